Source: an optimization exercise on an open RTL-to-GDS flow (aim: small area and a short achievable clock period). Production flows keep margins and buffers that such runs may drop.
RTL that was checked went through simulation tests only; none was proved equivalent to the original.
Runs are listed by start time; runs that overlapped did not see each other's results, and the first one shown may already differ from the original design.
Some runs may be left out. An edit can pass the tests and still lose a function that they never use.
Function not checked in runs 2, 3, 10, 15 to 18, 26, 29, 32 and 33: the RTL went through the layout flow alone.
The clock cells of runs 9 to 36 come from the design's own scripts or RTL, not from TritonCTS.
No driver is modelled on the clock port, so clock power and skew are understated where the tree is cut down; a real chip needs a root buffer or a tree.
Power and IR drop assume default switching activity.

==> flow/design.v <==
module KSA (s, a, b, c);
   parameter BITS = 64;
   parameter LEVELS = 6;
   input [BITS-1:0]  a;
   input [BITS-1:0]  b;
   input             c;       
   output [BITS:0]   s;       
   wire [BITS-1:0]   Plvl[LEVELS:0], Glvl[LEVELS:0];
   assign Plvl[0][BITS-1:0] = a^b;
   assign Glvl[0][BITS-1:0] = {a[BITS-1:1]&b[BITS-1:1], (a[0]&b[0]) | ((a[0]^b[0])&c)};
   genvar 	     lvl;
   generate
      for (lvl = 1; lvl <= LEVELS; lvl = lvl + 1) begin
	 assign Plvl[lvl][2**(lvl-1)-1:0] = Plvl[lvl-1][2**(lvl-1)-1:0];
	 assign Glvl[lvl][2**(lvl-1)-1:0] = Glvl[lvl-1][2**(lvl-1)-1:0];
	 assign Plvl[lvl][BITS-1:2**(lvl-1)] = Plvl[lvl-1][BITS-1:2**(lvl-1)] & Plvl[lvl-1][BITS-1 - 2**(lvl-1):0];
	 assign Glvl[lvl][BITS-1:2**(lvl-1)] = (Plvl[lvl-1][BITS-1:2**(lvl-1)] & Glvl[lvl-1][BITS-1 - 2**(lvl-1):0]) | Glvl[lvl-1][BITS-1:2**(lvl-1)];
      end
   endgenerate
   assign s = {1'b0, Plvl[0]}^{Glvl[LEVELS], c};
endmodule
module KSA_pipe(s, a, b, c, clk);
   parameter BITS = 64;
   parameter LEVELS = 6;
   input [BITS-1:0]	a;
   input [BITS-1:0] 	b;
   input 		c;
   input 		clk;
   output [BITS:0] 	s;
   wire [BITS-1:0] 	aIn;
   wire [BITS-1:0] 	bIn;
   wire 		cIn;
   wire [BITS:0] 	sOut;
   REGS #(.BITS(BITS)) inputBUF_A (aIn, a, clk);
   REGS #(.BITS(BITS)) inputBUF_B (bIn, b, clk);
   REG 			inputBUF_C (cIn, c, clk);
   KSA #(.BITS(BITS), .LEVELS(LEVELS))adder4 (sOut, aIn, bIn, cIn);
   REGS #(.BITS(BITS+1)) outputBUF_S (s, sOut, clk);
endmodule
module REGS (Q, D, clk);
   parameter BITS = 64;
   input [BITS-1:0]	D;
   input 		clk;
   output [BITS-1:0] 	Q;
   genvar 		i;
   generate
      for (i = 0; i < BITS; i = i + 1) begin
	 REG RR (Q[i], D[i], clk);
      end
   endgenerate
endmodule
module REG (Q, D, clk);
   input		D;
   input 		clk;
   output reg 		Q;
   always @ (posedge clk) begin
      Q <= D;
   end
endmodule
==> flow/run.sh <==
#!/bin/bash
# synth_recipe.tcl (not shown) runs the flow's synth.tcl, then flattens the netlist and writes it again
# the make line also repeats each setting of config.mk as NAME=value (left out here)
make -C /OpenROAD-flow-scripts/flow DESIGN_CONFIG=/design/flow/config.mk WORK_HOME=/design/flow/orfs CLKGATE_MAP_FILE= SYNTH_SCRIPT=/design/flow/synth_recipe.tcl finish
==> flow/config.mk <==
export PLATFORM = sky130hd
export DESIGN_NAME = KSA_pipe
export DESIGN_NICKNAME = KSA_pipe
export VERILOG_FILES = /design/flow/design.v
export SDC_FILE = /design/flow/constraint.sdc
export NUM_CORES = 4
export LEC_CHECK = 0
export CAP_MARGIN = 20
export CORE_MARGIN = 2
export CORE_UTILIZATION = 40
export SLEW_MARGIN = 20
==> flow/constraint.sdc <==
create_clock -name core_clock -period 3.4 [get_ports {clk}]
set_input_delay 0.6800 -clock core_clock [delete_from_list [all_inputs] [get_ports {clk}]]
set_output_delay 0.6800 -clock core_clock [all_outputs]
set_load 0.01 [all_outputs]
==> run_results.csv, run 1 <==
group,metric,value,unit
run_status,outcome,"timing/DRC/antenna clean",
clock_tree,cts_root_buf,"sky130_fd_sc_hd__clkbuf_16",
timing,maximum_clock_skew_at_final_layout,0.00938,ns
synth,synth.cell_area,0.00818,sq mm
global_route,grt_max_degree,17,
placed_design,hpwl,14600,um
setup_path,crit_path_max_fanout,5,
setup_path,critical_path.startpoint_type,"flop",
die,io_pins,195,
global_route,first_global_vias,6004,
clock_tree,clkSinkCount,194,
die,floorplan.die.width,147,um
placed_design,io_buffers,194,
timing,timing.final.crit_share,94.5,%
finish,nets,1151,
synth,library_cell_with_the_highest_instance_count_after_synthesis,"sky130_fd_sc_hd__dfxtp_1",
setup_path,timing.critical_path.arrival,3.53,ns
timing,fmaxAchievable,0.311,GHz
clock_tree,path_clk_slew,0.07,ns
timing,timing_worst_slew_pin_value,0.545,ns
global_route,grt_first_pass_wirelength,29700,um
timing,rsz0062_at_grt,"false",
clock_tree,clock_insertion_delay_worst_skew,0.43,ns
synth,yosysUniqueCellTypes,55,
timing,final_setup_violation_count,0,
synth,synth-seq-area-share,47.5,%
setup_path,max_incr_delay_on_cp,0.57,ns
finish,fillers,1883,
clock_tree,cts_max_level,4,
placed_design,routabilityCongestion,0.850,
setup_path,ff2ff_path_depth,13,
synth,synthTopCellsByCount,"sky130_fd_sc_hd__dfxtp_1, sky130_fd_sc_hd__a21oi_1, sky130_fd_sc_hd__buf_4",
placed_design,place_area,0.00990,sq mm
synth,asyncSetResetFlopFracSynth,0,%
placed_design,dp_slack,-0.0721,ns
timing,hold_slack,0.548,ns
synth,postSynthRegisterBits,194,
finish,design_area,0.0105,sq mm
synth,dominantRegCellSynth,"sky130_fd_sc_hd__dfxtp_1",
die,core-area,0.0202,sq mm
timing,timing.final.hold_violations,0,
setup_path,cpLargestDelayFamily,"compound AO/OA/AOI/OAI gates",
die,fp.dieH,147,um
synth,synthesis.yosys.warnings,2,
flow_run,maxCapViolCount,0,
min_path,worstHoldPathType,"reg2reg",
setup_path,critical_path_required,3.72,ns
synth,synth_edf_count,0,
setup_path,slowest_stage,"sky130_fd_sc_hd__or4_4",
min_path,hold_depth,1,
route,detailedRoute.firstIterationViolations,351,
die,fp.dieArea,0.0216,sq mm
global_route,grt_use_total,17.4,%
setup_path,critical_path_depth,13,
synth,postSynthAreaPerCell,9.89,sq um
synth,synth_top_area_cell,"sky130_fd_sc_hd__dfxtp_1",
pwr,irDropWorstVdd,0.292,mV
clock_tree,cts-buffers-inserted,17,
pwr,leakage,4.39,nW
synth,synth_nets,1022,
route,route.detailed.wl_per_inst,15.1,um
synth,synth.top_cell.area_share,47.5,%
route,ant_nets,0,
die,row_count,52,
route,remaining_drc_errors,0,
global_route,initial_antenna_violation_count,2,
setup_path,cp_num_buf_inv,2,
finish,synthToLayoutAreaGrowth,28.6,%
clock_tree,clock_tree_from_tritoncts,"done",
synth,top_post_synthesis_cells_by_area,"sky130_fd_sc_hd__dfxtp_1, sky130_fd_sc_hd__ha_1, sky130_fd_sc_hd__buf_4, sky130_fd_sc_hd__a21oi_1, sky130_fd_sc_hd__xnor2_1",
timing,final-max-slew-violation-count,0,
setup_path,crit_type,"reg2reg",
route,vias,6068,
timing,final_period_minus_worst_setup_slack,3.21,ns
global_route,grt-ovfl-total,0,
timing,worst_slack,0.188,ns
synth,syn_inst,827,
route,first_pass_iters,4,
timing,timing.max_slew.rel_slack,63.3,%
clock_tree,ctsLongestPathBuffers,2,
pwr,cellPowerDensity,565,mW/mm^2
die,start_util,40.5,%
finish,drive_above_1_share,5.48,%
setup_path,path_cells,"inv_1 > fa_1 > inv_1 > fa_1 > a21oi_2 > nor3_1 > or4_4 > o311ai_2 > a31oi_1 > nand3b_1 > o21ba_4 > o41ai_4 > a221o_1",
setup_path,setup.worst_path.end_class,"flop",
route,vias_per_cell,4.90,
route,total_length_of_routed_wires,18700,um
## worst reg2reg max path: stages, from the launching register on
cell and delay, ns:
sky130_fd_sc_hd__dfxtp_1 0.30, sky130_fd_sc_hd__inv_1 0.07, sky130_fd_sc_hd__fa_1 0.19, sky130_fd_sc_hd__inv_1 0.05, sky130_fd_sc_hd__fa_1 0.40, sky130_fd_sc_hd__a21oi_2 0.18, sky130_fd_sc_hd__nor3_1 0.07, sky130_fd_sc_hd__or4_4 0.57
sky130_fd_sc_hd__o311ai_2 0.30, sky130_fd_sc_hd__a31oi_1 0.17, sky130_fd_sc_hd__nand3b_1 0.17, sky130_fd_sc_hd__o21ba_4 0.18, sky130_fd_sc_hd__o41ai_4 0.10, sky130_fd_sc_hd__a221o_1 0.33
## cells by family (layout without fill, tap and decap cells)
kind of cell / Yosys count / count (layout) / synth area share (%)
compound gates: 219 / 219 / 17.0
simple gates: 173 / 173 / 10.4
buf+inv: 114 / 255 / 8.28
xor+xnor: 62 / 62 / 6.64
fa+ha+maj: 65 / 65 / 10.1
flops: 194 / 194 / 47.5
other cells: 0 / 1 / 0
## final timing paths
kind | from | to | slack [ns]
setup / recovery | inputBUF_A.genblk1[0].RR.Q | outputBUF_S.genblk1[64].RR.Q | 0.19
hold / removal | inputBUF_B.genblk1[1].RR.Q | outputBUF_S.genblk1[1].RR.Q | 0.55
setup reg to reg | inputBUF_A.genblk1[0].RR.Q | outputBUF_S.genblk1[64].RR.Q | 0.19
hold reg to reg | inputBUF_B.genblk1[1].RR.Q | outputBUF_S.genblk1[1].RR.Q | 0.55
## routing by layer
| metal | global-route usage (%) | vias up | wire length [um] |
|---|---|---|---|
| met1 | 22.6 | 2776 | 8630 |
| met2 | 27.9 | 166 | 8560 |
| li1 | - | 3103 | - |
| met5 | 0 | - | 0 |
| met4 | 6.73 | 0 | 414 |
| met3 | 4.47 | 23 | 1100 |
## through the flow
step	instances	util (%)	setup TNS [ns]	power (W)
after floorplan	827	-	0	0.00360
after global placement	1205	49.1	0	0.00405
after detailed placement	1205	49.1	-0.161	0.00405
after CTS	1236	52.0	0	0.00601
after global routing	1238	52.1	0	0.00625
final	1239	52.2	0	0.00595
## cell usage in the layout, fill, tap and decap left out, types with 14 or more instances in the layout
| cell type | n |
|---|---|
| sky130_fd_sc_hd__xor2_1 | 26 |
| sky130_fd_sc_hd__nand3_1 | 19 |
| sky130_fd_sc_hd__o21bai_1 | 14 |
| sky130_fd_sc_hd__a21o_1 | 30 |
| sky130_fd_sc_hd__o21ai_0 | 26 |
| sky130_fd_sc_hd__clkbuf_16 | 17 |
| sky130_fd_sc_hd__dfxtp_1 | 194 |
| sky130_fd_sc_hd__o21ai_1 | 18 |
| sky130_fd_sc_hd__nand4_1 | 24 |
| sky130_fd_sc_hd__ha_1 | 63 |
| sky130_fd_sc_hd__clkdlybuf4s50_1 | 194 |
| sky130_fd_sc_hd__nor2_1 | 34 |
| sky130_fd_sc_hd__xnor2_1 | 36 |
| sky130_fd_sc_hd__nand2_1 | 54 |
| sky130_fd_sc_hd__inv_1 | 25 |
| sky130_fd_sc_hd__a21oi_1 | 76 |
## final cells by class
cell class / count / area [sq um] / share of cell area, %
clock inverter: 10 / 98.8 / 0.940
inverter: 25 / 93.8 / 0.892
antenna: 1 / 2.50 / 0.0238
timing repair buffer: 199 / 1980 / 18.8
tap: 270 / 338 / 3.21
sequential: 194 / 3880 / 36.9
clock buffer: 21 / 470 / 4.47
multi-input combinational: 519 / 3650 / 34.7
## registers in the layout, summed over array words and instances (netlist names)
signal and count:
inputBUF_B.genblk1.RR.Q 64, inputBUF_A.genblk1.RR.Q 64, outputBUF_S.genblk1.RR.Q 65, inputBUF_C.Q 1
## power by group
group          internal, W  switching (W)
Sequential         0.00254      0.0000862
Clock              0.00107       0.000866
Combinational     0.000738       0.000649
Total              0.00435        0.00160
## repair_timing
item / 4_1_cts / 5_1_grt
endpoints found under the hold margin: 0 / 0
endpoints found under the setup margin: 5 / 3
gates resized for setup: 3 / 3
hold buffers: 0 / 0
pin swaps: 1 / 2
buffers inserted: 0 / 2
==> run 2: changes to the inputs <==
==> flow/design.v (replaced) <==
module KSA (s, x);
   parameter BITS = 64;
   parameter K    = 16;
   localparam NB  = BITS / K;
   input  [NB*(K+1)-1:0] x;
   output [BITS:0]       s;
   reg [NB:0]   cy;       
   reg [K-1:0]  lo;
   reg          run;
   reg [BITS:0] t;
   integer      j, i;
   always @* begin
      cy[0] = 1'b0;
      for (j = 0; j < NB; j = j + 1)
        cy[j+1] = x[j*(K+1)+K] | (&x[j*(K+1) +: K] & cy[j]);
      for (j = 0; j < NB; j = j + 1) begin
         lo  = x[j*(K+1) +: K];
         run = cy[j];
         for (i = 0; i < K; i = i + 1) begin
            t[j*K+i] = lo[i] ^ run;
            run      = run & lo[i];
         end
      end
      t[BITS] = cy[NB];
   end
   assign s = t;
endmodule
module KSA_pipe(s, a, b, c, clk);
   parameter BITS = 64;
   parameter K    = 16;             
   localparam NB  = BITS / K;       
   input [BITS-1:0] a;
   input [BITS-1:0] b;
   input            c;
   input            clk;
   output [BITS:0]  s;
   reg  [NB*(K+1)-1:0] xr;
   reg  [BITS:0]       sr;
   wire [BITS:0]       sOut;
   integer j;
   always @(posedge clk) begin
      for (j = 0; j < NB; j = j + 1)
        xr[j*(K+1) +: K+1] <= {1'b0, a[j*K +: K]} + {1'b0, b[j*K +: K]} + ((j == 0) ? c : 1'b0);
   end
   KSA #(.BITS(BITS), .K(K)) adder (.s(sOut), .x(xr));
   always @(posedge clk)
     sr <= sOut;
   assign s = sr;
endmodule
--- a/flow/config.mk
+++ b/flow/config.mk
@@ -5,7 +5,9 @@
 export SDC_FILE = /design/flow/constraint.sdc
 export NUM_CORES = 4
 export LEC_CHECK = 0
+export ABC_CLOCK_PERIOD_IN_PS = 1200
 export CAP_MARGIN = 20
 export CORE_MARGIN = 2
 export CORE_UTILIZATION = 40
+export SETUP_SLACK_MARGIN = 2.0
 export SLEW_MARGIN = 20
==> run_results.csv, run 2 <==
group,metric,value,unit
synth,asyncSetResetFlopFracSynth,0,%
finish,drive_above_1_share,57.5,%
global_route,grt_max_degree,17,
setup_path,cp_num_buf_inv,0,
finish,final_cell_count_no_fill,1091,
synth,yosysUniqueCellTypes,46,
finish,mostFrequentLayoutCells,"sky130_fd_sc_hd__buf_6, sky130_fd_sc_hd__dfxtp_1, sky130_fd_sc_hd__ha_4",
timing,fmaxAchievable,0.288,GHz
die,fp.dieArea,0.0166,sq mm
clock_tree,cts_max_level,4,
timing,timing.final.crit_share,102,%
synth,synth_nets,821,
synth,synth_top_area_cell,"sky130_fd_sc_hd__dfxtp_1",
timing,final_setup_violation_count,1,
setup_path,critical_path_required,3.70,ns
finish,layout_top_registers,"xr x68, sr x65",
placed_design,place_area,0.00933,sq mm
min_path,min_delay_worst_endpoint,"sr[11]",
setup_path,timing.critical_path.arrival,3.77,ns
clock_tree,clkSinkCount,133,
global_route,initial_antenna_violation_count,1,
route,route.detailed.wl_per_inst,16.3,um
timing,timing_worst_slew_pin_value,0.365,ns
setup_path,crit_path_max_fanout,2,
die,io_pins,195,
clock_tree,cts_root_buf,"sky130_fd_sc_hd__clkbuf_16",
synth,synth_edf_count,0,
clock_tree,path_clk_slew,0.06,ns
setup_path,r2r_slack,-0.07,ns
finish,synthToLayoutAreaGrowth,84.1,%
clock_tree,post_cts_hold_buffer_count,0,
setup_path,critical_path.startpoint_type,"flop",
route,vias,5515,
global_route,grt_first_pass_wirelength,27200,um
synth,library_cell_with_the_highest_instance_count_after_synthesis,"sky130_fd_sc_hd__dfxtp_1",
timing,maximum_clock_skew_at_final_layout,0.00566,ns
die,fp.dieH,129,um
setup_path,path_cells,"nand4_1 > nor4_2 > a41o_1 > a21o_1 > ha_4 > ha_4 > ha_4 > ha_4 > ha_4 > ha_4 > ha_4 > ha_4 > ha_4 > ha_4 > ha_4 > ha_4 > ha_4 > ha_4 > ha_4 > xor2_1",
setup_path,cpLargestDelayFamily,"adder cells",
timing,final_period_minus_worst_setup_slack,3.47,ns
synth,synthesis.yosys.warnings,2,
setup_path,slowest_stage,"sky130_fd_sc_hd__dfxtp_2",
placed_design,post_placement_cell_count,972,
pwr,irDropWorstVdd,0.360,mV
min_path,hold_depth,0,
synth,dominantRegCellSynth,"sky130_fd_sc_hd__dfxtp_1",
global_route,grt-ovfl-total,0,
pwr,cellPowerDensity,510,mW/mm^2
synth,synth-seq-area-share,42.7,%
setup_path,setup.worst_path.end_class,"flop",
finish,largest-register,"xr",
finish,design_area,0.0115,sq mm
finish,final_util,75.5,%
pwr,report.power.total,0.00585,W
setup_path,crit_type,"reg2reg",
route,remaining_drc_errors,0,
timing,timing.final.hold_violations,0,
synth,postSynthRegisterBits,133,
synth,postSynthAreaPerCell,10.8,sq um
die,start_util,41.0,%
setup_path,worst_path_most_repeated_cell,"sky130_fd_sc_hd__ha_4",
setup_path,max_incr_delay_on_cp,0.32,ns
clock_tree,ctsLongestPathBuffers,2,
synth,synth.cell_area,0.00623,sq mm
clock_tree,clock_insertion_delay_worst_skew,0.41,ns
run_status,outcome,"failed layout checks",
synth,synth.top_cell.area_share,42.7,%
run_status,layout.failed_checks,"negative setup slack",
synth,synthTopCellsByCount,"sky130_fd_sc_hd__dfxtp_1, sky130_fd_sc_hd__ha_1, sky130_fd_sc_hd__a21oi_1, sky130_fd_sc_hd__nor2_1",
setup_path,critical_path.reg2reg.startpoint,"xr[19]",
timing,timing.max_slew.rel_slack,75.4,%
route,total_length_of_routed_wires,17800,um
setup_path,critical_path.reg2reg.endpoint,"sr[63]",
timing,worst_slack,-0.0694,ns
die,core-area,0.0152,sq mm
route,detailedRoute.firstIterationViolations,164,
placed_design,io_buffers,194,
flow_run,maxCapViolCount,0,
timing,final-max-slew-violation-count,0,
global_route,first_global_vias,5781,
die,row_count,45,
setup_path,critical_path_depth,20,
clock_tree,cts-buffers-inserted,17,
placed_design,routabilityCongestion,0.875,
synth,syn_inst,578,
route,first_pass_iters,5,
finish,mostFrequentLayoutCell,"sky130_fd_sc_hd__buf_6",
route,vias_per_cell,5.05,
finish,nets,1132,
global_route,grt_use_total,20.9,%
finish,largest_register_ff_count,68,
synth,top_post_synthesis_cells_by_area,"sky130_fd_sc_hd__dfxtp_1, sky130_fd_sc_hd__ha_1, sky130_fd_sc_hd__xnor2_1, sky130_fd_sc_hd__a21oi_1, sky130_fd_sc_hd__a21o_1",
clock_tree,clock_tree_from_tritoncts,"done",
die,floorplan.die.width,129,um
pwr,leakage,4.84,nW
setup_path,ff2ff_path_depth,20,
timing,rsz0062_at_grt,"true",
placed_design,hpwl,12400,um
route,ant_nets,0,
min_path,min-delay-start,"xr[11]",
min_path,worstHoldPathType,"reg2reg",
finish,fillers,1023,
run 2: cell count changes after synthesis, sizes merged, moves of 10 or more:
cell / previous run / this run
nand4: 24 / 14
nand2: 54 / 22
buf: 67 / 0
nand3: 19 / 5
a21oi: 77 / 39
o21bai: 14 / 3
ha: 63 / 108
dfxtp: 194 / 133
xor2: 26 / 15
clkbuf: 22 / 0
run 2: worst max-delay path by stage:
stage                 from     end  slack (ns)
floorplan           xr[20]  sr[63]        0.07
global route        xr[19]  sr[63]       -0.17
detailed placement  xr[19]  sr[63]       -0.13
finish              xr[19]  sr[63]       -0.07
CTS                 xr[20]  sr[63]       -0.14
global placement    xr[20]  sr[63]       -0.06
run 2: cells by family after synthesis:
logic type               Yosys count  synth area share [%]
adder cells (fa/ha/maj)          113                  23.3
XOR/XNOR                          46                  6.46
AND/OR/NAND/NOR                  114                  9.19
buffers and inverters             23                  1.39
flip-flops                       133                  42.7
AO/OA/AOI/OAI                    149                  16.9
run 2: cell type report:
cell class | instances | area (sq um) | share of cell area [%]
Multi-Input combinational cell | 422 | 5080 | 44.3
Tap cell | 188 | 235 | 2.05
Timing Repair Buffer | 292 | 2680 | 23.4
Antenna cell | 1 | 2.50 | 0.0218
Clock inverter | 13 | 180 | 1.57
Inverter | 23 | 106 | 0.927
Clock buffer | 19 | 453 | 3.95
Sequential cell | 133 | 2730 | 23.8
run 2: repair_timing:
action,in CTS,in global routing
gates resized for setup,677,117
pin swaps,132,78
endpoints found under the setup margin,176,166
buffers inserted,69,17
run 2: per-layer routing:
layer / GRT usage [%] / routed length [um] / up-vias
met1: 23.0 / 7010 / 2587
met4: 9.78 / 529 / 0
met3: 6.40 / 1250 / 37
met2: 36.8 / 8990 / 164
li1: - / - / 2727
met5: 0 / 0 / -
run 2: power by group:
part	switching, W	total, W	internal, W
Combinational	0.000749	0.00178	0.00103
Clock	0.000672	0.00193	0.00126
Sequential	0.000202	0.00214	0.00194
Total	0.00162	0.00585	0.00423
run 2: stage by stage:
step	setup slack (ns)	setup TNS [ns]	hold WS, ns
global route	-0.172	-0.359	0.331
global placement	-0.0615	-0.0615	0.311
floorplan	0.0665	0	0.310
finish	-0.0694	-0.0694	0.325
CTS	-0.144	-0.244	0.325
detailed placement	-0.126	-0.197	0.312
==> run 3: changes to the inputs <==
==> flow/config.mk (replaced) <==
export PLATFORM = sky130hd
export DESIGN_NAME = KSA_pipe
export DESIGN_NICKNAME = KSA_pipe
export VERILOG_FILES = /design/flow/design.v
export SDC_FILE = /design/flow/constraint.sdc
export NUM_CORES = 4
export LEC_CHECK = 0
export CAP_MARGIN = 20
export CORE_MARGIN = 2
export CORE_UTILIZATION = 40
export SLEW_MARGIN = 20
==> run_results.csv, run 3 <==
group,metric,value,unit
die,fp.dieArea,0.0166,sq mm
min_path,hold_depth,0,
die,io_pins,195,
clock_tree,clkSinkCount,133,
clock_tree,cts_root_buf,"sky130_fd_sc_hd__clkbuf_16",
timing,maximum_clock_skew_at_final_layout,0.00387,ns
timing,fin_tns_setup,-0.201,ns
finish,synthToLayoutAreaGrowth,56.6,%
die,row_count,45,
timing,final-max-slew-violation-count,0,
setup_path,path_cells,"nand4_1 > nor4_2 > a41o_1 > a21o_1 > ha_2 > ha_4 > ha_4 > ha_4 > ha_4 > ha_4 > ha_4 > ha_4 > ha_4 > ha_4 > ha_4 > ha_4 > ha_4 > ha_4 > ha_4 > xor2_1",
global_route,initial_antenna_violation_count,0,
min_path,worstHoldPathType,"reg2reg",
synth,synth_top_area_cell,"sky130_fd_sc_hd__dfxtp_1",
run_status,outcome,"failed layout checks",
setup_path,critical_path.reg2reg.startpoint,"xr[20]",
timing,timing.final.hold_violations,0,
finish,mostFrequentLayoutCell,"sky130_fd_sc_hd__clkdlybuf4s50_1",
clock_tree,clock_insertion_delay_worst_skew,0.41,ns
setup_path,cp_num_buf_inv,0,
setup_path,max_incr_delay_on_cp,0.32,ns
pwr,report.power.total,0.00552,W
synth,postSynthRegisterBits,133,
clock_tree,cts-buffers-inserted,17,
setup_path,r2r_slack,-0.13,ns
route,remaining_drc_errors,0,
die,floorplan.die.width,129,um
finish,mostFrequentLayoutCells,"sky130_fd_sc_hd__clkdlybuf4s50_1, sky130_fd_sc_hd__dfxtp_1, sky130_fd_sc_hd__ha_1",
placed_design,io_buffers,194,
setup_path,ff2ff_path_depth,20,
timing,timing_worst_slew_pin_value,0.405,ns
setup_path,crit_path_max_fanout,2,
synth,synth_nets,821,
placed_design,dp_slack,-0.580,ns
synth,synthTopCellsByCount,"sky130_fd_sc_hd__dfxtp_1, sky130_fd_sc_hd__ha_1, sky130_fd_sc_hd__a21oi_1, sky130_fd_sc_hd__nor2_1",
finish,count_of_inserted_antenna_diode_cells,0,
timing,worst_slack,-0.133,ns
synth,top_post_synthesis_cells_by_area,"sky130_fd_sc_hd__dfxtp_1, sky130_fd_sc_hd__ha_1, sky130_fd_sc_hd__xnor2_1, sky130_fd_sc_hd__a21oi_1, sky130_fd_sc_hd__a21o_1",
timing,timing.max_slew.rel_slack,72.7,%
finish,largest_register_ff_count,68,
setup_path,worst_path_most_repeated_cell,"sky130_fd_sc_hd__ha_4",
finish,design_area,0.00976,sq mm
pwr,cellPowerDensity,566,mW/mm^2
global_route,grt_first_pass_wirelength,23200,um
setup_path,setup.worst_path.end_class,"flop",
setup_path,slowest_stage,"sky130_fd_sc_hd__dfxtp_2",
route,route.detailed.wl_per_inst,14.2,um
route,vias,5043,
synth,postSynthAreaPerCell,10.8,sq um
synth,synth_edf_count,0,
route,first_pass_iters,4,
die,start_util,41.0,%
synth,syn_inst,578,
placed_design,hpwl,11700,um
clock_tree,path_clk_slew,0.06,ns
die,core-area,0.0152,sq mm
route,total_length_of_routed_wires,14600,um
finish,largest-register,"xr",
setup_path,timing.critical_path.arrival,3.83,ns
setup_path,crit_type,"reg2reg",
global_route,grt_max_degree,17,
pwr,leakage,4.18,nW
flow_run,maxCapViolCount,0,
synth,synth.top_cell.area_share,42.7,%
synth,synth-seq-area-share,42.7,%
setup_path,cpLargestDelayFamily,"adder cells",
timing,rsz0062_at_grt,"true",
clock_tree,clock_tree_from_tritoncts,"done",
finish,nets,1071,
global_route,grt-ovfl-total,0,
finish,drive_above_1_share,15.5,%
setup_path,critical_path.reg2reg.endpoint,"sr[63]",
timing,timing.final.crit_share,104,%
route,ant_nets,0,
placed_design,place_area,0.00871,sq mm
clock_tree,ctsLongestPathBuffers,2,
setup_path,critical_path_required,3.69,ns
global_route,grt_use_total,17.9,%
timing,final_period_minus_worst_setup_slack,3.53,ns
route,detailedRoute.firstIterationViolations,155,
setup_path,critical_path.startpoint_type,"flop",
synth,library_cell_with_the_highest_instance_count_after_synthesis,"sky130_fd_sc_hd__dfxtp_1",
placed_design,routabilityCongestion,0.846,
synth,synthesis.yosys.warnings,2,
global_route,first_global_vias,5058,
clock_tree,cts_max_level,4,
min_path,min_delay_worst_endpoint,"sr[11]",
die,fp.dieH,129,um
min_path,min-delay-start,"xr[11]",
synth,dominantRegCellSynth,"sky130_fd_sc_hd__dfxtp_1",
timing,fmaxAchievable,0.283,GHz
timing,final_setup_violation_count,3,
route,vias_per_cell,4.90,
pwr,irDropWorstVdd,0.359,mV
finish,layout_top_registers,"xr x68, sr x65",
synth,synth.cell_area,0.00623,sq mm
synth,yosysUniqueCellTypes,46,
run_status,layout.failed_checks,"negative setup slack",
synth,asyncSetResetFlopFracSynth,0,%
-- run 3: cell types whose count changed in the layout (fill, tap and decap cells not counted), sizes merged, moves of 2 or more --
cell and change:
clkinv -2, dlymetal6s2s -2, buf -169, clkbuf +2, clkdlybuf4s15 -2, dlygate4sd2 -34, inv +2, clkdlybuf4s50 +146
clkinvlp -3
-- run 3: final cells by class --
cell class,instances,area (sq um)
Clock buffer,21,480
Clock inverter,11,195
Fill cell,1228,5440
Inverter,23,86.3
Multi-Input combinational cell,422,3870
Sequential cell,133,2670
Tap cell,188,235
Timing Repair Buffer,231,2220
-- run 3: logic make-up after synthesis --
group	share of synthesized area [%]
compound gates	16.9
xor+xnor	6.46
fa+ha+maj	23.3
buf+inv	1.39
flops	42.7
simple gates	9.19
-- run 3: power breakdown --
part / switching [W] / internal, W / total (W)
Clock: 0.000641 / 0.00138 / 0.00202
Sequential: 0.000158 / 0.00191 / 0.00207
Combinational: 0.000591 / 0.000842 / 0.00143
Total: 0.00139 / 0.00413 / 0.00552
-- run 3: worst max-delay path by stage --
stage           start  endpoint  cells after the start
2_1_floorplan  xr[19]    sr[62]                     19
3_3_place_gp   xr[19]    sr[62]                     20
3_5_place_dp   xr[20]    sr[62]                     20
4_1_cts        xr[18]    sr[63]                     20
5_1_grt        xr[20]    sr[63]                     20
6_report       xr[20]    sr[63]                     20
-- run 3: per-layer routing --
layer / GRT usage [%] / vias to the layer above / wire (um)
li1: - / 2606 / -
met1: 20.9 / 2273 / 6440
met2: 31.0 / 143 / 6990
met3: 4.66 / 21 / 798
met4: 7.74 / 0 / 339
met5: 0 / - / 0
-- run 3: what timing repair did --
item,CTS,global route
endpoints found under the setup margin,10,7
hold buffers,0,0
pin swaps,8,5
resized for setup,50,7
setup buffers,1,2
-- run 3: stage by stage --
step                utilization [%]  hold slack [ns]  instances
finish                         64.2            0.322       1029
global placement               57.3            0.310        995
CTS                            64.0            0.325       1027
floorplan                         -            0.310        578
detailed placement             57.3            0.312        995
global route                   64.2            0.329       1029
==> run 4: changes to the inputs <==
==> flow/design.v (replaced) <==
module KSA (s, x);
   input  [79:0] x;
   output [64:0] s;
   wire bp1_1;
   wire bp2_2;
   wire bp3_3;
   wire bp4_4;
   wire bp5_5;
   wire bp6_6;
   wire bp7_7;
   wire bp8_8;
   wire bp9_9;
   wire bp10_10;
   wire bp11_11;
   wire bp12_12;
   wire bp13_13;
   wire bp14_14;
   wire bp15_15;
   wire s2_g16;
   wire s2_g17;
   wire s2_p18;
   wire s2_g19;
   wire s2_p20;
   wire s2_g21;
   wire s2_p22;
   wire s2_g23;
   wire s2_p24;
   wire s2_g25;
   wire s2_p26;
   wire s2_g27;
   wire s2_p28;
   wire s2_g29;
   wire s2_p30;
   wire s2_g31;
   wire s2_g32;
   wire s2_g33;
   wire s2_p34;
   wire s2_g35;
   wire s2_p36;
   wire s2_g37;
   wire s2_p38;
   wire s2_g39;
   wire s2_p40;
   wire s2_g41;
   wire s2_p42;
   wire s2_g43;
   wire s2_p44;
   wire s2_g45;
   wire s2_g46;
   wire s2_g47;
   wire s2_g48;
   wire s2_g49;
   wire s2_p50;
   wire s2_g51;
   wire s2_p52;
   wire s2_g53;
   wire s2_p54;
   wire s2_g55;
   wire s2_p56;
   wire s2_g57;
   wire s2_g58;
   wire s2_g59;
   wire s2_g60;
   wire s2_g61;
   wire s2_g62;
   wire s2_g63;
   wire s2_g64;
   assign bp1_1 = x[5] & x[6] & x[7] & x[8];
   assign bp2_2 = x[10] & x[11] & x[12] & x[13];
   assign bp3_3 = x[15] & x[16] & x[17] & x[18];
   assign bp4_4 = x[20] & x[21] & x[22] & x[23];
   assign bp5_5 = x[25] & x[26] & x[27] & x[28];
   assign bp6_6 = x[30] & x[31] & x[32] & x[33];
   assign bp7_7 = x[35] & x[36] & x[37] & x[38];
   assign bp8_8 = x[40] & x[41] & x[42] & x[43];
   assign bp9_9 = x[45] & x[46] & x[47] & x[48];
   assign bp10_10 = x[50] & x[51] & x[52] & x[53];
   assign bp11_11 = x[55] & x[56] & x[57] & x[58];
   assign bp12_12 = x[60] & x[61] & x[62] & x[63];
   assign bp13_13 = x[65] & x[66] & x[67] & x[68];
   assign bp14_14 = x[70] & x[71] & x[72] & x[73];
   assign bp15_15 = x[75] & x[76] & x[77] & x[78];
   assign s2_g16 = x[9] | (bp1_1 & x[4]);
   assign s2_g17 = x[19] | (bp3_3 & x[14]);
   assign s2_p18 = bp3_3 & bp2_2;
   assign s2_g19 = x[29] | (bp5_5 & x[24]);
   assign s2_p20 = bp5_5 & bp4_4;
   assign s2_g21 = x[39] | (bp7_7 & x[34]);
   assign s2_p22 = bp7_7 & bp6_6;
   assign s2_g23 = x[49] | (bp9_9 & x[44]);
   assign s2_p24 = bp9_9 & bp8_8;
   assign s2_g25 = x[59] | (bp11_11 & x[54]);
   assign s2_p26 = bp11_11 & bp10_10;
   assign s2_g27 = x[69] | (bp13_13 & x[64]);
   assign s2_p28 = bp13_13 & bp12_12;
   assign s2_g29 = x[79] | (bp15_15 & x[74]);
   assign s2_p30 = bp15_15 & bp14_14;
   assign s2_g31 = x[14] | (bp2_2 & s2_g16);
   assign s2_g32 = s2_g17 | (s2_p18 & s2_g16);
   assign s2_g33 = x[34] | (bp6_6 & s2_g19);
   assign s2_p34 = bp6_6 & s2_p20;
   assign s2_g35 = s2_g21 | (s2_p22 & s2_g19);
   assign s2_p36 = s2_p22 & s2_p20;
   assign s2_g37 = x[54] | (bp10_10 & s2_g23);
   assign s2_p38 = bp10_10 & s2_p24;
   assign s2_g39 = s2_g25 | (s2_p26 & s2_g23);
   assign s2_p40 = s2_p26 & s2_p24;
   assign s2_g41 = x[74] | (bp14_14 & s2_g27);
   assign s2_p42 = bp14_14 & s2_p28;
   assign s2_g43 = s2_g29 | (s2_p30 & s2_g27);
   assign s2_p44 = s2_p30 & s2_p28;
   assign s2_g45 = x[24] | (bp4_4 & s2_g32);
   assign s2_g46 = s2_g19 | (s2_p20 & s2_g32);
   assign s2_g47 = s2_g33 | (s2_p34 & s2_g32);
   assign s2_g48 = s2_g35 | (s2_p36 & s2_g32);
   assign s2_g49 = x[64] | (bp12_12 & s2_g39);
   assign s2_p50 = bp12_12 & s2_p40;
   assign s2_g51 = s2_g27 | (s2_p28 & s2_g39);
   assign s2_p52 = s2_p28 & s2_p40;
   assign s2_g53 = s2_g41 | (s2_p42 & s2_g39);
   assign s2_p54 = s2_p42 & s2_p40;
   assign s2_g55 = s2_g43 | (s2_p44 & s2_g39);
   assign s2_p56 = s2_p44 & s2_p40;
   assign s2_g57 = x[44] | (bp8_8 & s2_g48);
   assign s2_g58 = s2_g23 | (s2_p24 & s2_g48);
   assign s2_g59 = s2_g37 | (s2_p38 & s2_g48);
   assign s2_g60 = s2_g39 | (s2_p40 & s2_g48);
   assign s2_g61 = s2_g49 | (s2_p50 & s2_g48);
   assign s2_g62 = s2_g51 | (s2_p52 & s2_g48);
   assign s2_g63 = s2_g53 | (s2_p54 & s2_g48);
   assign s2_g64 = s2_g55 | (s2_p56 & s2_g48);
   assign s[0] = x[0];
   assign s[1] = x[1];
   assign s[2] = x[2];
   assign s[3] = x[3];
   assign s[4] = x[5] ^ x[4];
   assign s[5] = x[6] ^ x[4] & x[5];
   assign s[6] = x[7] ^ x[4] & x[5] & x[6];
   assign s[7] = x[8] ^ x[4] & x[5] & x[6] & x[7];
   assign s[8] = x[10] ^ s2_g16;
   assign s[9] = x[11] ^ s2_g16 & x[10];
   assign s[10] = x[12] ^ s2_g16 & x[10] & x[11];
   assign s[11] = x[13] ^ s2_g16 & x[10] & x[11] & x[12];
   assign s[12] = x[15] ^ s2_g31;
   assign s[13] = x[16] ^ s2_g31 & x[15];
   assign s[14] = x[17] ^ s2_g31 & x[15] & x[16];
   assign s[15] = x[18] ^ s2_g31 & x[15] & x[16] & x[17];
   assign s[16] = x[20] ^ s2_g32;
   assign s[17] = x[21] ^ s2_g32 & x[20];
   assign s[18] = x[22] ^ s2_g32 & x[20] & x[21];
   assign s[19] = x[23] ^ s2_g32 & x[20] & x[21] & x[22];
   assign s[20] = x[25] ^ s2_g45;
   assign s[21] = x[26] ^ s2_g45 & x[25];
   assign s[22] = x[27] ^ s2_g45 & x[25] & x[26];
   assign s[23] = x[28] ^ s2_g45 & x[25] & x[26] & x[27];
   assign s[24] = x[30] ^ s2_g46;
   assign s[25] = x[31] ^ s2_g46 & x[30];
   assign s[26] = x[32] ^ s2_g46 & x[30] & x[31];
   assign s[27] = x[33] ^ s2_g46 & x[30] & x[31] & x[32];
   assign s[28] = x[35] ^ s2_g47;
   assign s[29] = x[36] ^ s2_g47 & x[35];
   assign s[30] = x[37] ^ s2_g47 & x[35] & x[36];
   assign s[31] = x[38] ^ s2_g47 & x[35] & x[36] & x[37];
   assign s[32] = x[40] ^ s2_g48;
   assign s[33] = x[41] ^ s2_g48 & x[40];
   assign s[34] = x[42] ^ s2_g48 & x[40] & x[41];
   assign s[35] = x[43] ^ s2_g48 & x[40] & x[41] & x[42];
   assign s[36] = x[45] ^ s2_g57;
   assign s[37] = x[46] ^ s2_g57 & x[45];
   assign s[38] = x[47] ^ s2_g57 & x[45] & x[46];
   assign s[39] = x[48] ^ s2_g57 & x[45] & x[46] & x[47];
   assign s[40] = x[50] ^ s2_g58;
   assign s[41] = x[51] ^ s2_g58 & x[50];
   assign s[42] = x[52] ^ s2_g58 & x[50] & x[51];
   assign s[43] = x[53] ^ s2_g58 & x[50] & x[51] & x[52];
   assign s[44] = x[55] ^ s2_g59;
   assign s[45] = x[56] ^ s2_g59 & x[55];
   assign s[46] = x[57] ^ s2_g59 & x[55] & x[56];
   assign s[47] = x[58] ^ s2_g59 & x[55] & x[56] & x[57];
   assign s[48] = x[60] ^ s2_g60;
   assign s[49] = x[61] ^ s2_g60 & x[60];
   assign s[50] = x[62] ^ s2_g60 & x[60] & x[61];
   assign s[51] = x[63] ^ s2_g60 & x[60] & x[61] & x[62];
   assign s[52] = x[65] ^ s2_g61;
   assign s[53] = x[66] ^ s2_g61 & x[65];
   assign s[54] = x[67] ^ s2_g61 & x[65] & x[66];
   assign s[55] = x[68] ^ s2_g61 & x[65] & x[66] & x[67];
   assign s[56] = x[70] ^ s2_g62;
   assign s[57] = x[71] ^ s2_g62 & x[70];
   assign s[58] = x[72] ^ s2_g62 & x[70] & x[71];
   assign s[59] = x[73] ^ s2_g62 & x[70] & x[71] & x[72];
   assign s[60] = x[75] ^ s2_g63;
   assign s[61] = x[76] ^ s2_g63 & x[75];
   assign s[62] = x[77] ^ s2_g63 & x[75] & x[76];
   assign s[63] = x[78] ^ s2_g63 & x[75] & x[76] & x[77];
   assign s[64] = s2_g64;
endmodule
module KSA_pipe(s, a, b, c, clk);
   input [63:0] a;
   input [63:0] b;
   input        c;
   input        clk;
   output [64:0] s;
   wire [79:0] x;
   reg  [79:0] xr;
   wire [64:0] sOut;
   reg  [64:0] sr;
   wire s1b0_p1;
   wire s1b0_p2;
   wire s1b0_p3;
   wire s1b0_p4;
   wire s1b0_g5;
   wire s1b0_g6;
   wire s1b0_g7;
   wire s1b0_g8;
   wire s1b0_g9;
   wire s1b0_g10;
   wire s1b0_g11;
   wire s1b0_g12;
   wire s1b1_p13;
   wire s1b1_p14;
   wire s1b1_p15;
   wire s1b1_p16;
   wire s1b1_g17;
   wire s1b1_g18;
   wire s1b1_g19;
   wire s1b1_g20;
   wire s1b1_g21;
   wire s1b1_g22;
   wire s1b1_g23;
   wire s1b2_p24;
   wire s1b2_p25;
   wire s1b2_p26;
   wire s1b2_p27;
   wire s1b2_g28;
   wire s1b2_g29;
   wire s1b2_g30;
   wire s1b2_g31;
   wire s1b2_g32;
   wire s1b2_g33;
   wire s1b2_g34;
   wire s1b3_p35;
   wire s1b3_p36;
   wire s1b3_p37;
   wire s1b3_p38;
   wire s1b3_g39;
   wire s1b3_g40;
   wire s1b3_g41;
   wire s1b3_g42;
   wire s1b3_g43;
   wire s1b3_g44;
   wire s1b3_g45;
   wire s1b4_p46;
   wire s1b4_p47;
   wire s1b4_p48;
   wire s1b4_p49;
   wire s1b4_g50;
   wire s1b4_g51;
   wire s1b4_g52;
   wire s1b4_g53;
   wire s1b4_g54;
   wire s1b4_g55;
   wire s1b4_g56;
   wire s1b5_p57;
   wire s1b5_p58;
   wire s1b5_p59;
   wire s1b5_p60;
   wire s1b5_g61;
   wire s1b5_g62;
   wire s1b5_g63;
   wire s1b5_g64;
   wire s1b5_g65;
   wire s1b5_g66;
   wire s1b5_g67;
   wire s1b6_p68;
   wire s1b6_p69;
   wire s1b6_p70;
   wire s1b6_p71;
   wire s1b6_g72;
   wire s1b6_g73;
   wire s1b6_g74;
   wire s1b6_g75;
   wire s1b6_g76;
   wire s1b6_g77;
   wire s1b6_g78;
   wire s1b7_p79;
   wire s1b7_p80;
   wire s1b7_p81;
   wire s1b7_p82;
   wire s1b7_g83;
   wire s1b7_g84;
   wire s1b7_g85;
   wire s1b7_g86;
   wire s1b7_g87;
   wire s1b7_g88;
   wire s1b7_g89;
   wire s1b8_p90;
   wire s1b8_p91;
   wire s1b8_p92;
   wire s1b8_p93;
   wire s1b8_g94;
   wire s1b8_g95;
   wire s1b8_g96;
   wire s1b8_g97;
   wire s1b8_g98;
   wire s1b8_g99;
   wire s1b8_g100;
   wire s1b9_p101;
   wire s1b9_p102;
   wire s1b9_p103;
   wire s1b9_p104;
   wire s1b9_g105;
   wire s1b9_g106;
   wire s1b9_g107;
   wire s1b9_g108;
   wire s1b9_g109;
   wire s1b9_g110;
   wire s1b9_g111;
   wire s1b10_p112;
   wire s1b10_p113;
   wire s1b10_p114;
   wire s1b10_p115;
   wire s1b10_g116;
   wire s1b10_g117;
   wire s1b10_g118;
   wire s1b10_g119;
   wire s1b10_g120;
   wire s1b10_g121;
   wire s1b10_g122;
   wire s1b11_p123;
   wire s1b11_p124;
   wire s1b11_p125;
   wire s1b11_p126;
   wire s1b11_g127;
   wire s1b11_g128;
   wire s1b11_g129;
   wire s1b11_g130;
   wire s1b11_g131;
   wire s1b11_g132;
   wire s1b11_g133;
   wire s1b12_p134;
   wire s1b12_p135;
   wire s1b12_p136;
   wire s1b12_p137;
   wire s1b12_g138;
   wire s1b12_g139;
   wire s1b12_g140;
   wire s1b12_g141;
   wire s1b12_g142;
   wire s1b12_g143;
   wire s1b12_g144;
   wire s1b13_p145;
   wire s1b13_p146;
   wire s1b13_p147;
   wire s1b13_p148;
   wire s1b13_g149;
   wire s1b13_g150;
   wire s1b13_g151;
   wire s1b13_g152;
   wire s1b13_g153;
   wire s1b13_g154;
   wire s1b13_g155;
   wire s1b14_p156;
   wire s1b14_p157;
   wire s1b14_p158;
   wire s1b14_p159;
   wire s1b14_g160;
   wire s1b14_g161;
   wire s1b14_g162;
   wire s1b14_g163;
   wire s1b14_g164;
   wire s1b14_g165;
   wire s1b14_g166;
   wire s1b15_p167;
   wire s1b15_p168;
   wire s1b15_p169;
   wire s1b15_p170;
   wire s1b15_g171;
   wire s1b15_g172;
   wire s1b15_g173;
   wire s1b15_g174;
   wire s1b15_g175;
   wire s1b15_g176;
   wire s1b15_g177;
   assign s1b0_p1 = a[0] ^ b[0];
   assign s1b0_p2 = a[1] ^ b[1];
   assign s1b0_p3 = a[2] ^ b[2];
   assign s1b0_p4 = a[3] ^ b[3];
   assign s1b0_g5 = a[0] & b[0];
   assign s1b0_g6 = a[1] & b[1];
   assign s1b0_g7 = a[2] & b[2];
   assign s1b0_g8 = a[3] & b[3];
   assign s1b0_g9 = s1b0_g5 | (s1b0_p1 & c);
   assign s1b0_g10 = s1b0_g6 | (s1b0_p2 & s1b0_g9);
   assign s1b0_g11 = s1b0_g7 | (s1b0_p3 & s1b0_g10);
   assign s1b0_g12 = s1b0_g8 | (s1b0_p4 & s1b0_g11);
   assign x[0] = s1b0_p1 ^ c;
   assign x[1] = s1b0_p2 ^ s1b0_g9;
   assign x[2] = s1b0_p3 ^ s1b0_g10;
   assign x[3] = s1b0_p4 ^ s1b0_g11;
   assign x[4] = s1b0_g12;
   assign s1b1_p13 = a[4] ^ b[4];
   assign s1b1_p14 = a[5] ^ b[5];
   assign s1b1_p15 = a[6] ^ b[6];
   assign s1b1_p16 = a[7] ^ b[7];
   assign s1b1_g17 = a[4] & b[4];
   assign s1b1_g18 = a[5] & b[5];
   assign s1b1_g19 = a[6] & b[6];
   assign s1b1_g20 = a[7] & b[7];
   assign s1b1_g21 = s1b1_g18 | (s1b1_p14 & s1b1_g17);
   assign s1b1_g22 = s1b1_g19 | (s1b1_p15 & s1b1_g21);
   assign s1b1_g23 = s1b1_g20 | (s1b1_p16 & s1b1_g22);
   assign x[5] = s1b1_p13;
   assign x[6] = s1b1_p14 ^ s1b1_g17;
   assign x[7] = s1b1_p15 ^ s1b1_g21;
   assign x[8] = s1b1_p16 ^ s1b1_g22;
   assign x[9] = s1b1_g23;
   assign s1b2_p24 = a[8] ^ b[8];
   assign s1b2_p25 = a[9] ^ b[9];
   assign s1b2_p26 = a[10] ^ b[10];
   assign s1b2_p27 = a[11] ^ b[11];
   assign s1b2_g28 = a[8] & b[8];
   assign s1b2_g29 = a[9] & b[9];
   assign s1b2_g30 = a[10] & b[10];
   assign s1b2_g31 = a[11] & b[11];
   assign s1b2_g32 = s1b2_g29 | (s1b2_p25 & s1b2_g28);
   assign s1b2_g33 = s1b2_g30 | (s1b2_p26 & s1b2_g32);
   assign s1b2_g34 = s1b2_g31 | (s1b2_p27 & s1b2_g33);
   assign x[10] = s1b2_p24;
   assign x[11] = s1b2_p25 ^ s1b2_g28;
   assign x[12] = s1b2_p26 ^ s1b2_g32;
   assign x[13] = s1b2_p27 ^ s1b2_g33;
   assign x[14] = s1b2_g34;
   assign s1b3_p35 = a[12] ^ b[12];
   assign s1b3_p36 = a[13] ^ b[13];
   assign s1b3_p37 = a[14] ^ b[14];
   assign s1b3_p38 = a[15] ^ b[15];
   assign s1b3_g39 = a[12] & b[12];
   assign s1b3_g40 = a[13] & b[13];
   assign s1b3_g41 = a[14] & b[14];
   assign s1b3_g42 = a[15] & b[15];
   assign s1b3_g43 = s1b3_g40 | (s1b3_p36 & s1b3_g39);
   assign s1b3_g44 = s1b3_g41 | (s1b3_p37 & s1b3_g43);
   assign s1b3_g45 = s1b3_g42 | (s1b3_p38 & s1b3_g44);
   assign x[15] = s1b3_p35;
   assign x[16] = s1b3_p36 ^ s1b3_g39;
   assign x[17] = s1b3_p37 ^ s1b3_g43;
   assign x[18] = s1b3_p38 ^ s1b3_g44;
   assign x[19] = s1b3_g45;
   assign s1b4_p46 = a[16] ^ b[16];
   assign s1b4_p47 = a[17] ^ b[17];
   assign s1b4_p48 = a[18] ^ b[18];
   assign s1b4_p49 = a[19] ^ b[19];
   assign s1b4_g50 = a[16] & b[16];
   assign s1b4_g51 = a[17] & b[17];
   assign s1b4_g52 = a[18] & b[18];
   assign s1b4_g53 = a[19] & b[19];
   assign s1b4_g54 = s1b4_g51 | (s1b4_p47 & s1b4_g50);
   assign s1b4_g55 = s1b4_g52 | (s1b4_p48 & s1b4_g54);
   assign s1b4_g56 = s1b4_g53 | (s1b4_p49 & s1b4_g55);
   assign x[20] = s1b4_p46;
   assign x[21] = s1b4_p47 ^ s1b4_g50;
   assign x[22] = s1b4_p48 ^ s1b4_g54;
   assign x[23] = s1b4_p49 ^ s1b4_g55;
   assign x[24] = s1b4_g56;
   assign s1b5_p57 = a[20] ^ b[20];
   assign s1b5_p58 = a[21] ^ b[21];
   assign s1b5_p59 = a[22] ^ b[22];
   assign s1b5_p60 = a[23] ^ b[23];
   assign s1b5_g61 = a[20] & b[20];
   assign s1b5_g62 = a[21] & b[21];
   assign s1b5_g63 = a[22] & b[22];
   assign s1b5_g64 = a[23] & b[23];
   assign s1b5_g65 = s1b5_g62 | (s1b5_p58 & s1b5_g61);
   assign s1b5_g66 = s1b5_g63 | (s1b5_p59 & s1b5_g65);
   assign s1b5_g67 = s1b5_g64 | (s1b5_p60 & s1b5_g66);
   assign x[25] = s1b5_p57;
   assign x[26] = s1b5_p58 ^ s1b5_g61;
   assign x[27] = s1b5_p59 ^ s1b5_g65;
   assign x[28] = s1b5_p60 ^ s1b5_g66;
   assign x[29] = s1b5_g67;
   assign s1b6_p68 = a[24] ^ b[24];
   assign s1b6_p69 = a[25] ^ b[25];
   assign s1b6_p70 = a[26] ^ b[26];
   assign s1b6_p71 = a[27] ^ b[27];
   assign s1b6_g72 = a[24] & b[24];
   assign s1b6_g73 = a[25] & b[25];
   assign s1b6_g74 = a[26] & b[26];
   assign s1b6_g75 = a[27] & b[27];
   assign s1b6_g76 = s1b6_g73 | (s1b6_p69 & s1b6_g72);
   assign s1b6_g77 = s1b6_g74 | (s1b6_p70 & s1b6_g76);
   assign s1b6_g78 = s1b6_g75 | (s1b6_p71 & s1b6_g77);
   assign x[30] = s1b6_p68;
   assign x[31] = s1b6_p69 ^ s1b6_g72;
   assign x[32] = s1b6_p70 ^ s1b6_g76;
   assign x[33] = s1b6_p71 ^ s1b6_g77;
   assign x[34] = s1b6_g78;
   assign s1b7_p79 = a[28] ^ b[28];
   assign s1b7_p80 = a[29] ^ b[29];
   assign s1b7_p81 = a[30] ^ b[30];
   assign s1b7_p82 = a[31] ^ b[31];
   assign s1b7_g83 = a[28] & b[28];
   assign s1b7_g84 = a[29] & b[29];
   assign s1b7_g85 = a[30] & b[30];
   assign s1b7_g86 = a[31] & b[31];
   assign s1b7_g87 = s1b7_g84 | (s1b7_p80 & s1b7_g83);
   assign s1b7_g88 = s1b7_g85 | (s1b7_p81 & s1b7_g87);
   assign s1b7_g89 = s1b7_g86 | (s1b7_p82 & s1b7_g88);
   assign x[35] = s1b7_p79;
   assign x[36] = s1b7_p80 ^ s1b7_g83;
   assign x[37] = s1b7_p81 ^ s1b7_g87;
   assign x[38] = s1b7_p82 ^ s1b7_g88;
   assign x[39] = s1b7_g89;
   assign s1b8_p90 = a[32] ^ b[32];
   assign s1b8_p91 = a[33] ^ b[33];
   assign s1b8_p92 = a[34] ^ b[34];
   assign s1b8_p93 = a[35] ^ b[35];
   assign s1b8_g94 = a[32] & b[32];
   assign s1b8_g95 = a[33] & b[33];
   assign s1b8_g96 = a[34] & b[34];
   assign s1b8_g97 = a[35] & b[35];
   assign s1b8_g98 = s1b8_g95 | (s1b8_p91 & s1b8_g94);
   assign s1b8_g99 = s1b8_g96 | (s1b8_p92 & s1b8_g98);
   assign s1b8_g100 = s1b8_g97 | (s1b8_p93 & s1b8_g99);
   assign x[40] = s1b8_p90;
   assign x[41] = s1b8_p91 ^ s1b8_g94;
   assign x[42] = s1b8_p92 ^ s1b8_g98;
   assign x[43] = s1b8_p93 ^ s1b8_g99;
   assign x[44] = s1b8_g100;
   assign s1b9_p101 = a[36] ^ b[36];
   assign s1b9_p102 = a[37] ^ b[37];
   assign s1b9_p103 = a[38] ^ b[38];
   assign s1b9_p104 = a[39] ^ b[39];
   assign s1b9_g105 = a[36] & b[36];
   assign s1b9_g106 = a[37] & b[37];
   assign s1b9_g107 = a[38] & b[38];
   assign s1b9_g108 = a[39] & b[39];
   assign s1b9_g109 = s1b9_g106 | (s1b9_p102 & s1b9_g105);
   assign s1b9_g110 = s1b9_g107 | (s1b9_p103 & s1b9_g109);
   assign s1b9_g111 = s1b9_g108 | (s1b9_p104 & s1b9_g110);
   assign x[45] = s1b9_p101;
   assign x[46] = s1b9_p102 ^ s1b9_g105;
   assign x[47] = s1b9_p103 ^ s1b9_g109;
   assign x[48] = s1b9_p104 ^ s1b9_g110;
   assign x[49] = s1b9_g111;
   assign s1b10_p112 = a[40] ^ b[40];
   assign s1b10_p113 = a[41] ^ b[41];
   assign s1b10_p114 = a[42] ^ b[42];
   assign s1b10_p115 = a[43] ^ b[43];
   assign s1b10_g116 = a[40] & b[40];
   assign s1b10_g117 = a[41] & b[41];
   assign s1b10_g118 = a[42] & b[42];
   assign s1b10_g119 = a[43] & b[43];
   assign s1b10_g120 = s1b10_g117 | (s1b10_p113 & s1b10_g116);
   assign s1b10_g121 = s1b10_g118 | (s1b10_p114 & s1b10_g120);
   assign s1b10_g122 = s1b10_g119 | (s1b10_p115 & s1b10_g121);
   assign x[50] = s1b10_p112;
   assign x[51] = s1b10_p113 ^ s1b10_g116;
   assign x[52] = s1b10_p114 ^ s1b10_g120;
   assign x[53] = s1b10_p115 ^ s1b10_g121;
   assign x[54] = s1b10_g122;
   assign s1b11_p123 = a[44] ^ b[44];
   assign s1b11_p124 = a[45] ^ b[45];
   assign s1b11_p125 = a[46] ^ b[46];
   assign s1b11_p126 = a[47] ^ b[47];
   assign s1b11_g127 = a[44] & b[44];
   assign s1b11_g128 = a[45] & b[45];
   assign s1b11_g129 = a[46] & b[46];
   assign s1b11_g130 = a[47] & b[47];
   assign s1b11_g131 = s1b11_g128 | (s1b11_p124 & s1b11_g127);
   assign s1b11_g132 = s1b11_g129 | (s1b11_p125 & s1b11_g131);
   assign s1b11_g133 = s1b11_g130 | (s1b11_p126 & s1b11_g132);
   assign x[55] = s1b11_p123;
   assign x[56] = s1b11_p124 ^ s1b11_g127;
   assign x[57] = s1b11_p125 ^ s1b11_g131;
   assign x[58] = s1b11_p126 ^ s1b11_g132;
   assign x[59] = s1b11_g133;
   assign s1b12_p134 = a[48] ^ b[48];
   assign s1b12_p135 = a[49] ^ b[49];
   assign s1b12_p136 = a[50] ^ b[50];
   assign s1b12_p137 = a[51] ^ b[51];
   assign s1b12_g138 = a[48] & b[48];
   assign s1b12_g139 = a[49] & b[49];
   assign s1b12_g140 = a[50] & b[50];
   assign s1b12_g141 = a[51] & b[51];
   assign s1b12_g142 = s1b12_g139 | (s1b12_p135 & s1b12_g138);
   assign s1b12_g143 = s1b12_g140 | (s1b12_p136 & s1b12_g142);
   assign s1b12_g144 = s1b12_g141 | (s1b12_p137 & s1b12_g143);
   assign x[60] = s1b12_p134;
   assign x[61] = s1b12_p135 ^ s1b12_g138;
   assign x[62] = s1b12_p136 ^ s1b12_g142;
   assign x[63] = s1b12_p137 ^ s1b12_g143;
   assign x[64] = s1b12_g144;
   assign s1b13_p145 = a[52] ^ b[52];
   assign s1b13_p146 = a[53] ^ b[53];
   assign s1b13_p147 = a[54] ^ b[54];
   assign s1b13_p148 = a[55] ^ b[55];
   assign s1b13_g149 = a[52] & b[52];
   assign s1b13_g150 = a[53] & b[53];
   assign s1b13_g151 = a[54] & b[54];
   assign s1b13_g152 = a[55] & b[55];
   assign s1b13_g153 = s1b13_g150 | (s1b13_p146 & s1b13_g149);
   assign s1b13_g154 = s1b13_g151 | (s1b13_p147 & s1b13_g153);
   assign s1b13_g155 = s1b13_g152 | (s1b13_p148 & s1b13_g154);
   assign x[65] = s1b13_p145;
   assign x[66] = s1b13_p146 ^ s1b13_g149;
   assign x[67] = s1b13_p147 ^ s1b13_g153;
   assign x[68] = s1b13_p148 ^ s1b13_g154;
   assign x[69] = s1b13_g155;
   assign s1b14_p156 = a[56] ^ b[56];
   assign s1b14_p157 = a[57] ^ b[57];
   assign s1b14_p158 = a[58] ^ b[58];
   assign s1b14_p159 = a[59] ^ b[59];
   assign s1b14_g160 = a[56] & b[56];
   assign s1b14_g161 = a[57] & b[57];
   assign s1b14_g162 = a[58] & b[58];
   assign s1b14_g163 = a[59] & b[59];
   assign s1b14_g164 = s1b14_g161 | (s1b14_p157 & s1b14_g160);
   assign s1b14_g165 = s1b14_g162 | (s1b14_p158 & s1b14_g164);
   assign s1b14_g166 = s1b14_g163 | (s1b14_p159 & s1b14_g165);
   assign x[70] = s1b14_p156;
   assign x[71] = s1b14_p157 ^ s1b14_g160;
   assign x[72] = s1b14_p158 ^ s1b14_g164;
   assign x[73] = s1b14_p159 ^ s1b14_g165;
   assign x[74] = s1b14_g166;
   assign s1b15_p167 = a[60] ^ b[60];
   assign s1b15_p168 = a[61] ^ b[61];
   assign s1b15_p169 = a[62] ^ b[62];
   assign s1b15_p170 = a[63] ^ b[63];
   assign s1b15_g171 = a[60] & b[60];
   assign s1b15_g172 = a[61] & b[61];
   assign s1b15_g173 = a[62] & b[62];
   assign s1b15_g174 = a[63] & b[63];
   assign s1b15_g175 = s1b15_g172 | (s1b15_p168 & s1b15_g171);
   assign s1b15_g176 = s1b15_g173 | (s1b15_p169 & s1b15_g175);
   assign s1b15_g177 = s1b15_g174 | (s1b15_p170 & s1b15_g176);
   assign x[75] = s1b15_p167;
   assign x[76] = s1b15_p168 ^ s1b15_g171;
   assign x[77] = s1b15_p169 ^ s1b15_g175;
   assign x[78] = s1b15_p170 ^ s1b15_g176;
   assign x[79] = s1b15_g177;
   always @(posedge clk)
     xr <= x;
   KSA adder (.s(sOut), .x(xr));
   always @(posedge clk)
     sr <= sOut;
   assign s = sr;
endmodule
==> flow/flow/run.sh (new file) <==
#!/bin/bash
# Layout: the standard flow, except that synthesis maps no full or half
# adder cells (ADDER_MAP_FILE empty), so that abc maps the adder logic itself.
set -euo pipefail
bash standard.sh ADDER_MAP_FILE= finish > standard.log 2>&1
==> flow/standard.sh (new file) <==
#!/bin/bash
# synth_recipe.tcl (not shown) runs the flow's synth.tcl, then flattens the netlist and writes it again
# the make line also repeats each setting of config.mk as NAME=value (left out here)
make -C /OpenROAD-flow-scripts/flow DESIGN_CONFIG=/design/flow/config.mk WORK_HOME=/design/flow/orfs CLKGATE_MAP_FILE= SYNTH_SCRIPT=/design/flow/synth_recipe.tcl "${@:-finish}"
--- a/flow/config.mk
+++ b/flow/config.mk
@@ -5,7 +5,9 @@
 export SDC_FILE = /design/flow/constraint.sdc
 export NUM_CORES = 4
 export LEC_CHECK = 0
+export ABC_AREA = 1
 export CAP_MARGIN = 20
 export CORE_MARGIN = 2
 export CORE_UTILIZATION = 40
+export SETUP_SLACK_MARGIN = 1.6
 export SLEW_MARGIN = 20
removed: flow/run.sh
==> run_results.csv, run 4 <==
group,metric,value,unit
finish,design_area,0.00903,sq mm
die,io_pins,195,
setup_path,crit_type,"in2reg",
synth,synth.cell_area,0.00622,sq mm
global_route,grt_use_total,16.3,%
finish,mostFrequentLayoutCell,"sky130_fd_sc_hd__dfxtp_1",
clock_tree,ctsLongestPathBuffers,2,
setup_path,critical_path.startpoint_type,"input port",
global_route,grt-ovfl-total,0,
timing,timing_worst_slew_pin_value,0.433,ns
finish,nets,1020,
setup_path,setup.worst_path.end_class,"flop",
timing,final_period_minus_worst_setup_slack,1.77,ns
clock_tree,cts_max_level,4,
global_route,grt_max_degree,17,
synth,synthesis.yosys.warnings,1,
timing,final-max-slew-violation-count,0,
synth,asyncSetResetFlopFracSynth,0,%
pwr,cellPowerDensity,570,mW/mm^2
synth,synth-seq-area-share,46.6,%
finish,final_util,59.4,%
placed_design,io_buffers,194,
synth,synth_edf_count,0,
setup_path,crit_path_max_fanout,3,
clock_tree,path_clk_slew,0.06,ns
pwr,irDropWorstVdd,0.359,mV
global_route,first_global_vias,4686,
die,fp.dieH,129,um
synth,yosysUniqueCellTypes,30,
route,vias,4859,
placed_design,hpwl,10700,um
route,vias_per_cell,4.45,
timing,hold_slack,0.326,ns
synth,postSynthRegisterBits,145,
timing,timing.final.crit_share,52.0,%
synth,dominantRegCellSynth,"sky130_fd_sc_hd__dfxtp_1",
route,total_length_of_routed_wires,13200,um
finish,count_of_inserted_antenna_diode_cells,0,
synth,library_cell_with_the_highest_instance_count_after_synthesis,"sky130_fd_sc_hd__dfxtp_1",
setup_path,path_cells,"clkdlybuf4s50_1 > nor2_1 > o21ai_1 > maj3_1 > maj3_1",
synth,synth_top_area_cell,"sky130_fd_sc_hd__dfxtp_1",
placed_design,place_area,0.00840,sq mm
clock_tree,cts-buffers-inserted,17,
finish,mostFrequentLayoutCells,"sky130_fd_sc_hd__dfxtp_1, sky130_fd_sc_hd__clkdlybuf4s50_1, sky130_fd_sc_hd__xor2_1",
setup_path,r2r_slack,1.75,ns
placed_design,routabilityCongestion,0.803,
timing,timing.max_slew.rel_slack,71.1,%
pwr,report.power.total,0.00515,W
min_path,worstHoldPathType,"reg2reg",
route,route.detailed.wl_per_inst,12.1,um
pwr,leakage,4.17,nW
synth,synthTopCellsByCount,"sky130_fd_sc_hd__dfxtp_1, sky130_fd_sc_hd__xor2_1, sky130_fd_sc_hd__nand2_1",
route,remaining_drc_errors,0,
synth,postSynthAreaPerCell,9.24,sq um
clock_tree,post_cts_hold_buffer_count,0,
synth,synth_nets,804,
route,first_pass_iters,4,
route,ant_nets,0,
timing,rsz0062_at_grt,"true",
die,core-area,0.0152,sq mm
timing,maximum_clock_skew_at_final_layout,0.00913,ns
global_route,grt_first_pass_wirelength,21000,um
route,detailedRoute.firstIterationViolations,153,
synth,syn_inst,674,
setup_path,timing.critical_path.arrival,2.06,ns
timing,final_setup_violation_count,0,
finish,layout_top_registers,"xr x80, sr x65",
timing,fin_tns_setup,0,ns
synth,synth.top_cell.area_share,46.6,%
synth,top_post_synthesis_cells_by_area,"sky130_fd_sc_hd__dfxtp_1, sky130_fd_sc_hd__xor2_1, sky130_fd_sc_hd__nand2_1, sky130_fd_sc_hd__maj3_1, sky130_fd_sc_hd__nor2_1",
setup_path,max_incr_delay_on_cp,0.45,ns
clock_tree,clock_tree_from_tritoncts,"done",
die,fp.dieArea,0.0166,sq mm
finish,drive_above_1_share,15.2,%
finish,synthToLayoutAreaGrowth,45.1,%
global_route,initial_antenna_violation_count,0,
clock_tree,clock_insertion_delay_worst_skew,0.41,ns
setup_path,worst_path_most_repeated_cell,"sky130_fd_sc_hd__maj3_1",
run_status,outcome,"timing/DRC/antenna clean",
clock_tree,clkSinkCount,145,
timing,timing.final.hold_violations,0,
finish,largest_register_ff_count,80,
die,floorplan.die.width,129,um
finish,largest-register,"xr",
setup_path,slowest_stage,"sky130_fd_sc_hd__clkdlybuf4s50_1",
flow_run,maxCapViolCount,0,
clock_tree,cts_root_buf,"sky130_fd_sc_hd__clkbuf_16",
die,row_count,45,
timing,fmaxAchievable,0.565,GHz
setup_path,critical_path_required,3.69,ns
die,start_util,40.9,%
run 4: cell types whose count changed in the layout (fill, tap and decap cells not counted), sizes merged, moves of 31 or more:
cell           delta
buf              -35
clkdlybuf4s50    -71
dlygate4sd2      +65
ha              -108
inv              +42
maj3             +31
nand2           +115
nor2             +56
xor2             +97
run 4: path summary, 6_finish.rpt:
| kind | from | to | cells past startpoint |
|---|---|---|---|
| worst max-delay path | b[9] | xr[14] | 5 |
| worst min-delay path | xr[2] | sr[2] | 0 |
| worst max register to register | xr[47] | sr[61] | 11 |
| worst min register to register | xr[2] | sr[2] | 0 |
run 4: area by class of cell:
class	count	area, sq um
inverters	62	233
well taps	188	235
clock inverters	13	150
multi-input cells	468	3160
fillers	1365	6170
repair buffers	196	1890
flip-flops and latches	145	2910
clock buffers	19	453
run 4: through the flow:
stage          instances  setup slack (ns)
2_1_floorplan        674              1.64
3_3_place_gp        1056              1.12
3_5_place_dp        1056              1.08
4_1_cts             1089              1.60
5_1_grt             1091              1.55
6_report            1091              1.63
run 4: worst max-delay path, delay by kind of cell:
kind                     cells  cell delay (ns)
AO/OA/AOI/OAI                1             0.10
AND/OR/NAND/NOR              1             0.13
buffers and inverters        1             0.45
adder cells (fa/ha/maj)      2             0.70
run 4: layer usage:
metal	routed length [um]	share of wire [%]	GRT usage (%)	vias up
met5	0	0	0	-
met4	252	1.9	6.14	0
met3	743	5.6	5.95	16
met2	6810	52	28.9	112
met1	5360	41	17.7	2176
li1	-	-	-	2555
run 4: timing repair:
action,4_1_cts,5_1_grt
buffers inserted,1,1
cloned,0,1
endpoints found under the setup margin,74,33
endpoints found under the hold margin,0,0
gates resized for setup,76,42
pin swaps,1,4
run 4: cells by family after synthesis:
logic type | count (synthesis) | share of synthesized area, %
XOR/XNOR | 134 | 19.1
AND/OR/NAND/NOR | 260 | 21.6
AO/OA/AOI/OAI | 42 | 3.94
buffers and inverters | 62 | 3.74
flip-flops | 145 | 46.6
adder cells (fa/ha/maj) | 31 | 4.98
run 4: report_power, final:
group	leakage [nW]	total (W)	switching (W)	internal (W)
clock	0.279	0.00185	0.000720	0.00113
combinational	2.67	0.00110	0.000552	0.000551
sequential	1.22	0.00219	0.000167	0.00203
total	4.17	0.00515	0.00144	0.00371
==> run 5: changes to the inputs <==
--- a/flow/config.mk
+++ b/flow/config.mk
@@ -9,5 +9,5 @@
 export CAP_MARGIN = 20
 export CORE_MARGIN = 2
 export CORE_UTILIZATION = 40
-export SETUP_SLACK_MARGIN = 1.6
+export SETUP_SLACK_MARGIN = 2.0
 export SLEW_MARGIN = 20
==> run_results.csv, run 5 <==
group,metric,value,unit
finish,largest_register_ff_count,80,
pwr,irDropWorstVdd,0.408,mV
timing,final_period_minus_worst_setup_slack,1.57,ns
route,route.detailed.wl_per_inst,12.3,um
timing,final_setup_violation_count,0,
clock_tree,post_cts_hold_buffer_count,0,
global_route,grt_max_degree,17,
route,first_pass_iters,4,
clock_tree,clock_insertion_delay_worst_skew,0.41,ns
setup_path,critical_path.startpoint_type,"flop",
die,io_pins,195,
synth,synth_nets,804,
finish,design_area,0.0101,sq mm
setup_path,max_incr_delay_on_cp,0.39,ns
synth,synth.top_cell.area_share,46.6,%
timing,timing.final.crit_share,46.1,%
timing,fmaxAchievable,0.638,GHz
global_route,initial_antenna_violation_count,2,
finish,synthToLayoutAreaGrowth,62.1,%
finish,largest-register,"xr",
global_route,first_global_vias,5220,
clock_tree,cts_max_level,4,
synth,synthesis.yosys.warnings,1,
synth,postSynthRegisterBits,145,
clock_tree,clkSinkCount,145,
route,remaining_drc_errors,0,
clock_tree,path_clk_slew,0.06,ns
placed_design,routabilityCongestion,0.731,
pwr,leakage,4.63,nW
timing,timing.final.hold_violations,0,
synth,synth_edf_count,0,
finish,final_cell_count_no_fill,1155,
synth,dominantRegCellSynth,"sky130_fd_sc_hd__dfxtp_1",
route,vias_per_cell,4.47,
synth,asyncSetResetFlopFracSynth,0,%
placed_design,hpwl,10500,um
setup_path,setup.worst_path.end_class,"flop",
global_route,grt-ovfl-total,0,
finish,nets,1082,
timing,maximum_clock_skew_at_final_layout,0.00721,ns
run_status,outcome,"timing/DRC/antenna clean",
global_route,grt_use_total,17.6,%
finish,mostFrequentLayoutCell,"sky130_fd_sc_hd__xor2_1",
die,fp.dieArea,0.0166,sq mm
finish,layout_top_registers,"xr x80, sr x65",
flow_run,maxCapViolCount,0,
die,core-area,0.0152,sq mm
synth,postSynthAreaPerCell,9.24,sq um
clock_tree,ctsLongestPathBuffers,2,
timing,fin_tns_setup,0,ns
die,floorplan.die.width,129,um
timing,rsz0062_at_grt,"true",
finish,mostFrequentLayoutCells,"sky130_fd_sc_hd__xor2_1, sky130_fd_sc_hd__dfxtp_2, sky130_fd_sc_hd__nand2_1",
die,fp.dieH,129,um
route,ant_nets,0,
placed_design,post_placement_cell_count,1056,
route,total_length_of_routed_wires,14200,um
clock_tree,cts-buffers-inserted,17,
timing,final-max-slew-violation-count,0,
route,detailedRoute.firstIterationViolations,146,
die,start_util,40.9,%
synth,syn_inst,674,
synth,synthTopCellsByCount,"sky130_fd_sc_hd__dfxtp_1, sky130_fd_sc_hd__xor2_1, sky130_fd_sc_hd__nand2_1",
placed_design,place_area,0.00875,sq mm
synth,library_cell_with_the_highest_instance_count_after_synthesis,"sky130_fd_sc_hd__dfxtp_1",
setup_path,timing.critical_path.arrival,1.87,ns
global_route,grt_first_pass_wirelength,23000,um
setup_path,crit_path_max_fanout,5,
route,vias,5162,
synth,yosysUniqueCellTypes,30,
synth,synth-seq-area-share,46.6,%
setup_path,critical_path_required,3.70,ns
setup_path,crit_type,"reg2reg",
timing,hold_slack,0.326,ns
synth,synth_top_area_cell,"sky130_fd_sc_hd__dfxtp_1",
finish,drive_above_1_share,49.5,%
clock_tree,cts_root_buf,"sky130_fd_sc_hd__clkbuf_16",
synth,synth.cell_area,0.00622,sq mm
setup_path,path_cells,"nand4_4 > buf_4 > nor3_4 > nand3_4 > nand2_4 > nand2_2 > xnor2_2",
pwr,cellPowerDensity,562,mW/mm^2
placed_design,io_buffers,194,
synth,top_post_synthesis_cells_by_area,"sky130_fd_sc_hd__dfxtp_1, sky130_fd_sc_hd__xor2_1, sky130_fd_sc_hd__nand2_1, sky130_fd_sc_hd__maj3_1, sky130_fd_sc_hd__nor2_1",
clock_tree,clock_tree_from_tritoncts,"done",
die,row_count,45,
setup_path,slowest_stage,"sky130_fd_sc_hd__dfxtp_2",
min_path,worstHoldPathType,"reg2reg",
timing,timing_worst_slew_pin_value,0.369,ns
timing,timing.max_slew.rel_slack,75.3,%
run 5: changes by cell type in the layout (fill, tap and decap cells not counted), sizes merged:
cell	previous run	this run
clkbuf	19	33
dlygate4sd2	65	39
bufinv	2	5
clkinvlp	5	2
inv	66	62
buf	2	148
clkdlybuf4s50	123	34
clkinv	2	3
dlymetal6s2s	6	0
diode	0	2
clkdlybuf4s15	0	26
run 5: layout make-up:
| type | count | area, sq um |
|---|---|---|
| clock buffer | 22 | 474 |
| sequential | 145 | 3020 |
| tap | 188 | 235 |
| timing repair buffer | 258 | 2180 |
| inverter | 62 | 233 |
| clock inverter | 10 | 180 |
| multi-input combinational | 468 | 3760 |
| fill | 1257 | 5110 |
| antenna | 2 | 5.00 |
run 5: what timing repair did:
item / CTS / global route
resized for setup: 563 / 116
setup endpoints to repair: 143 / 141
pin swaps: 57 / 62
gates cloned: 1 / 0
buffers inserted: 47 / 17
run 5: path summary, 6_finish.rpt:
check,start,to,slack [ns],depth (start not counted)
setup / recovery,xr[51],sr[62],1.83,7
setup reg to reg,xr[51],sr[62],1.83,7
hold / removal,xr[1],sr[1],0.33,0
hold reg to reg,xr[1],sr[1],0.33,0
run 5: power breakdown:
part           switching (W)  total, W  internal (W)
Clock               0.000672   0.00203       0.00136
Combinational       0.000661   0.00138      0.000715
Sequential          0.000193   0.00226       0.00207
Total                0.00153   0.00567       0.00414
run 5: worst max-delay path, delay by kind of cell (launching register included):
kind	cells	cell delay [ns]
AND/OR/NAND/NOR	5	0.77
flip-flops	1	0.39
buffers and inverters	1	0.17
XOR/XNOR	1	0.12
run 5: cell families after synthesis:
kind of cell	after synthesis	share of synthesized area [%]
AOI/OAI and AO/OA	42	3.94
adders and majority gates	31	4.98
buffers and inverters	62	3.74
and+or+nand+nor	260	21.6
DFF	145	46.6
xor gates and xnor gates	134	19.1
run 5: metal layers:
metal,up-vias,part of all wire (%),global-route usage [%]
met4,0,2.3,8.06
met3,24,7.8,6.20
li1,2685,-,-
met5,-,0,0
met1,2312,38,18.8
met2,141,52,31.3
run 5: metrics by stage:
step / util (%) / setup WS (ns) / power, W
after floorplan: - / 1.81 / 0.00283
after global placement: 57.6 / 1.21 / 0.00350
after detailed placement: 57.6 / 1.19 / 0.00352
after CTS: 64.6 / 1.82 / 0.00562
after global routing: 66.4 / 1.71 / 0.00596
final: 66.4 / 1.83 / 0.00567
==> run 6: changes to the inputs <==
==> flow/flow/run.sh (replaced) <==
#!/bin/bash
# Layout: the standard flow (standard.sh) with these changes: synthesis maps
# no full or half adder cells (ADDER_MAP_FILE empty), so abc maps the adder logic
# itself; and the make variables below for port buffers and clock tree synthesis.
set -euo pipefail
bash standard.sh ADDER_MAP_FILE= BUFFER_PORTS_ARGS=-buffer_cell\ sky130_fd_sc_hd__buf_2 finish > standard.log 2>&1
==> run_results.csv, run 6 <==
group,metric,value,unit
min_path,hold_depth,0,
global_route,grt_first_pass_wirelength,21300,um
synth,top_post_synthesis_cells_by_area,"sky130_fd_sc_hd__dfxtp_1, sky130_fd_sc_hd__xor2_1, sky130_fd_sc_hd__nand2_1, sky130_fd_sc_hd__maj3_1, sky130_fd_sc_hd__nor2_1",
finish,synthToLayoutAreaGrowth,52.5,%
route,detailedRoute.firstIterationViolations,144,
clock_tree,clkSinkCount,145,
die,core-area,0.0152,sq mm
synth,syn_inst,674,
timing,final_period_minus_worst_setup_slack,1.61,ns
setup_path,timing.critical_path.arrival,1.91,ns
timing,timing.final.crit_share,47.4,%
die,row_count,45,
synth,synth_top_area_cell,"sky130_fd_sc_hd__dfxtp_1",
synth,synth-seq-area-share,46.6,%
setup_path,critical_path_required,3.70,ns
finish,drive_above_1_share,58.8,%
finish,count_of_inserted_antenna_diode_cells,0,
synth,postSynthRegisterBits,145,
timing,final-max-slew-violation-count,0,
die,fp.dieH,129,um
synth,synthesis.yosys.warnings,1,
timing,fin_tns_setup,0,ns
route,ant_nets,0,
finish,regArea,0.00303,sq mm
timing,fmaxAchievable,0.620,GHz
finish,largest_register_ff_count,80,
route,vias,5176,
flow_run,maxCapViolCount,0,
finish,final_cell_count_no_fill,1133,
finish,mostFrequentLayoutCell,"sky130_fd_sc_hd__buf_2",
global_route,grt_use_total,16.2,%
setup_path,setup.worst_path.end_class,"flop",
route,total_length_of_routed_wires,13800,um
global_route,grt_max_degree,17,
pwr,irDropWorstVdd,0.354,mV
die,start_util,40.9,%
finish,nets,1062,
synth,synth.cell_area,0.00622,sq mm
synth,synth_edf_count,0,
timing,rsz0062_at_grt,"true",
global_route,grt-ovfl-total,0,
timing,timing_worst_slew_pin_value,0.405,ns
run_status,outcome,"timing/DRC/antenna clean",
finish,layout_top_registers,"xr x80, sr x65",
synth,yosysUniqueCellTypes,30,
timing,final_setup_violation_count,0,
clock_tree,clock_insertion_delay_worst_skew,0.41,ns
timing,timing.max_slew.rel_slack,72.9,%
global_route,first_global_vias,5014,
synth,library_cell_with_the_highest_instance_count_after_synthesis,"sky130_fd_sc_hd__dfxtp_1",
timing,timing.final.hold_violations,0,
placed_design,post_placement_cell_count,1056,
synth,synthTopCellsByCount,"sky130_fd_sc_hd__dfxtp_1, sky130_fd_sc_hd__xor2_1, sky130_fd_sc_hd__nand2_1",
route,vias_per_cell,4.57,
clock_tree,clock_tree_from_tritoncts,"done",
global_route,initial_antenna_violation_count,0,
synth,asyncSetResetFlopFracSynth,0,%
die,io_pins,195,
clock_tree,cts_root_buf,"sky130_fd_sc_hd__clkbuf_16",
setup_path,ff2ff_path_depth,11,
finish,fillers,1268,
pwr,cellPowerDensity,569,mW/mm^2
synth,postSynthAreaPerCell,9.24,sq um
placed_design,routabilityCongestion,0.799,
finish,multiInputGateArea,0.00380,sq mm
placed_design,hpwl,9940,um
route,route.detailed.wl_per_inst,12.2,um
pwr,leakage,4.43,nW
placed_design,io_buffers,194,
die,floorplan.die.width,129,um
clock_tree,ctsLongestPathBuffers,2,
synth,synth.top_cell.area_share,46.6,%
timing,maximum_clock_skew_at_final_layout,0.0101,ns
setup_path,critical_path.startpoint_type,"flop",
clock_tree,post_cts_hold_buffer_count,0,
setup_path,crit_type,"reg2reg",
min_path,worstHoldPathType,"reg2reg",
synth,synth_nets,804,
die,fp.dieArea,0.0166,sq mm
synth,dominantRegCellSynth,"sky130_fd_sc_hd__dfxtp_1",
finish,largest-register,"xr",
route,first_pass_iters,4,
clock_tree,path_clk_slew,0.06,ns
route,remaining_drc_errors,0,
clock_tree,cts-buffers-inserted,17,
clock_tree,cts_max_level,4,
finish,mostFrequentLayoutCells,"sky130_fd_sc_hd__buf_2, sky130_fd_sc_hd__xor2_1, sky130_fd_sc_hd__dfxtp_2",
setup_path,crit_path_max_fanout,5,
-- run 6: repair_timing --
action                                  CTS  global route
pin swaps                                26            42
endpoints found under the setup margin  110           116
setup buffers                            23            21
gates resized for setup                  95           126
cloned                                    1             0
-- run 6: kinds of logic after synthesis --
kind of cell,synth area share [%]
and+or+nand+nor,21.6
buffers and inverters,3.74
xor gates and xnor gates,19.1
adders and majority gates,4.98
DFF,46.6
AOI/OAI and AO/OA,3.94
-- run 6: layout make-up --
cell class / instances / area share [%]
clock buffer: 21 / 4.85
clock inverter: 11 / 1.19
inverter: 62 / 2.45
multi-input combinational: 468 / 40.1
sequential: 145 / 31.9
tap: 188 / 2.48
timing repair buffer: 238 / 17.0
-- run 6: worst paths after layout --
| check | from | end | slack, ns |
|---|---|---|---|
| worst max register to register | xr[10] | sr[58] | 1.79 |
| worst max-delay path | xr[10] | sr[58] | 1.79 |
| worst min-delay path | xr[2] | sr[2] | 0.33 |
| worst min register to register | xr[2] | sr[2] | 0.33 |
-- run 6: power breakdown --
| part | internal (W) | switching [W] |
|---|---|---|
| combinational | 0.000689 | 0.000663 |
| clock | 0.00111 | 0.000661 |
| sequential | 0.00207 | 0.000205 |
-- run 6: per-layer routing --
metal	GRT usage [%]	up-vias	part of all wire, %
met2	29.4	144	53
met4	7.23	0	2.1
li1	-	2630	-
met3	5.61	19	6.3
met5	0	-	0
met1	16.9	2383	39
-- run 6: through the flow --
| stage | instance area [sq um] | total power (W) | util, % | hold WS, ns | setup slack [ns] |
|---|---|---|---|---|---|
| floorplan | 6570 | 0.00283 | - | 0.310 | 1.81 |
| global placement | 7780 | 0.00323 | 51.2 | 0.312 | 1.63 |
| detailed placement | 7780 | 0.00326 | 51.2 | 0.315 | 1.59 |
| CTS | 8870 | 0.00524 | 58.3 | 0.328 | 1.81 |
| global route | 9490 | 0.00567 | 62.5 | 0.339 | 1.69 |
| finish | 9490 | 0.00540 | 62.5 | 0.326 | 1.79 |
-- run 6: critical path: stages, from the launching register on --
cell and delay, ns:
sky130_fd_sc_hd__dfxtp_2 0.34, sky130_fd_sc_hd__nand4_1 0.18, sky130_fd_sc_hd__nor2_4 0.18, sky130_fd_sc_hd__nand2_4 0.08
sky130_fd_sc_hd__nand2_8 0.09, sky130_fd_sc_hd__nand2_8 0.09, sky130_fd_sc_hd__nand2_8 0.15, sky130_fd_sc_hd__nand2_4 0.08
sky130_fd_sc_hd__nand2_4 0.07, sky130_fd_sc_hd__nand2_2 0.06, sky130_fd_sc_hd__o21ai_1 0.12, sky130_fd_sc_hd__nand2_1 0.06
==> run 7: changes to the inputs <==
==> flow/flow/run.sh (replaced) <==
#!/bin/bash
# Layout: the standard flow (standard.sh) with these changes: synthesis maps
# no full or half adder cells (ADDER_MAP_FILE empty), so abc maps the adder logic
# itself; and the make variables below for port buffers and clock tree synthesis.
set -euo pipefail
bash standard.sh ADDER_MAP_FILE= BUFFER_PORTS_ARGS=-buffer_cell\ sky130_fd_sc_hd__buf_1 CTS_ARGS=-sink_clustering_enable\ -repair_clock_nets\ -dont_use_dummy_load\ -buf_list\ sky130_fd_sc_hd__clkbuf_8\ -sink_clustering_size\ 24\ -sink_clustering_max_diameter\ 80 finish > standard.log 2>&1
==> run_results.csv, run 7 <==
group,metric,value,unit
route,ant_nets,0,
finish,synthToLayoutAreaGrowth,41.1,%
placed_design,hpwl,8960,um
route,total_length_of_routed_wires,12100,um
synth,synth_nets,804,
setup_path,timing.critical_path.arrival,1.93,ns
synth,asyncSetResetFlopFracSynth,0,%
synth,postSynthRegisterBits,145,
global_route,first_global_vias,4434,
synth,synthesis.yosys.warnings,1,
finish,largest_register_ff_count,80,
clock_tree,post_cts_hold_buffer_count,0,
route,vias_per_cell,4.43,
clock_tree,cts-buffers-inserted,17,
synth,dominantRegCellSynth,"sky130_fd_sc_hd__dfxtp_1",
timing,timing_worst_slew_pin_value,0.365,ns
setup_path,critical_path.reg2reg.endpoint,"sr[35]",
die,floorplan.die.width,129,um
finish,mostFrequentLayoutCell,"sky130_fd_sc_hd__buf_1",
die,fp.dieH,129,um
synth,yosysUniqueCellTypes,30,
flow_run,maxCapViolCount,0,
synth,synthXorXnorAreaFrac,19.1,%
synth,synthTopCellsByCount,"sky130_fd_sc_hd__dfxtp_1, sky130_fd_sc_hd__xor2_1, sky130_fd_sc_hd__nand2_1",
setup_path,worst_path_most_repeated_cell,"sky130_fd_sc_hd__nand2_8",
global_route,grt_use_total,14.8,%
finish,largest-register,"xr",
setup_path,critical_path_depth,10,
finish,drive_above_1_share,42.8,%
pwr,report.power.total,0.00448,W
global_route,grt-ovfl-total,0,
finish,fillers,1356,
setup_path,path_cells,"nand4_1 > nor2_4 > nand2_4 > nand2_8 > nand2_8 > nand2_8 > nand2_4 > nor2_4 > nand2_2 > xor2_1",
run_status,outcome,"timing/DRC/antenna clean",
setup_path,ff2ff_path_depth,10,
setup_path,critical_path.startpoint_type,"flop",
global_route,grt_max_degree,17,
timing,timing.max_slew.rel_slack,75.6,%
route,first_pass_iters,4,
route,route.detailed.wl_per_inst,10.9,um
setup_path,r2r_slack,1.78,ns
pwr,cellPowerDensity,510,mW/mm^2
pwr,leakage,3.88,nW
synth,synth_compound_area_share,3.94,%
setup_path,timing.critical_path.from,"xr[10]",
global_route,initial_antenna_violation_count,0,
die,start_util,40.9,%
min_path,worstHoldPathType,"reg2reg",
synth,syn_inst,674,
setup_path,crit_type,"reg2reg",
synth,library_cell_with_the_highest_instance_count_after_synthesis,"sky130_fd_sc_hd__dfxtp_1",
synth,synth.top_cell.area_share,46.6,%
clock_tree,path_clk_slew,0.08,ns
clock_tree,cts_root_buf,"sky130_fd_sc_hd__clkbuf_8",
timing,timing.final.hold_violations,0,
placed_design,io_buffers,194,
timing,final_period_minus_worst_setup_slack,1.62,ns
synth,synth_edf_count,0,
timing,final-max-slew-violation-count,0,
finish,nets,1055,
setup_path,max_incr_delay_on_cp,0.34,ns
timing,final_setup_violation_count,0,
route,remaining_drc_errors,0,
clock_tree,clkSinkCount,145,
synth,synth_top_area_cell,"sky130_fd_sc_hd__dfxtp_1",
clock_tree,clock_insertion_delay_worst_skew,0.45,ns
synth,postSynthAreaPerCell,9.24,sq um
timing,fin_tns_setup,0,ns
clock_tree,cts_max_level,4,
die,row_count,45,
synth,synth_simple_gate_area_share,21.6,%
pwr,irDropWorstVdd,0.227,mV
finish,count_of_inserted_antenna_diode_cells,0,
finish,layout_top_registers,"xr x80, sr x65",
synth,synth-seq-area-share,46.6,%
route,vias,4918,
timing,maximum_clock_skew_at_final_layout,0.0213,ns
timing,timing.final.crit_share,47.7,%
setup_path,critical_path_required,3.71,ns
synth,synth-adder-area-share,4.98,%
die,io_pins,195,
synth,post_synth_mux_area_share,0,%
setup_path,crit_path_end,"sr[35]",
setup_path,crit_path_max_fanout,5,
timing,rsz0062_at_grt,"true",
route,detailedRoute.firstIterationViolations,100,
die,core-area,0.0152,sq mm
setup_path,cp_num_buf_inv,0,
timing,fmaxAchievable,0.617,GHz
clock_tree,clock_tree_from_tritoncts,"done",
global_route,grt_first_pass_wirelength,19100,um
synth,synth.cell_area,0.00622,sq mm
finish,mostFrequentLayoutCells,"sky130_fd_sc_hd__buf_1, sky130_fd_sc_hd__xor2_1, sky130_fd_sc_hd__dfxtp_2",
placed_design,routabilityCongestion,0.795,
clock_tree,ctsLongestPathBuffers,2,
synth,dominant_combinational_cell_family_by_area_after_synthesis,"simple AND/OR/NAND/NOR gates",
synth,top_post_synthesis_cells_by_area,"sky130_fd_sc_hd__dfxtp_1, sky130_fd_sc_hd__xor2_1, sky130_fd_sc_hd__nand2_1, sky130_fd_sc_hd__maj3_1, sky130_fd_sc_hd__nor2_1",
die,fp.dieArea,0.0166,sq mm
setup_path,cpLargestDelayFamily,"simple AND/OR/NAND/NOR gates",
setup_path,setup.worst_path.end_class,"flop",
setup_path,critical_path.reg2reg.startpoint,"xr[10]",
setup_path,slowest_stage,"sky130_fd_sc_hd__dfxtp_2",
run 7: cell counts after synthesis:
Identical to the previous run, type by type.
run 7: how the worst min path moves through the flow:
stage,start,to,depth (start not counted)
2_1_floorplan,xr[0],sr[0],0
3_3_place_gp,xr[0],sr[0],0
3_5_place_dp,xr[1],sr[1],0
4_1_cts,xr[0],sr[0],0
5_1_grt,xr[1],sr[1],0
6_report,xr[0],sr[0],0
run 7: what timing repair did:
item | in CTS | in global routing
pin swaps | 22 | 27
hold endpoints to repair | 0 | 0
gates resized for setup | 159 | 93
cloned | 1 | 0
setup endpoints to repair | 112 | 117
buffers inserted | 23 | 14
run 7: report_power, final:
part | internal, W | leakage (nW) | switching (W)
registers | 0.00207 | 1.23 | 0.000195
logic | 0.000639 | 2.53 | 0.000613
clock network | 0.000439 | 0.122 | 0.000529
run 7: kinds of logic after synthesis:
group / count (synthesis)
compound gates: 42
fa+ha+maj: 31
xor+xnor: 134
buf+inv: 62
flops: 145
simple gates: 260
run 7: per-layer routing:
layer | track usage [%] | part of all wire (%) | routed length (um) | vias up
met5 | 0 | 0 | 0 | -
met4 | 7.23 | 2.4 | 286 | 0
met3 | 6.11 | 7.3 | 884 | 20
met2 | 24.1 | 48 | 5750 | 138
met1 | 16.9 | 43 | 5140 | 2156
li1 | - | - | - | 2604
run 7: layout make-up:
type                    instances  area (sq um)  share of cell area (%)
multi-input cells             468          3690                    42.1
flip-flops and latches        145          3020                    34.4
repair buffers                231          1360                    15.5
well taps                     188           235                    2.68
clock buffers                  17           234                    2.66
inverters                      62           233                    2.65
run 7: per-stage QoR:
stage                     cells  util, %  worst slack (ns)  cell area [sq um]  hold WS, ns
after floorplan             674        -              1.81               6570        0.310
after global placement     1056     49.6              1.57               7540        0.312
final                      1111     57.8              1.78               8780        0.327
after CTS                  1097     55.2              1.78               8390        0.327
after detailed placement   1056     49.6              1.54               7540        0.318
after global routing       1111     57.8              1.66               8780        0.331
==> run 8: changes to the inputs <==
--- a/flow/design.v
+++ b/flow/design.v
@@ -1,134 +1,104 @@
 module KSA (s, x);
-   input  [79:0] x;
+   input  [94:0] x;
    output [64:0] s;
-   wire bp1_1;
-   wire bp2_2;
-   wire bp3_3;
-   wire bp4_4;
-   wire bp5_5;
-   wire bp6_6;
-   wire bp7_7;
-   wire bp8_8;
-   wire bp9_9;
-   wire bp10_10;
-   wire bp11_11;
-   wire bp12_12;
-   wire bp13_13;
-   wire bp14_14;
-   wire bp15_15;
+   wire s2_g1;
+   wire s2_g2;
+   wire s2_p3;
+   wire s2_g4;
+   wire s2_p5;
+   wire s2_g6;
+   wire s2_p7;
+   wire s2_g8;
+   wire s2_p9;
+   wire s2_g10;
+   wire s2_p11;
+   wire s2_g12;
+   wire s2_p13;
+   wire s2_g14;
+   wire s2_p15;
    wire s2_g16;
    wire s2_g17;
-   wire s2_p18;
-   wire s2_g19;
-   wire s2_p20;
-   wire s2_g21;
-   wire s2_p22;
-   wire s2_g23;
-   wire s2_p24;
-   wire s2_g25;
-   wire s2_p26;
-   wire s2_g27;
-   wire s2_p28;
-   wire s2_g29;
-   wire s2_p30;
+   wire s2_g18;
+   wire s2_p19;
+   wire s2_g20;
+   wire s2_p21;
+   wire s2_g22;
+   wire s2_p23;
+   wire s2_g24;
+   wire s2_p25;
+   wire s2_g26;
+   wire s2_p27;
+   wire s2_g28;
+   wire s2_p29;
+   wire s2_g30;
    wire s2_g31;
    wire s2_g32;
    wire s2_g33;
-   wire s2_p34;
-   wire s2_g35;
-   wire s2_p36;
-   wire s2_g37;
-   wire s2_p38;
-   wire s2_g39;
-   wire s2_p40;
-   wire s2_g41;
-   wire s2_p42;
+   wire s2_g34;
+   wire s2_p35;
+   wire s2_g36;
+   wire s2_p37;
+   wire s2_g38;
+   wire s2_p39;
+   wire s2_g40;
+   wire s2_p41;
+   wire s2_g42;
    wire s2_g43;
-   wire s2_p44;
+   wire s2_g44;
    wire s2_g45;
    wire s2_g46;
    wire s2_g47;
    wire s2_g48;
    wire s2_g49;
-   wire s2_p50;
-   wire s2_g51;
-   wire s2_p52;
-   wire s2_g53;
-   wire s2_p54;
-   wire s2_g55;
-   wire s2_p56;
-   wire s2_g57;
-   wire s2_g58;
-   wire s2_g59;
-   wire s2_g60;
-   wire s2_g61;
-   wire s2_g62;
-   wire s2_g63;
-   wire s2_g64;
-   assign bp1_1 = x[5] & x[6] & x[7] & x[8];
-   assign bp2_2 = x[10] & x[11] & x[12] & x[13];
-   assign bp3_3 = x[15] & x[16] & x[17] & x[18];
-   assign bp4_4 = x[20] & x[21] & x[22] & x[23];
-   assign bp5_5 = x[25] & x[26] & x[27] & x[28];
-   assign bp6_6 = x[30] & x[31] & x[32] & x[33];
-   assign bp7_7 = x[35] & x[36] & x[37] & x[38];
-   assign bp8_8 = x[40] & x[41] & x[42] & x[43];
-   assign bp9_9 = x[45] & x[46] & x[47] & x[48];
-   assign bp10_10 = x[50] & x[51] & x[52] & x[53];
-   assign bp11_11 = x[55] & x[56] & x[57] & x[58];
-   assign bp12_12 = x[60] & x[61] & x[62] & x[63];
-   assign bp13_13 = x[65] & x[66] & x[67] & x[68];
-   assign bp14_14 = x[70] & x[71] & x[72] & x[73];
-   assign bp15_15 = x[75] & x[76] & x[77] & x[78];
-   assign s2_g16 = x[9] | (bp1_1 & x[4]);
-   assign s2_g17 = x[19] | (bp3_3 & x[14]);
-   assign s2_p18 = bp3_3 & bp2_2;
-   assign s2_g19 = x[29] | (bp5_5 & x[24]);
-   assign s2_p20 = bp5_5 & bp4_4;
-   assign s2_g21 = x[39] | (bp7_7 & x[34]);
-   assign s2_p22 = bp7_7 & bp6_6;
-   assign s2_g23 = x[49] | (bp9_9 & x[44]);
-   assign s2_p24 = bp9_9 & bp8_8;
-   assign s2_g25 = x[59] | (bp11_11 & x[54]);
-   assign s2_p26 = bp11_11 & bp10_10;
-   assign s2_g27 = x[69] | (bp13_13 & x[64]);
-   assign s2_p28 = bp13_13 & bp12_12;
-   assign s2_g29 = x[79] | (bp15_15 & x[74]);
-   assign s2_p30 = bp15_15 & bp14_14;
-   assign s2_g31 = x[14] | (bp2_2 & s2_g16);
-   assign s2_g32 = s2_g17 | (s2_p18 & s2_g16);
-   assign s2_g33 = x[34] | (bp6_6 & s2_g19);
-   assign s2_p34 = bp6_6 & s2_p20;
-   assign s2_g35 = s2_g21 | (s2_p22 & s2_g19);
-   assign s2_p36 = s2_p22 & s2_p20;
-   assign s2_g37 = x[54] | (bp10_10 & s2_g23);
-   assign s2_p38 = bp10_10 & s2_p24;
-   assign s2_g39 = s2_g25 | (s2_p26 & s2_g23);
-   assign s2_p40 = s2_p26 & s2_p24;
-   assign s2_g41 = x[74] | (bp14_14 & s2_g27);
-   assign s2_p42 = bp14_14 & s2_p28;
-   assign s2_g43 = s2_g29 | (s2_p30 & s2_g27);
-   assign s2_p44 = s2_p30 & s2_p28;
-   assign s2_g45 = x[24] | (bp4_4 & s2_g32);
-   assign s2_g46 = s2_g19 | (s2_p20 & s2_g32);
-   assign s2_g47 = s2_g33 | (s2_p34 & s2_g32);
-   assign s2_g48 = s2_g35 | (s2_p36 & s2_g32);
-   assign s2_g49 = x[64] | (bp12_12 & s2_g39);
-   assign s2_p50 = bp12_12 & s2_p40;
-   assign s2_g51 = s2_g27 | (s2_p28 & s2_g39);
-   assign s2_p52 = s2_p28 & s2_p40;
-   assign s2_g53 = s2_g41 | (s2_p42 & s2_g39);
-   assign s2_p54 = s2_p42 & s2_p40;
-   assign s2_g55 = s2_g43 | (s2_p44 & s2_g39);
-   assign s2_p56 = s2_p44 & s2_p40;
-   assign s2_g57 = x[44] | (bp8_8 & s2_g48);
-   assign s2_g58 = s2_g23 | (s2_p24 & s2_g48);
-   assign s2_g59 = s2_g37 | (s2_p38 & s2_g48);
-   assign s2_g60 = s2_g39 | (s2_p40 & s2_g48);
-   assign s2_g61 = s2_g49 | (s2_p50 & s2_g48);
-   assign s2_g62 = s2_g51 | (s2_p52 & s2_g48);
-   assign s2_g63 = s2_g53 | (s2_p54 & s2_g48);
-   assign s2_g64 = s2_g55 | (s2_p56 & s2_g48);
+   assign s2_g1 = x[9] | (x[80] & x[4]);
+   assign s2_g2 = x[19] | (x[82] & x[14]);
+   assign s2_p3 = x[82] & x[81];
+   assign s2_g4 = x[29] | (x[84] & x[24]);
+   assign s2_p5 = x[84] & x[83];
+   assign s2_g6 = x[39] | (x[86] & x[34]);
+   assign s2_p7 = x[86] & x[85];
+   assign s2_g8 = x[49] | (x[88] & x[44]);
+   assign s2_p9 = x[88] & x[87];
+   assign s2_g10 = x[59] | (x[90] & x[54]);
+   assign s2_p11 = x[90] & x[89];
+   assign s2_g12 = x[69] | (x[92] & x[64]);
+   assign s2_p13 = x[92] & x[91];
+   assign s2_g14 = x[79] | (x[94] & x[74]);
+   assign s2_p15 = x[94] & x[93];
+   assign s2_g16 = x[14] | (x[81] & s2_g1);
+   assign s2_g17 = s2_g2 | (s2_p3 & s2_g1);
+   assign s2_g18 = x[34] | (x[85] & s2_g4);
+   assign s2_p19 = x[85] & s2_p5;
+   assign s2_g20 = s2_g6 | (s2_p7 & s2_g4);
+   assign s2_p21 = s2_p7 & s2_p5;
+   assign s2_g22 = x[54] | (x[89] & s2_g8);
+   assign s2_p23 = x[89] & s2_p9;
+   assign s2_g24 = s2_g10 | (s2_p11 & s2_g8);
+   assign s2_p25 = s2_p11 & s2_p9;
+   assign s2_g26 = x[74] | (x[93] & s2_g12);
+   assign s2_p27 = x[93] & s2_p13;
+   assign s2_g28 = s2_g14 | (s2_p15 & s2_g12);
+   assign s2_p29 = s2_p15 & s2_p13;
+   assign s2_g30 = x[24] | (x[83] & s2_g17);
+   assign s2_g31 = s2_g4 | (s2_p5 & s2_g17);
+   assign s2_g32 = s2_g18 | (s2_p19 & s2_g17);
+   assign s2_g33 = s2_g20 | (s2_p21 & s2_g17);
+   assign s2_g34 = x[64] | (x[91] & s2_g24);
+   assign s2_p35 = x[91] & s2_p25;
+   assign s2_g36 = s2_g12 | (s2_p13 & s2_g24);
+   assign s2_p37 = s2_p13 & s2_p25;
+   assign s2_g38 = s2_g26 | (s2_p27 & s2_g24);
+   assign s2_p39 = s2_p27 & s2_p25;
+   assign s2_g40 = s2_g28 | (s2_p29 & s2_g24);
+   assign s2_p41 = s2_p29 & s2_p25;
+   assign s2_g42 = x[44] | (x[87] & s2_g33);
+   assign s2_g43 = s2_g8 | (s2_p9 & s2_g33);
+   assign s2_g44 = s2_g22 | (s2_p23 & s2_g33);
+   assign s2_g45 = s2_g24 | (s2_p25 & s2_g33);
+   assign s2_g46 = s2_g34 | (s2_p35 & s2_g33);
+   assign s2_g47 = s2_g36 | (s2_p37 & s2_g33);
+   assign s2_g48 = s2_g38 | (s2_p39 & s2_g33);
+   assign s2_g49 = s2_g40 | (s2_p41 & s2_g33);
    assign s[0] = x[0];
    assign s[1] = x[1];
    assign s[2] = x[2];
@@ -137,63 +107,63 @@
    assign s[5] = x[6] ^ x[4] & x[5];
    assign s[6] = x[7] ^ x[4] & x[5] & x[6];
    assign s[7] = x[8] ^ x[4] & x[5] & x[6] & x[7];
-   assign s[8] = x[10] ^ s2_g16;
-   assign s[9] = x[11] ^ s2_g16 & x[10];
-   assign s[10] = x[12] ^ s2_g16 & x[10] & x[11];
-   assign s[11] = x[13] ^ s2_g16 & x[10] & x[11] & x[12];
-   assign s[12] = x[15] ^ s2_g31;
-   assign s[13] = x[16] ^ s2_g31 & x[15];
-   assign s[14] = x[17] ^ s2_g31 & x[15] & x[16];
-   assign s[15] = x[18] ^ s2_g31 & x[15] & x[16] & x[17];
-   assign s[16] = x[20] ^ s2_g32;
-   assign s[17] = x[21] ^ s2_g32 & x[20];
-   assign s[18] = x[22] ^ s2_g32 & x[20] & x[21];
-   assign s[19] = x[23] ^ s2_g32 & x[20] & x[21] & x[22];
-   assign s[20] = x[25] ^ s2_g45;
-   assign s[21] = x[26] ^ s2_g45 & x[25];
-   assign s[22] = x[27] ^ s2_g45 & x[25] & x[26];
-   assign s[23] = x[28] ^ s2_g45 & x[25] & x[26] & x[27];
-   assign s[24] = x[30] ^ s2_g46;
-   assign s[25] = x[31] ^ s2_g46 & x[30];
-   assign s[26] = x[32] ^ s2_g46 & x[30] & x[31];
-   assign s[27] = x[33] ^ s2_g46 & x[30] & x[31] & x[32];
-   assign s[28] = x[35] ^ s2_g47;
-   assign s[29] = x[36] ^ s2_g47 & x[35];
-   assign s[30] = x[37] ^ s2_g47 & x[35] & x[36];
-   assign s[31] = x[38] ^ s2_g47 & x[35] & x[36] & x[37];
-   assign s[32] = x[40] ^ s2_g48;
-   assign s[33] = x[41] ^ s2_g48 & x[40];
-   assign s[34] = x[42] ^ s2_g48 & x[40] & x[41];
-   assign s[35] = x[43] ^ s2_g48 & x[40] & x[41] & x[42];
-   assign s[36] = x[45] ^ s2_g57;
-   assign s[37] = x[46] ^ s2_g57 & x[45];
-   assign s[38] = x[47] ^ s2_g57 & x[45] & x[46];
-   assign s[39] = x[48] ^ s2_g57 & x[45] & x[46] & x[47];
-   assign s[40] = x[50] ^ s2_g58;
-   assign s[41] = x[51] ^ s2_g58 & x[50];
-   assign s[42] = x[52] ^ s2_g58 & x[50] & x[51];
-   assign s[43] = x[53] ^ s2_g58 & x[50] & x[51] & x[52];
-   assign s[44] = x[55] ^ s2_g59;
-   assign s[45] = x[56] ^ s2_g59 & x[55];
-   assign s[46] = x[57] ^ s2_g59 & x[55] & x[56];
-   assign s[47] = x[58] ^ s2_g59 & x[55] & x[56] & x[57];
-   assign s[48] = x[60] ^ s2_g60;
-   assign s[49] = x[61] ^ s2_g60 & x[60];
-   assign s[50] = x[62] ^ s2_g60 & x[60] & x[61];
-   assign s[51] = x[63] ^ s2_g60 & x[60] & x[61] & x[62];
-   assign s[52] = x[65] ^ s2_g61;
-   assign s[53] = x[66] ^ s2_g61 & x[65];
-   assign s[54] = x[67] ^ s2_g61 & x[65] & x[66];
-   assign s[55] = x[68] ^ s2_g61 & x[65] & x[66] & x[67];
-   assign s[56] = x[70] ^ s2_g62;
-   assign s[57] = x[71] ^ s2_g62 & x[70];
-   assign s[58] = x[72] ^ s2_g62 & x[70] & x[71];
-   assign s[59] = x[73] ^ s2_g62 & x[70] & x[71] & x[72];
-   assign s[60] = x[75] ^ s2_g63;
-   assign s[61] = x[76] ^ s2_g63 & x[75];
-   assign s[62] = x[77] ^ s2_g63 & x[75] & x[76];
-   assign s[63] = x[78] ^ s2_g63 & x[75] & x[76] & x[77];
-   assign s[64] = s2_g64;
+   assign s[8] = x[10] ^ s2_g1;
+   assign s[9] = x[11] ^ s2_g1 & x[10];
+   assign s[10] = x[12] ^ s2_g1 & x[10] & x[11];
+   assign s[11] = x[13] ^ s2_g1 & x[10] & x[11] & x[12];
+   assign s[12] = x[15] ^ s2_g16;
+   assign s[13] = x[16] ^ s2_g16 & x[15];
+   assign s[14] = x[17] ^ s2_g16 & x[15] & x[16];
+   assign s[15] = x[18] ^ s2_g16 & x[15] & x[16] & x[17];
+   assign s[16] = x[20] ^ s2_g17;
+   assign s[17] = x[21] ^ s2_g17 & x[20];
+   assign s[18] = x[22] ^ s2_g17 & x[20] & x[21];
+   assign s[19] = x[23] ^ s2_g17 & x[20] & x[21] & x[22];
+   assign s[20] = x[25] ^ s2_g30;
+   assign s[21] = x[26] ^ s2_g30 & x[25];
+   assign s[22] = x[27] ^ s2_g30 & x[25] & x[26];
+   assign s[23] = x[28] ^ s2_g30 & x[25] & x[26] & x[27];
+   assign s[24] = x[30] ^ s2_g31;
+   assign s[25] = x[31] ^ s2_g31 & x[30];
+   assign s[26] = x[32] ^ s2_g31 & x[30] & x[31];
+   assign s[27] = x[33] ^ s2_g31 & x[30] & x[31] & x[32];
+   assign s[28] = x[35] ^ s2_g32;
+   assign s[29] = x[36] ^ s2_g32 & x[35];
+   assign s[30] = x[37] ^ s2_g32 & x[35] & x[36];
+   assign s[31] = x[38] ^ s2_g32 & x[35] & x[36] & x[37];
+   assign s[32] = x[40] ^ s2_g33;
+   assign s[33] = x[41] ^ s2_g33 & x[40];
+   assign s[34] = x[42] ^ s2_g33 & x[40] & x[41];
+   assign s[35] = x[43] ^ s2_g33 & x[40] & x[41] & x[42];
+   assign s[36] = x[45] ^ s2_g42;
+   assign s[37] = x[46] ^ s2_g42 & x[45];
+   assign s[38] = x[47] ^ s2_g42 & x[45] & x[46];
+   assign s[39] = x[48] ^ s2_g42 & x[45] & x[46] & x[47];
+   assign s[40] = x[50] ^ s2_g43;
+   assign s[41] = x[51] ^ s2_g43 & x[50];
+   assign s[42] = x[52] ^ s2_g43 & x[50] & x[51];
+   assign s[43] = x[53] ^ s2_g43 & x[50] & x[51] & x[52];
+   assign s[44] = x[55] ^ s2_g44;
+   assign s[45] = x[56] ^ s2_g44 & x[55];
+   assign s[46] = x[57] ^ s2_g44 & x[55] & x[56];
+   assign s[47] = x[58] ^ s2_g44 & x[55] & x[56] & x[57];
+   assign s[48] = x[60] ^ s2_g45;
+   assign s[49] = x[61] ^ s2_g45 & x[60];
+   assign s[50] = x[62] ^ s2_g45 & x[60] & x[61];
+   assign s[51] = x[63] ^ s2_g45 & x[60] & x[61] & x[62];
+   assign s[52] = x[65] ^ s2_g46;
+   assign s[53] = x[66] ^ s2_g46 & x[65];
+   assign s[54] = x[67] ^ s2_g46 & x[65] & x[66];
+   assign s[55] = x[68] ^ s2_g46 & x[65] & x[66] & x[67];
+   assign s[56] = x[70] ^ s2_g47;
+   assign s[57] = x[71] ^ s2_g47 & x[70];
+   assign s[58] = x[72] ^ s2_g47 & x[70] & x[71];
+   assign s[59] = x[73] ^ s2_g47 & x[70] & x[71] & x[72];
+   assign s[60] = x[75] ^ s2_g48;
+   assign s[61] = x[76] ^ s2_g48 & x[75];
+   assign s[62] = x[77] ^ s2_g48 & x[75] & x[76];
+   assign s[63] = x[78] ^ s2_g48 & x[75] & x[76] & x[77];
+   assign s[64] = s2_g49;
 endmodule
 module KSA_pipe(s, a, b, c, clk);
    input [63:0] a;
@@ -201,8 +171,8 @@
    input        c;
    input        clk;
    output [64:0] s;
-   wire [79:0] x;
-   reg  [79:0] xr;
+   wire [94:0] x;
+   reg  [94:0] xr;
    wire [64:0] sOut;
    reg  [64:0] sr;
    wire s1b0_p1;
@@ -415,6 +385,7 @@
    assign x[7] = s1b1_p15 ^ s1b1_g21;
    assign x[8] = s1b1_p16 ^ s1b1_g22;
    assign x[9] = s1b1_g23;
+   assign x[80] = s1b1_p13 & s1b1_p14 & s1b1_p15 & s1b1_p16;
    assign s1b2_p24 = a[8] ^ b[8];
    assign s1b2_p25 = a[9] ^ b[9];
    assign s1b2_p26 = a[10] ^ b[10];
@@ -431,6 +402,7 @@
    assign x[12] = s1b2_p26 ^ s1b2_g32;
    assign x[13] = s1b2_p27 ^ s1b2_g33;
    assign x[14] = s1b2_g34;
+   assign x[81] = s1b2_p24 & s1b2_p25 & s1b2_p26 & s1b2_p27;
    assign s1b3_p35 = a[12] ^ b[12];
    assign s1b3_p36 = a[13] ^ b[13];
    assign s1b3_p37 = a[14] ^ b[14];
@@ -447,6 +419,7 @@
    assign x[17] = s1b3_p37 ^ s1b3_g43;
    assign x[18] = s1b3_p38 ^ s1b3_g44;
    assign x[19] = s1b3_g45;
+   assign x[82] = s1b3_p35 & s1b3_p36 & s1b3_p37 & s1b3_p38;
    assign s1b4_p46 = a[16] ^ b[16];
    assign s1b4_p47 = a[17] ^ b[17];
    assign s1b4_p48 = a[18] ^ b[18];
@@ -463,6 +436,7 @@
    assign x[22] = s1b4_p48 ^ s1b4_g54;
    assign x[23] = s1b4_p49 ^ s1b4_g55;
    assign x[24] = s1b4_g56;
+   assign x[83] = s1b4_p46 & s1b4_p47 & s1b4_p48 & s1b4_p49;
    assign s1b5_p57 = a[20] ^ b[20];
    assign s1b5_p58 = a[21] ^ b[21];
    assign s1b5_p59 = a[22] ^ b[22];
@@ -479,6 +453,7 @@
    assign x[27] = s1b5_p59 ^ s1b5_g65;
    assign x[28] = s1b5_p60 ^ s1b5_g66;
    assign x[29] = s1b5_g67;
+   assign x[84] = s1b5_p57 & s1b5_p58 & s1b5_p59 & s1b5_p60;
    assign s1b6_p68 = a[24] ^ b[24];
    assign s1b6_p69 = a[25] ^ b[25];
    assign s1b6_p70 = a[26] ^ b[26];
@@ -495,6 +470,7 @@
    assign x[32] = s1b6_p70 ^ s1b6_g76;
    assign x[33] = s1b6_p71 ^ s1b6_g77;
    assign x[34] = s1b6_g78;
+   assign x[85] = s1b6_p68 & s1b6_p69 & s1b6_p70 & s1b6_p71;
    assign s1b7_p79 = a[28] ^ b[28];
    assign s1b7_p80 = a[29] ^ b[29];
    assign s1b7_p81 = a[30] ^ b[30];
@@ -511,6 +487,7 @@
    assign x[37] = s1b7_p81 ^ s1b7_g87;
    assign x[38] = s1b7_p82 ^ s1b7_g88;
    assign x[39] = s1b7_g89;
+   assign x[86] = s1b7_p79 & s1b7_p80 & s1b7_p81 & s1b7_p82;
    assign s1b8_p90 = a[32] ^ b[32];
    assign s1b8_p91 = a[33] ^ b[33];
    assign s1b8_p92 = a[34] ^ b[34];
@@ -527,6 +504,7 @@
    assign x[42] = s1b8_p92 ^ s1b8_g98;
    assign x[43] = s1b8_p93 ^ s1b8_g99;
    assign x[44] = s1b8_g100;
+   assign x[87] = s1b8_p90 & s1b8_p91 & s1b8_p92 & s1b8_p93;
    assign s1b9_p101 = a[36] ^ b[36];
    assign s1b9_p102 = a[37] ^ b[37];
    assign s1b9_p103 = a[38] ^ b[38];
@@ -543,6 +521,7 @@
    assign x[47] = s1b9_p103 ^ s1b9_g109;
    assign x[48] = s1b9_p104 ^ s1b9_g110;
    assign x[49] = s1b9_g111;
+   assign x[88] = s1b9_p101 & s1b9_p102 & s1b9_p103 & s1b9_p104;
    assign s1b10_p112 = a[40] ^ b[40];
    assign s1b10_p113 = a[41] ^ b[41];
    assign s1b10_p114 = a[42] ^ b[42];
@@ -559,6 +538,7 @@
    assign x[52] = s1b10_p114 ^ s1b10_g120;
    assign x[53] = s1b10_p115 ^ s1b10_g121;
    assign x[54] = s1b10_g122;
+   assign x[89] = s1b10_p112 & s1b10_p113 & s1b10_p114 & s1b10_p115;
    assign s1b11_p123 = a[44] ^ b[44];
    assign s1b11_p124 = a[45] ^ b[45];
    assign s1b11_p125 = a[46] ^ b[46];
@@ -575,6 +555,7 @@
    assign x[57] = s1b11_p125 ^ s1b11_g131;
    assign x[58] = s1b11_p126 ^ s1b11_g132;
    assign x[59] = s1b11_g133;
+   assign x[90] = s1b11_p123 & s1b11_p124 & s1b11_p125 & s1b11_p126;
    assign s1b12_p134 = a[48] ^ b[48];
    assign s1b12_p135 = a[49] ^ b[49];
    assign s1b12_p136 = a[50] ^ b[50];
@@ -591,6 +572,7 @@
    assign x[62] = s1b12_p136 ^ s1b12_g142;
    assign x[63] = s1b12_p137 ^ s1b12_g143;
    assign x[64] = s1b12_g144;
+   assign x[91] = s1b12_p134 & s1b12_p135 & s1b12_p136 & s1b12_p137;
    assign s1b13_p145 = a[52] ^ b[52];
    assign s1b13_p146 = a[53] ^ b[53];
    assign s1b13_p147 = a[54] ^ b[54];
@@ -607,6 +589,7 @@
    assign x[67] = s1b13_p147 ^ s1b13_g153;
    assign x[68] = s1b13_p148 ^ s1b13_g154;
    assign x[69] = s1b13_g155;
+   assign x[92] = s1b13_p145 & s1b13_p146 & s1b13_p147 & s1b13_p148;
    assign s1b14_p156 = a[56] ^ b[56];
    assign s1b14_p157 = a[57] ^ b[57];
    assign s1b14_p158 = a[58] ^ b[58];
@@ -623,6 +606,7 @@
    assign x[72] = s1b14_p158 ^ s1b14_g164;
    assign x[73] = s1b14_p159 ^ s1b14_g165;
    assign x[74] = s1b14_g166;
+   assign x[93] = s1b14_p156 & s1b14_p157 & s1b14_p158 & s1b14_p159;
    assign s1b15_p167 = a[60] ^ b[60];
    assign s1b15_p168 = a[61] ^ b[61];
    assign s1b15_p169 = a[62] ^ b[62];
@@ -639,6 +623,7 @@
    assign x[77] = s1b15_p169 ^ s1b15_g175;
    assign x[78] = s1b15_p170 ^ s1b15_g176;
    assign x[79] = s1b15_g177;
+   assign x[94] = s1b15_p167 & s1b15_p168 & s1b15_p169 & s1b15_p170;
    always @(posedge clk)
      xr <= x;
    KSA adder (.s(sOut), .x(xr));
==> flow/flow/run.sh (replaced) <==
#!/bin/bash
# Layout: the standard flow (standard.sh) with these changes: synthesis maps
# no full or half adder cells (ADDER_MAP_FILE empty), so abc maps the adder logic
# itself; and the make variables below for port buffers and clock tree synthesis.
set -euo pipefail
bash standard.sh ADDER_MAP_FILE= BUFFER_PORTS_ARGS=-buffer_cell\ sky130_fd_sc_hd__buf_1 CTS_ARGS=-sink_clustering_enable\ -repair_clock_nets\ -dont_use_dummy_load\ -root_buf\ sky130_fd_sc_hd__clkbuf_16\ -buf_list\ sky130_fd_sc_hd__clkbuf_16\ -sink_clustering_size\ 40\ -sink_clustering_max_diameter\ 200 finish > standard.log 2>&1
==> run_results.csv, run 8 <==
group,metric,value,unit
timing,fmaxAchievable,0.652,GHz
setup_path,setup.worst_path.end_class,"output pin",
setup_path,cp_num_buf_inv,1,
die,fp.dieArea,0.0170,sq mm
die,start_util,40.6,%
global_route,grt-ovfl-total,0,
pwr,report.power.total,0.00501,W
synth,yosysUniqueCellTypes,19,
placed_design,hpwl,9680,um
global_route,grt_max_degree,17,
pwr,cellPowerDensity,563,mW/mm^2
global_route,grt_first_pass_wirelength,19900,um
finish,nets,1143,
finish,mostFrequentLayoutCell,"sky130_fd_sc_hd__nand2_1",
finish,final_cell_count_no_fill,1227,
global_route,first_global_vias,4572,
pwr,irDropWorstVdd,0.358,mV
timing,final_setup_violation_count,0,
timing,timing.max_slew.rel_slack,68.1,%
timing,timing.final.hold_violations,0,
global_route,initial_antenna_violation_count,0,
synth,synthTopCellsByCount,"sky130_fd_sc_hd__nand2_1, sky130_fd_sc_hd__dfxtp_1, sky130_fd_sc_hd__xor2_1",
run_status,outcome,"timing/DRC/antenna clean",
placed_design,dp_slack,1.71,ns
clock_tree,post_cts_hold_buffer_count,0,
timing,hold_slack,0.324,ns
route,vias,5188,
global_route,grt_use_total,15.1,%
setup_path,crit_type,"reg2out",
setup_path,critical_path_required,2.72,ns
route,route.detailed.wl_per_inst,10.4,um
synth,postSynthRegisterBits,160,
finish,layout_top_registers,"xr x95, sr x65",
synth,synthesis.yosys.warnings,1,
route,vias_per_cell,4.23,
timing,timing_worst_slew_pin_value,0.478,ns
timing,worst_slack,1.87,ns
clock_tree,cts_root_buf,"sky130_fd_sc_hd__clkbuf_16",
flow_run,maxCapViolCount,0,
synth,dominantRegCellSynth,"sky130_fd_sc_hd__dfxtp_1",
clock_tree,clock_tree_from_tritoncts,"done",
die,io_pins,195,
finish,drive_above_1_share,24.2,%
synth,asyncSetResetFlopFracSynth,0,%
synth,synth.top_cell.area_share,50.2,%
finish,largest_register_ff_count,95,
synth,synth_edf_count,0,
setup_path,crit_path_max_fanout,1,
synth,synth_top_area_cell,"sky130_fd_sc_hd__dfxtp_1",
synth,synth-seq-area-share,50.2,%
setup_path,timing.critical_path.arrival,0.85,ns
placed_design,post_placement_cell_count,1198,
clock_tree,clkSinkCount,160,
setup_path,slowest_stage,"sky130_fd_sc_hd__dfxtp_1",
die,fp.dieH,130,um
timing,final-max-slew-violation-count,0,
finish,fillers,1476,
setup_path,max_incr_delay_on_cp,0.31,ns
setup_path,critical_path.startpoint_type,"flop",
finish,largest-register,"xr",
min_path,worstHoldPathType,"reg2reg",
timing,timing.final.crit_share,45.1,%
synth,synth.cell_area,0.00638,sq mm
route,total_length_of_routed_wires,12700,um
pwr,leakage,4.32,nW
finish,mostFrequentLayoutCells,"sky130_fd_sc_hd__nand2_1, sky130_fd_sc_hd__buf_1, sky130_fd_sc_hd__dfxtp_1",
clock_tree,path_clk_slew,0.06,ns
clock_tree,cts_max_level,4,
die,floorplan.die.width,130,um
route,first_pass_iters,5,
placed_design,routabilityCongestion,0.763,
setup_path,path_cells,"buf_2",
synth,syn_inst,788,
synth,top_post_synthesis_cells_by_area,"sky130_fd_sc_hd__dfxtp_1, sky130_fd_sc_hd__xor2_1, sky130_fd_sc_hd__nand2_1, sky130_fd_sc_hd__inv_1, sky130_fd_sc_hd__nor2_1",
synth,synth_nets,918,
clock_tree,cts-buffers-inserted,17,
route,ant_nets,0,
timing,fin_tns_setup,0,ns
finish,count_of_inserted_antenna_diode_cells,0,
die,core-area,0.0157,sq mm
clock_tree,clock_insertion_delay_worst_skew,0.42,ns
timing,maximum_clock_skew_at_final_layout,0.0227,ns
clock_tree,ctsLongestPathBuffers,2,
placed_design,io_buffers,194,
setup_path,cpLargestDelayFamily,"flip-flops",
route,remaining_drc_errors,0,
die,row_count,46,
synth,library_cell_with_the_highest_instance_count_after_synthesis,"sky130_fd_sc_hd__nand2_1",
finish,synthToLayoutAreaGrowth,39.5,%
timing,rsz0062_at_grt,"true",
route,detailedRoute.firstIterationViolations,103,
timing,final_period_minus_worst_setup_slack,1.53,ns
synth,postSynthAreaPerCell,8.10,sq um
==> run 8: changes by cell type in the layout (fill, tap and decap cells not counted), sizes merged, moves of 2 or more <==
cell	delta
inv	+35
buf	-24
nor4	+15
nand4	-6
nand2	+102
clkbuf	-2
a21oi	+3
xor2	-5
xnor2	-14
dfxtp	+15
nand3	-6
maj3	-31
nor2	+7
==> run 8: cell families after synthesis <==
group                  synth area share [%]
AO/OA/AOI/OAI                          4.02
XOR/XNOR                               15.8
flip-flops                             50.2
AND/OR/NAND/NOR                        24.3
buffers and inverters                  5.70
==> run 8: report_power, final <==
part | internal [W] | switching (W)
Sequential | 0.00223 | 0.000165
Clock | 0.000865 | 0.000624
Combinational | 0.000542 | 0.000584
==> run 8: final timing paths <==
| check | cells after the start | from | slack [ns] | endpoint |
|---|---|---|---|---|
| setup / recovery | 1 | sr[8] | 1.87 | s[8] |
| hold / removal | 0 | xr[1] | 0.32 | sr[1] |
| setup reg to reg | 11 | xr[4] | 1.98 | sr[58] |
| hold reg to reg | 0 | xr[1] | 0.32 | sr[1] |
==> run 8: metrics by stage <==
step,util (%),cell area [sq um]
after global placement,48.2,7570
after detailed placement,48.2,7570
after global routing,56.7,8900
final,56.7,8900
after CTS,53.8,8460
after floorplan,-,6570
==> run 8: per-layer routing <==
metal / up-vias / share of wire, % / track usage, %
met1: 2215 / 44 / 17.8
met2: 116 / 49 / 25.3
li1: 2836 / - / -
met3: 21 / 5.5 / 4.59
met5: - / 0 / 0
met4: 0 / 1.9 / 6.76
==> run 8: final cells by class <==
type | instances | area, sq um | share of cell area (%)
Tap cell | 216 | 270 | 3.04
Inverter | 97 | 364 | 4.09
Multi-Input combinational cell | 532 | 3440 | 38.6
Sequential cell | 160 | 3260 | 36.6
Timing Repair Buffer | 205 | 1150 | 12.9
Clock buffer | 17 | 425 | 4.78
==> run 8: worst register-to-register path: stages, from the launching register on <==
cell,delay (ns)
sky130_fd_sc_hd__dfxtp_2,0.34
sky130_fd_sc_hd__nand2_2,0.07
sky130_fd_sc_hd__nand2_2,0.07
sky130_fd_sc_hd__nand2_2,0.06
sky130_fd_sc_hd__nand2_4,0.12
sky130_fd_sc_hd__nand2_8,0.10
sky130_fd_sc_hd__nand2_8,0.13
sky130_fd_sc_hd__nand2_4,0.09
sky130_fd_sc_hd__nand2_4,0.08
sky130_fd_sc_hd__nand2_4,0.06
sky130_fd_sc_hd__o21ai_2,0.12
sky130_fd_sc_hd__nand2_1,0.06
==> run 8: repair_timing <==
item	4_1_cts	5_1_grt
resized for setup	151	98
pin swaps	9	26
endpoints found under the hold margin	0	0
endpoints found under the setup margin	102	101
setup buffers	5	6
gates cloned	1	0
==> run 9: changes to the inputs <==
==> flow/flow/run.sh (replaced) <==
#!/bin/bash
# Layout: the standard flow (standard.sh) with these changes: synthesis maps
# no full or half adder cells (ADDER_MAP_FILE empty), so abc maps the adder logic
# itself; ports get the buffer cell named below; and after clock tree synthesis
# flow/clocktree.tcl replaces the tree by one level of buffers driven by the clock
# port.  The flow's output goes to standard.log, and ORFS's own logs to orfs/logs.
set -euo pipefail
bash standard.sh ADDER_MAP_FILE= "POST_CTS_TCL=$PWD/flow/clocktree.tcl" BUFFER_PORTS_ARGS=-buffer_cell\ sky130_fd_sc_hd__buf_1 CTS_ARGS=-sink_clustering_enable\ -dont_use_dummy_load\ -root_buf\ sky130_fd_sc_hd__clkbuf_16\ -buf_list\ sky130_fd_sc_hd__clkbuf_16\ -sink_clustering_size\ 40\ -sink_clustering_max_diameter\ 200 CLKTREE_CELL=sky130_fd_sc_hd__clkbuf_8 CLKTREE_NLEAF=3 CLKTREE_LEAF_CELL=sky130_fd_sc_hd__clkbuf_8 finish > standard.log 2>&1
==> flow/flow/clocktree.tcl (new file) <==
set nbuf 4
if {[info exists ::env(CLKTREE_NBUF)]} { set nbuf $::env(CLKTREE_NBUF) }
set bufcell sky130_fd_sc_hd__clkbuf_16
if {[info exists ::env(CLKTREE_CELL)]} { set bufcell $::env(CLKTREE_CELL) }

set db [ord::get_db]
set block [ord::get_db_block]
set port_net [[$block findBTerm clk] getNet]

set sinks {}
foreach inst [$block getInsts] {
  if {[[$inst getMaster] isSequential]} {
    lappend sinks [$inst findITerm CLK]
  }
}
puts "clocktree: [llength $sinks] register clock pins"

# the cells CTS added: drivers of clock nets other than the port's net
set old_insts {}
set old_nets {}
foreach net [$block getNets] {
  if {[$net getSigType] ne "CLOCK" || $net eq $port_net} { continue }
  lappend old_nets $net
  foreach it [$net getITerms] {
    if {[$it isOutputSignal]} { lappend old_insts [$it getInst] }
  }
}
# cells hanging on the port net other than registers (root buffers, loads)
foreach it [$port_net getITerms] {
  set inst [$it getInst]
  if {![[$inst getMaster] isSequential] && [lsearch -exact $old_insts $inst] < 0} {
    lappend old_insts $inst
  }
}
puts "clocktree: removing [llength $old_insts] cells and [llength $old_nets] nets"
foreach s $sinks { $s disconnect }
foreach inst $old_insts { odb::dbInst_destroy $inst }
foreach net $old_nets { odb::dbNet_destroy $net }

# split the registers into nbuf groups of equal size by position
proc loc {it} {
  set b [[$it getInst] getBBox]
  return [list [expr {([$b xMin] + [$b xMax]) / 2}] [expr {([$b yMin] + [$b yMax]) / 2}]]
}
set pts {}
foreach s $sinks { lappend pts [concat [loc $s] [list $s]] }
proc split_groups {pts n axis} {
  if {$n <= 1} { return [list $pts] }
  set sorted [lsort -integer -index $axis $pts]
  set n1 [expr {$n / 2}]
  set cut [expr {[llength $sorted] * $n1 / $n}]
  set a [lrange $sorted 0 [expr {$cut - 1}]]
  set b [lrange $sorted $cut end]
  set nxt [expr {1 - $axis}]
  return [concat [split_groups $a $n1 $nxt] [split_groups $b [expr {$n - $n1}] $nxt]]
}
# first cut along the longer side of the registers' spread
set xs [lsort -integer [lmap p $pts {lindex $p 0}]]
set ys [lsort -integer [lmap p $pts {lindex $p 1}]]
set axis [expr {([lindex $xs end] - [lindex $xs 0]) >= ([lindex $ys end] - [lindex $ys 0]) ? 0 : 1}]
set groups [split_groups $pts $nbuf $axis]

set nleaf 0
if {[info exists ::env(CLKTREE_NLEAF)]} { set nleaf $::env(CLKTREE_NLEAF) }
set leafcell $bufcell
if {[info exists ::env(CLKTREE_LEAF_CELL)]} { set leafcell $::env(CLKTREE_LEAF_CELL) }

proc centre {grp} {
  set sx 0; set sy 0
  foreach p $grp { incr sx [lindex $p 0]; incr sy [lindex $p 1] }
  return [list [expr {$sx / [llength $grp]}] [expr {$sy / [llength $grp]}]]
}
# a buffer of cell type mname at (x, y), input from net in, driving a new net
proc add_buf {name mname in x y} {
  set master [[ord::get_db] findMaster $mname]
  set block [ord::get_db_block]
  set buf [odb::dbInst_create $block $master $name]
  set net [odb::dbNet_create $block "${name}_net"]
  $net setSigType CLOCK
  [$buf findITerm A] connect $in
  [$buf findITerm X] connect $net
  $buf setLocation [expr {$x - [$master getWidth] / 2}] [expr {$y - [$master getHeight] / 2}]
  $buf setPlacementStatus PLACED
  return $net
}

set g 0
foreach grp $groups {
  lassign [centre $grp] cx cy
  if {$nleaf <= 1} {
    set net [add_buf "clktree_buf_$g" $bufcell $port_net $cx $cy]
    foreach p $grp { [lindex $p 2] connect $net }
    puts "clocktree: buffer $g drives [llength $grp] registers at ($cx, $cy)"
  } else {
    # leaves first, so the root sits at the centre of its leaves
    set leaves [split_groups $grp $nleaf [expr {1 - $axis}]]
    set lpts {}
    foreach lg $leaves { lappend lpts [centre $lg] }
    lassign [centre $lpts] rx ry
    set rnet [add_buf "clktree_buf_$g" $bufcell $port_net $rx $ry]
    set l 0
    foreach lg $leaves {
      lassign [centre $lg] lx ly
      set net [add_buf "clktree_buf_${g}_$l" $leafcell $rnet $lx $ly]
      foreach p $lg { [lindex $p 2] connect $net }
      puts "clocktree: buffer ${g}_$l drives [llength $lg] registers at ($lx, $ly)"
      incr l
    }
  }
  incr g
}

detailed_placement
estimate_parasitics -placement
report_clock_skew
if { !$::env(SKIP_CTS_REPAIR_TIMING) } {
  repair_timing_helper
  detailed_placement
}
check_placement -verbose
report_clock_skew
report_wns
--- a/flow/config.mk
+++ b/flow/config.mk
@@ -8,6 +8,7 @@
 export ABC_AREA = 1
 export CAP_MARGIN = 20
 export CORE_MARGIN = 2
-export CORE_UTILIZATION = 40
+export CORE_UTILIZATION = 50
+export PLACE_DENSITY = 0.65
 export SETUP_SLACK_MARGIN = 2.0
 export SLEW_MARGIN = 20
==> run_results.csv, run 9 <==
group,metric,value,unit
synth,synth_nets,918,
run_status,outcome,"timing/DRC/antenna clean",
synth,yosysUniqueCellTypes,19,
finish,final_util,68.1,%
finish,regArea,0.00325,sq mm
pwr,irDropWorstVdd,0.411,mV
finish,multiInputGateArea,0.00332,sq mm
synth,top_post_synthesis_cells_by_area,"sky130_fd_sc_hd__dfxtp_1, sky130_fd_sc_hd__xor2_1, sky130_fd_sc_hd__nand2_1, sky130_fd_sc_hd__inv_1, sky130_fd_sc_hd__nor2_1",
placed_design,hpwl,9350,um
setup_path,timing.critical_path.arrival,0.74,ns
finish,fillers,1125,
synth,library_cell_with_the_highest_instance_count_after_synthesis,"sky130_fd_sc_hd__nand2_1",
route,total_length_of_routed_wires,12300,um
die,core-area,0.0125,sq mm
setup_path,critical_path.startpoint_type,"flop",
finish,design_area,0.00852,sq mm
timing,final_setup_violation_count,0,
route,vias,5263,
timing,final-max-slew-violation-count,0,
synth,postSynthAreaPerCell,8.10,sq um
synth,synth-seq-area-share,50.2,%
min_path,min-delay-start,"xr[2]",
finish,largest_register_ff_count,95,
flow_run,maxCapViolCount,0,
global_route,first_global_vias,4753,
die,row_count,41,
route,remaining_drc_errors,0,
setup_path,cpLargestDelayFamily,"flip-flops",
setup_path,cp_num_buf_inv,1,
finish,mostFrequentLayoutCell,"sky130_fd_sc_hd__nand2_1",
setup_path,setup.worst_path.end_class,"output pin",
timing,fin_tns_setup,0,ns
setup_path,crit_type,"reg2out",
die,fp.dieArea,0.0137,sq mm
synth,postSynthRegisterBits,160,
route,vias_per_cell,4.45,
route,detailedRoute.firstIterationViolations,154,
min_path,worstHoldPathType,"reg2reg",
setup_path,path_cells,"buf_6",
synth,synthTopCellsByCount,"sky130_fd_sc_hd__nand2_1, sky130_fd_sc_hd__dfxtp_1, sky130_fd_sc_hd__xor2_1",
setup_path,critical_path.reg2reg.startpoint,"xr[85]",
global_route,grt_max_degree,15,
clock_tree,path_clk_slew,0.09,ns
finish,layout_top_registers,"xr x95, sr x65",
die,start_util,51.0,%
global_route,grt_use_total,17.8,%
clock_tree,clkSinkCount,160,
global_route,initial_antenna_violation_count,0,
synth,synth_top_area_cell,"sky130_fd_sc_hd__dfxtp_1",
pwr,leakage,4.17,nW
timing,maximum_clock_skew_at_final_layout,0.0178,ns
synth,syn_inst,788,
finish,synthToLayoutAreaGrowth,33.5,%
route,route.detailed.wl_per_inst,10.4,um
placed_design,io_buffers,194,
route,first_pass_iters,4,
setup_path,ff2ff_path_depth,11,
synth,synthesis.yosys.warnings,1,
route,ant_nets,0,
placed_design,routabilityCongestion,0.799,
setup_path,slowest_stage,"sky130_fd_sc_hd__dfxtp_2",
min_path,hold_depth,0,
timing,worst_slack,1.98,ns
timing,final_period_minus_worst_setup_slack,1.42,ns
finish,largest-register,"xr",
synth,dominantRegCellSynth,"sky130_fd_sc_hd__dfxtp_1",
timing,rsz0062_at_grt,"true",
die,io_pins,195,
min_path,min_delay_worst_endpoint,"sr[2]",
timing,timing.final.crit_share,41.7,%
synth,synth.cell_area,0.00638,sq mm
setup_path,max_incr_delay_on_cp,0.33,ns
synth,asyncSetResetFlopFracSynth,0,%
pwr,cellPowerDensity,519,mW/mm^2
setup_path,critical_path_required,2.72,ns
setup_path,crit_path_max_fanout,1,
synth,synth_edf_count,0,
die,fp.dieH,117,um
global_route,grt_first_pass_wirelength,19400,um
setup_path,r2r_slack,2.01,ns
setup_path,critical_path.reg2reg.endpoint,"sr[46]",
clock_tree,clock_insertion_delay_worst_skew,0.29,ns
timing,timing.final.hold_violations,0,
timing,timing_worst_slew_pin_value,0.368,ns
placed_design,dp_slack,1.72,ns
finish,nets,1143,
synth,synth.top_cell.area_share,50.2,%
finish,count_of_inserted_antenna_diode_cells,0,
global_route,grt-ovfl-total,0,
finish,mostFrequentLayoutCells,"sky130_fd_sc_hd__nand2_1, sky130_fd_sc_hd__dfxtp_1, sky130_fd_sc_hd__buf_1",
placed_design,place_area,0.00751,sq mm
timing,fmaxAchievable,0.705,GHz
die,floorplan.die.width,117,um
finish,drive_above_1_share,25.7,%
timing,timing.max_slew.rel_slack,75.2,%
==> run 9: power breakdown <==
group | internal, W | leakage [nW] | switching (W) | total, W
sequential | 0.00222 | 1.35 | 0.000164 | 0.00239
combinational | 0.000521 | 2.71 | 0.000572 | 0.00109
clock | 0.000425 | 0.115 | 0.000520 | 0.000946
total | 0.00317 | 4.17 | 0.00126 | 0.00442
==> run 9: cell type report <==
class	instances	share of cell area, %
Sequential cell	160	38.1
Timing Repair Buffer	206	13.5
Tap cell	172	2.53
Inverter	97	4.27
Multi-Input combinational cell	532	39.0
Buffer	16	2.58
==> run 9: worst max path at each step <==
stage | startpoint | end | depth (start not counted)
2_1_floorplan | a[0] | xr[3] | 8
3_3_place_gp | b[61] | xr[78] | 7
3_5_place_dp | a[0] | xr[4] | 9
5_1_grt | xr[4] | sr[43] | 10
6_report | sr[64] | s[64] | 1
==> run 9: worst reg2reg max path, delay by kind of cell (launching register included) <==
kind / cells / cell delay, ns
AOI/OAI and AO/OA: 1 / 0.17
buffers and inverters: 2 / 0.21
and+or+nand+nor: 8 / 0.56
DFF: 1 / 0.33
==> run 9: per-layer routing <==
metal / up-vias / global-route usage, % / share of wire [%]
met5: - / 0 / 0
met4: 0 / 6.67 / 3.1
li1: 2843 / - / -
met3: 25 / 5.25 / 6.4
met2: 135 / 31.7 / 50
met1: 2260 / 20.2 / 41
==> run 9: cell families (layout without fill, tap and decap cells) <==
logic type / Yosys count / in the layout / share of synthesized area (%)
xor gates and xnor gates: 115 / 115 / 15.8
DFF: 160 / 160 / 50.2
AOI/OAI and AO/OA: 45 / 45 / 4.02
buffers and inverters: 97 / 319 / 5.70
and+or+nand+nor: 371 / 372 / 24.3
==> run 9: through the flow <==
stage / instances / hold slack, ns / total power, W
after global routing: 1183 / 0.339 / 0.00472
after global placement: 1154 / 0.314 / 0.00323
final: 1183 / 0.332 / 0.00442
after detailed placement: 1154 / 0.313 / 0.00324
after floorplan: 788 / 0.310 / 0.00292
==> run 10: too many edits to list; what changed since run 9 <==
flow/design.v: 633 -> 765 lines; modules unchanged: 0
  KSA: edited, 167 -> 235 lines, not shown
  KSA_pipe: edited, 466 -> 530 lines, shown in part
==> module KSA_pipe, changes in run 10, first 94 of 920 lines <==
@@ -19,172 +19,204 @@
    wire s1b0_g9;
    wire s1b0_g10;
    wire s1b0_g11;
-   wire s1b0_g12;
-   wire s1b1_p13;
-   wire s1b1_p14;
+   wire s1b0_p12;
+   wire s1b0_g13;
+   wire s1b0_g14;
    wire s1b1_p15;
    wire s1b1_p16;
-   wire s1b1_g17;
-   wire s1b1_g18;
+   wire s1b1_p17;
+   wire s1b1_p18;
    wire s1b1_g19;
    wire s1b1_g20;
    wire s1b1_g21;
    wire s1b1_g22;
    wire s1b1_g23;
-   wire s1b2_p24;
-   wire s1b2_p25;
-   wire s1b2_p26;
-   wire s1b2_p27;
-   wire s1b2_g28;
-   wire s1b2_g29;
-   wire s1b2_g30;
-   wire s1b2_g31;
+   wire s1b1_g24;
+   wire s1b1_p25;
+   wire s1b1_g26;
+   wire s1b1_g27;
+   wire s1b2_p28;
+   wire s1b2_p29;
+   wire s1b2_p30;
+   wire s1b2_p31;
    wire s1b2_g32;
    wire s1b2_g33;
    wire s1b2_g34;
-   wire s1b3_p35;
-   wire s1b3_p36;
-   wire s1b3_p37;
-   wire s1b3_p38;
-   wire s1b3_g39;
-   wire s1b3_g40;
-   wire s1b3_g41;
-   wire s1b3_g42;
-   wire s1b3_g43;
-   wire s1b3_g44;
+   wire s1b2_g35;
+   wire s1b2_g36;
+   wire s1b2_g37;
+   wire s1b2_p38;
+   wire s1b2_g39;
+   wire s1b2_g40;
+   wire s1b3_p41;
+   wire s1b3_p42;
+   wire s1b3_p43;
+   wire s1b3_p44;
    wire s1b3_g45;
-   wire s1b4_p46;
-   wire s1b4_p47;
-   wire s1b4_p48;
-   wire s1b4_p49;
-   wire s1b4_g50;
-   wire s1b4_g51;
-   wire s1b4_g52;
-   wire s1b4_g53;
-   wire s1b4_g54;
-   wire s1b4_g55;
-   wire s1b4_g56;
-   wire s1b5_p57;
-   wire s1b5_p58;
-   wire s1b5_p59;
-   wire s1b5_p60;
-   wire s1b5_g61;
-   wire s1b5_g62;
-   wire s1b5_g63;
-   wire s1b5_g64;
-   wire s1b5_g65;
-   wire s1b5_g66;
-   wire s1b5_g67;
-   wire s1b6_p68;
-   wire s1b6_p69;
-   wire s1b6_p70;
-   wire s1b6_p71;
-   wire s1b6_g72;
-   wire s1b6_g73;
-   wire s1b6_g74;
-   wire s1b6_g75;
-   wire s1b6_g76;
-   wire s1b6_g77;
-   wire s1b6_g78;
==> flow/flow/run.sh (replaced) <==
#!/bin/bash
# Layout: the standard flow (standard.sh) with these changes: synthesis maps
# no full or half adder cells (ADDER_MAP_FILE empty), so abc maps the adder logic
# itself; ports get the buffer cell named below; and after clock tree synthesis
# flow/clocktree.tcl replaces the tree by one level of buffers driven by the clock
# port.  The flow's output goes to standard.log, and ORFS's own logs to orfs/logs.
set -euo pipefail
bash standard.sh ADDER_MAP_FILE= "POST_CTS_TCL=$PWD/flow/clocktree.tcl" BUFFER_PORTS_ARGS=-buffer_cell\ sky130_fd_sc_hd__buf_1 CTS_ARGS=-sink_clustering_enable\ -dont_use_dummy_load\ -root_buf\ sky130_fd_sc_hd__clkbuf_16\ -buf_list\ sky130_fd_sc_hd__clkbuf_16\ -sink_clustering_size\ 40\ -sink_clustering_max_diameter\ 200 CLKTREE_CELL=sky130_fd_sc_hd__clkbuf_16 CLKTREE_NLEAF=3 CLKTREE_LEAF_CELL=sky130_fd_sc_hd__clkbuf_16 finish > standard.log 2>&1
--- a/flow/config.mk
+++ b/flow/config.mk
@@ -10,5 +10,5 @@
 export CORE_MARGIN = 2
 export CORE_UTILIZATION = 50
 export PLACE_DENSITY = 0.65
-export SETUP_SLACK_MARGIN = 2.0
+export SETUP_SLACK_MARGIN = 2.1
 export SLEW_MARGIN = 20
==> run_results.csv, run 10 <==
group,metric,value,unit
clock_tree,clkSinkCount,160,
setup_path,max_incr_delay_on_cp,0.33,ns
setup_path,critical_path_required,2.72,ns
synth,postSynthAreaPerCell,8.20,sq um
route,first_pass_iters,4,
timing,fin_tns_setup,0,ns
finish,largest-register,"xr",
run_status,outcome,"timing/DRC/antenna clean",
setup_path,cpLargestDelayFamily,"flip-flops",
setup_path,cp_num_buf_inv,1,
route,ant_nets,0,
pwr,netSwitchingPower,0.00139,W
synth,top_post_synthesis_cells_by_area,"sky130_fd_sc_hd__dfxtp_1, sky130_fd_sc_hd__xor2_1, sky130_fd_sc_hd__nand2_1, sky130_fd_sc_hd__inv_1, sky130_fd_sc_hd__nor2_1",
finish,nets,1195,
global_route,first_global_vias,5200,
die,row_count,41,
pwr,share_seq_of_total_power,47.4,%
die,core-area,0.0127,sq mm
global_route,grt-ovfl-total,0,
route,route.detailed.wl_per_inst,11.7,um
finish,synthToLayoutAreaGrowth,49.2,%
route,vias,5642,
route,vias_per_cell,4.57,
global_route,initial_antenna_violation_count,0,
synth,synth_nets,931,
finish,largest_register_ff_count,95,
pwr,p_comb_share,25.2,%
placed_design,hpwl,9960,um
die,start_util,51.6,%
die,fp.dieArea,0.0141,sq mm
global_route,grt_first_pass_wirelength,21900,um
pwr,power_report.internal_total,0.00371,W
route,total_length_of_routed_wires,14500,um
global_route,grt_max_degree,15,
die,floorplan.die.width,119,um
die,io_pins,195,
synth,synth_edf_count,0,
min_path,worstHoldPathType,"reg2reg",
synth,syn_inst,801,
timing,worst_slack,2.01,ns
timing,maximum_clock_skew_at_final_layout,0.00627,ns
placed_design,routabilityCongestion,0.799,
finish,layout_top_registers,"xr x95, sr x65",
die,fp.dieH,119,um
timing,timing_worst_slew_pin_value,0.324,ns
synth,library_cell_with_the_highest_instance_count_after_synthesis,"sky130_fd_sc_hd__nand2_1",
setup_path,setup.worst_path.end_class,"output pin",
timing,final_setup_violation_count,0,
pwr,cellPowerDensity,520,mW/mm^2
clock_tree,clock_insertion_delay_worst_skew,0.27,ns
route,remaining_drc_errors,0,
synth,postSynthRegisterBits,160,
pwr,irDropWorstVdd,0.398,mV
setup_path,slowest_stage,"sky130_fd_sc_hd__dfxtp_2",
timing,timing.final.hold_violations,0,
placed_design,io_buffers,194,
pwr,leakage,4.79,nW
timing,fmaxAchievable,0.718,GHz
timing,rsz0062_at_grt,"true",
setup_path,timing.critical_path.arrival,0.71,ns
setup_path,crit_path_max_fanout,1,
synth,synth.cell_area,0.00657,sq mm
finish,mostFrequentLayoutCells,"sky130_fd_sc_hd__nand2_1, sky130_fd_sc_hd__dfxtp_1, sky130_fd_sc_hd__buf_1",
global_route,grt_use_total,18.8,%
pwr,share_clk_of_total_power,27.5,%
setup_path,critical_path.startpoint_type,"flop",
placed_design,dp_slack,1.62,ns
synth,yosysUniqueCellTypes,31,
flow_run,maxCapViolCount,0,
synth,synthesis.yosys.warnings,1,
synth,dominantRegCellSynth,"sky130_fd_sc_hd__dfxtp_1",
timing,timing.max_slew.rel_slack,78.3,%
synth,synth_top_area_cell,"sky130_fd_sc_hd__dfxtp_1",
synth,synthTopCellsByCount,"sky130_fd_sc_hd__nand2_1, sky130_fd_sc_hd__dfxtp_1, sky130_fd_sc_hd__xor2_1",
synth,asyncSetResetFlopFracSynth,0,%
clock_tree,path_clk_slew,0.06,ns
pwr,power.switching_fraction,27.2,%
timing,final_period_minus_worst_setup_slack,1.39,ns
timing,timing.final.crit_share,41.0,%
finish,mostFrequentLayoutCell,"sky130_fd_sc_hd__nand2_1",
synth,synth.top_cell.area_share,48.8,%
setup_path,path_cells,"buf_6",
setup_path,crit_type,"reg2out",
finish,count_of_inserted_antenna_diode_cells,0,
route,detailedRoute.firstIterationViolations,162,
timing,final-max-slew-violation-count,0,
finish,drive_above_1_share,37.3,%
synth,synth-seq-area-share,48.8,%
-- run 10: cell types whose count changed in the layout (fill, tap and decap cells not counted), moves of 20 or more --
cell	previous run	this run
sky130_fd_sc_hd__inv_1	96	71
sky130_fd_sc_hd__nand2_4	11	31
sky130_fd_sc_hd__inv_2	1	22
sky130_fd_sc_hd__nand3_1	0	20
sky130_fd_sc_hd__nand2_1	190	148
sky130_fd_sc_hd__buf_4	12	54
-- run 10: per-layer routing --
| metal | GRT usage (%) | up-vias | wire (um) |
|---|---|---|---|
| li1 | - | 2952 | - |
| met1 | 22.5 | 2514 | 5830 |
| met2 | 32.8 | 144 | 7400 |
| met3 | 4.54 | 32 | 877 |
| met4 | 6.25 | 0 | 363 |
| met5 | 0 | - | 0 |
-- run 10: per-stage QoR --
stage / util [%] / instances / hold slack [ns] / cell area (sq um) / total power (W)
6_report: 77.0 / 1235 / 0.322 / 9800 / 0.00510
2_1_floorplan: - / 801 / 0.310 / 6750 / 0.00296
3_3_place_gp: 60.5 / 1167 / 0.311 / 7690 / 0.00328
5_1_grt: 77.0 / 1235 / 0.339 / 9800 / 0.00538
3_5_place_dp: 60.5 / 1167 / 0.313 / 7690 / 0.00329
-- run 10: kinds of logic (layout without fill, tap and decap cells) --
family / count (synthesis) / in the layout / share of synthesized area (%)
xor gates and xnor gates: 129 / 129 / 17.3
buffers and inverters: 97 / 359 / 5.54
DFF: 160 / 160 / 48.8
and+or+nand+nor: 364 / 364 / 24.2
AOI/OAI and AO/OA: 51 / 51 / 4.12
-- run 10: worst register-to-register path, delay by kind of cell (launching register included) --
kind	cells	cell delay [ns]
xor+xnor	1	0.16
flops	1	0.39
simple gates	7	0.70
-- run 10: layout make-up --
class                           instances  area, sq um
Tap cell                              172          215
Multi-Input combinational cell        544         3850
Timing Repair Buffer                  246         1680
Fill cell                             918         2920
Buffer                                 16          400
Inverter                               97          377
Sequential cell                       160         3280
-- run 10: power by group through the flow --
stage / Clock (W) / Sequential (W) / Combinational [W]
global route: 0.00152 / 0.00245 / 0.00141
finish: 0.00140 / 0.00241 / 0.00128
detailed placement: 0 / 0.00240 / 0.000893
floorplan: 0 / 0.00247 / 0.000483
global placement: 0 / 0.00240 / 0.000883
-- run 10: final timing paths --
check | startpoint | endpoint | slack, ns | depth (start not counted)
worst min-delay path | xr[1] | sr[1] | 0.32 | 0
worst max-delay path | sr[50] | s[50] | 2.01 | 1
worst max register to register | xr[84] | sr[62] | 2.03 | 8
worst min register to register | xr[1] | sr[1] | 0.32 | 0
==> run 11: changes to the inputs <==
==> flow/design.v: back to that of run 8 <==
==> flow/flow/run.sh (replaced) <==
#!/bin/bash
# Layout: the standard flow (standard.sh) with these changes: synthesis maps
# no full or half adder cells (ADDER_MAP_FILE empty), so abc maps the adder logic
# itself; ports get the buffer cell named below; and after clock tree synthesis
# flow/clocktree.tcl replaces the tree by one level of buffers driven by the clock
# port.  The flow's output goes to standard.log, and ORFS's own logs to orfs/logs.
set -euo pipefail
bash standard.sh ADDER_MAP_FILE= "POST_CTS_TCL=$PWD/flow/clocktree.tcl" BUFFER_PORTS_ARGS=-buffer_cell\ sky130_fd_sc_hd__buf_1 CTS_ARGS=-sink_clustering_enable\ -dont_use_dummy_load\ -root_buf\ sky130_fd_sc_hd__clkbuf_16\ -buf_list\ sky130_fd_sc_hd__clkbuf_16\ -sink_clustering_size\ 40\ -sink_clustering_max_diameter\ 200 CLKTREE_CELL=sky130_fd_sc_hd__clkbuf_8 CLKTREE_NLEAF=3 CLKTREE_LEAF_CELL=sky130_fd_sc_hd__clkbuf_8 finish > standard.log 2>&1
--- a/flow/config.mk
+++ b/flow/config.mk
@@ -10,5 +10,5 @@
 export CORE_MARGIN = 2
 export CORE_UTILIZATION = 50
 export PLACE_DENSITY = 0.65
-export SETUP_SLACK_MARGIN = 2.1
+export SETUP_SLACK_MARGIN = 1.9
 export SLEW_MARGIN = 20
==> run_results.csv, run 11 <==
group,metric,value,unit
run_status,outcome,"timing/DRC/antenna clean",
setup_path,crit_path_max_fanout,2,
finish,largest-register,"xr",
synth,asyncSetResetFlopFracSynth,0,%
global_route,grt_first_pass_wirelength,19700,um
timing,timing.final.crit_share,42.4,%
timing,final_setup_violation_count,0,
global_route,grt_use_total,18.1,%
placed_design,io_buffers,194,
timing,rsz0062_at_grt,"true",
global_route,grt_max_degree,15,
setup_path,crit_type,"in2reg",
timing,timing.max_slew.rel_slack,74.1,%
finish,layout_top_registers,"xr x95, sr x65",
route,ant_nets,0,
route,detailedRoute.firstIterationViolations,193,
setup_path,critical_path_required,3.62,ns
finish,mostFrequentLayoutCell,"sky130_fd_sc_hd__nand2_1",
synth,dominantRegCellSynth,"sky130_fd_sc_hd__dfxtp_1",
synth,synth.cell_area,0.00638,sq mm
die,row_count,41,
timing,hold_slack,0.332,ns
setup_path,timing.critical_path.arrival,1.66,ns
setup_path,critical_path.reg2reg.startpoint,"xr[4]",
timing,fin_tns_setup,0,ns
route,first_pass_iters,7,
finish,final_util,64.4,%
synth,postSynthAreaPerCell,8.10,sq um
setup_path,timing.critical_path.from,"a[45]",
finish,mostFrequentLayoutCells,"sky130_fd_sc_hd__nand2_1, sky130_fd_sc_hd__dfxtp_1, sky130_fd_sc_hd__buf_1",
pwr,irDropWorstVdd,0.342,mV
placed_design,routabilityCongestion,0.811,
pwr,report.power.total,0.00434,W
timing,timing_worst_slew_pin_value,0.385,ns
global_route,first_global_vias,4618,
pwr,cellPowerDensity,538,mW/mm^2
synth,synth.top_cell.area_share,50.2,%
synth,synth_edf_count,0,
timing,timing.final.hold_violations,0,
timing,maximum_clock_skew_at_final_layout,0.0135,ns
synth,synth_top_area_cell,"sky130_fd_sc_hd__dfxtp_1",
die,floorplan.die.width,117,um
route,remaining_drc_errors,0,
synth,synthTopCellsByCount,"sky130_fd_sc_hd__nand2_1, sky130_fd_sc_hd__dfxtp_1, sky130_fd_sc_hd__xor2_1",
timing,final_period_minus_worst_setup_slack,1.44,ns
min_path,min-delay-start,"xr[0]",
global_route,initial_antenna_violation_count,0,
finish,nets,1137,
die,core-area,0.0125,sq mm
finish,count_of_inserted_antenna_diode_cells,0,
synth,syn_inst,788,
synth,synth_nets,918,
timing,final-max-slew-violation-count,0,
min_path,worstHoldPathType,"reg2reg",
synth,yosysUniqueCellTypes,19,
die,fp.dieH,117,um
clock_tree,path_clk_slew,0.09,ns
finish,largest_register_ff_count,95,
global_route,grt-ovfl-total,0,
route,route.detailed.wl_per_inst,10.7,um
clock_tree,clock_insertion_delay_worst_skew,0.28,ns
route,vias,5182,
synth,top_post_synthesis_cells_by_area,"sky130_fd_sc_hd__dfxtp_1, sky130_fd_sc_hd__xor2_1, sky130_fd_sc_hd__nand2_1, sky130_fd_sc_hd__inv_1, sky130_fd_sc_hd__nor2_1",
synth,synthesis.yosys.warnings,1,
synth,library_cell_with_the_highest_instance_count_after_synthesis,"sky130_fd_sc_hd__nand2_1",
die,start_util,51.0,%
flow_run,maxCapViolCount,0,
timing,fmaxAchievable,0.694,GHz
synth,synth-seq-area-share,50.2,%
die,io_pins,195,
placed_design,hpwl,9490,um
finish,drive_above_1_share,18.0,%
pwr,leakage,4.02,nW
finish,synthToLayoutAreaGrowth,26.2,%
die,fp.dieArea,0.0137,sq mm
setup_path,setup.worst_path.end_class,"flop",
synth,postSynthRegisterBits,160,
setup_path,critical_path.startpoint_type,"input port",
route,total_length_of_routed_wires,12600,um
clock_tree,clkSinkCount,160,
route,vias_per_cell,4.40,
==> run 11: cell count changes after synthesis, moves of 4 or more <==
cell | before | now
sky130_fd_sc_hd__o21ai_1 | 15 | 0
sky130_fd_sc_hd__nand4_1 | 4 | 16
sky130_fd_sc_hd__xnor2_1 | 14 | 8
sky130_fd_sc_hd__and2_1 | 4 | 0
sky130_fd_sc_hd__inv_1 | 93 | 97
sky130_fd_sc_hd__a21oi_2 | 0 | 4
sky130_fd_sc_hd__xor2_1 | 114 | 107
sky130_fd_sc_hd__nor4_1 | 0 | 15
sky130_fd_sc_hd__nor2_2 | 4 | 8
sky130_fd_sc_hd__nand2_1 | 204 | 219
sky130_fd_sc_hd__nand3_2 | 10 | 0
sky130_fd_sc_hd__nand3_1 | 22 | 1
sky130_fd_sc_hd__nand2_2 | 13 | 17
sky130_fd_sc_hd__o21ai_0 | 15 | 24
==> run 11: path summary, 6_finish.rpt <==
kind	to	slack, ns	cells past startpoint
setup / recovery	xr[58]	1.96	7
hold reg to reg	sr[0]	0.33	0
setup reg to reg	sr[35]	1.99	10
hold / removal	sr[0]	0.33	0
==> run 11: area by class of cell <==
cell class / instances / area, sq um
tap: 172 / 215
sequential: 160 / 3240
inverter: 97 / 364
multi-input combinational: 532 / 3010
buffer: 16 / 220
timing repair buffer: 200 / 1010
fill: 1146 / 4460
==> run 11: routing by layer <==
metal | GRT usage [%] | wire, um | part of all wire [%]
met2 | 30.3 | 5810 | 46
met4 | 4.39 | 156 | 1.2
met5 | 0 | 0 | 0
met1 | 23.7 | 5820 | 46
met3 | 4.17 | 790 | 6.3
==> run 11: through the flow <==
stage	std cells	area [sq um]	setup WS [ns]
after floorplan	788	6380	1.93
after global placement	1154	7330	1.68
after detailed placement	1154	7330	1.64
after global routing	1177	8060	1.85
final	1177	8060	1.96
==> run 11: worst max-delay path, stage by stage <==
cell and delay [ns]:
sky130_fd_sc_hd__buf_1 0.11, sky130_fd_sc_hd__xor2_1 0.25, sky130_fd_sc_hd__inv_1 0.12, sky130_fd_sc_hd__o21ai_2 0.17, sky130_fd_sc_hd__nand2_1 0.07, sky130_fd_sc_hd__nand2_1 0.10, sky130_fd_sc_hd__xor2_1 0.17
==> run 11: cells by family (layout without fill, tap and decap cells) <==
| group | Yosys count | after routing | share of synthesized area, % |
|---|---|---|---|
| flops | 160 | 160 | 50.2 |
| buf+inv | 97 | 313 | 5.70 |
| xor+xnor | 115 | 115 | 15.8 |
| simple gates | 371 | 372 | 24.3 |
| compound gates | 45 | 45 | 4.02 |
==> run 11: report_power, final <==
part / total, W / switching, W / internal, W
registers: 0.00237 / 0.000158 / 0.00222
logic: 0.00100 / 0.000544 / 0.000455
clock network: 0.000962 / 0.000536 / 0.000426
==> run 12: changes to the inputs <==
--- a/flow/config.mk
+++ b/flow/config.mk
@@ -10,5 +10,5 @@
 export CORE_MARGIN = 2
 export CORE_UTILIZATION = 50
 export PLACE_DENSITY = 0.65
-export SETUP_SLACK_MARGIN = 1.9
+export SETUP_SLACK_MARGIN = 1.6
 export SLEW_MARGIN = 20
==> run_results.csv, run 12 <==
group,metric,value,unit
route,total_length_of_routed_wires,11800,um
die,fp.dieArea,0.0137,sq mm
synth,postSynthRegisterBits,160,
timing,timing.max_slew.rel_slack,75.9,%
timing,final_period_minus_worst_setup_slack,1.57,ns
global_route,grt_max_degree,15,
route,remaining_drc_errors,0,
synth,library_cell_with_the_highest_instance_count_after_synthesis,"sky130_fd_sc_hd__nand2_1",
synth,synth.top_cell.area_share,50.2,%
route,detailedRoute.firstIterationViolations,141,
timing,rsz0062_at_grt,"false",
placed_design,hpwl,9520,um
synth,dominantRegCellSynth,"sky130_fd_sc_hd__dfxtp_1",
setup_path,crit_type,"reg2reg",
finish,final_util,60.3,%
synth,postSynthAreaPerCell,8.10,sq um
placed_design,routabilityCongestion,0.859,
finish,mostFrequentLayoutCells,"sky130_fd_sc_hd__nand2_1, sky130_fd_sc_hd__buf_1, sky130_fd_sc_hd__dfxtp_1",
pwr,cellPowerDensity,546,mW/mm^2
synth,synth_top_area_cell,"sky130_fd_sc_hd__dfxtp_1",
setup_path,critical_path_required,3.58,ns
finish,layout_top_registers,"xr x95, sr x65",
global_route,first_global_vias,4427,
synth,synthesis.yosys.warnings,1,
finish,largest-register,"xr",
synth,synthTopCellsByCount,"sky130_fd_sc_hd__nand2_1, sky130_fd_sc_hd__dfxtp_1, sky130_fd_sc_hd__xor2_1",
synth,syn_inst,788,
global_route,grt_first_pass_wirelength,18800,um
route,first_pass_iters,4,
setup_path,crit_path_max_fanout,10,
timing,maximum_clock_skew_at_final_layout,0.0188,ns
pwr,power.switching_fraction,28.6,%
finish,largest_register_ff_count,95,
setup_path,setup.worst_path.end_class,"flop",
setup_path,critical_path.startpoint_type,"flop",
timing,timing_worst_slew_pin_value,0.361,ns
placed_design,io_buffers,194,
placed_design,dp_slack,1.57,ns
synth,synth-seq-area-share,50.2,%
timing,timing.final.hold_violations,0,
die,fp.dieH,117,um
pwr,netSwitchingPower,0.00118,W
synth,synth_edf_count,0,
run_status,outcome,"timing/DRC/antenna clean",
die,row_count,41,
die,floorplan.die.width,117,um
pwr,irDropWorstVdd,0.256,mV
finish,synthToLayoutAreaGrowth,18.2,%
setup_path,timing.critical_path.arrival,1.75,ns
global_route,grt-ovfl-total,0,
timing,fmaxAchievable,0.637,GHz
route,vias_per_cell,4.39,
timing,final-max-slew-violation-count,0,
timing,fin_tns_setup,0,ns
route,ant_nets,0,
pwr,share_clk_of_total_power,23.0,%
global_route,initial_antenna_violation_count,0,
route,vias,5131,
pwr,report.power.total,0.00412,W
route,route.detailed.wl_per_inst,10.1,um
finish,mostFrequentLayoutCell,"sky130_fd_sc_hd__nand2_1",
setup_path,path_cells,"nand2_1 > nand2_2 > nand2_2 > nand2_4 > nand2_2 > nand2_4 > nand2_2 > nand2_2 > nand2_1 > o21ai_0 > nand2_1",
pwr,leakage,3.68,nW
pwr,share_seq_of_total_power,56.9,%
setup_path,slowest_stage,"sky130_fd_sc_hd__dfxtp_1",
timing,hold_slack,0.324,ns
min_path,worstHoldPathType,"reg2reg",
pwr,p_comb_share,20.1,%
finish,count_of_inserted_antenna_diode_cells,0,
setup_path,cpLargestDelayFamily,"simple AND/OR/NAND/NOR gates",
die,core-area,0.0125,sq mm
die,io_pins,195,
global_route,grt_use_total,17.3,%
synth,top_post_synthesis_cells_by_area,"sky130_fd_sc_hd__dfxtp_1, sky130_fd_sc_hd__xor2_1, sky130_fd_sc_hd__nand2_1, sky130_fd_sc_hd__inv_1, sky130_fd_sc_hd__nor2_1",
synth,yosysUniqueCellTypes,19,
synth,asyncSetResetFlopFracSynth,0,%
synth,synth_nets,918,
timing,worst_slack,1.83,ns
pwr,power_report.internal_total,0.00294,W
synth,synth.cell_area,0.00638,sq mm
setup_path,cp_num_buf_inv,0,
setup_path,worst_path_most_repeated_cell,"sky130_fd_sc_hd__nand2_2",
timing,timing.final.crit_share,46.2,%
finish,nets,1130,
finish,drive_above_1_share,4.81,%
setup_path,max_incr_delay_on_cp,0.36,ns
flow_run,maxCapViolCount,0,
clock_tree,clkSinkCount,160,
clock_tree,clock_insertion_delay_worst_skew,0.29,ns
die,start_util,51.0,%
timing,final_setup_violation_count,0,
clock_tree,path_clk_slew,0.09,ns
[run 12: cell counts after synthesis]
No cell type changed its count.
[run 12: path summary, 6_finish.rpt]
path,startpoint,to,depth (start not counted),slack (ns)
min,xr[2],sr[2],0,0.32
min reg2reg,xr[2],sr[2],0,0.32
max reg2reg,xr[4],sr[58],11,1.83
max,xr[4],sr[58],11,1.83
[run 12: logic make-up after synthesis]
family	synth area share (%)
and+or+nand+nor	24.3
buffers and inverters	5.70
xor gates and xnor gates	15.8
DFF	50.2
AOI/OAI and AO/OA	4.02
[run 12: per-layer routing]
layer  track usage (%)  routed length (um)  vias to the layer above
met5                 0                   0                        -
met4              4.55                 190                        0
met3              4.53                 781                       15
met2              28.8                5260                      148
met1              22.3                5590                     2148
li1                  -                   -                     2820
[run 12: final cells by class]
type                            instances  area [sq um]
Fill cell                            1188          4970
Sequential cell                       160          3200
Multi-Input combinational cell        531          2820
Timing Repair Buffer                  194           728
Inverter                               97           364
Buffer                                 16           220
Tap cell                              172           215
[run 12: power by group through the flow]
| stage | combinational [W] | sequential, W | clock [W] |
|---|---|---|---|
| after floorplan | 0.000448 | 0.00245 | 0 |
| after global placement | 0.000824 | 0.00239 | 0 |
| after detailed placement | 0.000834 | 0.00239 | 0 |
| after global routing | 0.000953 | 0.00238 | 0.00105 |
| final | 0.000828 | 0.00234 | 0.000946 |
[run 12: metrics by stage]
step	instance area, sq um	std cells
2_1_floorplan	6380	788
3_3_place_gp	7330	1154
3_5_place_dp	7330	1154
5_1_grt	7550	1170
6_report	7550	1170
==> run 13: changes to the inputs <==
--- a/flow/config.mk
+++ b/flow/config.mk
@@ -10,5 +10,5 @@
 export CORE_MARGIN = 2
 export CORE_UTILIZATION = 50
 export PLACE_DENSITY = 0.65
-export SETUP_SLACK_MARGIN = 1.6
+export SETUP_SLACK_MARGIN = 1.7
 export SLEW_MARGIN = 20
==> run_results.csv, run 13 <==
group,metric,value,unit
finish,synthToLayoutAreaGrowth,18.4,%
placed_design,io_buffers,194,
timing,timing.final.crit_share,45.8,%
min_path,worstHoldPathType,"reg2reg",
timing,final_setup_violation_count,0,
timing,final_period_minus_worst_setup_slack,1.56,ns
synth,synthesis.yosys.warnings,1,
route,total_length_of_routed_wires,11800,um
placed_design,routabilityCongestion,0.859,
setup_path,crit_path_max_fanout,2,
finish,largest-register,"xr",
die,io_pins,195,
finish,regArea,0.00320,sq mm
route,dr_wl_met3,801,um
finish,multiInputGateArea,0.00283,sq mm
timing,final-max-slew-violation-count,0,
route,route.detailed.wl_per_inst,10.1,um
setup_path,setup.worst_path.end_class,"flop",
setup_path,ff2ff_path_depth,11,
timing,timing.final.hold_violations,0,
route,first_pass_iters,4,
setup_path,critical_path.startpoint_type,"input port",
clock_tree,clock_insertion_delay_worst_skew,0.29,ns
timing,timing.max_slew.rel_slack,73.1,%
route,vias,5127,
synth,synth_top_area_cell,"sky130_fd_sc_hd__dfxtp_1",
synth,dominantRegCellSynth,"sky130_fd_sc_hd__dfxtp_1",
flow_run,maxCapViolCount,0,
die,start_util,51.0,%
route,route.met2.wl,5260,um
finish,nets,1130,
placed_design,post_placement_cell_count,1154,
route,routed.top_layer,"met4",
finish,mostFrequentLayoutCell,"sky130_fd_sc_hd__nand2_1",
die,floorplan.die.width,117,um
timing,timing_worst_slew_pin_value,0.404,ns
clock_tree,path_clk_slew,0.09,ns
global_route,first_global_vias,4427,
finish,largest_register_ff_count,95,
clock_tree,clkSinkCount,160,
route,ant_nets,0,
die,fp.dieArea,0.0137,sq mm
synth,synth_nets,918,
timing,maximum_clock_skew_at_final_layout,0.0187,ns
die,row_count,41,
synth,synth.top_cell.area_share,50.2,%
pwr,leakage,3.68,nW
finish,fillers,1188,
synth,asyncSetResetFlopFracSynth,0,%
finish,drive_above_1_share,4.81,%
placed_design,hpwl,9520,um
finish,mostFrequentLayoutCells,"sky130_fd_sc_hd__nand2_1, sky130_fd_sc_hd__buf_1, sky130_fd_sc_hd__dfxtp_1",
synth,syn_inst,788,
die,core-area,0.0125,sq mm
route,vias_per_cell,4.38,
pwr,cellPowerDensity,545,mW/mm^2
synth,library_cell_with_the_highest_instance_count_after_synthesis,"sky130_fd_sc_hd__nand2_1",
global_route,grt_first_pass_wirelength,18800,um
timing,rsz0062_at_grt,"true",
synth,synth.cell_area,0.00638,sq mm
synth,synth-seq-area-share,50.2,%
finish,count_of_inserted_antenna_diode_cells,0,
synth,synthTopCellsByCount,"sky130_fd_sc_hd__nand2_1, sky130_fd_sc_hd__dfxtp_1, sky130_fd_sc_hd__xor2_1",
synth,postSynthAreaPerCell,8.10,sq um
setup_path,critical_path_required,3.62,ns
timing,hold_slack,0.324,ns
global_route,initial_antenna_violation_count,0,
global_route,grt-ovfl-total,0,
timing,fmaxAchievable,0.642,GHz
setup_path,timing.critical_path.arrival,1.78,ns
route,met1_wirelength,5550,um
route,remaining_drc_errors,0,
run_status,outcome,"timing/DRC/antenna clean",
global_route,grt_use_total,17.3,%
synth,synth_edf_count,0,
finish,final_cell_count_no_fill,1170,
setup_path,crit_type,"in2reg",
finish,layout_top_registers,"xr x95, sr x65",
synth,postSynthRegisterBits,160,
synth,top_post_synthesis_cells_by_area,"sky130_fd_sc_hd__dfxtp_1, sky130_fd_sc_hd__xor2_1, sky130_fd_sc_hd__nand2_1, sky130_fd_sc_hd__inv_1, sky130_fd_sc_hd__nor2_1",
synth,yosysUniqueCellTypes,19,
min_path,hold_depth,0,
pwr,irDropWorstVdd,0.257,mV
die,fp.dieH,117,um
global_route,grt_max_degree,15,
timing,fin_tns_setup,0,ns
route,detailedRoute.firstIterationViolations,147,
==> run 13: cell types whose count changed in the layout (fill, tap and decap cells not counted) <==
cell,previous run,this run
sky130_fd_sc_hd__nand2_4,2,1
sky130_fd_sc_hd__nand2_8,0,1
sky130_fd_sc_hd__o21ai_0,24,23
sky130_fd_sc_hd__o21ai_1,0,1
==> run 13: layer usage <==
layer,global-route usage (%),up-vias
li1,-,2822
met1,22.3,2143
met2,28.8,147
met3,4.53,15
met4,4.55,0
met5,0,-
==> run 13: per-stage QoR <==
step	power, W	worst slack [ns]	cell area [sq um]	util [%]
2_1_floorplan	0.00290	1.87	6380	-
3_3_place_gp	0.00321	1.60	7330	58.5
3_5_place_dp	0.00322	1.57	7330	58.5
5_1_grt	0.00439	1.70	7560	60.4
6_report	0.00412	1.84	7560	60.4
==> run 13: report_power, final <==
group	internal, W	total [W]	switching, W	leakage (nW)
sequential	0.00220	0.00234	0.000142	1.35
combinational	0.000315	0.000830	0.000515	2.22
clock	0.000425	0.000946	0.000520	0.115
==> run 13: critical path: stages <==
cell                      delay [ns]
sky130_fd_sc_hd__buf_1          0.11
sky130_fd_sc_hd__xor2_1         0.29
sky130_fd_sc_hd__inv_1          0.09
sky130_fd_sc_hd__o21ai_0        0.28
sky130_fd_sc_hd__nand2_1        0.09
sky130_fd_sc_hd__nand2_1        0.10
sky130_fd_sc_hd__xor2_1         0.14
==> run 13: path summary, 6_finish.rpt <==
path	start	to	slack, ns
setup / recovery	a[17]	xr[23]	1.84
setup reg to reg	xr[4]	sr[58]	1.88
hold reg to reg	xr[2]	sr[2]	0.32
hold / removal	xr[2]	sr[2]	0.32
==> run 13: kinds of logic after synthesis <==
kind of cell / after synthesis / synth area share, %
buffers and inverters: 97 / 5.70
xor gates and xnor gates: 115 / 15.8
and+or+nand+nor: 371 / 24.3
DFF: 160 / 50.2
AOI/OAI and AO/OA: 45 / 4.02
==> run 13: area by class of cell <==
type | count | area share, %
Sequential cell | 160 | 42.4
Multi-Input combinational cell | 531 | 37.4
Timing Repair Buffer | 194 | 9.64
Inverter | 97 | 4.82
Buffer | 16 | 2.91
Tap cell | 172 | 2.85
==> run 14: changes to the inputs <==
--- a/flow/config.mk
+++ b/flow/config.mk
@@ -10,5 +10,5 @@
 export CORE_MARGIN = 2
 export CORE_UTILIZATION = 50
 export PLACE_DENSITY = 0.65
-export SETUP_SLACK_MARGIN = 1.7
+export SETUP_SLACK_MARGIN = 1.8
 export SLEW_MARGIN = 20
==> run_results.csv, run 14 <==
group,metric,value,unit
finish,synthToLayoutAreaGrowth,19.6,%
finish,nets,1133,
placed_design,hpwl,9520,um
setup_path,timing.critical_path.from,"a[5]",
setup_path,critical_path.reg2reg.startpoint,"xr[88]",
global_route,grt_first_pass_wirelength,18800,um
clock_tree,clock_insertion_delay_worst_skew,0.29,ns
global_route,grt_max_degree,15,
finish,mostFrequentLayoutCells,"sky130_fd_sc_hd__nand2_1, sky130_fd_sc_hd__buf_1, sky130_fd_sc_hd__dfxtp_1",
synth,synthTopCellsByCount,"sky130_fd_sc_hd__nand2_1, sky130_fd_sc_hd__dfxtp_1, sky130_fd_sc_hd__xor2_1",
setup_path,crit_path_max_fanout,2,
timing,maximum_clock_skew_at_final_layout,0.0196,ns
timing,hold_slack,0.325,ns
synth,syn_inst,788,
synth,synth_top_area_cell,"sky130_fd_sc_hd__dfxtp_1",
route,first_pass_iters,4,
route,route.detailed.wl_per_inst,10.3,um
clock_tree,path_clk_slew,0.08,ns
pwr,cellPowerDensity,543,mW/mm^2
route,remaining_drc_errors,0,
die,io_pins,195,
synth,yosysUniqueCellTypes,19,
flow_run,maxCapViolCount,0,
min_path,min-delay-start,"xr[2]",
finish,count_of_inserted_antenna_diode_cells,0,
finish,final_cell_count_no_fill,1173,
finish,largest_register_ff_count,95,
timing,fin_tns_setup,0,ns
global_route,grt_use_total,17.3,%
route,vias,5151,
route,detailedRoute.firstIterationViolations,144,
synth,postSynthAreaPerCell,8.10,sq um
setup_path,path_cells,"buf_1 > xor2_1 > inv_1 > o21ai_0 > nand2_1 > nand2_1 > xor2_1",
pwr,leakage,3.73,nW
die,floorplan.die.width,117,um
die,fp.dieH,117,um
clock_tree,clkSinkCount,160,
timing,final_period_minus_worst_setup_slack,1.48,ns
finish,layout_top_registers,"xr x95, sr x65",
synth,asyncSetResetFlopFracSynth,0,%
run_status,outcome,"timing/DRC/antenna clean",
synth,top_post_synthesis_cells_by_area,"sky130_fd_sc_hd__dfxtp_1, sky130_fd_sc_hd__xor2_1, sky130_fd_sc_hd__nand2_1, sky130_fd_sc_hd__inv_1, sky130_fd_sc_hd__nor2_1",
timing,timing.final.crit_share,43.6,%
setup_path,crit_type,"in2reg",
synth,postSynthRegisterBits,160,
setup_path,cp_num_buf_inv,2,
die,fp.dieArea,0.0137,sq mm
setup_path,timing.critical_path.arrival,1.69,ns
timing,final_setup_violation_count,0,
global_route,grt-ovfl-total,0,
finish,regArea,0.00320,sq mm
timing,rsz0062_at_grt,"true",
setup_path,max_incr_delay_on_cp,0.25,ns
route,ant_nets,0,
die,row_count,41,
finish,largest-register,"xr",
pwr,irDropWorstVdd,0.257,mV
global_route,first_global_vias,4427,
die,core-area,0.0125,sq mm
placed_design,io_buffers,194,
synth,library_cell_with_the_highest_instance_count_after_synthesis,"sky130_fd_sc_hd__nand2_1",
synth,synth-seq-area-share,50.2,%
synth,dominantRegCellSynth,"sky130_fd_sc_hd__dfxtp_1",
synth,synthesis.yosys.warnings,1,
finish,final_util,61.0,%
min_path,worstHoldPathType,"reg2reg",
synth,synth_edf_count,0,
setup_path,critical_path.startpoint_type,"input port",
setup_path,cpLargestDelayFamily,"XOR/XNOR gates",
synth,synth.cell_area,0.00638,sq mm
setup_path,setup.worst_path.end_class,"flop",
global_route,initial_antenna_violation_count,0,
finish,drive_above_1_share,6.89,%
synth,synth_nets,918,
timing,timing_worst_slew_pin_value,0.334,ns
timing,timing.max_slew.rel_slack,77.7,%
timing,fmaxAchievable,0.674,GHz
timing,timing.final.hold_violations,0,
finish,multiInputGateArea,0.00287,sq mm
finish,fillers,1181,
die,start_util,51.0,%
timing,final-max-slew-violation-count,0,
placed_design,routabilityCongestion,0.859,
setup_path,critical_path_required,3.61,ns
synth,synth.top_cell.area_share,50.2,%
setup_path,slowest_stage,"sky130_fd_sc_hd__o21ai_0",
route,vias_per_cell,4.39,
placed_design,post_placement_cell_count,1154,
finish,mostFrequentLayoutCell,"sky130_fd_sc_hd__nand2_1",
route,total_length_of_routed_wires,12000,um
run 14: where the power goes:
part           leakage, nW  internal, W  total [W]  switching, W
logic                 2.27     0.000331   0.000855      0.000524
clock network        0.115     0.000425   0.000947      0.000521
registers             1.35      0.00220    0.00234      0.000142
total                 3.73      0.00296    0.00415       0.00119
run 14: cells by family (layout without fill, tap and decap cells):
| family | Yosys count | count (layout) | share of synthesized area (%) |
|---|---|---|---|
| compound gates | 45 | 45 | 4.02 |
| simple gates | 371 | 372 | 24.3 |
| xor+xnor | 115 | 115 | 15.8 |
| flops | 160 | 160 | 50.2 |
| buf+inv | 97 | 309 | 5.70 |
run 14: final cells by class:
type	instances	share of cell area [%]
multi-input combinational	532	37.6
sequential	160	42.0
buffer	16	2.89
inverter	97	4.77
timing repair buffer	196	9.92
tap	172	2.82
run 14: layer usage:
| layer | track usage (%) | vias up | wire length [um] |
|---|---|---|---|
| met5 | 0 | - | 0 |
| met4 | 4.55 | 0 | 196 |
| met3 | 4.53 | 17 | 774 |
| met2 | 28.8 | 137 | 5360 |
| met1 | 22.3 | 2168 | 5700 |
| li1 | - | 2829 | - |
run 14: per-stage QoR:
step	setup WS [ns]	power [W]	area (sq um)
after detailed placement	1.57	0.00322	7330
after global routing	1.77	0.00442	7630
after floorplan	1.87	0.00290	6380
final	1.92	0.00415	7630
after global placement	1.60	0.00321	7330
run 14: path summary, 6_finish.rpt:
path,slack (ns),depth (start not counted),endpoint
setup / recovery,1.92,7,xr[8]
hold / removal,0.32,0,sr[2]
setup reg to reg,1.95,8,sr[62]
hold reg to reg,0.32,0,sr[2]
run 14: worst register-to-register path: stages, from the launching register on:
cell	delay, ns
sky130_fd_sc_hd__dfxtp_1	0.37
sky130_fd_sc_hd__nand2_1	0.10
sky130_fd_sc_hd__inv_1	0.10
sky130_fd_sc_hd__nand2_1	0.17
sky130_fd_sc_hd__nor3_2	0.20
sky130_fd_sc_hd__nand2_2	0.11
sky130_fd_sc_hd__nand2_2	0.10
sky130_fd_sc_hd__nand3_1	0.08
sky130_fd_sc_hd__xnor2_1	0.13
## Run 15: large edit since run 14, in outline
flow/design.v: 633 -> 697 lines; modules unchanged: 1
  KSA_pipe: edited, 466 -> 530 lines, shown in part
==> module KSA_pipe, changes in run 15, first 94 of 920 lines <==
@@ -19,172 +19,204 @@
    wire s1b0_g9;
    wire s1b0_g10;
    wire s1b0_g11;
-   wire s1b0_g12;
-   wire s1b1_p13;
-   wire s1b1_p14;
+   wire s1b0_p12;
+   wire s1b0_g13;
+   wire s1b0_g14;
    wire s1b1_p15;
    wire s1b1_p16;
-   wire s1b1_g17;
-   wire s1b1_g18;
+   wire s1b1_p17;
+   wire s1b1_p18;
    wire s1b1_g19;
    wire s1b1_g20;
    wire s1b1_g21;
    wire s1b1_g22;
    wire s1b1_g23;
-   wire s1b2_p24;
-   wire s1b2_p25;
-   wire s1b2_p26;
-   wire s1b2_p27;
-   wire s1b2_g28;
-   wire s1b2_g29;
-   wire s1b2_g30;
-   wire s1b2_g31;
+   wire s1b1_g24;
+   wire s1b1_p25;
+   wire s1b1_g26;
+   wire s1b1_g27;
+   wire s1b2_p28;
+   wire s1b2_p29;
+   wire s1b2_p30;
+   wire s1b2_p31;
    wire s1b2_g32;
    wire s1b2_g33;
    wire s1b2_g34;
-   wire s1b3_p35;
-   wire s1b3_p36;
-   wire s1b3_p37;
-   wire s1b3_p38;
-   wire s1b3_g39;
-   wire s1b3_g40;
-   wire s1b3_g41;
-   wire s1b3_g42;
-   wire s1b3_g43;
-   wire s1b3_g44;
+   wire s1b2_g35;
+   wire s1b2_g36;
+   wire s1b2_g37;
+   wire s1b2_p38;
+   wire s1b2_g39;
+   wire s1b2_g40;
+   wire s1b3_p41;
+   wire s1b3_p42;
+   wire s1b3_p43;
+   wire s1b3_p44;
    wire s1b3_g45;
-   wire s1b4_p46;
-   wire s1b4_p47;
-   wire s1b4_p48;
-   wire s1b4_p49;
-   wire s1b4_g50;
-   wire s1b4_g51;
-   wire s1b4_g52;
-   wire s1b4_g53;
-   wire s1b4_g54;
-   wire s1b4_g55;
-   wire s1b4_g56;
-   wire s1b5_p57;
-   wire s1b5_p58;
-   wire s1b5_p59;
-   wire s1b5_p60;
-   wire s1b5_g61;
-   wire s1b5_g62;
-   wire s1b5_g63;
-   wire s1b5_g64;
-   wire s1b5_g65;
-   wire s1b5_g66;
-   wire s1b5_g67;
-   wire s1b6_p68;
-   wire s1b6_p69;
-   wire s1b6_p70;
-   wire s1b6_p71;
-   wire s1b6_g72;
-   wire s1b6_g73;
-   wire s1b6_g74;
-   wire s1b6_g75;
-   wire s1b6_g76;
-   wire s1b6_g77;
-   wire s1b6_g78;
==> run_results.csv, run 15 <==
group,metric,value,unit
synth,synth-seq-area-share,50.3,%
clock_tree,clock_insertion_delay_worst_skew,0.29,ns
finish,largest-register,"xr",
synth,library_cell_with_the_highest_instance_count_after_synthesis,"sky130_fd_sc_hd__nand2_1",
min_path,worstHoldPathType,"reg2reg",
synth,asyncSetResetFlopFracSynth,0,%
route,detailedRoute.firstIterationViolations,204,
pwr,cellPowerDensity,542,mW/mm^2
finish,final_cell_count_no_fill,1173,
finish,largest_register_ff_count,95,
timing,fmaxAchievable,0.655,GHz
timing,timing.final.crit_share,44.9,%
setup_path,timing.critical_path.arrival,1.75,ns
setup_path,critical_path.startpoint_type,"input port",
clock_tree,path_clk_slew,0.08,ns
finish,drive_above_1_share,6.59,%
die,io_pins,195,
placed_design,routabilityCongestion,0.789,
finish,synthToLayoutAreaGrowth,19.5,%
finish,layout_top_registers,"xr x95, sr x65",
synth,dominantRegCellSynth,"sky130_fd_sc_hd__dfxtp_1",
global_route,first_global_vias,4483,
die,core-area,0.0125,sq mm
timing,timing.max_slew.rel_slack,75.9,%
timing,final-max-slew-violation-count,0,
global_route,grt-ovfl-total,0,
finish,design_area,0.00762,sq mm
synth,synth_top_area_cell,"sky130_fd_sc_hd__dfxtp_1",
synth,synth_edf_count,0,
synth,syn_inst,790,
synth,synth_nets,920,
route,ant_nets,0,
setup_path,crit_path_max_fanout,2,
route,vias_per_cell,4.39,
die,fp.dieArea,0.0137,sq mm
route,remaining_drc_errors,0,
timing,rsz0062_at_grt,"true",
finish,count_of_inserted_antenna_diode_cells,0,
timing,fin_tns_setup,0,ns
global_route,initial_antenna_violation_count,0,
finish,fillers,1201,
flow_run,maxCapViolCount,0,
setup_path,path_cells,"buf_1 > xor2_1 > inv_1 > o21ai_1 > nand2_1 > nand2_1 > xor2_1",
synth,postSynthAreaPerCell,8.07,sq um
route,total_length_of_routed_wires,11700,um
placed_design,hpwl,9280,um
die,row_count,41,
placed_design,io_buffers,194,
timing,hold_slack,0.331,ns
die,start_util,50.9,%
setup_path,crit_type,"in2reg",
placed_design,place_area,0.00732,sq mm
synth,synth.cell_area,0.00637,sq mm
timing,final_period_minus_worst_setup_slack,1.53,ns
route,vias,5150,
setup_path,critical_path_required,3.62,ns
synth,postSynthRegisterBits,160,
finish,nets,1133,
global_route,grt_use_total,17.1,%
timing,timing.final.hold_violations,0,
synth,synth.top_cell.area_share,50.3,%
synth,top_post_synthesis_cells_by_area,"sky130_fd_sc_hd__dfxtp_1, sky130_fd_sc_hd__xor2_1, sky130_fd_sc_hd__nand2_1, sky130_fd_sc_hd__nor2_1, sky130_fd_sc_hd__inv_1",
global_route,grt_first_pass_wirelength,18600,um
setup_path,setup.worst_path.end_class,"flop",
timing,final_setup_violation_count,0,
timing,maximum_clock_skew_at_final_layout,0.0138,ns
finish,mostFrequentLayoutCells,"sky130_fd_sc_hd__nand2_1, sky130_fd_sc_hd__buf_1, sky130_fd_sc_hd__dfxtp_1",
global_route,grt_max_degree,15,
setup_path,slowest_stage,"sky130_fd_sc_hd__xor2_1",
route,first_pass_iters,5,
finish,final_util,60.9,%
pwr,leakage,3.69,nW
run_status,outcome,"timing/DRC/antenna clean",
synth,yosysUniqueCellTypes,19,
placed_design,post_placement_cell_count,1156,
synth,synthTopCellsByCount,"sky130_fd_sc_hd__nand2_1, sky130_fd_sc_hd__dfxtp_1, sky130_fd_sc_hd__nor2_1",
die,floorplan.die.width,117,um
die,fp.dieH,117,um
timing,timing_worst_slew_pin_value,0.358,ns
synth,synthesis.yosys.warnings,1,
setup_path,max_incr_delay_on_cp,0.29,ns
clock_tree,clkSinkCount,160,
pwr,irDropWorstVdd,0.372,mV
route,route.detailed.wl_per_inst,9.97,um
-- run 15: changes by cell type after synthesis, moves of 3 or more --
cell	change
sky130_fd_sc_hd__nor4_1	-15
sky130_fd_sc_hd__o21ai_0	+8
sky130_fd_sc_hd__nor2_1	+25
sky130_fd_sc_hd__xor2_1	-8
sky130_fd_sc_hd__nand3_1	+18
sky130_fd_sc_hd__a31oi_1	+3
sky130_fd_sc_hd__xnor2_1	+4
sky130_fd_sc_hd__nand2_1	-33
sky130_fd_sc_hd__o211ai_1	+3
-- run 15: per-stage QoR --
step / setup slack, ns / power (W)
after floorplan: 1.87 / 0.00289
after global routing: 1.77 / 0.00441
after global placement: 1.58 / 0.00320
final: 1.87 / 0.00413
after detailed placement: 1.51 / 0.00321
-- run 15: metal layers --
metal	track usage, %	vias to the layer above	share of wire (%)
met5	0	-	0
met4	7.22	0	2.7
met3	3.76	20	6.0
met2	28.8	125	45
met1	21.2	2172	47
li1	-	2833	-
-- run 15: critical path: cells and delay by family --
family                 cells  cell delay [ns]
XOR/XNOR                   2             0.43
buffers and inverters      2             0.22
AO/OA/AOI/OAI              1             0.22
AND/OR/NAND/NOR            2             0.19
-- run 15: path summary, 6_finish.rpt --
kind | start | endpoint | slack, ns | cells past startpoint
hold reg to reg | xr[2] | sr[2] | 0.33 | 0
setup reg to reg | xr[4] | sr[38] | 1.94 | 11
setup / recovery | a[53] | xr[68] | 1.87 | 7
hold / removal | xr[2] | sr[2] | 0.33 | 0
-- run 15: report_power, final --
group | switching (W) | total, W | internal (W)
sequential | 0.000140 | 0.00234 | 0.00220
clock | 0.000523 | 0.000948 | 0.000425
combinational | 0.000513 | 0.000841 | 0.000328
total | 0.00118 | 0.00413 | 0.00295
-- run 15: logic make-up (layout without fill, tap and decap cells) --
logic type	Yosys count	count (layout)	synth area share, %
flops	160	160	50.3
buf+inv	96	306	5.65
xor+xnor	111	111	15.3
simple gates	365	366	23.7
compound gates	58	58	5.10
-- run 15: cell type report --
cell class | count | area [sq um] | share of cell area, %
repair buffers | 194 | 739 | 9.71
inverters | 96 | 360 | 4.73
flip-flops and latches | 160 | 3200 | 42.1
well taps | 172 | 215 | 2.82
multi-input cells | 535 | 2880 | 37.8
plain buffers | 16 | 220 | 2.89
--- run 16: outline of the changes from run 15 ---
flow/design.v: 697 -> 729 lines; modules unchanged: 0
  KSA: edited, 167 -> 103 lines, not shown
  KSA_pipe: edited, 530 -> 626 lines, shown in part
==> module KSA_pipe, changes in run 16, first 94 of 1121 lines <==
@@ -4,523 +4,619 @@
    input        c;
    input        clk;
    output [64:0] s;
-   wire [94:0] x;
-   reg  [94:0] xr;
+   wire [78:0] x;
+   reg  [78:0] xr;
    wire [64:0] sOut;
    reg  [64:0] sr;
    wire s1b0_p1;
    wire s1b0_p2;
    wire s1b0_p3;
    wire s1b0_p4;
-   wire s1b0_g5;
-   wire s1b0_g6;
-   wire s1b0_g7;
-   wire s1b0_g8;
+   wire s1b0_p5;
+   wire s1b0_p6;
+   wire s1b0_p7;
+   wire s1b0_p8;
    wire s1b0_g9;
    wire s1b0_g10;
    wire s1b0_g11;
-   wire s1b0_p12;
+   wire s1b0_g12;
    wire s1b0_g13;
    wire s1b0_g14;
-   wire s1b1_p15;
-   wire s1b1_p16;
-   wire s1b1_p17;
-   wire s1b1_p18;
-   wire s1b1_g19;
-   wire s1b1_g20;
-   wire s1b1_g21;
-   wire s1b1_g22;
-   wire s1b1_g23;
-   wire s1b1_g24;
-   wire s1b1_p25;
-   wire s1b1_g26;
-   wire s1b1_g27;
-   wire s1b2_p28;
-   wire s1b2_p29;
-   wire s1b2_p30;
-   wire s1b2_p31;
-   wire s1b2_g32;
-   wire s1b2_g33;
-   wire s1b2_g34;
-   wire s1b2_g35;
-   wire s1b2_g36;
-   wire s1b2_g37;
-   wire s1b2_p38;
-   wire s1b2_g39;
-   wire s1b2_g40;
-   wire s1b3_p41;
-   wire s1b3_p42;
-   wire s1b3_p43;
-   wire s1b3_p44;
-   wire s1b3_g45;
-   wire s1b3_g46;
-   wire s1b3_g47;
-   wire s1b3_g48;
-   wire s1b3_g49;
-   wire s1b3_g50;
-   wire s1b3_p51;
-   wire s1b3_g52;
-   wire s1b3_g53;
-   wire s1b4_p54;
-   wire s1b4_p55;
-   wire s1b4_p56;
-   wire s1b4_p57;
-   wire s1b4_g58;
-   wire s1b4_g59;
-   wire s1b4_g60;
-   wire s1b4_g61;
-   wire s1b4_g62;
-   wire s1b4_g63;
-   wire s1b4_p64;
-   wire s1b4_g65;
-   wire s1b4_g66;
-   wire s1b5_p67;
-   wire s1b5_p68;
-   wire s1b5_p69;
-   wire s1b5_p70;
-   wire s1b5_g71;
-   wire s1b5_g72;
-   wire s1b5_g73;
-   wire s1b5_g74;
-   wire s1b5_g75;
-   wire s1b5_g76;
-   wire s1b5_p77;
-   wire s1b5_g78;
-   wire s1b5_g79;
==> run_results.csv, run 16 <==
group,metric,value,unit
synth,postSynthRegisterBits,144,
finish,nets,1180,
route,total_length_of_routed_wires,12200,um
run_status,outcome,"timing/DRC/antenna clean",
die,start_util,50.7,%
setup_path,crit_path_max_fanout,4,
min_path,min_delay_worst_endpoint,"sr[6]",
synth,asyncSetResetFlopFracSynth,0,%
synth,library_cell_with_the_highest_instance_count_after_synthesis,"sky130_fd_sc_hd__nand2_1",
pwr,cellPowerDensity,501,mW/mm^2
finish,largest_register_ff_count,79,
setup_path,critical_path.reg2reg.startpoint,"xr[8]",
die,row_count,41,
synth,synth.cell_area,0.00632,sq mm
timing,rsz0062_at_grt,"true",
synth,synth.top_cell.area_share,45.6,%
timing,maximum_clock_skew_at_final_layout,0.0139,ns
finish,layout_top_registers,"xr x79, sr x65",
pwr,irDropWorstVdd,0.257,mV
synth,synth_simple_gate_area_share,29.8,%
setup_path,ff2ff_path_depth,11,
route,remaining_drc_errors,0,
global_route,first_global_vias,4637,
route,detailedRoute.firstIterationViolations,195,
min_path,min-delay-start,"xr[6]",
timing,final_setup_violation_count,0,
finish,multiInputGateArea,0.00330,sq mm
timing,fmaxAchievable,0.639,GHz
finish,drive_above_1_share,15.1,%
finish,regArea,0.00288,sq mm
finish,count_of_inserted_antenna_diode_cells,0,
min_path,worstHoldPathType,"reg2reg",
timing,final_period_minus_worst_setup_slack,1.56,ns
finish,design_area,0.00791,sq mm
die,floorplan.die.width,116,um
synth,synthesis.yosys.warnings,1,
placed_design,place_area,0.00736,sq mm
finish,largest-register,"xr",
placed_design,io_buffers,194,
flow_run,maxCapViolCount,0,
die,core-area,0.0125,sq mm
synth,dominantRegCellSynth,"sky130_fd_sc_hd__dfxtp_1",
setup_path,r2r_slack,1.85,ns
global_route,initial_antenna_violation_count,0,
global_route,grt_first_pass_wirelength,19200,um
finish,mostFrequentLayoutCell,"sky130_fd_sc_hd__buf_1",
placed_design,routabilityCongestion,0.808,
route,vias,5415,
placed_design,hpwl,9640,um
setup_path,setup.worst_path.end_class,"flop",
synth,synth-seq-area-share,45.6,%
setup_path,critical_path.reg2reg.endpoint,"sr[39]",
die,fp.dieH,116,um
setup_path,critical_path_required,3.57,ns
timing,final-max-slew-violation-count,0,
route,vias_per_cell,4.44,
finish,fillers,1161,
synth,synth_nets,951,
global_route,grt_max_degree,13,
synth,synth_compound_area_share,5.01,%
timing,timing_worst_slew_pin_value,0.397,ns
synth,postSynthAreaPerCell,7.70,sq um
clock_tree,path_clk_slew,0.08,ns
synth,dominant_combinational_cell_family_by_area_after_synthesis,"simple AND/OR/NAND/NOR gates",
min_path,hold_depth,0,
route,ant_nets,0,
timing,timing.max_slew.rel_slack,73.3,%
synth,top_post_synthesis_cells_by_area,"sky130_fd_sc_hd__dfxtp_1, sky130_fd_sc_hd__nand2_1, sky130_fd_sc_hd__xor2_1, sky130_fd_sc_hd__nor2_1, sky130_fd_sc_hd__inv_1",
timing,timing.final.hold_violations,0,
synth,synthTopCellsByCount,"sky130_fd_sc_hd__nand2_1, sky130_fd_sc_hd__dfxtp_1, sky130_fd_sc_hd__nor2_1",
synth,yosysUniqueCellTypes,33,
clock_tree,clkSinkCount,144,
route,first_pass_iters,4,
synth,synth_edf_count,0,
pwr,leakage,3.83,nW
synth,syn_inst,821,
die,fp.dieArea,0.0136,sq mm
setup_path,crit_type,"in2reg",
timing,fin_tns_setup,0,ns
synth,synth-adder-area-share,0.792,%
setup_path,critical_path.startpoint_type,"input port",
setup_path,timing.critical_path.arrival,1.74,ns
clock_tree,clock_insertion_delay_worst_skew,0.28,ns
route,route.detailed.wl_per_inst,9.99,um
synth,post_synth_mux_area_share,0,%
finish,synthToLayoutAreaGrowth,25.1,%
finish,mostFrequentLayoutCells,"sky130_fd_sc_hd__buf_1, sky130_fd_sc_hd__nand2_1, sky130_fd_sc_hd__dfxtp_1",
global_route,grt_use_total,17.5,%
timing,timing.final.crit_share,46.0,%
die,io_pins,195,
synth,synthXorXnorAreaFrac,12.2,%
synth,synth_top_area_cell,"sky130_fd_sc_hd__dfxtp_1",
global_route,grt-ovfl-total,0,
run 16: changes by cell type after synthesis, sizes merged, moves of 7 or more:
cell   before  now
o21ai      32   11
a21oi      18   25
dfxtp     160  144
xor2       99   72
nor3        1   11
or2         0   12
inv        96  110
nor2      124  143
nand3      19   30
run 16: critical path, stage by stage:
cell and delay (ns):
sky130_fd_sc_hd__buf_1 0.11, sky130_fd_sc_hd__nand2_4 0.07, sky130_fd_sc_hd__inv_2 0.04, sky130_fd_sc_hd__maj3_2 0.33, sky130_fd_sc_hd__nand2_2 0.09, sky130_fd_sc_hd__nand2_4 0.06
sky130_fd_sc_hd__nand2_2 0.07, sky130_fd_sc_hd__nand2_2 0.07, sky130_fd_sc_hd__nand2_2 0.06, sky130_fd_sc_hd__nand2_1 0.05, sky130_fd_sc_hd__nand2_1 0.06, sky130_fd_sc_hd__nand2_1 0.04
run 16: worst max path at each step:
stage | from | end | slack [ns] | cells after the start
after floorplan | a[50] | xr[61] | 1.73 | 11
after global placement | b[41] | xr[52] | 1.53 | 9
after detailed placement | a[41] | xr[52] | 1.48 | 9
after global routing | xr[8] | sr[39] | 1.76 | 11
final | a[24] | xr[34] | 1.84 | 12
run 16: final cells by class:
type                            count  share of cell area (%)
Multi-Input combinational cell    566                    41.8
Buffer                             16                    2.79
Timing Repair Buffer              211                    11.0
Inverter                          111                    5.29
Tap cell                          172                    2.72
Sequential cell                   144                    36.5
run 16: report_power, final:
group / switching [W] / internal (W) / total (W)
registers: 0.000133 / 0.00199 / 0.00212
logic: 0.000557 / 0.000366 / 0.000924
clock network: 0.000484 / 0.000424 / 0.000909
run 16: per-layer routing:
metal / vias to the layer above / part of all wire [%] / track usage, %
met3: 21 / 9.4 / 7.47
met4: 0 / 1.7 / 4.76
met5: - / 0 / 0
met1: 2268 / 43 / 20.7
met2: 141 / 46 / 29.3
li1: 2985 / - / -
run 16: metrics by stage:
step	hold slack [ns]	power, W	std cells	setup slack [ns]	util, %
after global routing	0.335	0.00423	1220	1.76	63.4
final	0.328	0.00396	1220	1.84	63.4
after detailed placement	0.314	0.00302	1187	1.48	59.1
after floorplan	0.310	0.00272	821	1.73	-
after global placement	0.310	0.00301	1187	1.53	59.1
run 16: cells by family after synthesis:
| logic type | after synthesis |
|---|---|
| flops | 144 |
| simple gates | 419 |
| compound gates | 54 |
| fa+ha+maj | 5 |
| buf+inv | 111 |
| xor+xnor | 88 |
==> run 17: changes to the inputs <==
==> flow/design.v (replaced) <==
module KSA (s, x);
   input  [91:0] x;
   output [64:0] s;
   wire s2_g1;
   wire s2_g2;
   wire s2_p3;
   wire s2_g4;
   wire s2_g5;
   assign s2_g1 = x[42] | (x[43] & x[19]);
   assign s2_g2 = x[90] | (x[91] & x[66]);
   assign s2_p3 = x[91] & x[67];
   assign s2_g4 = x[66] | (x[67] & s2_g1);
   assign s2_g5 = s2_g2 | (s2_p3 & s2_g1);
   assign s[0] = x[0];
   assign s[1] = x[1];
   assign s[2] = x[2];
   assign s[3] = x[3];
   assign s[4] = x[4] ^ (x[16]);
   assign s[5] = x[5] ^ ((x[16] & x[4]));
   assign s[6] = x[6] ^ ((x[16] & x[4] & x[5]));
   assign s[7] = x[7] ^ ((x[16] & x[4] & x[5] & x[6]));
   assign s[8] = x[8] ^ (x[17]);
   assign s[9] = x[9] ^ ((x[17] & x[8]));
   assign s[10] = x[10] ^ ((x[17] & x[8] & x[9]));
   assign s[11] = x[11] ^ ((x[17] & x[8] & x[9] & x[10]));
   assign s[12] = x[12] ^ (x[18]);
   assign s[13] = x[13] ^ ((x[18] & x[12]));
   assign s[14] = x[14] ^ ((x[18] & x[12] & x[13]));
   assign s[15] = x[15] ^ ((x[18] & x[12] & x[13] & x[14]));
   assign s[16] = x[20] ^ ((x[19]));
   assign s[17] = x[21] ^ ((x[20] & x[19]));
   assign s[18] = x[22] ^ ((x[20] & x[21] & x[19]));
   assign s[19] = x[23] ^ ((x[20] & x[21] & x[22] & x[19]));
   assign s[20] = x[24] ^ (x[36] | (x[37] & x[19]));
   assign s[21] = x[25] ^ ((x[36] & x[24]) | (x[37] & x[24] & x[19]));
   assign s[22] = x[26] ^ ((x[36] & x[24] & x[25]) | (x[37] & x[24] & x[25] & x[19]));
   assign s[23] = x[27] ^ ((x[36] & x[24] & x[25] & x[26]) | (x[37] & x[24] & x[25] & x[26] & x[19]));
   assign s[24] = x[28] ^ (x[38] | (x[39] & x[19]));
   assign s[25] = x[29] ^ ((x[38] & x[28]) | (x[39] & x[28] & x[19]));
   assign s[26] = x[30] ^ ((x[38] & x[28] & x[29]) | (x[39] & x[28] & x[29] & x[19]));
   assign s[27] = x[31] ^ ((x[38] & x[28] & x[29] & x[30]) | (x[39] & x[28] & x[29] & x[30] & x[19]));
   assign s[28] = x[32] ^ (x[40] | (x[41] & x[19]));
   assign s[29] = x[33] ^ ((x[40] & x[32]) | (x[41] & x[32] & x[19]));
   assign s[30] = x[34] ^ ((x[40] & x[32] & x[33]) | (x[41] & x[32] & x[33] & x[19]));
   assign s[31] = x[35] ^ ((x[40] & x[32] & x[33] & x[34]) | (x[41] & x[32] & x[33] & x[34] & x[19]));
   assign s[32] = x[44] ^ ((s2_g1));
   assign s[33] = x[45] ^ ((x[44] & s2_g1));
   assign s[34] = x[46] ^ ((x[44] & x[45] & s2_g1));
   assign s[35] = x[47] ^ ((x[44] & x[45] & x[46] & s2_g1));
   assign s[36] = x[48] ^ (x[60] | (x[61] & s2_g1));
   assign s[37] = x[49] ^ ((x[60] & x[48]) | (x[61] & x[48] & s2_g1));
   assign s[38] = x[50] ^ ((x[60] & x[48] & x[49]) | (x[61] & x[48] & x[49] & s2_g1));
   assign s[39] = x[51] ^ ((x[60] & x[48] & x[49] & x[50]) | (x[61] & x[48] & x[49] & x[50] & s2_g1));
   assign s[40] = x[52] ^ (x[62] | (x[63] & s2_g1));
   assign s[41] = x[53] ^ ((x[62] & x[52]) | (x[63] & x[52] & s2_g1));
   assign s[42] = x[54] ^ ((x[62] & x[52] & x[53]) | (x[63] & x[52] & x[53] & s2_g1));
   assign s[43] = x[55] ^ ((x[62] & x[52] & x[53] & x[54]) | (x[63] & x[52] & x[53] & x[54] & s2_g1));
   assign s[44] = x[56] ^ (x[64] | (x[65] & s2_g1));
   assign s[45] = x[57] ^ ((x[64] & x[56]) | (x[65] & x[56] & s2_g1));
   assign s[46] = x[58] ^ ((x[64] & x[56] & x[57]) | (x[65] & x[56] & x[57] & s2_g1));
   assign s[47] = x[59] ^ ((x[64] & x[56] & x[57] & x[58]) | (x[65] & x[56] & x[57] & x[58] & s2_g1));
   assign s[48] = x[68] ^ ((s2_g4));
   assign s[49] = x[69] ^ ((x[68] & s2_g4));
   assign s[50] = x[70] ^ ((x[68] & x[69] & s2_g4));
   assign s[51] = x[71] ^ ((x[68] & x[69] & x[70] & s2_g4));
   assign s[52] = x[72] ^ (x[84] | (x[85] & s2_g4));
   assign s[53] = x[73] ^ ((x[84] & x[72]) | (x[85] & x[72] & s2_g4));
   assign s[54] = x[74] ^ ((x[84] & x[72] & x[73]) | (x[85] & x[72] & x[73] & s2_g4));
   assign s[55] = x[75] ^ ((x[84] & x[72] & x[73] & x[74]) | (x[85] & x[72] & x[73] & x[74] & s2_g4));
   assign s[56] = x[76] ^ (x[86] | (x[87] & s2_g4));
   assign s[57] = x[77] ^ ((x[86] & x[76]) | (x[87] & x[76] & s2_g4));
   assign s[58] = x[78] ^ ((x[86] & x[76] & x[77]) | (x[87] & x[76] & x[77] & s2_g4));
   assign s[59] = x[79] ^ ((x[86] & x[76] & x[77] & x[78]) | (x[87] & x[76] & x[77] & x[78] & s2_g4));
   assign s[60] = x[80] ^ (x[88] | (x[89] & s2_g4));
   assign s[61] = x[81] ^ ((x[88] & x[80]) | (x[89] & x[80] & s2_g4));
   assign s[62] = x[82] ^ ((x[88] & x[80] & x[81]) | (x[89] & x[80] & x[81] & s2_g4));
   assign s[63] = x[83] ^ ((x[88] & x[80] & x[81] & x[82]) | (x[89] & x[80] & x[81] & x[82] & s2_g4));
   assign s[64] = x[90] | (x[91] & s2_g4);
endmodule
module KSA_pipe(s, a, b, c, clk);
   input [63:0] a;
   input [63:0] b;
   input        c;
   input        clk;
   output [64:0] s;
   wire [91:0] x;
   reg  [91:0] xr;
   wire [64:0] sOut;
   reg  [64:0] sr;
   wire p0_1;
   wire p0_2;
   wire p0_3;
   wire p0_4;
   wire g0_5;
   wire g0_6;
   wire g0_7;
   wire g0_8;
   wire g0_9;
   wire c0_g10;
   wire c0_g11;
   wire c0_g12;
   wire p1_13;
   wire p1_14;
   wire p1_15;
   wire p1_16;
   wire g1_17;
   wire g1_18;
   wire g1_19;
   wire g1_20;
   wire c1_g21;
   wire c1_g22;
   wire c1_g23;
   wire bp1_24;
   wire p2_25;
   wire p2_26;
   wire p2_27;
   wire p2_28;
   wire g2_29;
   wire g2_30;
   wire g2_31;
   wire g2_32;
   wire c2_g33;
   wire c2_g34;
   wire c2_g35;
   wire bp2_36;
   wire p3_37;
   wire p3_38;
   wire p3_39;
   wire p3_40;
   wire g3_41;
   wire g3_42;
   wire g3_43;
   wire g3_44;
   wire c3_g45;
   wire c3_g46;
   wire c3_g47;
   wire bp3_48;
   wire q0_g49;
   wire q0_g50;
   wire q0_p51;
   wire q0_g52;
   wire q0_g53;
   wire p4_54;
   wire p4_55;
   wire p4_56;
   wire p4_57;
   wire g4_58;
   wire g4_59;
   wire g4_60;
   wire g4_61;
   wire c4_g62;
   wire c4_g63;
   wire c4_g64;
   wire bp4_65;
   wire p5_66;
   wire p5_67;
   wire p5_68;
   wire p5_69;
   wire g5_70;
   wire g5_71;
   wire g5_72;
   wire g5_73;
   wire c5_g74;
   wire c5_g75;
   wire c5_g76;
   wire bp5_77;
   wire p6_78;
   wire p6_79;
   wire p6_80;
   wire p6_81;
   wire g6_82;
   wire g6_83;
   wire g6_84;
   wire g6_85;
   wire c6_g86;
   wire c6_g87;
   wire c6_g88;
   wire bp6_89;
   wire p7_90;
   wire p7_91;
   wire p7_92;
   wire p7_93;
   wire g7_94;
   wire g7_95;
   wire g7_96;
   wire g7_97;
   wire c7_g98;
   wire c7_g99;
   wire c7_g100;
   wire bp7_101;
   wire q1_g102;
   wire q1_p103;
   wire q1_g104;
   wire q1_p105;
   wire q1_g106;
   wire q1_p107;
   wire q1_g108;
   wire q1_p109;
   wire p8_110;
   wire p8_111;
   wire p8_112;
   wire p8_113;
   wire g8_114;
   wire g8_115;
   wire g8_116;
   wire g8_117;
   wire c8_g118;
   wire c8_g119;
   wire c8_g120;
   wire bp8_121;
   wire p9_122;
   wire p9_123;
   wire p9_124;
   wire p9_125;
   wire g9_126;
   wire g9_127;
   wire g9_128;
   wire g9_129;
   wire c9_g130;
   wire c9_g131;
   wire c9_g132;
   wire bp9_133;
   wire p10_134;
   wire p10_135;
   wire p10_136;
   wire p10_137;
   wire g10_138;
   wire g10_139;
   wire g10_140;
   wire g10_141;
   wire c10_g142;
   wire c10_g143;
   wire c10_g144;
   wire bp10_145;
   wire p11_146;
   wire p11_147;
   wire p11_148;
   wire p11_149;
   wire g11_150;
   wire g11_151;
   wire g11_152;
   wire g11_153;
   wire c11_g154;
   wire c11_g155;
   wire c11_g156;
   wire bp11_157;
   wire q2_g158;
   wire q2_p159;
   wire q2_g160;
   wire q2_p161;
   wire q2_g162;
   wire q2_p163;
   wire q2_g164;
   wire q2_p165;
   wire p12_166;
   wire p12_167;
   wire p12_168;
   wire p12_169;
   wire g12_170;
   wire g12_171;
   wire g12_172;
   wire g12_173;
   wire c12_g174;
   wire c12_g175;
   wire c12_g176;
   wire bp12_177;
   wire p13_178;
   wire p13_179;
   wire p13_180;
   wire p13_181;
   wire g13_182;
   wire g13_183;
   wire g13_184;
   wire g13_185;
   wire c13_g186;
   wire c13_g187;
   wire c13_g188;
   wire bp13_189;
   wire p14_190;
   wire p14_191;
   wire p14_192;
   wire p14_193;
   wire g14_194;
   wire g14_195;
   wire g14_196;
   wire g14_197;
   wire c14_g198;
   wire c14_g199;
   wire c14_g200;
   wire bp14_201;
   wire p15_202;
   wire p15_203;
   wire p15_204;
   wire p15_205;
   wire g15_206;
   wire g15_207;
   wire g15_208;
   wire g15_209;
   wire c15_g210;
   wire c15_g211;
   wire c15_g212;
   wire bp15_213;
   wire q3_g214;
   wire q3_p215;
   wire q3_g216;
   wire q3_p217;
   wire q3_g218;
   wire q3_p219;
   wire q3_g220;
   wire q3_p221;
   assign p0_1 = a[0] ^ b[0];
   assign p0_2 = a[1] ^ b[1];
   assign p0_3 = a[2] ^ b[2];
   assign p0_4 = a[3] ^ b[3];
   assign g0_5 = a[0] & b[0];
   assign g0_6 = a[1] & b[1];
   assign g0_7 = a[2] & b[2];
   assign g0_8 = a[3] & b[3];
   assign g0_9 = g0_5 | (p0_1 & c);
   assign c0_g10 = g0_6 | (p0_2 & g0_9);
   assign c0_g11 = g0_7 | (p0_3 & c0_g10);
   assign c0_g12 = g0_8 | (p0_4 & c0_g11);
   assign p1_13 = a[4] ^ b[4];
   assign p1_14 = a[5] ^ b[5];
   assign p1_15 = a[6] ^ b[6];
   assign p1_16 = a[7] ^ b[7];
   assign g1_17 = a[4] & b[4];
   assign g1_18 = a[5] & b[5];
   assign g1_19 = a[6] & b[6];
   assign g1_20 = a[7] & b[7];
   assign c1_g21 = g1_18 | (p1_14 & g1_17);
   assign c1_g22 = g1_19 | (p1_15 & c1_g21);
   assign c1_g23 = g1_20 | (p1_16 & c1_g22);
   assign bp1_24 = p1_13 & p1_14 & p1_15 & p1_16;
   assign p2_25 = a[8] ^ b[8];
   assign p2_26 = a[9] ^ b[9];
   assign p2_27 = a[10] ^ b[10];
   assign p2_28 = a[11] ^ b[11];
   assign g2_29 = a[8] & b[8];
   assign g2_30 = a[9] & b[9];
   assign g2_31 = a[10] & b[10];
   assign g2_32 = a[11] & b[11];
   assign c2_g33 = g2_30 | (p2_26 & g2_29);
   assign c2_g34 = g2_31 | (p2_27 & c2_g33);
   assign c2_g35 = g2_32 | (p2_28 & c2_g34);
   assign bp2_36 = p2_25 & p2_26 & p2_27 & p2_28;
   assign p3_37 = a[12] ^ b[12];
   assign p3_38 = a[13] ^ b[13];
   assign p3_39 = a[14] ^ b[14];
   assign p3_40 = a[15] ^ b[15];
   assign g3_41 = a[12] & b[12];
   assign g3_42 = a[13] & b[13];
   assign g3_43 = a[14] & b[14];
   assign g3_44 = a[15] & b[15];
   assign c3_g45 = g3_42 | (p3_38 & g3_41);
   assign c3_g46 = g3_43 | (p3_39 & c3_g45);
   assign c3_g47 = g3_44 | (p3_40 & c3_g46);
   assign bp3_48 = p3_37 & p3_38 & p3_39 & p3_40;
   assign q0_g49 = c1_g23 | (bp1_24 & c0_g12);
   assign q0_g50 = c3_g47 | (bp3_48 & c2_g35);
   assign q0_p51 = bp3_48 & bp2_36;
   assign q0_g52 = c2_g35 | (bp2_36 & q0_g49);
   assign q0_g53 = q0_g50 | (q0_p51 & q0_g49);
   assign p4_54 = a[16] ^ b[16];
   assign p4_55 = a[17] ^ b[17];
   assign p4_56 = a[18] ^ b[18];
   assign p4_57 = a[19] ^ b[19];
   assign g4_58 = a[16] & b[16];
   assign g4_59 = a[17] & b[17];
   assign g4_60 = a[18] & b[18];
   assign g4_61 = a[19] & b[19];
   assign c4_g62 = g4_59 | (p4_55 & g4_58);
   assign c4_g63 = g4_60 | (p4_56 & c4_g62);
   assign c4_g64 = g4_61 | (p4_57 & c4_g63);
   assign bp4_65 = p4_54 & p4_55 & p4_56 & p4_57;
   assign p5_66 = a[20] ^ b[20];
   assign p5_67 = a[21] ^ b[21];
   assign p5_68 = a[22] ^ b[22];
   assign p5_69 = a[23] ^ b[23];
   assign g5_70 = a[20] & b[20];
   assign g5_71 = a[21] & b[21];
   assign g5_72 = a[22] & b[22];
   assign g5_73 = a[23] & b[23];
   assign c5_g74 = g5_71 | (p5_67 & g5_70);
   assign c5_g75 = g5_72 | (p5_68 & c5_g74);
   assign c5_g76 = g5_73 | (p5_69 & c5_g75);
   assign bp5_77 = p5_66 & p5_67 & p5_68 & p5_69;
   assign p6_78 = a[24] ^ b[24];
   assign p6_79 = a[25] ^ b[25];
   assign p6_80 = a[26] ^ b[26];
   assign p6_81 = a[27] ^ b[27];
   assign g6_82 = a[24] & b[24];
   assign g6_83 = a[25] & b[25];
   assign g6_84 = a[26] & b[26];
   assign g6_85 = a[27] & b[27];
   assign c6_g86 = g6_83 | (p6_79 & g6_82);
   assign c6_g87 = g6_84 | (p6_80 & c6_g86);
   assign c6_g88 = g6_85 | (p6_81 & c6_g87);
   assign bp6_89 = p6_78 & p6_79 & p6_80 & p6_81;
   assign p7_90 = a[28] ^ b[28];
   assign p7_91 = a[29] ^ b[29];
   assign p7_92 = a[30] ^ b[30];
   assign p7_93 = a[31] ^ b[31];
   assign g7_94 = a[28] & b[28];
   assign g7_95 = a[29] & b[29];
   assign g7_96 = a[30] & b[30];
   assign g7_97 = a[31] & b[31];
   assign c7_g98 = g7_95 | (p7_91 & g7_94);
   assign c7_g99 = g7_96 | (p7_92 & c7_g98);
   assign c7_g100 = g7_97 | (p7_93 & c7_g99);
   assign bp7_101 = p7_90 & p7_91 & p7_92 & p7_93;
   assign q1_g102 = c5_g76 | (bp5_77 & c4_g64);
   assign q1_p103 = bp5_77 & bp4_65;
   assign q1_g104 = c7_g100 | (bp7_101 & c6_g88);
   assign q1_p105 = bp7_101 & bp6_89;
   assign q1_g106 = c6_g88 | (bp6_89 & q1_g102);
   assign q1_p107 = bp6_89 & q1_p103;
   assign q1_g108 = q1_g104 | (q1_p105 & q1_g102);
   assign q1_p109 = q1_p105 & q1_p103;
   assign p8_110 = a[32] ^ b[32];
   assign p8_111 = a[33] ^ b[33];
   assign p8_112 = a[34] ^ b[34];
   assign p8_113 = a[35] ^ b[35];
   assign g8_114 = a[32] & b[32];
   assign g8_115 = a[33] & b[33];
   assign g8_116 = a[34] & b[34];
   assign g8_117 = a[35] & b[35];
   assign c8_g118 = g8_115 | (p8_111 & g8_114);
   assign c8_g119 = g8_116 | (p8_112 & c8_g118);
   assign c8_g120 = g8_117 | (p8_113 & c8_g119);
   assign bp8_121 = p8_110 & p8_111 & p8_112 & p8_113;
   assign p9_122 = a[36] ^ b[36];
   assign p9_123 = a[37] ^ b[37];
   assign p9_124 = a[38] ^ b[38];
   assign p9_125 = a[39] ^ b[39];
   assign g9_126 = a[36] & b[36];
   assign g9_127 = a[37] & b[37];
   assign g9_128 = a[38] & b[38];
   assign g9_129 = a[39] & b[39];
   assign c9_g130 = g9_127 | (p9_123 & g9_126);
   assign c9_g131 = g9_128 | (p9_124 & c9_g130);
   assign c9_g132 = g9_129 | (p9_125 & c9_g131);
   assign bp9_133 = p9_122 & p9_123 & p9_124 & p9_125;
   assign p10_134 = a[40] ^ b[40];
   assign p10_135 = a[41] ^ b[41];
   assign p10_136 = a[42] ^ b[42];
   assign p10_137 = a[43] ^ b[43];
   assign g10_138 = a[40] & b[40];
   assign g10_139 = a[41] & b[41];
   assign g10_140 = a[42] & b[42];
   assign g10_141 = a[43] & b[43];
   assign c10_g142 = g10_139 | (p10_135 & g10_138);
   assign c10_g143 = g10_140 | (p10_136 & c10_g142);
   assign c10_g144 = g10_141 | (p10_137 & c10_g143);
   assign bp10_145 = p10_134 & p10_135 & p10_136 & p10_137;
   assign p11_146 = a[44] ^ b[44];
   assign p11_147 = a[45] ^ b[45];
   assign p11_148 = a[46] ^ b[46];
   assign p11_149 = a[47] ^ b[47];
   assign g11_150 = a[44] & b[44];
   assign g11_151 = a[45] & b[45];
   assign g11_152 = a[46] & b[46];
   assign g11_153 = a[47] & b[47];
   assign c11_g154 = g11_151 | (p11_147 & g11_150);
   assign c11_g155 = g11_152 | (p11_148 & c11_g154);
   assign c11_g156 = g11_153 | (p11_149 & c11_g155);
   assign bp11_157 = p11_146 & p11_147 & p11_148 & p11_149;
   assign q2_g158 = c9_g132 | (bp9_133 & c8_g120);
   assign q2_p159 = bp9_133 & bp8_121;
   assign q2_g160 = c11_g156 | (bp11_157 & c10_g144);
   assign q2_p161 = bp11_157 & bp10_145;
   assign q2_g162 = c10_g144 | (bp10_145 & q2_g158);
   assign q2_p163 = bp10_145 & q2_p159;
   assign q2_g164 = q2_g160 | (q2_p161 & q2_g158);
   assign q2_p165 = q2_p161 & q2_p159;
   assign p12_166 = a[48] ^ b[48];
   assign p12_167 = a[49] ^ b[49];
   assign p12_168 = a[50] ^ b[50];
   assign p12_169 = a[51] ^ b[51];
   assign g12_170 = a[48] & b[48];
   assign g12_171 = a[49] & b[49];
   assign g12_172 = a[50] & b[50];
   assign g12_173 = a[51] & b[51];
   assign c12_g174 = g12_171 | (p12_167 & g12_170);
   assign c12_g175 = g12_172 | (p12_168 & c12_g174);
   assign c12_g176 = g12_173 | (p12_169 & c12_g175);
   assign bp12_177 = p12_166 & p12_167 & p12_168 & p12_169;
   assign p13_178 = a[52] ^ b[52];
   assign p13_179 = a[53] ^ b[53];
   assign p13_180 = a[54] ^ b[54];
   assign p13_181 = a[55] ^ b[55];
   assign g13_182 = a[52] & b[52];
   assign g13_183 = a[53] & b[53];
   assign g13_184 = a[54] & b[54];
   assign g13_185 = a[55] & b[55];
   assign c13_g186 = g13_183 | (p13_179 & g13_182);
   assign c13_g187 = g13_184 | (p13_180 & c13_g186);
   assign c13_g188 = g13_185 | (p13_181 & c13_g187);
   assign bp13_189 = p13_178 & p13_179 & p13_180 & p13_181;
   assign p14_190 = a[56] ^ b[56];
   assign p14_191 = a[57] ^ b[57];
   assign p14_192 = a[58] ^ b[58];
   assign p14_193 = a[59] ^ b[59];
   assign g14_194 = a[56] & b[56];
   assign g14_195 = a[57] & b[57];
   assign g14_196 = a[58] & b[58];
   assign g14_197 = a[59] & b[59];
   assign c14_g198 = g14_195 | (p14_191 & g14_194);
   assign c14_g199 = g14_196 | (p14_192 & c14_g198);
   assign c14_g200 = g14_197 | (p14_193 & c14_g199);
   assign bp14_201 = p14_190 & p14_191 & p14_192 & p14_193;
   assign p15_202 = a[60] ^ b[60];
   assign p15_203 = a[61] ^ b[61];
   assign p15_204 = a[62] ^ b[62];
   assign p15_205 = a[63] ^ b[63];
   assign g15_206 = a[60] & b[60];
   assign g15_207 = a[61] & b[61];
   assign g15_208 = a[62] & b[62];
   assign g15_209 = a[63] & b[63];
   assign c15_g210 = g15_207 | (p15_203 & g15_206);
   assign c15_g211 = g15_208 | (p15_204 & c15_g210);
   assign c15_g212 = g15_209 | (p15_205 & c15_g211);
   assign bp15_213 = p15_202 & p15_203 & p15_204 & p15_205;
   assign q3_g214 = c13_g188 | (bp13_189 & c12_g176);
   assign q3_p215 = bp13_189 & bp12_177;
   assign q3_g216 = c15_g212 | (bp15_213 & c14_g200);
   assign q3_p217 = bp15_213 & bp14_201;
   assign q3_g218 = c14_g200 | (bp14_201 & q3_g214);
   assign q3_p219 = bp14_201 & q3_p215;
   assign q3_g220 = q3_g216 | (q3_p217 & q3_g214);
   assign q3_p221 = q3_p217 & q3_p215;
   assign x[0] = p0_1 ^ c;
   assign x[1] = p0_2 ^ g0_9;
   assign x[2] = p0_3 ^ c0_g10;
   assign x[3] = p0_4 ^ c0_g11;
   assign x[4] = p1_13;
   assign x[5] = p1_14 ^ g1_17;
   assign x[6] = p1_15 ^ c1_g21;
   assign x[7] = p1_16 ^ c1_g22;
   assign x[8] = p2_25;
   assign x[9] = p2_26 ^ g2_29;
   assign x[10] = p2_27 ^ c2_g33;
   assign x[11] = p2_28 ^ c2_g34;
   assign x[12] = p3_37;
   assign x[13] = p3_38 ^ g3_41;
   assign x[14] = p3_39 ^ c3_g45;
   assign x[15] = p3_40 ^ c3_g46;
   assign x[16] = c0_g12;
   assign x[17] = q0_g49;
   assign x[18] = q0_g52;
   assign x[19] = q0_g53;
   assign x[20] = p4_54;
   assign x[21] = p4_55 ^ g4_58;
   assign x[22] = p4_56 ^ c4_g62;
   assign x[23] = p4_57 ^ c4_g63;
   assign x[24] = p5_66;
   assign x[25] = p5_67 ^ g5_70;
   assign x[26] = p5_68 ^ c5_g74;
   assign x[27] = p5_69 ^ c5_g75;
   assign x[28] = p6_78;
   assign x[29] = p6_79 ^ g6_82;
   assign x[30] = p6_80 ^ c6_g86;
   assign x[31] = p6_81 ^ c6_g87;
   assign x[32] = p7_90;
   assign x[33] = p7_91 ^ g7_94;
   assign x[34] = p7_92 ^ c7_g98;
   assign x[35] = p7_93 ^ c7_g99;
   assign x[36] = c4_g64;
   assign x[37] = bp4_65;
   assign x[38] = q1_g102;
   assign x[39] = q1_p103;
   assign x[40] = q1_g106;
   assign x[41] = q1_p107;
   assign x[42] = q1_g108;
   assign x[43] = q1_p109;
   assign x[44] = p8_110;
   assign x[45] = p8_111 ^ g8_114;
   assign x[46] = p8_112 ^ c8_g118;
   assign x[47] = p8_113 ^ c8_g119;
   assign x[48] = p9_122;
   assign x[49] = p9_123 ^ g9_126;
   assign x[50] = p9_124 ^ c9_g130;
   assign x[51] = p9_125 ^ c9_g131;
   assign x[52] = p10_134;
   assign x[53] = p10_135 ^ g10_138;
   assign x[54] = p10_136 ^ c10_g142;
   assign x[55] = p10_137 ^ c10_g143;
   assign x[56] = p11_146;
   assign x[57] = p11_147 ^ g11_150;
   assign x[58] = p11_148 ^ c11_g154;
   assign x[59] = p11_149 ^ c11_g155;
   assign x[60] = c8_g120;
   assign x[61] = bp8_121;
   assign x[62] = q2_g158;
   assign x[63] = q2_p159;
   assign x[64] = q2_g162;
   assign x[65] = q2_p163;
   assign x[66] = q2_g164;
   assign x[67] = q2_p165;
   assign x[68] = p12_166;
   assign x[69] = p12_167 ^ g12_170;
   assign x[70] = p12_168 ^ c12_g174;
   assign x[71] = p12_169 ^ c12_g175;
   assign x[72] = p13_178;
   assign x[73] = p13_179 ^ g13_182;
   assign x[74] = p13_180 ^ c13_g186;
   assign x[75] = p13_181 ^ c13_g187;
   assign x[76] = p14_190;
   assign x[77] = p14_191 ^ g14_194;
   assign x[78] = p14_192 ^ c14_g198;
   assign x[79] = p14_193 ^ c14_g199;
   assign x[80] = p15_202;
   assign x[81] = p15_203 ^ g15_206;
   assign x[82] = p15_204 ^ c15_g210;
   assign x[83] = p15_205 ^ c15_g211;
   assign x[84] = c12_g176;
   assign x[85] = bp12_177;
   assign x[86] = q3_g214;
   assign x[87] = q3_p215;
   assign x[88] = q3_g218;
   assign x[89] = q3_p219;
   assign x[90] = q3_g220;
   assign x[91] = q3_p221;
   always @(posedge clk)
     xr <= x;
   KSA adder (.s(sOut), .x(xr));
   always @(posedge clk)
     sr <= sOut;
   assign s = sr;
endmodule
==> run_results.csv, run 17 <==
group,metric,value,unit
placed_design,routabilityCongestion,0.833,
route,first_pass_iters,4,
finish,largest_register_ff_count,92,
route,detailedRoute.firstIterationViolations,149,
pwr,irDropWorstVdd,0.315,mV
timing,timing.max_slew.rel_slack,78.4,%
route,ant_nets,0,
die,row_count,40,
placed_design,hpwl,9460,um
placed_design,io_buffers,194,
timing,maximum_clock_skew_at_final_layout,0.0120,ns
timing,final_setup_violation_count,0,
finish,mostFrequentLayoutCell,"sky130_fd_sc_hd__nand2_1",
setup_path,r2r_slack,1.99,ns
setup_path,timing.critical_path.arrival,1.75,ns
setup_path,max_incr_delay_on_cp,0.16,ns
global_route,grt-ovfl-total,0,
synth,syn_inst,717,
synth,synth_edf_count,0,
synth,yosysUniqueCellTypes,22,
synth,postSynthAreaPerCell,8.53,sq um
synth,asyncSetResetFlopFracSynth,0,%
setup_path,critical_path_required,3.62,ns
route,remaining_drc_errors,0,
setup_path,cpLargestDelayFamily,"simple AND/OR/NAND/NOR gates",
timing,final_period_minus_worst_setup_slack,1.53,ns
synth,synth.top_cell.area_share,51.4,%
clock_tree,path_clk_slew,0.08,ns
finish,synthToLayoutAreaGrowth,21.0,%
synth,library_cell_with_the_highest_instance_count_after_synthesis,"sky130_fd_sc_hd__nand2_1",
die,fp.dieArea,0.0131,sq mm
synth,synth_nets,847,
clock_tree,clkSinkCount,157,
die,fp.dieH,115,um
finish,fillers,1128,
finish,count_of_inserted_antenna_diode_cells,0,
die,start_util,51.1,%
pwr,report.power.total,0.00405,W
global_route,initial_antenna_violation_count,0,
setup_path,critical_path.startpoint_type,"input port",
global_route,first_global_vias,4808,
run_status,outcome,"timing/DRC/antenna clean",
clock_tree,clock_insertion_delay_worst_skew,0.28,ns
route,vias_per_cell,4.58,
timing,fin_tns_setup,0,ns
timing,fmaxAchievable,0.655,GHz
timing,rsz0062_at_grt,"true",
synth,synth_top_area_cell,"sky130_fd_sc_hd__dfxtp_1",
synth,dominantRegCellSynth,"sky130_fd_sc_hd__dfxtp_1",
setup_path,setup.worst_path.end_class,"flop",
setup_path,cp_num_buf_inv,1,
setup_path,slowest_stage,"sky130_fd_sc_hd__o21ai_2",
timing,final-max-slew-violation-count,0,
timing,timing.final.hold_violations,0,
timing,timing_worst_slew_pin_value,0.323,ns
finish,drive_above_1_share,7.53,%
die,io_pins,195,
route,total_length_of_routed_wires,11800,um
synth,top_post_synthesis_cells_by_area,"sky130_fd_sc_hd__dfxtp_1, sky130_fd_sc_hd__xor2_1, sky130_fd_sc_hd__nand2_1, sky130_fd_sc_hd__nor2_1, sky130_fd_sc_hd__inv_1",
synth,synthesis.yosys.warnings,1,
synth,synth.cell_area,0.00611,sq mm
finish,mostFrequentLayoutCells,"sky130_fd_sc_hd__nand2_1, sky130_fd_sc_hd__buf_1, sky130_fd_sc_hd__dfxtp_1",
pwr,cellPowerDensity,547,mW/mm^2
timing,timing.final.crit_share,44.9,%
synth,synthTopCellsByCount,"sky130_fd_sc_hd__nand2_1, sky130_fd_sc_hd__dfxtp_1, sky130_fd_sc_hd__nor2_1",
setup_path,crit_path_max_fanout,3,
die,core-area,0.0120,sq mm
synth,synth-seq-area-share,51.4,%
flow_run,maxCapViolCount,0,
finish,largest-register,"xr",
finish,nets,1062,
setup_path,path_cells,"buf_1 > nor2_2 > o21ai_2 > nand2_1 > nand2_2 > nand2_1 > nand2_2 > nand2_1 > nand2_2 > nand2_1 > nand2_2 > nand2_1 > nand2_1",
die,floorplan.die.width,115,um
global_route,grt_use_total,18.0,%
pwr,leakage,3.57,nW
global_route,grt_max_degree,15,
finish,layout_top_registers,"xr x92, sr x65",
setup_path,worst_path_most_repeated_cell,"sky130_fd_sc_hd__nand2_1",
synth,postSynthRegisterBits,157,
setup_path,crit_type,"in2reg",
global_route,grt_first_pass_wirelength,19300,um
min_path,worstHoldPathType,"reg2reg",
route,vias,4930,
route,route.detailed.wl_per_inst,10.9,um
[run 17: cells by family (layout without fill, tap and decap cells)]
family	count (synthesis)	after routing	synth area share [%]
adders and majority gates	4	4	0.655
AOI/OAI and AO/OA	25	25	3.17
and+or+nand+nor	348	348	23.7
DFF	157	157	51.4
buffers and inverters	63	276	3.87
xor gates and xnor gates	120	120	17.2
[run 17: metrics by stage]
step | setup WS, ns | hold WS [ns] | instance area, sq um | cells | util [%]
finish | 1.87 | 0.333 | 7400 | 1077 | 61.9
detailed placement | 1.52 | 0.314 | 7030 | 1058 | 58.7
global placement | 1.54 | 0.311 | 7030 | 1058 | 58.7
global route | 1.76 | 0.345 | 7400 | 1077 | 61.9
floorplan | 1.80 | 0.310 | 6110 | 717 | -
[run 17: per-layer routing]
metal | vias to the layer above | GRT usage (%) | share of wire [%]
li1 | 2597 | - | -
met1 | 2199 | 19.4 | 40
met2 | 126 | 35.2 | 53
met3 | 8 | 4.18 | 5.9
met4 | 0 | 4.15 | 0.93
met5 | - | 0 | 0
[run 17: final timing paths]
| kind | startpoint | endpoint | cells past startpoint |
|---|---|---|---|
| min | xr[2] | sr[2] | 0 |
| max reg2reg | xr[19] | sr[63] | 8 |
| min reg2reg | xr[2] | sr[2] | 0 |
| max | b[0] | xr[19] | 13 |
[run 17: final cells by class]
cell class / count / area [sq um] / share of cell area [%]
well taps: 147 / 184 / 2.49
flip-flops and latches: 157 / 3140 / 42.5
repair buffers: 197 / 762 / 10.3
inverters: 63 / 236 / 3.20
multi-input cells: 497 / 2850 / 38.6
plain buffers: 16 / 220 / 2.98
[run 17: where the power goes]
group          internal, W  total, W  switching (W)
Clock             0.000425  0.000938       0.000513
Combinational     0.000327  0.000830       0.000502
Sequential         0.00216   0.00228       0.000119
==> run 18: changes to the inputs <==
==> flow/design.v (replaced) <==
module KSA (s, x);
   input  [93:0] x;
   output [64:0] s;
   wire s2_g1;
   wire s2_g2;
   wire s2_p3;
   wire s2_g4;
   wire s2_p5;
   wire s2_g6;
   wire s2_p7;
   wire s2_g8;
   wire s2_g9;
   wire s2_g10;
   wire s2_p11;
   wire s2_g12;
   wire s2_p13;
   wire s2_g14;
   wire s2_g15;
   wire s2_g16;
   wire s2_g17;
   assign s2_g1 = x[20] | (x[21] & x[9]);
   assign s2_g2 = x[44] | (x[45] & x[32]);
   assign s2_p3 = x[45] & x[33];
   assign s2_g4 = x[68] | (x[69] & x[56]);
   assign s2_p5 = x[69] & x[57];
   assign s2_g6 = x[92] | (x[93] & x[80]);
   assign s2_p7 = x[93] & x[81];
   assign s2_g8 = x[32] | (x[33] & s2_g1);
   assign s2_g9 = s2_g2 | (s2_p3 & s2_g1);
   assign s2_g10 = x[80] | (x[81] & s2_g4);
   assign s2_p11 = x[81] & s2_p5;
   assign s2_g12 = s2_g6 | (s2_p7 & s2_g4);
   assign s2_p13 = s2_p7 & s2_p5;
   assign s2_g14 = x[56] | (x[57] & s2_g9);
   assign s2_g15 = s2_g4 | (s2_p5 & s2_g9);
   assign s2_g16 = s2_g10 | (s2_p11 & s2_g9);
   assign s2_g17 = s2_g12 | (s2_p13 & s2_g9);
   assign s[0] = x[0];
   assign s[1] = x[1];
   assign s[2] = x[2];
   assign s[3] = x[3];
   assign s[4] = x[4] ^ (x[8]);
   assign s[5] = x[5] ^ ((x[8] & x[4]));
   assign s[6] = x[6] ^ ((x[8] & x[4] & x[5]));
   assign s[7] = x[7] ^ ((x[8] & x[4] & x[5] & x[6]));
   assign s[8] = x[10] ^ ((x[9]));
   assign s[9] = x[11] ^ ((x[10] & x[9]));
   assign s[10] = x[12] ^ ((x[10] & x[11] & x[9]));
   assign s[11] = x[13] ^ ((x[10] & x[11] & x[12] & x[9]));
   assign s[12] = x[14] ^ (x[18] | (x[19] & x[9]));
   assign s[13] = x[15] ^ ((x[18] & x[14]) | (x[19] & x[14] & x[9]));
   assign s[14] = x[16] ^ ((x[18] & x[14] & x[15]) | (x[19] & x[14] & x[15] & x[9]));
   assign s[15] = x[17] ^ ((x[18] & x[14] & x[15] & x[16]) | (x[19] & x[14] & x[15] & x[16] & x[9]));
   assign s[16] = x[22] ^ ((s2_g1));
   assign s[17] = x[23] ^ ((x[22] & s2_g1));
   assign s[18] = x[24] ^ ((x[22] & x[23] & s2_g1));
   assign s[19] = x[25] ^ ((x[22] & x[23] & x[24] & s2_g1));
   assign s[20] = x[26] ^ (x[30] | (x[31] & s2_g1));
   assign s[21] = x[27] ^ ((x[30] & x[26]) | (x[31] & x[26] & s2_g1));
   assign s[22] = x[28] ^ ((x[30] & x[26] & x[27]) | (x[31] & x[26] & x[27] & s2_g1));
   assign s[23] = x[29] ^ ((x[30] & x[26] & x[27] & x[28]) | (x[31] & x[26] & x[27] & x[28] & s2_g1));
   assign s[24] = x[34] ^ ((s2_g8));
   assign s[25] = x[35] ^ ((x[34] & s2_g8));
   assign s[26] = x[36] ^ ((x[34] & x[35] & s2_g8));
   assign s[27] = x[37] ^ ((x[34] & x[35] & x[36] & s2_g8));
   assign s[28] = x[38] ^ (x[42] | (x[43] & s2_g8));
   assign s[29] = x[39] ^ ((x[42] & x[38]) | (x[43] & x[38] & s2_g8));
   assign s[30] = x[40] ^ ((x[42] & x[38] & x[39]) | (x[43] & x[38] & x[39] & s2_g8));
   assign s[31] = x[41] ^ ((x[42] & x[38] & x[39] & x[40]) | (x[43] & x[38] & x[39] & x[40] & s2_g8));
   assign s[32] = x[46] ^ ((s2_g9));
   assign s[33] = x[47] ^ ((x[46] & s2_g9));
   assign s[34] = x[48] ^ ((x[46] & x[47] & s2_g9));
   assign s[35] = x[49] ^ ((x[46] & x[47] & x[48] & s2_g9));
   assign s[36] = x[50] ^ (x[54] | (x[55] & s2_g9));
   assign s[37] = x[51] ^ ((x[54] & x[50]) | (x[55] & x[50] & s2_g9));
   assign s[38] = x[52] ^ ((x[54] & x[50] & x[51]) | (x[55] & x[50] & x[51] & s2_g9));
   assign s[39] = x[53] ^ ((x[54] & x[50] & x[51] & x[52]) | (x[55] & x[50] & x[51] & x[52] & s2_g9));
   assign s[40] = x[58] ^ ((s2_g14));
   assign s[41] = x[59] ^ ((x[58] & s2_g14));
   assign s[42] = x[60] ^ ((x[58] & x[59] & s2_g14));
   assign s[43] = x[61] ^ ((x[58] & x[59] & x[60] & s2_g14));
   assign s[44] = x[62] ^ (x[66] | (x[67] & s2_g14));
   assign s[45] = x[63] ^ ((x[66] & x[62]) | (x[67] & x[62] & s2_g14));
   assign s[46] = x[64] ^ ((x[66] & x[62] & x[63]) | (x[67] & x[62] & x[63] & s2_g14));
   assign s[47] = x[65] ^ ((x[66] & x[62] & x[63] & x[64]) | (x[67] & x[62] & x[63] & x[64] & s2_g14));
   assign s[48] = x[70] ^ ((s2_g15));
   assign s[49] = x[71] ^ ((x[70] & s2_g15));
   assign s[50] = x[72] ^ ((x[70] & x[71] & s2_g15));
   assign s[51] = x[73] ^ ((x[70] & x[71] & x[72] & s2_g15));
   assign s[52] = x[74] ^ (x[78] | (x[79] & s2_g15));
   assign s[53] = x[75] ^ ((x[78] & x[74]) | (x[79] & x[74] & s2_g15));
   assign s[54] = x[76] ^ ((x[78] & x[74] & x[75]) | (x[79] & x[74] & x[75] & s2_g15));
   assign s[55] = x[77] ^ ((x[78] & x[74] & x[75] & x[76]) | (x[79] & x[74] & x[75] & x[76] & s2_g15));
   assign s[56] = x[82] ^ ((s2_g16));
   assign s[57] = x[83] ^ ((x[82] & s2_g16));
   assign s[58] = x[84] ^ ((x[82] & x[83] & s2_g16));
   assign s[59] = x[85] ^ ((x[82] & x[83] & x[84] & s2_g16));
   assign s[60] = x[86] ^ (x[90] | (x[91] & s2_g16));
   assign s[61] = x[87] ^ ((x[90] & x[86]) | (x[91] & x[86] & s2_g16));
   assign s[62] = x[88] ^ ((x[90] & x[86] & x[87]) | (x[91] & x[86] & x[87] & s2_g16));
   assign s[63] = x[89] ^ ((x[90] & x[86] & x[87] & x[88]) | (x[91] & x[86] & x[87] & x[88] & s2_g16));
   assign s[64] = x[92] | (x[93] & s2_g16);
endmodule
module KSA_pipe(s, a, b, c, clk);
   input [63:0] a;
   input [63:0] b;
   input        c;
   input        clk;
   output [64:0] s;
   wire [93:0] x;
   reg  [93:0] xr;
   wire [64:0] sOut;
   reg  [64:0] sr;
   wire p0_1;
   wire p0_2;
   wire p0_3;
   wire p0_4;
   wire g0_5;
   wire g0_6;
   wire g0_7;
   wire g0_8;
   wire g0_9;
   wire c0_g10;
   wire c0_g11;
   wire c0_p12;
   wire c0_g13;
   wire c0_g14;
   wire p1_15;
   wire p1_16;
   wire p1_17;
   wire p1_18;
   wire g1_19;
   wire g1_20;
   wire g1_21;
   wire g1_22;
   wire c1_g23;
   wire c1_g24;
   wire c1_p25;
   wire c1_g26;
   wire c1_g27;
   wire bp1_28;
   wire q0_g29;
   wire p2_30;
   wire p2_31;
   wire p2_32;
   wire p2_33;
   wire g2_34;
   wire g2_35;
   wire g2_36;
   wire g2_37;
   wire c2_g38;
   wire c2_g39;
   wire c2_p40;
   wire c2_g41;
   wire c2_g42;
   wire bp2_43;
   wire p3_44;
   wire p3_45;
   wire p3_46;
   wire p3_47;
   wire g3_48;
   wire g3_49;
   wire g3_50;
   wire g3_51;
   wire c3_g52;
   wire c3_g53;
   wire c3_p54;
   wire c3_g55;
   wire c3_g56;
   wire bp3_57;
   wire q1_g58;
   wire q1_p59;
   wire p4_60;
   wire p4_61;
   wire p4_62;
   wire p4_63;
   wire g4_64;
   wire g4_65;
   wire g4_66;
   wire g4_67;
   wire c4_g68;
   wire c4_g69;
   wire c4_p70;
   wire c4_g71;
   wire c4_g72;
   wire bp4_73;
   wire p5_74;
   wire p5_75;
   wire p5_76;
   wire p5_77;
   wire g5_78;
   wire g5_79;
   wire g5_80;
   wire g5_81;
   wire c5_g82;
   wire c5_g83;
   wire c5_p84;
   wire c5_g85;
   wire c5_g86;
   wire bp5_87;
   wire q2_g88;
   wire q2_p89;
   wire p6_90;
   wire p6_91;
   wire p6_92;
   wire p6_93;
   wire g6_94;
   wire g6_95;
   wire g6_96;
   wire g6_97;
   wire c6_g98;
   wire c6_g99;
   wire c6_p100;
   wire c6_g101;
   wire c6_g102;
   wire bp6_103;
   wire p7_104;
   wire p7_105;
   wire p7_106;
   wire p7_107;
   wire g7_108;
   wire g7_109;
   wire g7_110;
   wire g7_111;
   wire c7_g112;
   wire c7_g113;
   wire c7_p114;
   wire c7_g115;
   wire c7_g116;
   wire bp7_117;
   wire q3_g118;
   wire q3_p119;
   wire p8_120;
   wire p8_121;
   wire p8_122;
   wire p8_123;
   wire g8_124;
   wire g8_125;
   wire g8_126;
   wire g8_127;
   wire c8_g128;
   wire c8_g129;
   wire c8_p130;
   wire c8_g131;
   wire c8_g132;
   wire bp8_133;
   wire p9_134;
   wire p9_135;
   wire p9_136;
   wire p9_137;
   wire g9_138;
   wire g9_139;
   wire g9_140;
   wire g9_141;
   wire c9_g142;
   wire c9_g143;
   wire c9_p144;
   wire c9_g145;
   wire c9_g146;
   wire bp9_147;
   wire q4_g148;
   wire q4_p149;
   wire p10_150;
   wire p10_151;
   wire p10_152;
   wire p10_153;
   wire g10_154;
   wire g10_155;
   wire g10_156;
   wire g10_157;
   wire c10_g158;
   wire c10_g159;
   wire c10_p160;
   wire c10_g161;
   wire c10_g162;
   wire bp10_163;
   wire p11_164;
   wire p11_165;
   wire p11_166;
   wire p11_167;
   wire g11_168;
   wire g11_169;
   wire g11_170;
   wire g11_171;
   wire c11_g172;
   wire c11_g173;
   wire c11_p174;
   wire c11_g175;
   wire c11_g176;
   wire bp11_177;
   wire q5_g178;
   wire q5_p179;
   wire p12_180;
   wire p12_181;
   wire p12_182;
   wire p12_183;
   wire g12_184;
   wire g12_185;
   wire g12_186;
   wire g12_187;
   wire c12_g188;
   wire c12_g189;
   wire c12_p190;
   wire c12_g191;
   wire c12_g192;
   wire bp12_193;
   wire p13_194;
   wire p13_195;
   wire p13_196;
   wire p13_197;
   wire g13_198;
   wire g13_199;
   wire g13_200;
   wire g13_201;
   wire c13_g202;
   wire c13_g203;
   wire c13_p204;
   wire c13_g205;
   wire c13_g206;
   wire bp13_207;
   wire q6_g208;
   wire q6_p209;
   wire p14_210;
   wire p14_211;
   wire p14_212;
   wire p14_213;
   wire g14_214;
   wire g14_215;
   wire g14_216;
   wire g14_217;
   wire c14_g218;
   wire c14_g219;
   wire c14_p220;
   wire c14_g221;
   wire c14_g222;
   wire bp14_223;
   wire p15_224;
   wire p15_225;
   wire p15_226;
   wire p15_227;
   wire g15_228;
   wire g15_229;
   wire g15_230;
   wire g15_231;
   wire c15_g232;
   wire c15_g233;
   wire c15_p234;
   wire c15_g235;
   wire c15_g236;
   wire bp15_237;
   wire q7_g238;
   wire q7_p239;
   assign p0_1 = a[0] ^ b[0];
   assign p0_2 = a[1] ^ b[1];
   assign p0_3 = a[2] ^ b[2];
   assign p0_4 = a[3] ^ b[3];
   assign g0_5 = a[0] & b[0];
   assign g0_6 = a[1] & b[1];
   assign g0_7 = a[2] & b[2];
   assign g0_8 = a[3] & b[3];
   assign g0_9 = g0_5 | (p0_1 & c);
   assign c0_g10 = g0_6 | (p0_2 & g0_9);
   assign c0_g11 = g0_8 | (p0_4 & g0_7);
   assign c0_p12 = p0_4 & p0_3;
   assign c0_g13 = g0_7 | (p0_3 & c0_g10);
   assign c0_g14 = c0_g11 | (c0_p12 & c0_g10);
   assign p1_15 = a[4] ^ b[4];
   assign p1_16 = a[5] ^ b[5];
   assign p1_17 = a[6] ^ b[6];
   assign p1_18 = a[7] ^ b[7];
   assign g1_19 = a[4] & b[4];
   assign g1_20 = a[5] & b[5];
   assign g1_21 = a[6] & b[6];
   assign g1_22 = a[7] & b[7];
   assign c1_g23 = g1_20 | (p1_16 & g1_19);
   assign c1_g24 = g1_22 | (p1_18 & g1_21);
   assign c1_p25 = p1_18 & p1_17;
   assign c1_g26 = g1_21 | (p1_17 & c1_g23);
   assign c1_g27 = c1_g24 | (c1_p25 & c1_g23);
   assign bp1_28 = p1_15 & p1_16 & p1_17 & p1_18;
   assign q0_g29 = c1_g27 | (bp1_28 & c0_g14);
   assign p2_30 = a[8] ^ b[8];
   assign p2_31 = a[9] ^ b[9];
   assign p2_32 = a[10] ^ b[10];
   assign p2_33 = a[11] ^ b[11];
   assign g2_34 = a[8] & b[8];
   assign g2_35 = a[9] & b[9];
   assign g2_36 = a[10] & b[10];
   assign g2_37 = a[11] & b[11];
   assign c2_g38 = g2_35 | (p2_31 & g2_34);
   assign c2_g39 = g2_37 | (p2_33 & g2_36);
   assign c2_p40 = p2_33 & p2_32;
   assign c2_g41 = g2_36 | (p2_32 & c2_g38);
   assign c2_g42 = c2_g39 | (c2_p40 & c2_g38);
   assign bp2_43 = p2_30 & p2_31 & p2_32 & p2_33;
   assign p3_44 = a[12] ^ b[12];
   assign p3_45 = a[13] ^ b[13];
   assign p3_46 = a[14] ^ b[14];
   assign p3_47 = a[15] ^ b[15];
   assign g3_48 = a[12] & b[12];
   assign g3_49 = a[13] & b[13];
   assign g3_50 = a[14] & b[14];
   assign g3_51 = a[15] & b[15];
   assign c3_g52 = g3_49 | (p3_45 & g3_48);
   assign c3_g53 = g3_51 | (p3_47 & g3_50);
   assign c3_p54 = p3_47 & p3_46;
   assign c3_g55 = g3_50 | (p3_46 & c3_g52);
   assign c3_g56 = c3_g53 | (c3_p54 & c3_g52);
   assign bp3_57 = p3_44 & p3_45 & p3_46 & p3_47;
   assign q1_g58 = c3_g56 | (bp3_57 & c2_g42);
   assign q1_p59 = bp3_57 & bp2_43;
   assign p4_60 = a[16] ^ b[16];
   assign p4_61 = a[17] ^ b[17];
   assign p4_62 = a[18] ^ b[18];
   assign p4_63 = a[19] ^ b[19];
   assign g4_64 = a[16] & b[16];
   assign g4_65 = a[17] & b[17];
   assign g4_66 = a[18] & b[18];
   assign g4_67 = a[19] & b[19];
   assign c4_g68 = g4_65 | (p4_61 & g4_64);
   assign c4_g69 = g4_67 | (p4_63 & g4_66);
   assign c4_p70 = p4_63 & p4_62;
   assign c4_g71 = g4_66 | (p4_62 & c4_g68);
   assign c4_g72 = c4_g69 | (c4_p70 & c4_g68);
   assign bp4_73 = p4_60 & p4_61 & p4_62 & p4_63;
   assign p5_74 = a[20] ^ b[20];
   assign p5_75 = a[21] ^ b[21];
   assign p5_76 = a[22] ^ b[22];
   assign p5_77 = a[23] ^ b[23];
   assign g5_78 = a[20] & b[20];
   assign g5_79 = a[21] & b[21];
   assign g5_80 = a[22] & b[22];
   assign g5_81 = a[23] & b[23];
   assign c5_g82 = g5_79 | (p5_75 & g5_78);
   assign c5_g83 = g5_81 | (p5_77 & g5_80);
   assign c5_p84 = p5_77 & p5_76;
   assign c5_g85 = g5_80 | (p5_76 & c5_g82);
   assign c5_g86 = c5_g83 | (c5_p84 & c5_g82);
   assign bp5_87 = p5_74 & p5_75 & p5_76 & p5_77;
   assign q2_g88 = c5_g86 | (bp5_87 & c4_g72);
   assign q2_p89 = bp5_87 & bp4_73;
   assign p6_90 = a[24] ^ b[24];
   assign p6_91 = a[25] ^ b[25];
   assign p6_92 = a[26] ^ b[26];
   assign p6_93 = a[27] ^ b[27];
   assign g6_94 = a[24] & b[24];
   assign g6_95 = a[25] & b[25];
   assign g6_96 = a[26] & b[26];
   assign g6_97 = a[27] & b[27];
   assign c6_g98 = g6_95 | (p6_91 & g6_94);
   assign c6_g99 = g6_97 | (p6_93 & g6_96);
   assign c6_p100 = p6_93 & p6_92;
   assign c6_g101 = g6_96 | (p6_92 & c6_g98);
   assign c6_g102 = c6_g99 | (c6_p100 & c6_g98);
   assign bp6_103 = p6_90 & p6_91 & p6_92 & p6_93;
   assign p7_104 = a[28] ^ b[28];
   assign p7_105 = a[29] ^ b[29];
   assign p7_106 = a[30] ^ b[30];
   assign p7_107 = a[31] ^ b[31];
   assign g7_108 = a[28] & b[28];
   assign g7_109 = a[29] & b[29];
   assign g7_110 = a[30] & b[30];
   assign g7_111 = a[31] & b[31];
   assign c7_g112 = g7_109 | (p7_105 & g7_108);
   assign c7_g113 = g7_111 | (p7_107 & g7_110);
   assign c7_p114 = p7_107 & p7_106;
   assign c7_g115 = g7_110 | (p7_106 & c7_g112);
   assign c7_g116 = c7_g113 | (c7_p114 & c7_g112);
   assign bp7_117 = p7_104 & p7_105 & p7_106 & p7_107;
   assign q3_g118 = c7_g116 | (bp7_117 & c6_g102);
   assign q3_p119 = bp7_117 & bp6_103;
   assign p8_120 = a[32] ^ b[32];
   assign p8_121 = a[33] ^ b[33];
   assign p8_122 = a[34] ^ b[34];
   assign p8_123 = a[35] ^ b[35];
   assign g8_124 = a[32] & b[32];
   assign g8_125 = a[33] & b[33];
   assign g8_126 = a[34] & b[34];
   assign g8_127 = a[35] & b[35];
   assign c8_g128 = g8_125 | (p8_121 & g8_124);
   assign c8_g129 = g8_127 | (p8_123 & g8_126);
   assign c8_p130 = p8_123 & p8_122;
   assign c8_g131 = g8_126 | (p8_122 & c8_g128);
   assign c8_g132 = c8_g129 | (c8_p130 & c8_g128);
   assign bp8_133 = p8_120 & p8_121 & p8_122 & p8_123;
   assign p9_134 = a[36] ^ b[36];
   assign p9_135 = a[37] ^ b[37];
   assign p9_136 = a[38] ^ b[38];
   assign p9_137 = a[39] ^ b[39];
   assign g9_138 = a[36] & b[36];
   assign g9_139 = a[37] & b[37];
   assign g9_140 = a[38] & b[38];
   assign g9_141 = a[39] & b[39];
   assign c9_g142 = g9_139 | (p9_135 & g9_138);
   assign c9_g143 = g9_141 | (p9_137 & g9_140);
   assign c9_p144 = p9_137 & p9_136;
   assign c9_g145 = g9_140 | (p9_136 & c9_g142);
   assign c9_g146 = c9_g143 | (c9_p144 & c9_g142);
   assign bp9_147 = p9_134 & p9_135 & p9_136 & p9_137;
   assign q4_g148 = c9_g146 | (bp9_147 & c8_g132);
   assign q4_p149 = bp9_147 & bp8_133;
   assign p10_150 = a[40] ^ b[40];
   assign p10_151 = a[41] ^ b[41];
   assign p10_152 = a[42] ^ b[42];
   assign p10_153 = a[43] ^ b[43];
   assign g10_154 = a[40] & b[40];
   assign g10_155 = a[41] & b[41];
   assign g10_156 = a[42] & b[42];
   assign g10_157 = a[43] & b[43];
   assign c10_g158 = g10_155 | (p10_151 & g10_154);
   assign c10_g159 = g10_157 | (p10_153 & g10_156);
   assign c10_p160 = p10_153 & p10_152;
   assign c10_g161 = g10_156 | (p10_152 & c10_g158);
   assign c10_g162 = c10_g159 | (c10_p160 & c10_g158);
   assign bp10_163 = p10_150 & p10_151 & p10_152 & p10_153;
   assign p11_164 = a[44] ^ b[44];
   assign p11_165 = a[45] ^ b[45];
   assign p11_166 = a[46] ^ b[46];
   assign p11_167 = a[47] ^ b[47];
   assign g11_168 = a[44] & b[44];
   assign g11_169 = a[45] & b[45];
   assign g11_170 = a[46] & b[46];
   assign g11_171 = a[47] & b[47];
   assign c11_g172 = g11_169 | (p11_165 & g11_168);
   assign c11_g173 = g11_171 | (p11_167 & g11_170);
   assign c11_p174 = p11_167 & p11_166;
   assign c11_g175 = g11_170 | (p11_166 & c11_g172);
   assign c11_g176 = c11_g173 | (c11_p174 & c11_g172);
   assign bp11_177 = p11_164 & p11_165 & p11_166 & p11_167;
   assign q5_g178 = c11_g176 | (bp11_177 & c10_g162);
   assign q5_p179 = bp11_177 & bp10_163;
   assign p12_180 = a[48] ^ b[48];
   assign p12_181 = a[49] ^ b[49];
   assign p12_182 = a[50] ^ b[50];
   assign p12_183 = a[51] ^ b[51];
   assign g12_184 = a[48] & b[48];
   assign g12_185 = a[49] & b[49];
   assign g12_186 = a[50] & b[50];
   assign g12_187 = a[51] & b[51];
   assign c12_g188 = g12_185 | (p12_181 & g12_184);
   assign c12_g189 = g12_187 | (p12_183 & g12_186);
   assign c12_p190 = p12_183 & p12_182;
   assign c12_g191 = g12_186 | (p12_182 & c12_g188);
   assign c12_g192 = c12_g189 | (c12_p190 & c12_g188);
   assign bp12_193 = p12_180 & p12_181 & p12_182 & p12_183;
   assign p13_194 = a[52] ^ b[52];
   assign p13_195 = a[53] ^ b[53];
   assign p13_196 = a[54] ^ b[54];
   assign p13_197 = a[55] ^ b[55];
   assign g13_198 = a[52] & b[52];
   assign g13_199 = a[53] & b[53];
   assign g13_200 = a[54] & b[54];
   assign g13_201 = a[55] & b[55];
   assign c13_g202 = g13_199 | (p13_195 & g13_198);
   assign c13_g203 = g13_201 | (p13_197 & g13_200);
   assign c13_p204 = p13_197 & p13_196;
   assign c13_g205 = g13_200 | (p13_196 & c13_g202);
   assign c13_g206 = c13_g203 | (c13_p204 & c13_g202);
   assign bp13_207 = p13_194 & p13_195 & p13_196 & p13_197;
   assign q6_g208 = c13_g206 | (bp13_207 & c12_g192);
   assign q6_p209 = bp13_207 & bp12_193;
   assign p14_210 = a[56] ^ b[56];
   assign p14_211 = a[57] ^ b[57];
   assign p14_212 = a[58] ^ b[58];
   assign p14_213 = a[59] ^ b[59];
   assign g14_214 = a[56] & b[56];
   assign g14_215 = a[57] & b[57];
   assign g14_216 = a[58] & b[58];
   assign g14_217 = a[59] & b[59];
   assign c14_g218 = g14_215 | (p14_211 & g14_214);
   assign c14_g219 = g14_217 | (p14_213 & g14_216);
   assign c14_p220 = p14_213 & p14_212;
   assign c14_g221 = g14_216 | (p14_212 & c14_g218);
   assign c14_g222 = c14_g219 | (c14_p220 & c14_g218);
   assign bp14_223 = p14_210 & p14_211 & p14_212 & p14_213;
   assign p15_224 = a[60] ^ b[60];
   assign p15_225 = a[61] ^ b[61];
   assign p15_226 = a[62] ^ b[62];
   assign p15_227 = a[63] ^ b[63];
   assign g15_228 = a[60] & b[60];
   assign g15_229 = a[61] & b[61];
   assign g15_230 = a[62] & b[62];
   assign g15_231 = a[63] & b[63];
   assign c15_g232 = g15_229 | (p15_225 & g15_228);
   assign c15_g233 = g15_231 | (p15_227 & g15_230);
   assign c15_p234 = p15_227 & p15_226;
   assign c15_g235 = g15_230 | (p15_226 & c15_g232);
   assign c15_g236 = c15_g233 | (c15_p234 & c15_g232);
   assign bp15_237 = p15_224 & p15_225 & p15_226 & p15_227;
   assign q7_g238 = c15_g236 | (bp15_237 & c14_g222);
   assign q7_p239 = bp15_237 & bp14_223;
   assign x[0] = p0_1 ^ c;
   assign x[1] = p0_2 ^ g0_9;
   assign x[2] = p0_3 ^ c0_g10;
   assign x[3] = p0_4 ^ c0_g13;
   assign x[4] = p1_15;
   assign x[5] = p1_16 ^ g1_19;
   assign x[6] = p1_17 ^ c1_g23;
   assign x[7] = p1_18 ^ c1_g26;
   assign x[8] = c0_g14;
   assign x[9] = q0_g29;
   assign x[10] = p2_30;
   assign x[11] = p2_31 ^ g2_34;
   assign x[12] = p2_32 ^ c2_g38;
   assign x[13] = p2_33 ^ c2_g41;
   assign x[14] = p3_44;
   assign x[15] = p3_45 ^ g3_48;
   assign x[16] = p3_46 ^ c3_g52;
   assign x[17] = p3_47 ^ c3_g55;
   assign x[18] = c2_g42;
   assign x[19] = bp2_43;
   assign x[20] = q1_g58;
   assign x[21] = q1_p59;
   assign x[22] = p4_60;
   assign x[23] = p4_61 ^ g4_64;
   assign x[24] = p4_62 ^ c4_g68;
   assign x[25] = p4_63 ^ c4_g71;
   assign x[26] = p5_74;
   assign x[27] = p5_75 ^ g5_78;
   assign x[28] = p5_76 ^ c5_g82;
   assign x[29] = p5_77 ^ c5_g85;
   assign x[30] = c4_g72;
   assign x[31] = bp4_73;
   assign x[32] = q2_g88;
   assign x[33] = q2_p89;
   assign x[34] = p6_90;
   assign x[35] = p6_91 ^ g6_94;
   assign x[36] = p6_92 ^ c6_g98;
   assign x[37] = p6_93 ^ c6_g101;
   assign x[38] = p7_104;
   assign x[39] = p7_105 ^ g7_108;
   assign x[40] = p7_106 ^ c7_g112;
   assign x[41] = p7_107 ^ c7_g115;
   assign x[42] = c6_g102;
   assign x[43] = bp6_103;
   assign x[44] = q3_g118;
   assign x[45] = q3_p119;
   assign x[46] = p8_120;
   assign x[47] = p8_121 ^ g8_124;
   assign x[48] = p8_122 ^ c8_g128;
   assign x[49] = p8_123 ^ c8_g131;
   assign x[50] = p9_134;
   assign x[51] = p9_135 ^ g9_138;
   assign x[52] = p9_136 ^ c9_g142;
   assign x[53] = p9_137 ^ c9_g145;
   assign x[54] = c8_g132;
   assign x[55] = bp8_133;
   assign x[56] = q4_g148;
   assign x[57] = q4_p149;
   assign x[58] = p10_150;
   assign x[59] = p10_151 ^ g10_154;
   assign x[60] = p10_152 ^ c10_g158;
   assign x[61] = p10_153 ^ c10_g161;
   assign x[62] = p11_164;
   assign x[63] = p11_165 ^ g11_168;
   assign x[64] = p11_166 ^ c11_g172;
   assign x[65] = p11_167 ^ c11_g175;
   assign x[66] = c10_g162;
   assign x[67] = bp10_163;
   assign x[68] = q5_g178;
   assign x[69] = q5_p179;
   assign x[70] = p12_180;
   assign x[71] = p12_181 ^ g12_184;
   assign x[72] = p12_182 ^ c12_g188;
   assign x[73] = p12_183 ^ c12_g191;
   assign x[74] = p13_194;
   assign x[75] = p13_195 ^ g13_198;
   assign x[76] = p13_196 ^ c13_g202;
   assign x[77] = p13_197 ^ c13_g205;
   assign x[78] = c12_g192;
   assign x[79] = bp12_193;
   assign x[80] = q6_g208;
   assign x[81] = q6_p209;
   assign x[82] = p14_210;
   assign x[83] = p14_211 ^ g14_214;
   assign x[84] = p14_212 ^ c14_g218;
   assign x[85] = p14_213 ^ c14_g221;
   assign x[86] = p15_224;
   assign x[87] = p15_225 ^ g15_228;
   assign x[88] = p15_226 ^ c15_g232;
   assign x[89] = p15_227 ^ c15_g235;
   assign x[90] = c14_g222;
   assign x[91] = bp14_223;
   assign x[92] = q7_g238;
   assign x[93] = q7_p239;
   always @(posedge clk)
     xr <= x;
   KSA adder (.s(sOut), .x(xr));
   always @(posedge clk)
     sr <= sOut;
   assign s = sr;
endmodule
==> run_results.csv, run 18 <==
group,metric,value,unit
synth,dominantRegCellSynth,"sky130_fd_sc_hd__dfxtp_1",
global_route,initial_antenna_violation_count,0,
synth,synthTopCellsByCount,"sky130_fd_sc_hd__nand2_1, sky130_fd_sc_hd__dfxtp_1, sky130_fd_sc_hd__nor2_1",
synth,synthesis.yosys.warnings,1,
placed_design,io_buffers,194,
route,vias,5707,
setup_path,ff2ff_path_depth,9,
finish,layout_top_registers,"xr x94, sr x65",
pwr,p_comb_share,21.0,%
setup_path,slowest_stage,"sky130_fd_sc_hd__xnor2_1",
timing,final_period_minus_worst_setup_slack,1.48,ns
clock_tree,path_clk_slew,0.08,ns
timing,maximum_clock_skew_at_final_layout,0.0136,ns
setup_path,setup.worst_path.end_class,"flop",
route,vias_per_cell,4.42,
synth,synth.cell_area,0.00677,sq mm
flow_run,maxCapViolCount,0,
setup_path,critical_path.reg2reg.startpoint,"xr[9]",
finish,largest-register,"xr",
pwr,netSwitchingPower,0.00119,W
clock_tree,clock_insertion_delay_worst_skew,0.29,ns
synth,synth_top_area_cell,"sky130_fd_sc_hd__dfxtp_1",
die,io_pins,195,
setup_path,crit_type,"in2reg",
pwr,irDropWorstVdd,0.245,mV
global_route,grt-ovfl-total,0,
setup_path,crit_path_end,"xr[56]",
global_route,grt_first_pass_wirelength,20300,um
timing,rsz0062_at_grt,"false",
finish,synthToLayoutAreaGrowth,17.4,%
global_route,first_global_vias,5000,
setup_path,timing.critical_path.from,"b[33]",
synth,postSynthAreaPerCell,7.47,sq um
timing,final-max-slew-violation-count,0,
placed_design,place_area,0.00772,sq mm
route,first_pass_iters,6,
setup_path,critical_path.startpoint_type,"input port",
synth,synth-seq-area-share,47.0,%
finish,count_of_inserted_antenna_diode_cells,0,
run_status,outcome,"timing/DRC/antenna clean",
finish,largest_register_ff_count,94,
global_route,grt_use_total,17.0,%
pwr,power.switching_fraction,28.9,%
synth,yosysUniqueCellTypes,30,
synth,synth.top_cell.area_share,47.0,%
pwr,share_seq_of_total_power,55.8,%
finish,design_area,0.00795,sq mm
finish,nets,1248,
setup_path,max_incr_delay_on_cp,0.39,ns
route,route.detailed.wl_per_inst,9.55,um
route,detailedRoute.firstIterationViolations,183,
placed_design,hpwl,10000,um
die,core-area,0.0132,sq mm
setup_path,critical_path_required,3.58,ns
setup_path,cpLargestDelayFamily,"XOR/XNOR gates",
finish,drive_above_1_share,4.03,%
timing,timing_worst_slew_pin_value,0.430,ns
die,fp.dieArea,0.0145,sq mm
setup_path,critical_path.reg2reg.endpoint,"sr[60]",
setup_path,path_cells,"buf_1 > xnor2_1 > o21ai_0 > nand2_1 > nand2_1 > nand2_1 > nand2_1",
route,remaining_drc_errors,0,
timing,fmaxAchievable,0.674,GHz
timing,final_setup_violation_count,0,
synth,syn_inst,906,
die,start_util,51.1,%
synth,library_cell_with_the_highest_instance_count_after_synthesis,"sky130_fd_sc_hd__nand2_1",
die,row_count,42,
setup_path,critical_path_depth,7,
pwr,cellPowerDensity,517,mW/mm^2
pwr,share_clk_of_total_power,23.1,%
synth,postSynthRegisterBits,159,
synth,synth_edf_count,0,
synth,synth_nets,1036,
route,total_length_of_routed_wires,12300,um
timing,fin_tns_setup,0,ns
setup_path,r2r_slack,2.10,ns
timing,timing.max_slew.rel_slack,71.0,%
route,ant_nets,0,
placed_design,routabilityCongestion,0.774,
pwr,power_report.internal_total,0.00293,W
setup_path,timing.critical_path.arrival,1.67,ns
die,fp.dieH,120,um
clock_tree,clkSinkCount,159,
setup_path,crit_path_max_fanout,3,
setup_path,cp_num_buf_inv,1,
synth,asyncSetResetFlopFracSynth,0,%
global_route,grt_max_degree,15,
finish,fillers,1264,
min_path,worstHoldPathType,"reg2reg",
timing,timing.final.crit_share,43.7,%
setup_path,worst_path_most_repeated_cell,"sky130_fd_sc_hd__nand2_1",
die,floorplan.die.width,120,um
finish,mostFrequentLayoutCell,"sky130_fd_sc_hd__nand2_1",
pwr,leakage,4.00,nW
synth,top_post_synthesis_cells_by_area,"sky130_fd_sc_hd__dfxtp_1, sky130_fd_sc_hd__nand2_1, sky130_fd_sc_hd__xor2_1, sky130_fd_sc_hd__nor2_1, sky130_fd_sc_hd__inv_1",
timing,timing.final.hold_violations,0,
finish,mostFrequentLayoutCells,"sky130_fd_sc_hd__nand2_1, sky130_fd_sc_hd__buf_1, sky130_fd_sc_hd__dfxtp_1",
## run 18: through the flow
| stage | hold slack (ns) | cells | worst slack [ns] | utilization (%) | power, W |
|---|---|---|---|---|---|
| after floorplan | 0.310 | 906 | 1.96 | - | 0.00289 |
| after global placement | 0.311 | 1276 | 1.69 | 58.3 | 0.00319 |
| after detailed placement | 0.315 | 1276 | 1.67 | 58.3 | 0.00321 |
| after global routing | 0.338 | 1292 | 1.80 | 60.0 | 0.00439 |
| final | 0.327 | 1292 | 1.92 | 60.0 | 0.00411 |
## run 18: area by class of cell
cell class	count	area, sq um	area share [%]
well taps	176	220	2.77
repair buffers	194	741	9.32
multi-input cells	633	3160	39.7
inverters	114	428	5.38
plain buffers	16	220	2.77
flip-flops and latches	159	3180	40.0
## run 18: worst min path at each step
stage | startpoint | endpoint | slack, ns | cells past startpoint
after floorplan | xr[0] | sr[0] | 0.31 | 0
after global placement | xr[1] | sr[1] | 0.31 | 0
after detailed placement | xr[3] | sr[3] | 0.32 | 0
after global routing | xr[0] | sr[0] | 0.34 | 0
final | xr[3] | sr[3] | 0.33 | 0
## run 18: routing by layer
metal | global-route usage, % | wire length, um | vias to the layer above
met1 | 20.1 | 5500 | 2384
met3 | 4.86 | 944 | 13
li1 | - | - | 3182
met4 | 4.72 | 173 | 0
met5 | 0 | 0 | -
met2 | 30.0 | 5720 | 128
## run 18: power groups by stage
stage / Combinational (W) / Sequential (W) / Clock (W)
2_1_floorplan: 0.000483 / 0.00241 / 0
3_3_place_gp: 0.000855 / 0.00234 / 0
3_5_place_dp: 0.000866 / 0.00235 / 0
5_1_grt: 0.000991 / 0.00233 / 0.00107
6_report: 0.000865 / 0.00230 / 0.000952
## run 18: logic make-up (layout without fill, tap and decap cells)
kind of cell / Yosys count / count (layout) / synth area share [%]
xor gates and xnor gates: 97 / 97 / 12.5
and+or+nand+nor: 479 / 479 / 29.4
buffers and inverters: 114 / 324 / 6.32
DFF: 159 / 159 / 47.0
AOI/OAI and AO/OA: 57 / 57 / 4.69
==> run 19: changes to the inputs <==
==> flow/design.v (replaced) <==
module KSA (s, x);
   input  [93:0] x;
   output [64:0] s;
   wire s2_g1;
   wire s2_g2;
   wire s2_p3;
   wire s2_g4;
   wire s2_p5;
   wire s2_g6;
   wire s2_p7;
   wire s2_g8;
   wire s2_g9;
   wire s2_g10;
   wire s2_p11;
   wire s2_g12;
   wire s2_p13;
   wire s2_g14;
   wire s2_g15;
   wire s2_g16;
   wire s2_g17;
   assign s2_g1 = x[20] | (x[21] & x[9]);
   assign s2_g2 = x[44] | (x[45] & x[32]);
   assign s2_p3 = x[45] & x[33];
   assign s2_g4 = x[68] | (x[69] & x[56]);
   assign s2_p5 = x[69] & x[57];
   assign s2_g6 = x[92] | (x[93] & x[80]);
   assign s2_p7 = x[93] & x[81];
   assign s2_g8 = x[32] | (x[33] & s2_g1);
   assign s2_g9 = s2_g2 | (s2_p3 & s2_g1);
   assign s2_g10 = x[80] | (x[81] & s2_g4);
   assign s2_p11 = x[81] & s2_p5;
   assign s2_g12 = s2_g6 | (s2_p7 & s2_g4);
   assign s2_p13 = s2_p7 & s2_p5;
   assign s2_g14 = x[56] | (x[57] & s2_g9);
   assign s2_g15 = s2_g4 | (s2_p5 & s2_g9);
   assign s2_g16 = s2_g10 | (s2_p11 & s2_g9);
   assign s2_g17 = s2_g12 | (s2_p13 & s2_g9);
   assign s[0] = x[0];
   assign s[1] = x[1];
   assign s[2] = x[2];
   assign s[3] = x[3];
   assign s[4] = x[4] ^ (x[8]);
   assign s[5] = x[5] ^ ((x[8] & x[4]));
   assign s[6] = x[6] ^ ((x[8] & x[4] & x[5]));
   assign s[7] = x[7] ^ ((x[8] & x[4] & x[5] & x[6]));
   assign s[8] = x[10] ^ ((x[9]));
   assign s[9] = x[11] ^ ((x[10] & x[9]));
   assign s[10] = x[12] ^ ((x[10] & x[11] & x[9]));
   assign s[11] = x[13] ^ ((x[10] & x[11] & x[12] & x[9]));
   assign s[12] = x[14] ^ (x[18] | (x[19] & x[9]));
   assign s[13] = x[15] ^ ((x[18] & x[14]) | (x[19] & x[14] & x[9]));
   assign s[14] = x[16] ^ ((x[18] & x[14] & x[15]) | (x[19] & x[14] & x[15] & x[9]));
   assign s[15] = x[17] ^ ((x[18] & x[14] & x[15] & x[16]) | (x[19] & x[14] & x[15] & x[16] & x[9]));
   assign s[16] = x[22] ^ ((s2_g1));
   assign s[17] = x[23] ^ ((x[22] & s2_g1));
   assign s[18] = x[24] ^ ((x[22] & x[23] & s2_g1));
   assign s[19] = x[25] ^ ((x[22] & x[23] & x[24] & s2_g1));
   assign s[20] = x[26] ^ (x[30] | (x[31] & s2_g1));
   assign s[21] = x[27] ^ ((x[30] & x[26]) | (x[31] & x[26] & s2_g1));
   assign s[22] = x[28] ^ ((x[30] & x[26] & x[27]) | (x[31] & x[26] & x[27] & s2_g1));
   assign s[23] = x[29] ^ ((x[30] & x[26] & x[27] & x[28]) | (x[31] & x[26] & x[27] & x[28] & s2_g1));
   assign s[24] = x[34] ^ ((s2_g8));
   assign s[25] = x[35] ^ ((x[34] & s2_g8));
   assign s[26] = x[36] ^ ((x[34] & x[35] & s2_g8));
   assign s[27] = x[37] ^ ((x[34] & x[35] & x[36] & s2_g8));
   assign s[28] = x[38] ^ (x[42] | (x[43] & s2_g8));
   assign s[29] = x[39] ^ ((x[42] & x[38]) | (x[43] & x[38] & s2_g8));
   assign s[30] = x[40] ^ ((x[42] & x[38] & x[39]) | (x[43] & x[38] & x[39] & s2_g8));
   assign s[31] = x[41] ^ ((x[42] & x[38] & x[39] & x[40]) | (x[43] & x[38] & x[39] & x[40] & s2_g8));
   assign s[32] = x[46] ^ ((s2_g9));
   assign s[33] = x[47] ^ ((x[46] & s2_g9));
   assign s[34] = x[48] ^ ((x[46] & x[47] & s2_g9));
   assign s[35] = x[49] ^ ((x[46] & x[47] & x[48] & s2_g9));
   assign s[36] = x[50] ^ (x[54] | (x[55] & s2_g9));
   assign s[37] = x[51] ^ ((x[54] & x[50]) | (x[55] & x[50] & s2_g9));
   assign s[38] = x[52] ^ ((x[54] & x[50] & x[51]) | (x[55] & x[50] & x[51] & s2_g9));
   assign s[39] = x[53] ^ ((x[54] & x[50] & x[51] & x[52]) | (x[55] & x[50] & x[51] & x[52] & s2_g9));
   assign s[40] = x[58] ^ ((s2_g14));
   assign s[41] = x[59] ^ ((x[58] & s2_g14));
   assign s[42] = x[60] ^ ((x[58] & x[59] & s2_g14));
   assign s[43] = x[61] ^ ((x[58] & x[59] & x[60] & s2_g14));
   assign s[44] = x[62] ^ (x[66] | (x[67] & s2_g14));
   assign s[45] = x[63] ^ ((x[66] & x[62]) | (x[67] & x[62] & s2_g14));
   assign s[46] = x[64] ^ ((x[66] & x[62] & x[63]) | (x[67] & x[62] & x[63] & s2_g14));
   assign s[47] = x[65] ^ ((x[66] & x[62] & x[63] & x[64]) | (x[67] & x[62] & x[63] & x[64] & s2_g14));
   assign s[48] = x[70] ^ ((s2_g15));
   assign s[49] = x[71] ^ ((x[70] & s2_g15));
   assign s[50] = x[72] ^ ((x[70] & x[71] & s2_g15));
   assign s[51] = x[73] ^ ((x[70] & x[71] & x[72] & s2_g15));
   assign s[52] = x[74] ^ (x[78] | (x[79] & s2_g15));
   assign s[53] = x[75] ^ ((x[78] & x[74]) | (x[79] & x[74] & s2_g15));
   assign s[54] = x[76] ^ ((x[78] & x[74] & x[75]) | (x[79] & x[74] & x[75] & s2_g15));
   assign s[55] = x[77] ^ ((x[78] & x[74] & x[75] & x[76]) | (x[79] & x[74] & x[75] & x[76] & s2_g15));
   assign s[56] = x[82] ^ ((s2_g16));
   assign s[57] = x[83] ^ ((x[82] & s2_g16));
   assign s[58] = x[84] ^ ((x[82] & x[83] & s2_g16));
   assign s[59] = x[85] ^ ((x[82] & x[83] & x[84] & s2_g16));
   assign s[60] = x[86] ^ (x[90] | (x[91] & s2_g16));
   assign s[61] = x[87] ^ ((x[90] & x[86]) | (x[91] & x[86] & s2_g16));
   assign s[62] = x[88] ^ ((x[90] & x[86] & x[87]) | (x[91] & x[86] & x[87] & s2_g16));
   assign s[63] = x[89] ^ ((x[90] & x[86] & x[87] & x[88]) | (x[91] & x[86] & x[87] & x[88] & s2_g16));
   assign s[64] = x[92] | (x[93] & s2_g16);
endmodule
module KSA_pipe(s, a, b, c, clk);
   input [63:0] a;
   input [63:0] b;
   input        c;
   input        clk;
   output [64:0] s;
   wire [93:0] x;
   reg  [93:0] xr;
   wire [64:0] sOut;
   reg  [64:0] sr;
   wire p0_1;
   wire p0_2;
   wire p0_3;
   wire p0_4;
   wire g0_5;
   wire g0_6;
   wire g0_7;
   wire g0_8;
   wire g0_9;
   wire c0_g10;
   wire c0_g11;
   wire c0_g12;
   wire p1_13;
   wire p1_14;
   wire p1_15;
   wire p1_16;
   wire g1_17;
   wire g1_18;
   wire g1_19;
   wire g1_20;
   wire c1_g21;
   wire c1_g22;
   wire c1_g23;
   wire bp1_24;
   wire q0_g25;
   wire p2_26;
   wire p2_27;
   wire p2_28;
   wire p2_29;
   wire g2_30;
   wire g2_31;
   wire g2_32;
   wire g2_33;
   wire c2_g34;
   wire c2_g35;
   wire c2_g36;
   wire bp2_37;
   wire p3_38;
   wire p3_39;
   wire p3_40;
   wire p3_41;
   wire g3_42;
   wire g3_43;
   wire g3_44;
   wire g3_45;
   wire c3_g46;
   wire c3_g47;
   wire c3_g48;
   wire bp3_49;
   wire q1_g50;
   wire q1_p51;
   wire p4_52;
   wire p4_53;
   wire p4_54;
   wire p4_55;
   wire g4_56;
   wire g4_57;
   wire g4_58;
   wire g4_59;
   wire c4_g60;
   wire c4_g61;
   wire c4_g62;
   wire bp4_63;
   wire p5_64;
   wire p5_65;
   wire p5_66;
   wire p5_67;
   wire g5_68;
   wire g5_69;
   wire g5_70;
   wire g5_71;
   wire c5_g72;
   wire c5_g73;
   wire c5_g74;
   wire bp5_75;
   wire q2_g76;
   wire q2_p77;
   wire p6_78;
   wire p6_79;
   wire p6_80;
   wire p6_81;
   wire g6_82;
   wire g6_83;
   wire g6_84;
   wire g6_85;
   wire c6_g86;
   wire c6_g87;
   wire c6_g88;
   wire bp6_89;
   wire p7_90;
   wire p7_91;
   wire p7_92;
   wire p7_93;
   wire g7_94;
   wire g7_95;
   wire g7_96;
   wire g7_97;
   wire c7_g98;
   wire c7_g99;
   wire c7_g100;
   wire bp7_101;
   wire q3_g102;
   wire q3_p103;
   wire p8_104;
   wire p8_105;
   wire p8_106;
   wire p8_107;
   wire g8_108;
   wire g8_109;
   wire g8_110;
   wire g8_111;
   wire c8_g112;
   wire c8_g113;
   wire c8_g114;
   wire bp8_115;
   wire p9_116;
   wire p9_117;
   wire p9_118;
   wire p9_119;
   wire g9_120;
   wire g9_121;
   wire g9_122;
   wire g9_123;
   wire c9_g124;
   wire c9_g125;
   wire c9_g126;
   wire bp9_127;
   wire q4_g128;
   wire q4_p129;
   wire p10_130;
   wire p10_131;
   wire p10_132;
   wire p10_133;
   wire g10_134;
   wire g10_135;
   wire g10_136;
   wire g10_137;
   wire c10_g138;
   wire c10_g139;
   wire c10_g140;
   wire bp10_141;
   wire p11_142;
   wire p11_143;
   wire p11_144;
   wire p11_145;
   wire g11_146;
   wire g11_147;
   wire g11_148;
   wire g11_149;
   wire c11_g150;
   wire c11_g151;
   wire c11_g152;
   wire bp11_153;
   wire q5_g154;
   wire q5_p155;
   wire p12_156;
   wire p12_157;
   wire p12_158;
   wire p12_159;
   wire g12_160;
   wire g12_161;
   wire g12_162;
   wire g12_163;
   wire c12_g164;
   wire c12_g165;
   wire c12_g166;
   wire bp12_167;
   wire p13_168;
   wire p13_169;
   wire p13_170;
   wire p13_171;
   wire g13_172;
   wire g13_173;
   wire g13_174;
   wire g13_175;
   wire c13_g176;
   wire c13_g177;
   wire c13_g178;
   wire bp13_179;
   wire q6_g180;
   wire q6_p181;
   wire p14_182;
   wire p14_183;
   wire p14_184;
   wire p14_185;
   wire g14_186;
   wire g14_187;
   wire g14_188;
   wire g14_189;
   wire c14_g190;
   wire c14_g191;
   wire c14_g192;
   wire bp14_193;
   wire p15_194;
   wire p15_195;
   wire p15_196;
   wire p15_197;
   wire g15_198;
   wire g15_199;
   wire g15_200;
   wire g15_201;
   wire c15_g202;
   wire c15_g203;
   wire c15_g204;
   wire bp15_205;
   wire q7_g206;
   wire q7_p207;
   assign p0_1 = a[0] ^ b[0];
   assign p0_2 = a[1] ^ b[1];
   assign p0_3 = a[2] ^ b[2];
   assign p0_4 = a[3] ^ b[3];
   assign g0_5 = a[0] & b[0];
   assign g0_6 = a[1] & b[1];
   assign g0_7 = a[2] & b[2];
   assign g0_8 = a[3] & b[3];
   assign g0_9 = g0_5 | (p0_1 & c);
   assign c0_g10 = g0_6 | (p0_2 & g0_9);
   assign c0_g11 = g0_7 | (p0_3 & c0_g10);
   assign c0_g12 = g0_8 | (p0_4 & c0_g11);
   assign p1_13 = a[4] ^ b[4];
   assign p1_14 = a[5] ^ b[5];
   assign p1_15 = a[6] ^ b[6];
   assign p1_16 = a[7] ^ b[7];
   assign g1_17 = a[4] & b[4];
   assign g1_18 = a[5] & b[5];
   assign g1_19 = a[6] & b[6];
   assign g1_20 = a[7] & b[7];
   assign c1_g21 = g1_18 | (p1_14 & g1_17);
   assign c1_g22 = g1_19 | (p1_15 & c1_g21);
   assign c1_g23 = g1_20 | (p1_16 & c1_g22);
   assign bp1_24 = p1_13 & p1_14 & p1_15 & p1_16;
   assign q0_g25 = c1_g23 | (bp1_24 & c0_g12);
   assign p2_26 = a[8] ^ b[8];
   assign p2_27 = a[9] ^ b[9];
   assign p2_28 = a[10] ^ b[10];
   assign p2_29 = a[11] ^ b[11];
   assign g2_30 = a[8] & b[8];
   assign g2_31 = a[9] & b[9];
   assign g2_32 = a[10] & b[10];
   assign g2_33 = a[11] & b[11];
   assign c2_g34 = g2_31 | (p2_27 & g2_30);
   assign c2_g35 = g2_32 | (p2_28 & c2_g34);
   assign c2_g36 = g2_33 | (p2_29 & c2_g35);
   assign bp2_37 = p2_26 & p2_27 & p2_28 & p2_29;
   assign p3_38 = a[12] ^ b[12];
   assign p3_39 = a[13] ^ b[13];
   assign p3_40 = a[14] ^ b[14];
   assign p3_41 = a[15] ^ b[15];
   assign g3_42 = a[12] & b[12];
   assign g3_43 = a[13] & b[13];
   assign g3_44 = a[14] & b[14];
   assign g3_45 = a[15] & b[15];
   assign c3_g46 = g3_43 | (p3_39 & g3_42);
   assign c3_g47 = g3_44 | (p3_40 & c3_g46);
   assign c3_g48 = g3_45 | (p3_41 & c3_g47);
   assign bp3_49 = p3_38 & p3_39 & p3_40 & p3_41;
   assign q1_g50 = c3_g48 | (bp3_49 & c2_g36);
   assign q1_p51 = bp3_49 & bp2_37;
   assign p4_52 = a[16] ^ b[16];
   assign p4_53 = a[17] ^ b[17];
   assign p4_54 = a[18] ^ b[18];
   assign p4_55 = a[19] ^ b[19];
   assign g4_56 = a[16] & b[16];
   assign g4_57 = a[17] & b[17];
   assign g4_58 = a[18] & b[18];
   assign g4_59 = a[19] & b[19];
   assign c4_g60 = g4_57 | (p4_53 & g4_56);
   assign c4_g61 = g4_58 | (p4_54 & c4_g60);
   assign c4_g62 = g4_59 | (p4_55 & c4_g61);
   assign bp4_63 = p4_52 & p4_53 & p4_54 & p4_55;
   assign p5_64 = a[20] ^ b[20];
   assign p5_65 = a[21] ^ b[21];
   assign p5_66 = a[22] ^ b[22];
   assign p5_67 = a[23] ^ b[23];
   assign g5_68 = a[20] & b[20];
   assign g5_69 = a[21] & b[21];
   assign g5_70 = a[22] & b[22];
   assign g5_71 = a[23] & b[23];
   assign c5_g72 = g5_69 | (p5_65 & g5_68);
   assign c5_g73 = g5_70 | (p5_66 & c5_g72);
   assign c5_g74 = g5_71 | (p5_67 & c5_g73);
   assign bp5_75 = p5_64 & p5_65 & p5_66 & p5_67;
   assign q2_g76 = c5_g74 | (bp5_75 & c4_g62);
   assign q2_p77 = bp5_75 & bp4_63;
   assign p6_78 = a[24] ^ b[24];
   assign p6_79 = a[25] ^ b[25];
   assign p6_80 = a[26] ^ b[26];
   assign p6_81 = a[27] ^ b[27];
   assign g6_82 = a[24] & b[24];
   assign g6_83 = a[25] & b[25];
   assign g6_84 = a[26] & b[26];
   assign g6_85 = a[27] & b[27];
   assign c6_g86 = g6_83 | (p6_79 & g6_82);
   assign c6_g87 = g6_84 | (p6_80 & c6_g86);
   assign c6_g88 = g6_85 | (p6_81 & c6_g87);
   assign bp6_89 = p6_78 & p6_79 & p6_80 & p6_81;
   assign p7_90 = a[28] ^ b[28];
   assign p7_91 = a[29] ^ b[29];
   assign p7_92 = a[30] ^ b[30];
   assign p7_93 = a[31] ^ b[31];
   assign g7_94 = a[28] & b[28];
   assign g7_95 = a[29] & b[29];
   assign g7_96 = a[30] & b[30];
   assign g7_97 = a[31] & b[31];
   assign c7_g98 = g7_95 | (p7_91 & g7_94);
   assign c7_g99 = g7_96 | (p7_92 & c7_g98);
   assign c7_g100 = g7_97 | (p7_93 & c7_g99);
   assign bp7_101 = p7_90 & p7_91 & p7_92 & p7_93;
   assign q3_g102 = c7_g100 | (bp7_101 & c6_g88);
   assign q3_p103 = bp7_101 & bp6_89;
   assign p8_104 = a[32] ^ b[32];
   assign p8_105 = a[33] ^ b[33];
   assign p8_106 = a[34] ^ b[34];
   assign p8_107 = a[35] ^ b[35];
   assign g8_108 = a[32] & b[32];
   assign g8_109 = a[33] & b[33];
   assign g8_110 = a[34] & b[34];
   assign g8_111 = a[35] & b[35];
   assign c8_g112 = g8_109 | (p8_105 & g8_108);
   assign c8_g113 = g8_110 | (p8_106 & c8_g112);
   assign c8_g114 = g8_111 | (p8_107 & c8_g113);
   assign bp8_115 = p8_104 & p8_105 & p8_106 & p8_107;
   assign p9_116 = a[36] ^ b[36];
   assign p9_117 = a[37] ^ b[37];
   assign p9_118 = a[38] ^ b[38];
   assign p9_119 = a[39] ^ b[39];
   assign g9_120 = a[36] & b[36];
   assign g9_121 = a[37] & b[37];
   assign g9_122 = a[38] & b[38];
   assign g9_123 = a[39] & b[39];
   assign c9_g124 = g9_121 | (p9_117 & g9_120);
   assign c9_g125 = g9_122 | (p9_118 & c9_g124);
   assign c9_g126 = g9_123 | (p9_119 & c9_g125);
   assign bp9_127 = p9_116 & p9_117 & p9_118 & p9_119;
   assign q4_g128 = c9_g126 | (bp9_127 & c8_g114);
   assign q4_p129 = bp9_127 & bp8_115;
   assign p10_130 = a[40] ^ b[40];
   assign p10_131 = a[41] ^ b[41];
   assign p10_132 = a[42] ^ b[42];
   assign p10_133 = a[43] ^ b[43];
   assign g10_134 = a[40] & b[40];
   assign g10_135 = a[41] & b[41];
   assign g10_136 = a[42] & b[42];
   assign g10_137 = a[43] & b[43];
   assign c10_g138 = g10_135 | (p10_131 & g10_134);
   assign c10_g139 = g10_136 | (p10_132 & c10_g138);
   assign c10_g140 = g10_137 | (p10_133 & c10_g139);
   assign bp10_141 = p10_130 & p10_131 & p10_132 & p10_133;
   assign p11_142 = a[44] ^ b[44];
   assign p11_143 = a[45] ^ b[45];
   assign p11_144 = a[46] ^ b[46];
   assign p11_145 = a[47] ^ b[47];
   assign g11_146 = a[44] & b[44];
   assign g11_147 = a[45] & b[45];
   assign g11_148 = a[46] & b[46];
   assign g11_149 = a[47] & b[47];
   assign c11_g150 = g11_147 | (p11_143 & g11_146);
   assign c11_g151 = g11_148 | (p11_144 & c11_g150);
   assign c11_g152 = g11_149 | (p11_145 & c11_g151);
   assign bp11_153 = p11_142 & p11_143 & p11_144 & p11_145;
   assign q5_g154 = c11_g152 | (bp11_153 & c10_g140);
   assign q5_p155 = bp11_153 & bp10_141;
   assign p12_156 = a[48] ^ b[48];
   assign p12_157 = a[49] ^ b[49];
   assign p12_158 = a[50] ^ b[50];
   assign p12_159 = a[51] ^ b[51];
   assign g12_160 = a[48] & b[48];
   assign g12_161 = a[49] & b[49];
   assign g12_162 = a[50] & b[50];
   assign g12_163 = a[51] & b[51];
   assign c12_g164 = g12_161 | (p12_157 & g12_160);
   assign c12_g165 = g12_162 | (p12_158 & c12_g164);
   assign c12_g166 = g12_163 | (p12_159 & c12_g165);
   assign bp12_167 = p12_156 & p12_157 & p12_158 & p12_159;
   assign p13_168 = a[52] ^ b[52];
   assign p13_169 = a[53] ^ b[53];
   assign p13_170 = a[54] ^ b[54];
   assign p13_171 = a[55] ^ b[55];
   assign g13_172 = a[52] & b[52];
   assign g13_173 = a[53] & b[53];
   assign g13_174 = a[54] & b[54];
   assign g13_175 = a[55] & b[55];
   assign c13_g176 = g13_173 | (p13_169 & g13_172);
   assign c13_g177 = g13_174 | (p13_170 & c13_g176);
   assign c13_g178 = g13_175 | (p13_171 & c13_g177);
   assign bp13_179 = p13_168 & p13_169 & p13_170 & p13_171;
   assign q6_g180 = c13_g178 | (bp13_179 & c12_g166);
   assign q6_p181 = bp13_179 & bp12_167;
   assign p14_182 = a[56] ^ b[56];
   assign p14_183 = a[57] ^ b[57];
   assign p14_184 = a[58] ^ b[58];
   assign p14_185 = a[59] ^ b[59];
   assign g14_186 = a[56] & b[56];
   assign g14_187 = a[57] & b[57];
   assign g14_188 = a[58] & b[58];
   assign g14_189 = a[59] & b[59];
   assign c14_g190 = g14_187 | (p14_183 & g14_186);
   assign c14_g191 = g14_188 | (p14_184 & c14_g190);
   assign c14_g192 = g14_189 | (p14_185 & c14_g191);
   assign bp14_193 = p14_182 & p14_183 & p14_184 & p14_185;
   assign p15_194 = a[60] ^ b[60];
   assign p15_195 = a[61] ^ b[61];
   assign p15_196 = a[62] ^ b[62];
   assign p15_197 = a[63] ^ b[63];
   assign g15_198 = a[60] & b[60];
   assign g15_199 = a[61] & b[61];
   assign g15_200 = a[62] & b[62];
   assign g15_201 = a[63] & b[63];
   assign c15_g202 = g15_199 | (p15_195 & g15_198);
   assign c15_g203 = g15_200 | (p15_196 & c15_g202);
   assign c15_g204 = g15_201 | (p15_197 & c15_g203);
   assign bp15_205 = p15_194 & p15_195 & p15_196 & p15_197;
   assign q7_g206 = c15_g204 | (bp15_205 & c14_g192);
   assign q7_p207 = bp15_205 & bp14_193;
   assign x[0] = p0_1 ^ c;
   assign x[1] = p0_2 ^ g0_9;
   assign x[2] = p0_3 ^ c0_g10;
   assign x[3] = p0_4 ^ c0_g11;
   assign x[4] = p1_13;
   assign x[5] = p1_14 ^ g1_17;
   assign x[6] = p1_15 ^ c1_g21;
   assign x[7] = p1_16 ^ c1_g22;
   assign x[8] = c0_g12;
   assign x[9] = q0_g25;
   assign x[10] = p2_26;
   assign x[11] = p2_27 ^ g2_30;
   assign x[12] = p2_28 ^ c2_g34;
   assign x[13] = p2_29 ^ c2_g35;
   assign x[14] = p3_38;
   assign x[15] = p3_39 ^ g3_42;
   assign x[16] = p3_40 ^ c3_g46;
   assign x[17] = p3_41 ^ c3_g47;
   assign x[18] = c2_g36;
   assign x[19] = bp2_37;
   assign x[20] = q1_g50;
   assign x[21] = q1_p51;
   assign x[22] = p4_52;
   assign x[23] = p4_53 ^ g4_56;
   assign x[24] = p4_54 ^ c4_g60;
   assign x[25] = p4_55 ^ c4_g61;
   assign x[26] = p5_64;
   assign x[27] = p5_65 ^ g5_68;
   assign x[28] = p5_66 ^ c5_g72;
   assign x[29] = p5_67 ^ c5_g73;
   assign x[30] = c4_g62;
   assign x[31] = bp4_63;
   assign x[32] = q2_g76;
   assign x[33] = q2_p77;
   assign x[34] = p6_78;
   assign x[35] = p6_79 ^ g6_82;
   assign x[36] = p6_80 ^ c6_g86;
   assign x[37] = p6_81 ^ c6_g87;
   assign x[38] = p7_90;
   assign x[39] = p7_91 ^ g7_94;
   assign x[40] = p7_92 ^ c7_g98;
   assign x[41] = p7_93 ^ c7_g99;
   assign x[42] = c6_g88;
   assign x[43] = bp6_89;
   assign x[44] = q3_g102;
   assign x[45] = q3_p103;
   assign x[46] = p8_104;
   assign x[47] = p8_105 ^ g8_108;
   assign x[48] = p8_106 ^ c8_g112;
   assign x[49] = p8_107 ^ c8_g113;
   assign x[50] = p9_116;
   assign x[51] = p9_117 ^ g9_120;
   assign x[52] = p9_118 ^ c9_g124;
   assign x[53] = p9_119 ^ c9_g125;
   assign x[54] = c8_g114;
   assign x[55] = bp8_115;
   assign x[56] = q4_g128;
   assign x[57] = q4_p129;
   assign x[58] = p10_130;
   assign x[59] = p10_131 ^ g10_134;
   assign x[60] = p10_132 ^ c10_g138;
   assign x[61] = p10_133 ^ c10_g139;
   assign x[62] = p11_142;
   assign x[63] = p11_143 ^ g11_146;
   assign x[64] = p11_144 ^ c11_g150;
   assign x[65] = p11_145 ^ c11_g151;
   assign x[66] = c10_g140;
   assign x[67] = bp10_141;
   assign x[68] = q5_g154;
   assign x[69] = q5_p155;
   assign x[70] = p12_156;
   assign x[71] = p12_157 ^ g12_160;
   assign x[72] = p12_158 ^ c12_g164;
   assign x[73] = p12_159 ^ c12_g165;
   assign x[74] = p13_168;
   assign x[75] = p13_169 ^ g13_172;
   assign x[76] = p13_170 ^ c13_g176;
   assign x[77] = p13_171 ^ c13_g177;
   assign x[78] = c12_g166;
   assign x[79] = bp12_167;
   assign x[80] = q6_g180;
   assign x[81] = q6_p181;
   assign x[82] = p14_182;
   assign x[83] = p14_183 ^ g14_186;
   assign x[84] = p14_184 ^ c14_g190;
   assign x[85] = p14_185 ^ c14_g191;
   assign x[86] = p15_194;
   assign x[87] = p15_195 ^ g15_198;
   assign x[88] = p15_196 ^ c15_g202;
   assign x[89] = p15_197 ^ c15_g203;
   assign x[90] = c14_g192;
   assign x[91] = bp14_193;
   assign x[92] = q7_g206;
   assign x[93] = q7_p207;
   always @(posedge clk)
     xr <= x;
   KSA adder (.s(sOut), .x(xr));
   always @(posedge clk)
     sr <= sOut;
   assign s = sr;
endmodule
==> flow/flow/run.sh (replaced) <==
#!/bin/bash
# Layout: the standard flow (standard.sh) with these changes: synthesis maps
# no full or half adder cells (ADDER_MAP_FILE empty), so abc maps the adder logic
# itself; ports get the buffer cell named below; and after clock tree synthesis
# flow/clocktree.tcl replaces the tree by one level of buffers driven by the clock
# port.  The flow's output goes to standard.log, and ORFS's own logs to orfs/logs.
set -euo pipefail
bash standard.sh ADDER_MAP_FILE= "POST_CTS_TCL=$PWD/flow/clocktree.tcl" BUFFER_PORTS_ARGS=-buffer_cell\ sky130_fd_sc_hd__buf_1 CTS_ARGS=-sink_clustering_enable\ -dont_use_dummy_load\ -root_buf\ sky130_fd_sc_hd__clkbuf_16\ -buf_list\ sky130_fd_sc_hd__clkbuf_16\ -sink_clustering_size\ 40\ -sink_clustering_max_diameter\ 200 CLKTREE_CELL=sky130_fd_sc_hd__clkbuf_8 CLKTREE_NLEAF=4 CLKTREE_LEAF_CELL=sky130_fd_sc_hd__clkbuf_4 finish > standard.log 2>&1
==> run_results.csv, run 19 <==
group,metric,value,unit
global_route,grt_first_pass_wirelength,18200,um
synth,postSynthRegisterBits,159,
timing,maximum_clock_skew_at_final_layout,0.0217,ns
route,total_length_of_routed_wires,11300,um
synth,synth_compound_area_share,3.88,%
pwr,share_seq_of_total_power,58.1,%
pwr,power_report.internal_total,0.00284,W
min_path,hold_depth,0,
placed_design,dp_slack,1.56,ns
synth,library_cell_with_the_highest_instance_count_after_synthesis,"sky130_fd_sc_hd__nand2_1",
setup_path,slowest_stage,"sky130_fd_sc_hd__dfxtp_1",
timing,timing.max_slew.rel_slack,77.3,%
route,ant_nets,0,
timing,fmaxAchievable,0.665,GHz
synth,synth_simple_gate_area_share,23.6,%
timing,final_period_minus_worst_setup_slack,1.50,ns
route,detailedRoute.firstIterationViolations,166,
finish,drive_above_1_share,4.76,%
synth,dominantRegCellSynth,"sky130_fd_sc_hd__dfxtp_1",
global_route,grt-ovfl-total,0,
timing,rsz0062_at_grt,"true",
synth,synth_nets,882,
die,io_pins,195,
global_route,first_global_vias,4406,
timing,timing.final.crit_share,44.2,%
setup_path,timing.critical_path.arrival,0.82,ns
setup_path,critical_path.reg2reg.endpoint,"sr[62]",
route,first_pass_iters,6,
timing,timing.final.hold_violations,0,
finish,mostFrequentLayoutCells,"sky130_fd_sc_hd__nand2_1, sky130_fd_sc_hd__buf_1, sky130_fd_sc_hd__dfxtp_1",
pwr,report.power.total,0.00399,W
setup_path,max_incr_delay_on_cp,0.32,ns
synth,synth-adder-area-share,0,%
setup_path,crit_type,"reg2out",
die,fp.dieArea,0.0134,sq mm
timing,worst_slack,1.90,ns
setup_path,cpLargestDelayFamily,"flip-flops",
pwr,irDropWorstVdd,0.220,mV
min_path,worstHoldPathType,"reg2reg",
finish,nets,1098,
die,fp.dieH,116,um
synth,synthesis.yosys.warnings,1,
synth,synthXorXnorAreaFrac,17.2,%
synth,asyncSetResetFlopFracSynth,0,%
pwr,share_clk_of_total_power,21.4,%
finish,count_of_inserted_antenna_diode_cells,0,
route,route.detailed.wl_per_inst,10.0,um
synth,dominant_combinational_cell_family_by_area_after_synthesis,"simple AND/OR/NAND/NOR gates",
pwr,cellPowerDensity,540,mW/mm^2
setup_path,r2r_slack,1.98,ns
run_status,outcome,"timing/DRC/antenna clean",
finish,mostFrequentLayoutCell,"sky130_fd_sc_hd__nand2_1",
pwr,power.switching_fraction,28.9,%
setup_path,setup.worst_path.end_class,"output pin",
clock_tree,clkSinkCount,159,
synth,synth.top_cell.area_share,50.9,%
finish,layout_top_registers,"xr x94, sr x65",
finish,largest-register,"xr",
clock_tree,path_clk_slew,0.11,ns
setup_path,timing.critical_path.from,"sr[36]",
global_route,grt_use_total,17.0,%
route,remaining_drc_errors,0,
setup_path,ff2ff_path_depth,7,
synth,post_synth_mux_area_share,0,%
synth,top_post_synthesis_cells_by_area,"sky130_fd_sc_hd__dfxtp_1, sky130_fd_sc_hd__xor2_1, sky130_fd_sc_hd__nand2_1, sky130_fd_sc_hd__inv_1, sky130_fd_sc_hd__nor2_1",
setup_path,crit_path_max_fanout,1,
setup_path,critical_path.reg2reg.startpoint,"xr[9]",
setup_path,critical_path.startpoint_type,"flop",
route,vias_per_cell,4.30,
min_path,min-delay-start,"xr[0]",
synth,synthTopCellsByCount,"sky130_fd_sc_hd__nand2_1, sky130_fd_sc_hd__dfxtp_1, sky130_fd_sc_hd__xor2_1",
pwr,p_comb_share,20.5,%
synth,synth.cell_area,0.00626,sq mm
pwr,leakage,3.55,nW
flow_run,maxCapViolCount,0,
global_route,initial_antenna_violation_count,0,
die,floorplan.die.width,116,um
timing,fin_tns_setup,0,ns
synth,syn_inst,752,
global_route,grt_max_degree,11,
synth,postSynthAreaPerCell,8.32,sq um
synth,synth_edf_count,0,
timing,timing_worst_slew_pin_value,0.338,ns
die,row_count,40,
route,vias,4880,
placed_design,hpwl,9060,um
setup_path,path_cells,"buf_1",
placed_design,io_buffers,194,
timing,final-max-slew-violation-count,0,
clock_tree,clock_insertion_delay_worst_skew,0.31,ns
synth,yosysUniqueCellTypes,22,
finish,synthToLayoutAreaGrowth,18.1,%
placed_design,routabilityCongestion,0.778,
timing,final_setup_violation_count,0,
synth,synth-seq-area-share,50.9,%
setup_path,cp_num_buf_inv,1,
pwr,netSwitchingPower,0.00115,W
die,start_util,51.7,%
setup_path,critical_path_required,2.72,ns
finish,largest_register_ff_count,94,
synth,synth_top_area_cell,"sky130_fd_sc_hd__dfxtp_1",
min_path,min_delay_worst_endpoint,"sr[0]",
die,core-area,0.0121,sq mm
timing,hold_slack,0.322,ns
[run 19: worst reg2reg max path, delay by kind of cell, from the launching register on]
kind             cells  cell delay [ns]
AND/OR/NAND/NOR      5             0.52
AO/OA/AOI/OAI        2             0.39
flip-flops           1             0.42
[run 19: stage by stage]
stage               utilization (%)  cells  instance area (sq um)
floorplan                         -    752                   6260
global placement               59.4   1114                   7200
detailed placement             59.4   1114                   7200
global route                   61.0   1134                   7390
finish                         61.0   1134                   7390
[run 19: worst max-delay path by stage]
stage,to,slack [ns],cells past startpoint
floorplan,xr[20],1.80,9
global placement,xr[56],1.59,10
detailed placement,xr[56],1.56,10
global route,xr[9],1.80,11
finish,s[36],1.90,1
[run 19: cells by family (layout without fill, tap and decap cells)]
family | count (synthesis) | after routing
and+or+nand+nor | 353 | 353
DFF | 159 | 159
AOI/OAI and AO/OA | 42 | 42
buffers and inverters | 75 | 289
xor gates and xnor gates | 123 | 123
[run 19: routing by layer]
| layer | vias to the layer above | GRT usage, % | part of all wire, % |
|---|---|---|---|
| met5 | - | 0 | 0 |
| met3 | 26 | 4.86 | 6.7 |
| met4 | 0 | 7.38 | 2.7 |
| met1 | 1975 | 20.7 | 47 |
| met2 | 129 | 28.2 | 44 |
| li1 | 2750 | - | - |
[run 19: area by class of cell]
class / count / area [sq um]
fillers: 1173 / 4720
inverters: 75 / 282
repair buffers: 194 / 737
well taps: 168 / 210
flip-flops and latches: 159 / 3180
multi-input cells: 518 / 2800
plain buffers: 20 / 175
[run 19: power by group through the flow]
stage	combinational (W)	sequential [W]	clock, W
2_1_floorplan	0.000432	0.00244	0
3_3_place_gp	0.000815	0.00236	0
3_5_place_dp	0.000822	0.00236	0
5_1_grt	0.000935	0.00236	0.000954
6_report	0.000818	0.00232	0.000852
==> run 20: changes to the inputs <==
==> flow/flow/run.sh (replaced) <==
#!/bin/bash
# Layout: the standard flow (standard.sh) with these changes: synthesis maps
# no full or half adder cells (ADDER_MAP_FILE empty), so abc maps the adder logic
# itself; ports get the buffer cell named below; and after clock tree synthesis
# flow/clocktree.tcl replaces the tree by one level of buffers driven by the clock
# port.  The flow's output goes to standard.log, and ORFS's own logs to orfs/logs.
set -euo pipefail
bash standard.sh ADDER_MAP_FILE= "POST_CTS_TCL=$PWD/flow/clocktree.tcl" BUFFER_PORTS_ARGS=-buffer_cell\ sky130_fd_sc_hd__buf_1 CTS_ARGS=-sink_clustering_enable\ -dont_use_dummy_load\ -root_buf\ sky130_fd_sc_hd__clkbuf_16\ -buf_list\ sky130_fd_sc_hd__clkbuf_16\ -sink_clustering_size\ 40\ -sink_clustering_max_diameter\ 200 CLKTREE_CELL=sky130_fd_sc_hd__clkbuf_8 CLKTREE_NLEAF=3 CLKTREE_LEAF_CELL=sky130_fd_sc_hd__clkbuf_8 finish > standard.log 2>&1
==> run_results.csv, run 20 <==
group,metric,value,unit
global_route,first_global_vias,4344,
synth,top_post_synthesis_cells_by_area,"sky130_fd_sc_hd__dfxtp_1, sky130_fd_sc_hd__xor2_1, sky130_fd_sc_hd__nand2_1, sky130_fd_sc_hd__inv_1, sky130_fd_sc_hd__nor2_1",
route,route.detailed.wl_per_inst,9.93,um
synth,synth-seq-area-share,50.9,%
synth,dominantRegCellSynth,"sky130_fd_sc_hd__dfxtp_1",
finish,drive_above_1_share,4.37,%
placed_design,hpwl,9060,um
min_path,hold_depth,0,
route,vias,4832,
timing,fmaxAchievable,0.672,GHz
synth,synth_top_area_cell,"sky130_fd_sc_hd__dfxtp_1",
setup_path,critical_path_required,3.58,ns
die,start_util,51.7,%
route,remaining_drc_errors,0,
finish,mostFrequentLayoutCell,"sky130_fd_sc_hd__nand2_1",
pwr,irDropWorstVdd,0.258,mV
placed_design,io_buffers,194,
timing,timing.final.hold_violations,0,
timing,timing.final.crit_share,43.8,%
timing,fin_tns_setup,0,ns
die,io_pins,195,
setup_path,crit_path_max_fanout,2,
timing,timing.max_slew.rel_slack,76.4,%
finish,synthToLayoutAreaGrowth,18.8,%
route,vias_per_cell,4.28,
global_route,grt_use_total,16.8,%
run_status,outcome,"timing/DRC/antenna clean",
timing,timing_worst_slew_pin_value,0.351,ns
synth,synthTopCellsByCount,"sky130_fd_sc_hd__nand2_1, sky130_fd_sc_hd__dfxtp_1, sky130_fd_sc_hd__xor2_1",
synth,synth.top_cell.area_share,50.9,%
clock_tree,path_clk_slew,0.08,ns
synth,asyncSetResetFlopFracSynth,0,%
synth,library_cell_with_the_highest_instance_count_after_synthesis,"sky130_fd_sc_hd__nand2_1",
route,detailedRoute.firstIterationViolations,158,
finish,nets,1094,
finish,largest-register,"xr",
pwr,cellPowerDensity,549,mW/mm^2
synth,syn_inst,752,
die,fp.dieArea,0.0134,sq mm
route,total_length_of_routed_wires,11200,um
timing,final_setup_violation_count,0,
finish,largest_register_ff_count,94,
synth,postSynthRegisterBits,159,
die,floorplan.die.width,116,um
setup_path,critical_path.startpoint_type,"input port",
setup_path,timing.critical_path.arrival,1.67,ns
finish,mostFrequentLayoutCells,"sky130_fd_sc_hd__nand2_1, sky130_fd_sc_hd__buf_1, sky130_fd_sc_hd__dfxtp_1",
synth,yosysUniqueCellTypes,22,
synth,postSynthAreaPerCell,8.32,sq um
global_route,grt_first_pass_wirelength,18000,um
finish,fillers,1164,
global_route,grt-ovfl-total,0,
pwr,leakage,3.56,nW
synth,synth.cell_area,0.00626,sq mm
synth,synthesis.yosys.warnings,1,
timing,maximum_clock_skew_at_final_layout,0.0143,ns
timing,rsz0062_at_grt,"true",
synth,synth_edf_count,0,
route,first_pass_iters,6,
setup_path,ff2ff_path_depth,8,
clock_tree,clkSinkCount,159,
placed_design,routabilityCongestion,0.778,
setup_path,setup.worst_path.end_class,"flop",
synth,synth_nets,882,
setup_path,crit_type,"in2reg",
placed_design,post_placement_cell_count,1114,
clock_tree,clock_insertion_delay_worst_skew,0.28,ns
finish,final_cell_count_no_fill,1130,
route,ant_nets,0,
finish,layout_top_registers,"xr x94, sr x65",
finish,count_of_inserted_antenna_diode_cells,0,
die,fp.dieH,116,um
global_route,initial_antenna_violation_count,0,
setup_path,r2r_slack,1.98,ns
die,row_count,40,
global_route,grt_max_degree,15,
timing,final_period_minus_worst_setup_slack,1.49,ns
flow_run,maxCapViolCount,0,
timing,final-max-slew-violation-count,0,
die,core-area,0.0121,sq mm
min_path,worstHoldPathType,"reg2reg",
-- run 20: path summary, 6_finish.rpt --
path,from,to
max,b[41],xr[68]
max reg2reg,xr[9],sr[55]
min reg2reg,xr[1],sr[1]
min,xr[1],sr[1]
-- run 20: per-layer routing --
layer,GRT usage [%],wire length [um]
met3,4.71,797
met4,6.43,194
met5,0,0
met1,20.4,5190
met2,28.4,5040
-- run 20: where the power goes --
part | switching (W) | internal (W) | leakage (nW)
registers | 0.000131 | 0.00219 | 1.34
clock network | 0.000515 | 0.000425 | 0.115
logic | 0.000498 | 0.000322 | 2.11
-- run 20: layout make-up --
cell class | count | area [sq um] | area share, %
Inverter | 75 | 282 | 3.79
Sequential cell | 159 | 3180 | 42.8
Multi-Input combinational cell | 518 | 2800 | 37.7
Timing Repair Buffer | 194 | 737 | 9.91
Buffer | 16 | 220 | 2.96
Tap cell | 168 | 210 | 2.83
-- run 20: worst max-delay path: stages --
cell	delay (ns)
sky130_fd_sc_hd__buf_1	0.08
sky130_fd_sc_hd__or2_2	0.30
sky130_fd_sc_hd__nand2_1	0.09
sky130_fd_sc_hd__o21ai_0	0.13
sky130_fd_sc_hd__nand2_1	0.09
sky130_fd_sc_hd__nand2_1	0.07
sky130_fd_sc_hd__nand2_1	0.06
sky130_fd_sc_hd__nand2_1	0.06
sky130_fd_sc_hd__nand2_1	0.06
sky130_fd_sc_hd__nand2_1	0.04
-- run 20: kinds of logic (layout without fill, tap and decap cells) --
kind of cell	count (synthesis)	count (layout)	synth area share, %
buffers and inverters	75	285	4.50
and+or+nand+nor	353	353	23.6
AOI/OAI and AO/OA	42	42	3.88
xor gates and xnor gates	123	123	17.2
DFF	159	159	50.9
-- run 20: through the flow --
| step | setup WS, ns | cell area [sq um] | utilization [%] | hold WS [ns] | total power, W |
|---|---|---|---|---|---|
| final | 1.91 | 7430 | 61.4 | 0.321 | 0.00408 |
| after global routing | 1.77 | 7430 | 61.4 | 0.338 | 0.00434 |
| after detailed placement | 1.56 | 7200 | 59.4 | 0.314 | 0.00319 |
| after global placement | 1.59 | 7200 | 59.4 | 0.310 | 0.00318 |
| after floorplan | 1.80 | 6260 | - | 0.310 | 0.00287 |
==> run 21: changes to the inputs <==
==> flow/flow/run.sh (replaced) <==
#!/bin/bash
# Layout: the standard flow (standard.sh) with these changes: synthesis maps
# no full or half adder cells (ADDER_MAP_FILE empty), so abc maps the adder logic
# itself; ports get the buffer cell named below; and after clock tree synthesis
# flow/clocktree.tcl replaces the tree by one level of buffers driven by the clock
# port; before resizing flow/outbuf.tcl makes the output ports' buffers OUTBUF_CELL.
# The flow's output goes to standard.log, and ORFS's own logs to orfs/logs.
set -euo pipefail
bash standard.sh ADDER_MAP_FILE= "PRE_RESIZE_TCL=$PWD/flow/outbuf.tcl" "POST_CTS_TCL=$PWD/flow/clocktree.tcl" BUFFER_PORTS_ARGS=-buffer_cell\ sky130_fd_sc_hd__buf_1 CTS_ARGS=-sink_clustering_enable\ -dont_use_dummy_load\ -root_buf\ sky130_fd_sc_hd__clkbuf_16\ -buf_list\ sky130_fd_sc_hd__clkbuf_16\ -sink_clustering_size\ 40\ -sink_clustering_max_diameter\ 200 CLKTREE_CELL=sky130_fd_sc_hd__clkbuf_4 CLKTREE_NLEAF=4 CLKTREE_LEAF_CELL=sky130_fd_sc_hd__clkbuf_4 OUTBUF_CELL=sky130_fd_sc_hd__buf_2 finish > standard.log 2>&1
==> flow/flow/outbuf.tcl (new file) <==
# Runs before ORFS's resize step (PRE_RESIZE_TCL): the output ports' buffers,
# which buffer_ports made of the smallest buffer, become OUTBUF_CELL.
set cell sky130_fd_sc_hd__buf_2
if {[info exists ::env(OUTBUF_CELL)]} { set cell $::env(OUTBUF_CELL) }
set n 0
foreach bt [[ord::get_db_block] getBTerms] {
  if {[$bt getIoType] ne "OUTPUT"} { continue }
  foreach it [[$bt getNet] getITerms] {
    if {[$it isOutputSignal]} {
      replace_cell [[$it getInst] getName] $cell
      incr n
    }
  }
}
puts "outbuf: $n output port drivers made $cell"
==> run_results.csv, run 21 <==
group,metric,value,unit
run_status,outcome,"timing/DRC/antenna clean",
synth,synthTopCellsByCount,"sky130_fd_sc_hd__nand2_1, sky130_fd_sc_hd__dfxtp_1, sky130_fd_sc_hd__xor2_1",
clock_tree,clock_insertion_delay_worst_skew,0.34,ns
setup_path,ff2ff_path_depth,6,
placed_design,hpwl,9080,um
global_route,grt-ovfl-total,0,
route,vias_per_cell,4.33,
setup_path,slowest_stage,"sky130_fd_sc_hd__dfxtp_1",
die,start_util,51.7,%
finish,mostFrequentLayoutCells,"sky130_fd_sc_hd__nand2_1, sky130_fd_sc_hd__dfxtp_1, sky130_fd_sc_hd__buf_1",
synth,syn_inst,752,
global_route,initial_antenna_violation_count,0,
pwr,share_seq_of_total_power,58.2,%
pwr,share_clk_of_total_power,20.1,%
timing,timing_worst_slew_pin_value,0.363,ns
pwr,leakage,3.69,nW
synth,synthesis.yosys.warnings,1,
clock_tree,path_clk_slew,0.11,ns
finish,final_util,61.4,%
timing,timing.max_slew.rel_slack,75.6,%
route,detailedRoute.firstIterationViolations,194,
synth,synth-seq-area-share,50.9,%
min_path,min_delay_worst_endpoint,"sr[0]",
finish,largest-register,"xr",
setup_path,r2r_slack,1.97,ns
die,fp.dieArea,0.0134,sq mm
die,row_count,40,
route,total_length_of_routed_wires,11300,um
setup_path,cp_num_buf_inv,1,
synth,synth.cell_area,0.00626,sq mm
global_route,grt_max_degree,11,
timing,final_setup_violation_count,0,
timing,timing.final.crit_share,44.3,%
timing,maximum_clock_skew_at_final_layout,0.0267,ns
placed_design,routabilityCongestion,0.778,
timing,final_period_minus_worst_setup_slack,1.51,ns
setup_path,path_cells,"buf_2",
finish,multiInputGateArea,0.00280,sq mm
setup_path,critical_path.reg2reg.startpoint,"xr[9]",
route,ant_nets,0,
finish,synthToLayoutAreaGrowth,18.8,%
route,vias,4915,
setup_path,cpLargestDelayFamily,"flip-flops",
min_path,hold_depth,0,
synth,synth.top_cell.area_share,50.9,%
global_route,grt_use_total,17.0,%
pwr,irDropWorstVdd,0.289,mV
flow_run,maxCapViolCount,0,
setup_path,crit_type,"reg2out",
setup_path,crit_path_max_fanout,1,
finish,fillers,1167,
setup_path,max_incr_delay_on_cp,0.37,ns
finish,largest_register_ff_count,94,
synth,synth_nets,882,
setup_path,critical_path.startpoint_type,"flop",
finish,mostFrequentLayoutCell,"sky130_fd_sc_hd__nand2_1",
die,io_pins,195,
clock_tree,clkSinkCount,159,
setup_path,timing.critical_path.arrival,0.83,ns
timing,fmaxAchievable,0.664,GHz
finish,nets,1098,
timing,fin_tns_setup,0,ns
min_path,worstHoldPathType,"reg2reg",
synth,asyncSetResetFlopFracSynth,0,%
synth,dominantRegCellSynth,"sky130_fd_sc_hd__dfxtp_1",
synth,postSynthRegisterBits,159,
route,remaining_drc_errors,0,
finish,drive_above_1_share,10.8,%
die,core-area,0.0121,sq mm
finish,regArea,0.00318,sq mm
min_path,min-delay-start,"xr[0]",
timing,timing.final.hold_violations,0,
synth,synth_edf_count,0,
global_route,grt_first_pass_wirelength,18200,um
synth,yosysUniqueCellTypes,22,
setup_path,critical_path_required,2.72,ns
die,fp.dieH,116,um
setup_path,setup.worst_path.end_class,"output pin",
pwr,power_report.internal_total,0.00283,W
route,first_pass_iters,4,
pwr,cellPowerDensity,534,mW/mm^2
synth,top_post_synthesis_cells_by_area,"sky130_fd_sc_hd__dfxtp_1, sky130_fd_sc_hd__xor2_1, sky130_fd_sc_hd__nand2_1, sky130_fd_sc_hd__inv_1, sky130_fd_sc_hd__nor2_1",
timing,final-max-slew-violation-count,0,
pwr,power.switching_fraction,28.9,%
timing,rsz0062_at_grt,"false",
synth,library_cell_with_the_highest_instance_count_after_synthesis,"sky130_fd_sc_hd__nand2_1",
synth,postSynthAreaPerCell,8.32,sq um
finish,layout_top_registers,"xr x94, sr x65",
route,route.detailed.wl_per_inst,9.99,um
setup_path,critical_path.reg2reg.endpoint,"sr[43]",
placed_design,io_buffers,194,
pwr,p_comb_share,21.6,%
finish,count_of_inserted_antenna_diode_cells,0,
global_route,first_global_vias,4380,
die,floorplan.die.width,116,um
pwr,netSwitchingPower,0.00115,W
synth,synth_top_area_cell,"sky130_fd_sc_hd__dfxtp_1",
-- run 21: routing by layer --
layer  vias up  global-route usage (%)  wire (um)
met2       131                    27.9       4960
met3        23                    4.76        797
met1      2001                    20.9       5290
met5         -                       0          0
met4         0                    7.14        287
li1       2760                       -          -
-- run 21: cell families after synthesis --
family	after synthesis	synth area share (%)
XOR/XNOR	123	17.2
AND/OR/NAND/NOR	353	23.6
flip-flops	159	50.9
AO/OA/AOI/OAI	42	3.88
buffers and inverters	75	4.50
-- run 21: stage by stage --
| step | setup slack [ns] | instances | area, sq um | hold WS (ns) | total power [W] |
|---|---|---|---|---|---|
| finish | 1.89 | 1134 | 7440 | 0.316 | 0.00397 |
| detailed placement | 1.57 | 1114 | 7280 | 0.314 | 0.00323 |
| floorplan | 1.80 | 752 | 6260 | 0.310 | 0.00287 |
| global route | 1.81 | 1134 | 7440 | 0.330 | 0.00423 |
| global placement | 1.59 | 1114 | 7200 | 0.310 | 0.00318 |
-- run 21: power by group through the flow --
| stage | logic, W | clock network, W | registers (W) |
|---|---|---|---|
| finish | 0.000860 | 0.000799 | 0.00231 |
| global route | 0.000979 | 0.000900 | 0.00235 |
| detailed placement | 0.000871 | 0 | 0.00236 |
| global placement | 0.000815 | 0 | 0.00236 |
| floorplan | 0.000432 | 0 | 0.00244 |
-- run 21: final cells by class --
type / count / area share [%]
Sequential cell: 159 / 42.8
Multi-Input combinational cell: 518 / 37.7
Timing Repair Buffer: 194 / 10.9
Inverter: 75 / 3.79
Tap cell: 168 / 2.83
Buffer: 20 / 2.02
-- run 21: worst max-delay path by stage --
stage / startpoint / end / slack [ns] / depth (start not counted)
final: sr[9] / s[9] / 1.89 / 1
after global routing: xr[9] / sr[53] / 1.81 / 8
after detailed placement: b[33] / xr[56] / 1.57 / 10
after global placement: b[33] / xr[56] / 1.59 / 10
after floorplan: b[9] / xr[20] / 1.80 / 9
==> run 22: changes to the inputs <==
==> flow/flow/run.sh (replaced) <==
#!/bin/bash
# Layout: the standard flow (standard.sh) with these changes: synthesis maps
# no full or half adder cells (ADDER_MAP_FILE empty), so abc maps the adder logic
# itself; ports get the buffer cell named below; and after clock tree synthesis
# flow/clocktree.tcl replaces the tree by one level of buffers driven by the clock
# port; before resizing flow/outbuf.tcl makes the output ports' buffers OUTBUF_CELL.
# The flow's output goes to standard.log, and ORFS's own logs to orfs/logs.
set -euo pipefail
bash standard.sh ADDER_MAP_FILE= "PRE_RESIZE_TCL=$PWD/flow/outbuf.tcl" "POST_CTS_TCL=$PWD/flow/clocktree.tcl" BUFFER_PORTS_ARGS=-buffer_cell\ sky130_fd_sc_hd__buf_1 CTS_ARGS=-sink_clustering_enable\ -dont_use_dummy_load\ -root_buf\ sky130_fd_sc_hd__clkbuf_16\ -buf_list\ sky130_fd_sc_hd__clkbuf_16\ -sink_clustering_size\ 40\ -sink_clustering_max_diameter\ 200 CLKTREE_CELL=sky130_fd_sc_hd__clkbuf_8 CLKTREE_NLEAF=4 CLKTREE_LEAF_CELL=sky130_fd_sc_hd__clkbuf_4 OUTBUF_CELL=sky130_fd_sc_hd__buf_2 finish > standard.log 2>&1
==> run_results.csv, run 22 <==
group,metric,value,unit
clock_tree,clkSinkCount,159,
synth,synthTopCellsByCount,"sky130_fd_sc_hd__nand2_1, sky130_fd_sc_hd__dfxtp_1, sky130_fd_sc_hd__xor2_1",
global_route,first_global_vias,4380,
setup_path,timing.critical_path.arrival,0.80,ns
synth,dominantRegCellSynth,"sky130_fd_sc_hd__dfxtp_1",
timing,maximum_clock_skew_at_final_layout,0.0246,ns
setup_path,crit_type,"reg2out",
synth,syn_inst,752,
die,start_util,51.7,%
timing,timing.final.hold_violations,0,
synth,synth_nets,882,
finish,largest-register,"xr",
setup_path,setup.worst_path.end_class,"output pin",
die,core-area,0.0121,sq mm
synth,top_post_synthesis_cells_by_area,"sky130_fd_sc_hd__dfxtp_1, sky130_fd_sc_hd__xor2_1, sky130_fd_sc_hd__nand2_1, sky130_fd_sc_hd__inv_1, sky130_fd_sc_hd__nor2_1",
timing,final-max-slew-violation-count,0,
pwr,netSwitchingPower,0.00115,W
pwr,share_seq_of_total_power,57.5,%
pwr,leakage,3.70,nW
synth,synth-seq-area-share,50.9,%
synth,synth_edf_count,0,
timing,timing.max_slew.rel_slack,75.6,%
pwr,power.switching_fraction,28.5,%
clock_tree,clock_insertion_delay_worst_skew,0.31,ns
flow_run,maxCapViolCount,0,
timing,fmaxAchievable,0.678,GHz
global_route,grt_use_total,17.0,%
synth,synth.cell_area,0.00626,sq mm
finish,regArea,0.00318,sq mm
synth,synthesis.yosys.warnings,1,
timing,timing_worst_slew_pin_value,0.363,ns
finish,nets,1098,
die,io_pins,195,
pwr,p_comb_share,21.4,%
route,remaining_drc_errors,0,
pwr,power_report.internal_total,0.00288,W
placed_design,hpwl,9080,um
setup_path,max_incr_delay_on_cp,0.37,ns
die,floorplan.die.width,116,um
pwr,irDropWorstVdd,0.289,mV
route,first_pass_iters,4,
timing,rsz0062_at_grt,"false",
pwr,share_clk_of_total_power,21.1,%
finish,mostFrequentLayoutCells,"sky130_fd_sc_hd__nand2_1, sky130_fd_sc_hd__dfxtp_1, sky130_fd_sc_hd__buf_1",
finish,count_of_inserted_antenna_diode_cells,0,
synth,library_cell_with_the_highest_instance_count_after_synthesis,"sky130_fd_sc_hd__nand2_1",
finish,layout_top_registers,"xr x94, sr x65",
finish,largest_register_ff_count,94,
setup_path,critical_path.startpoint_type,"flop",
global_route,initial_antenna_violation_count,0,
setup_path,cpLargestDelayFamily,"flip-flops",
global_route,grt_max_degree,11,
finish,drive_above_1_share,10.8,%
route,vias_per_cell,4.34,
synth,postSynthAreaPerCell,8.32,sq um
placed_design,routabilityCongestion,0.778,
route,vias,4916,
pwr,cellPowerDensity,539,mW/mm^2
placed_design,io_buffers,194,
die,row_count,40,
synth,asyncSetResetFlopFracSynth,0,%
min_path,worstHoldPathType,"reg2reg",
clock_tree,path_clk_slew,0.11,ns
global_route,grt_first_pass_wirelength,18200,um
pwr,report.power.total,0.00402,W
finish,multiInputGateArea,0.00280,sq mm
finish,mostFrequentLayoutCell,"sky130_fd_sc_hd__nand2_1",
route,ant_nets,0,
setup_path,critical_path_required,2.72,ns
synth,postSynthRegisterBits,159,
setup_path,path_cells,"buf_2",
timing,final_setup_violation_count,0,
timing,fin_tns_setup,0,ns
route,detailedRoute.firstIterationViolations,194,
route,total_length_of_routed_wires,11300,um
synth,yosysUniqueCellTypes,22,
die,fp.dieH,116,um
synth,synth.top_cell.area_share,50.9,%
route,route.detailed.wl_per_inst,9.99,um
die,fp.dieArea,0.0134,sq mm
timing,final_period_minus_worst_setup_slack,1.48,ns
run_status,outcome,"timing/DRC/antenna clean",
setup_path,crit_path_max_fanout,1,
synth,synth_top_area_cell,"sky130_fd_sc_hd__dfxtp_1",
finish,fillers,1158,
global_route,grt-ovfl-total,0,
setup_path,slowest_stage,"sky130_fd_sc_hd__dfxtp_1",
setup_path,cp_num_buf_inv,1,
finish,synthToLayoutAreaGrowth,19.2,%
timing,timing.final.crit_share,43.4,%
[run 22: metal layers]
| metal | track usage [%] | wire length (um) | vias to the layer above |
|---|---|---|---|
| li1 | - | - | 2760 |
| met1 | 20.9 | 5300 | 2002 |
| met2 | 27.9 | 4950 | 131 |
| met3 | 4.76 | 785 | 23 |
| met4 | 7.14 | 286 | 0 |
| met5 | 0 | 0 | - |
[run 22: metrics by stage]
stage | cells | instance area (sq um) | utilization [%] | hold slack (ns) | setup slack (ns)
after floorplan | 752 | 6260 | - | 0.310 | 1.80
after global placement | 1114 | 7200 | 59.4 | 0.310 | 1.59
after detailed placement | 1114 | 7280 | 60.1 | 0.314 | 1.57
after global routing | 1134 | 7460 | 61.6 | 0.330 | 1.80
final | 1134 | 7460 | 61.6 | 0.316 | 1.92
[run 22: cell type report]
type	count	share of cell area (%)
buffer	20	2.35
inverter	75	3.77
multi-input combinational	518	37.5
sequential	159	42.7
timing repair buffer	194	10.9
tap	168	2.82
[run 22: worst paths after layout]
kind	endpoint	slack, ns	cells after the start	from
setup reg to reg	sr[43]	1.97	6	xr[9]
setup / recovery	s[9]	1.92	1	sr[9]
hold / removal	sr[0]	0.32	0	xr[0]
hold reg to reg	sr[0]	0.32	0	xr[0]
[run 22: cell families after synthesis]
group	after synthesis	synth area share [%]
AND/OR/NAND/NOR	353	23.6
flip-flops	159	50.9
XOR/XNOR	123	17.2
buffers and inverters	75	4.50
AO/OA/AOI/OAI	42	3.88
[run 22: power by group through the flow]
stage                     registers [W]  logic, W  clock network [W]
after floorplan                 0.00244  0.000432                  0
after global placement          0.00236  0.000815                  0
after detailed placement        0.00236  0.000871                  0
after global routing            0.00235  0.000979           0.000951
final                           0.00231  0.000860           0.000849
==> run 23: changes to the inputs <==
--- a/flow/config.mk
+++ b/flow/config.mk
@@ -9,6 +9,7 @@
 export CAP_MARGIN = 20
 export CORE_MARGIN = 2
 export CORE_UTILIZATION = 50
+export GPL_TIMING_DRIVEN = 1
 export PLACE_DENSITY = 0.65
 export SETUP_SLACK_MARGIN = 1.8
 export SLEW_MARGIN = 20
==> run_results.csv, run 23 <==
group,metric,value,unit
run_status,outcome,"timing/DRC/antenna clean",
timing,timing.max_slew.rel_slack,75.6,%
clock_tree,clock_insertion_delay_worst_skew,0.31,ns
placed_design,io_buffers,194,
synth,dominantRegCellSynth,"sky130_fd_sc_hd__dfxtp_1",
route,detailedRoute.firstIterationViolations,194,
route,first_pass_iters,4,
global_route,first_global_vias,4380,
synth,yosysUniqueCellTypes,22,
setup_path,cpLargestDelayFamily,"flip-flops",
finish,synthToLayoutAreaGrowth,19.2,%
setup_path,critical_path.reg2reg.startpoint,"xr[9]",
global_route,grt_first_pass_wirelength,18200,um
timing,final_setup_violation_count,0,
synth,library_cell_with_the_highest_instance_count_after_synthesis,"sky130_fd_sc_hd__nand2_1",
placed_design,post_placement_cell_count,1114,
placed_design,hpwl,9080,um
setup_path,timing.critical_path.from,"sr[9]",
timing,final-max-slew-violation-count,0,
finish,design_area,0.00746,sq mm
pwr,leakage,3.70,nW
synth,synth_top_area_cell,"sky130_fd_sc_hd__dfxtp_1",
pwr,power_report.internal_total,0.00288,W
global_route,met3_usage,4.76,%
finish,count_of_inserted_antenna_diode_cells,0,
setup_path,slowest_stage,"sky130_fd_sc_hd__dfxtp_1",
route,vias,4916,
global_route,grt-ovfl-total,0,
setup_path,setup.worst_path.end_class,"output pin",
die,floorplan.die.width,116,um
route,route.detailed.wl_per_inst,9.99,um
finish,largest-register,"xr",
placed_design,routabilityCongestion,0.778,
placed_design,place_area,0.00728,sq mm
die,row_count,40,
setup_path,crit_path_end,"s[9]",
setup_path,path_cells,"buf_2",
clock_tree,clkSinkCount,159,
route,total_length_of_routed_wires,11300,um
global_route,grt_busiest_layer,"met2",
timing,rsz0062_at_grt,"false",
die,core-area,0.0121,sq mm
route,vias_per_cell,4.34,
pwr,p_comb_share,21.4,%
clock_tree,path_clk_slew,0.11,ns
global_route,grt_max_degree,11,
timing,maximum_clock_skew_at_final_layout,0.0246,ns
timing,timing_worst_slew_pin_value,0.363,ns
die,fp.dieH,116,um
pwr,irDropWorstVdd,0.289,mV
pwr,report.power.total,0.00402,W
synth,asyncSetResetFlopFracSynth,0,%
synth,syn_inst,752,
setup_path,critical_path_required,2.72,ns
synth,top_post_synthesis_cells_by_area,"sky130_fd_sc_hd__dfxtp_1, sky130_fd_sc_hd__xor2_1, sky130_fd_sc_hd__nand2_1, sky130_fd_sc_hd__inv_1, sky130_fd_sc_hd__nor2_1",
synth,synth_edf_count,0,
synth,postSynthRegisterBits,159,
die,io_pins,195,
finish,largest_register_ff_count,94,
die,fp.dieArea,0.0134,sq mm
synth,synth-seq-area-share,50.9,%
pwr,share_seq_of_total_power,57.5,%
pwr,netSwitchingPower,0.00115,W
synth,synth.top_cell.area_share,50.9,%
synth,synth_nets,882,
route,remaining_drc_errors,0,
setup_path,critical_path_depth,1,
global_route,grt.met1_usage,20.9,%
pwr,power.switching_fraction,28.5,%
pwr,share_clk_of_total_power,21.1,%
global_route,grt_use_total,17.0,%
route,ant_nets,0,
finish,drive_above_1_share,10.8,%
setup_path,max_incr_delay_on_cp,0.37,ns
finish,nets,1098,
setup_path,r2r_slack,1.97,ns
setup_path,crit_path_max_fanout,1,
global_route,initial_antenna_violation_count,0,
min_path,worstHoldPathType,"reg2reg",
synth,synthesis.yosys.warnings,1,
pwr,cellPowerDensity,539,mW/mm^2
setup_path,critical_path.reg2reg.endpoint,"sr[43]",
timing,fmaxAchievable,0.678,GHz
timing,timing.final.hold_violations,0,
setup_path,critical_path.startpoint_type,"flop",
global_route,grtUsageMet2,27.9,%
synth,synthTopCellsByCount,"sky130_fd_sc_hd__nand2_1, sky130_fd_sc_hd__dfxtp_1, sky130_fd_sc_hd__xor2_1",
die,start_util,51.7,%
synth,synth.cell_area,0.00626,sq mm
timing,timing.final.crit_share,43.4,%
finish,mostFrequentLayoutCells,"sky130_fd_sc_hd__nand2_1, sky130_fd_sc_hd__dfxtp_1, sky130_fd_sc_hd__buf_1",
setup_path,timing.critical_path.arrival,0.80,ns
flow_run,maxCapViolCount,0,
finish,final_cell_count_no_fill,1134,
setup_path,ff2ff_path_depth,6,
timing,final_period_minus_worst_setup_slack,1.48,ns
finish,final_util,61.6,%
finish,layout_top_registers,"xr x94, sr x65",
finish,fillers,1158,
setup_path,cp_num_buf_inv,1,
setup_path,crit_type,"reg2out",
synth,postSynthAreaPerCell,8.32,sq um
timing,fin_tns_setup,0,ns
finish,mostFrequentLayoutCell,"sky130_fd_sc_hd__nand2_1",
## run 23: cell counts after synthesis
Identical to the previous run, type by type.
## run 23: power by group through the flow
stage	Combinational, W	Clock, W	Sequential, W
floorplan	0.000432	0	0.00244
global placement	0.000815	0	0.00236
detailed placement	0.000871	0	0.00236
global route	0.000979	0.000951	0.00235
finish	0.000860	0.000849	0.00231
## run 23: how the worst min path moves through the flow
stage | cells past startpoint | end | from | slack [ns]
after floorplan | 0 | sr[0] | xr[0] | 0.31
after global placement | 0 | sr[0] | xr[0] | 0.31
after detailed placement | 0 | sr[1] | xr[1] | 0.31
after global routing | 0 | sr[0] | xr[0] | 0.33
final | 0 | sr[0] | xr[0] | 0.32
## run 23: area by class of cell
| type | instances | area [sq um] | area share [%] |
|---|---|---|---|
| sequential | 159 | 3180 | 42.7 |
| inverter | 75 | 282 | 3.77 |
| buffer | 20 | 175 | 2.35 |
| multi-input combinational | 518 | 2800 | 37.5 |
| timing repair buffer | 194 | 810 | 10.9 |
| tap | 168 | 210 | 2.82 |
## run 23: cell families (layout without fill, tap and decap cells)
logic type	after synthesis	in the layout	share of synthesized area (%)
AO/OA/AOI/OAI	42	42	3.88
AND/OR/NAND/NOR	353	353	23.6
flip-flops	159	159	50.9
XOR/XNOR	123	123	17.2
buffers and inverters	75	289	4.50
## run 23: layer usage
layer	up-vias	share of wire (%)
li1	2760	-
met1	2002	47
met2	131	44
met3	23	6.9
met4	0	2.5
met5	-	0
## run 23: metrics by stage
step	hold slack (ns)	setup WS, ns
finish	0.316	1.92
global route	0.330	1.80
detailed placement	0.314	1.57
global placement	0.310	1.59
floorplan	0.310	1.80
## run 23: worst reg2reg max path, cell delays in order, from the launching register on
cell                      delay [ns]
sky130_fd_sc_hd__dfxtp_1        0.43
sky130_fd_sc_hd__a21oi_4        0.11
sky130_fd_sc_hd__o21ai_4        0.29
sky130_fd_sc_hd__nand2_1        0.14
sky130_fd_sc_hd__nand2_4        0.15
sky130_fd_sc_hd__nand3_1        0.11
sky130_fd_sc_hd__xnor2_1        0.13
==> run 24: changes to the inputs <==
--- a/flow/config.mk
+++ b/flow/config.mk
@@ -8,8 +8,7 @@
 export ABC_AREA = 1
 export CAP_MARGIN = 20
 export CORE_MARGIN = 2
-export CORE_UTILIZATION = 50
-export GPL_TIMING_DRIVEN = 1
-export PLACE_DENSITY = 0.65
+export CORE_UTILIZATION = 65
+export PLACE_DENSITY = 0.8
 export SETUP_SLACK_MARGIN = 1.8
 export SLEW_MARGIN = 20
==> run_results.csv, run 24 <==
group,metric,value,unit
finish,layout_top_registers,"xr x94, sr x65",
timing,maximum_clock_skew_at_final_layout,0.0148,ns
min_path,worstHoldPathType,"reg2reg",
pwr,irDropWorstVdd,0.320,mV
route,vias_per_cell,4.87,
timing,timing.max_slew.rel_slack,74.5,%
timing,final_period_minus_worst_setup_slack,1.51,ns
setup_path,critical_path.reg2reg.endpoint,"sr[53]",
finish,mostFrequentLayoutCell,"sky130_fd_sc_hd__nand2_1",
setup_path,crit_type,"in2reg",
die,fp.dieArea,0.0104,sq mm
setup_path,critical_path_required,3.61,ns
setup_path,slowest_stage,"sky130_fd_sc_hd__or2_2",
finish,fillers,647,
route,first_pass_iters,4,
synth,synthesis.yosys.warnings,1,
synth,top_post_synthesis_cells_by_area,"sky130_fd_sc_hd__dfxtp_1, sky130_fd_sc_hd__xor2_1, sky130_fd_sc_hd__nand2_1, sky130_fd_sc_hd__inv_1, sky130_fd_sc_hd__nor2_1",
synth,synth_top_area_cell,"sky130_fd_sc_hd__dfxtp_1",
die,row_count,35,
timing,timing_worst_slew_pin_value,0.379,ns
die,fp.dieH,102,um
synth,synth_edf_count,0,
timing,fin_tns_setup,0,ns
synth,library_cell_with_the_highest_instance_count_after_synthesis,"sky130_fd_sc_hd__nand2_1",
die,core-area,0.00928,sq mm
setup_path,timing.critical_path.from,"b[41]",
setup_path,critical_path.reg2reg.startpoint,"xr[9]",
setup_path,r2r_slack,1.95,ns
finish,final_util,80.0,%
run_status,outcome,"timing/DRC/antenna clean",
timing,rsz0062_at_grt,"false",
route,remaining_drc_errors,0,
timing,fmaxAchievable,0.662,GHz
synth,postSynthAreaPerCell,8.32,sq um
timing,timing.final.hold_violations,0,
die,start_util,67.4,%
pwr,cellPowerDensity,547,mW/mm^2
route,detailedRoute.firstIterationViolations,123,
timing,timing.final.crit_share,44.4,%
setup_path,setup.worst_path.end_class,"flop",
finish,count_of_inserted_antenna_diode_cells,0,
setup_path,max_incr_delay_on_cp,0.30,ns
setup_path,crit_path_max_fanout,2,
placed_design,io_buffers,194,
synth,synthTopCellsByCount,"sky130_fd_sc_hd__nand2_1, sky130_fd_sc_hd__dfxtp_1, sky130_fd_sc_hd__xor2_1",
setup_path,critical_path.startpoint_type,"input port",
route,route.detailed.wl_per_inst,12.0,um
pwr,leakage,3.71,nW
global_route,initial_antenna_violation_count,0,
setup_path,ff2ff_path_depth,7,
die,io_pins,195,
global_route,grt_first_pass_wirelength,20800,um
route,total_length_of_routed_wires,13100,um
setup_path,cp_num_buf_inv,1,
setup_path,crit_path_end,"xr[68]",
timing,final_setup_violation_count,0,
placed_design,hpwl,10000,um
synth,synth.cell_area,0.00626,sq mm
finish,mostFrequentLayoutCells,"sky130_fd_sc_hd__nand2_1, sky130_fd_sc_hd__dfxtp_1, sky130_fd_sc_hd__buf_1",
global_route,first_global_vias,5116,
flow_run,maxCapViolCount,0,
route,ant_nets,0,
finish,nets,1099,
finish,synthToLayoutAreaGrowth,18.6,%
setup_path,cpLargestDelayFamily,"simple AND/OR/NAND/NOR gates",
setup_path,timing.critical_path.arrival,1.72,ns
finish,largest_register_ff_count,94,
setup_path,path_cells,"buf_1 > or2_2 > nand2_1 > o21ai_0 > nand2_1 > nand2_1 > nand2_1 > nand2_1 > nand2_1 > nand2_1",
finish,drive_above_1_share,11.1,%
clock_tree,path_clk_slew,0.10,ns
clock_tree,clkSinkCount,159,
placed_design,routabilityCongestion,0.917,
synth,yosysUniqueCellTypes,22,
synth,postSynthRegisterBits,159,
setup_path,worst_path_most_repeated_cell,"sky130_fd_sc_hd__nand2_1",
synth,synth_nets,882,
global_route,grt_use_total,24.8,%
route,vias,5341,
setup_path,critical_path_depth,10,
synth,dominantRegCellSynth,"sky130_fd_sc_hd__dfxtp_1",
clock_tree,clock_insertion_delay_worst_skew,0.30,ns
die,floorplan.die.width,102,um
global_route,grt_max_degree,11,
synth,asyncSetResetFlopFracSynth,0,%
global_route,grt-ovfl-total,0,
synth,synth-seq-area-share,50.9,%
timing,final-max-slew-violation-count,0,
finish,largest-register,"xr",
synth,syn_inst,752,
synth,synth.top_cell.area_share,50.9,%
[run 24: cell types whose count changed in the layout (fill, tap and decap cells not counted), sizes merged]
cell / previous run / this run
buf: 194 / 195
[run 24: through the flow]
step	total power, W	hold WS (ns)	setup slack [ns]	cell area [sq um]	instances
3_5_place_dp	0.00324	0.317	1.57	7230	1075
6_report	0.00406	0.324	1.89	7420	1096
5_1_grt	0.00428	0.341	1.80	7420	1096
3_3_place_gp	0.00316	0.311	1.66	7150	1075
2_1_floorplan	0.00287	0.310	1.80	6260	752
[run 24: routing by layer]
layer / vias to the layer above / routed length [um] / global-route usage, %
li1: 2765 / - / -
met1: 2361 / 5440 / 28.3
met2: 180 / 6420 / 44.9
met3: 35 / 911 / 5.88
met4: 0 / 339 / 9.44
met5: - / 0 / 0
[run 24: worst min-delay path by stage]
stage,cells after the start,startpoint,slack (ns),endpoint
after floorplan,0,xr[0],0.31,sr[0]
after global placement,0,xr[1],0.31,sr[1]
after detailed placement,0,xr[3],0.32,sr[3]
after global routing,0,xr[0],0.34,sr[0]
final,0,xr[1],0.32,sr[1]
[run 24: final cells by class]
cell class | count | area (sq um) | share of cell area, %
multi-input cells | 518 | 2800 | 37.8
well taps | 129 | 161 | 2.17
inverters | 75 | 282 | 3.79
repair buffers | 195 | 817 | 11.0
plain buffers | 20 | 175 | 2.36
flip-flops and latches | 159 | 3180 | 42.9
[run 24: cells by family (layout without fill, tap and decap cells)]
family / count (synthesis) / in the layout / synth area share (%)
xor+xnor: 123 / 123 / 17.2
simple gates: 353 / 353 / 23.6
flops: 159 / 159 / 50.9
compound gates: 42 / 42 / 3.88
buf+inv: 75 / 290 / 4.50
[run 24: worst reg2reg max path: cells and delay by family, from the launching register on]
| family | cells | cell delay, ns |
|---|---|---|
| AND/OR/NAND/NOR | 5 | 0.60 |
| flip-flops | 1 | 0.39 |
| AO/OA/AOI/OAI | 2 | 0.36 |
[run 24: power by group]
| group | switching (W) | total (W) | internal, W |
|---|---|---|---|
| Combinational | 0.000527 | 0.000891 | 0.000365 |
| Clock | 0.000518 | 0.000846 | 0.000327 |
| Sequential | 0.000138 | 0.00233 | 0.00219 |
==> run 25: changes to the inputs <==
==> flow/flow/run.sh (replaced) <==
#!/bin/bash
# Layout: the standard flow (standard.sh), with these changes:
#  - synthesis maps no full or half adder cells (ADDER_MAP_FILE empty), so abc
#    maps the adder logic itself;
#  - buffer_ports buffers every port with buf_1, and before the resize step
#    flow/outbuf.tcl makes the output ports' buffers OUTBUF_CELL (buf_2);
#  - after clock tree synthesis flow/clocktree.tcl replaces the tree by a
#    balanced two-level tree (CLKTREE_*: 4 first-level buffers driven straight
#    from the clock port, each driving 4 leaf buffers), then repairs timing as
#    the CTS step does.
# The flow's output goes to standard.log, and ORFS's own logs to orfs/logs.
set -euo pipefail
bash standard.sh ADDER_MAP_FILE= "PRE_RESIZE_TCL=$PWD/flow/outbuf.tcl" "POST_CTS_TCL=$PWD/flow/clocktree.tcl" BUFFER_PORTS_ARGS=-buffer_cell\ sky130_fd_sc_hd__buf_1 CTS_ARGS=-sink_clustering_enable\ -dont_use_dummy_load\ -root_buf\ sky130_fd_sc_hd__clkbuf_16\ -buf_list\ sky130_fd_sc_hd__clkbuf_16\ -sink_clustering_size\ 40\ -sink_clustering_max_diameter\ 200 CLKTREE_CELL=sky130_fd_sc_hd__clkbuf_8 CLKTREE_NLEAF=4 CLKTREE_LEAF_CELL=sky130_fd_sc_hd__clkbuf_4 OUTBUF_CELL=sky130_fd_sc_hd__buf_2 finish > standard.log 2>&1
--- a/flow/config.mk
+++ b/flow/config.mk
@@ -8,7 +8,7 @@
 export ABC_AREA = 1
 export CAP_MARGIN = 20
 export CORE_MARGIN = 2
-export CORE_UTILIZATION = 65
-export PLACE_DENSITY = 0.8
+export CORE_UTILIZATION = 50
+export PLACE_DENSITY = 0.65
 export SETUP_SLACK_MARGIN = 1.8
 export SLEW_MARGIN = 20
==> run_results.csv, run 25 <==
group,metric,value,unit
run_status,outcome,"timing/DRC/antenna clean",
synth,asyncSetResetFlopFracSynth,0,%
die,core-area,0.0121,sq mm
finish,largest-register,"xr",
finish,mostFrequentLayoutCell,"sky130_fd_sc_hd__nand2_1",
synth,syn_inst,752,
synth,synthTopCellsByCount,"sky130_fd_sc_hd__nand2_1, sky130_fd_sc_hd__dfxtp_1, sky130_fd_sc_hd__xor2_1",
setup_path,max_incr_delay_on_cp,0.37,ns
timing,final_period_minus_worst_setup_slack,1.48,ns
die,floorplan.die.width,116,um
setup_path,cp_num_buf_inv,1,
timing,fmaxAchievable,0.678,GHz
timing,final-max-slew-violation-count,0,
finish,count_of_inserted_antenna_diode_cells,0,
route,ant_nets,0,
route,vias_per_cell,4.34,
finish,nets,1098,
pwr,irDropWorstVdd,0.289,mV
finish,drive_above_1_share,10.8,%
timing,timing.final.hold_violations,0,
placed_design,routabilityCongestion,0.778,
die,fp.dieH,116,um
synth,synth_nets,882,
timing,final_setup_violation_count,0,
placed_design,hpwl,9080,um
global_route,grt_use_total,17.0,%
synth,yosysUniqueCellTypes,22,
die,fp.dieArea,0.0134,sq mm
route,remaining_drc_errors,0,
timing,timing_worst_slew_pin_value,0.363,ns
timing,timing.max_slew.rel_slack,75.6,%
setup_path,timing.critical_path.arrival,0.80,ns
synth,synth.cell_area,0.00626,sq mm
setup_path,setup.worst_path.end_class,"output pin",
route,route.detailed.wl_per_inst,9.99,um
clock_tree,clkSinkCount,159,
global_route,first_global_vias,4380,
setup_path,cpLargestDelayFamily,"flip-flops",
synth,dominantRegCellSynth,"sky130_fd_sc_hd__dfxtp_1",
timing,timing.final.crit_share,43.4,%
placed_design,dp_slack,1.57,ns
finish,largest_register_ff_count,94,
global_route,grt_max_degree,11,
pwr,report.power.total,0.00402,W
min_path,worstHoldPathType,"reg2reg",
finish,regArea,0.00318,sq mm
clock_tree,clock_insertion_delay_worst_skew,0.31,ns
finish,layout_top_registers,"xr x94, sr x65",
route,first_pass_iters,4,
timing,fin_tns_setup,0,ns
setup_path,critical_path.startpoint_type,"flop",
route,detailedRoute.firstIterationViolations,194,
setup_path,crit_type,"reg2out",
finish,final_util,61.6,%
synth,top_post_synthesis_cells_by_area,"sky130_fd_sc_hd__dfxtp_1, sky130_fd_sc_hd__xor2_1, sky130_fd_sc_hd__nand2_1, sky130_fd_sc_hd__inv_1, sky130_fd_sc_hd__nor2_1",
finish,mostFrequentLayoutCells,"sky130_fd_sc_hd__nand2_1, sky130_fd_sc_hd__dfxtp_1, sky130_fd_sc_hd__buf_1",
route,total_length_of_routed_wires,11300,um
setup_path,path_cells,"buf_2",
synth,synth.top_cell.area_share,50.9,%
placed_design,io_buffers,194,
placed_design,place_area,0.00728,sq mm
die,start_util,51.7,%
finish,fillers,1158,
synth,synth_top_area_cell,"sky130_fd_sc_hd__dfxtp_1",
setup_path,crit_path_max_fanout,1,
timing,maximum_clock_skew_at_final_layout,0.0246,ns
route,vias,4916,
synth,synth_edf_count,0,
synth,postSynthAreaPerCell,8.32,sq um
pwr,leakage,3.70,nW
synth,library_cell_with_the_highest_instance_count_after_synthesis,"sky130_fd_sc_hd__nand2_1",
die,row_count,40,
global_route,grt-ovfl-total,0,
synth,postSynthRegisterBits,159,
global_route,initial_antenna_violation_count,0,
clock_tree,path_clk_slew,0.11,ns
global_route,grt_first_pass_wirelength,18200,um
flow_run,maxCapViolCount,0,
finish,synthToLayoutAreaGrowth,19.2,%
pwr,cellPowerDensity,539,mW/mm^2
setup_path,critical_path_required,2.72,ns
synth,synth-seq-area-share,50.9,%
timing,rsz0062_at_grt,"false",
finish,design_area,0.00746,sq mm
setup_path,slowest_stage,"sky130_fd_sc_hd__dfxtp_1",
synth,synthesis.yosys.warnings,1,
timing,worst_slack,1.92,ns
finish,multiInputGateArea,0.00280,sq mm
die,io_pins,195,
[run 25: cell counts after synthesis]
Identical to the previous run, type by type.
[run 25: through the flow]
| step | instances | hold WS [ns] |
|---|---|---|
| 2_1_floorplan | 752 | 0.310 |
| 3_3_place_gp | 1114 | 0.310 |
| 3_5_place_dp | 1114 | 0.314 |
| 5_1_grt | 1134 | 0.330 |
| 6_report | 1134 | 0.316 |
[run 25: path summary, 6_finish.rpt]
| check | startpoint | to | slack, ns | depth (start not counted) |
|---|---|---|---|---|
| min reg2reg | xr[0] | sr[0] | 0.32 | 0 |
| min | xr[0] | sr[0] | 0.32 | 0 |
| max | sr[9] | s[9] | 1.92 | 1 |
| max reg2reg | xr[9] | sr[43] | 1.97 | 6 |
[run 25: layout make-up]
class	instances	share of cell area, %
tap	168	2.82
timing repair buffer	194	10.9
multi-input combinational	518	37.5
buffer	20	2.35
inverter	75	3.77
sequential	159	42.7
[run 25: where the power goes]
group          switching, W  internal (W)
logic              0.000497      0.000363
registers          0.000127       0.00219
clock network      0.000522      0.000327
total               0.00115       0.00288
[run 25: cells by family after synthesis]
kind of cell    count (synthesis)  synth area share, %
flops                         159                 50.9
buf+inv                        75                 4.50
compound gates                 42                 3.88
xor+xnor                      123                 17.2
simple gates                  353                 23.6
[run 25: per-layer routing]
layer  up-vias  wire length (um)  GRT usage, %
met1      2002              5300          20.9
met4         0               286          7.14
met2       131              4950          27.9
met5         -                 0             0
met3        23               785          4.76
li1       2760                 -             -
[run 25: worst register-to-register path, cell delays in order, from the launching register on]
cell	delay (ns)
sky130_fd_sc_hd__dfxtp_1	0.43
sky130_fd_sc_hd__a21oi_4	0.11
sky130_fd_sc_hd__o21ai_4	0.29
sky130_fd_sc_hd__nand2_1	0.14
sky130_fd_sc_hd__nand2_4	0.15
sky130_fd_sc_hd__nand3_1	0.11
sky130_fd_sc_hd__xnor2_1	0.13
--- run 26: outline of the changes from run 25 ---
flow/design.v: 628 -> 892 lines; modules unchanged: 0
  KSA: edited, 103 -> 79 lines, not shown
  KSA_pipe: edited, 525 -> 813 lines, shown in part
==> module KSA_pipe, changes in run 26, first 108 of 1307 lines <==
@@ -4,518 +4,806 @@
    input        c;
    input        clk;
    output [64:0] s;
-   wire [93:0] x;
-   reg  [93:0] xr;
+   wire [77:0] x;
+   reg  [77:0] xr;
    wire [64:0] sOut;
    reg  [64:0] sr;
    wire p0_1;
    wire p0_2;
    wire p0_3;
    wire p0_4;
-   wire g0_5;
-   wire g0_6;
-   wire g0_7;
-   wire g0_8;
+   wire p0_5;
+   wire p0_6;
+   wire p0_7;
+   wire p0_8;
    wire g0_9;
-   wire c0_g10;
-   wire c0_g11;
-   wire c0_g12;
-   wire p1_13;
-   wire p1_14;
-   wire p1_15;
-   wire p1_16;
-   wire g1_17;
-   wire g1_18;
-   wire g1_19;
-   wire g1_20;
-   wire c1_g21;
-   wire c1_g22;
-   wire c1_g23;
-   wire bp1_24;
-   wire q0_g25;
-   wire p2_26;
-   wire p2_27;
-   wire p2_28;
-   wire p2_29;
-   wire g2_30;
-   wire g2_31;
-   wire g2_32;
-   wire g2_33;
-   wire c2_g34;
-   wire c2_g35;
-   wire c2_g36;
-   wire bp2_37;
-   wire p3_38;
-   wire p3_39;
-   wire p3_40;
-   wire p3_41;
-   wire g3_42;
-   wire g3_43;
-   wire g3_44;
-   wire g3_45;
-   wire c3_g46;
-   wire c3_g47;
-   wire c3_g48;
-   wire bp3_49;
-   wire q1_g50;
-   wire q1_p51;
-   wire p4_52;
-   wire p4_53;
-   wire p4_54;
-   wire p4_55;
-   wire g4_56;
-   wire g4_57;
-   wire g4_58;
-   wire g4_59;
-   wire c4_g60;
-   wire c4_g61;
-   wire c4_g62;
-   wire bp4_63;
-   wire p5_64;
-   wire p5_65;
-   wire p5_66;
-   wire p5_67;
-   wire g5_68;
-   wire g5_69;
-   wire g5_70;
-   wire g5_71;
-   wire c5_g72;
-   wire c5_g73;
-   wire c5_g74;
-   wire bp5_75;
-   wire q2_g76;
-   wire q2_p77;
-   wire p6_78;
-   wire p6_79;
-   wire p6_80;
-   wire p6_81;
-   wire g6_82;
-   wire g6_83;
-   wire g6_84;
-   wire g6_85;
-   wire c6_g86;
-   wire c6_g87;
-   wire c6_g88;
-   wire bp6_89;
-   wire p7_90;
-   wire p7_91;
-   wire p7_92;
-   wire p7_93;
-   wire g7_94;
==> run_results.csv, run 26 <==
group,metric,value,unit
timing,maximum_clock_skew_at_final_layout,0.0178,ns
die,fp.dieH,121,um
timing,timing.max_slew.rel_slack,68.1,%
setup_path,crit_path_max_fanout,3,
placed_design,routabilityCongestion,0.875,
timing,timing.final.crit_share,44.0,%
setup_path,crit_path_end,"xr[32]",
finish,nets,1302,
synth,postSynthRegisterBits,143,
clock_tree,clock_insertion_delay_worst_skew,0.30,ns
timing,timing_worst_slew_pin_value,0.475,ns
global_route,grt_max_degree,11,
die,row_count,42,
synth,synth.cell_area,0.00681,sq mm
die,fp.dieArea,0.0146,sq mm
setup_path,setup.worst_path.end_class,"flop",
route,ant_nets,0,
route,remaining_drc_errors,0,
setup_path,critical_path_required,3.65,ns
timing,fmaxAchievable,0.669,GHz
global_route,first_global_vias,5419,
route,route.detailed.wl_per_inst,10.1,um
timing,timing.final.hold_violations,0,
die,start_util,51.2,%
synth,top_post_synthesis_cells_by_area,"sky130_fd_sc_hd__dfxtp_1, sky130_fd_sc_hd__nand2_1, sky130_fd_sc_hd__nor2_1, sky130_fd_sc_hd__xor2_1, sky130_fd_sc_hd__inv_1",
setup_path,cpLargestDelayFamily,"simple AND/OR/NAND/NOR gates",
timing,rsz0062_at_grt,"true",
finish,largest-register,"xr",
pwr,cellPowerDensity,477,mW/mm^2
placed_design,io_buffers,194,
setup_path,timing.critical_path.from,"b[25]",
synth,syn_inst,956,
synth,postSynthAreaPerCell,7.13,sq um
setup_path,path_cells,"buf_1 > xor2_1 > nand2_2 > nand2_2 > nand2_1 > nand2_2 > nand2_2 > nand2_1 > nand2_1 > nand2_1",
setup_path,r2r_slack,1.93,ns
setup_path,critical_path.reg2reg.startpoint,"xr[17]",
placed_design,post_placement_cell_count,1326,
placed_design,hpwl,11100,um
finish,mostFrequentLayoutCell,"sky130_fd_sc_hd__nand2_1",
finish,synthToLayoutAreaGrowth,18.8,%
run_status,outcome,"timing/DRC/antenna clean",
finish,largest_register_ff_count,78,
route,detailedRoute.firstIterationViolations,251,
setup_path,crit_type,"in2reg",
die,core-area,0.0133,sq mm
synth,synth.top_cell.area_share,42.0,%
global_route,initial_antenna_violation_count,0,
clock_tree,path_clk_slew,0.09,ns
synth,synth-seq-area-share,42.0,%
setup_path,slowest_stage,"sky130_fd_sc_hd__xor2_1",
min_path,worstHoldPathType,"reg2reg",
die,floorplan.die.width,121,um
setup_path,critical_path.reg2reg.endpoint,"sr[62]",
synth,asyncSetResetFlopFracSynth,0,%
setup_path,critical_path_depth,10,
finish,final_util,60.9,%
synth,synth_nets,1086,
setup_path,cp_num_buf_inv,1,
route,vias_per_cell,4.57,
route,total_length_of_routed_wires,13600,um
pwr,report.power.total,0.00386,W
die,io_pins,195,
clock_tree,clkSinkCount,143,
flow_run,maxCapViolCount,0,
pwr,irDropWorstVdd,0.146,mV
global_route,grt-ovfl-total,0,
finish,mostFrequentLayoutCells,"sky130_fd_sc_hd__nand2_1, sky130_fd_sc_hd__nor2_1, sky130_fd_sc_hd__dfxtp_1",
setup_path,critical_path.startpoint_type,"input port",
synth,dominantRegCellSynth,"sky130_fd_sc_hd__dfxtp_1",
setup_path,ff2ff_path_depth,5,
synth,synthTopCellsByCount,"sky130_fd_sc_hd__nand2_1, sky130_fd_sc_hd__nor2_1, sky130_fd_sc_hd__dfxtp_1",
global_route,grt_use_total,18.7,%
global_route,grt_first_pass_wirelength,22300,um
pwr,leakage,4.16,nW
finish,final_cell_count_no_fill,1346,
finish,count_of_inserted_antenna_diode_cells,0,
finish,drive_above_1_share,12.6,%
setup_path,timing.critical_path.arrival,1.74,ns
timing,final_setup_violation_count,0,
setup_path,max_incr_delay_on_cp,0.35,ns
synth,synth_edf_count,0,
timing,fin_tns_setup,0,ns
finish,layout_top_registers,"xr x78, sr x65",
timing,final-max-slew-violation-count,0,
synth,synthesis.yosys.warnings,1,
synth,yosysUniqueCellTypes,32,
timing,final_period_minus_worst_setup_slack,1.50,ns
route,vias,6156,
synth,library_cell_with_the_highest_instance_count_after_synthesis,"sky130_fd_sc_hd__nand2_1",
synth,synth_top_area_cell,"sky130_fd_sc_hd__dfxtp_1",
route,first_pass_iters,5,
[run 26: changes by cell type after synthesis, moves of 10 or more]
cell,change
sky130_fd_sc_hd__a21oi_1,+33
sky130_fd_sc_hd__dfxtp_1,-16
sky130_fd_sc_hd__inv_1,+51
sky130_fd_sc_hd__nand2_2,+11
sky130_fd_sc_hd__nor2_1,+113
sky130_fd_sc_hd__nor2_2,+10
sky130_fd_sc_hd__o21ai_0,+15
sky130_fd_sc_hd__xnor2_1,+12
sky130_fd_sc_hd__xor2_1,-49
[run 26: through the flow]
| stage | hold WS (ns) | worst slack (ns) | instance area, sq um |
|---|---|---|---|
| after floorplan | 0.310 | 1.82 | 6810 |
| after global placement | 0.310 | 1.53 | 7760 |
| after detailed placement | 0.315 | 1.53 | 7840 |
| after global routing | 0.340 | 1.78 | 8090 |
| final | 0.334 | 1.90 | 8090 |
[run 26: layout make-up]
cell class                 instances  area [sq um]
buffer                            20           175
fill                            1295          5200
inverter                         125           469
multi-input combinational        688          3560
sequential                       143          2860
tap                              176           220
timing repair buffer             194           810
[run 26: report_power, final]
group,internal [W],switching [W],total [W]
registers,0.00197,0.000126,0.00210
logic,0.000393,0.000573,0.000966
clock network,0.000327,0.000471,0.000798
[run 26: worst min-delay path by stage]
stage | start | end | cells past startpoint
after floorplan | xr[0] | sr[0] | 0
after global placement | xr[2] | sr[2] | 0
after detailed placement | xr[2] | sr[2] | 0
after global routing | xr[2] | sr[2] | 0
final | xr[5] | sr[5] | 0
[run 26: logic make-up (layout without fill, tap and decap cells)]
group | count (synthesis) | count (layout) | synth area share, %
buffers and inverters | 125 | 339 | 6.89
flip-flops | 143 | 143 | 42.0
AND/OR/NAND/NOR | 500 | 500 | 31.4
AO/OA/AOI/OAI | 101 | 101 | 8.43
XOR/XNOR | 87 | 87 | 11.3
[run 26: layer usage]
layer	global-route usage (%)	routed length, um	vias up
met5	0	0	-
met4	5.74	288	0
met3	6.27	1140	27
met2	32.4	6240	167
met1	21.8	5880	2581
li1	-	-	3381
==> run 27: changes to the inputs <==
==> flow/design.v: back to that of run 19 <==
--- a/flow/config.mk
+++ b/flow/config.mk
@@ -10,5 +10,5 @@
 export CORE_MARGIN = 2
 export CORE_UTILIZATION = 50
 export PLACE_DENSITY = 0.65
-export SETUP_SLACK_MARGIN = 1.8
+export SETUP_SLACK_MARGIN = 1.9
 export SLEW_MARGIN = 20
==> run_results.csv, run 27 <==
group,metric,value,unit
timing,fin_tns_setup,0,ns
synth,postSynthAreaPerCell,8.32,sq um
placed_design,io_buffers,194,
setup_path,critical_path_required,2.72,ns
flow_run,maxCapViolCount,0,
setup_path,slowest_stage,"sky130_fd_sc_hd__dfxtp_2",
timing,final_setup_violation_count,0,
timing,timing.final.hold_violations,0,
synth,dominantRegCellSynth,"sky130_fd_sc_hd__dfxtp_1",
run_status,outcome,"timing/DRC/antenna clean",
synth,postSynthRegisterBits,159,
finish,drive_above_1_share,14.9,%
synth,synth_top_area_cell,"sky130_fd_sc_hd__dfxtp_1",
synth,synth_simple_gate_area_share,23.6,%
timing,rsz0062_at_grt,"true",
finish,nets,1100,
timing,maximum_clock_skew_at_final_layout,0.0216,ns
route,remaining_drc_errors,0,
pwr,cellPowerDensity,536,mW/mm^2
pwr,leakage,3.80,nW
die,core-area,0.0121,sq mm
synth,synth_compound_area_share,3.88,%
clock_tree,clock_insertion_delay_worst_skew,0.31,ns
finish,mostFrequentLayoutCell,"sky130_fd_sc_hd__nand2_1",
synth,synth-seq-area-share,50.9,%
die,fp.dieH,116,um
pwr,p_comb_share,22.9,%
route,total_length_of_routed_wires,12400,um
finish,layout_top_registers,"xr x94, sr x65",
clock_tree,clkSinkCount,159,
synth,yosysUniqueCellTypes,22,
synth,syn_inst,752,
setup_path,crit_path_max_fanout,1,
pwr,netSwitchingPower,0.00118,W
pwr,power.switching_fraction,28.4,%
placed_design,routabilityCongestion,0.836,
pwr,irDropWorstVdd,0.275,mV
route,ant_nets,0,
synth,synth.top_cell.area_share,50.9,%
timing,fmaxAchievable,0.693,GHz
route,vias_per_cell,4.51,
timing,final-max-slew-violation-count,0,
synth,synthesis.yosys.warnings,1,
route,detailedRoute.firstIterationViolations,177,
synth,synthXorXnorAreaFrac,17.2,%
setup_path,path_cells,"buf_6",
synth,synth-adder-area-share,0,%
die,start_util,51.7,%
die,row_count,40,
min_path,worstHoldPathType,"reg2reg",
placed_design,dp_slack,1.63,ns
die,fp.dieArea,0.0134,sq mm
synth,asyncSetResetFlopFracSynth,0,%
die,floorplan.die.width,116,um
synth,dominant_combinational_cell_family_by_area_after_synthesis,"simple AND/OR/NAND/NOR gates",
timing,final_period_minus_worst_setup_slack,1.44,ns
global_route,grt_max_degree,11,
setup_path,setup.worst_path.end_class,"output pin",
setup_path,cpLargestDelayFamily,"flip-flops",
route,vias,5129,
setup_path,critical_path.startpoint_type,"flop",
finish,synthToLayoutAreaGrowth,23.6,%
synth,top_post_synthesis_cells_by_area,"sky130_fd_sc_hd__dfxtp_1, sky130_fd_sc_hd__xor2_1, sky130_fd_sc_hd__nand2_1, sky130_fd_sc_hd__inv_1, sky130_fd_sc_hd__nor2_1",
finish,mostFrequentLayoutCells,"sky130_fd_sc_hd__nand2_1, sky130_fd_sc_hd__dfxtp_1, sky130_fd_sc_hd__buf_1",
synth,synth.cell_area,0.00626,sq mm
timing,timing.final.crit_share,42.4,%
synth,synthTopCellsByCount,"sky130_fd_sc_hd__nand2_1, sky130_fd_sc_hd__dfxtp_1, sky130_fd_sc_hd__xor2_1",
timing,timing.max_slew.rel_slack,75.5,%
global_route,first_global_vias,4961,
timing,timing_worst_slew_pin_value,0.363,ns
finish,largest_register_ff_count,94,
pwr,share_clk_of_total_power,20.4,%
clock_tree,path_clk_slew,0.10,ns
synth,synth_edf_count,0,
finish,count_of_inserted_antenna_diode_cells,0,
global_route,grt-ovfl-total,0,
setup_path,max_incr_delay_on_cp,0.34,ns
die,io_pins,195,
setup_path,timing.critical_path.arrival,0.76,ns
finish,largest-register,"xr",
setup_path,cp_num_buf_inv,1,
pwr,share_seq_of_total_power,56.6,%
global_route,initial_antenna_violation_count,0,
pwr,report.power.total,0.00414,W
pwr,power_report.internal_total,0.00297,W
global_route,grt_use_total,18.7,%
timing,worst_slack,1.96,ns
synth,library_cell_with_the_highest_instance_count_after_synthesis,"sky130_fd_sc_hd__nand2_1",
synth,synth_nets,882,
global_route,grt_first_pass_wirelength,20300,um
synth,post_synth_mux_area_share,0,%
placed_design,hpwl,9890,um
route,route.detailed.wl_per_inst,11.0,um
setup_path,crit_type,"reg2out",
route,first_pass_iters,4,
==> run 27: changes by cell type after synthesis, moves of 15 or more <==
cell	before	now
sky130_fd_sc_hd__inv_1	125	74
sky130_fd_sc_hd__o21ai_0	30	15
sky130_fd_sc_hd__nor2_1	186	73
sky130_fd_sc_hd__xor2_1	54	103
sky130_fd_sc_hd__a21oi_1	54	21
sky130_fd_sc_hd__dfxtp_1	143	159
==> run 27: kinds of logic after synthesis <==
| kind of cell | after synthesis |
|---|---|
| AND/OR/NAND/NOR | 353 |
| XOR/XNOR | 123 |
| flip-flops | 159 |
| AO/OA/AOI/OAI | 42 |
| buffers and inverters | 75 |
==> run 27: routing by layer <==
| layer | up-vias | track usage (%) | wire length, um |
|---|---|---|---|
| met5 | - | 0 | 0 |
| met4 | 0 | 6.11 | 286 |
| met3 | 24 | 5.39 | 789 |
| met2 | 131 | 32.7 | 5950 |
| met1 | 2213 | 22.2 | 5420 |
| li1 | 2761 | - | - |
==> run 27: area by class of cell <==
type | count | area [sq um]
inverter | 75 | 282
buffer | 20 | 175
tap | 168 | 210
timing repair buffer | 196 | 956
sequential | 159 | 3210
multi-input combinational | 518 | 2900
fill | 1075 | 4380
==> run 27: metrics by stage <==
step           hold slack [ns]  cells  util [%]  cell area [sq um]
2_1_floorplan            0.310    752         -               6320
3_3_place_gp             0.311   1114      59.9               7260
3_5_place_dp             0.315   1114      60.6               7340
5_1_grt                  0.337   1136      63.8               7730
6_report                 0.321   1136      63.8               7730
==> run 27: path summary, 6_finish.rpt <==
kind                                to  cells after the start   start  slack [ns]
worst max register to register  sr[39]                      6  xr[21]        2.04
worst max-delay path             s[57]                      1  sr[57]        1.96
worst min-delay path             sr[0]                      0   xr[0]        0.32
worst min register to register   sr[0]                      0   xr[0]        0.32
==> run 27: power by group through the flow <==
stage                     clock (W)  sequential, W  combinational [W]
after global routing       0.000960        0.00238            0.00107
after global placement            0        0.00236           0.000816
after floorplan                   0        0.00244           0.000442
final                      0.000846        0.00235           0.000951
after detailed placement          0        0.00236           0.000881
==> run 28: changes to the inputs <==
--- a/flow/config.mk
+++ b/flow/config.mk
@@ -10,5 +10,5 @@
 export CORE_MARGIN = 2
 export CORE_UTILIZATION = 50
 export PLACE_DENSITY = 0.65
-export SETUP_SLACK_MARGIN = 1.9
+export SETUP_SLACK_MARGIN = 1.85
 export SLEW_MARGIN = 20
==> run_results.csv, run 28 <==
group,metric,value,unit
placed_design,io_buffers,194,
finish,nets,1098,
pwr,cellPowerDensity,540,mW/mm^2
synth,postSynthRegisterBits,159,
synth,synth_top_area_cell,"sky130_fd_sc_hd__dfxtp_1",
route,vias,5086,
clock_tree,clock_insertion_delay_worst_skew,0.31,ns
min_path,hold_depth,0,
route,remaining_drc_errors,0,
setup_path,max_incr_delay_on_cp,0.35,ns
setup_path,path_cells,"buf_6",
route,route.detailed.wl_per_inst,10.7,um
placed_design,routabilityCongestion,0.835,
synth,top_post_synthesis_cells_by_area,"sky130_fd_sc_hd__dfxtp_1, sky130_fd_sc_hd__xor2_1, sky130_fd_sc_hd__nand2_1, sky130_fd_sc_hd__inv_1, sky130_fd_sc_hd__nor2_1",
die,start_util,51.7,%
setup_path,critical_path.startpoint_type,"flop",
pwr,leakage,3.72,nW
flow_run,maxCapViolCount,0,
finish,multiInputGateArea,0.00283,sq mm
timing,timing_worst_slew_pin_value,0.355,ns
setup_path,cp_num_buf_inv,1,
finish,regArea,0.00320,sq mm
setup_path,cpLargestDelayFamily,"flip-flops",
synth,synth_nets,882,
global_route,first_global_vias,4847,
global_route,grt_max_degree,11,
timing,timing.max_slew.rel_slack,76.2,%
die,core-area,0.0121,sq mm
finish,layout_top_registers,"xr x94, sr x65",
synth,postSynthAreaPerCell,8.32,sq um
global_route,initial_antenna_violation_count,0,
synth,synth_edf_count,0,
synth,synthesis.yosys.warnings,1,
clock_tree,path_clk_slew,0.11,ns
finish,count_of_inserted_antenna_diode_cells,0,
synth,synth-seq-area-share,50.9,%
finish,mostFrequentLayoutCells,"sky130_fd_sc_hd__nand2_1, sky130_fd_sc_hd__dfxtp_1, sky130_fd_sc_hd__buf_1",
synth,synthTopCellsByCount,"sky130_fd_sc_hd__nand2_1, sky130_fd_sc_hd__dfxtp_1, sky130_fd_sc_hd__xor2_1",
route,ant_nets,0,
finish,drive_above_1_share,12.9,%
timing,fin_tns_setup,0,ns
route,first_pass_iters,4,
finish,largest_register_ff_count,94,
die,io_pins,195,
global_route,grt_first_pass_wirelength,20000,um
route,vias_per_cell,4.49,
finish,synthToLayoutAreaGrowth,20.7,%
die,fp.dieH,116,um
setup_path,ff2ff_path_depth,8,
setup_path,crit_type,"reg2out",
timing,timing.final.crit_share,42.5,%
setup_path,slowest_stage,"sky130_fd_sc_hd__dfxtp_1",
synth,asyncSetResetFlopFracSynth,0,%
timing,rsz0062_at_grt,"true",
timing,fmaxAchievable,0.692,GHz
die,floorplan.die.width,116,um
route,total_length_of_routed_wires,12200,um
global_route,grt_use_total,18.4,%
clock_tree,clkSinkCount,159,
synth,dominantRegCellSynth,"sky130_fd_sc_hd__dfxtp_1",
synth,synth.top_cell.area_share,50.9,%
run_status,outcome,"timing/DRC/antenna clean",
min_path,worstHoldPathType,"reg2reg",
synth,synth.cell_area,0.00626,sq mm
placed_design,dp_slack,1.62,ns
die,fp.dieArea,0.0134,sq mm
setup_path,setup.worst_path.end_class,"output pin",
global_route,grt-ovfl-total,0,
synth,syn_inst,752,
timing,final-max-slew-violation-count,0,
die,row_count,40,
setup_path,critical_path_depth,1,
timing,hold_slack,0.325,ns
finish,fillers,1120,
setup_path,crit_path_max_fanout,1,
setup_path,critical_path_required,2.72,ns
timing,timing.final.hold_violations,0,
setup_path,timing.critical_path.arrival,0.77,ns
timing,maximum_clock_skew_at_final_layout,0.0195,ns
finish,mostFrequentLayoutCell,"sky130_fd_sc_hd__nand2_1",
route,detailedRoute.firstIterationViolations,181,
synth,yosysUniqueCellTypes,22,
timing,final_setup_violation_count,0,
finish,largest-register,"xr",
synth,library_cell_with_the_highest_instance_count_after_synthesis,"sky130_fd_sc_hd__nand2_1",
placed_design,hpwl,9680,um
timing,final_period_minus_worst_setup_slack,1.45,ns
timing,worst_slack,1.95,ns
pwr,irDropWorstVdd,0.301,mV
## run 28: cell counts after synthesis
No cell type changed its count.
## run 28: final timing paths
check / startpoint / end / slack [ns]
worst max-delay path: sr[36] / s[36] / 1.95
worst min-delay path: xr[0] / sr[0] / 0.32
worst max register to register: xr[21] / sr[29] / 2.02
worst min register to register: xr[0] / sr[0] / 0.32
## run 28: cells by family after synthesis
| kind of cell | after synthesis | share of synthesized area (%) |
|---|---|---|
| flip-flops | 159 | 50.9 |
| AO/OA/AOI/OAI | 42 | 3.88 |
| AND/OR/NAND/NOR | 353 | 23.6 |
| XOR/XNOR | 123 | 17.2 |
| buffers and inverters | 75 | 4.50 |
## run 28: layout make-up
type | instances | share of cell area (%)
buffer | 20 | 2.32
inverter | 75 | 3.73
multi-input combinational | 518 | 37.4
timing repair buffer | 194 | 11.4
sequential | 159 | 42.3
tap | 168 | 2.78
## run 28: power breakdown
group / internal [W] / leakage, nW / switching, W
Sequential: 0.00219 / 1.34 / 0.000138
Clock: 0.000327 / 0.102 / 0.000522
Combinational: 0.000387 / 2.28 / 0.000507
## run 28: stage by stage
stage               cells  area [sq um]  util, %  total power (W)
floorplan             752          6280        -          0.00287
global placement     1114          7210     59.6          0.00317
detailed placement   1114          7300     60.2          0.00324
global route         1134          7550     62.4          0.00433
finish               1134          7550     62.4          0.00408
## run 28: metal layers
metal  global-route usage, %  vias to the layer above  wire, um
met5                       0                        -         0
met4                    5.40                        0       218
met3                    5.81                       25       878
met2                    32.6                      140      5780
met1                    21.4                     2166      5300
li1                        -                     2755         -
==> run 29: changes to the inputs <==
--- a/flow/design.v
+++ b/flow/design.v
@@ -9,7 +9,7 @@
    wire s2_g6;
    wire s2_p7;
    wire s2_g8;
-   wire s2_g9;
+   wire s2_p9;
    wire s2_g10;
    wire s2_p11;
    wire s2_g12;
@@ -17,24 +17,44 @@
    wire s2_g14;
    wire s2_g15;
    wire s2_g16;
-   wire s2_g17;
+   wire s2_p17;
+   wire s2_g18;
+   wire s2_p19;
+   wire s2_g20;
+   wire s2_p21;
+   wire s2_g22;
+   wire s2_p23;
+   wire s2_g24;
+   wire s2_g25;
+   wire s2_g26;
+   wire s2_g27;
    assign s2_g1 = x[20] | (x[21] & x[9]);
-   assign s2_g2 = x[44] | (x[45] & x[32]);
-   assign s2_p3 = x[45] & x[33];
-   assign s2_g4 = x[68] | (x[69] & x[56]);
-   assign s2_p5 = x[69] & x[57];
-   assign s2_g6 = x[92] | (x[93] & x[80]);
-   assign s2_p7 = x[93] & x[81];
-   assign s2_g8 = x[32] | (x[33] & s2_g1);
-   assign s2_g9 = s2_g2 | (s2_p3 & s2_g1);
-   assign s2_g10 = x[80] | (x[81] & s2_g4);
-   assign s2_p11 = x[81] & s2_p5;
-   assign s2_g12 = s2_g6 | (s2_p7 & s2_g4);
-   assign s2_p13 = s2_p7 & s2_p5;
-   assign s2_g14 = x[56] | (x[57] & s2_g9);
-   assign s2_g15 = s2_g4 | (s2_p5 & s2_g9);
-   assign s2_g16 = s2_g10 | (s2_p11 & s2_g9);
-   assign s2_g17 = s2_g12 | (s2_p13 & s2_g9);
+   assign s2_g2 = x[32] | (x[33] & x[20]);
+   assign s2_p3 = x[33] & x[21];
+   assign s2_g4 = x[44] | (x[45] & x[32]);
+   assign s2_p5 = x[45] & x[33];
+   assign s2_g6 = x[56] | (x[57] & x[44]);
+   assign s2_p7 = x[57] & x[45];
+   assign s2_g8 = x[68] | (x[69] & x[56]);
+   assign s2_p9 = x[69] & x[57];
+   assign s2_g10 = x[80] | (x[81] & x[68]);
+   assign s2_p11 = x[81] & x[69];
+   assign s2_g12 = x[92] | (x[93] & x[80]);
+   assign s2_p13 = x[93] & x[81];
+   assign s2_g14 = s2_g2 | (s2_p3 & x[9]);
+   assign s2_g15 = s2_g4 | (s2_p5 & s2_g1);
+   assign s2_g16 = s2_g6 | (s2_p7 & s2_g2);
+   assign s2_p17 = s2_p7 & s2_p3;
+   assign s2_g18 = s2_g8 | (s2_p9 & s2_g4);
+   assign s2_p19 = s2_p9 & s2_p5;
+   assign s2_g20 = s2_g10 | (s2_p11 & s2_g6);
+   assign s2_p21 = s2_p11 & s2_p7;
+   assign s2_g22 = s2_g12 | (s2_p13 & s2_g8);
+   assign s2_p23 = s2_p13 & s2_p9;
+   assign s2_g24 = s2_g16 | (s2_p17 & x[9]);
+   assign s2_g25 = s2_g18 | (s2_p19 & s2_g1);
+   assign s2_g26 = s2_g20 | (s2_p21 & s2_g14);
+   assign s2_g27 = s2_g22 | (s2_p23 & s2_g15);
    assign s[0] = x[0];
    assign s[1] = x[1];
    assign s[2] = x[2];
@@ -59,47 +79,47 @@
    assign s[21] = x[27] ^ ((x[30] & x[26]) | (x[31] & x[26] & s2_g1));
    assign s[22] = x[28] ^ ((x[30] & x[26] & x[27]) | (x[31] & x[26] & x[27] & s2_g1));
    assign s[23] = x[29] ^ ((x[30] & x[26] & x[27] & x[28]) | (x[31] & x[26] & x[27] & x[28] & s2_g1));
-   assign s[24] = x[34] ^ ((s2_g8));
-   assign s[25] = x[35] ^ ((x[34] & s2_g8));
-   assign s[26] = x[36] ^ ((x[34] & x[35] & s2_g8));
-   assign s[27] = x[37] ^ ((x[34] & x[35] & x[36] & s2_g8));
-   assign s[28] = x[38] ^ (x[42] | (x[43] & s2_g8));
-   assign s[29] = x[39] ^ ((x[42] & x[38]) | (x[43] & x[38] & s2_g8));
-   assign s[30] = x[40] ^ ((x[42] & x[38] & x[39]) | (x[43] & x[38] & x[39] & s2_g8));
-   assign s[31] = x[41] ^ ((x[42] & x[38] & x[39] & x[40]) | (x[43] & x[38] & x[39] & x[40] & s2_g8));
-   assign s[32] = x[46] ^ ((s2_g9));
-   assign s[33] = x[47] ^ ((x[46] & s2_g9));
-   assign s[34] = x[48] ^ ((x[46] & x[47] & s2_g9));
-   assign s[35] = x[49] ^ ((x[46] & x[47] & x[48] & s2_g9));
-   assign s[36] = x[50] ^ (x[54] | (x[55] & s2_g9));
-   assign s[37] = x[51] ^ ((x[54] & x[50]) | (x[55] & x[50] & s2_g9));
-   assign s[38] = x[52] ^ ((x[54] & x[50] & x[51]) | (x[55] & x[50] & x[51] & s2_g9));
-   assign s[39] = x[53] ^ ((x[54] & x[50] & x[51] & x[52]) | (x[55] & x[50] & x[51] & x[52] & s2_g9));
-   assign s[40] = x[58] ^ ((s2_g14));
-   assign s[41] = x[59] ^ ((x[58] & s2_g14));
-   assign s[42] = x[60] ^ ((x[58] & x[59] & s2_g14));
-   assign s[43] = x[61] ^ ((x[58] & x[59] & x[60] & s2_g14));
-   assign s[44] = x[62] ^ (x[66] | (x[67] & s2_g14));
-   assign s[45] = x[63] ^ ((x[66] & x[62]) | (x[67] & x[62] & s2_g14));
-   assign s[46] = x[64] ^ ((x[66] & x[62] & x[63]) | (x[67] & x[62] & x[63] & s2_g14));
-   assign s[47] = x[65] ^ ((x[66] & x[62] & x[63] & x[64]) | (x[67] & x[62] & x[63] & x[64] & s2_g14));
-   assign s[48] = x[70] ^ ((s2_g15));
-   assign s[49] = x[71] ^ ((x[70] & s2_g15));
-   assign s[50] = x[72] ^ ((x[70] & x[71] & s2_g15));
-   assign s[51] = x[73] ^ ((x[70] & x[71] & x[72] & s2_g15));
-   assign s[52] = x[74] ^ (x[78] | (x[79] & s2_g15));
-   assign s[53] = x[75] ^ ((x[78] & x[74]) | (x[79] & x[74] & s2_g15));
-   assign s[54] = x[76] ^ ((x[78] & x[74] & x[75]) | (x[79] & x[74] & x[75] & s2_g15));
-   assign s[55] = x[77] ^ ((x[78] & x[74] & x[75] & x[76]) | (x[79] & x[74] & x[75] & x[76] & s2_g15));
-   assign s[56] = x[82] ^ ((s2_g16));
-   assign s[57] = x[83] ^ ((x[82] & s2_g16));
-   assign s[58] = x[84] ^ ((x[82] & x[83] & s2_g16));
-   assign s[59] = x[85] ^ ((x[82] & x[83] & x[84] & s2_g16));
-   assign s[60] = x[86] ^ (x[90] | (x[91] & s2_g16));
-   assign s[61] = x[87] ^ ((x[90] & x[86]) | (x[91] & x[86] & s2_g16));
-   assign s[62] = x[88] ^ ((x[90] & x[86] & x[87]) | (x[91] & x[86] & x[87] & s2_g16));
-   assign s[63] = x[89] ^ ((x[90] & x[86] & x[87] & x[88]) | (x[91] & x[86] & x[87] & x[88] & s2_g16));
-   assign s[64] = x[92] | (x[93] & s2_g16);
+   assign s[24] = x[34] ^ ((s2_g14));
+   assign s[25] = x[35] ^ ((x[34] & s2_g14));
+   assign s[26] = x[36] ^ ((x[34] & x[35] & s2_g14));
+   assign s[27] = x[37] ^ ((x[34] & x[35] & x[36] & s2_g14));
+   assign s[28] = x[38] ^ (x[42] | (x[43] & s2_g14));
+   assign s[29] = x[39] ^ ((x[42] & x[38]) | (x[43] & x[38] & s2_g14));
+   assign s[30] = x[40] ^ ((x[42] & x[38] & x[39]) | (x[43] & x[38] & x[39] & s2_g14));
+   assign s[31] = x[41] ^ ((x[42] & x[38] & x[39] & x[40]) | (x[43] & x[38] & x[39] & x[40] & s2_g14));
+   assign s[32] = x[46] ^ ((s2_g15));
+   assign s[33] = x[47] ^ ((x[46] & s2_g15));
+   assign s[34] = x[48] ^ ((x[46] & x[47] & s2_g15));
+   assign s[35] = x[49] ^ ((x[46] & x[47] & x[48] & s2_g15));
+   assign s[36] = x[50] ^ (x[54] | (x[55] & s2_g15));
+   assign s[37] = x[51] ^ ((x[54] & x[50]) | (x[55] & x[50] & s2_g15));
+   assign s[38] = x[52] ^ ((x[54] & x[50] & x[51]) | (x[55] & x[50] & x[51] & s2_g15));
+   assign s[39] = x[53] ^ ((x[54] & x[50] & x[51] & x[52]) | (x[55] & x[50] & x[51] & x[52] & s2_g15));
+   assign s[40] = x[58] ^ ((s2_g24));
+   assign s[41] = x[59] ^ ((x[58] & s2_g24));
+   assign s[42] = x[60] ^ ((x[58] & x[59] & s2_g24));
+   assign s[43] = x[61] ^ ((x[58] & x[59] & x[60] & s2_g24));
+   assign s[44] = x[62] ^ (x[66] | (x[67] & s2_g24));
+   assign s[45] = x[63] ^ ((x[66] & x[62]) | (x[67] & x[62] & s2_g24));
+   assign s[46] = x[64] ^ ((x[66] & x[62] & x[63]) | (x[67] & x[62] & x[63] & s2_g24));
+   assign s[47] = x[65] ^ ((x[66] & x[62] & x[63] & x[64]) | (x[67] & x[62] & x[63] & x[64] & s2_g24));
+   assign s[48] = x[70] ^ ((s2_g25));
+   assign s[49] = x[71] ^ ((x[70] & s2_g25));
+   assign s[50] = x[72] ^ ((x[70] & x[71] & s2_g25));
+   assign s[51] = x[73] ^ ((x[70] & x[71] & x[72] & s2_g25));
+   assign s[52] = x[74] ^ (x[78] | (x[79] & s2_g25));
+   assign s[53] = x[75] ^ ((x[78] & x[74]) | (x[79] & x[74] & s2_g25));
+   assign s[54] = x[76] ^ ((x[78] & x[74] & x[75]) | (x[79] & x[74] & x[75] & s2_g25));
+   assign s[55] = x[77] ^ ((x[78] & x[74] & x[75] & x[76]) | (x[79] & x[74] & x[75] & x[76] & s2_g25));
+   assign s[56] = x[82] ^ ((s2_g26));
+   assign s[57] = x[83] ^ ((x[82] & s2_g26));
+   assign s[58] = x[84] ^ ((x[82] & x[83] & s2_g26));
+   assign s[59] = x[85] ^ ((x[82] & x[83] & x[84] & s2_g26));
+   assign s[60] = x[86] ^ (x[90] | (x[91] & s2_g26));
+   assign s[61] = x[87] ^ ((x[90] & x[86]) | (x[91] & x[86] & s2_g26));
+   assign s[62] = x[88] ^ ((x[90] & x[86] & x[87]) | (x[91] & x[86] & x[87] & s2_g26));
+   assign s[63] = x[89] ^ ((x[90] & x[86] & x[87] & x[88]) | (x[91] & x[86] & x[87] & x[88] & s2_g26));
+   assign s[64] = x[92] | (x[93] & s2_g26);
 endmodule
 module KSA_pipe(s, a, b, c, clk);
    input [63:0] a;
--- a/flow/config.mk
+++ b/flow/config.mk
@@ -10,5 +10,5 @@
 export CORE_MARGIN = 2
 export CORE_UTILIZATION = 50
 export PLACE_DENSITY = 0.65
-export SETUP_SLACK_MARGIN = 1.85
+export SETUP_SLACK_MARGIN = 1.8
 export SLEW_MARGIN = 20
==> run_results.csv, run 29 <==
group,metric,value,unit
run_status,outcome,"timing/DRC/antenna clean",
pwr,report.power.total,0.00404,W
timing,timing.final.crit_share,43.1,%
route,first_pass_iters,4,
setup_path,cp_num_buf_inv,1,
min_path,min-delay-start,"xr[0]",
finish,synthToLayoutAreaGrowth,18.9,%
timing,timing.final.hold_violations,0,
finish,count_of_inserted_antenna_diode_cells,0,
die,io_pins,195,
synth,synthTopCellsByCount,"sky130_fd_sc_hd__nand2_1, sky130_fd_sc_hd__dfxtp_1, sky130_fd_sc_hd__xor2_1",
timing,final_period_minus_worst_setup_slack,1.47,ns
setup_path,timing.critical_path.arrival,0.79,ns
route,vias,5021,
placed_design,routabilityCongestion,0.844,
setup_path,crit_type,"reg2out",
min_path,hold_depth,0,
route,remaining_drc_errors,0,
clock_tree,path_clk_slew,0.10,ns
timing,fin_tns_setup,0,ns
setup_path,ff2ff_path_depth,6,
setup_path,path_cells,"buf_2",
synth,yosysUniqueCellTypes,25,
finish,layout_top_registers,"xr x94, sr x65",
synth,dominantRegCellSynth,"sky130_fd_sc_hd__dfxtp_1",
setup_path,critical_path.startpoint_type,"flop",
timing,final_setup_violation_count,0,
die,core-area,0.0125,sq mm
finish,largest-register,"xr",
route,vias_per_cell,4.35,
synth,asyncSetResetFlopFracSynth,0,%
route,route.met2.wl,5050,um
timing,timing_worst_slew_pin_value,0.361,ns
setup_path,critical_path.reg2reg.startpoint,"xr[9]",
finish,mostFrequentLayoutCells,"sky130_fd_sc_hd__nand2_1, sky130_fd_sc_hd__dfxtp_1, sky130_fd_sc_hd__buf_1",
synth,synthesis.yosys.warnings,1,
finish,final_util,60.4,%
finish,nets,1114,
setup_path,critical_path_required,2.72,ns
clock_tree,clock_insertion_delay_worst_skew,0.31,ns
setup_path,slowest_stage,"sky130_fd_sc_hd__dfxtp_1",
synth,synth_top_area_cell,"sky130_fd_sc_hd__dfxtp_1",
global_route,grt_use_total,16.6,%
setup_path,crit_path_max_fanout,1,
synth,postSynthRegisterBits,159,
route,dr_wl_met3,765,um
setup_path,critical_path.reg2reg.endpoint,"sr[50]",
placed_design,io_buffers,194,
min_path,worstHoldPathType,"reg2reg",
synth,synth.cell_area,0.00636,sq mm
finish,drive_above_1_share,11.2,%
setup_path,cpLargestDelayFamily,"flip-flops",
global_route,grt_first_pass_wirelength,18200,um
die,row_count,41,
route,routed.top_layer,"met4",
timing,maximum_clock_skew_at_final_layout,0.0198,ns
finish,largest_register_ff_count,94,
setup_path,setup.worst_path.end_class,"output pin",
placed_design,hpwl,9060,um
min_path,min_delay_worst_endpoint,"sr[0]",
timing,timing.max_slew.rel_slack,75.7,%
finish,fillers,1220,
finish,mostFrequentLayoutCell,"sky130_fd_sc_hd__nand2_1",
global_route,initial_antenna_violation_count,0,
global_route,grt-ovfl-total,0,
timing,final-max-slew-violation-count,0,
die,start_util,50.8,%
die,floorplan.die.width,117,um
synth,postSynthAreaPerCell,8.28,sq um
die,fp.dieArea,0.0136,sq mm
timing,fmaxAchievable,0.682,GHz
global_route,grt_max_degree,11,
flow_run,maxCapViolCount,0,
setup_path,max_incr_delay_on_cp,0.35,ns
synth,top_post_synthesis_cells_by_area,"sky130_fd_sc_hd__dfxtp_1, sky130_fd_sc_hd__xor2_1, sky130_fd_sc_hd__nand2_1, sky130_fd_sc_hd__inv_1, sky130_fd_sc_hd__nor2_1",
route,met1_wirelength,4990,um
route,ant_nets,0,
die,fp.dieH,117,um
route,total_length_of_routed_wires,11200,um
setup_path,r2r_slack,2.05,ns
synth,synth_nets,898,
synth,syn_inst,768,
finish,multiInputGateArea,0.00287,sq mm
pwr,irDropWorstVdd,0.241,mV
synth,library_cell_with_the_highest_instance_count_after_synthesis,"sky130_fd_sc_hd__nand2_1",
global_route,first_global_vias,4456,
pwr,leakage,3.77,nW
pwr,cellPowerDensity,534,mW/mm^2
clock_tree,clkSinkCount,159,
route,route.detailed.wl_per_inst,9.68,um
setup_path,timing.critical_path.from,"sr[56]",
timing,rsz0062_at_grt,"false",
synth,synth-seq-area-share,50.1,%
route,detailedRoute.firstIterationViolations,167,
synth,synth.top_cell.area_share,50.1,%
synth,synth_edf_count,0,
finish,regArea,0.00318,sq mm
run 29: cell count changes after synthesis, moves of 3 or more:
cell	change
sky130_fd_sc_hd__a21oi_1	-5
sky130_fd_sc_hd__nand2_1	+12
sky130_fd_sc_hd__inv_1	+7
sky130_fd_sc_hd__xnor2_1	+3
sky130_fd_sc_hd__nor2_2	+3
sky130_fd_sc_hd__nor2_1	-11
run 29: how the worst max path moves through the flow:
stage	endpoint	slack [ns]	cells after the start
detailed placement	xr[68]	1.62	10
global route	xr[92]	1.82	10
global placement	xr[80]	1.65	10
floorplan	xr[20]	1.80	9
finish	s[56]	1.93	1
run 29: layout make-up:
| type | instances | share of cell area, % |
|---|---|---|
| well taps | 172 | 2.85 |
| flip-flops and latches | 159 | 42.1 |
| plain buffers | 20 | 2.32 |
| repair buffers | 194 | 10.7 |
| inverters | 81 | 4.02 |
| multi-input cells | 528 | 38.0 |
run 29: report_power, final:
part           leakage (nW)  total (W)  internal (W)  switching (W)
clock                 0.102   0.000846      0.000327       0.000519
combinational          2.33   0.000873      0.000371       0.000502
sequential             1.34    0.00232       0.00219       0.000127
total                  3.77    0.00404       0.00289        0.00115
run 29: through the flow:
stage / hold WS [ns] / cell area, sq um / instances / setup slack, ns
2_1_floorplan: 0.310 / 6360 / 768 / 1.80
3_3_place_gp: 0.312 / 7300 / 1134 / 1.65
3_5_place_dp: 0.314 / 7380 / 1134 / 1.62
5_1_grt: 0.344 / 7560 / 1154 / 1.82
6_report: 0.334 / 7560 / 1154 / 1.93
run 29: kinds of logic after synthesis:
family | Yosys count | share of synthesized area, %
simple gates | 362 | 24.0
buf+inv | 81 | 4.78
xor+xnor | 125 | 17.2
compound gates | 41 | 3.88
flops | 159 | 50.1
run 29: routing by layer:
metal	global-route usage [%]	up-vias
met3	3.94	33
met5	0	-
met1	19.7	2052
li1	-	2792
met2	28.4	144
met4	7.69	0
run 29: worst reg2reg max path, delay by kind of cell (launching register included):
family / cells / cell delay (ns)
AND/OR/NAND/NOR: 3 / 0.35
flip-flops: 1 / 0.43
XOR/XNOR: 1 / 0.14
AO/OA/AOI/OAI: 2 / 0.36
==> run 30: changes to the inputs <==
==> flow/design.v: back to that of run 19 <==
--- a/flow/config.mk
+++ b/flow/config.mk
@@ -10,5 +10,6 @@
 export CORE_MARGIN = 2
 export CORE_UTILIZATION = 50
 export PLACE_DENSITY = 0.65
-export SETUP_SLACK_MARGIN = 1.8
+export SETUP_SLACK_MARGIN = 2.1
 export SLEW_MARGIN = 20
+export TNS_END_PERCENT = 5
==> run_results.csv, run 30 <==
group,metric,value,unit
setup_path,cp_num_buf_inv,1,
synth,postSynthAreaPerCell,8.32,sq um
synth,postSynthRegisterBits,159,
setup_path,slowest_stage,"sky130_fd_sc_hd__dfxtp_1",
synth,synth-seq-area-share,50.9,%
synth,synth_nets,882,
setup_path,critical_path.startpoint_type,"flop",
setup_path,max_incr_delay_on_cp,0.33,ns
setup_path,crit_path_max_fanout,1,
setup_path,critical_path.reg2reg.startpoint,"xr[9]",
min_path,worstHoldPathType,"reg2reg",
finish,fillers,1089,
pwr,share_seq_of_total_power,56.2,%
global_route,initial_antenna_violation_count,0,
min_path,min-delay-start,"xr[0]",
finish,largest-register,"xr",
route,first_pass_iters,7,
synth,syn_inst,752,
clock_tree,clock_insertion_delay_worst_skew,0.30,ns
placed_design,io_buffers,194,
timing,final_setup_violation_count,0,
die,start_util,51.7,%
min_path,min_delay_worst_endpoint,"sr[0]",
placed_design,hpwl,9780,um
timing,fmaxAchievable,0.690,GHz
global_route,grt_use_total,18.8,%
route,detailedRoute.firstIterationViolations,148,
finish,layout_top_registers,"xr x94, sr x65",
route,ant_nets,0,
die,io_pins,195,
synth,synth.top_cell.area_share,50.9,%
finish,synthToLayoutAreaGrowth,25.7,%
synth,yosysUniqueCellTypes,22,
synth,synth_edf_count,0,
pwr,power_report.internal_total,0.00294,W
clock_tree,clkSinkCount,159,
die,row_count,40,
finish,largest_register_ff_count,94,
route,remaining_drc_errors,0,
synth,dominantRegCellSynth,"sky130_fd_sc_hd__dfxtp_1",
setup_path,r2r_slack,2.01,ns
global_route,grt_max_degree,11,
pwr,leakage,3.87,nW
finish,mostFrequentLayoutCells,"sky130_fd_sc_hd__nand2_1, sky130_fd_sc_hd__dfxtp_1, sky130_fd_sc_hd__buf_1",
setup_path,timing.critical_path.arrival,0.77,ns
finish,drive_above_1_share,17.7,%
route,vias_per_cell,4.52,
pwr,netSwitchingPower,0.00121,W
global_route,first_global_vias,4889,
pwr,irDropWorstVdd,0.264,mV
die,fp.dieH,116,um
route,route.detailed.wl_per_inst,11.2,um
finish,mostFrequentLayoutCell,"sky130_fd_sc_hd__nand2_1",
synth,asyncSetResetFlopFracSynth,0,%
min_path,hold_depth,0,
timing,maximum_clock_skew_at_final_layout,0.0176,ns
setup_path,critical_path_required,2.72,ns
synth,synthTopCellsByCount,"sky130_fd_sc_hd__nand2_1, sky130_fd_sc_hd__dfxtp_1, sky130_fd_sc_hd__xor2_1",
route,vias,5170,
setup_path,setup.worst_path.end_class,"output pin",
timing,rsz0062_at_grt,"true",
synth,synthesis.yosys.warnings,1,
global_route,grt-ovfl-total,0,
setup_path,path_cells,"buf_2",
setup_path,cpLargestDelayFamily,"flip-flops",
pwr,cellPowerDensity,527,mW/mm^2
synth,library_cell_with_the_highest_instance_count_after_synthesis,"sky130_fd_sc_hd__nand2_1",
synth,top_post_synthesis_cells_by_area,"sky130_fd_sc_hd__dfxtp_1, sky130_fd_sc_hd__xor2_1, sky130_fd_sc_hd__nand2_1, sky130_fd_sc_hd__inv_1, sky130_fd_sc_hd__nor2_1",
finish,nets,1109,
flow_run,maxCapViolCount,0,
finish,final_cell_count_no_fill,1145,
run_status,outcome,"timing/DRC/antenna clean",
timing,timing.final.hold_violations,0,
timing,timing.final.crit_share,42.6,%
setup_path,ff2ff_path_depth,9,
placed_design,post_placement_cell_count,1114,
timing,final-max-slew-violation-count,0,
global_route,grt_first_pass_wirelength,20400,um
synth,synth.cell_area,0.00626,sq mm
route,total_length_of_routed_wires,12800,um
pwr,p_comb_share,23.0,%
timing,fin_tns_setup,0,ns
synth,synth_top_area_cell,"sky130_fd_sc_hd__dfxtp_1",
setup_path,crit_type,"reg2out",
timing,final_period_minus_worst_setup_slack,1.45,ns
placed_design,routabilityCongestion,0.835,
die,floorplan.die.width,116,um
pwr,share_clk_of_total_power,20.8,%
finish,count_of_inserted_antenna_diode_cells,0,
setup_path,critical_path.reg2reg.endpoint,"sr[62]",
pwr,power.switching_fraction,29.1,%
die,core-area,0.0121,sq mm
die,fp.dieArea,0.0134,sq mm
timing,timing.max_slew.rel_slack,77.6,%
clock_tree,path_clk_slew,0.11,ns
timing,timing_worst_slew_pin_value,0.335,ns
-- run 30: changes by cell type after synthesis, moves of 3 or more --
cell | previous run | this run
sky130_fd_sc_hd__nand2_1 | 223 | 211
sky130_fd_sc_hd__nor2_1 | 62 | 73
sky130_fd_sc_hd__inv_1 | 81 | 74
sky130_fd_sc_hd__a21oi_1 | 16 | 21
sky130_fd_sc_hd__nor2_2 | 3 | 0
sky130_fd_sc_hd__xnor2_1 | 23 | 20
-- run 30: how the worst max path moves through the flow --
| stage | depth (start not counted) | startpoint | endpoint |
|---|---|---|---|
| 2_1_floorplan | 9 | b[9] | xr[20] |
| 3_3_place_gp | 11 | c | xr[9] |
| 3_5_place_dp | 7 | b[53] | xr[80] |
| 5_1_grt | 1 | sr[21] | s[21] |
| 6_report | 1 | sr[56] | s[56] |
-- run 30: routing by layer --
layer | global-route usage, % | wire [um]
met4 | 6.75 | 230
met3 | 4.13 | 730
met1 | 22.8 | 5660
met5 | 0 | 0
met2 | 32.8 | 6210
-- run 30: cell families after synthesis --
family | after synthesis | synth area share (%)
buf+inv | 75 | 4.50
simple gates | 353 | 23.6
xor+xnor | 123 | 17.2
compound gates | 42 | 3.88
flops | 159 | 50.9
-- run 30: cell type report --
class,instances,area [sq um],area share [%]
Buffer,20,175,2.23
Inverter,75,282,3.58
Sequential cell,159,3200,40.7
Tap cell,168,210,2.67
Multi-Input combinational cell,520,3040,38.6
Timing Repair Buffer,203,961,12.2
-- run 30: power groups by stage --
stage                     combinational [W]  sequential (W)  clock (W)
after floorplan                    0.000442         0.00244          0
after detailed placement           0.000881         0.00236          0
after global placement             0.000816         0.00236          0
final                              0.000953         0.00233   0.000862
after global routing                0.00107         0.00237   0.000974
-- run 30: per-stage QoR --
stage                     power [W]  util, %  hold WS (ns)  instance area (sq um)  setup WS, ns
after global routing        0.00441     64.9         0.336                   7870          1.91
after floorplan             0.00288        -         0.310                   6320          1.92
after global placement      0.00318     59.9         0.311                   7260          1.72
final                       0.00415     64.9         0.314                   7870          1.95
after detailed placement    0.00324     60.6         0.313                   7340          1.64
==> run 31: changes to the inputs <==
--- a/flow/config.mk
+++ b/flow/config.mk
@@ -10,6 +10,6 @@
 export CORE_MARGIN = 2
 export CORE_UTILIZATION = 50
 export PLACE_DENSITY = 0.65
-export SETUP_SLACK_MARGIN = 2.1
+export SETUP_SLACK_MARGIN = 2.0
 export SLEW_MARGIN = 20
 export TNS_END_PERCENT = 5
==> run_results.csv, run 31 <==
group,metric,value,unit
timing,final_period_minus_worst_setup_slack,1.45,ns
synth,synth.cell_area,0.00626,sq mm
finish,largest-register,"xr",
synth,synth-adder-area-share,0,%
finish,fillers,1082,
synth,synth_nets,882,
clock_tree,clock_insertion_delay_worst_skew,0.31,ns
setup_path,crit_path_max_fanout,1,
finish,layout_top_registers,"xr x94, sr x65",
setup_path,max_incr_delay_on_cp,0.33,ns
finish,count_of_inserted_antenna_diode_cells,0,
setup_path,slowest_stage,"sky130_fd_sc_hd__dfxtp_2",
route,vias_per_cell,4.47,
pwr,leakage,3.78,nW
finish,final_cell_count_no_fill,1137,
synth,synth.top_cell.area_share,50.9,%
placed_design,io_buffers,194,
synth,post_synth_mux_area_share,0,%
route,vias,5079,
pwr,share_clk_of_total_power,20.9,%
setup_path,cp_num_buf_inv,1,
finish,nets,1101,
timing,maximum_clock_skew_at_final_layout,0.0252,ns
synth,synth_edf_count,0,
die,start_util,51.7,%
synth,postSynthAreaPerCell,8.32,sq um
setup_path,critical_path_depth,1,
finish,mostFrequentLayoutCell,"sky130_fd_sc_hd__nand2_1",
setup_path,cpLargestDelayFamily,"flip-flops",
synth,postSynthRegisterBits,159,
setup_path,path_cells,"buf_2",
die,fp.dieH,116,um
synth,dominantRegCellSynth,"sky130_fd_sc_hd__dfxtp_1",
clock_tree,path_clk_slew,0.11,ns
synth,synth_compound_area_share,3.88,%
route,first_pass_iters,4,
timing,timing.final.crit_share,42.5,%
min_path,worstHoldPathType,"reg2reg",
pwr,p_comb_share,22.2,%
synth,top_post_synthesis_cells_by_area,"sky130_fd_sc_hd__dfxtp_1, sky130_fd_sc_hd__xor2_1, sky130_fd_sc_hd__nand2_1, sky130_fd_sc_hd__inv_1, sky130_fd_sc_hd__nor2_1",
pwr,share_seq_of_total_power,56.8,%
die,io_pins,195,
die,floorplan.die.width,116,um
setup_path,timing.critical_path.arrival,0.77,ns
finish,mostFrequentLayoutCells,"sky130_fd_sc_hd__nand2_1, sky130_fd_sc_hd__dfxtp_1, sky130_fd_sc_hd__buf_1",
die,row_count,40,
global_route,initial_antenna_violation_count,0,
flow_run,maxCapViolCount,0,
setup_path,crit_type,"reg2out",
global_route,grt-ovfl-total,0,
synth,synth_simple_gate_area_share,23.6,%
finish,multiInputGateArea,0.00293,sq mm
timing,fmaxAchievable,0.691,GHz
synth,synthTopCellsByCount,"sky130_fd_sc_hd__nand2_1, sky130_fd_sc_hd__dfxtp_1, sky130_fd_sc_hd__xor2_1",
placed_design,hpwl,9880,um
timing,timing_worst_slew_pin_value,0.342,ns
route,remaining_drc_errors,0,
global_route,grt_max_degree,11,
finish,largest_register_ff_count,94,
finish,design_area,0.00766,sq mm
synth,asyncSetResetFlopFracSynth,0,%
synth,dominant_combinational_cell_family_by_area_after_synthesis,"simple AND/OR/NAND/NOR gates",
pwr,netSwitchingPower,0.00118,W
global_route,grt_use_total,18.7,%
synth,library_cell_with_the_highest_instance_count_after_synthesis,"sky130_fd_sc_hd__nand2_1",
run_status,outcome,"timing/DRC/antenna clean",
pwr,power_report.internal_total,0.00292,W
finish,regArea,0.00320,sq mm
global_route,first_global_vias,4786,
global_route,grt_first_pass_wirelength,20100,um
setup_path,critical_path_required,2.72,ns
synth,synth_top_area_cell,"sky130_fd_sc_hd__dfxtp_1",
clock_tree,clkSinkCount,159,
route,total_length_of_routed_wires,12400,um
timing,worst_slack,1.95,ns
finish,synthToLayoutAreaGrowth,22.5,%
timing,timing.final.hold_violations,0,
setup_path,setup.worst_path.end_class,"output pin",
placed_design,routabilityCongestion,0.836,
synth,synth-seq-area-share,50.9,%
timing,fin_tns_setup,0,ns
die,fp.dieArea,0.0134,sq mm
route,ant_nets,0,
synth,synthXorXnorAreaFrac,17.2,%
pwr,power.switching_fraction,28.8,%
placed_design,post_placement_cell_count,1114,
timing,timing.max_slew.rel_slack,77.0,%
timing,rsz0062_at_grt,"true",
placed_design,place_area,0.00734,sq mm
synth,syn_inst,752,
finish,drive_above_1_share,14.8,%
route,route.detailed.wl_per_inst,10.9,um
route,detailedRoute.firstIterationViolations,118,
pwr,irDropWorstVdd,0.309,mV
min_path,hold_depth,0,
synth,yosysUniqueCellTypes,22,
timing,final-max-slew-violation-count,0,
die,core-area,0.0121,sq mm
setup_path,critical_path.startpoint_type,"flop",
placed_design,dp_slack,1.63,ns
timing,final_setup_violation_count,0,
synth,synthesis.yosys.warnings,1,
pwr,cellPowerDensity,535,mW/mm^2
setup_path,ff2ff_path_depth,6,
-- run 31: kinds of logic (layout without fill, tap and decap cells) --
kind of cell           after synthesis  after routing
XOR/XNOR                           123            123
AO/OA/AOI/OAI                       42             42
buffers and inverters               75            292
flip-flops                         159            159
AND/OR/NAND/NOR                    353            353
-- run 31: final timing paths --
check                           endpoint    from  slack, ns
worst max-delay path               s[57]  sr[57]       1.95
worst max register to register    sr[39]  xr[21]       2.10
worst min register to register     sr[2]   xr[2]       0.31
worst min-delay path               sr[2]   xr[2]       0.31
-- run 31: through the flow --
| step | hold slack [ns] | util, % | total power [W] |
|---|---|---|---|
| global route | 0.327 | 63.3 | 0.00436 |
| floorplan | 0.310 | - | 0.00288 |
| finish | 0.311 | 63.3 | 0.00410 |
| detailed placement | 0.315 | 60.6 | 0.00324 |
| global placement | 0.311 | 59.9 | 0.00318 |
-- run 31: power by group through the flow --
stage / logic, W / registers [W] / clock network, W
finish: 0.000911 / 0.00233 / 0.000857
global route: 0.00103 / 0.00236 / 0.000967
detailed placement: 0.000882 / 0.00236 / 0
global placement: 0.000816 / 0.00236 / 0
floorplan: 0.000442 / 0.00244 / 0
-- run 31: final cells by class --
type,count,share of cell area [%]
repair buffers,197,11.3
multi-input cells,518,38.3
plain buffers,20,2.29
well taps,168,2.74
flip-flops and latches,159,41.7
inverters,75,3.67
-- run 31: per-layer routing --
| layer | vias up | track usage [%] | part of all wire [%] |
|---|---|---|---|
| li1 | 2761 | - | - |
| met1 | 2161 | 22.5 | 44 |
| met2 | 135 | 32.6 | 48 |
| met3 | 22 | 4.08 | 5.9 |
| met4 | 0 | 7.06 | 2.3 |
| met5 | - | 0 | 0 |
==> run 32: too many edits to list; what changed since run 31 <==
flow/design.v: 628 -> 756 lines; modules unchanged: 1
  KSA_pipe: edited, 525 -> 653 lines, shown in part
==> module KSA_pipe as of run 32, first 114 of 653 lines <==
module KSA_pipe(s, a, b, c, clk);
   input [63:0] a;
   input [63:0] b;
   input        c;
   input        clk;
   output [64:0] s;
   wire [93:0] x;
   reg  [93:0] xr;
   wire [64:0] sOut;
   reg  [64:0] sr;
   wire p0_1;
   wire p0_2;
   wire p0_3;
   wire p0_4;
   wire g0_5;
   wire g0_6;
   wire g0_7;
   wire g0_8;
   wire g0_9;
   wire t0_10;
   wire t0_11;
   wire t0_12;
   wire t0_13;
   wire c0_g14;
   wire c0_g15;
   wire c0_g16;
   wire p1_17;
   wire p1_18;
   wire p1_19;
   wire p1_20;
   wire g1_21;
   wire g1_22;
   wire g1_23;
   wire g1_24;
   wire t1_25;
   wire t1_26;
   wire t1_27;
   wire t1_28;
   wire c1_g29;
   wire c1_g30;
   wire c1_g31;
   wire bp1_32;
   wire q0_g33;
   wire p2_34;
   wire p2_35;
   wire p2_36;
   wire p2_37;
   wire g2_38;
   wire g2_39;
   wire g2_40;
   wire g2_41;
   wire t2_42;
   wire t2_43;
   wire t2_44;
   wire t2_45;
   wire c2_g46;
   wire c2_g47;
   wire c2_g48;
   wire bp2_49;
   wire p3_50;
   wire p3_51;
   wire p3_52;
   wire p3_53;
   wire g3_54;
   wire g3_55;
   wire g3_56;
   wire g3_57;
   wire t3_58;
   wire t3_59;
   wire t3_60;
   wire t3_61;
   wire c3_g62;
   wire c3_g63;
   wire c3_g64;
   wire bp3_65;
   wire q1_g66;
   wire q1_p67;
   wire p4_68;
   wire p4_69;
   wire p4_70;
   wire p4_71;
   wire g4_72;
   wire g4_73;
   wire g4_74;
   wire g4_75;
   wire t4_76;
   wire t4_77;
   wire t4_78;
   wire t4_79;
   wire c4_g80;
   wire c4_g81;
   wire c4_g82;
   wire bp4_83;
   wire p5_84;
   wire p5_85;
   wire p5_86;
   wire p5_87;
   wire g5_88;
   wire g5_89;
   wire g5_90;
   wire g5_91;
   wire t5_92;
   wire t5_93;
   wire t5_94;
   wire t5_95;
   wire c5_g96;
   wire c5_g97;
   wire c5_g98;
   wire bp5_99;
   wire q2_g100;
   wire q2_p101;
   wire p6_102;
   wire p6_103;
   wire p6_104;
--- a/flow/config.mk
+++ b/flow/config.mk
@@ -10,6 +10,5 @@
 export CORE_MARGIN = 2
 export CORE_UTILIZATION = 50
 export PLACE_DENSITY = 0.65
-export SETUP_SLACK_MARGIN = 2.0
+export SETUP_SLACK_MARGIN = 1.8
 export SLEW_MARGIN = 20
-export TNS_END_PERCENT = 5
==> run_results.csv, run 32 <==
group,metric,value,unit
route,remaining_drc_errors,0,
synth,yosysUniqueCellTypes,30,
placed_design,io_buffers,194,
setup_path,cpLargestDelayFamily,"flip-flops",
timing,final_period_minus_worst_setup_slack,1.47,ns
timing,fin_tns_setup,0,ns
die,floorplan.die.width,118,um
placed_design,routabilityCongestion,0.868,
placed_design,dp_slack,1.71,ns
finish,layout_top_registers,"xr x94, sr x65",
finish,fillers,1214,
finish,multiInputGateArea,0.00292,sq mm
route,vias,5366,
die,fp.dieArea,0.0138,sq mm
synth,synth_nets,964,
setup_path,critical_path.startpoint_type,"flop",
route,first_pass_iters,5,
die,io_pins,195,
route,dr_wl_met3,759,um
route,route.detailed.wl_per_inst,9.77,um
finish,mostFrequentLayoutCells,"sky130_fd_sc_hd__nand2_1, sky130_fd_sc_hd__dfxtp_1, sky130_fd_sc_hd__buf_1",
setup_path,crit_type,"reg2out",
route,ant_nets,0,
run_status,outcome,"timing/DRC/antenna clean",
die,core-area,0.0126,sq mm
synth,synth.top_cell.area_share,49.3,%
pwr,leakage,3.90,nW
synth,dominantRegCellSynth,"sky130_fd_sc_hd__dfxtp_1",
route,met1_wirelength,5630,um
timing,fmaxAchievable,0.680,GHz
timing,timing_worst_slew_pin_value,0.428,ns
synth,top_post_synthesis_cells_by_area,"sky130_fd_sc_hd__dfxtp_1, sky130_fd_sc_hd__nand2_1, sky130_fd_sc_hd__xor2_1, sky130_fd_sc_hd__nor2_1, sky130_fd_sc_hd__inv_1",
pwr,power_report.internal_total,0.00288,W
timing,final_setup_violation_count,0,
route,detailedRoute.firstIterationViolations,213,
synth,synth.cell_area,0.00646,sq mm
timing,timing.final.crit_share,43.2,%
setup_path,crit_path_max_fanout,1,
global_route,grt_first_pass_wirelength,20900,um
synth,syn_inst,834,
finish,drive_above_1_share,11.1,%
setup_path,setup.worst_path.end_class,"output pin",
pwr,share_clk_of_total_power,21.0,%
finish,design_area,0.00766,sq mm
pwr,cellPowerDensity,528,mW/mm^2
setup_path,critical_path_required,2.72,ns
global_route,initial_antenna_violation_count,0,
flow_run,maxCapViolCount,0,
setup_path,max_incr_delay_on_cp,0.36,ns
synth,synthTopCellsByCount,"sky130_fd_sc_hd__nand2_1, sky130_fd_sc_hd__dfxtp_1, sky130_fd_sc_hd__nor2_1",
setup_path,path_cells,"buf_2",
synth,synth_top_area_cell,"sky130_fd_sc_hd__dfxtp_1",
setup_path,slowest_stage,"sky130_fd_sc_hd__dfxtp_1",
min_path,worstHoldPathType,"reg2reg",
placed_design,place_area,0.00748,sq mm
pwr,netSwitchingPower,0.00116,W
pwr,share_seq_of_total_power,57.0,%
finish,regArea,0.00318,sq mm
route,route.met2.wl,5250,um
synth,synthesis.yosys.warnings,1,
timing,timing.final.hold_violations,0,
timing,timing.max_slew.rel_slack,71.2,%
synth,postSynthAreaPerCell,7.74,sq um
pwr,p_comb_share,21.9,%
clock_tree,clock_insertion_delay_worst_skew,0.31,ns
die,fp.dieH,118,um
global_route,grt_use_total,18.0,%
route,total_length_of_routed_wires,11900,um
synth,library_cell_with_the_highest_instance_count_after_synthesis,"sky130_fd_sc_hd__nand2_1",
finish,synthToLayoutAreaGrowth,18.6,%
finish,count_of_inserted_antenna_diode_cells,0,
timing,maximum_clock_skew_at_final_layout,0.0132,ns
route,routed.top_layer,"met4",
synth,asyncSetResetFlopFracSynth,0,%
finish,largest-register,"xr",
clock_tree,clkSinkCount,159,
pwr,power.switching_fraction,28.8,%
finish,largest_register_ff_count,94,
global_route,first_global_vias,5039,
timing,final-max-slew-violation-count,0,
clock_tree,path_clk_slew,0.11,ns
pwr,irDropWorstVdd,0.277,mV
timing,worst_slack,1.93,ns
finish,nets,1180,
global_route,grt-ovfl-total,0,
global_route,grt_max_degree,11,
finish,final_util,60.7,%
die,row_count,41,
pwr,report.power.total,0.00404,W
finish,mostFrequentLayoutCell,"sky130_fd_sc_hd__nand2_1",
setup_path,timing.critical_path.arrival,0.79,ns
synth,synth_edf_count,0,
synth,synth-seq-area-share,49.3,%
synth,postSynthRegisterBits,159,
route,vias_per_cell,4.40,
setup_path,cp_num_buf_inv,1,
die,start_util,51.2,%
timing,rsz0062_at_grt,"false",
placed_design,hpwl,9630,um
run 32: power groups by stage:
stage / registers [W] / clock network, W / logic, W
floorplan: 0.00242 / 0 / 0.000467
global placement: 0.00235 / 0 / 0.000836
detailed placement: 0.00235 / 0 / 0.000892
global route: 0.00234 / 0.000976 / 0.00100
finish: 0.00230 / 0.000850 / 0.000885
run 32: cell type report:
| type | instances | area share, % |
|---|---|---|
| inverter | 94 | 4.61 |
| buffer | 20 | 2.29 |
| timing repair buffer | 194 | 10.6 |
| sequential | 159 | 41.6 |
| tap | 172 | 2.81 |
| multi-input combinational | 581 | 38.2 |
run 32: per-layer routing:
layer  vias to the layer above  track usage (%)
met3                        24             3.49
met2                       135             29.9
li1                       2985                -
met1                      2222             23.4
met5                         -                0
met4                         0             6.40
run 32: worst paths after layout:
kind / slack (ns) / endpoint / start / depth (start not counted)
worst max-delay path: 1.93 / s[44] / sr[44] / 1
worst min-delay path: 0.32 / sr[3] / xr[3] / 0
worst max register to register: 2.05 / sr[50] / xr[9] / 8
worst min register to register: 0.32 / sr[3] / xr[3] / 0
run 32: stage by stage:
stage | hold slack [ns] | std cells
final | 0.324 | 1220
after global routing | 0.328 | 1220
after global placement | 0.310 | 1200
after detailed placement | 0.312 | 1200
after floorplan | 0.310 | 834
run 32: kinds of logic after synthesis:
kind of cell | after synthesis | synth area share (%)
xor gates and xnor gates | 78 | 10.6
buffers and inverters | 94 | 5.46
and+or+nand+nor | 452 | 29.8
DFF | 159 | 49.3
AOI/OAI and AO/OA | 51 | 4.82
--- run 33: outline of the changes from run 32 ---
flow/design.v: 756 -> 820 lines; modules unchanged: 1
  KSA_pipe: edited, 653 -> 717 lines, shown in part
==> module KSA_pipe, changes in run 33, first 109 of 1282 lines <==
@@ -23,262 +23,294 @@
    wire t0_13;
    wire c0_g14;
    wire c0_g15;
-   wire c0_g16;
-   wire p1_17;
-   wire p1_18;
+   wire c0_p16;
+   wire c0_g17;
+   wire c0_g18;
    wire p1_19;
    wire p1_20;
-   wire g1_21;
-   wire g1_22;
+   wire p1_21;
+   wire p1_22;
    wire g1_23;
    wire g1_24;
-   wire t1_25;
-   wire t1_26;
+   wire g1_25;
+   wire g1_26;
    wire t1_27;
    wire t1_28;
-   wire c1_g29;
-   wire c1_g30;
+   wire t1_29;
+   wire t1_30;
    wire c1_g31;
-   wire bp1_32;
-   wire q0_g33;
-   wire p2_34;
-   wire p2_35;
-   wire p2_36;
-   wire p2_37;
-   wire g2_38;
-   wire g2_39;
-   wire g2_40;
-   wire g2_41;
-   wire t2_42;
-   wire t2_43;
-   wire t2_44;
-   wire t2_45;
-   wire c2_g46;
-   wire c2_g47;
-   wire c2_g48;
-   wire bp2_49;
-   wire p3_50;
-   wire p3_51;
-   wire p3_52;
-   wire p3_53;
-   wire g3_54;
-   wire g3_55;
-   wire g3_56;
-   wire g3_57;
-   wire t3_58;
-   wire t3_59;
-   wire t3_60;
-   wire t3_61;
-   wire c3_g62;
-   wire c3_g63;
-   wire c3_g64;
-   wire bp3_65;
-   wire q1_g66;
-   wire q1_p67;
-   wire p4_68;
-   wire p4_69;
-   wire p4_70;
-   wire p4_71;
-   wire g4_72;
-   wire g4_73;
-   wire g4_74;
-   wire g4_75;
-   wire t4_76;
-   wire t4_77;
-   wire t4_78;
-   wire t4_79;
-   wire c4_g80;
-   wire c4_g81;
-   wire c4_g82;
-   wire bp4_83;
-   wire p5_84;
-   wire p5_85;
-   wire p5_86;
-   wire p5_87;
-   wire g5_88;
-   wire g5_89;
-   wire g5_90;
-   wire g5_91;
-   wire t5_92;
-   wire t5_93;
-   wire t5_94;
-   wire t5_95;
-   wire c5_g96;
-   wire c5_g97;
-   wire c5_g98;
-   wire bp5_99;
-   wire q2_g100;
-   wire q2_p101;
-   wire p6_102;
-   wire p6_103;
-   wire p6_104;
-   wire p6_105;
-   wire g6_106;
-   wire g6_107;
-   wire g6_108;
-   wire g6_109;
-   wire t6_110;
-   wire t6_111;
==> run_results.csv, run 33 <==
group,metric,value,unit
global_route,first_global_vias,5020,
setup_path,crit_type,"reg2out",
synth,postSynthRegisterBits,159,
placed_design,hpwl,9680,um
route,remaining_drc_errors,0,
synth,synth.top_cell.area_share,48.1,%
timing,final_period_minus_worst_setup_slack,1.47,ns
setup_path,max_incr_delay_on_cp,0.36,ns
synth,synth_nets,990,
setup_path,critical_path.startpoint_type,"flop",
synth,library_cell_with_the_highest_instance_count_after_synthesis,"sky130_fd_sc_hd__nand2_1",
flow_run,maxCapViolCount,0,
synth,synthesis.yosys.warnings,1,
timing,final_setup_violation_count,0,
setup_path,critical_path_required,2.72,ns
die,row_count,42,
synth,top_post_synthesis_cells_by_area,"sky130_fd_sc_hd__dfxtp_1, sky130_fd_sc_hd__nand2_1, sky130_fd_sc_hd__xor2_1, sky130_fd_sc_hd__nor2_1, sky130_fd_sc_hd__inv_1",
finish,layout_top_registers,"xr x94, sr x65",
finish,drive_above_1_share,12.3,%
synth,dominantRegCellSynth,"sky130_fd_sc_hd__dfxtp_1",
setup_path,slowest_stage,"sky130_fd_sc_hd__dfxtp_1",
die,io_pins,195,
die,start_util,50.6,%
route,ant_nets,0,
finish,mostFrequentLayoutCells,"sky130_fd_sc_hd__nand2_1, sky130_fd_sc_hd__dfxtp_1, sky130_fd_sc_hd__buf_1",
finish,final_util,59.8,%
synth,syn_inst,860,
finish,synthToLayoutAreaGrowth,18.2,%
finish,design_area,0.00782,sq mm
die,fp.dieH,119,um
timing,timing.final.hold_violations,0,
finish,multiInputGateArea,0.00307,sq mm
placed_design,routabilityCongestion,0.806,
finish,mostFrequentLayoutCell,"sky130_fd_sc_hd__nand2_1",
timing,fmaxAchievable,0.678,GHz
timing,timing.final.crit_share,43.4,%
timing,fin_tns_setup,0,ns
placed_design,place_area,0.00765,sq mm
synth,yosysUniqueCellTypes,27,
timing,maximum_clock_skew_at_final_layout,0.0216,ns
setup_path,cpLargestDelayFamily,"flip-flops",
die,floorplan.die.width,119,um
clock_tree,clock_insertion_delay_worst_skew,0.30,ns
setup_path,crit_path_max_fanout,1,
global_route,grt_first_pass_wirelength,20200,um
synth,synthTopCellsByCount,"sky130_fd_sc_hd__nand2_1, sky130_fd_sc_hd__dfxtp_1, sky130_fd_sc_hd__nor2_1",
finish,fillers,1227,
setup_path,timing.critical_path.from,"sr[46]",
timing,rsz0062_at_grt,"false",
pwr,irDropWorstVdd,0.212,mV
timing,timing_worst_slew_pin_value,0.368,ns
synth,synth-seq-area-share,48.1,%
pwr,cellPowerDensity,521,mW/mm^2
synth,synth_edf_count,0,
timing,timing.max_slew.rel_slack,75.3,%
route,route.detailed.wl_per_inst,9.64,um
finish,regArea,0.00318,sq mm
setup_path,cp_num_buf_inv,1,
clock_tree,path_clk_slew,0.11,ns
setup_path,r2r_slack,2.03,ns
placed_design,io_buffers,194,
route,first_pass_iters,4,
route,detailedRoute.firstIterationViolations,182,
die,fp.dieArea,0.0142,sq mm
timing,final-max-slew-violation-count,0,
setup_path,timing.critical_path.arrival,0.79,ns
die,core-area,0.0131,sq mm
min_path,worstHoldPathType,"reg2reg",
route,vias,5584,
min_path,min-delay-start,"xr[2]",
finish,largest-register,"xr",
pwr,leakage,3.99,nW
synth,asyncSetResetFlopFracSynth,0,%
synth,synth.cell_area,0.00662,sq mm
global_route,grt-ovfl-total,0,
route,total_length_of_routed_wires,12100,um
synth,postSynthAreaPerCell,7.69,sq um
setup_path,setup.worst_path.end_class,"output pin",
setup_path,path_cells,"buf_2",
global_route,grt_use_total,17.3,%
global_route,initial_antenna_violation_count,0,
global_route,grt_max_degree,11,
synth,synth_top_area_cell,"sky130_fd_sc_hd__dfxtp_1",
setup_path,critical_path.reg2reg.startpoint,"xr[9]",
clock_tree,clkSinkCount,159,
finish,nets,1206,
finish,largest_register_ff_count,94,
run_status,outcome,"timing/DRC/antenna clean",
route,vias_per_cell,4.47,
finish,count_of_inserted_antenna_diode_cells,0,
run 33: cell count changes after synthesis, sizes merged, moves of 4 or more:
cell and change:
or2 +18, nand3 -10, nor3 -9, o211ai +7, a21oi +6, nand2 +6
nor2 -5, nand4 +4, nor4 +4, o21ai +4
run 33: through the flow:
stage | hold WS, ns | total power, W | worst slack [ns] | std cells
floorplan | 0.310 | 0.00293 | 1.97 | 860
detailed placement | 0.315 | 0.00328 | 1.79 | 1230
global placement | 0.316 | 0.00323 | 1.82 | 1230
finish | 0.333 | 0.00407 | 1.93 | 1250
global route | 0.348 | 0.00435 | 1.88 | 1250
run 33: per-layer routing:
| layer | vias up | part of all wire [%] | global-route usage, % |
|---|---|---|---|
| li1 | 3085 | - | - |
| met1 | 2330 | 43 | 18.7 |
| met2 | 137 | 49 | 32.2 |
| met3 | 32 | 5.4 | 3.26 |
| met4 | 0 | 3.3 | 7.96 |
| met5 | - | 0 | 0 |
run 33: worst paths after layout:
| check | to | cells after the start |
|---|---|---|
| worst max-delay path | s[46] | 1 |
| worst min register to register | sr[2] | 0 |
| worst min-delay path | sr[2] | 0 |
| worst max register to register | sr[47] | 9 |
run 33: kinds of logic (layout without fill, tap and decap cells):
logic type,count (synthesis),after routing,share of synthesized area [%]
AND/OR/NAND/NOR,460,460,30.2
AO/OA/AOI/OAI,64,64,5.56
XOR/XNOR,81,81,10.7
buffers and inverters,96,310,5.45
flip-flops,159,159,48.1
run 33: layout make-up:
type	count	area share, %
Buffer	20	2.24
Sequential cell	159	40.7
Inverter	96	4.61
Multi-Input combinational cell	605	39.3
Tap cell	176	2.82
Timing Repair Buffer	194	10.3
run 33: where the power goes:
part,internal (W),switching (W)
Combinational,0.000388,0.000526
Clock,0.000327,0.000516
Sequential,0.00218,0.000133
==> run 34: changes to the inputs <==
==> flow/design.v: back to that of run 19 <==
==> flow/flow/run.sh (replaced) <==
#!/bin/bash
# Layout: the standard flow (standard.sh), with these changes:
#  - synthesis maps no full or half adder cells (ADDER_MAP_FILE empty), so abc
#    maps the adder logic itself;
#  - buffer_ports buffers every port with buf_1, and before the resize step
#    flow/outbuf.tcl makes the output ports' buffers OUTBUF_CELL (buf_2);
#  - after clock tree synthesis flow/clocktree.tcl replaces the tree by a
#    balanced two-level tree (CLKTREE_*: 4 first-level buffers driven straight
#    from the clock port, each driving 4 leaf buffers), then repairs timing as
#    the CTS step does.
# The flow's output goes to standard.log, and ORFS's own logs to orfs/logs.
set -euo pipefail
bash standard.sh ADDER_MAP_FILE= "PRE_RESIZE_TCL=$PWD/flow/outbuf.tcl" "POST_CTS_TCL=$PWD/flow/clocktree.tcl" BUFFER_PORTS_ARGS=-buffer_cell\ sky130_fd_sc_hd__buf_1 CTS_ARGS=-sink_clustering_enable\ -dont_use_dummy_load\ -root_buf\ sky130_fd_sc_hd__clkbuf_16\ -buf_list\ sky130_fd_sc_hd__clkbuf_16\ -sink_clustering_size\ 40\ -sink_clustering_max_diameter\ 200 CLKTREE_CELL=sky130_fd_sc_hd__clkbuf_8 CLKTREE_NLEAF=4 CLKTREE_LEAF_CELL=sky130_fd_sc_hd__clkbuf_4 OUTBUF_CELL=sky130_fd_sc_hd__buf_4 OUTBUF_NEAR_DRIVER=1 finish > standard.log 2>&1
==> flow/flow/outbuf.tcl (replaced) <==
# Runs before ORFS's resize step (PRE_RESIZE_TCL): the output ports' buffers,
# which buffer_ports made of the smallest buffer, become OUTBUF_CELL; with
# OUTBUF_NEAR_DRIVER=1 each is also moved next to the register that drives it
# (detailed placement legalises it later), so the register drives a short wire
# and the buffer the long one to the port.
set cell sky130_fd_sc_hd__buf_2
if {[info exists ::env(OUTBUF_CELL)]} { set cell $::env(OUTBUF_CELL) }
set near 0
if {[info exists ::env(OUTBUF_NEAR_DRIVER)]} { set near $::env(OUTBUF_NEAR_DRIVER) }
set n 0
foreach bt [[ord::get_db_block] getBTerms] {
  if {[$bt getIoType] ne "OUTPUT"} { continue }
  foreach it [[$bt getNet] getITerms] {
    if {![$it isOutputSignal]} { continue }
    set buf [$it getInst]
    replace_cell [$buf getName] $cell
    incr n
    if {$near} {
      foreach bit [$buf getITerms] {
        if {![$bit isInputSignal]} { continue }
        foreach dit [[$bit getNet] getITerms] {
          if {[$dit isOutputSignal]} {
            set loc [[$dit getInst] getLocation]
            $buf setLocation [lindex $loc 0] [lindex $loc 1]
          }
        }
      }
    }
  }
}
puts "outbuf: $n output port drivers made $cell (moved next to their drivers: $near)"
==> run_results.csv, run 34 <==
group,metric,value,unit
synth,yosysUniqueCellTypes,22,
timing,rsz0062_at_grt,"false",
finish,count_of_inserted_antenna_diode_cells,0,
die,start_util,51.7,%
die,io_pins,195,
clock_tree,clock_insertion_delay_worst_skew,0.31,ns
setup_path,critical_path_required,3.61,ns
finish,regArea,0.00318,sq mm
global_route,grt-ovfl-total,0,
timing,worst_slack,1.93,ns
pwr,cellPowerDensity,541,mW/mm^2
timing,maximum_clock_skew_at_final_layout,0.0213,ns
clock_tree,path_clk_slew,0.10,ns
synth,syn_inst,752,
die,fp.dieH,116,um
synth,dominantRegCellSynth,"sky130_fd_sc_hd__dfxtp_1",
timing,fin_tns_setup,0,ns
synth,synth.top_cell.area_share,50.9,%
min_path,worstHoldPathType,"reg2reg",
finish,largest_register_ff_count,94,
placed_design,routabilityCongestion,0.778,
route,remaining_drc_errors,0,
global_route,grt_use_total,17.6,%
global_route,grt_first_pass_wirelength,18800,um
finish,drive_above_1_share,10.8,%
run_status,outcome,"timing/DRC/antenna clean",
flow_run,maxCapViolCount,0,
pwr,irDropWorstVdd,0.311,mV
route,total_length_of_routed_wires,11600,um
die,floorplan.die.width,116,um
placed_design,dp_slack,1.57,ns
finish,largest-register,"xr",
die,row_count,40,
finish,mostFrequentLayoutCell,"sky130_fd_sc_hd__nand2_1",
finish,final_cell_count_no_fill,1134,
global_route,first_global_vias,4462,
timing,timing_worst_slew_pin_value,0.379,ns
pwr,report.power.total,0.00412,W
synth,library_cell_with_the_highest_instance_count_after_synthesis,"sky130_fd_sc_hd__nand2_1",
setup_path,timing.critical_path.arrival,1.68,ns
setup_path,crit_path_max_fanout,2,
global_route,initial_antenna_violation_count,0,
finish,fillers,1130,
synth,top_post_synthesis_cells_by_area,"sky130_fd_sc_hd__dfxtp_1, sky130_fd_sc_hd__xor2_1, sky130_fd_sc_hd__nand2_1, sky130_fd_sc_hd__inv_1, sky130_fd_sc_hd__nor2_1",
placed_design,hpwl,9580,um
placed_design,post_placement_cell_count,1114,
finish,multiInputGateArea,0.00280,sq mm
timing,final-max-slew-violation-count,0,
synth,synth_edf_count,0,
setup_path,setup.worst_path.end_class,"flop",
finish,mostFrequentLayoutCells,"sky130_fd_sc_hd__nand2_1, sky130_fd_sc_hd__dfxtp_1, sky130_fd_sc_hd__buf_1",
synth,synth.cell_area,0.00626,sq mm
timing,final_period_minus_worst_setup_slack,1.47,ns
route,first_pass_iters,4,
die,fp.dieArea,0.0134,sq mm
route,vias_per_cell,4.35,
clock_tree,clkSinkCount,159,
synth,synth_nets,882,
synth,postSynthAreaPerCell,8.32,sq um
synth,postSynthRegisterBits,159,
die,core-area,0.0121,sq mm
timing,timing.final.crit_share,43.2,%
route,ant_nets,0,
pwr,leakage,3.76,nW
synth,synthTopCellsByCount,"sky130_fd_sc_hd__nand2_1, sky130_fd_sc_hd__dfxtp_1, sky130_fd_sc_hd__xor2_1",
timing,timing.max_slew.rel_slack,74.5,%
placed_design,io_buffers,194,
finish,layout_top_registers,"xr x94, sr x65",
synth,synthesis.yosys.warnings,1,
setup_path,crit_type,"in2reg",
finish,nets,1098,
synth,synth_top_area_cell,"sky130_fd_sc_hd__dfxtp_1",
route,detailedRoute.firstIterationViolations,142,
route,route.detailed.wl_per_inst,10.3,um
synth,synth-seq-area-share,50.9,%
synth,asyncSetResetFlopFracSynth,0,%
route,vias,4936,
setup_path,critical_path.startpoint_type,"input port",
timing,fmaxAchievable,0.680,GHz
global_route,grt_max_degree,11,
timing,timing.final.hold_violations,0,
finish,synthToLayoutAreaGrowth,21.8,%
timing,final_setup_violation_count,0,
[run 34: cell count changes in the layout (fill, tap and decap cells not counted), sizes merged, moves of 2 or more]
cell	before	now
nand2	267	215
nor2	116	73
xor2	60	103
inv	96	75
or2	24	7
a21oi	35	22
nor3	1	9
o211ai	7	0
nand3b	4	0
a21boi	0	2
[run 34: final timing paths]
check | from | to | slack, ns | cells after the start
max | b[41] | xr[68] | 1.93 | 10
min reg2reg | xr[1] | sr[1] | 0.33 | 0
max reg2reg | xr[9] | sr[57] | 1.97 | 6
min | xr[1] | sr[1] | 0.33 | 0
[run 34: kinds of logic after synthesis]
family                 synth area share, %
XOR/XNOR                              17.2
flip-flops                            50.9
buffers and inverters                 4.50
AO/OA/AOI/OAI                         3.88
AND/OR/NAND/NOR                       23.6
[run 34: critical path, stage by stage]
cell,delay [ns]
sky130_fd_sc_hd__buf_1,0.08
sky130_fd_sc_hd__or2_2,0.30
sky130_fd_sc_hd__nand2_1,0.09
sky130_fd_sc_hd__o21ai_0,0.13
sky130_fd_sc_hd__nand2_1,0.10
sky130_fd_sc_hd__nand2_1,0.08
sky130_fd_sc_hd__nand2_1,0.06
sky130_fd_sc_hd__nand2_1,0.06
sky130_fd_sc_hd__nand2_1,0.06
sky130_fd_sc_hd__nand2_1,0.04
[run 34: through the flow]
| stage | hold slack [ns] | util (%) | area (sq um) |
|---|---|---|---|
| floorplan | 0.310 | - | 6260 |
| global placement | 0.310 | 59.4 | 7200 |
| finish | 0.332 | 62.9 | 7620 |
| detailed placement | 0.312 | 61.4 | 7440 |
| global route | 0.345 | 62.9 | 7620 |
[run 34: layout make-up]
cell class / count / area share (%)
flip-flops and latches: 159 / 41.8
repair buffers: 194 / 12.8
well taps: 168 / 2.76
inverters: 75 / 3.69
plain buffers: 20 / 2.30
multi-input cells: 518 / 36.7
[run 34: power breakdown]
group / switching (W) / leakage [nW] / internal (W)
sequential: 0.000134 / 1.34 / 0.00219
combinational: 0.000507 / 2.32 / 0.000452
clock: 0.000514 / 0.102 / 0.000327
[run 34: routing by layer]
layer | global-route usage (%) | wire length (um) | vias to the layer above | part of all wire, %
met1 | 19.7 | 5060 | 2039 | 44
met5 | 0 | 0 | - | 0
met4 | 7.30 | 268 | 0 | 2.3
li1 | - | - | 2753 | -
met2 | 30.5 | 5320 | 126 | 46
met3 | 6.22 | 978 | 18 | 8.4
==> run 35: changes to the inputs <==
==> flow/flow/run.sh (replaced) <==
#!/bin/bash
# Layout: the standard flow (standard.sh), with these changes:
#  - synthesis maps no full or half adder cells (ADDER_MAP_FILE empty), so abc
#    maps the adder logic itself;
#  - buffer_ports buffers every port with buf_1, and before the resize step
#    flow/outbuf.tcl makes the output ports' buffers OUTBUF_CELL (buf_2);
#  - after clock tree synthesis flow/clocktree.tcl replaces the tree by a
#    balanced two-level tree (CLKTREE_*: 4 first-level buffers driven straight
#    from the clock port, each driving 4 leaf buffers), then repairs timing as
#    the CTS step does.
# The flow's output goes to standard.log, and ORFS's own logs to orfs/logs.
set -euo pipefail
bash standard.sh ADDER_MAP_FILE= "PRE_RESIZE_TCL=$PWD/flow/outbuf.tcl" "POST_CTS_TCL=$PWD/flow/clocktree.tcl" BUFFER_PORTS_ARGS=-buffer_cell\ sky130_fd_sc_hd__buf_1 CTS_ARGS=-sink_clustering_enable\ -dont_use_dummy_load\ -root_buf\ sky130_fd_sc_hd__clkbuf_16\ -buf_list\ sky130_fd_sc_hd__clkbuf_16\ -sink_clustering_size\ 40\ -sink_clustering_max_diameter\ 200 CLKTREE_CELL=sky130_fd_sc_hd__clkbuf_8 CLKTREE_NLEAF=4 CLKTREE_LEAF_CELL=sky130_fd_sc_hd__clkbuf_4 OUTBUF_CELL=sky130_fd_sc_hd__buf_2 OUTBUF_NEAR_DRIVER=1 finish > standard.log 2>&1
==> run_results.csv, run 35 <==
group,metric,value,unit
run_status,outcome,"timing/DRC/antenna clean",
clock_tree,path_clk_slew,0.10,ns
finish,largest_register_ff_count,94,
route,route.detailed.wl_per_inst,10.1,um
route,vias,4924,
setup_path,max_incr_delay_on_cp,0.34,ns
global_route,initial_antenna_violation_count,0,
die,floorplan.die.width,116,um
finish,count_of_inserted_antenna_diode_cells,0,
timing,final-max-slew-violation-count,0,
setup_path,crit_type,"reg2out",
finish,synthToLayoutAreaGrowth,19.2,%
setup_path,setup.worst_path.end_class,"output pin",
clock_tree,clkSinkCount,159,
placed_design,io_buffers,194,
timing,final_period_minus_worst_setup_slack,1.46,ns
min_path,min_delay_worst_endpoint,"sr[0]",
finish,regArea,0.00318,sq mm
die,fp.dieH,116,um
setup_path,critical_path.reg2reg.endpoint,"sr[55]",
pwr,report.power.total,0.00402,W
finish,mostFrequentLayoutCells,"sky130_fd_sc_hd__nand2_1, sky130_fd_sc_hd__dfxtp_1, sky130_fd_sc_hd__buf_1",
synth,synth_simple_gate_area_share,23.6,%
placed_design,hpwl,9380,um
die,io_pins,195,
synth,synth.cell_area,0.00626,sq mm
setup_path,ff2ff_path_depth,8,
setup_path,timing.critical_path.arrival,0.78,ns
synth,top_post_synthesis_cells_by_area,"sky130_fd_sc_hd__dfxtp_1, sky130_fd_sc_hd__xor2_1, sky130_fd_sc_hd__nand2_1, sky130_fd_sc_hd__inv_1, sky130_fd_sc_hd__nor2_1",
flow_run,maxCapViolCount,0,
route,vias_per_cell,4.34,
timing,timing.final.crit_share,42.8,%
synth,synth.top_cell.area_share,50.9,%
timing,worst_slack,1.94,ns
setup_path,r2r_slack,1.97,ns
global_route,grt_first_pass_wirelength,18700,um
route,first_pass_iters,4,
synth,synth-seq-area-share,50.9,%
setup_path,critical_path.reg2reg.startpoint,"xr[9]",
global_route,grt.met1_usage,20.8,%
setup_path,cpLargestDelayFamily,"flip-flops",
synth,asyncSetResetFlopFracSynth,0,%
setup_path,critical_path.startpoint_type,"flop",
pwr,leakage,3.70,nW
clock_tree,clock_insertion_delay_worst_skew,0.31,ns
die,start_util,51.7,%
timing,maximum_clock_skew_at_final_layout,0.0206,ns
placed_design,dp_slack,1.58,ns
synth,synth_edf_count,0,
pwr,irDropWorstVdd,0.277,mV
die,row_count,40,
die,fp.dieArea,0.0134,sq mm
pwr,cellPowerDensity,539,mW/mm^2
timing,rsz0062_at_grt,"false",
synth,syn_inst,752,
route,total_length_of_routed_wires,11500,um
synth,post_synth_mux_area_share,0,%
setup_path,crit_path_max_fanout,1,
finish,drive_above_1_share,10.8,%
pwr,power.switching_fraction,28.4,%
placed_design,routabilityCongestion,0.778,
finish,largest-register,"xr",
finish,multiInputGateArea,0.00280,sq mm
pwr,share_seq_of_total_power,57.5,%
route,detailedRoute.firstIterationViolations,176,
pwr,netSwitchingPower,0.00114,W
setup_path,slowest_stage,"sky130_fd_sc_hd__dfxtp_1",
pwr,power_report.internal_total,0.00288,W
global_route,grt_use_total,17.4,%
finish,design_area,0.00746,sq mm
synth,synth_top_area_cell,"sky130_fd_sc_hd__dfxtp_1",
timing,fin_tns_setup,0,ns
synth,postSynthRegisterBits,159,
global_route,met3_usage,5.49,%
synth,postSynthAreaPerCell,8.32,sq um
timing,timing_worst_slew_pin_value,0.353,ns
min_path,hold_depth,0,
synth,synth_nets,882,
finish,mostFrequentLayoutCell,"sky130_fd_sc_hd__nand2_1",
min_path,min-delay-start,"xr[0]",
die,core-area,0.0121,sq mm
setup_path,cp_num_buf_inv,1,
global_route,grtUsageMet2,29.4,%
route,ant_nets,0,
synth,synthTopCellsByCount,"sky130_fd_sc_hd__nand2_1, sky130_fd_sc_hd__dfxtp_1, sky130_fd_sc_hd__xor2_1",
placed_design,place_area,0.00728,sq mm
synth,synth-adder-area-share,0,%
finish,nets,1098,
setup_path,critical_path_required,2.72,ns
synth,synthXorXnorAreaFrac,17.2,%
min_path,worstHoldPathType,"reg2reg",
timing,fmaxAchievable,0.687,GHz
timing,timing.max_slew.rel_slack,76.2,%
global_route,grt_max_degree,11,
global_route,grt_busiest_layer,"met2",
timing,final_setup_violation_count,0,
pwr,share_clk_of_total_power,21.0,%
setup_path,path_cells,"buf_2",
timing,hold_slack,0.332,ns
synth,dominant_combinational_cell_family_by_area_after_synthesis,"simple AND/OR/NAND/NOR gates",
finish,layout_top_registers,"xr x94, sr x65",
synth,synthesis.yosys.warnings,1,
global_route,grt-ovfl-total,0,
synth,library_cell_with_the_highest_instance_count_after_synthesis,"sky130_fd_sc_hd__nand2_1",
global_route,first_global_vias,4453,
synth,yosysUniqueCellTypes,22,
finish,fillers,1188,
synth,dominantRegCellSynth,"sky130_fd_sc_hd__dfxtp_1",
pwr,p_comb_share,21.6,%
timing,timing.final.hold_violations,0,
synth,synth_compound_area_share,3.88,%
route,remaining_drc_errors,0,
==> run 35: final cells by class <==
cell class,count,share of cell area (%)
sequential,159,42.7
multi-input combinational,518,37.5
timing repair buffer,194,10.9
inverter,75,3.77
tap,168,2.82
buffer,20,2.35
==> run 35: kinds of logic (layout without fill, tap and decap cells) <==
group / after synthesis / in the layout
flip-flops: 159 / 159
AO/OA/AOI/OAI: 42 / 42
AND/OR/NAND/NOR: 353 / 353
buffers and inverters: 75 / 289
XOR/XNOR: 123 / 123
==> run 35: power by group through the flow <==
stage                     clock network (W)  registers [W]  logic [W]
final                              0.000843        0.00231   0.000868
after global routing               0.000959        0.00235   0.000989
after detailed placement                  0        0.00235   0.000879
after global placement                    0        0.00236   0.000815
after floorplan                           0        0.00244   0.000432
==> run 35: layer usage <==
metal	routed length, um	part of all wire [%]	up-vias
met3	874	7.6	25
met1	5150	45	2010
met5	0	0	-
li1	-	-	2756
met2	5170	45	133
met4	263	2.3	0
==> run 35: how the worst max path moves through the flow <==
stage / startpoint / endpoint / slack, ns / depth (start not counted)
after floorplan: b[9] / xr[20] / 1.80 / 9
after global placement: b[33] / xr[56] / 1.59 / 10
after detailed placement: b[33] / xr[56] / 1.58 / 10
after global routing: b[57] / xr[92] / 1.84 / 10
final: sr[15] / s[15] / 1.94 / 1
==> run 35: metrics by stage <==
stage	std cells	utilization, %
finish	1134	61.6
global route	1134	61.6
floorplan	752	-
global placement	1114	59.4
detailed placement	1114	60.1
==> run 36: changes to the inputs <==
--- a/flow/flow/run.sh
+++ b/flow/flow/run.sh
@@ -3,7 +3,8 @@
 #  - synthesis maps no full or half adder cells (ADDER_MAP_FILE empty), so abc
 #    maps the adder logic itself;
 #  - buffer_ports buffers every port with buf_1, and before the resize step
-#    flow/outbuf.tcl makes the output ports' buffers OUTBUF_CELL (buf_2);
+#    flow/outbuf.tcl makes the output ports' buffers OUTBUF_CELL (buf_2) and
+#    moves each next to the register that drives it (OUTBUF_NEAR_DRIVER);
 #  - after clock tree synthesis flow/clocktree.tcl replaces the tree by a
 #    balanced two-level tree (CLKTREE_*: 4 first-level buffers driven straight
 #    from the clock port, each driving 4 leaf buffers), then repairs timing as
==> run_results.csv, run 36 <==
group,metric,value,unit
synth,yosysUniqueCellTypes,22,
route,route.detailed.wl_per_inst,10.1,um
setup_path,cpLargestDelayFamily,"flip-flops",
pwr,irDropWorstVdd,0.277,mV
finish,fillers,1188,
setup_path,cp_num_buf_inv,1,
route,vias_per_cell,4.34,
clock_tree,clock_insertion_delay_worst_skew,0.31,ns
setup_path,crit_type,"reg2out",
timing,fmaxAchievable,0.687,GHz
synth,synth_simple_gate_area_share,23.6,%
finish,count_of_inserted_antenna_diode_cells,0,
route,ant_nets,0,
synth,synthesis.yosys.warnings,1,
pwr,cellPowerDensity,539,mW/mm^2
synth,synth-seq-area-share,50.9,%
global_route,first_global_vias,4453,
finish,nets,1098,
die,start_util,51.7,%
setup_path,path_cells,"buf_2",
synth,synth-adder-area-share,0,%
finish,mostFrequentLayoutCells,"sky130_fd_sc_hd__nand2_1, sky130_fd_sc_hd__dfxtp_1, sky130_fd_sc_hd__buf_1",
timing,maximum_clock_skew_at_final_layout,0.0206,ns
finish,synthToLayoutAreaGrowth,19.2,%
die,core-area,0.0121,sq mm
synth,library_cell_with_the_highest_instance_count_after_synthesis,"sky130_fd_sc_hd__nand2_1",
synth,postSynthRegisterBits,159,
synth,synth_top_area_cell,"sky130_fd_sc_hd__dfxtp_1",
synth,synth.cell_area,0.00626,sq mm
clock_tree,clkSinkCount,159,
synth,synth_compound_area_share,3.88,%
setup_path,crit_path_max_fanout,1,
route,remaining_drc_errors,0,
min_path,worstHoldPathType,"reg2reg",
global_route,initial_antenna_violation_count,0,
placed_design,hpwl,9380,um
route,total_length_of_routed_wires,11500,um
timing,fin_tns_setup,0,ns
finish,largest_register_ff_count,94,
setup_path,r2r_slack,1.97,ns
placed_design,dp_slack,1.58,ns
timing,timing_worst_slew_pin_value,0.353,ns
die,fp.dieArea,0.0134,sq mm
synth,dominant_combinational_cell_family_by_area_after_synthesis,"simple AND/OR/NAND/NOR gates",
finish,drive_above_1_share,10.8,%
synth,synth_edf_count,0,
die,io_pins,195,
finish,regArea,0.00318,sq mm
flow_run,maxCapViolCount,0,
synth,post_synth_mux_area_share,0,%
synth,postSynthAreaPerCell,8.32,sq um
setup_path,max_incr_delay_on_cp,0.34,ns
finish,largest-register,"xr",
global_route,grt_first_pass_wirelength,18700,um
setup_path,critical_path_required,2.72,ns
route,detailedRoute.firstIterationViolations,176,
setup_path,timing.critical_path.from,"sr[15]",
timing,final_setup_violation_count,0,
timing,final-max-slew-violation-count,0,
finish,design_area,0.00746,sq mm
setup_path,setup.worst_path.end_class,"output pin",
timing,hold_slack,0.332,ns
global_route,grt_max_degree,11,
setup_path,ff2ff_path_depth,8,
finish,layout_top_registers,"xr x94, sr x65",
die,row_count,40,
clock_tree,path_clk_slew,0.10,ns
global_route,grt-ovfl-total,0,
synth,synth_nets,882,
timing,worst_slack,1.94,ns
setup_path,slowest_stage,"sky130_fd_sc_hd__dfxtp_1",
synth,synthTopCellsByCount,"sky130_fd_sc_hd__nand2_1, sky130_fd_sc_hd__dfxtp_1, sky130_fd_sc_hd__xor2_1",
global_route,grt_use_total,17.4,%
die,fp.dieH,116,um
synth,dominantRegCellSynth,"sky130_fd_sc_hd__dfxtp_1",
setup_path,crit_path_end,"s[15]",
placed_design,place_area,0.00728,sq mm
finish,mostFrequentLayoutCell,"sky130_fd_sc_hd__nand2_1",
placed_design,routabilityCongestion,0.778,
finish,multiInputGateArea,0.00280,sq mm
synth,top_post_synthesis_cells_by_area,"sky130_fd_sc_hd__dfxtp_1, sky130_fd_sc_hd__xor2_1, sky130_fd_sc_hd__nand2_1, sky130_fd_sc_hd__inv_1, sky130_fd_sc_hd__nor2_1",
timing,rsz0062_at_grt,"false",
synth,synthXorXnorAreaFrac,17.2,%
synth,syn_inst,752,
setup_path,critical_path.startpoint_type,"flop",
timing,timing.final.crit_share,42.8,%
synth,asyncSetResetFlopFracSynth,0,%
timing,timing.final.hold_violations,0,
pwr,leakage,3.70,nW
run_status,outcome,"timing/DRC/antenna clean",
setup_path,critical_path.reg2reg.endpoint,"sr[55]",
route,first_pass_iters,4,
setup_path,critical_path_depth,1,
route,vias,4924,
setup_path,timing.critical_path.arrival,0.78,ns
timing,final_period_minus_worst_setup_slack,1.46,ns
timing,timing.max_slew.rel_slack,76.2,%
synth,synth.top_cell.area_share,50.9,%
setup_path,critical_path.reg2reg.startpoint,"xr[9]",
placed_design,io_buffers,194,
die,floorplan.die.width,116,um
==> run 36: cell counts after synthesis <==
Identical to the previous run, type by type.
==> run 36: kinds of logic (layout without fill, tap and decap cells) <==
| group | Yosys count | in the layout |
|---|---|---|
| buffers and inverters | 75 | 289 |
| and+or+nand+nor | 353 | 353 |
| AOI/OAI and AO/OA | 42 | 42 |
| DFF | 159 | 159 |
| xor gates and xnor gates | 123 | 123 |
==> run 36: worst min-delay path by stage <==
stage / cells after the start / start / slack, ns / to
6_report: 0 / xr[0] / 0.33 / sr[0]
2_1_floorplan: 0 / xr[0] / 0.31 / sr[0]
5_1_grt: 0 / xr[1] / 0.34 / sr[1]
3_5_place_dp: 0 / xr[1] / 0.31 / sr[1]
3_3_place_gp: 0 / xr[0] / 0.31 / sr[0]
==> run 36: power breakdown <==
group / internal (W) / leakage, nW / total, W / switching (W)
Sequential: 0.00219 / 1.34 / 0.00231 / 0.000124
Clock: 0.000327 / 0.102 / 0.000843 / 0.000515
Combinational: 0.000363 / 2.26 / 0.000868 / 0.000504
Total: 0.00288 / 3.70 / 0.00402 / 0.00114
==> run 36: routing by layer <==
layer | GRT usage [%] | wire length [um] | up-vias
met2 | 29.4 | 5170 | 133
met3 | 5.49 | 874 | 25
li1 | - | - | 2756
met1 | 20.8 | 5150 | 2010
met4 | 6.83 | 263 | 0
met5 | 0 | 0 | -
==> run 36: metrics by stage <==
stage	instances	power [W]	utilization, %
global route	1134	0.00430	61.6
detailed placement	1114	0.00323	60.1
floorplan	752	0.00287	-
global placement	1114	0.00318	59.4
finish	1134	0.00402	61.6
==> run 36: area by class of cell <==
cell class,instances,area share (%)
Multi-Input combinational cell,518,37.5
Inverter,75,3.77
Buffer,20,2.35
Timing Repair Buffer,194,10.9
Tap cell,168,2.82
Sequential cell,159,42.7

[separate check: timing with driven ports]
Ports are ideal in the flow. The routed layouts listed here were re-timed in OpenROAD. Step 1 assumes that a clkbuf_16 drives the clock port and a buf_2 every other input. Step 2 moves the port delays by t, midway between the first and last clock arrival at a register: inputs arrive t later, outputs are due t later. That takes back most of the time a late clock gives input paths. Three values: ideal, step 1, step 2; two values: the first two.
run | t, ns | setup slack, ns | pins driven straight from the clock port
run 1 | 0.472 | 0.188 / 0.188 / 0.188 | 1
run 2 | 0.451 | -0.069 / -0.069 / -0.069 | 1
run 3 | 0.443 | -0.133 / -0.133 / -0.133 | 1
run 4 | 0.449 | 1.630 / 1.642 / 1.194 | 1
run 5 | 0.453 | 1.831 / 1.828 / 1.563 | 1
run 6 | 0.446 | 1.788 / 1.788 / 1.596 | 1
run 7 | 0.470 | 1.779 / 1.779 / 1.607 | 1
run 8 | 0.450 | 1.866 / 1.824 / 1.714 | 1
run 9 | 0.353 | 1.981 / 1.911 / 1.752 | 4
run 10 | 0.350 | 2.007 / 1.924 / 1.769 | 4
run 11 | 0.346 | 1.959 / 1.912 / 1.659 | 4
run 12 | 0.344 | 1.831 / 1.831 / 1.544 | 4
run 13 | 0.344 | 1.842 / 1.837 / 1.544 | 4
run 14 | 0.344 | 1.916 / 1.864 / 1.617 | 4
run 15 | 0.350 | 1.874 / 1.860 / 1.571 | 4
run 16 | 0.342 | 1.835 / 1.846 / 1.538 | 4
run 17 | 0.342 | 1.873 / 1.866 / 1.576 | 4
run 18 | 0.346 | 1.916 / 1.870 / 1.618 | 4
run 19 | 0.363 | 1.897 / 1.828 / 1.624 | 4
run 20 | 0.343 | 1.912 / 1.869 / 1.617 | 4
run 21 | 0.384 | 1.894 / 1.834 / 1.631 | 4
run 22 | 0.361 | 1.924 / 1.856 / 1.631 | 4
run 23 | 0.361 | 1.924 / 1.856 / 1.631 | 4
run 24 | 0.363 | 1.890 / 1.843 / 1.568 | 4
run 25 | 0.361 | 1.924 / 1.856 / 1.631 | 4
run 26 | 0.357 | 1.905 / 1.843 / 1.589 | 4
run 27 | 0.366 | 1.957 / 1.886 / 1.680 | 4
run 28 | 0.363 | 1.955 / 1.887 / 1.640 | 4
run 29 | 0.363 | 1.934 / 1.866 / 1.629 | 4
run 30 | 0.362 | 1.951 / 1.885 / 1.657 | 4
run 31 | 0.363 | 1.954 / 1.887 / 1.717 | 4
run 32 | 0.365 | 1.930 / 1.862 / 1.707 | 4
run 33 | 0.365 | 1.925 / 1.854 / 1.760 | 4
run 34 | 0.364 | 1.930 / 1.879 / 1.612 | 4
run 35 | 0.358 | 1.944 / 1.881 / 1.627 | 4
run 36 | 0.358 | 1.944 / 1.881 / 1.627 | 4
For run 4, which loses most, drivers alone change the setup slack by +0.012 ns; drivers and shift together by -0.436 ns.
